What follows belongs to an exercise in optimizing a design on an open flow for small area and a short achievable clock period; a production flow would make more cautious choices. RTL that was checked went through simulation tests only; none was proved equivalent to the original. Order is by start time. A run may have started before the one above it ended, and the first run may already hold edits. The series may have gaps, and a smaller design here may also do less where the tests do not look. For runs 1 to 8, 11 to 14, 21 and 24, only the layout was checked, not whether the RTL still works. Power is estimated from default activity; no workload was simulated.

==> flow/design.v <==
module neuron(
    input  logic clk,
    input  logic rst_n,
    input  logic signed [7:0] x,
    input  logic signed [7:0] w,
    input  logic signed [7:0] bias,
    output logic signed [17:0] y
);
  logic [7:0] x1;
  logic [3:0] bone, btwo, bneg;
  wire [8:0] we = {w, 1'b0};
  logic [3:0] one_d, two_d, neg_d;
  always_comb begin
    for (int i = 0; i < 4; i++) begin
      one_d[i] = we[2*i+1] ^ we[2*i];
      two_d[i] = (we[2*i+2] & ~we[2*i+1] & ~we[2*i]) | (~we[2*i+2] & we[2*i+1] & we[2*i]);
      neg_d[i] = we[2*i+2] & ~(we[2*i+1] & we[2*i]);
    end
  end
  always_ff @(posedge clk or negedge rst_n) begin
    if (!rst_n) begin
      x1 <= 8'd0; bone <= 4'd0; btwo <= 4'd0; bneg <= 4'd0;
    end else begin
      x1 <= x; bone <= one_d; btwo <= two_d; bneg <= neg_d;
    end
  end
  wire sel0_0 = (bone[0] & x1[0]);
  wire sel0_1 = (bone[0] & x1[1]) | (btwo[0] & x1[0]);
  wire sel0_2 = (bone[0] & x1[2]) | (btwo[0] & x1[1]);
  wire sel0_3 = (bone[0] & x1[3]) | (btwo[0] & x1[2]);
  wire sel0_4 = (bone[0] & x1[4]) | (btwo[0] & x1[3]);
  wire sel0_5 = (bone[0] & x1[5]) | (btwo[0] & x1[4]);
  wire sel0_6 = (bone[0] & x1[6]) | (btwo[0] & x1[5]);
  wire sel0_7 = (bone[0] & x1[7]) | (btwo[0] & x1[6]);
  wire sel0_8 = (bone[0] & x1[7]) | (btwo[0] & x1[7]);
  wire pp0_0 = sel0_0 ^ bneg[0];
  wire pp0_1 = sel0_1 ^ bneg[0];
  wire pp0_2 = sel0_2 ^ bneg[0];
  wire pp0_3 = sel0_3 ^ bneg[0];
  wire pp0_4 = sel0_4 ^ bneg[0];
  wire pp0_5 = sel0_5 ^ bneg[0];
  wire pp0_6 = sel0_6 ^ bneg[0];
  wire pp0_7 = sel0_7 ^ bneg[0];
  wire ps0_s = sel0_8 ^ bneg[0];
  wire sel1_0 = (bone[1] & x1[0]);
  wire sel1_1 = (bone[1] & x1[1]) | (btwo[1] & x1[0]);
  wire sel1_2 = (bone[1] & x1[2]) | (btwo[1] & x1[1]);
  wire sel1_3 = (bone[1] & x1[3]) | (btwo[1] & x1[2]);
  wire sel1_4 = (bone[1] & x1[4]) | (btwo[1] & x1[3]);
  wire sel1_5 = (bone[1] & x1[5]) | (btwo[1] & x1[4]);
  wire sel1_6 = (bone[1] & x1[6]) | (btwo[1] & x1[5]);
  wire sel1_7 = (bone[1] & x1[7]) | (btwo[1] & x1[6]);
  wire sel1_8 = (bone[1] & x1[7]) | (btwo[1] & x1[7]);
  wire pp1_0 = sel1_0 ^ bneg[1];
  wire pp1_1 = sel1_1 ^ bneg[1];
  wire pp1_2 = sel1_2 ^ bneg[1];
  wire pp1_3 = sel1_3 ^ bneg[1];
  wire pp1_4 = sel1_4 ^ bneg[1];
  wire pp1_5 = sel1_5 ^ bneg[1];
  wire pp1_6 = sel1_6 ^ bneg[1];
  wire pp1_7 = sel1_7 ^ bneg[1];
  wire ps1_s = sel1_8 ^ bneg[1];
  wire sel2_0 = (bone[2] & x1[0]);
  wire sel2_1 = (bone[2] & x1[1]) | (btwo[2] & x1[0]);
  wire sel2_2 = (bone[2] & x1[2]) | (btwo[2] & x1[1]);
  wire sel2_3 = (bone[2] & x1[3]) | (btwo[2] & x1[2]);
  wire sel2_4 = (bone[2] & x1[4]) | (btwo[2] & x1[3]);
  wire sel2_5 = (bone[2] & x1[5]) | (btwo[2] & x1[4]);
  wire sel2_6 = (bone[2] & x1[6]) | (btwo[2] & x1[5]);
  wire sel2_7 = (bone[2] & x1[7]) | (btwo[2] & x1[6]);
  wire sel2_8 = (bone[2] & x1[7]) | (btwo[2] & x1[7]);
  wire pp2_0 = sel2_0 ^ bneg[2];
  wire pp2_1 = sel2_1 ^ bneg[2];
  wire pp2_2 = sel2_2 ^ bneg[2];
  wire pp2_3 = sel2_3 ^ bneg[2];
  wire pp2_4 = sel2_4 ^ bneg[2];
  wire pp2_5 = sel2_5 ^ bneg[2];
  wire pp2_6 = sel2_6 ^ bneg[2];
  wire pp2_7 = sel2_7 ^ bneg[2];
  wire ps2_s = sel2_8 ^ bneg[2];
  wire sel3_0 = (bone[3] & x1[0]);
  wire sel3_1 = (bone[3] & x1[1]) | (btwo[3] & x1[0]);
  wire sel3_2 = (bone[3] & x1[2]) | (btwo[3] & x1[1]);
  wire sel3_3 = (bone[3] & x1[3]) | (btwo[3] & x1[2]);
  wire sel3_4 = (bone[3] & x1[4]) | (btwo[3] & x1[3]);
  wire sel3_5 = (bone[3] & x1[5]) | (btwo[3] & x1[4]);
  wire sel3_6 = (bone[3] & x1[6]) | (btwo[3] & x1[5]);
  wire sel3_7 = (bone[3] & x1[7]) | (btwo[3] & x1[6]);
  wire sel3_8 = (bone[3] & x1[7]) | (btwo[3] & x1[7]);
  wire pp3_0 = sel3_0;
  wire pp3_1 = sel3_1 ^ (bneg[3] & (sel3_0));
  wire pp3_2 = sel3_2 ^ (bneg[3] & (sel3_0 | sel3_1));
  wire pp3_3 = sel3_3 ^ (bneg[3] & (sel3_0 | sel3_1 | sel3_2));
  wire pp3_4 = sel3_4 ^ (bneg[3] & (sel3_0 | sel3_1 | sel3_2 | sel3_3));
  wire pp3_5 = sel3_5 ^ (bneg[3] & (sel3_0 | sel3_1 | sel3_2 | sel3_3 | sel3_4));
  wire pp3_6 = sel3_6 ^ bneg[3];
  wire pp3_7 = sel3_7 ^ bneg[3];
  wire ps3_s = sel3_8 ^ bneg[3];
  wire neg3c = bneg[3] & ~(sel3_0 | sel3_1 | sel3_2 | sel3_3 | sel3_4 | sel3_5);
  wire hs0 = pp0_4 ^ pp1_2;
  wire hc0 = pp0_4 & pp1_2;
  wire hs1 = pp0_5 ^ pp1_3;
  wire hc1 = pp0_5 & pp1_3;
  wire fs2 = pp0_6 ^ pp1_4 ^ pp2_2;
  wire fc2 = (pp0_6 & pp1_4) | (pp0_6 & pp2_2) | (pp1_4 & pp2_2);
  wire fs3 = pp0_7 ^ pp1_5 ^ pp2_3;
  wire fc3 = (pp0_7 & pp1_5) | (pp0_7 & pp2_3) | (pp1_5 & pp2_3);
  wire fs4 = ps0_s ^ pp1_6 ^ pp2_4;
  wire fc4 = (ps0_s & pp1_6) | (ps0_s & pp2_4) | (pp1_6 & pp2_4);
  wire fs5 = ps0_s ^ pp1_7 ^ pp2_5;
  wire fc5 = (ps0_s & pp1_7) | (ps0_s & pp2_5) | (pp1_7 & pp2_5);
  wire fs6 = ~ps0_s ^ ~ps1_s ^ pp2_6;
  wire fc6 = (~ps0_s & ~ps1_s) | (~ps0_s & pp2_6) | (~ps1_s & pp2_6);
  wire hs7 = pp2_7 ^ 1'b1;
  wire hc7 = pp2_7 & 1'b1;
  wire hs8 = ~ps2_s ^ pp3_6;
  wire hc8 = ~ps2_s & pp3_6;
  wire hs9 = pp0_2 ^ pp1_0;
  wire hc9 = pp0_2 & pp1_0;
  wire hs10 = pp0_3 ^ pp1_1;
  wire hc10 = pp0_3 & pp1_1;
  wire fs11 = pp2_0 ^ bneg[2] ^ hs0;
  wire fc11 = (pp2_0 & bneg[2]) | (pp2_0 & hs0) | (bneg[2] & hs0);
  wire fs12 = pp2_1 ^ hs1 ^ hc0;
  wire fc12 = (pp2_1 & hs1) | (pp2_1 & hc0) | (hs1 & hc0);
  wire fs13 = pp3_0 ^ hc1 ^ fs2;
  wire fc13 = (pp3_0 & hc1) | (pp3_0 & fs2) | (hc1 & fs2);
  wire fs14 = pp3_1 ^ fs3 ^ fc2;
  wire fc14 = (pp3_1 & fs3) | (pp3_1 & fc2) | (fs3 & fc2);
  wire fs15 = pp3_2 ^ fs4 ^ fc3;
  wire fc15 = (pp3_2 & fs4) | (pp3_2 & fc3) | (fs4 & fc3);
  wire fs16 = pp3_3 ^ fs5 ^ fc4;
  wire fc16 = (pp3_3 & fs5) | (pp3_3 & fc4) | (fs5 & fc4);
  wire fs17 = pp3_4 ^ fs6 ^ fc5;
  wire fc17 = (pp3_4 & fs6) | (pp3_4 & fc5) | (fs6 & fc5);
  wire fs18 = pp3_5 ^ hs7 ^ fc6;
  wire fc18 = (pp3_5 & hs7) | (pp3_5 & fc6) | (hs7 & fc6);
  wire fs19 = neg3c ^ hs8 ^ hc7;
  wire fc19 = (neg3c & hs8) | (neg3c & hc7) | (hs8 & hc7);
  wire fs20 = pp3_7 ^ 1'b1 ^ hc8;
  wire fc20 = (pp3_7 & 1'b1) | (pp3_7 & hc8) | (1'b1 & hc8);
  logic [16:0] ps, pc;
  assign ps[15] = 1'b1;
  assign ps[16] = 1'b1;
  assign pc[1] = 1'b0;
  assign pc[15] = 1'b0;
  assign pc[16] = 1'b0;
  always_ff @(posedge clk) begin
    ps[0] <= pp0_0;
    ps[1] <= pp0_1;
    ps[2] <= bneg[1];
    ps[3] <= hs10;
    ps[4] <= fs11;
    ps[5] <= fs12;
    ps[6] <= fs13;
    ps[7] <= fs14;
    ps[8] <= fs15;
    ps[9] <= fs16;
    ps[10] <= fs17;
    ps[11] <= fs18;
    ps[12] <= fs19;
    ps[13] <= fs20;
    ps[14] <= ~ps3_s;
    pc[0] <= bneg[0];
    pc[2] <= hs9;
    pc[3] <= hc9;
    pc[4] <= hc10;
    pc[5] <= fc11;
    pc[6] <= fc12;
    pc[7] <= fc13;
    pc[8] <= fc14;
    pc[9] <= fc15;
    pc[10] <= fc16;
    pc[11] <= fc17;
    pc[12] <= fc18;
    pc[13] <= fc19;
    pc[14] <= fc20;
  end
  logic [16:0] acc;
  wire [16:0] cs_s = acc ^ ps ^ pc;
  wire [16:0] cs_c = (acc & ps) | (acc & pc) | (ps & pc);
  wire [16:0] acc_d = cs_s + {cs_c[15:0], 1'b0};
  always_ff @(posedge clk or negedge rst_n) begin
    if (!rst_n) acc <= 17'd0;
    else acc <= acc_d;
  end
  logic vld;
  always_ff @(posedge clk or negedge rst_n) begin
    if (!rst_n) vld <= 1'b0;
    else vld <= 1'b1;
  end
  logic [17:0] v;
  wire [8:0] vlo = {1'b0, acc[7:0]} + {1'b0, bias};
  wire [9:0] ah  = {acc[16], acc[16:8]};
  wire [9:0] ahp = ah + 10'd1;
  wire [9:0] ahm = ah - 10'd1;
  wire vup = vlo[8] & ~bias[7];
  wire vdn = ~vlo[8] & bias[7];
  wire [9:0] vhi = vup ? ahp : (vdn ? ahm : ah);
  always_ff @(posedge clk) v <= {vhi, vlo[7:0]};
  logic [16:0] r;
  wire keep = vld & ~v[17];
  always_ff @(posedge clk) r <= v[16:0] & {17{keep}};
  logic [16:0] r2, yr;
  always_ff @(posedge clk or negedge rst_n) begin
    if (!rst_n) begin r2 <= 17'd0; yr <= 17'd0; end
    else begin r2 <= r; yr <= r2; end
  end
  assign y = {1'b0, yr};
endmodule
==> flow/run.sh <==
#!/bin/bash
# synth_recipe.tcl (not shown) runs the flow's synth.tcl, then flattens the netlist and writes it again
# the make line also repeats each setting of config.mk as NAME=value (left out here)
make -C /OpenROAD-flow-scripts/flow DESIGN_CONFIG=/design/flow/config.mk WORK_HOME=/design/flow/orfs CLKGATE_MAP_FILE= SYNTH_SCRIPT=/design/flow/synth_recipe.tcl finish
==> flow/config.mk <==
export PLATFORM = sky130hd
export DESIGN_NAME = neuron
export DESIGN_NICKNAME = neuron
export VERILOG_FILES = /design/flow/design.v
export SDC_FILE = /design/flow/constraint.sdc
export NUM_CORES = 4
export LEC_CHECK = 0
export CAP_MARGIN = 20
export CORE_MARGIN = 2
export CORE_UTILIZATION = 40
export SETUP_SLACK_MARGIN = 3.3
export SLEW_MARGIN = 20
==> flow/constraint.sdc <==
create_clock -name core_clock -period 6.0 [get_ports {clk}]
set_input_delay 1.2000 -clock core_clock [delete_from_list [all_inputs] [get_ports {clk}]]
set_output_delay 1.2000 -clock core_clock [all_outputs]
set_load 0.01 [all_outputs]
==> tab_implementation.tex, run 1 <==
\begin{tabular}{lr}
\hline
Metric & Value \\
\hline
\multicolumn{2}{l}{\textbf{Pwr}} \\
Power, Total & around 4.6 mW \\
LEAKAGE & 3.36 nW \\
Worst VDD drop & 0.285 mV \\
Pwr per Cell Area & approximately 600 nW/um\^{}2 \\
\multicolumn{2}{l}{\textbf{Finish}} \\
Most common cell after layout, fill and taps aside & dfrtp\_1 \\
Layout Utilization & 50.4\% \\
Fraction of final layout cells sized beyond drive strength 1 & between 10\% and 20\% \\
Antenna cells & 0 \\
Layout Area Growth over Synthesis & 23.1\% \\
Non-Filler Cell Area, Final & 7690 sq um \\
Leading cell types in the layout, fill and taps excluded & dfrtp\_1, dfxtp\_1, inv\_1 \\
Fill cell count & around 1.3k \\
Final Net Count & just under 700 \\
\multicolumn{2}{l}{\textbf{Clock tree}} \\
Count of H-tree levels built during CTS & 4 \\
Clock sink count & 136 \\
CTS Root Cell & clkbuf\_16 \\
Number of buffers on the longest clock path & 2 \\
CTS clk-pin slew, worst paths & approximately 0.060 ns \\
Clock buffers created by TritonCTS & 17 \\
Worst-Skew Late Latency & 0.41 ns \\
Hold bufs inserted after CTS & 0 \\
Clock tree from TritonCTS & done \\
\multicolumn{2}{l}{\textbf{Synth}} \\
Flop and latch count out of synthesis & $\sim$140 \\
Fraction of post-synthesis cell area in the top cell type by area & 28.8\% \\
Post-synth ARST share & roughly 53\% \\
Main flop type after synthesis & dfrtp\_1 \\
Syn Area/Cell & about 11 sq um \\
Number of nets produced by synthesis & $\sim$640 \\
Proportion of synthesized chip area in sequential cells & about half \\
Count of flip-flops with a built-in enable after synthesis & 0 \\
Number of distinct standard cells referenced by the synthesized netlist & 53 \\
Post-synthesis adder-cell area fraction & between 10\% and 20\% \\
Largest family of logic cells by synthesized area & adder cells \\
Yosys warning count & 1 \\
Post-synthesis cell type with the largest combined area & dfrtp\_1 \\
Instance count of the mapped netlist & around 550 \\
Area share of and/or/nand/nor cells after synthesis & 9.17\% \\
Synthesized area & 6250 sq um \\
Compound-gate portion of the synthesized area & 11.0\% \\
Cell types with the largest area share after synthesis & dfrtp\_1, dfxtp\_1, fa\_1 \\
Share of the synthesized netlist area taken by xor and xnor gates & approximately 7.8\% \\
Portion of netlist area occupied by mux cells & around 2.0\% \\
\multicolumn{2}{l}{\textbf{Critical path}} \\
Arrival time worst endpoint & 3.03 ns \\
Type of destination of the critical path & register \\
Worst Setup Path Type & register to register \\
Nature of the critical path startpoint & register \\
R2R Setup Slk & about 3.3 ns \\
Reg2reg end & acc[16] \\
Crit path capture & acc[16] \\
Number of cell instances on the worst register-to-register path & 8 \\
R2r startpoint & acc[2] \\
CP max FO & 3 \\
CP required & $\sim$6.3 ns \\
Startpoint of the worst setup timing path & acc[2] \\
\multicolumn{2}{l}{\textbf{Timing}} \\
Setup-failing EPs final & 0 \\
Max\_slew headroom & between 40\% and 50\% \\
Final Worst Setup Slack & roughly 3.3 ns \\
Final hold violation count & 0 \\
Aggregate negative setup slack & 0 ns \\
Final Max Tran Viols & 0 \\
Max Clk Rate & $\sim$370 MHz \\
Worst Max-Slew Pin Slew & approximately 0.86 ns \\
Unrepaired setup endpoints after global routing & yes \\
Final worst-path cycle share & a little under half \\
Post-layout minimum cycle time & $\sim$2.7 ns \\
Final worst clock skew & about 0.0064 ns \\
\multicolumn{2}{l}{\textbf{Placement}} \\
Placed Area & a little under 7000 sq um \\
DPL Wire Length & roughly 7300 um \\
Count of buffers inserted at the top-level ports & 42 \\
Setup WS pre-CTS & about 2.2 ns \\
Global placement routability congestion & approximately 0.86 \\
\multicolumn{2}{l}{\textbf{Detailed routing}} \\
DRC violation count after routing & 0 \\
Wirelength, routed & a little over 10,000 um \\
First DRT Iteration DRCs & between 100 and 150 \\
Residual antenna-violating net count after detailed routing & 0 \\
Via density per instance & approximately 4.7 \\
Wire length per cell after detailed routing & roughly 13 um \\
Overall via count from detail\_route & around 3.8k \\
First drt pass iteration count & 4 \\
\multicolumn{2}{l}{\textbf{Die}} \\
Area enclosed by the die boundary & around 17,000 sq um \\
IO Count & 44 \\
FP Rows & 45 \\
Die boundary width & $\sim$130 um \\
Die height & between 100 and 150 um \\
Core Box Area & around 15,000 sq um \\
Starting utilization of the core area & roughly two fifths \\
\multicolumn{2}{l}{\textbf{Flow run}} \\
Max-cap violation count & 0 \\
\multicolumn{2}{l}{\textbf{GRT}} \\
Largest net degree at the start of global routing & between 70 and 80 \\
Vias in the first global route & between 3k and 4k \\
Antenna violations before repair & 0 \\
Wire length of the first global-routing pass & roughly 18,000 um \\
Total global routing track utilization & between 10\% and 20\% \\
Congestion Overflow GR & 0 \\
\multicolumn{2}{l}{\textbf{Hold path}} \\
Startpoint of the lowest-slack hold path & r[12] \\
Type of the worst min-delay path & register to register \\
\multicolumn{2}{l}{\textbf{Status}} \\
Status & timing/DRC/antenna clean \\
\hline
\end{tabular}
## area by class of cell
class | instances | area [sq um] | area share (%)
clock buffers | 19 | 433 | 5.63
clock inverters | 13 | 145 | 1.89
inverters | 37 | 139 | 1.80
multi-input cells | 346 | 3080 | 40.0
flip-flops and latches | 136 | 3080 | 40.1
well taps | 211 | 264 | 3.43
repair buffers | 57 | 553 | 7.19
## state kept, by name (all words and copies together), names as in the netlist
register	cells
v	18
acc	17
r2	17
r	17
yr	17
ps	15
pc	14
x1	8
bneg	4
bone	4
btwo	4
vld	1
## cell usage after synthesis (all sizes together), types with 3 or more instances
master / instances
dfrtp: 72
dfxtp: 64
ha: 37
inv: 37
xnor2: 34
fa: 29
a22oi: 24
clkbuf: 24
nand2: 22
nor2: 22
o21ai: 22
xor2: 22
a21oi: 20
and2: 18
nor2b: 12
mux2i: 10
nand3: 10
nand2b: 6
nor3: 6
nand3b: 5
o31ai: 5
a21o: 4
a211oi: 3
a22o: 3
buf: 3
o21a: 3
o31a: 3
## kinds of logic after synthesis
family                     Yosys count
DFF                                136
and+or+nand+nor                    109
AOI/OAI and AO/OA                  101
adders and majority gates           66
buffers and inverters               64
xor gates and xnor gates            56
muxes                               12
other                                2
## power breakdown
part	total (mW)	internal [mW]	switching, mW	leakage (nW)
Clock	1.01	0.616	0.391	0.275
Sequential	1.43	1.24	0.189	1.44
Combinational	2.19	1.11	1.08	1.65
## critical path: stages (launching register included)
cell	delay (ns)
dfrtp_1	0.40
fa_1	0.47
ha_1	0.31
a211o_1	0.29
a211oi_2	0.31
nor3_1	0.10
o31a_1	0.30
o211a_1	0.25
a211oi_2	0.19
## repair_timing
action / CTS / global route
pin swaps: 10 / 3
endpoints found under the setup margin: 12 / 14
gates resized for setup: 22 / 16
setup buffers: 8 / 6
## worst min-delay path by stage
stage          slack, ns  depth (start not counted)  endpoint
2_1_floorplan       0.32                          0     r2[0]
5_1_grt             0.33                          0     r2[2]
6_report            0.33                          0    r2[12]
3_5_place_dp        0.32                          0    r2[11]
3_3_place_gp        0.32                          0    r2[13]
4_1_cts             0.33                          0     r2[1]
## through the flow
stage / std cells / hold slack, ns
6_report: 819 / 0.325
3_5_place_dp: 773 / 0.320
2_1_floorplan: 546 / 0.316
5_1_grt: 819 / 0.328
3_3_place_gp: 773 / 0.317
4_1_cts: 813 / 0.328
## metal layers
layer | share of wire, % | GRT usage, % | vias up | wire length [um]
li1 | - | - | 1936 | -
met1 | 46 | 16.4 | 1795 | 4710
met2 | 50 | 23.2 | 80 | 5150
met3 | 3.2 | 4.13 | 12 | 333
met4 | 1.2 | 6.07 | 0 | 123
met5 | 0 | 0 | - | 0
==> run 2: changes to the inputs <==
--- a/flow/design.v
+++ b/flow/design.v
@@ -192,10 +192,3 @@
   logic [17:0] v;
-  wire [8:0] vlo = {1'b0, acc[7:0]} + {1'b0, bias};
-  wire [9:0] ah  = {acc[16], acc[16:8]};
-  wire [9:0] ahp = ah + 10'd1;
-  wire [9:0] ahm = ah - 10'd1;
-  wire vup = vlo[8] & ~bias[7];
-  wire vdn = ~vlo[8] & bias[7];
-  wire [9:0] vhi = vup ? ahp : (vdn ? ahm : ah);
-  always_ff @(posedge clk) v <= {vhi, vlo[7:0]};
+  always_ff @(posedge clk) v <= {acc[16], acc} + {{10{bias[7]}}, bias};
   logic [16:0] r;
==> run 2 against run 1 <==
Register-to-register slack gained 0.13 ns. Critical path depth grew 1. Total power grew 1.0%. Worst hold slack gained 0.0021 ns. Core utilization shrank 1.6 points. Combinational power grew 4%. Clock power is essentially flat. Via count grew 6.5%.
==> tab_implementation.tex, run 2 <==
\begin{tabular}{lr}
\hline
Metric & Value \\
\hline
\multicolumn{2}{l}{\textbf{Finish}} \\
Final Net Count & 709 (was 687) \\
Layout Utilization & 48.8\% (was 50.4\%) \\
Most common cell after layout, fill and taps aside & dfrtp\_1 (unchanged) \\
Post-layout instance count excluding filler cells & 840 (was 819) \\
Fill cell count & 1,454 (was 1,331) \\
Non-Filler Cell Area, Final & 7750 sq um (was 7690 sq um) \\
Fraction of final layout cells sized beyond drive strength 1 & 10.3\% (was 12.8\%) \\
Most flops, register & v (unchanged) \\
Leading cell types in the layout, fill and taps excluded & dfrtp\_1, dfxtp\_1, inv\_1 (unchanged) \\
Flip-flop count of the largest register after layout & 18 (unchanged) \\
Antenna cells & 0 (unchanged) \\
Layout Area Growth over Synthesis & 19.5\% (was 23.1\%) \\
Combined flip-flop and latch cell area & 3080 sq um (unchanged) \\
Footprint of the multi-input gates & 3250 sq um (was 3080 sq um) \\
\multicolumn{2}{l}{\textbf{Timing}} \\
Unrepaired setup endpoints after global routing & no (was yes) \\
Max\_slew headroom & 41.5\% (was 42.4\%) \\
Worst slack on hold paths & 0.327 ns (was 0.325 ns) \\
Worst Max-Slew Pin Slew & 0.877 ns (was 0.864 ns) \\
Aggregate negative setup slack & 0 ns (unchanged) \\
Post-layout minimum cycle time & 2.66 ns (was 2.70 ns) \\
Final worst-path cycle share & 44.3\% (was 45.1\%) \\
Setup-failing EPs final & 0 (unchanged) \\
Final Max Tran Viols & 0 (unchanged) \\
Final hold violation count & 0 (unchanged) \\
Max Clk Rate & 376 MHz (was 370 MHz) \\
Final worst clock skew & 0.00702 ns (was 0.00643 ns) \\
\multicolumn{2}{l}{\textbf{Critical path}} \\
Nature of the critical path startpoint & input pin (was register) \\
Type of destination of the critical path & register (unchanged) \\
CP required & 6.35 ns (was 6.33 ns) \\
Worst Setup Path Type & input pin to register (was register to register) \\
CP max FO & 3 (unchanged) \\
Arrival time worst endpoint & 3.01 ns (was 3.03 ns) \\
\multicolumn{2}{l}{\textbf{Synth}} \\
Proportion of synthesized chip area in sequential cells & 47.5\% (was 49.3\%) \\
Most common library cells after synthesis & dfrtp\_1, dfxtp\_1, ha\_1 (was dfrtp\_1, dfxtp\_1, ha\_1, inv\_1, xnor2\_1) \\
Instance count of the mapped netlist & 576 (was 546) \\
Syn Area/Cell & 11.3 sq um (was 11.5 sq um) \\
Synthesized area & 6480 sq um (was 6250 sq um) \\
Flop and latch count out of synthesis & 136 (unchanged) \\
Number of nets produced by synthesis & 673 (was 638) \\
Post-synthesis cell type with the largest combined area & dfrtp\_1 (unchanged) \\
Fraction of post-synthesis cell area in the top cell type by area & 27.8\% (was 28.8\%) \\
Main flop type after synthesis & dfrtp\_1 (unchanged) \\
Post-synth ARST share & 52.9\% (unchanged) \\
Most common cell in the synthesized netlist & dfrtp\_1 (unchanged) \\
Cell types with the largest area share after synthesis & dfrtp\_1, dfxtp\_1, fa\_1 (unchanged) \\
Number of distinct standard cells referenced by the synthesized netlist & 57 (was 53) \\
Yosys warning count & 1 (unchanged) \\
Count of flip-flops with a built-in enable after synthesis & 0 (unchanged) \\
\multicolumn{2}{l}{\textbf{Clock tree}} \\
CTS Root Cell & clkbuf\_16 (unchanged) \\
Count of H-tree levels built during CTS & 4 (unchanged) \\
Clock sink count & 136 (unchanged) \\
Clock tree from TritonCTS & done (unchanged) \\
Number of buffers on the longest clock path & 2 (unchanged) \\
Hold bufs inserted after CTS & 0 (unchanged) \\
Clock buffers created by TritonCTS & 17 (unchanged) \\
CTS clk-pin slew, worst paths & 0.06 ns (about the same) \\
Worst-Skew Late Latency & 0.42 ns (was 0.41 ns) \\
\multicolumn{2}{l}{\textbf{Die}} \\
Area enclosed by the die boundary & 17,200 sq um (was 16,600 sq um) \\
Die height & 131 um (was 129 um) \\
FP Rows & 46 (was 45) \\
Die boundary width & 131 um (was 129 um) \\
IO Count & 44 (unchanged) \\
Core Box Area & 15,900 sq um (was 15,300 sq um) \\
Starting utilization of the core area & 40.8\% (was 41.0\%) \\
\multicolumn{2}{l}{\textbf{GRT}} \\
Total global routing track utilization & 14.1\% (was 13.8\%) \\
Congestion Overflow GR & 0 (unchanged) \\
Vias in the first global route & 4,179 (was 3,941) \\
Largest net degree at the start of global routing & 73 (unchanged) \\
Wire length of the first global-routing pass & 19,400 um (was 17,900 um) \\
Antenna violations before repair & 0 (unchanged) \\
\multicolumn{2}{l}{\textbf{Detailed routing}} \\
Overall via count from detail\_route & 4,071 (was 3,823) \\
Wirelength, routed & 11,000 um (was 10,300 um) \\
First DRT Iteration DRCs & 126 (was 133) \\
DRC violation count after routing & 0 (unchanged) \\
Wire length per cell after detailed routing & 13.1 um (was 12.6 um) \\
Residual antenna-violating net count after detailed routing & 0 (unchanged) \\
Via density per instance & 4.85 (was 4.67) \\
First drt pass iteration count & 4 (unchanged) \\
\multicolumn{2}{l}{\textbf{Flow run}} \\
Max-cap violation count & 0 (unchanged) \\
\multicolumn{2}{l}{\textbf{Placement}} \\
DPL Wire Length & 8090 um (was 7250 um) \\
Number of placed cells counting well taps & 807 (was 773) \\
Global placement routability congestion & 0.863 (about the same) \\
Placed Area & 7080 sq um (was 6860 sq um) \\
Count of buffers inserted at the top-level ports & 42 (unchanged) \\
\multicolumn{2}{l}{\textbf{Pwr}} \\
Worst VDD drop & 0.294 mV (was 0.285 mV) \\
Pwr per Cell Area & 603 nW/um\^{}2 (was 601 nW/um\^{}2) \\
LEAKAGE & 3.41 nW (was 3.36 nW) \\
\multicolumn{2}{l}{\textbf{Hold path}} \\
Type of the worst min-delay path & register to register (unchanged) \\
\multicolumn{2}{l}{\textbf{Status}} \\
Status & timing/DRC/antenna clean (unchanged) \\
\hline
\end{tabular}
==> run 2: cell types whose count changed in the layout (fill, tap and decap cells not counted), moves of 5 or more <==
cell | previous run | this run
a21o_1 | 3 | 13
buf_4 | 12 | 3
a21oi_1 | 18 | 26
o21a_1 | 2 | 8
nand3_1 | 10 | 5
o211ai_1 | 0 | 5
xor2_1 | 22 | 27
==> run 2: final timing paths <==
kind	cells past startpoint	slack [ns]	endpoint	start
worst max-delay path	9	3.34	v[16]	bias[2]
worst min-delay path	0	0.33	r2[11]	r[11]
worst max register to register	12	3.43	acc[13]	acc[0]
worst min register to register	0	0.33	r2[11]	r[11]
max in group asynchronous	2	4.44	bone[3]	rst_n
min in group asynchronous	2	0.98	yr[0]	rst_n
==> run 2: logic make-up after synthesis <==
kind of cell,count (synthesis),synth area share [%]
AO/OA/AOI/OAI,137,14.8
flip-flops,136,47.5
AND/OR/NAND/NOR,103,8.18
adder cells (fa/ha/maj),71,17.1
buffers and inverters,67,4.09
XOR/XNOR,58,7.83
other,2,0.116
multiplexers,2,0.347
==> run 2: area by class of cell <==
cell class | count | area share [%]
clock buffer | 19 | 5.84
clock inverter | 12 | 1.57
inverter | 39 | 1.89
multi-input combinational | 373 | 41.9
sequential | 136 | 39.8
tap | 216 | 3.49
timing repair buffer | 45 | 5.57
==> run 2: metrics by stage <==
stage	power [mW]	setup WS (ns)
after floorplan	3.15	3.27
after global placement	3.58	2.48
after detailed placement	3.63	2.41
after CTS	4.69	3.30
after global routing	5.10	3.30
final	4.67	3.34
==> run 2: where the power goes <==
part	total [mW]	internal [mW]	switching [mW]
Sequential	1.42	1.25	0.162
Clock	0.981	0.594	0.387
Combinational	2.28	1.07	1.21
==> run 2: critical path: stages <==
cell and delay [ns]:
clkdlybuf4s50_1 0.45, ha_4 0.31, nand2b_4 0.07, a21oi_4 0.19
o211ai_1 0.10, buf_4 0.16, a211o_1 0.26, o211ai_1 0.11
xor2_1 0.15
==> run 2: metal layers <==
metal	global-route usage, %	part of all wire (%)	wire, um
met5	0	0	0
met4	5.80	1.7	187
met3	5.13	4.6	510
met2	24.4	51	5600
met1	15.8	43	4710
==> run 2: what timing repair did <==
action | in CTS | in global routing
gates resized for setup | 17 | 9
pin swaps | 9 | 6
endpoints found under the setup margin | 10 | 8
cloned | 0 | 0
buffers inserted | 1 | 1
==> run 3: changes to the inputs <==
==> flow/flow/run.sh (new file) <==
#!/bin/bash
# Standard ORFS layout, except that the port buffers are the smallest
# plain buffer (buffer_ports picks a slow delay cell by default).
# Each step's full output goes to a log file in the work folder.
set -euo pipefail
export BUFFER_PORTS_ARGS="-buffer_cell sky130_fd_sc_hd__buf_1"
bash standard.sh synth > synth.log 2>&1
bash standard.sh > layout.log 2>&1
==> flow/standard.sh (new file) <==
#!/bin/bash
# synth_recipe.tcl (not shown) runs the flow's synth.tcl, then flattens the netlist and writes it again
# the make line also repeats each setting of config.mk as NAME=value (left out here)
make -C /OpenROAD-flow-scripts/flow DESIGN_CONFIG=/design/flow/config.mk WORK_HOME=/design/flow/orfs CLKGATE_MAP_FILE= SYNTH_SCRIPT=/design/flow/synth_recipe.tcl "${@:-finish}"
--- a/flow/config.mk
+++ b/flow/config.mk
@@ -10,3 +10,6 @@
 export CORE_UTILIZATION = 40
-export SETUP_SLACK_MARGIN = 3.3
+export CTS_BUF_LIST = sky130_fd_sc_hd__clkbuf_4 sky130_fd_sc_hd__clkbuf_8
+export CTS_CLUSTER_DIAMETER = 100
+export CTS_CLUSTER_SIZE = 30
+export SETUP_SLACK_MARGIN = 3.4
 export SLEW_MARGIN = 20
removed: flow/run.sh
==> run 3 against run 2 <==
First-iteration DRC count is 5.6% higher. Clock skew is 0.0081 ns higher. Combinational power hardly changed. Critical path type unchanged. Largest power group unchanged.
==> tab_implementation.tex, run 3 <==
\begin{tabular}{lr}
\hline
Metric & Value \\
\hline
\multicolumn{2}{l}{\textbf{Finish}} \\
Final Net Count & 708 (was 709) \\
Layout Area Growth over Synthesis & 12.6\% (was 19.5\%) \\
Most flops, register & v (unchanged) \\
Flip-flop count of the largest register after layout & 18 (unchanged) \\
Fraction of final layout cells sized beyond drive strength 1 & 10.4\% (was 10.3\%) \\
Non-Filler Cell Area, Final & 7300 sq um (was 7750 sq um) \\
Leading cell types in the layout, fill and taps excluded & dfrtp\_1, dfxtp\_1, buf\_1 (was dfrtp\_1, dfxtp\_1, inv\_1) \\
Antenna cells & 0 (unchanged) \\
Fill cell count & 1,492 (was 1,454) \\
Most common cell after layout, fill and taps aside & dfrtp\_1 (unchanged) \\
Post-layout instance count excluding filler cells & 840 (unchanged) \\
\multicolumn{2}{l}{\textbf{Clock tree}} \\
CTS clk-pin slew, worst paths & 0.08 ns (was 0.06 ns) \\
Worst-Skew Late Latency & 0.45 ns (was 0.42 ns) \\
Clock buffers created by TritonCTS & 17 (unchanged) \\
Number of buffers on the longest clock path & 2 (unchanged) \\
Clock tree from TritonCTS & done (unchanged) \\
Clock sink count & 136 (unchanged) \\
CTS Root Cell & clkbuf\_8 (was clkbuf\_16) \\
Count of H-tree levels built during CTS & 4 (unchanged) \\
\multicolumn{2}{l}{\textbf{Critical path}} \\
Arrival time worst endpoint & 2.93 ns (was 3.01 ns) \\
Nature of the critical path startpoint & input pin (unchanged) \\
CP max FO & 3 (unchanged) \\
Worst Setup Path Type & input pin to register (unchanged) \\
CP required & 6.38 ns (was 6.35 ns) \\
Type of destination of the critical path & register (unchanged) \\
\multicolumn{2}{l}{\textbf{GRT}} \\
Vias in the first global route & 3,936 (was 4,179) \\
Largest net degree at the start of global routing & 73 (unchanged) \\
Congestion Overflow GR & 0 (unchanged) \\
Total global routing track utilization & 13.5\% (was 14.1\%) \\
Wire length of the first global-routing pass & 18,400 um (was 19,400 um) \\
Antenna violations before repair & 0 (unchanged) \\
\multicolumn{2}{l}{\textbf{Detailed routing}} \\
First DRT Iteration DRCs & 133 (was 126) \\
Wirelength, routed & 10,800 um (was 11,000 um) \\
Residual antenna-violating net count after detailed routing & 0 (unchanged) \\
Overall via count from detail\_route & 4,066 (was 4,071) \\
First drt pass iteration count & 4 (unchanged) \\
Wire length per cell after detailed routing & 12.9 um (was 13.1 um) \\
Met2 WL post-DR & 5310 um (was 5600 um) \\
DRT met1 WL & 4640 um (was 4710 um) \\
Detailed route wirelength on metal3 & 466 um (was 510 um) \\
Highest Signal Layer & met4 (unchanged) \\
DRC violation count after routing & 0 (unchanged) \\
Via density per instance & 4.84 (was 4.85) \\
\multicolumn{2}{l}{\textbf{Synth}} \\
Number of nets produced by synthesis & 673 (unchanged) \\
Instance count of the mapped netlist & 576 (unchanged) \\
Post-synthesis cell type with the largest combined area & dfrtp\_1 (unchanged) \\
Syn Area/Cell & 11.3 sq um (unchanged) \\
Main flop type after synthesis & dfrtp\_1 (unchanged) \\
Flop and latch count out of synthesis & 136 (unchanged) \\
Most common cell in the synthesized netlist & dfrtp\_1 (unchanged) \\
Synthesized area & 6480 sq um (unchanged) \\
Number of distinct standard cells referenced by the synthesized netlist & 57 (unchanged) \\
Fraction of post-synthesis cell area in the top cell type by area & 27.8\% (unchanged) \\
Most common library cells after synthesis & dfrtp\_1, dfxtp\_1, ha\_1 (unchanged) \\
Yosys warning count & 1 (unchanged) \\
Count of flip-flops with a built-in enable after synthesis & 0 (unchanged) \\
Post-synth ARST share & 52.9\% (unchanged) \\
Cell types with the largest area share after synthesis & dfrtp\_1, dfxtp\_1, fa\_1 (unchanged) \\
Proportion of synthesized chip area in sequential cells & 47.5\% (unchanged) \\
\multicolumn{2}{l}{\textbf{Pwr}} \\
Net switching component of the power & 1.77 mW (was 1.76 mW) \\
Pwr per Cell Area & 600 nW/um\^{}2 (was 603 nW/um\^{}2) \\
Share of power burned in the clock network & 16.2\% (was 21.0\%) \\
LEAKAGE & 3.21 nW (was 3.41 nW) \\
Internal portion of total power & 2.61 mW (was 2.92 mW) \\
Share of total power in combinational logic & 51.7\% (was 48.7\%) \\
Reg power frac & 32.1\% (was 30.3\%) \\
Net switching share of the total power & 40.4\% (was 37.6\%) \\
Worst VDD drop & 0.216 mV (was 0.294 mV) \\
\multicolumn{2}{l}{\textbf{Die}} \\
FP Rows & 46 (unchanged) \\
Die height & 131 um (unchanged) \\
Die boundary width & 131 um (unchanged) \\
Area enclosed by the die boundary & 17,200 sq um (unchanged) \\
Starting utilization of the core area & 40.8\% (unchanged) \\
Core Box Area & 15,900 sq um (unchanged) \\
IO Count & 44 (unchanged) \\
\multicolumn{2}{l}{\textbf{Timing}} \\
Final worst clock skew & 0.0151 ns (was 0.00702 ns) \\
Aggregate negative setup slack & 0 ns (unchanged) \\
Worst Max-Slew Pin Slew & 0.941 ns (was 0.877 ns) \\
Final Max Tran Viols & 0 (unchanged) \\
Max Clk Rate & 392 MHz (was 376 MHz) \\
Final worst-path cycle share & 42.5\% (was 44.3\%) \\
Worst slack on hold paths & 0.330 ns (was 0.327 ns) \\
Unrepaired setup endpoints after global routing & yes (was no) \\
Final hold violation count & 0 (unchanged) \\
Max\_slew headroom & 37.2\% (was 41.5\%) \\
Post-layout minimum cycle time & 2.55 ns (was 2.66 ns) \\
Final Worst Setup Slack & 3.45 ns (was 3.34 ns) \\
Setup-failing EPs final & 0 (unchanged) \\
\multicolumn{2}{l}{\textbf{Flow run}} \\
Max-cap violation count & 0 (unchanged) \\
\multicolumn{2}{l}{\textbf{Hold path}} \\
Type of the worst min-delay path & register to register (unchanged) \\
\multicolumn{2}{l}{\textbf{Placement}} \\
Placed Area & 6860 sq um (was 7080 sq um) \\
Number of placed cells counting well taps & 806 (was 807) \\
Count of buffers inserted at the top-level ports & 42 (unchanged) \\
Setup WS pre-CTS & 2.71 ns (was 2.41 ns) \\
Global placement routability congestion & 0.872 (was 0.863) \\
DPL Wire Length & 8170 um (was 8090 um) \\
\multicolumn{2}{l}{\textbf{Status}} \\
Status & timing/DRC/antenna clean (unchanged) \\
\hline
\end{tabular}
## run 3: changes by cell type in the layout (fill, tap and decap cells not counted), sizes merged
cell / change
dlymetal6s2s: -2
clkbuf: -1
inv: +4
buf: +37
clkinvlp: -1
clkdlybuf4s50: -34
dlygate4sd2: -3
## run 3: logic make-up (layout without fill, tap and decap cells)
kind of cell	after synthesis	in the layout	share of synthesized area [%]
AO/OA/AOI/OAI	137	137	14.8
XOR/XNOR	58	58	7.83
adder cells (fa/ha/maj)	71	71	17.1
buffers and inverters	67	115	4.09
flip-flops	136	136	47.5
multiplexers	2	2	0.347
other	2	2	0.116
AND/OR/NAND/NOR	103	103	8.18
## run 3: worst paths after layout
kind                       slack (ns)  cells after the start      end    start
max                              3.45                     10    v[16]  bias[0]
min                              0.33                      0    r2[0]     r[0]
max reg2reg                      3.54                      8  acc[16]   acc[9]
min reg2reg                      0.33                      0    r2[0]     r[0]
max in group asynchronous        4.48                      1    x1[6]    rst_n
min in group asynchronous        0.92                      1    yr[3]    rst_n
## run 3: final cells by class
type / count / area, sq um / share of cell area (%)
Tap cell: 216 / 270 / 3.70
Sequential cell: 136 / 3080 / 42.2
Clock buffer: 17 / 234 / 3.21
Inverter: 39 / 146 / 2.01
Multi-Input combinational cell: 373 / 3240 / 44.4
Clock inverter: 15 / 144 / 1.97
Timing Repair Buffer: 44 / 181 / 2.49
## run 3: worst max-delay path, stage by stage
cell and delay, ns:
clkbuf_2 0.10, ha_4 0.14, inv_2 0.04, fa_2 0.36, nand2b_4 0.16, a21oi_4 0.18
o211ai_1 0.18, a211o_1 0.32, o211ai_1 0.09, xor2_1 0.15
## run 3: per-stage QoR
step                util [%]  power [mW]
floorplan                  -        3.17
global placement        43.2        3.58
detailed placement      43.2        3.62
CTS                     45.6        4.35
global route            46.0        4.82
finish                  46.0        4.38
## run 3: what timing repair did
item | in CTS | in global routing
cloned | 0 | 0
setup buffers | 1 | 1
setup endpoints to repair | 5 | 6
pin swaps | 0 | 4
hold buffers | 0 | 0
endpoints found under the hold margin | 0 | 0
gates resized for setup | 2 | 10
## run 3: layer usage
metal  GRT usage, %  vias to the layer above
met4           7.07                        0
met2           22.4                       97
li1               -                     2034
met3           4.55                       30
met5              0                        -
met1           15.4                     1905
## run 3: power by group through the flow
stage | sequential, mW | combinational (mW) | clock (mW)
finish | 1.41 | 2.26 | 0.710
global route | 1.45 | 2.58 | 0.791
CTS | 1.42 | 2.20 | 0.740
detailed placement | 1.44 | 2.18 | 0
global placement | 1.43 | 2.15 | 0
floorplan | 1.39 | 1.77 | 0
==> run 4: changes to the inputs <==
--- a/flow/config.mk
+++ b/flow/config.mk
@@ -10,5 +10,2 @@
 export CORE_UTILIZATION = 40
-export CTS_BUF_LIST = sky130_fd_sc_hd__clkbuf_4 sky130_fd_sc_hd__clkbuf_8
-export CTS_CLUSTER_DIAMETER = 100
-export CTS_CLUSTER_SIZE = 30
 export SETUP_SLACK_MARGIN = 3.4
==> run 4 against run 3 <==
Worst setup slack improved by 0.042 ns. Maximum frequency increased by 1.7%. Via count increased by 0.20%. Global-route usage increased by 0.072 points. Largest cell class unchanged. Count of clock-buffer cells in the layout unchanged. Worst hold slack got worse by 0.0044 ns. Register-to-register slack about the same. Still clean on timing, DRC and antenna.
==> tab_implementation.tex, run 4 <==
\begin{tabular}{lr}
\hline
Metric & Value \\
\hline
\multicolumn{2}{l}{\textbf{Finish}} \\
Antenna cells & 0 (unchanged) \\
Layout Area Growth over Synthesis & 15.4\% (was 12.6\%) \\
Leading cell types in the layout, fill and taps excluded & dfrtp\_1, dfxtp\_1, buf\_1 (unchanged) \\
Post-layout instance count excluding filler cells & 840 (unchanged) \\
Non-Filler Cell Area, Final & 7480 sq um (was 7300 sq um) \\
Flip-flop count of the largest register after layout & 18 (unchanged) \\
Fraction of final layout cells sized beyond drive strength 1 & 10.4\% (unchanged) \\
Most flops, register & v (unchanged) \\
Final Net Count & 708 (unchanged) \\
Fill cell count & 1,472 (was 1,492) \\
Layout Utilization & 47.1\% (was 46.0\%) \\
Combined flip-flop and latch cell area & 3080 sq um (unchanged) \\
Footprint of the multi-input gates & 3230 sq um (was 3240 sq um) \\
Most common cell after layout, fill and taps aside & dfrtp\_1 (unchanged) \\
\multicolumn{2}{l}{\textbf{Timing}} \\
Setup-failing EPs final & 0 (unchanged) \\
Unrepaired setup endpoints after global routing & no (was yes) \\
Final hold violation count & 0 (unchanged) \\
Worst Max-Slew Pin Slew & 0.953 ns (was 0.941 ns) \\
Post-layout minimum cycle time & 2.51 ns (was 2.55 ns) \\
Final Worst Setup Slack & 3.49 ns (was 3.45 ns) \\
Worst slack on hold paths & 0.326 ns (was 0.330 ns) \\
Final worst clock skew & 0.00731 ns (was 0.0151 ns) \\
Aggregate negative setup slack & 0 ns (unchanged) \\
Final worst-path cycle share & 41.8\% (was 42.5\%) \\
Max\_slew headroom & 36.5\% (was 37.2\%) \\
Final Max Tran Viols & 0 (unchanged) \\
Max Clk Rate & 399 MHz (was 392 MHz) \\
\multicolumn{2}{l}{\textbf{Die}} \\
Die boundary width & 131 um (unchanged) \\
Starting utilization of the core area & 40.8\% (unchanged) \\
Area enclosed by the die boundary & 17,200 sq um (unchanged) \\
Core Box Area & 15,900 sq um (unchanged) \\
Die height & 131 um (unchanged) \\
IO Count & 44 (unchanged) \\
FP Rows & 46 (unchanged) \\
\multicolumn{2}{l}{\textbf{GRT}} \\
Antenna violations before repair & 0 (unchanged) \\
Total global routing track utilization & 13.5\% (about the same) \\
Vias in the first global route & 3,965 (was 3,936) \\
Wire length of the first global-routing pass & 18,600 um (was 18,400 um) \\
Largest net degree at the start of global routing & 73 (unchanged) \\
Congestion Overflow GR & 0 (unchanged) \\
\multicolumn{2}{l}{\textbf{Synth}} \\
Yosys warning count & 1 (unchanged) \\
Post-synth ARST share & 52.9\% (unchanged) \\
Share of the synthesized netlist area taken by xor and xnor gates & 7.83\% (unchanged) \\
Number of nets produced by synthesis & 673 (unchanged) \\
Post-synthesis cell type with the largest combined area & dfrtp\_1 (unchanged) \\
Largest family of logic cells by synthesized area & adder cells (unchanged) \\
Most common cell in the synthesized netlist & dfrtp\_1 (unchanged) \\
Most common library cells after synthesis & dfrtp\_1, dfxtp\_1, ha\_1 (unchanged) \\
Synthesized area & 6480 sq um (unchanged) \\
Syn Area/Cell & 11.3 sq um (unchanged) \\
Count of flip-flops with a built-in enable after synthesis & 0 (unchanged) \\
Main flop type after synthesis & dfrtp\_1 (unchanged) \\
Compound-gate portion of the synthesized area & 14.8\% (unchanged) \\
Post-synthesis adder-cell area fraction & 17.1\% (unchanged) \\
Portion of netlist area occupied by mux cells & 0.347\% (unchanged) \\
Cell types with the largest area share after synthesis & dfrtp\_1, dfxtp\_1, fa\_1 (unchanged) \\
Proportion of synthesized chip area in sequential cells & 47.5\% (unchanged) \\
Number of distinct standard cells referenced by the synthesized netlist & 57 (unchanged) \\
Area share of and/or/nand/nor cells after synthesis & 8.18\% (unchanged) \\
Instance count of the mapped netlist & 576 (unchanged) \\
Flop and latch count out of synthesis & 136 (unchanged) \\
Fraction of post-synthesis cell area in the top cell type by area & 27.8\% (unchanged) \\
\multicolumn{2}{l}{\textbf{Clock tree}} \\
Number of buffers on the longest clock path & 2 (unchanged) \\
CTS Root Cell & clkbuf\_16 (was clkbuf\_8) \\
CTS clk-pin slew, worst paths & 0.06 ns (was 0.08 ns) \\
Clock tree from TritonCTS & done (unchanged) \\
Clock sink count & 136 (unchanged) \\
Hold bufs inserted after CTS & 0 (unchanged) \\
Clock buffers created by TritonCTS & 17 (unchanged) \\
Worst-Skew Late Latency & 0.42 ns (was 0.45 ns) \\
Count of H-tree levels built during CTS & 4 (unchanged) \\
\multicolumn{2}{l}{\textbf{Critical path}} \\
Type of destination of the critical path & register (unchanged) \\
CP max FO & 3 (unchanged) \\
Worst Setup Path Type & input pin to register (unchanged) \\
Arrival time worst endpoint & 2.86 ns (was 2.93 ns) \\
Nature of the critical path startpoint & input pin (unchanged) \\
CP required & 6.35 ns (was 6.38 ns) \\
\multicolumn{2}{l}{\textbf{Detailed routing}} \\
DRC violation count after routing & 0 (unchanged) \\
Wirelength, routed & 10,800 um (about the same) \\
Residual antenna-violating net count after detailed routing & 0 (unchanged) \\
Overall via count from detail\_route & 4,074 (was 4,066) \\
Via density per instance & 4.85 (was 4.84) \\
First drt pass iteration count & 4 (unchanged) \\
First DRT Iteration DRCs & 144 (was 133) \\
Wire length per cell after detailed routing & 12.8 um (was 12.9 um) \\
\multicolumn{2}{l}{\textbf{Status}} \\
Status & timing/DRC/antenna clean (unchanged) \\
\multicolumn{2}{l}{\textbf{Hold path}} \\
Type of the worst min-delay path & register to register (unchanged) \\
\multicolumn{2}{l}{\textbf{Flow run}} \\
Max-cap violation count & 0 (unchanged) \\
\multicolumn{2}{l}{\textbf{Placement}} \\
DPL Wire Length & 8170 um (unchanged) \\
Number of placed cells counting well taps & 806 (unchanged) \\
Setup WS pre-CTS & 2.71 ns (unchanged) \\
Global placement routability congestion & 0.872 (unchanged) \\
Count of buffers inserted at the top-level ports & 42 (unchanged) \\
Placed Area & 6860 sq um (unchanged) \\
\multicolumn{2}{l}{\textbf{Pwr}} \\
Pwr per Cell Area & 618 nW/um\^{}2 (was 600 nW/um\^{}2) \\
LEAKAGE & 3.29 nW (was 3.21 nW) \\
Power, Total & 4.62 mW (was 4.38 mW) \\
Worst VDD drop & 0.321 mV (was 0.216 mV) \\
\hline
\end{tabular}
## run 4: changes by cell type in the layout (fill, tap and decap cells not counted)
cell	previous run	this run
o2111ai_1	0	1
o31ai_1	5	6
clkbuf_16	0	17
o2111ai_2	1	0
ha_2	0	2
clkbuf_8	17	0
ha_1	38	36
o31ai_2	1	0
## run 4: layer usage
layer / global-route usage (%) / share of wire, % / up-vias
li1: - / - / 2038
met1: 15.5 / 43 / 1910
met2: 22.8 / 49 / 94
met3: 4.55 / 4.1 / 32
met4: 6.52 / 4.1 / 0
met5: 0 / 0 / -
## run 4: worst paths after layout
check,cells past startpoint,from,slack (ns),end
setup reg to reg,8,acc[9],3.54,acc[16]
setup / recovery,10,bias[0],3.49,v[16]
hold / removal,0,r[5],0.33,r2[5]
hold reg to reg,0,r[5],0.33,r2[5]
max in group asynchronous,1,rst_n,4.43,bneg[1]
min in group asynchronous,1,rst_n,0.96,yr[3]
## run 4: report_power, final
group          internal [mW]  switching [mW]  total (mW)
Combinational           1.02            1.21        2.23
Clock                  0.579           0.405       0.984
Sequential              1.25           0.156        1.41
## run 4: cell families (layout without fill, tap and decap cells)
kind of cell / count (synthesis) / count (layout)
adder cells (fa/ha/maj): 71 / 71
XOR/XNOR: 58 / 58
AO/OA/AOI/OAI: 137 / 137
multiplexers: 2 / 2
buffers and inverters: 67 / 115
flip-flops: 136 / 136
other: 2 / 2
AND/OR/NAND/NOR: 103 / 103
## run 4: repair_timing
item	CTS	global route
resized for setup	4	8
pin swaps	0	7
setup buffers	0	2
hold endpoints to repair	0	0
setup endpoints to repair	6	6
## run 4: critical path: stages
cell and delay (ns):
clkbuf_2 0.10, ha_4 0.13, inv_2 0.03, fa_2 0.34, nand2b_4 0.16, a21oi_4 0.18, o211ai_1 0.18, a211o_1 0.29
o211ai_1 0.09, xor2_1 0.15
## run 4: area by class of cell
| class | count | share of cell area (%) |
|---|---|---|
| flip-flops and latches | 136 | 41.2 |
| repair buffers | 44 | 2.42 |
| inverters | 39 | 1.96 |
| clock buffers | 17 | 5.68 |
| clock inverters | 15 | 1.92 |
| multi-input cells | 373 | 43.2 |
| well taps | 216 | 3.61 |
==> run 5: changes to the inputs <==
--- a/flow/config.mk
+++ b/flow/config.mk
@@ -10,3 +10,6 @@
 export CORE_UTILIZATION = 40
-export SETUP_SLACK_MARGIN = 3.4
+export CTS_BUF_LIST = sky130_fd_sc_hd__clkbuf_4 sky130_fd_sc_hd__clkbuf_8
+export CTS_CLUSTER_DIAMETER = 100
+export CTS_CLUSTER_SIZE = 30
+export SETUP_SLACK_MARGIN = 3.6
 export SLEW_MARGIN = 20
==> run 5 against run 4 <==
Worst setup slack better by 0.0072 ns. Count of clock-buffer cells in the layout up 3. Critical path depth unchanged. Synthesized cell count unchanged. Still clean on timing, DRC and antenna.
==> tab_implementation.tex, run 5 <==
\begin{tabular}{lr}
\hline
Metric & Value \\
\hline
\multicolumn{2}{l}{\textbf{Timing}} \\
Worst Max-Slew Pin Slew & 0.937 ns (was 0.953 ns) \\
Max Clk Rate & 400 MHz (was 399 MHz) \\
Final worst clock skew & 0.0141 ns (was 0.00731 ns) \\
Setup-failing EPs final & 0 (unchanged) \\
Aggregate negative setup slack & 0 ns (unchanged) \\
Post-layout minimum cycle time & 2.50 ns (was 2.51 ns) \\
Max\_slew headroom & 37.5\% (was 36.5\%) \\
Final hold violation count & 0 (unchanged) \\
Final Max Tran Viols & 0 (unchanged) \\
Unrepaired setup endpoints after global routing & yes (was no) \\
Worst slack on hold paths & 0.329 ns (was 0.326 ns) \\
Final worst-path cycle share & 41.6\% (was 41.8\%) \\
\multicolumn{2}{l}{\textbf{Finish}} \\
Post-layout instance count excluding filler cells & 846 (was 840) \\
Fraction of final layout cells sized beyond drive strength 1 & 14.8\% (was 10.4\%) \\
Layout Area Growth over Synthesis & 16.5\% (was 15.4\%) \\
Leading cell types in the layout, fill and taps excluded & dfrtp\_1, dfxtp\_1, buf\_1 (unchanged) \\
Non-Filler Cell Area, Final & 7550 sq um (was 7480 sq um) \\
Final Net Count & 714 (was 708) \\
Antenna cells & 0 (unchanged) \\
Flip-flop count of the largest register after layout & 18 (unchanged) \\
Most common cell after layout, fill and taps aside & dfrtp\_1 (unchanged) \\
Most flops, register & v (unchanged) \\
\multicolumn{2}{l}{\textbf{Clock tree}} \\
Clock buffers created by TritonCTS & 17 (unchanged) \\
Count of H-tree levels built during CTS & 4 (unchanged) \\
Hold bufs inserted after CTS & 0 (unchanged) \\
Clock tree from TritonCTS & done (unchanged) \\
CTS Root Cell & clkbuf\_8 (was clkbuf\_16) \\
Worst-Skew Late Latency & 0.44 ns (was 0.42 ns) \\
Number of buffers on the longest clock path & 2 (unchanged) \\
CTS clk-pin slew, worst paths & 0.07 ns (was 0.06 ns) \\
Clock sink count & 136 (unchanged) \\
\multicolumn{2}{l}{\textbf{Detailed routing}} \\
DRC violation count after routing & 0 (unchanged) \\
First drt pass iteration count & 4 (unchanged) \\
Met2 WL post-DR & 5680 um (was 5270 um) \\
First DRT Iteration DRCs & 126 (was 144) \\
Residual antenna-violating net count after detailed routing & 0 (unchanged) \\
Highest Signal Layer & met4 (unchanged) \\
Wirelength, routed & 11,100 um (was 10,800 um) \\
DRT met1 WL & 4780 um (was 4620 um) \\
Via density per instance & 4.86 (was 4.85) \\
Wire length per cell after detailed routing & 13.1 um (was 12.8 um) \\
Detailed route wirelength on metal3 & 386 um (was 444 um) \\
Overall via count from detail\_route & 4,111 (was 4,074) \\
\multicolumn{2}{l}{\textbf{Critical path}} \\
Slowest CP cell & fa\_2 (unchanged) \\
CP max FO & 3 (unchanged) \\
Series of cell instances along the critical path & buf\_2, ha\_4, inv\_2, fa\_2, nand2b\_4, a21oi\_4, o211ai\_1, a211o\_1, o211ai\_1, xor2\_1 (was clkbuf\_2, ha\_4, inv\_2, fa\_2, nand2b\_4, a21oi\_4, o211ai\_1, a211o\_1, o211ai\_1, xor2\_1) \\
Largest stage delay on the critical path & 0.34 ns (about the same) \\
Type of destination of the critical path & register (unchanged) \\
Arrival time worst endpoint & 2.87 ns (was 2.86 ns) \\
Most common cell on crit path & o211ai\_1 (unchanged) \\
CP required & 6.37 ns (was 6.35 ns) \\
Worst Setup Path Type & input pin to register (unchanged) \\
Nature of the critical path startpoint & input pin (unchanged) \\
\multicolumn{2}{l}{\textbf{Synth}} \\
Proportion of synthesized chip area in sequential cells & 47.5\% (unchanged) \\
Synthesized area & 6480 sq um (unchanged) \\
Post-synthesis cell type with the largest combined area & dfrtp\_1 (unchanged) \\
Flop and latch count out of synthesis & 136 (unchanged) \\
Fraction of post-synthesis cell area in the top cell type by area & 27.8\% (unchanged) \\
Count of flip-flops with a built-in enable after synthesis & 0 (unchanged) \\
Yosys warning count & 1 (unchanged) \\
Cell types with the largest area share after synthesis & dfrtp\_1, dfxtp\_1, fa\_1 (unchanged) \\
Most common library cells after synthesis & dfrtp\_1, dfxtp\_1, ha\_1 (unchanged) \\
Main flop type after synthesis & dfrtp\_1 (unchanged) \\
Instance count of the mapped netlist & 576 (unchanged) \\
Number of nets produced by synthesis & 673 (unchanged) \\
Most common cell in the synthesized netlist & dfrtp\_1 (unchanged) \\
Post-synth ARST share & 52.9\% (unchanged) \\
Number of distinct standard cells referenced by the synthesized netlist & 57 (unchanged) \\
Syn Area/Cell & 11.3 sq um (unchanged) \\
\multicolumn{2}{l}{\textbf{GRT}} \\
Wire length of the first global-routing pass & 19,400 um (was 18,600 um) \\
Total global routing track utilization & 14.1\% (was 13.5\%) \\
Antenna violations before repair & 0 (unchanged) \\
Congestion Overflow GR & 0 (unchanged) \\
Vias in the first global route & 4,168 (was 3,965) \\
Largest net degree at the start of global routing & 73 (unchanged) \\
\multicolumn{2}{l}{\textbf{Flow run}} \\
Max-cap violation count & 0 (unchanged) \\
\multicolumn{2}{l}{\textbf{Placement}} \\
DPL Wire Length & 8120 um (was 8170 um) \\
Global placement routability congestion & 0.867 (was 0.872) \\
Count of buffers inserted at the top-level ports & 42 (unchanged) \\
Number of placed cells counting well taps & 806 (unchanged) \\
Placed Area & 6910 sq um (was 6860 sq um) \\
\multicolumn{2}{l}{\textbf{Die}} \\
Die height & 131 um (unchanged) \\
Die boundary width & 131 um (unchanged) \\
Area enclosed by the die boundary & 17,200 sq um (unchanged) \\
IO Count & 44 (unchanged) \\
Starting utilization of the core area & 40.8\% (unchanged) \\
Core Box Area & 15,900 sq um (unchanged) \\
FP Rows & 46 (unchanged) \\
\multicolumn{2}{l}{\textbf{Pwr}} \\
Pwr per Cell Area & 625 nW/um\^{}2 (was 618 nW/um\^{}2) \\
Power, Total & 4.72 mW (was 4.62 mW) \\
Worst VDD drop & 0.229 mV (was 0.321 mV) \\
LEAKAGE & 3.27 nW (was 3.29 nW) \\
\multicolumn{2}{l}{\textbf{Status}} \\
Status & timing/DRC/antenna clean (unchanged) \\
\multicolumn{2}{l}{\textbf{Hold path}} \\
Type of the worst min-delay path & register to register (unchanged) \\
\hline
\end{tabular}
run 5: layout make-up:
class,instances,area (sq um)
clock buffer,20,269
clock inverter,12,164
fill,1436,8330
inverter,39,146
multi-input combinational,373,3390
sequential,136,3080
tap,216,270
timing repair buffer,50,231
run 5: critical path, delay by kind of cell:
kind	cells	cell delay [ns]
AND/OR/NAND/NOR	1	0.16
buffers and inverters	2	0.13
adder cells (fa/ha/maj)	2	0.47
XOR/XNOR	1	0.15
AO/OA/AOI/OAI	4	0.74
run 5: logic make-up (layout without fill, tap and decap cells):
group	count (synthesis)	count (layout)	synth area share, %
AO/OA/AOI/OAI	137	137	14.8
XOR/XNOR	58	58	7.83
adder cells (fa/ha/maj)	71	71	17.1
buffers and inverters	67	121	4.09
flip-flops	136	136	47.5
multiplexers	2	2	0.347
other	2	2	0.116
AND/OR/NAND/NOR	103	103	8.18
run 5: final timing paths:
kind / from / to / slack, ns / cells past startpoint
max: bias[0] / v[16] / 3.50 / 10
min: r[14] / r2[14] / 0.33 / 0
max reg2reg: acc[2] / acc[15] / 3.56 / 9
min reg2reg: r[14] / r2[14] / 0.33 / 0
max in group asynchronous: rst_n / x1[3] / 4.46 / 1
min in group asynchronous: rst_n / yr[0] / 0.94 / 1
run 5: metal layers:
| metal | vias to the layer above | global-route usage [%] |
|---|---|---|
| met4 | 0 | 5.98 |
| met2 | 87 | 24.6 |
| met5 | - | 0 |
| met3 | 21 | 4.82 |
| met1 | 1955 | 15.6 |
| li1 | 2048 | - |
run 5: where the power goes:
group	total [mW]	internal (mW)	switching [mW]
registers	1.41	1.25	0.161
clock network	0.800	0.444	0.356
logic	2.51	1.20	1.31
total	4.72	2.89	1.83
run 5: what timing repair did:
action	4_1_cts	5_1_grt
setup endpoints to repair	15	16
hold endpoints to repair	0	0
resized for setup	25	10
buffers inserted	4	4
pin swaps	13	6
run 5: per-stage QoR:
stage | utilization, % | worst slack (ns)
after floorplan | - | 3.27
after global placement | 43.5 | 2.73
after detailed placement | 43.5 | 2.66
after CTS | 47.1 | 3.52
after global routing | 47.6 | 3.45
final | 47.6 | 3.50
==> run 6: changes to the inputs <==
==> flow/flow/run.sh (replaced) <==
#!/bin/bash
# Standard ORFS layout, except that the port buffers are the smallest
# plain buffer (buffer_ports picks a slow delay cell by default) and the
# clock tree uses fewer, larger sink clusters and no dummy loads.
# Each step's full output goes to a log file in the work folder.
set -euo pipefail
export BUFFER_PORTS_ARGS="-buffer_cell sky130_fd_sc_hd__buf_1"
export CTS_ARGS="-sink_clustering_enable -repair_clock_nets -sink_clustering_size 30 -sink_clustering_max_diameter 200 -buf_list {sky130_fd_sc_hd__clkbuf_4 sky130_fd_sc_hd__clkbuf_8} -dont_use_dummy_load"
bash standard.sh synth > synth.log 2>&1
bash standard.sh > layout.log 2>&1
--- a/flow/config.mk
+++ b/flow/config.mk
@@ -10,5 +10,2 @@
 export CORE_UTILIZATION = 40
-export CTS_BUF_LIST = sky130_fd_sc_hd__clkbuf_4 sky130_fd_sc_hd__clkbuf_8
-export CTS_CLUSTER_DIAMETER = 100
-export CTS_CLUSTER_SIZE = 30
 export SETUP_SLACK_MARGIN = 3.6
==> run 6 against run 5 <==
Critical path type unchanged. Sequential share of layout area grew 0.93 points. Total power shrank 5.5%. Largest cell class unchanged. Clock skew grew 0.0077 ns. Synthesized area unchanged. Still clean on timing, DRC and antenna.
==> tab_implementation.tex, run 6 <==
\begin{tabular}{lr}
\hline
Metric & Value \\
\hline
\multicolumn{2}{l}{\textbf{Critical path}} \\
CP required & 6.37 ns (about the same) \\
CP max FO & 3 (unchanged) \\
R2R Setup Slk & 3.57 ns (was 3.56 ns) \\
R2r startpoint & acc[2] (unchanged) \\
Arrival time worst endpoint & 2.84 ns (was 2.87 ns) \\
Number of cell instances on the worst register-to-register path & 9 (unchanged) \\
Reg2reg end & acc[11] (was acc[15]) \\
Type of destination of the critical path & register (unchanged) \\
Worst Setup Path Type & input pin to register (unchanged) \\
Nature of the critical path startpoint & input pin (unchanged) \\
\multicolumn{2}{l}{\textbf{Detailed routing}} \\
Wirelength, routed & 11,000 um (was 11,100 um) \\
Residual antenna-violating net count after detailed routing & 0 (unchanged) \\
First DRT Iteration DRCs & 128 (was 126) \\
Overall via count from detail\_route & 4,065 (was 4,111) \\
Via density per instance & 4.89 (was 4.86) \\
DRC violation count after routing & 0 (unchanged) \\
Wire length per cell after detailed routing & 13.3 um (was 13.1 um) \\
First drt pass iteration count & 4 (unchanged) \\
\multicolumn{2}{l}{\textbf{Timing}} \\
Setup-failing EPs final & 0 (unchanged) \\
Final worst clock skew & 0.0219 ns (was 0.0141 ns) \\
Unrepaired setup endpoints after global routing & yes (unchanged) \\
Final Max Tran Viols & 0 (unchanged) \\
Worst slack on hold paths & 0.326 ns (was 0.329 ns) \\
Post-layout minimum cycle time & 2.47 ns (was 2.50 ns) \\
Max\_slew headroom & 37.9\% (was 37.5\%) \\
Max Clk Rate & 405 MHz (was 400 MHz) \\
Final worst-path cycle share & 41.2\% (was 41.6\%) \\
Aggregate negative setup slack & 0 ns (unchanged) \\
Worst Max-Slew Pin Slew & 0.931 ns (was 0.937 ns) \\
Final hold violation count & 0 (unchanged) \\
\multicolumn{2}{l}{\textbf{Clock tree}} \\
Hold bufs inserted after CTS & 0 (unchanged) \\
Worst-Skew Late Latency & 0.43 ns (was 0.44 ns) \\
CTS Root Cell & clkbuf\_8 (unchanged) \\
Number of buffers on the longest clock path & 2 (unchanged) \\
Clock buffers created by TritonCTS & 17 (unchanged) \\
Count of H-tree levels built during CTS & 4 (unchanged) \\
Clock tree from TritonCTS & done (unchanged) \\
CTS clk-pin slew, worst paths & 0.07 ns (about the same) \\
Clock sink count & 136 (unchanged) \\
\multicolumn{2}{l}{\textbf{Synth}} \\
Syn Area/Cell & 11.3 sq um (unchanged) \\
Instance count of the mapped netlist & 576 (unchanged) \\
Number of distinct standard cells referenced by the synthesized netlist & 57 (unchanged) \\
Fraction of post-synthesis cell area in the top cell type by area & 27.8\% (unchanged) \\
Post-synth ARST share & 52.9\% (unchanged) \\
Number of nets produced by synthesis & 673 (unchanged) \\
Flop and latch count out of synthesis & 136 (unchanged) \\
Main flop type after synthesis & dfrtp\_1 (unchanged) \\
Most common cell in the synthesized netlist & dfrtp\_1 (unchanged) \\
Cell types with the largest area share after synthesis & dfrtp\_1, dfxtp\_1, fa\_1 (unchanged) \\
Proportion of synthesized chip area in sequential cells & 47.5\% (unchanged) \\
Synthesized area & 6480 sq um (unchanged) \\
Count of flip-flops with a built-in enable after synthesis & 0 (unchanged) \\
Most common library cells after synthesis & dfrtp\_1, dfxtp\_1, ha\_1 (unchanged) \\
Post-synthesis cell type with the largest combined area & dfrtp\_1 (unchanged) \\
Yosys warning count & 1 (unchanged) \\
\multicolumn{2}{l}{\textbf{Finish}} \\
Layout Area Growth over Synthesis & 13.9\% (was 16.5\%) \\
Antenna cells & 0 (unchanged) \\
Most flops, register & v (unchanged) \\
Fill cell count & 1,448 (was 1,436) \\
Most common cell after layout, fill and taps aside & dfrtp\_1 (unchanged) \\
Combined flip-flop and latch cell area & 3080 sq um (unchanged) \\
Final Net Count & 714 (unchanged) \\
Layout Utilization & 46.5\% (was 47.6\%) \\
Fraction of final layout cells sized beyond drive strength 1 & 13.2\% (was 14.8\%) \\
Flip-flop count of the largest register after layout & 18 (unchanged) \\
Leading cell types in the layout, fill and taps excluded & dfrtp\_1, dfxtp\_1, buf\_1 (unchanged) \\
Footprint of the multi-input gates & 3410 sq um (was 3390 sq um) \\
\multicolumn{2}{l}{\textbf{GRT}} \\
Total global routing track utilization & 14.0\% (was 14.1\%) \\
Wire length of the first global-routing pass & 19,300 um (was 19,400 um) \\
Antenna violations before repair & 0 (unchanged) \\
Largest net degree at the start of global routing & 73 (unchanged) \\
Vias in the first global route & 4,139 (was 4,168) \\
Congestion Overflow GR & 0 (unchanged) \\
\multicolumn{2}{l}{\textbf{Die}} \\
Die height & 131 um (unchanged) \\
Die boundary width & 131 um (unchanged) \\
FP Rows & 46 (unchanged) \\
Area enclosed by the die boundary & 17,200 sq um (unchanged) \\
IO Count & 44 (unchanged) \\
Core Box Area & 15,900 sq um (unchanged) \\
Starting utilization of the core area & 40.8\% (unchanged) \\
\multicolumn{2}{l}{\textbf{Flow run}} \\
Max-cap violation count & 0 (unchanged) \\
\multicolumn{2}{l}{\textbf{Placement}} \\
Global placement routability congestion & 0.867 (unchanged) \\
Count of buffers inserted at the top-level ports & 42 (unchanged) \\
DPL Wire Length & 8120 um (unchanged) \\
\multicolumn{2}{l}{\textbf{Hold path}} \\
Type of the worst min-delay path & register to register (unchanged) \\
Startpoint of the lowest-slack hold path & r[15] (was r[14]) \\
Number of cells on the worst hold path & 0 (unchanged) \\
Worst hold path endpoint & r2[15] (was r2[14]) \\
\multicolumn{2}{l}{\textbf{Pwr}} \\
Worst VDD drop & 0.233 mV (was 0.229 mV) \\
LEAKAGE & 3.18 nW (was 3.27 nW) \\
Pwr per Cell Area & 604 nW/um\^{}2 (was 625 nW/um\^{}2) \\
Power, Total & 4.46 mW (was 4.72 mW) \\
\multicolumn{2}{l}{\textbf{Status}} \\
Status & timing/DRC/antenna clean (unchanged) \\
\hline
\end{tabular}
## run 6: routing by layer
layer	GRT usage [%]	part of all wire (%)	vias up
met2	24.3	51	83
met4	6.76	2.7	0
met1	15.7	43	1928
met3	4.24	3.4	22
met5	0	0	-
li1	-	-	2032
## run 6: final cells by class
type                            instances  share of cell area (%)
Clock buffer                           17                    3.17
Multi-Input combinational cell        373                    46.2
Inverter                               39                    1.98
Tap cell                              216                    3.66
Timing Repair Buffer                   50                    3.27
Sequential cell                       136                    41.7
## run 6: worst max path at each step
stage / slack, ns / cells past startpoint / start / end
floorplan: 3.27 / 9 / bias[0] / v[16]
global placement: 2.73 / 8 / bias[7] / v[16]
detailed placement: 2.66 / 8 / bias[7] / v[16]
CTS: 3.52 / 10 / bias[0] / v[16]
global route: 3.45 / 9 / acc[2] / acc[11]
finish: 3.53 / 10 / bias[0] / v[16]
## run 6: power breakdown
group | total, mW | switching [mW] | internal, mW | leakage (nW)
sequential | 1.42 | 0.161 | 1.25 | 1.44
combinational | 2.51 | 1.32 | 1.20 | 1.62
clock | 0.534 | 0.285 | 0.248 | 0.122
## run 6: critical path, cell delays in order
cell and delay, ns:
buf_6 0.08, ha_4 0.12, inv_2 0.03, fa_2 0.34, nand2b_4 0.16, a21oi_4 0.18, o211ai_1 0.17, a211o_1 0.30
o211ai_1 0.11, xor2_1 0.15
## run 6: kinds of logic (layout without fill, tap and decap cells)
family / count (synthesis) / count (layout) / share of synthesized area [%]
AO/OA/AOI/OAI: 137 / 137 / 14.8
flip-flops: 136 / 136 / 47.5
AND/OR/NAND/NOR: 103 / 103 / 8.18
adder cells (fa/ha/maj): 71 / 71 / 17.1
buffers and inverters: 67 / 106 / 4.09
XOR/XNOR: 58 / 58 / 7.83
other: 2 / 2 / 0.116
multiplexers: 2 / 2 / 0.347
## run 6: per-stage QoR
step / setup WS [ns] / instances / instance area, sq um
after floorplan: 3.27 / 576 / 6600
after global placement: 2.73 / 806 / 6910
after detailed placement: 2.66 / 806 / 6910
after CTS: 3.52 / 827 / 7290
after global routing: 3.45 / 831 / 7390
final: 3.53 / 831 / 7390
## run 6: timing repair
action | CTS | global route
resized for setup | 25 | 18
setup endpoints to repair | 16 | 17
setup buffers | 4 | 4
pin swaps | 13 | 10
==> run 7: changes to the inputs <==
--- a/flow/config.mk
+++ b/flow/config.mk
@@ -9,3 +9,4 @@
 export CORE_MARGIN = 2
-export CORE_UTILIZATION = 40
+export CORE_UTILIZATION = 55
+export PLACE_DENSITY = 0.75
 export SETUP_SLACK_MARGIN = 3.6
==> run 7 against run 6 <==
Die area is 27% lower. Clock power is 1% lower. Highest routed layer unchanged. Non-clock buffer count is 4 higher. Maximum frequency is 1.5% lower. Worst setup slack worse by 0.038 ns. Synthesized cell count stayed put. Core utilization is 17 points higher. Total power is 0.26% higher.
==> tab_implementation.tex, run 7 <==
\begin{tabular}{lr}
\hline
Metric & Value \\
\hline
\multicolumn{2}{l}{\textbf{Critical path}} \\
Arrival time worst endpoint & 2.87 ns (was 2.84 ns) \\
Type of destination of the critical path & register (unchanged) \\
Cell class contributing the biggest share of worst-path delay & compound AO/OA/AOI/OAI gates (unchanged) \\
Most common cell on crit path & o211ai\_1 (unchanged) \\
Series of cell instances along the critical path & buf\_8, ha\_4, inv\_2, fa\_2, nand2b\_4, a21oi\_4, o211ai\_1, buf\_4, a211o\_1, o211ai\_1, xor2\_1 (was buf\_6, ha\_4, inv\_2, fa\_2, nand2b\_4, a21oi\_4, o211ai\_1, a211o\_1, o211ai\_1, xor2\_1) \\
R2r startpoint & acc[2] (unchanged) \\
CP max FO & 3 (unchanged) \\
CP required & 6.36 ns (was 6.37 ns) \\
Largest stage delay on the critical path & 0.35 ns (was 0.34 ns) \\
Worst Setup Path Type & input pin to register (unchanged) \\
Nature of the critical path startpoint & input pin (unchanged) \\
R2R Setup Slk & 3.54 ns (was 3.57 ns) \\
Number of buffer and inverter instances along the worst setup path & 3 (was 2) \\
Number of cell instances on the worst register-to-register path & 9 (unchanged) \\
Slowest CP cell & fa\_2 (unchanged) \\
Reg2reg end & acc[11] (unchanged) \\
\multicolumn{2}{l}{\textbf{Detailed routing}} \\
First DRT Iteration DRCs & 208 (was 128) \\
Residual antenna-violating net count after detailed routing & 0 (unchanged) \\
Overall via count from detail\_route & 4,135 (was 4,065) \\
Wire length per cell after detailed routing & 14.0 um (was 13.3 um) \\
Via density per instance & 5.43 (was 4.89) \\
First drt pass iteration count & 4 (unchanged) \\
DRC violation count after routing & 0 (unchanged) \\
Wirelength, routed & 10,700 um (was 11,000 um) \\
\multicolumn{2}{l}{\textbf{Synth}} \\
Flop and latch count out of synthesis & 136 (unchanged) \\
Number of nets produced by synthesis & 673 (unchanged) \\
Instance count of the mapped netlist & 576 (unchanged) \\
Yosys warning count & 1 (unchanged) \\
Fraction of post-synthesis cell area in the top cell type by area & 27.8\% (unchanged) \\
Synthesized area & 6480 sq um (unchanged) \\
Most common library cells after synthesis & dfrtp\_1, dfxtp\_1, ha\_1 (unchanged) \\
Syn Area/Cell & 11.3 sq um (unchanged) \\
Post-synthesis cell type with the largest combined area & dfrtp\_1 (unchanged) \\
Main flop type after synthesis & dfrtp\_1 (unchanged) \\
Post-synth ARST share & 52.9\% (unchanged) \\
Most common cell in the synthesized netlist & dfrtp\_1 (unchanged) \\
Cell types with the largest area share after synthesis & dfrtp\_1, dfxtp\_1, fa\_1 (unchanged) \\
Number of distinct standard cells referenced by the synthesized netlist & 57 (unchanged) \\
Count of flip-flops with a built-in enable after synthesis & 0 (unchanged) \\
Proportion of synthesized chip area in sequential cells & 47.5\% (unchanged) \\
\multicolumn{2}{l}{\textbf{Placement}} \\
DPL Wire Length & 7850 um (was 8120 um) \\
Global placement routability congestion & 0.831 (was 0.867) \\
Count of buffers inserted at the top-level ports & 42 (unchanged) \\
\multicolumn{2}{l}{\textbf{Clock tree}} \\
Clock sink count & 136 (unchanged) \\
CTS Root Cell & clkbuf\_8 (unchanged) \\
Clock buffers created by TritonCTS & 17 (unchanged) \\
Hold bufs inserted after CTS & 0 (unchanged) \\
Count of H-tree levels built during CTS & 4 (unchanged) \\
CTS clk-pin slew, worst paths & 0.07 ns (about the same) \\
Number of buffers on the longest clock path & 2 (unchanged) \\
Worst-Skew Late Latency & 0.43 ns (about the same) \\
Clock tree from TritonCTS & done (unchanged) \\
\multicolumn{2}{l}{\textbf{Pwr}} \\
Share of power burned in the clock network & 11.8\% (was 12.0\%) \\
Pwr per Cell Area & 611 nW/um\^{}2 (was 604 nW/um\^{}2) \\
Net switching share of the total power & 39.2\% (was 39.5\%) \\
Net switching component of the power & 1.76 mW (about the same) \\
Worst VDD drop & 0.281 mV (was 0.233 mV) \\
Internal portion of total power & 2.72 mW (was 2.70 mW) \\
Share of total power in combinational logic & 56.4\% (was 56.3\%) \\
LEAKAGE & 3.20 nW (was 3.18 nW) \\
Reg power frac & 31.8\% (was 31.7\%) \\
\multicolumn{2}{l}{\textbf{GRT}} \\
Wire length of the first global-routing pass & 18,200 um (was 19,300 um) \\
Antenna violations before repair & 0 (unchanged) \\
Largest net degree at the start of global routing & 73 (unchanged) \\
Total global routing track utilization & 18.0\% (was 14.0\%) \\
Vias in the first global route & 4,139 (unchanged) \\
Congestion Overflow GR & 0 (unchanged) \\
\multicolumn{2}{l}{\textbf{Timing}} \\
Post-layout minimum cycle time & 2.51 ns (was 2.47 ns) \\
Aggregate negative setup slack & 0 ns (unchanged) \\
Max\_slew headroom & 42.1\% (was 37.9\%) \\
Final Max Tran Viols & 0 (unchanged) \\
Unrepaired setup endpoints after global routing & yes (unchanged) \\
Worst slack on hold paths & 0.306 ns (was 0.326 ns) \\
Worst Max-Slew Pin Slew & 0.868 ns (was 0.931 ns) \\
Max Clk Rate & 399 MHz (was 405 MHz) \\
Setup-failing EPs final & 0 (unchanged) \\
Final worst clock skew & 0.0276 ns (was 0.0219 ns) \\
Final hold violation count & 0 (unchanged) \\
Final worst-path cycle share & 41.8\% (was 41.2\%) \\
\multicolumn{2}{l}{\textbf{Die}} \\
FP Rows & 39 (was 46) \\
Die height & 113 um (was 131 um) \\
Die boundary width & 113 um (was 131 um) \\
Starting utilization of the core area & 56.5\% (was 40.8\%) \\
Core Box Area & 11,500 sq um (was 15,900 sq um) \\
Area enclosed by the die boundary & 12,700 sq um (was 17,200 sq um) \\
IO Count & 44 (unchanged) \\
\multicolumn{2}{l}{\textbf{Finish}} \\
Leading cell types in the layout, fill and taps excluded & dfrtp\_1, dfxtp\_1, buf\_1 (unchanged) \\
Flip-flop count of the largest register after layout & 18 (unchanged) \\
Layout Area Growth over Synthesis & 12.9\% (was 13.9\%) \\
Final Net Count & 718 (was 714) \\
Most flops, register & v (unchanged) \\
Most common cell after layout, fill and taps aside & dfrtp\_1 (unchanged) \\
Fraction of final layout cells sized beyond drive strength 1 & 13.7\% (was 13.2\%) \\
Antenna cells & 0 (unchanged) \\
\multicolumn{2}{l}{\textbf{Flow run}} \\
Max-cap violation count & 0 (unchanged) \\
\multicolumn{2}{l}{\textbf{Hold path}} \\
Startpoint of the lowest-slack hold path & r[0] (was r[15]) \\
Worst hold path endpoint & r2[0] (was r2[15]) \\
Number of cells on the worst hold path & 0 (unchanged) \\
Type of the worst min-delay path & register to register (unchanged) \\
\multicolumn{2}{l}{\textbf{Status}} \\
Status & timing/DRC/antenna clean (unchanged) \\
\hline
\end{tabular}
## run 7: cells by family (layout without fill, tap and decap cells)
group	count (synthesis)	after routing	synth area share, %
AOI/OAI and AO/OA	137	137	14.8
xor gates and xnor gates	58	58	7.83
adders and majority gates	71	71	17.1
buffers and inverters	67	110	4.09
DFF	136	136	47.5
muxes	2	2	0.347
other	2	2	0.116
and+or+nand+nor	103	103	8.18
## run 7: how the worst max path moves through the flow
| stage | cells past startpoint | from | slack, ns | endpoint |
|---|---|---|---|---|
| 6_report | 11 | bias[0] | 3.49 | v[16] |
| 5_1_grt | 11 | bias[0] | 3.42 | v[16] |
| 3_5_place_dp | 8 | bias[7] | 2.67 | v[16] |
| 4_1_cts | 11 | bias[0] | 3.51 | v[16] |
| 2_1_floorplan | 9 | bias[0] | 3.27 | v[16] |
| 3_3_place_gp | 8 | bias[7] | 2.76 | v[16] |
## run 7: final cells by class
type,instances,area [sq um]
Fill cell,843,4150
Tap cell,143,179
Inverter,39,146
Timing Repair Buffer,54,270
Sequential cell,136,3080
Clock buffer,17,234
Multi-Input combinational cell,373,3400
## run 7: timing repair
item                       4_1_cts  5_1_grt
resized for setup               29       14
cloned                           0        0
buffers inserted                 6        5
setup endpoints to repair       15       10
pin swaps                       12       19
## run 7: power groups by stage
stage	combinational, mW	clock [mW]	sequential [mW]
floorplan	1.79	0	1.40
global placement	2.10	0	1.43
detailed placement	2.17	0	1.44
CTS	2.37	0.545	1.43
global route	2.81	0.581	1.46
finish	2.52	0.527	1.42
## run 7: worst reg2reg max path, stage by stage, from the launching register on
cell and delay (ns):
dfrtp_1 0.41, fa_1 0.54, inv_2 0.05, fa_2 0.39
nor2b_4 0.14, o2111ai_2 0.14, a21o_1 0.25, a21boi_2 0.18
o31ai_2 0.10, a21boi_1 0.13
## run 7: routing by layer
layer	up-vias	GRT usage, %	part of all wire [%]
li1	2037	-	-
met1	1968	20.2	42
met2	97	30.9	50
met3	33	5.62	4.4
met4	0	9.35	3.1
met5	-	0	0
## run 7: stage by stage
stage	utilization, %	instance area [sq um]	power [mW]	setup slack [ns]	instances
finish	63.8	7320	4.47	3.49	762
global route	63.8	7320	4.86	3.42	762
CTS	63.1	7230	4.34	3.51	757
detailed placement	59.5	6820	3.61	2.67	734
global placement	59.5	6820	3.53	2.76	734
floorplan	-	6600	3.19	3.27	576
==> run 8: changes to the inputs <==
--- a/flow/config.mk
+++ b/flow/config.mk
@@ -9,5 +9,4 @@
 export CORE_MARGIN = 2
-export CORE_UTILIZATION = 55
-export PLACE_DENSITY = 0.75
-export SETUP_SLACK_MARGIN = 3.6
+export CORE_UTILIZATION = 40
+export SETUP_SLACK_MARGIN = 3.8
 export SLEW_MARGIN = 20
==> run 8 against run 7 <==
Still clean. Via count increased by 2.7%. First-iteration DRC count increased by 1.4%. Critical path depth decreased by 1. Register-to-register slack improved by 0.03 ns. Maximum frequency increased by 2.9%. Worst hold slack improved by 0.017 ns. Count of clock-buffer cells in the layout unchanged. Worst setup slack improved by 0.071 ns. Highest routed layer unchanged.
==> tab_implementation.tex, run 8 <==
\begin{tabular}{lr}
\hline
Metric & Value \\
\hline
\multicolumn{2}{l}{\textbf{Clock tree}} \\
Clock tree from TritonCTS & done (unchanged) \\
Clock sink count & 136 (unchanged) \\
CTS Root Cell & clkbuf\_8 (unchanged) \\
Count of H-tree levels built during CTS & 4 (unchanged) \\
Worst-Skew Late Latency & 0.43 ns (about the same) \\
Hold bufs inserted after CTS & 0 (unchanged) \\
Clock buffers created by TritonCTS & 17 (unchanged) \\
Number of buffers on the longest clock path & 2 (unchanged) \\
CTS clk-pin slew, worst paths & 0.07 ns (about the same) \\
\multicolumn{2}{l}{\textbf{Pwr}} \\
Net switching share of the total power & 39.5\% (was 39.2\%) \\
Net switching component of the power & 1.92 mW (was 1.76 mW) \\
Share of power burned in the clock network & 10.9\% (was 11.8\%) \\
Worst VDD drop & 0.259 mV (was 0.281 mV) \\
Internal portion of total power & 2.95 mW (was 2.72 mW) \\
Reg power frac & 29.1\% (was 31.8\%) \\
Pwr per Cell Area & 627 nW/um\^{}2 (was 611 nW/um\^{}2) \\
LEAKAGE & 3.34 nW (was 3.20 nW) \\
Power, Total & 4.87 mW (was 4.47 mW) \\
Share of total power in combinational logic & 60.0\% (was 56.4\%) \\
\multicolumn{2}{l}{\textbf{Timing}} \\
Setup-failing EPs final & 0 (unchanged) \\
Final Max Tran Viols & 0 (unchanged) \\
Post-layout minimum cycle time & 2.44 ns (was 2.51 ns) \\
Final hold violation count & 0 (unchanged) \\
Worst Max-Slew Pin Slew & 0.954 ns (was 0.868 ns) \\
Unrepaired setup endpoints after global routing & yes (unchanged) \\
Max\_slew headroom & 36.4\% (was 42.1\%) \\
Aggregate negative setup slack & 0 ns (unchanged) \\
Final worst clock skew & 0.0200 ns (was 0.0276 ns) \\
Final worst-path cycle share & 40.6\% (was 41.8\%) \\
Final Worst Setup Slack & 3.56 ns (was 3.49 ns) \\
Max Clk Rate & 410 MHz (was 399 MHz) \\
\multicolumn{2}{l}{\textbf{Synth}} \\
Most common cell in the synthesized netlist & dfrtp\_1 (unchanged) \\
Count of flip-flops with a built-in enable after synthesis & 0 (unchanged) \\
Number of distinct standard cells referenced by the synthesized netlist & 57 (unchanged) \\
Fraction of post-synthesis cell area in the top cell type by area & 27.8\% (unchanged) \\
Most common library cells after synthesis & dfrtp\_1, dfxtp\_1, ha\_1 (unchanged) \\
Syn Area/Cell & 11.3 sq um (unchanged) \\
Cell types with the largest area share after synthesis & dfrtp\_1, dfxtp\_1, fa\_1 (unchanged) \\
Main flop type after synthesis & dfrtp\_1 (unchanged) \\
Flop and latch count out of synthesis & 136 (unchanged) \\
Number of nets produced by synthesis & 673 (unchanged) \\
Synthesized area & 6480 sq um (unchanged) \\
Post-synthesis cell type with the largest combined area & dfrtp\_1 (unchanged) \\
Yosys warning count & 1 (unchanged) \\
Post-synth ARST share & 52.9\% (unchanged) \\
Proportion of synthesized chip area in sequential cells & 47.5\% (unchanged) \\
Instance count of the mapped netlist & 576 (unchanged) \\
\multicolumn{2}{l}{\textbf{Die}} \\
Area enclosed by the die boundary & 17,200 sq um (was 12,700 sq um) \\
FP Rows & 46 (was 39) \\
Starting utilization of the core area & 40.8\% (was 56.5\%) \\
Die height & 131 um (was 113 um) \\
IO Count & 44 (unchanged) \\
Die boundary width & 131 um (was 113 um) \\
Core Box Area & 15,900 sq um (was 11,500 sq um) \\
\multicolumn{2}{l}{\textbf{Finish}} \\
Layout Area Growth over Synthesis & 19.9\% (was 12.9\%) \\
Flip-flop count of the largest register after layout & 18 (unchanged) \\
Fill cell count & 1,410 (was 843) \\
Final Net Count & 742 (was 718) \\
Leading cell types in the layout, fill and taps excluded & dfrtp\_1, dfxtp\_1, buf\_4 (was dfrtp\_1, dfxtp\_1, buf\_1) \\
Antenna cells & 0 (unchanged) \\
Non-Filler Cell Area, Final & 7770 sq um (was 7320 sq um) \\
Fraction of final layout cells sized beyond drive strength 1 & 22.4\% (was 13.7\%) \\
Most flops, register & v (unchanged) \\
Post-layout instance count excluding filler cells & 859 (was 762) \\
\multicolumn{2}{l}{\textbf{GRT}} \\
Vias in the first global route & 4,350 (was 4,139) \\
Congestion Overflow GR & 0 (unchanged) \\
GR Layer Usage met3 & 3.97\% (was 5.62\%) \\
Largest net degree at the start of global routing & 73 (unchanged) \\
Total global routing track utilization & 14.6\% (was 18.0\%) \\
Wire length of the first global-routing pass & 20,200 um (was 18,200 um) \\
Met1 demand-to-capacity share in global routing & 16.6\% (was 20.2\%) \\
Antenna violations before repair & 0 (unchanged) \\
Gr busiest metal & met2 (unchanged) \\
Fraction of met2 tracks used by global routing & 24.9\% (was 30.9\%) \\
\multicolumn{2}{l}{\textbf{Hold path}} \\
Startpoint of the lowest-slack hold path & r[12] (was r[0]) \\
Type of the worst min-delay path & register to register (unchanged) \\
\multicolumn{2}{l}{\textbf{Critical path}} \\
Worst Setup Path Type & input pin to register (unchanged) \\
Startpoint of the worst setup timing path & bias[0] (unchanged) \\
R2r startpoint & acc[3] (was acc[2]) \\
Nature of the critical path startpoint & input pin (unchanged) \\
Arrival time worst endpoint & 2.81 ns (was 2.87 ns) \\
Type of destination of the critical path & register (unchanged) \\
CP max FO & 3 (unchanged) \\
CP required & 6.37 ns (was 6.36 ns) \\
\multicolumn{2}{l}{\textbf{Placement}} \\
Placed Area & 6940 sq um (was 6820 sq um) \\
Setup WS pre-CTS & 2.68 ns (was 2.67 ns) \\
Count of buffers inserted at the top-level ports & 42 (unchanged) \\
Global placement routability congestion & 0.879 (was 0.831) \\
DPL Wire Length & 8250 um (was 7850 um) \\
Number of placed cells counting well taps & 806 (was 734) \\
\multicolumn{2}{l}{\textbf{Flow run}} \\
Max-cap violation count & 0 (unchanged) \\
\multicolumn{2}{l}{\textbf{Detailed routing}} \\
Overall via count from detail\_route & 4,245 (was 4,135) \\
Wire length per cell after detailed routing & 13.5 um (was 14.0 um) \\
Via density per instance & 4.94 (was 5.43) \\
DRC violation count after routing & 0 (unchanged) \\
Wirelength, routed & 11,600 um (was 10,700 um) \\
Residual antenna-violating net count after detailed routing & 0 (unchanged) \\
First DRT Iteration DRCs & 211 (was 208) \\
First drt pass iteration count & 4 (unchanged) \\
\multicolumn{2}{l}{\textbf{Status}} \\
Status & timing/DRC/antenna clean (unchanged) \\
\hline
\end{tabular}
## run 8: cell counts after synthesis
Identical to the previous run, type by type.
## run 8: power groups by stage
stage          registers (mW)  clock network, mW  logic, mW
2_1_floorplan            1.40                  0       1.82
3_3_place_gp             1.44                  0       2.19
3_5_place_dp             1.45                  0       2.21
4_1_cts                  1.42              0.559       2.61
5_1_grt                  1.45              0.605       3.26
6_report                 1.42              0.533       2.92
## run 8: worst paths after layout
path / to / slack, ns / depth (start not counted)
setup reg to reg: acc[11] / 3.57 / 8
hold / removal: r2[12] / 0.32 / 0
setup / recovery: v[16] / 3.56 / 10
min in group asynchronous: r2[2] / 0.92 / 1
hold reg to reg: r2[12] / 0.32 / 0
max in group asynchronous: x1[3] / 4.36 / 1
## run 8: per-stage QoR
stage	utilization [%]	hold slack (ns)
3_3_place_gp	43.7	0.317
3_5_place_dp	43.7	0.320
6_report	48.9	0.324
5_1_grt	48.9	0.324
4_1_cts	47.1	0.324
2_1_floorplan	-	0.316
## run 8: kinds of logic after synthesis
| family | share of synthesized area [%] |
|---|---|
| AOI/OAI and AO/OA | 14.8 |
| DFF | 47.5 |
| and+or+nand+nor | 8.18 |
| adders and majority gates | 17.1 |
| buffers and inverters | 4.09 |
| xor gates and xnor gates | 7.83 |
| other | 0.116 |
| muxes | 0.347 |
## run 8: worst max-delay path, cell delays in order
cell	delay (ns)
buf_6	0.07
ha_4	0.12
inv_2	0.03
fa_2	0.34
nand2b_4	0.16
a21oi_4	0.14
o211ai_1	0.17
a211o_1	0.30
o211ai_1	0.12
xor2_1	0.15
## run 8: area by class of cell
type | count | area, sq um | area share, %
Sequential cell | 136 | 3100 | 39.8
Tap cell | 216 | 270 | 3.48
Multi-Input combinational cell | 373 | 3540 | 45.5
Inverter | 39 | 146 | 1.88
Clock buffer | 17 | 234 | 3.01
Timing Repair Buffer | 78 | 490 | 6.31
## run 8: routing by layer
metal | share of wire (%) | vias to the layer above
met2 | 50 | 109
met3 | 3.5 | 32
li1 | - | 2085
met1 | 43 | 2019
met5 | 0 | -
met4 | 3.6 | 0
## run 8: timing repair
action                     in CTS  in global routing
resized for setup              44                 44
setup endpoints to repair      25                 27
setup buffers                  19                 17
cloned                          0                  0
pin swaps                      39                 28
==> run 9: changes to the inputs <==
--- a/flow/design.v
+++ b/flow/design.v
@@ -178,9 +178,16 @@
   end
-  logic [16:0] acc;
+  logic [8:0] alo;
+  logic [16:9] ahi;
+  logic cy;
+  wire [16:0] acc = {ahi, alo};
   wire [16:0] cs_s = acc ^ ps ^ pc;
   wire [16:0] cs_c = (acc & ps) | (acc & pc) | (ps & pc);
-  wire [16:0] acc_d = cs_s + {cs_c[15:0], 1'b0};
-  always_ff @(posedge clk or negedge rst_n) begin
-    if (!rst_n) acc <= 17'd0;
-    else acc <= acc_d;
+  wire [9:0] lo_d = {1'b0, cs_s[8:0]} + {1'b0, cs_c[7:0], 1'b0};
+  wire [7:0] hi_d = cs_s[16:9] + cs_c[15:8] + {7'd0, cy};
+  always_ff @(posedge clk or negedge rst_n) begin
+    if (!rst_n) begin
+      alo <= 9'd0; ahi <= 8'd0; cy <= 1'b0;
+    end else begin
+      alo <= lo_d[8:0]; ahi <= hi_d; cy <= lo_d[9];
+    end
   end
@@ -191,7 +198,17 @@
   end
-  logic [17:0] v;
-  always_ff @(posedge clk) v <= {acc[16], acc} + {{10{bias[7]}}, bias};
+  logic [8:0] vlo, vh;
+  logic vcy, vb7;
+  always_ff @(posedge clk) begin
+    vlo <= {1'b0, alo[7:0]} + {1'b0, bias};
+    vh  <= acc[16:8];
+    vcy <= cy;
+    vb7 <= bias[7];
+  end
+  wire [8:0] sh = vh + {7'd0, vcy, 1'b0};           
+  wire c8 = vlo[8];
+  wire [9:0] vd = {{9{vb7 & ~c8}}, vb7 ^ c8};        
+  wire [9:0] vhi = {sh[8], sh} + vd;                 
   logic [16:0] r;
-  wire keep = vld & ~v[17];
-  always_ff @(posedge clk) r <= v[16:0] & {17{keep}};
+  wire keep = vld & ~vhi[9];
+  always_ff @(posedge clk) r <= {vhi[8:0], vlo[7:0]} & {17{keep}};
   logic [16:0] r2, yr;
==> run 9 against run 8 <==
Still clean on timing, DRC and antenna. Total power is 6.5% lower. Cell area down 2.7%. Clock power decreased by 0.8%. Critical path depth is the same. Final cell count fell by 4.2%. Critical endpoint is now ahi[15].
==> tab_implementation.tex, run 9 <==
\begin{tabular}{lr}
\hline
Metric & Value \\
\hline
\multicolumn{2}{l}{\textbf{Clock tree}} \\
Clock sink count & 139 (was 136) \\
Clock tree from TritonCTS & done (unchanged) \\
Count of H-tree levels built during CTS & 4 (unchanged) \\
Worst-Skew Late Latency & 0.42 ns (was 0.43 ns) \\
CTS clk-pin slew, worst paths & 0.07 ns (about the same) \\
Hold bufs inserted after CTS & 0 (unchanged) \\
Clock buffers created by TritonCTS & 17 (unchanged) \\
Number of buffers on the longest clock path & 2 (unchanged) \\
CTS Root Cell & clkbuf\_8 (unchanged) \\
\multicolumn{2}{l}{\textbf{Synth}} \\
Most common library cells after synthesis & dfrtp\_1, dfxtp\_1, inv\_1 (was dfrtp\_1, dfxtp\_1, ha\_1) \\
Flop and latch count out of synthesis & 139 (was 136) \\
Post-synthesis cell type with the largest combined area & dfrtp\_1 (unchanged) \\
Syn Area/Cell & 11.8 sq um (was 11.3 sq um) \\
Number of distinct standard cells referenced by the synthesized netlist & 53 (was 57) \\
Post-synth ARST share & 52.5\% (was 52.9\%) \\
Main flop type after synthesis & dfrtp\_1 (unchanged) \\
Instance count of the mapped netlist & 547 (was 576) \\
Most common cell in the synthesized netlist & dfrtp\_1 (unchanged) \\
Synthesized area & 6450 sq um (was 6480 sq um) \\
Yosys warning count & 1 (unchanged) \\
Number of nets produced by synthesis & 649 (was 673) \\
Count of flip-flops with a built-in enable after synthesis & 0 (unchanged) \\
Cell types with the largest area share after synthesis & dfrtp\_1, dfxtp\_1, fa\_1 (unchanged) \\
Proportion of synthesized chip area in sequential cells & 48.8\% (was 47.5\%) \\
Fraction of post-synthesis cell area in the top cell type by area & 28.3\% (was 27.8\%) \\
\multicolumn{2}{l}{\textbf{Finish}} \\
Layout Area Growth over Synthesis & 17.3\% (was 19.9\%) \\
Non-Filler Cell Area, Final & 7570 sq um (was 7770 sq um) \\
Fraction of final layout cells sized beyond drive strength 1 & 20.6\% (was 22.4\%) \\
Leading cell types in the layout, fill and taps excluded & dfrtp\_1, dfxtp\_1, inv\_1 (was dfrtp\_1, dfxtp\_1, buf\_4) \\
Antenna cells & 0 (unchanged) \\
Most common cell after layout, fill and taps aside & dfrtp\_1 \\
Final Net Count & 711 (was 742) \\
Fill cell count & 1,446 (was 1,410) \\
Biggest regs & r2 (17), r (17), yr (17) \\
\multicolumn{2}{l}{\textbf{Placement}} \\
Count of buffers inserted at the top-level ports & 42 (unchanged) \\
DPL Wire Length & 7150 um (was 8250 um) \\
Global placement routability congestion & 0.851 (was 0.879) \\
Placed Area & 6820 sq um (was 6940 sq um) \\
\multicolumn{2}{l}{\textbf{Flow run}} \\
Max-cap violation count & 0 (unchanged) \\
\multicolumn{2}{l}{\textbf{Critical path}} \\
Worst Setup Path Type & register to register (was input pin to register) \\
Nature of the critical path startpoint & register (was input pin) \\
CP required & 6.35 ns (was 6.37 ns) \\
Slowest CP cell & fa\_1 (was fa\_2) \\
Largest stage delay on the critical path & 0.47 ns (was 0.34 ns) \\
Reg2reg end & ahi[15] (was acc[11]) \\
Series of cell instances along the critical path & inv\_1, fa\_1, inv\_1, fa\_2, fa\_2, a21o\_1, a21oi\_2, o21bai\_1, a21oi\_1, xnor2\_1 (was buf\_6, ha\_4, inv\_2, fa\_2, nand2b\_4, a21oi\_4, o211ai\_1, a211o\_1, o211ai\_1, xor2\_1) \\
R2R Setup Slk & 3.58 ns (was 3.57 ns) \\
CP max FO & 2 (was 3) \\
Number of cell instances on the worst register-to-register path & 10 (was 8) \\
Arrival time worst endpoint & 2.77 ns (was 2.81 ns) \\
Type of destination of the critical path & register (unchanged) \\
R2r startpoint & ahi[9] (was acc[3]) \\
\multicolumn{2}{l}{\textbf{Timing}} \\
Post-layout minimum cycle time & 2.42 ns (was 2.44 ns) \\
Setup-failing EPs final & 0 (unchanged) \\
Unrepaired setup endpoints after global routing & yes (unchanged) \\
Max Clk Rate & 412 MHz (was 410 MHz) \\
Final hold violation count & 0 (unchanged) \\
Final worst-path cycle share & 40.4\% (was 40.6\%) \\
Worst Max-Slew Pin Slew & 0.893 ns (was 0.954 ns) \\
Aggregate negative setup slack & 0 ns (unchanged) \\
Final worst clock skew & 0.0194 ns (was 0.0200 ns) \\
Final Max Tran Viols & 0 (unchanged) \\
Max\_slew headroom & 40.5\% (was 36.4\%) \\
\multicolumn{2}{l}{\textbf{GRT}} \\
Vias in the first global route & 3,963 (was 4,350) \\
Congestion Overflow GR & 0 (unchanged) \\
Largest net degree at the start of global routing & 74 (was 73) \\
Total global routing track utilization & 13.0\% (was 14.6\%) \\
Antenna violations before repair & 0 (unchanged) \\
Wire length of the first global-routing pass & 17,400 um (was 20,200 um) \\
\multicolumn{2}{l}{\textbf{Detailed routing}} \\
First DRT Iteration DRCs & 113 (was 211) \\
Wirelength, routed & 10,200 um (was 11,600 um) \\
Overall via count from detail\_route & 3,846 (was 4,245) \\
First drt pass iteration count & 4 (unchanged) \\
DRC violation count after routing & 0 (unchanged) \\
Wire length per cell after detailed routing & 12.4 um (was 13.5 um) \\
Residual antenna-violating net count after detailed routing & 0 (unchanged) \\
Via density per instance & 4.67 (was 4.94) \\
\multicolumn{2}{l}{\textbf{Die}} \\
Core Box Area & 15,800 sq um (was 15,900 sq um) \\
Die height & 131 um (about the same) \\
Starting utilization of the core area & 40.8\% (about the same) \\
FP Rows & 46 (unchanged) \\
Die boundary width & 131 um (about the same) \\
IO Count & 44 (unchanged) \\
Area enclosed by the die boundary & 17,200 sq um (about the same) \\
\multicolumn{2}{l}{\textbf{Hold path}} \\
Worst hold path endpoint & r2[13] (was r2[12]) \\
Type of the worst min-delay path & register to register (unchanged) \\
Number of cells on the worst hold path & 0 (unchanged) \\
Startpoint of the lowest-slack hold path & r[13] (was r[12]) \\
\multicolumn{2}{l}{\textbf{Pwr}} \\
Worst VDD drop & 0.225 mV (was 0.259 mV) \\
Pwr per Cell Area & 602 nW/um\^{}2 (was 627 nW/um\^{}2) \\
LEAKAGE & 3.31 nW (was 3.34 nW) \\
\multicolumn{2}{l}{\textbf{Status}} \\
Status & timing/DRC/antenna clean (unchanged) \\
\hline
\end{tabular}
==> run 9: how the worst max path moves through the flow <==
stage	startpoint	to	slack (ns)	depth (start not counted)
after floorplan	bias[0]	vlo[8]	3.55	8
after global placement	bias[0]	vlo[8]	3.31	9
after detailed placement	bias[0]	vlo[8]	3.25	9
after CTS	ahi[9]	ahi[15]	3.56	10
after global routing	ahi[9]	ahi[15]	3.48	10
final	ahi[9]	ahi[15]	3.58	10
==> run 9: cell families (layout without fill, tap and decap cells) <==
logic type | Yosys count | count (layout) | share of synthesized area (%)
AO/OA/AOI/OAI | 118 | 118 | 13.6
XOR/XNOR | 59 | 59 | 8.01
adder cells (fa/ha/maj) | 76 | 76 | 18.5
buffers and inverters | 78 | 138 | 4.81
flip-flops | 139 | 139 | 48.8
multiplexers | 1 | 1 | 0.175
other | 2 | 2 | 0.116
AND/OR/NAND/NOR | 74 | 74 | 6.09
==> run 9: where the power goes <==
part	switching (mW)	internal (mW)
Sequential	0.174	1.30
Clock	0.280	0.249
Combinational	1.28	1.27
==> run 9: final cells by class <==
cell class                 instances  area, sq um  area share (%)
tap                              216          270            3.57
multi-input combinational        330         3290            43.4
inverter                          54          203            2.68
sequential                       139         3160            41.8
clock buffer                      17          234            3.09
timing repair buffer              67          414            5.47
==> run 9: worst max-delay path, delay by kind of cell, from the launching register on <==
family,cells,cell delay [ns]
adders and majority gates,3,1.19
AOI/OAI and AO/OA,4,0.58
DFF,1,0.35
xor gates and xnor gates,1,0.13
buffers and inverters,2,0.10
==> run 9: metrics by stage <==
step           std cells  utilization, %  power (mW)  setup slack [ns]  hold slack, ns
2_1_floorplan        547               -        3.11              3.55           0.316
6_report             823            47.8        4.56              3.58           0.325
5_1_grt              823            47.8        4.97              3.48           0.322
3_5_place_dp         783            43.1        3.49              3.25           0.320
4_1_cts              813            45.5        4.18              3.56           0.325
3_3_place_gp         783            43.1        3.39              3.31           0.318
==> run 9: repair_timing <==
item                                    CTS  global route
gates resized for setup                   9            65
gates cloned                              0             1
buffers inserted                         13             9
pin swaps                                12            43
endpoints found under the setup margin   24            38
==> run 9: routing by layer <==
layer	GRT usage, %	part of all wire, %
met5	0	0
met4	6.51	1.1
met3	4.44	4.2
met2	22.0	51
met1	14.7	44
==> run 10: changes to the inputs <==
--- a/flow/config.mk
+++ b/flow/config.mk
@@ -10,3 +10,3 @@
 export CORE_UTILIZATION = 40
-export SETUP_SLACK_MARGIN = 3.8
+export SETUP_SLACK_MARGIN = 3.6
 export SLEW_MARGIN = 20
==> run 10 against run 9 <==
Count of clock-buffer cells in the layout is the same. Sequential cell count unchanged. Via count is 0.57% higher. Routed wire length shrank 2.6%. Critical path depth is the same. Critical endpoint unchanged. Non-clock buffer count down 16. Synthesized area unchanged. Combinational power down 11%. Cell area is 5.1% lower. Maximum frequency shrank 2.8%.
==> tab_implementation.tex, run 10 <==
\begin{tabular}{lr}
\hline
Metric & Value \\
\hline
\multicolumn{2}{l}{\textbf{Critical path}} \\
Worst Setup Path Type & register to register (unchanged) \\
Type of destination of the critical path & register (unchanged) \\
R2R Setup Slk & 3.50 ns (was 3.58 ns) \\
Reg2reg end & ahi[15] (unchanged) \\
Number of cell instances on the worst register-to-register path & 10 (unchanged) \\
Arrival time worst endpoint & 2.84 ns (was 2.77 ns) \\
CP max FO & 2 (unchanged) \\
R2r startpoint & ps[9] (was ahi[9]) \\
Nature of the critical path startpoint & register (unchanged) \\
CP required & 6.35 ns (about the same) \\
\multicolumn{2}{l}{\textbf{Timing}} \\
Unrepaired setup endpoints after global routing & yes (unchanged) \\
Final Max Tran Viols & 0 (unchanged) \\
Max\_slew headroom & 40.7\% (was 40.5\%) \\
Final hold violation count & 0 (unchanged) \\
Worst Max-Slew Pin Slew & 0.890 ns (was 0.893 ns) \\
Post-layout minimum cycle time & 2.50 ns (was 2.42 ns) \\
Max Clk Rate & 401 MHz (was 412 MHz) \\
Final worst-path cycle share & 41.6\% (was 40.4\%) \\
Aggregate negative setup slack & 0 ns (unchanged) \\
Final worst clock skew & 0.0199 ns (was 0.0194 ns) \\
Worst slack on hold paths & 0.316 ns (was 0.325 ns) \\
Setup-failing EPs final & 0 (unchanged) \\
\multicolumn{2}{l}{\textbf{Synth}} \\
Number of distinct standard cells referenced by the synthesized netlist & 53 (unchanged) \\
Most common cell in the synthesized netlist & dfrtp\_1 (unchanged) \\
Cell types with the largest area share after synthesis & dfrtp\_1, dfxtp\_1, fa\_1 (unchanged) \\
Fraction of post-synthesis cell area in the top cell type by area & 28.3\% (unchanged) \\
Synthesized area & 6450 sq um (unchanged) \\
Post-synthesis cell type with the largest combined area & dfrtp\_1 (unchanged) \\
Main flop type after synthesis & dfrtp\_1 (unchanged) \\
Post-synth ARST share & 52.5\% (unchanged) \\
Number of nets produced by synthesis & 649 (unchanged) \\
Most common library cells after synthesis & dfrtp\_1, dfxtp\_1, inv\_1 (unchanged) \\
Syn Area/Cell & 11.8 sq um (unchanged) \\
Instance count of the mapped netlist & 547 (unchanged) \\
Proportion of synthesized chip area in sequential cells & 48.8\% (unchanged) \\
Flop and latch count out of synthesis & 139 (unchanged) \\
Count of flip-flops with a built-in enable after synthesis & 0 (unchanged) \\
Yosys warning count & 1 (unchanged) \\
\multicolumn{2}{l}{\textbf{Detailed routing}} \\
First DRT Iteration DRCs & 106 (was 113) \\
Via density per instance & 4.79 (was 4.67) \\
Residual antenna-violating net count after detailed routing & 0 (unchanged) \\
DRC violation count after routing & 0 (unchanged) \\
Wirelength, routed & 9910 um (was 10,200 um) \\
Overall via count from detail\_route & 3,868 (was 3,846) \\
First drt pass iteration count & 4 (unchanged) \\
Wire length per cell after detailed routing & 12.3 um (was 12.4 um) \\
\multicolumn{2}{l}{\textbf{Clock tree}} \\
Number of buffers on the longest clock path & 2 (unchanged) \\
CTS Root Cell & clkbuf\_8 (unchanged) \\
Clock buffers created by TritonCTS & 17 (unchanged) \\
Clock tree from TritonCTS & done (unchanged) \\
Clock sink count & 139 (unchanged) \\
Worst-Skew Late Latency & 0.42 ns (about the same) \\
CTS clk-pin slew, worst paths & 0.07 ns (about the same) \\
Count of H-tree levels built during CTS & 4 (unchanged) \\
\multicolumn{2}{l}{\textbf{Die}} \\
Die boundary width & 131 um (unchanged) \\
Die height & 131 um (unchanged) \\
Area enclosed by the die boundary & 17,200 sq um (unchanged) \\
Core Box Area & 15,800 sq um (unchanged) \\
IO Count & 44 (unchanged) \\
FP Rows & 46 (unchanged) \\
Starting utilization of the core area & 40.8\% (unchanged) \\
\multicolumn{2}{l}{\textbf{Pwr}} \\
LEAKAGE & 3.17 nW (was 3.31 nW) \\
Pwr per Cell Area & 591 nW/um\^{}2 (was 602 nW/um\^{}2) \\
Worst VDD drop & 0.220 mV (was 0.225 mV) \\
\multicolumn{2}{l}{\textbf{Hold path}} \\
Number of cells on the worst hold path & 0 (unchanged) \\
Worst hold path endpoint & r2[12] (was r2[13]) \\
Startpoint of the lowest-slack hold path & r[12] (was r[13]) \\
Type of the worst min-delay path & register to register (unchanged) \\
\multicolumn{2}{l}{\textbf{GRT}} \\
Wire length of the first global-routing pass & 17,100 um (was 17,400 um) \\
Vias in the first global route & 3,870 (was 3,963) \\
Total global routing track utilization & 12.8\% (was 13.0\%) \\
Antenna violations before repair & 0 (unchanged) \\
Largest net degree at the start of global routing & 74 (unchanged) \\
Congestion Overflow GR & 0 (unchanged) \\
\multicolumn{2}{l}{\textbf{Status}} \\
Status & timing/DRC/antenna clean (unchanged) \\
\multicolumn{2}{l}{\textbf{Placement}} \\
DPL Wire Length & 7400 um (was 7150 um) \\
Count of buffers inserted at the top-level ports & 42 (unchanged) \\
Global placement routability congestion & 0.849 (was 0.851) \\
\multicolumn{2}{l}{\textbf{Finish}} \\
Fraction of final layout cells sized beyond drive strength 1 & 10.5\% (was 20.6\%) \\
Antenna cells & 0 (unchanged) \\
Layout Area Growth over Synthesis & 11.3\% (was 17.3\%) \\
Most common cell after layout, fill and taps aside & dfrtp\_1 (unchanged) \\
Biggest regs & r2 (17), r (17), yr (17) (unchanged) \\
Leading cell types in the layout, fill and taps excluded & dfrtp\_1, dfxtp\_1, inv\_1 (unchanged) \\
Final Net Count & 695 (was 711) \\
\multicolumn{2}{l}{\textbf{Flow run}} \\
Max-cap violation count & 0 (unchanged) \\
\hline
\end{tabular}
-- run 10: cell count changes in the layout (fill, tap and decap cells not counted), sizes merged --
cell / previous run / this run
clkbuf: 22 / 17
buf: 62 / 51
-- run 10: layout make-up --
class	instances	area (sq um)
Timing Repair Buffer	51	249
Multi-Input combinational cell	330	3080
Clock buffer	17	234
Sequential cell	139	3150
Inverter	54	203
Tap cell	216	270
Fill cell	1461	8640
-- run 10: logic make-up after synthesis --
logic type	count (synthesis)	share of synthesized area (%)
buffers and inverters	78	4.81
and+or+nand+nor	74	6.09
xor gates and xnor gates	59	8.01
muxes	1	0.175
other	2	0.116
DFF	139	48.8
AOI/OAI and AO/OA	118	13.6
adders and majority gates	76	18.5
-- run 10: report_power, final --
part           leakage, nW  internal, mW  switching (mW)  total [mW]
clock network        0.122         0.249           0.279       0.527
logic                 1.58          1.08            1.17        2.26
registers             1.47          1.30           0.166        1.47
total                 3.17          2.63            1.62        4.25
-- run 10: worst max-delay path, stage by stage, from the launching register on --
cell	delay, ns
dfxtp_1	0.30
inv_1	0.05
fa_1	0.52
inv_1	0.05
fa_2	0.35
fa_2	0.37
a21o_1	0.18
a21oi_2	0.17
o21bai_1	0.15
a21oi_2	0.16
xnor2_1	0.13
-- run 10: per-layer routing --
| layer | vias up | GRT usage [%] | wire length [um] |
|---|---|---|---|
| li1 | 1928 | - | - |
| met1 | 1832 | 14.6 | 4390 |
| met2 | 91 | 21.8 | 4820 |
| met3 | 17 | 4.56 | 488 |
| met4 | 0 | 5.69 | 222 |
| met5 | - | 0 | 0 |
-- run 10: timing repair --
action / in CTS / in global routing
resized for setup: 2 / 12
hold buffers: 0 / 0
setup buffers: 5 / 2
hold endpoints to repair: 0 / 0
endpoints found under the setup margin: 4 / 12
pin swaps: 8 / 3
-- run 10: how the worst max path moves through the flow --
stage            start      end  slack, ns  depth (start not counted)
2_1_floorplan  bias[0]   vlo[8]       3.55                          8
3_3_place_gp   bias[0]   vlo[8]       3.31                          9
3_5_place_dp   bias[0]   vlo[8]       3.27                          9
4_1_cts         ahi[9]  ahi[15]       3.50                         10
5_1_grt         ahi[9]  ahi[15]       3.42                         10
6_report         ps[9]  ahi[15]       3.50                         10
-- run 10: stage by stage --
step | util, % | worst slack (ns) | area [sq um] | total power, mW | instances
CTS | 45.0 | 3.50 | 7120 | 4.18 | 805
finish | 45.4 | 3.50 | 7180 | 4.25 | 807
floorplan | - | 3.55 | 6480 | 3.10 | 547
global placement | 43.1 | 3.31 | 6820 | 3.38 | 783
global route | 45.4 | 3.42 | 7180 | 4.65 | 807
detailed placement | 43.1 | 3.27 | 6820 | 3.51 | 783
==> run 11: changes to the inputs <==
--- a/flow/design.v
+++ b/flow/design.v
@@ -185,3 +185,4 @@
   wire [9:0] lo_d = {1'b0, cs_s[8:0]} + {1'b0, cs_c[7:0], 1'b0};
-  wire [7:0] hi_d = cs_s[16:9] + cs_c[15:8] + {7'd0, cy};
+  wire [8:0] hi_w = {cs_s[16:9], 1'b1} + {cs_c[15:8], cy};
+  wire [7:0] hi_d = hi_w[8:1];
   always_ff @(posedge clk or negedge rst_n) begin
@@ -199,10 +200,9 @@
   logic [8:0] vlo, vh;
-  logic vcy, vb7;
+  logic vb7;
   always_ff @(posedge clk) begin
     vlo <= {1'b0, alo[7:0]} + {1'b0, bias};
-    vh  <= acc[16:8];
-    vcy <= cy;
+    vh  <= acc[16:8] + {7'd0, cy, 1'b0};              
     vb7 <= bias[7];
   end
-  wire [8:0] sh = vh + {7'd0, vcy, 1'b0};           
+  wire [8:0] sh = vh;
   wire c8 = vlo[8];
==> run 11 against run 10 <==
Non-clock buffer count up 2. Register-to-register slack better by 0.06 ns. Largest power group unchanged. Highest routed layer unchanged. Critical endpoint unchanged. Sequential power about the same. Final cell count up 4.6%. Synthesized area up 2.6%. Sequential cell count down 1. Still clean on timing, DRC and antenna. First-iteration DRC count up 66%. Worst hold slack worse by 0.011 ns. Clock power about the same. Via count up 3.3%.
==> tab_implementation.tex, run 11 <==
\begin{tabular}{lr}
\hline
Metric & Value \\
\hline
\multicolumn{2}{l}{\textbf{Finish}} \\
Biggest regs & r2 (17), r (17), yr (17) (unchanged) \\
Leading cell types in the layout, fill and taps excluded & dfrtp\_1, dfxtp\_1, inv\_1 (unchanged) \\
Layout Utilization & 45.2\% (was 45.4\%) \\
Final Net Count & 722 (was 695) \\
Most common cell after layout, fill and taps aside & dfrtp\_1 (unchanged) \\
Fraction of final layout cells sized beyond drive strength 1 & 12.2\% (was 10.5\%) \\
Non-Filler Cell Area, Final & 7390 sq um (was 7180 sq um) \\
Antenna cells & 0 (unchanged) \\
Layout Area Growth over Synthesis & 11.7\% (was 11.3\%) \\
Post-layout instance count excluding filler cells & 844 (was 807) \\
\multicolumn{2}{l}{\textbf{Detailed routing}} \\
Wire length per cell after detailed routing & 12.0 um (was 12.3 um) \\
Via density per instance & 4.74 (was 4.79) \\
Detailed route wirelength on metal3 & 455 um (was 488 um) \\
Highest Signal Layer & met4 (unchanged) \\
Overall via count from detail\_route & 3,997 (was 3,868) \\
First drt pass iteration count & 5 (was 4) \\
DRC violation count after routing & 0 (unchanged) \\
DRT met1 WL & 4670 um (was 4390 um) \\
First DRT Iteration DRCs & 176 (was 106) \\
Residual antenna-violating net count after detailed routing & 0 (unchanged) \\
Wirelength, routed & 10,100 um (was 9910 um) \\
Met2 WL post-DR & 4880 um (was 4820 um) \\
\multicolumn{2}{l}{\textbf{Pwr}} \\
Pwr per Cell Area & 561 nW/um\^{}2 (was 591 nW/um\^{}2) \\
Worst VDD drop & 0.178 mV (was 0.220 mV) \\
LEAKAGE & 3.25 nW (was 3.17 nW) \\
Power, Total & 4.15 mW (was 4.25 mW) \\
\multicolumn{2}{l}{\textbf{Critical path}} \\
Type of destination of the critical path & register (unchanged) \\
Arrival time worst endpoint & 2.79 ns (was 2.84 ns) \\
Nature of the critical path startpoint & register (unchanged) \\
CP max FO & 2 (unchanged) \\
Worst Setup Path Type & register to register (unchanged) \\
CP required & 6.36 ns (was 6.35 ns) \\
Number of cell instances on the worst register-to-register path & 10 (unchanged) \\
\multicolumn{2}{l}{\textbf{Die}} \\
Core Box Area & 16,300 sq um (was 15,800 sq um) \\
Area enclosed by the die boundary & 17,600 sq um (was 17,200 sq um) \\
Die height & 133 um (was 131 um) \\
Starting utilization of the core area & 40.5\% (was 40.8\%) \\
FP Rows & 47 (was 46) \\
IO Count & 44 (unchanged) \\
Die boundary width & 133 um (was 131 um) \\
\multicolumn{2}{l}{\textbf{Clock tree}} \\
Worst-Skew Late Latency & 0.44 ns (was 0.42 ns) \\
Clock sink count & 138 (was 139) \\
Number of buffers on the longest clock path & 2 (unchanged) \\
Clock tree from TritonCTS & done (unchanged) \\
CTS clk-pin slew, worst paths & 0.08 ns (was 0.07 ns) \\
Clock buffers created by TritonCTS & 17 (unchanged) \\
CTS Root Cell & clkbuf\_8 (unchanged) \\
Count of H-tree levels built during CTS & 4 (unchanged) \\
Hold bufs inserted after CTS & 0 (unchanged) \\
\multicolumn{2}{l}{\textbf{Synth}} \\
Most common library cells after synthesis & dfrtp\_1, dfxtp\_1, inv\_1 (unchanged) \\
Number of distinct standard cells referenced by the synthesized netlist & 59 (was 53) \\
Main flop type after synthesis & dfrtp\_1 (unchanged) \\
Cell types with the largest area share after synthesis & dfrtp\_1, dfxtp\_1, fa\_1 (unchanged) \\
Syn Area/Cell & 11.4 sq um (was 11.8 sq um) \\
Flop and latch count out of synthesis & 138 (was 139) \\
Most common cell in the synthesized netlist & dfrtp\_1 (unchanged) \\
Instance count of the mapped netlist & 582 (was 547) \\
Post-synth ARST share & 52.9\% (was 52.5\%) \\
Fraction of post-synthesis cell area in the top cell type by area & 27.6\% (was 28.3\%) \\
Count of flip-flops with a built-in enable after synthesis & 0 (unchanged) \\
Post-synthesis cell type with the largest combined area & dfrtp\_1 (unchanged) \\
Number of nets produced by synthesis & 678 (was 649) \\
Synthesized area & 6620 sq um (was 6450 sq um) \\
Yosys warning count & 1 (unchanged) \\
Proportion of synthesized chip area in sequential cells & 47.3\% (was 48.8\%) \\
\multicolumn{2}{l}{\textbf{Timing}} \\
Final worst-path cycle share & 40.6\% (was 41.6\%) \\
Final worst clock skew & 0.0204 ns (was 0.0199 ns) \\
Worst slack on hold paths & 0.305 ns (was 0.316 ns) \\
Aggregate negative setup slack & 0 ns (unchanged) \\
Unrepaired setup endpoints after global routing & yes (unchanged) \\
Setup-failing EPs final & 0 (unchanged) \\
Max\_slew headroom & 61.4\% (was 40.7\%) \\
Post-layout minimum cycle time & 2.43 ns (was 2.50 ns) \\
Worst Max-Slew Pin Slew & 0.579 ns (was 0.890 ns) \\
Final Max Tran Viols & 0 (unchanged) \\
Final Worst Setup Slack & 3.57 ns (was 3.50 ns) \\
Final hold violation count & 0 (unchanged) \\
Max Clk Rate & 411 MHz (was 401 MHz) \\
\multicolumn{2}{l}{\textbf{Placement}} \\
Global placement routability congestion & 0.834 (was 0.849) \\
DPL Wire Length & 7390 um (was 7400 um) \\
Setup WS pre-CTS & 2.99 ns (was 3.27 ns) \\
Number of placed cells counting well taps & 816 (was 783) \\
Placed Area & 6940 sq um (was 6820 sq um) \\
Count of buffers inserted at the top-level ports & 42 (unchanged) \\
\multicolumn{2}{l}{\textbf{Flow run}} \\
Max-cap violation count & 0 (unchanged) \\
\multicolumn{2}{l}{\textbf{Hold path}} \\
Type of the worst min-delay path & register to register (unchanged) \\
Number of cells on the worst hold path & 0 (unchanged) \\
\multicolumn{2}{l}{\textbf{GRT}} \\
Congestion Overflow GR & 0 (unchanged) \\
Vias in the first global route & 4,057 (was 3,870) \\
Wire length of the first global-routing pass & 17,800 um (was 17,100 um) \\
Antenna violations before repair & 0 (unchanged) \\
Total global routing track utilization & 12.6\% (was 12.8\%) \\
Largest net degree at the start of global routing & 74 (unchanged) \\
\multicolumn{2}{l}{\textbf{Status}} \\
Status & timing/DRC/antenna clean (unchanged) \\
\hline
\end{tabular}
[run 11: final timing paths]
path                        start      end  slack (ns)
max in group asynchronous   rst_n  bneg[1]        4.65
min in group asynchronous   rst_n    yr[0]        0.75
min reg2reg                  r[4]    r2[4]        0.30
max reg2reg                ahi[9]  ahi[15]        3.57
max                        ahi[9]  ahi[15]        3.57
min                          r[4]    r2[4]        0.30
[run 11: logic make-up (layout without fill, tap and decap cells)]
group                      Yosys count  count (layout)  share of synthesized area (%)
DFF                                138             138                           47.3
AOI/OAI and AO/OA                  114             114                           12.2
and+or+nand+nor                    104             104                           9.11
buffers and inverters               85             127                           5.41
adders and majority gates           70              70                           16.6
xor gates and xnor gates            67              67                           8.87
other                                2               2                          0.113
muxes                                2               2                          0.397
[run 11: layout make-up]
type | count | area, sq um
tap | 220 | 275
inverter | 57 | 214
multi-input combinational | 359 | 3250
clock buffer | 17 | 234
timing repair buffer | 53 | 294
fill | 1531 | 8950
sequential | 138 | 3130
[run 11: power by group]
part           leakage, nW  internal [mW]  total [mW]  switching [mW]
registers             1.46           1.28        1.49           0.211
logic                 1.67           1.06        2.13            1.07
clock network        0.122          0.248       0.528           0.279
total                 3.25           2.59        4.15            1.56
[run 11: timing repair]
action                                 CTS  global route
gates resized for setup                  2            20
setup endpoints to repair               18            26
setup buffers                            6             4
endpoints found under the hold margin    0             0
pin swaps                                3            12
[run 11: critical path, cell delays in order, from the launching register on]
cell,delay [ns]
dfrtp_1,0.36
inv_2,0.05
fa_1,0.53
inv_1,0.05
ha_1,0.26
a21o_1,0.17
a21oi_2,0.17
o21ai_2,0.08
or4_4,0.49
o311ai_4,0.08
xnor2_1,0.14
[run 11: per-layer routing]
layer	GRT usage, %	vias to the layer above
li1	-	2009
met5	0	-
met2	20.8	95
met4	5.56	0
met1	14.9	1882
met3	4.25	11
==> run 12: changes to the inputs <==
--- a/flow/config.mk
+++ b/flow/config.mk
@@ -10,3 +10,3 @@
 export CORE_UTILIZATION = 40
-export SETUP_SLACK_MARGIN = 3.6
+export SETUP_SLACK_MARGIN = 3.45
 export SLEW_MARGIN = 20
==> run 12 against run 11 <==
Still clean. Worst setup slack got worse by 0.011 ns. Cell area decreased by 2.8%. Die area did not move. Sequential share of layout area up 1.2 points. Sequential power about the same. Worst hold slack better by 0.023 ns. Clock skew rose by 0.0027 ns. Core utilization shrank 1.3 points. Routed wire length shrank 1.1%. Total power is 6.0% lower. Combinational power decreased by 11%. Global-route usage grew 0.068 points. Critical path type unchanged. Highest routed layer unchanged.
==> tab_implementation.tex, run 12 <==
\begin{tabular}{lr}
\hline
Metric & Value \\
\hline
\multicolumn{2}{l}{\textbf{Status}} \\
Status & timing/DRC/antenna clean (unchanged) \\
\multicolumn{2}{l}{\textbf{Clock tree}} \\
Clock sink count & 138 (unchanged) \\
CTS clk-pin slew, worst paths & 0.06 ns (was 0.08 ns) \\
Count of H-tree levels built during CTS & 4 (unchanged) \\
Hold bufs inserted after CTS & 0 (unchanged) \\
CTS Root Cell & clkbuf\_8 (unchanged) \\
Clock buffers created by TritonCTS & 17 (unchanged) \\
Worst-Skew Late Latency & 0.43 ns (was 0.44 ns) \\
Number of buffers on the longest clock path & 2 (unchanged) \\
Clock tree from TritonCTS & done (unchanged) \\
\multicolumn{2}{l}{\textbf{Synth}} \\
Fraction of post-synthesis cell area in the top cell type by area & 27.6\% (unchanged) \\
Proportion of synthesized chip area in sequential cells & 47.3\% (unchanged) \\
Instance count of the mapped netlist & 582 (unchanged) \\
Most common cell in the synthesized netlist & dfrtp\_1 (unchanged) \\
Yosys warning count & 1 (unchanged) \\
Cell types with the largest area share after synthesis & dfrtp\_1, dfxtp\_1, fa\_1 (unchanged) \\
Post-synthesis cell type with the largest combined area & dfrtp\_1 (unchanged) \\
Flop and latch count out of synthesis & 138 (unchanged) \\
Count of flip-flops with a built-in enable after synthesis & 0 (unchanged) \\
Main flop type after synthesis & dfrtp\_1 (unchanged) \\
Most common library cells after synthesis & dfrtp\_1, dfxtp\_1, inv\_1 (unchanged) \\
Syn Area/Cell & 11.4 sq um (unchanged) \\
Post-synth ARST share & 52.9\% (unchanged) \\
Number of nets produced by synthesis & 678 (unchanged) \\
Synthesized area & 6620 sq um (unchanged) \\
Number of distinct standard cells referenced by the synthesized netlist & 59 (unchanged) \\
\multicolumn{2}{l}{\textbf{Flow run}} \\
Max-cap violation count & 0 (unchanged) \\
\multicolumn{2}{l}{\textbf{Die}} \\
Area enclosed by the die boundary & 17,600 sq um (unchanged) \\
Core Box Area & 16,300 sq um (unchanged) \\
Die height & 133 um (unchanged) \\
FP Rows & 47 (unchanged) \\
IO Count & 44 (unchanged) \\
Starting utilization of the core area & 40.5\% (unchanged) \\
Die boundary width & 133 um (unchanged) \\
\multicolumn{2}{l}{\textbf{Timing}} \\
Unrepaired setup endpoints after global routing & yes (unchanged) \\
Final worst-path cycle share & 40.7\% (was 40.6\%) \\
Final hold violation count & 0 (unchanged) \\
Post-layout minimum cycle time & 2.44 ns (was 2.43 ns) \\
Final worst clock skew & 0.0231 ns (was 0.0204 ns) \\
Max\_slew headroom & 40.2\% (was 61.4\%) \\
Final Worst Setup Slack & 3.56 ns (was 3.57 ns) \\
Max Clk Rate & 409 MHz (was 411 MHz) \\
Final Max Tran Viols & 0 (unchanged) \\
Worst Max-Slew Pin Slew & 0.897 ns (was 0.579 ns) \\
Aggregate negative setup slack & 0 ns (unchanged) \\
Setup-failing EPs final & 0 (unchanged) \\
Worst slack on hold paths & 0.328 ns (was 0.305 ns) \\
\multicolumn{2}{l}{\textbf{Pwr}} \\
Worst VDD drop & 0.181 mV (was 0.178 mV) \\
LEAKAGE & 3.17 nW (was 3.25 nW) \\
Pwr per Cell Area & 543 nW/um\^{}2 (was 561 nW/um\^{}2) \\
Power, Total & 3.90 mW (was 4.15 mW) \\
\multicolumn{2}{l}{\textbf{Placement}} \\
Count of buffers inserted at the top-level ports & 42 (unchanged) \\
Number of placed cells counting well taps & 816 (unchanged) \\
DPL Wire Length & 7500 um (was 7390 um) \\
Setup WS pre-CTS & 3.00 ns (was 2.99 ns) \\
Placed Area & 6910 sq um (was 6940 sq um) \\
Global placement routability congestion & 0.839 (was 0.834) \\
\multicolumn{2}{l}{\textbf{GRT}} \\
Largest net degree at the start of global routing & 74 (unchanged) \\
Total global routing track utilization & 12.6\% (about the same) \\
Wire length of the first global-routing pass & 18,000 um (was 17,800 um) \\
Antenna violations before repair & 0 (unchanged) \\
Congestion Overflow GR & 0 (unchanged) \\
Vias in the first global route & 4,024 (was 4,057) \\
\multicolumn{2}{l}{\textbf{Finish}} \\
Combined flip-flop and latch cell area & 3130 sq um (unchanged) \\
Antenna cells & 0 (unchanged) \\
Post-layout instance count excluding filler cells & 835 (was 844) \\
Fraction of final layout cells sized beyond drive strength 1 & 7.64\% (was 12.2\%) \\
Layout Utilization & 44.0\% (was 45.2\%) \\
Final Net Count & 713 (was 722) \\
Layout Area Growth over Synthesis & 8.56\% (was 11.7\%) \\
Biggest regs & r2 (17), r (17), yr (17) (unchanged) \\
Leading cell types in the layout, fill and taps excluded & dfrtp\_1, dfxtp\_1, inv\_1 (unchanged) \\
Non-Filler Cell Area, Final & 7190 sq um (was 7390 sq um) \\
Most common cell after layout, fill and taps aside & dfrtp\_1 (unchanged) \\
Footprint of the multi-input gates & 3150 sq um (was 3250 sq um) \\
Fill cell count & 1,603 (was 1,531) \\
\multicolumn{2}{l}{\textbf{Critical path}} \\
Series of cell instances along the critical path & inv\_1, fa\_1, inv\_1, ha\_1, a21o\_1, a21oi\_2, o21ai\_1, or4\_1, o311ai\_1, xnor2\_1 (was inv\_2, fa\_1, inv\_1, ha\_1, a21o\_1, a21oi\_2, o21ai\_2, or4\_4, o311ai\_4, xnor2\_1) \\
CP max FO & 2 (unchanged) \\
Most common cell on crit path & inv\_1 \\
Type of destination of the critical path & register (unchanged) \\
Slowest CP cell & fa\_1 (unchanged) \\
Nature of the critical path startpoint & register (unchanged) \\
CP required & 6.34 ns (was 6.36 ns) \\
Largest stage delay on the critical path & 0.58 ns (was 0.53 ns) \\
Worst Setup Path Type & register to register (unchanged) \\
Arrival time worst endpoint & 2.79 ns (about the same) \\
Cell class contributing the biggest share of worst-path delay & adder cells (unchanged) \\
Number of buffer and inverter instances along the worst setup path & 2 (unchanged) \\
\multicolumn{2}{l}{\textbf{Detailed routing}} \\
First drt pass iteration count & 5 (unchanged) \\
First DRT Iteration DRCs & 168 (was 176) \\
Residual antenna-violating net count after detailed routing & 0 (unchanged) \\
Overall via count from detail\_route & 3,948 (was 3,997) \\
Via density per instance & 4.73 (was 4.74) \\
DRC violation count after routing & 0 (unchanged) \\
Wire length per cell after detailed routing & 12.0 um (about the same) \\
Wirelength, routed & 10,000 um (was 10,100 um) \\
\multicolumn{2}{l}{\textbf{Hold path}} \\
Type of the worst min-delay path & register to register (unchanged) \\
\hline
\end{tabular}
## run 12: path summary, 6_finish.rpt
check,cells after the start,endpoint,start,slack (ns)
setup / recovery,10,ahi[15],ps[9],3.56
hold / removal,0,r2[15],r[15],0.33
max in group asynchronous,1,x1[7],rst_n,4.50
hold reg to reg,0,r2[15],r[15],0.33
setup reg to reg,10,ahi[15],ps[9],3.56
min in group asynchronous,1,yr[2],rst_n,0.89
## run 12: metal layers
metal	share of wire [%]	global-route usage, %	wire, um	vias to the layer above
met2	48	21.2	4840	79
met4	1.7	4.84	169	0
met3	3.9	4.44	395	16
li1	-	-	-	1992
met5	0	0	0	-
met1	46	14.9	4620	1861
## run 12: kinds of logic (layout without fill, tap and decap cells)
| family | Yosys count | after routing | synth area share, % |
|---|---|---|---|
| and+or+nand+nor | 104 | 104 | 9.11 |
| DFF | 138 | 138 | 47.3 |
| xor gates and xnor gates | 67 | 67 | 8.87 |
| other | 2 | 2 | 0.113 |
| AOI/OAI and AO/OA | 114 | 114 | 12.2 |
| buffers and inverters | 85 | 118 | 5.41 |
| adders and majority gates | 70 | 70 | 16.6 |
| muxes | 2 | 2 | 0.397 |
## run 12: timing repair
item                                    CTS  global route
pin swaps                                 1             1
endpoints found under the setup margin   16            13
gates cloned                              0             0
resized for setup                         1             2
buffers inserted                          1             1
## run 12: final cells by class
| class | instances | share of cell area (%) |
|---|---|---|
| repair buffers | 44 | 2.63 |
| well taps | 220 | 3.83 |
| flip-flops and latches | 138 | 43.5 |
| inverters | 57 | 2.98 |
| multi-input cells | 359 | 43.8 |
| clock buffers | 17 | 3.26 |
## run 12: where the power goes
group / internal (mW) / switching (mW) / total (mW)
Sequential: 1.28 / 0.208 / 1.49
Clock: 0.249 / 0.274 / 0.522
Combinational: 0.923 / 0.969 / 1.89
Total: 2.45 / 1.45 / 3.90
==> run 13: changes to the inputs <==
--- a/flow/config.mk
+++ b/flow/config.mk
@@ -10,3 +10,3 @@
 export CORE_UTILIZATION = 40
-export SETUP_SLACK_MARGIN = 3.45
+export SETUP_SLACK_MARGIN = 3.2
 export SLEW_MARGIN = 20
==> run 13 against run 12 <==
Combinational power hardly changed. Sequential cell count stayed put. Critical path type unchanged. Register-to-register slack worse by 0.03 ns. Synthesized area stayed put. Largest cell class unchanged. Critical path depth stayed put. Sequential power hardly changed. Global-route usage hardly changed.
==> tab_implementation.tex, run 13 <==
\begin{tabular}{lr}
\hline
Metric & Value \\
\hline
\multicolumn{2}{l}{\textbf{Status}} \\
Status & timing/DRC/antenna clean (unchanged) \\
\multicolumn{2}{l}{\textbf{Placement}} \\
Count of buffers inserted at the top-level ports & 42 (unchanged) \\
DPL Wire Length & 7500 um (unchanged) \\
Global placement routability congestion & 0.839 (unchanged) \\
\multicolumn{2}{l}{\textbf{Synth}} \\
Yosys warning count & 1 (unchanged) \\
Post-synth ARST share & 52.9\% (unchanged) \\
Most common cell in the synthesized netlist & dfrtp\_1 (unchanged) \\
Flop and latch count out of synthesis & 138 (unchanged) \\
Number of distinct standard cells referenced by the synthesized netlist & 59 (unchanged) \\
Cell types with the largest area share after synthesis & dfrtp\_1, dfxtp\_1, fa\_1 (unchanged) \\
Post-synthesis cell type with the largest combined area & dfrtp\_1 (unchanged) \\
Most common library cells after synthesis & dfrtp\_1, dfxtp\_1, inv\_1 (unchanged) \\
Main flop type after synthesis & dfrtp\_1 (unchanged) \\
Fraction of post-synthesis cell area in the top cell type by area & 27.6\% (unchanged) \\
Synthesized area & 6620 sq um (unchanged) \\
Syn Area/Cell & 11.4 sq um (unchanged) \\
Proportion of synthesized chip area in sequential cells & 47.3\% (unchanged) \\
Number of nets produced by synthesis & 678 (unchanged) \\
Count of flip-flops with a built-in enable after synthesis & 0 (unchanged) \\
Instance count of the mapped netlist & 582 (unchanged) \\
\multicolumn{2}{l}{\textbf{Die}} \\
Die boundary width & 133 um (unchanged) \\
Die height & 133 um (unchanged) \\
FP Rows & 47 (unchanged) \\
Starting utilization of the core area & 40.5\% (unchanged) \\
Core Box Area & 16,300 sq um (unchanged) \\
Area enclosed by the die boundary & 17,600 sq um (unchanged) \\
IO Count & 44 (unchanged) \\
\multicolumn{2}{l}{\textbf{GRT}} \\
Vias in the first global route & 4,018 (was 4,024) \\
Fraction of met2 tracks used by global routing & 21.2\% (about the same) \\
GR Layer Usage met3 & 4.44\% (unchanged) \\
Gr busiest metal & met2 (unchanged) \\
Met1 demand-to-capacity share in global routing & 14.9\% (unchanged) \\
Antenna violations before repair & 0 (unchanged) \\
Congestion Overflow GR & 0 (unchanged) \\
Total global routing track utilization & 12.6\% (about the same) \\
Wire length of the first global-routing pass & 17,900 um (was 18,000 um) \\
Largest net degree at the start of global routing & 74 (unchanged) \\
\multicolumn{2}{l}{\textbf{Critical path}} \\
Worst Setup Path Type & register to register (unchanged) \\
Type of destination of the critical path & register (unchanged) \\
Largest stage delay on the critical path & 0.58 ns (about the same) \\
Most common cell on crit path & inv\_1 (unchanged) \\
CP required & 6.34 ns (about the same) \\
Nature of the critical path startpoint & register (unchanged) \\
Series of cell instances along the critical path & inv\_1, fa\_1, inv\_1, ha\_1, a21o\_1, a21oi\_2, o21ai\_1, or4\_1, o311ai\_1, xnor2\_1 (unchanged) \\
Number of buffer and inverter instances along the worst setup path & 2 (unchanged) \\
Cell class contributing the biggest share of worst-path delay & adder cells (unchanged) \\
Slowest CP cell & fa\_1 (unchanged) \\
Arrival time worst endpoint & 2.82 ns (was 2.79 ns) \\
CP max FO & 2 (unchanged) \\
\multicolumn{2}{l}{\textbf{Detailed routing}} \\
Wirelength, routed & 10,000 um (about the same) \\
Via density per instance & 4.74 (was 4.73) \\
First DRT Iteration DRCs & 148 (was 168) \\
Residual antenna-violating net count after detailed routing & 0 (unchanged) \\
First drt pass iteration count & 4 (was 5) \\
Overall via count from detail\_route & 3,949 (was 3,948) \\
DRC violation count after routing & 0 (unchanged) \\
Wire length per cell after detailed routing & 12.0 um (about the same) \\
\multicolumn{2}{l}{\textbf{Timing}} \\
Final worst clock skew & 0.0225 ns (was 0.0231 ns) \\
Worst Max-Slew Pin Slew & 0.897 ns (about the same) \\
Aggregate negative setup slack & 0 ns (unchanged) \\
Setup-failing EPs final & 0 (unchanged) \\
Worst slack on hold paths & 0.328 ns (about the same) \\
Max Clk Rate & 403 MHz (was 409 MHz) \\
Final Max Tran Viols & 0 (unchanged) \\
Unrepaired setup endpoints after global routing & no (was yes) \\
Final worst-path cycle share & 41.3\% (was 40.7\%) \\
Post-layout minimum cycle time & 2.48 ns (was 2.44 ns) \\
Max\_slew headroom & 40.2\% (about the same) \\
Final hold violation count & 0 (unchanged) \\
\multicolumn{2}{l}{\textbf{Pwr}} \\
Pwr per Cell Area & 540 nW/um\^{}2 (was 543 nW/um\^{}2) \\
Worst VDD drop & 0.181 mV (about the same) \\
Power, Total & 3.87 mW (was 3.90 mW) \\
LEAKAGE & 3.17 nW (about the same) \\
\multicolumn{2}{l}{\textbf{Clock tree}} \\
Worst-Skew Late Latency & 0.43 ns (about the same) \\
CTS clk-pin slew, worst paths & 0.06 ns (about the same) \\
Clock sink count & 138 (unchanged) \\
Count of H-tree levels built during CTS & 4 (unchanged) \\
Clock tree from TritonCTS & done (unchanged) \\
CTS Root Cell & clkbuf\_8 (unchanged) \\
Clock buffers created by TritonCTS & 17 (unchanged) \\
Hold bufs inserted after CTS & 0 (unchanged) \\
Number of buffers on the longest clock path & 2 (unchanged) \\
\multicolumn{2}{l}{\textbf{Finish}} \\
Leading cell types in the layout, fill and taps excluded & dfrtp\_1, dfxtp\_1, inv\_1 (unchanged) \\
Final Net Count & 712 (was 713) \\
Fraction of final layout cells sized beyond drive strength 1 & 7.49\% (was 7.64\%) \\
Layout Area Growth over Synthesis & 8.30\% (was 8.56\%) \\
Biggest regs & r2 (17), r (17), yr (17) (unchanged) \\
Antenna cells & 0 (unchanged) \\
Most common cell after layout, fill and taps aside & dfrtp\_1 (unchanged) \\
\multicolumn{2}{l}{\textbf{Flow run}} \\
Max-cap violation count & 0 (unchanged) \\
\multicolumn{2}{l}{\textbf{Hold path}} \\
Type of the worst min-delay path & register to register (unchanged) \\
\hline
\end{tabular}
[run 13: cell counts after synthesis]
Identical to the previous run, type by type.
[run 13: worst paths after layout]
kind,startpoint,endpoint,slack [ns],cells after the start
setup / recovery,ps[9],ahi[15],3.52,10
max in group asynchronous,rst_n,x1[7],4.50,1
hold / removal,r[15],r2[15],0.33,0
min in group asynchronous,rst_n,yr[2],0.89,1
hold reg to reg,r[15],r2[15],0.33,0
setup reg to reg,ps[9],ahi[15],3.52,10
[run 13: kinds of logic after synthesis]
kind of cell / count (synthesis) / synth area share (%)
AND/OR/NAND/NOR: 104 / 9.11
AO/OA/AOI/OAI: 114 / 12.2
XOR/XNOR: 67 / 8.87
multiplexers: 2 / 0.397
buffers and inverters: 85 / 5.41
adder cells (fa/ha/maj): 70 / 16.6
other: 2 / 0.113
flip-flops: 138 / 47.3
[run 13: where the power goes]
part | internal, mW | total [mW] | switching (mW)
Combinational | 0.904 | 1.86 | 0.960
Sequential | 1.28 | 1.49 | 0.208
Clock | 0.249 | 0.522 | 0.273
Total | 2.43 | 3.87 | 1.44
[run 13: area by class of cell]
class / count / area, sq um
clock buffers: 17 / 234
well taps: 220 / 275
inverters: 57 / 214
flip-flops and latches: 138 / 3130
multi-input cells: 359 / 3140
fillers: 1604 / 9180
repair buffers: 43 / 181
[run 13: repair_timing]
action,4_1_cts,5_1_grt
resized for setup,0,1
setup endpoints to repair,16,16
endpoints found under the hold margin,0,0
pin swaps,1,0
buffers inserted,1,0
[run 13: routing by layer]
layer  wire (um)  part of all wire [%]
met2        4840                    48
met5           0                     0
met4         148                   1.5
met3         380                   3.8
met1        4650                    46
[run 13: metrics by stage]
| step | setup slack [ns] | cell area [sq um] | std cells | util, % |
|---|---|---|---|---|
| 6_report | 3.52 | 7170 | 834 | 43.8 |
| 5_1_grt | 3.32 | 7170 | 834 | 43.8 |
| 4_1_cts | 3.30 | 7170 | 834 | 43.8 |
| 3_5_place_dp | 3.00 | 6910 | 816 | 42.3 |
| 3_3_place_gp | 3.07 | 6910 | 816 | 42.3 |
| 2_1_floorplan | 3.52 | 6620 | 582 | - |
==> run 14: changes to the inputs <==
--- a/flow/config.mk
+++ b/flow/config.mk
@@ -10,3 +10,3 @@
 export CORE_UTILIZATION = 40
-export SETUP_SLACK_MARGIN = 3.2
+export SETUP_SLACK_MARGIN = 0
 export SLEW_MARGIN = 20
==> run 14 against run 13 <==
Maximum frequency down 17%. Final cell count shrank 0.12%. Cell area is 0.31% lower. Core utilization fell by 0.14 points. Clock skew is 0.0013 ns lower. Total power is 0.30% lower. Critical path depth decreased by 2. Synthesized area unchanged. Routed wire length barely moved. Global-route usage hardly changed. Sequential share of layout area increased by 0.14 points. Largest cell class unchanged.
==> tab_implementation.tex, run 14 <==
\begin{tabular}{lr}
\hline
Metric & Value \\
\hline
\multicolumn{2}{l}{\textbf{Timing}} \\
Unrepaired setup endpoints after global routing & no (unchanged) \\
Max Clk Rate & 335 MHz (was 403 MHz) \\
Final hold violation count & 0 (unchanged) \\
Final worst-path cycle share & 49.8\% (was 41.3\%) \\
Worst slack on hold paths & 0.328 ns (about the same) \\
Max\_slew headroom & 40.8\% (was 40.2\%) \\
Aggregate negative setup slack & 0 ns (unchanged) \\
Setup-failing EPs final & 0 (unchanged) \\
Final Max Tran Viols & 0 (unchanged) \\
Post-layout minimum cycle time & 2.99 ns (was 2.48 ns) \\
Final worst clock skew & 0.0212 ns (was 0.0225 ns) \\
Worst Max-Slew Pin Slew & 0.889 ns (was 0.897 ns) \\
\multicolumn{2}{l}{\textbf{Synth}} \\
Count of flip-flops with a built-in enable after synthesis & 0 (unchanged) \\
Instance count of the mapped netlist & 582 (unchanged) \\
Yosys warning count & 1 (unchanged) \\
Main flop type after synthesis & dfrtp\_1 (unchanged) \\
Proportion of synthesized chip area in sequential cells & 47.3\% (unchanged) \\
Flop and latch count out of synthesis & 138 (unchanged) \\
Fraction of post-synthesis cell area in the top cell type by area & 27.6\% (unchanged) \\
Most common library cells after synthesis & dfrtp\_1, dfxtp\_1, inv\_1 (unchanged) \\
Synthesized area & 6620 sq um (unchanged) \\
Post-synthesis cell type with the largest combined area & dfrtp\_1 (unchanged) \\
Number of distinct standard cells referenced by the synthesized netlist & 59 (unchanged) \\
Post-synth ARST share & 52.9\% (unchanged) \\
Syn Area/Cell & 11.4 sq um (unchanged) \\
Most common cell in the synthesized netlist & dfrtp\_1 (unchanged) \\
Number of nets produced by synthesis & 678 (unchanged) \\
Cell types with the largest area share after synthesis & dfrtp\_1, dfxtp\_1, fa\_1 (unchanged) \\
\multicolumn{2}{l}{\textbf{Hold path}} \\
Number of cells on the worst hold path & 0 (unchanged) \\
Worst hold path endpoint & r2[15] (unchanged) \\
Type of the worst min-delay path & register to register (unchanged) \\
Startpoint of the lowest-slack hold path & r[15] (unchanged) \\
\multicolumn{2}{l}{\textbf{Finish}} \\
Antenna cells & 0 (unchanged) \\
Biggest regs & r2 (17), r (17), yr (17) (unchanged) \\
Fraction of final layout cells sized beyond drive strength 1 & 7.18\% (was 7.49\%) \\
Final Net Count & 711 (was 712) \\
Non-Filler Cell Area, Final & 7150 sq um (was 7170 sq um) \\
Most common cell after layout, fill and taps aside & dfrtp\_1 (unchanged) \\
Fill cell count & 1,601 (was 1,604) \\
Leading cell types in the layout, fill and taps excluded & dfrtp\_1, dfxtp\_1, inv\_1 (unchanged) \\
Layout Area Growth over Synthesis & 7.96\% (was 8.30\%) \\
\multicolumn{2}{l}{\textbf{Placement}} \\
Placed Area & 6910 sq um (unchanged) \\
Global placement routability congestion & 0.839 (unchanged) \\
Count of buffers inserted at the top-level ports & 42 (unchanged) \\
DPL Wire Length & 7500 um (unchanged) \\
\multicolumn{2}{l}{\textbf{Critical path}} \\
Slowest CP cell & o21ai\_4 (was fa\_1) \\
Number of cell instances on the worst register-to-register path & 8 (was 10) \\
CP required & 6.28 ns (was 6.34 ns) \\
Cell class contributing the biggest share of worst-path delay & compound AO/OA/AOI/OAI gates (was adder cells) \\
Path length in cells of the critical path & 8 (was 10) \\
R2r startpoint & vb7 (was ps[9]) \\
Number of buffer and inverter instances along the worst setup path & 0 (was 2) \\
Arrival time worst endpoint & 3.27 ns (was 2.82 ns) \\
Nature of the critical path startpoint & register (unchanged) \\
CP max FO & 20 (was 2) \\
Series of cell instances along the critical path & ha\_1, ha\_1, a311oi\_1, o21ai\_0, o31ai\_1, a21oi\_1, o21ai\_4, nor2\_1 (was inv\_1, fa\_1, inv\_1, ha\_1, a21o\_1, a21oi\_2, o21ai\_1, or4\_1, o311ai\_1, xnor2\_1) \\
Reg2reg end & r[14] (was ahi[15]) \\
Largest stage delay on the critical path & 0.69 ns (was 0.58 ns) \\
R2R Setup Slk & 3.01 ns (was 3.52 ns) \\
Most common cell on crit path & ha\_1 (was inv\_1) \\
Type of destination of the critical path & register (unchanged) \\
Worst Setup Path Type & register to register (unchanged) \\
\multicolumn{2}{l}{\textbf{Status}} \\
Status & timing/DRC/antenna clean (unchanged) \\
\multicolumn{2}{l}{\textbf{Clock tree}} \\
Number of buffers on the longest clock path & 2 (unchanged) \\
Post-cts gate resize count & 0 (unchanged) \\
Clock tree from TritonCTS & done (unchanged) \\
CTS Root Cell & clkbuf\_8 (unchanged) \\
Count of H-tree levels built during CTS & 4 (unchanged) \\
Clock sink count & 138 (unchanged) \\
Clock buffers created by TritonCTS & 17 (unchanged) \\
CTS clk-pin slew, worst paths & 0.06 ns (about the same) \\
Worst-Skew Late Latency & 0.43 ns (about the same) \\
Hold bufs inserted after CTS & 0 (unchanged) \\
Post-CTS repair timing setup buffer count & 0 (was 1) \\
\multicolumn{2}{l}{\textbf{GRT}} \\
Vias in the first global route & 4,008 (was 4,018) \\
Largest net degree at the start of global routing & 74 (unchanged) \\
Wire length of the first global-routing pass & 17,900 um (about the same) \\
Antenna violations before repair & 0 (unchanged) \\
Congestion Overflow GR & 0 (unchanged) \\
Total global routing track utilization & 12.6\% (about the same) \\
\multicolumn{2}{l}{\textbf{Pwr}} \\
LEAKAGE & 3.16 nW (was 3.17 nW) \\
Worst VDD drop & 0.181 mV (about the same) \\
Pwr per Cell Area & 540 nW/um\^{}2 (about the same) \\
\multicolumn{2}{l}{\textbf{Die}} \\
Starting utilization of the core area & 40.5\% (unchanged) \\
IO Count & 44 (unchanged) \\
Core Box Area & 16,300 sq um (unchanged) \\
Die height & 133 um (unchanged) \\
FP Rows & 47 (unchanged) \\
Die boundary width & 133 um (unchanged) \\
Area enclosed by the die boundary & 17,600 sq um (unchanged) \\
\multicolumn{2}{l}{\textbf{Detailed routing}} \\
First DRT Iteration DRCs & 171 (was 148) \\
Wirelength, routed & 10,000 um (about the same) \\
First drt pass iteration count & 4 (unchanged) \\
Residual antenna-violating net count after detailed routing & 0 (unchanged) \\
DRC violation count after routing & 0 (unchanged) \\
Overall via count from detail\_route & 3,960 (was 3,949) \\
Via density per instance & 4.75 (was 4.74) \\
Wire length per cell after detailed routing & 12.0 um (about the same) \\
\multicolumn{2}{l}{\textbf{Flow run}} \\
Max-cap violation count & 0 (unchanged) \\
\hline
\end{tabular}
-- run 14: cell counts after synthesis --
Identical to the previous run, type by type.
-- run 14: cells by family after synthesis --
group | count (synthesis) | share of synthesized area, %
xor gates and xnor gates | 67 | 8.87
adders and majority gates | 70 | 16.6
other | 2 | 0.113
AOI/OAI and AO/OA | 114 | 12.2
buffers and inverters | 85 | 5.41
and+or+nand+nor | 104 | 9.11
muxes | 2 | 0.397
DFF | 138 | 47.3
-- run 14: final cells by class --
class,count,area [sq um],share of cell area [%]
Clock buffer,17,234,3.27
Inverter,57,214,2.99
Multi-Input combinational cell,359,3130,43.8
Sequential cell,138,3130,43.8
Tap cell,220,275,3.85
Timing Repair Buffer,42,161,2.26
-- run 14: routing by layer --
| layer | vias to the layer above | GRT usage (%) | part of all wire, % |
|---|---|---|---|
| li1 | 1987 | - | - |
| met1 | 1872 | 14.9 | 46 |
| met2 | 82 | 21.2 | 48 |
| met3 | 19 | 4.44 | 3.9 |
| met4 | 0 | 4.84 | 2.0 |
| met5 | - | 0 | 0 |
-- run 14: metrics by stage --
stage | power (mW) | cells | utilization (%) | setup slack (ns)
2_1_floorplan | 3.04 | 582 | - | 3.52
3_3_place_gp | 3.31 | 816 | 42.3 | 3.07
3_5_place_dp | 3.38 | 816 | 42.3 | 3.00
4_1_cts | 3.92 | 833 | 43.7 | 2.98
5_1_grt | 4.27 | 833 | 43.7 | 2.67
6_report | 3.86 | 833 | 43.7 | 3.01
-- run 14: how the worst max path moves through the flow --
| stage | startpoint | end | slack (ns) |
|---|---|---|---|
| global route | vlo[8] | r[13] | 2.67 |
| global placement | vlo[8] | r[10] | 3.07 |
| floorplan | bias[0] | vlo[8] | 3.52 |
| finish | vb7 | r[14] | 3.01 |
| CTS | vb7 | r[13] | 2.98 |
| detailed placement | vlo[8] | r[11] | 3.00 |
-- run 14: worst reg2reg max path, stage by stage (launching register included) --
cell and delay, ns:
dfxtp_1 0.35, ha_1 0.63, ha_1 0.45, a311oi_1 0.28, o21ai_0 0.10, o31ai_1 0.10, a21oi_1 0.14, o21ai_4 0.69
nor2_1 0.11
-- run 14: report_power, final --
group	internal (mW)	total, mW	switching, mW
Sequential	1.28	1.49	0.208
Clock	0.248	0.523	0.275
Combinational	0.894	1.85	0.957
Total	2.42	3.86	1.44
==> run 15: changes to the inputs <==
--- a/flow/design.v
+++ b/flow/design.v
@@ -210,9 +210,16 @@
   wire [9:0] vhi = {sh[8], sh} + vd;                 
-  logic [16:0] r;
-  wire keep = vld & ~vhi[9];
-  always_ff @(posedge clk) r <= {vhi[8:0], vlo[7:0]} & {17{keep}};
-  logic [16:0] r2, yr;
-  always_ff @(posedge clk or negedge rst_n) begin
-    if (!rst_n) begin r2 <= 17'd0; yr <= 17'd0; end
-    else begin r2 <= r; yr <= r2; end
+  logic [17:0] v5;
+  always_ff @(posedge clk) v5 <= {vhi, vlo[7:0]};
+  logic vld2;
+  always_ff @(posedge clk or negedge rst_n) begin
+    if (!rst_n) vld2 <= 1'b0;
+    else vld2 <= vld;
+  end
+  logic [16:0] r2;
+  wire keep = vld2 & ~v5[17];
+  always_ff @(posedge clk) r2 <= v5[16:0] & {17{keep}};
+  logic [16:0] yr;
+  always_ff @(posedge clk or negedge rst_n) begin
+    if (!rst_n) yr <= 17'd0;
+    else yr <= r2;
   end
--- a/flow/config.mk
+++ b/flow/config.mk
@@ -10,3 +10,3 @@
 export CORE_UTILIZATION = 40
-export SETUP_SLACK_MARGIN = 0
+export SETUP_SLACK_MARGIN = 3.45
 export SLEW_MARGIN = 20
==> run 15 against run 14 <==
Still clean. Die area down 2.1%. Sequential share of layout area is 0.36 points higher. Combinational power decreased by 5%. Via count decreased by 1.2%. Count of clock-buffer cells in the layout unchanged. Final cell count fell by 1.4%. Non-clock buffer count is 1 higher. Synthesized cell count is 1.0% lower. Cell area fell by 2.1%. Largest power group unchanged.
==> tab_implementation.tex, run 15 <==
\begin{tabular}{lr}
\hline
Metric & Value \\
\hline
\multicolumn{2}{l}{\textbf{Synth}} \\
Fraction of post-synthesis cell area in the top cell type by area & 25.7\% (was 27.6\%) \\
Most common cell in the synthesized netlist & dfxtp\_1 (was dfrtp\_1) \\
Post-synth ARST share & 40.7\% (was 52.9\%) \\
Cell types with the largest area share after synthesis & dfxtp\_1, dfrtp\_1, fa\_1 (was dfrtp\_1, dfxtp\_1, fa\_1) \\
Share of the synthesized netlist area taken by xor and xnor gates & 8.93\% (was 8.87\%) \\
Largest family of logic cells by synthesized area & adder cells (unchanged) \\
Post-synthesis adder-cell area fraction & 16.8\% (was 16.6\%) \\
Flop and latch count out of synthesis & 140 (was 138) \\
Area share of and/or/nand/nor cells after synthesis & 9.39\% (was 9.11\%) \\
Proportion of synthesized chip area in sequential cells & 47.7\% (was 47.3\%) \\
Portion of netlist area occupied by mux cells & 0.329\% (was 0.397\%) \\
Syn Area/Cell & 11.2 sq um (was 11.4 sq um) \\
Number of distinct standard cells referenced by the synthesized netlist & 59 (unchanged) \\
Compound-gate portion of the synthesized area & 11.6\% (was 12.2\%) \\
Most common library cells after synthesis & dfxtp\_1, dfrtp\_1, xnor2\_1 (was dfrtp\_1, dfxtp\_1, inv\_1) \\
Number of nets produced by synthesis & 671 (was 678) \\
Instance count of the mapped netlist & 576 (was 582) \\
Count of flip-flops with a built-in enable after synthesis & 0 (unchanged) \\
Post-synthesis cell type with the largest combined area & dfxtp\_1 (was dfrtp\_1) \\
Main flop type after synthesis & dfxtp\_1 (was dfrtp\_1) \\
Yosys warning count & 1 (unchanged) \\
Synthesized area & 6470 sq um (was 6620 sq um) \\
\multicolumn{2}{l}{\textbf{Finish}} \\
Layout Area Growth over Synthesis & 8.10\% (was 7.96\%) \\
Non-Filler Cell Area, Final & 7000 sq um (was 7150 sq um) \\
Fill cell count & 1,484 (was 1,601) \\
Most common cell after layout, fill and taps aside & dfxtp\_1 (was dfrtp\_1) \\
Leading cell types in the layout, fill and taps excluded & dfxtp\_1, dfrtp\_1, xnor2\_1 (was dfrtp\_1, dfxtp\_1, inv\_1) \\
Most flops, register & v5 \\
Flip-flop count of the largest register after layout & 18 \\
Biggest regs & v5 (18), r2 (17), yr (17) (was r2 (17), r (17), yr (17)) \\
Antenna cells & 0 (unchanged) \\
Fraction of final layout cells sized beyond drive strength 1 & 5.29\% (was 7.18\%) \\
Final Net Count & 702 (was 711) \\
Post-layout instance count excluding filler cells & 821 (was 833) \\
\multicolumn{2}{l}{\textbf{Die}} \\
Starting utilization of the core area & 40.9\% (was 40.5\%) \\
IO Count & 44 (unchanged) \\
Die boundary width & 131 um (was 133 um) \\
Die height & 131 um (was 133 um) \\
Area enclosed by the die boundary & 17,200 sq um (was 17,600 sq um) \\
FP Rows & 46 (was 47) \\
Core Box Area & 15,800 sq um (was 16,300 sq um) \\
\multicolumn{2}{l}{\textbf{Critical path}} \\
Series of cell instances along the critical path & buf\_1, ha\_4, fa\_2, a21o\_1, a21oi\_2, nor2b\_1, o31ai\_2, a21boi\_1 (was ha\_1, ha\_1, a311oi\_1, o21ai\_0, o31ai\_1, a21oi\_1, o21ai\_4, nor2\_1) \\
Nature of the critical path startpoint & input pin (was register) \\
Cell class contributing the biggest share of worst-path delay & compound AO/OA/AOI/OAI gates (unchanged) \\
Worst Setup Path Type & input pin to register (was register to register) \\
Arrival time worst endpoint & 2.79 ns (was 3.27 ns) \\
Type of destination of the critical path & register (unchanged) \\
CP max FO & 2 (was 20) \\
CP required & 6.36 ns (was 6.28 ns) \\
Number of buffer and inverter instances along the worst setup path & 1 (was 0) \\
Largest stage delay on the critical path & 0.39 ns (was 0.69 ns) \\
Slowest CP cell & fa\_2 (was o21ai\_4) \\
\multicolumn{2}{l}{\textbf{Detailed routing}} \\
First drt pass iteration count & 4 (unchanged) \\
Residual antenna-violating net count after detailed routing & 0 (unchanged) \\
Wirelength, routed & 9790 um (was 10,000 um) \\
Overall via count from detail\_route & 3,914 (was 3,960) \\
Via density per instance & 4.77 (was 4.75) \\
Wire length per cell after detailed routing & 11.9 um (was 12.0 um) \\
First DRT Iteration DRCs & 269 (was 171) \\
DRC violation count after routing & 0 (unchanged) \\
\multicolumn{2}{l}{\textbf{Timing}} \\
Setup-failing EPs final & 0 (unchanged) \\
Final worst clock skew & 0.0177 ns (was 0.0212 ns) \\
Worst Max-Slew Pin Slew & 0.881 ns (was 0.889 ns) \\
Aggregate negative setup slack & 0 ns (unchanged) \\
Final Worst Setup Slack & 3.56 ns (was 3.01 ns) \\
Unrepaired setup endpoints after global routing & no (unchanged) \\
Final hold violation count & 0 (unchanged) \\
Final Max Tran Viols & 0 (unchanged) \\
Final worst-path cycle share & 40.6\% (was 49.8\%) \\
Max Clk Rate & 410 MHz (was 335 MHz) \\
Post-layout minimum cycle time & 2.44 ns (was 2.99 ns) \\
Max\_slew headroom & 41.3\% (was 40.8\%) \\
\multicolumn{2}{l}{\textbf{Pwr}} \\
Pwr per Cell Area & 547 nW/um\^{}2 (was 540 nW/um\^{}2) \\
LEAKAGE & 3.04 nW (was 3.16 nW) \\
Worst VDD drop & 0.248 mV (was 0.181 mV) \\
Power, Total & 3.83 mW (was 3.86 mW) \\
\multicolumn{2}{l}{\textbf{Hold path}} \\
Type of the worst min-delay path & register to register (unchanged) \\
\multicolumn{2}{l}{\textbf{GRT}} \\
Congestion Overflow GR & 0 (unchanged) \\
Vias in the first global route & 3,946 (was 4,008) \\
Largest net degree at the start of global routing & 58 (was 74) \\
Antenna violations before repair & 0 (unchanged) \\
Total global routing track utilization & 12.4\% (was 12.6\%) \\
Wire length of the first global-routing pass & 17,400 um (was 17,900 um) \\
\multicolumn{2}{l}{\textbf{Placement}} \\
Global placement routability congestion & 0.854 (was 0.839) \\
Count of buffers inserted at the top-level ports & 42 (unchanged) \\
Placed Area & 6750 sq um (was 6910 sq um) \\
DPL Wire Length & 7260 um (was 7500 um) \\
Number of placed cells counting well taps & 804 (was 816) \\
Setup WS pre-CTS & 3.07 ns (was 3.00 ns) \\
\multicolumn{2}{l}{\textbf{Status}} \\
Status & timing/DRC/antenna clean (unchanged) \\
\multicolumn{2}{l}{\textbf{Clock tree}} \\
Number of buffers on the longest clock path & 2 (unchanged) \\
CTS clk-pin slew, worst paths & 0.07 ns (was 0.06 ns) \\
Clock sink count & 140 (was 138) \\
Hold bufs inserted after CTS & 0 (unchanged) \\
CTS Root Cell & clkbuf\_8 (unchanged) \\
Clock buffers created by TritonCTS & 17 (unchanged) \\
Clock tree from TritonCTS & done (unchanged) \\
Count of H-tree levels built during CTS & 4 (unchanged) \\
Worst-Skew Late Latency & 0.43 ns (about the same) \\
\multicolumn{2}{l}{\textbf{Flow run}} \\
Max-cap violation count & 0 (unchanged) \\
\hline
\end{tabular}
run 15: path summary, 6_finish.rpt:
| kind | start | end | slack, ns | cells past startpoint |
|---|---|---|---|---|
| worst max register to register | alo[1] | cy | 3.60 | 8 |
| min in group asynchronous | rst_n | yr[1] | 0.88 | 2 |
| worst min register to register | vlo[7] | v5[7] | 0.32 | 0 |
| max in group asynchronous | rst_n | bone[1] | 4.61 | 2 |
| worst min-delay path | vlo[7] | v5[7] | 0.32 | 0 |
| worst max-delay path | bias[0] | vlo[6] | 3.56 | 8 |
run 15: cells by family after synthesis:
family,count (synthesis)
adder cells (fa/ha/maj),69
flip-flops,140
AO/OA/AOI/OAI,112
multiplexers,2
buffers and inverters,72
AND/OR/NAND/NOR,113
other,2
XOR/XNOR,66
run 15: layout make-up:
type / count / area [sq um] / share of cell area (%)
clock buffer: 17 / 234 / 3.34
inverter: 41 / 154 / 2.20
multi-input combinational: 364 / 3080 / 44.1
sequential: 140 / 3090 / 44.1
tap: 216 / 270 / 3.86
timing repair buffer: 43 / 166 / 2.38
run 15: repair_timing:
action                                  in CTS  in global routing
endpoints found under the setup margin       0                  2
gates resized for setup                      0                  2
setup buffers                                0                  0
run 15: metrics by stage:
stage	hold slack [ns]	util, %
after floorplan	0.310	-
after global placement	0.313	42.6
after detailed placement	0.312	42.6
after CTS	0.311	44.1
after global routing	0.318	44.2
final	0.316	44.2
run 15: layer usage:
metal,track usage [%],part of all wire [%]
met5,0,0
met4,5.92,1.9
met3,3.67,4.2
met2,21.3,49
met1,14.2,45
run 15: report_power, final:
part	internal, mW	switching (mW)
logic	0.869	0.896
registers	1.31	0.218
clock network	0.248	0.284
run 15: worst register-to-register path, stage by stage (launching register included):
cell     delay (ns)
dfrtp_1        0.44
ha_1           0.30
ha_1           0.21
fa_1           0.40
a21o_1         0.17
a21oi_1        0.27
o21ai_1        0.13
a21o_1         0.19
a21o_1         0.17
==> run 16: changes to the inputs <==
--- a/flow/config.mk
+++ b/flow/config.mk
@@ -10,3 +10,3 @@
 export CORE_UTILIZATION = 40
-export SETUP_SLACK_MARGIN = 3.45
+export SETUP_SLACK_MARGIN = 3.6
 export SLEW_MARGIN = 20
==> run 16 against run 15 <==
Global-route usage about the same. Core utilization increased by 0.32 points. Count of clock-buffer cells in the layout unchanged. Die area unchanged. Clock skew about the same. Cell area increased by 0.72%.
==> tab_implementation.tex, run 16 <==
\begin{tabular}{lr}
\hline
Metric & Value \\
\hline
\multicolumn{2}{l}{\textbf{Critical path}} \\
Largest stage delay on the critical path & 0.39 ns (about the same) \\
CP max FO & 2 (unchanged) \\
R2R Setup Slk & 3.63 ns (was 3.60 ns) \\
Worst Setup Path Type & input pin to register (unchanged) \\
Number of cell instances on the worst register-to-register path & 9 (was 8) \\
Nature of the critical path startpoint & input pin (unchanged) \\
R2r startpoint & ahi[9] (was alo[1]) \\
Arrival time worst endpoint & 2.73 ns (was 2.79 ns) \\
Cell class contributing the biggest share of worst-path delay & compound AO/OA/AOI/OAI gates (unchanged) \\
Slowest CP cell & fa\_2 (unchanged) \\
Number of buffer and inverter instances along the worst setup path & 1 (unchanged) \\
Path length in cells of the critical path & 8 (unchanged) \\
Type of destination of the critical path & register (unchanged) \\
Reg2reg end & ahi[15] (was cy) \\
CP required & 6.35 ns (was 6.36 ns) \\
Series of cell instances along the critical path & buf\_1, ha\_4, fa\_2, a21o\_1, a21oi\_2, nor2b\_1, o31ai\_2, a21boi\_2 (was buf\_1, ha\_4, fa\_2, a21o\_1, a21oi\_2, nor2b\_1, o31ai\_2, a21boi\_1) \\
\multicolumn{2}{l}{\textbf{Pwr}} \\
LEAKAGE & 3.06 nW (was 3.04 nW) \\
Pwr per Cell Area & 553 nW/um\^{}2 (was 547 nW/um\^{}2) \\
Worst VDD drop & 0.247 mV (was 0.248 mV) \\
\multicolumn{2}{l}{\textbf{Synth}} \\
Instance count of the mapped netlist & 576 (unchanged) \\
Largest family of logic cells by synthesized area & adder cells (unchanged) \\
Flop and latch count out of synthesis & 140 (unchanged) \\
Syn Area/Cell & 11.2 sq um (unchanged) \\
Most common cell in the synthesized netlist & dfxtp\_1 (unchanged) \\
Cell types with the largest area share after synthesis & dfxtp\_1, dfrtp\_1, fa\_1 (unchanged) \\
Yosys warning count & 1 (unchanged) \\
Number of distinct standard cells referenced by the synthesized netlist & 59 (unchanged) \\
Proportion of synthesized chip area in sequential cells & 47.7\% (unchanged) \\
Area share of and/or/nand/nor cells after synthesis & 9.39\% (unchanged) \\
Synthesized area & 6470 sq um (unchanged) \\
Post-synth ARST share & 40.7\% (unchanged) \\
Count of flip-flops with a built-in enable after synthesis & 0 (unchanged) \\
Post-synthesis cell type with the largest combined area & dfxtp\_1 (unchanged) \\
Compound-gate portion of the synthesized area & 11.6\% (unchanged) \\
Fraction of post-synthesis cell area in the top cell type by area & 25.7\% (unchanged) \\
Share of the synthesized netlist area taken by xor and xnor gates & 8.93\% (unchanged) \\
Main flop type after synthesis & dfxtp\_1 (unchanged) \\
Post-synthesis adder-cell area fraction & 16.8\% (unchanged) \\
Portion of netlist area occupied by mux cells & 0.329\% (unchanged) \\
Most common library cells after synthesis & dfxtp\_1, dfrtp\_1, xnor2\_1 (unchanged) \\
Number of nets produced by synthesis & 671 (unchanged) \\
\multicolumn{2}{l}{\textbf{Clock tree}} \\
Clock tree from TritonCTS & done (unchanged) \\
CTS clk-pin slew, worst paths & 0.07 ns (about the same) \\
CTS Root Cell & clkbuf\_8 (unchanged) \\
Number of buffers on the longest clock path & 2 (unchanged) \\
Count of H-tree levels built during CTS & 4 (unchanged) \\
Clock sink count & 140 (unchanged) \\
Clock buffers created by TritonCTS & 17 (unchanged) \\
Worst-Skew Late Latency & 0.42 ns (was 0.43 ns) \\
\multicolumn{2}{l}{\textbf{GRT}} \\
Congestion Overflow GR & 0 (unchanged) \\
Antenna violations before repair & 0 (unchanged) \\
Largest net degree at the start of global routing & 58 (unchanged) \\
Vias in the first global route & 3,952 (was 3,946) \\
Wire length of the first global-routing pass & 17,400 um (about the same) \\
Total global routing track utilization & 12.4\% (about the same) \\
\multicolumn{2}{l}{\textbf{Finish}} \\
Flip-flop count of the largest register after layout & 18 (unchanged) \\
Biggest regs & v5 (18), r2 (17), yr (17) (unchanged) \\
Footprint of the multi-input gates & 3110 sq um (was 3080 sq um) \\
Layout Area Growth over Synthesis & 8.87\% (was 8.10\%) \\
Antenna cells & 0 (unchanged) \\
Most common cell after layout, fill and taps aside & dfxtp\_1 (unchanged) \\
Final Net Count & 705 (was 702) \\
Layout Utilization & 44.5\% (was 44.2\%) \\
Fraction of final layout cells sized beyond drive strength 1 & 7.07\% (was 5.29\%) \\
Most flops, register & v5 (unchanged) \\
Fill cell count & 1,479 (was 1,484) \\
Combined flip-flop and latch cell area & 3090 sq um (unchanged) \\
Post-layout instance count excluding filler cells & 824 (was 821) \\
Leading cell types in the layout, fill and taps excluded & dfxtp\_1, dfrtp\_1, xnor2\_1 (unchanged) \\
\multicolumn{2}{l}{\textbf{Timing}} \\
Setup-failing EPs final & 0 (unchanged) \\
Final worst clock skew & 0.0174 ns (was 0.0177 ns) \\
Post-layout minimum cycle time & 2.38 ns (was 2.44 ns) \\
Aggregate negative setup slack & 0 ns (unchanged) \\
Worst Max-Slew Pin Slew & 0.789 ns (was 0.881 ns) \\
Final hold violation count & 0 (unchanged) \\
Final Max Tran Viols & 0 (unchanged) \\
Unrepaired setup endpoints after global routing & yes (was no) \\
Final worst-path cycle share & 39.6\% (was 40.6\%) \\
Max Clk Rate & 421 MHz (was 410 MHz) \\
Max\_slew headroom & 47.3\% (was 41.3\%) \\
\multicolumn{2}{l}{\textbf{Die}} \\
Starting utilization of the core area & 40.9\% (unchanged) \\
Core Box Area & 15,800 sq um (unchanged) \\
Die height & 131 um (unchanged) \\
IO Count & 44 (unchanged) \\
Die boundary width & 131 um (unchanged) \\
FP Rows & 46 (unchanged) \\
Area enclosed by the die boundary & 17,200 sq um (unchanged) \\
\multicolumn{2}{l}{\textbf{Detailed routing}} \\
Wirelength, routed & 9840 um (was 9790 um) \\
Wire length per cell after detailed routing & 11.9 um (about the same) \\
Residual antenna-violating net count after detailed routing & 0 (unchanged) \\
First drt pass iteration count & 5 (was 4) \\
DRC violation count after routing & 0 (unchanged) \\
Overall via count from detail\_route & 3,935 (was 3,914) \\
First DRT Iteration DRCs & 280 (was 269) \\
Via density per instance & 4.78 (was 4.77) \\
\multicolumn{2}{l}{\textbf{Flow run}} \\
Max-cap violation count & 0 (unchanged) \\
\multicolumn{2}{l}{\textbf{Placement}} \\
Number of placed cells counting well taps & 804 (unchanged) \\
DPL Wire Length & 7260 um (unchanged) \\
Global placement routability congestion & 0.854 (unchanged) \\
Count of buffers inserted at the top-level ports & 42 (unchanged) \\
\multicolumn{2}{l}{\textbf{Status}} \\
Status & timing/DRC/antenna clean (unchanged) \\
\multicolumn{2}{l}{\textbf{Hold path}} \\
Startpoint of the lowest-slack hold path & vlo[7] (unchanged) \\
Worst hold path endpoint & v5[7] (unchanged) \\
Type of the worst min-delay path & register to register (unchanged) \\
Number of cells on the worst hold path & 0 (unchanged) \\
\hline
\end{tabular}
## run 16: layout make-up
cell class | count | share of cell area (%)
well taps | 216 | 3.84
multi-input cells | 364 | 44.2
repair buffers | 46 | 2.68
flip-flops and latches | 140 | 43.8
clock buffers | 17 | 3.32
inverters | 41 | 2.18
## run 16: worst register-to-register path, delay by kind of cell, from the launching register on
kind            cells  cell delay (ns)
simple gates        1             0.07
compound gates      3             0.78
buf+inv             2             0.10
flops               1             0.36
xor+xnor            1             0.13
fa+ha+maj           2             0.81
## run 16: routing by layer
layer | global-route usage [%] | part of all wire [%] | vias to the layer above
met1 | 14.2 | 45 | 1855
met4 | 5.92 | 1.5 | 0
met2 | 21.3 | 48 | 97
met5 | 0 | 0 | -
met3 | 3.67 | 5.0 | 13
li1 | - | - | 1970
## run 16: logic make-up after synthesis
kind of cell	after synthesis
buffers and inverters	72
adder cells (fa/ha/maj)	69
multiplexers	2
flip-flops	140
other	2
AND/OR/NAND/NOR	113
AO/OA/AOI/OAI	112
XOR/XNOR	66
## run 16: timing repair
action                                  in CTS  in global routing
buffers inserted                             0                  3
hold buffers                                 0                  0
resized for setup                            3                  7
pin swaps                                    0                 11
endpoints found under the setup margin       3                  9
## run 16: per-stage QoR
stage / hold slack [ns] / total power, mW / cell area, sq um / worst slack [ns]
finish: 0.315 / 3.90 / 7050 / 3.62
floorplan: 0.310 / 3.00 / 6490 / 3.41
detailed placement: 0.312 / 3.31 / 6750 / 3.07
global route: 0.318 / 4.27 / 7050 / 3.54
CTS: 0.311 / 3.88 / 7000 / 3.58
global placement: 0.313 / 3.23 / 6750 / 3.22
## run 16: worst max-delay path by stage
stage                     slack (ns)      end    start
after floorplan                 3.41   vlo[6]  bias[0]
after global placement          3.22   vlo[6]  bias[0]
after detailed placement        3.07   vlo[6]  bias[0]
after CTS                       3.58   vlo[6]  bias[0]
after global routing            3.54  ahi[15]   ahi[9]
final                           3.62   vlo[6]  bias[0]
## run 16: power by group
| part | leakage (nW) | switching [mW] | internal, mW |
|---|---|---|---|
| Clock | 0.122 | 0.280 | 0.249 |
| Combinational | 1.54 | 0.927 | 0.908 |
| Sequential | 1.40 | 0.220 | 1.31 |
==> run 17: changes to the inputs <==
--- a/flow/config.mk
+++ b/flow/config.mk
@@ -7,2 +7,3 @@
 export LEC_CHECK = 0
+export ABC_AREA = 1
 export CAP_MARGIN = 20
==> run 17 against run 16 <==
Clock power is essentially flat. Final cell count grew 8.9%. Global-route usage grew 0.39 points. Sequential share of layout area grew 0.39 points. Worst hold slack gained 0.0024 ns. Critical path type is now register to register. Critical endpoint is now cy.
==> tab_implementation.tex, run 17 <==
\begin{tabular}{lr}
\hline
Metric & Value \\
\hline
\multicolumn{2}{l}{\textbf{Clock tree}} \\
Hold bufs inserted after CTS & 0 (unchanged) \\
Clock tree from TritonCTS & done (unchanged) \\
Count of H-tree levels built during CTS & 4 (unchanged) \\
Number of buffers on the longest clock path & 2 (unchanged) \\
Worst-Skew Late Latency & 0.44 ns (was 0.42 ns) \\
CTS Root Cell & clkbuf\_8 (unchanged) \\
Clock buffers created by TritonCTS & 17 (unchanged) \\
CTS clk-pin slew, worst paths & 0.07 ns (about the same) \\
Clock sink count & 140 (unchanged) \\
\multicolumn{2}{l}{\textbf{Finish}} \\
Layout Area Growth over Synthesis & 9.88\% (was 8.87\%) \\
Flip-flop count of the largest register after layout & 18 (unchanged) \\
Most common cell after layout, fill and taps aside & inv\_1 (was dfxtp\_1) \\
Non-Filler Cell Area, Final & 6980 sq um (was 7050 sq um) \\
Footprint of the multi-input gates & 2810 sq um (was 3110 sq um) \\
Most flops, register & v5 (unchanged) \\
Fill cell count & 1,473 (was 1,479) \\
Fraction of final layout cells sized beyond drive strength 1 & 6.46\% (was 7.07\%) \\
Combined flip-flop and latch cell area & 3090 sq um (unchanged) \\
Antenna cells & 0 (unchanged) \\
Biggest regs & v5 (18), r2 (17), yr (17) (unchanged) \\
Leading cell types in the layout, fill and taps excluded & inv\_1, dfxtp\_1, nand2\_1 (was dfxtp\_1, dfrtp\_1, xnor2\_1) \\
Final Net Count & 778 (was 705) \\
\multicolumn{2}{l}{\textbf{Timing}} \\
Setup-failing EPs final & 0 (unchanged) \\
Worst Max-Slew Pin Slew & 0.713 ns (was 0.789 ns) \\
Max\_slew headroom & 52.5\% (was 47.3\%) \\
Final hold violation count & 0 (unchanged) \\
Unrepaired setup endpoints after global routing & no (was yes) \\
Final Max Tran Viols & 0 (unchanged) \\
Aggregate negative setup slack & 0 ns (unchanged) \\
Final worst clock skew & 0.0179 ns (was 0.0174 ns) \\
Post-layout minimum cycle time & 2.24 ns (was 2.38 ns) \\
Max Clk Rate & 446 MHz (was 421 MHz) \\
Final worst-path cycle share & 37.4\% (was 39.6\%) \\
\multicolumn{2}{l}{\textbf{GRT}} \\
Vias in the first global route & 4,074 (was 3,952) \\
Antenna violations before repair & 0 (unchanged) \\
Wire length of the first global-routing pass & 17,000 um (was 17,400 um) \\
Total global routing track utilization & 12.8\% (was 12.4\%) \\
Congestion Overflow GR & 0 (unchanged) \\
Largest net degree at the start of global routing & 58 (unchanged) \\
\multicolumn{2}{l}{\textbf{Pwr}} \\
Share of total power in combinational logic & 46.2\% (was 47.1\%) \\
Reg power frac & 39.6\% (was 39.3\%) \\
LEAKAGE & 3.48 nW (was 3.06 nW) \\
Worst VDD drop & 0.181 mV (was 0.247 mV) \\
Internal portion of total power & 2.28 mW (was 2.47 mW) \\
Share of power burned in the clock network & 14.2\% (was 13.6\%) \\
Pwr per Cell Area & 531 nW/um\^{}2 (was 553 nW/um\^{}2) \\
Net switching component of the power & 1.43 mW (about the same) \\
Net switching share of the total power & 38.4\% (was 36.6\%) \\
\multicolumn{2}{l}{\textbf{Flow run}} \\
Max-cap violation count & 0 (unchanged) \\
\multicolumn{2}{l}{\textbf{Die}} \\
Die boundary width & 130 um (was 131 um) \\
Starting utilization of the core area & 40.5\% (was 40.9\%) \\
IO Count & 44 (unchanged) \\
Area enclosed by the die boundary & 16,900 sq um (was 17,200 sq um) \\
Core Box Area & 15,700 sq um (was 15,800 sq um) \\
FP Rows & 46 (unchanged) \\
Die height & 130 um (was 131 um) \\
\multicolumn{2}{l}{\textbf{Critical path}} \\
CP required & 6.31 ns (was 6.35 ns) \\
Type of destination of the critical path & register (unchanged) \\
Worst Setup Path Type & register to register (was input pin to register) \\
Arrival time worst endpoint & 2.56 ns (was 2.73 ns) \\
Number of cell instances on the worst register-to-register path & 8 (was 9) \\
R2r startpoint & alo[2] (was ahi[9]) \\
Nature of the critical path startpoint & register (was input pin) \\
Startpoint of the worst setup timing path & alo[2] (was bias[0]) \\
CP max FO & 2 (unchanged) \\
\multicolumn{2}{l}{\textbf{Synth}} \\
Most common cell in the synthesized netlist & inv\_1 (was dfxtp\_1) \\
Fraction of post-synthesis cell area in the top cell type by area & 26.1\% (was 25.7\%) \\
Post-synthesis cell type with the largest combined area & dfxtp\_1 (unchanged) \\
Syn Area/Cell & 10.1 sq um (was 11.2 sq um) \\
Cell types with the largest area share after synthesis & dfxtp\_1, dfrtp\_1, fa\_1 (unchanged) \\
Main flop type after synthesis & dfxtp\_1 (unchanged) \\
Flop and latch count out of synthesis & 140 (unchanged) \\
Post-synth ARST share & 40.7\% (unchanged) \\
Proportion of synthesized chip area in sequential cells & 48.6\% (was 47.7\%) \\
Yosys warning count & 1 (unchanged) \\
Count of flip-flops with a built-in enable after synthesis & 0 (unchanged) \\
Synthesized area & 6360 sq um (was 6470 sq um) \\
Number of distinct standard cells referenced by the synthesized netlist & 31 (was 59) \\
Most common library cells after synthesis & inv\_1, dfxtp\_1, nand2\_1 (was dfxtp\_1, dfrtp\_1, xnor2\_1) \\
Number of nets produced by synthesis & 723 (was 671) \\
Instance count of the mapped netlist & 628 (was 576) \\
\multicolumn{2}{l}{\textbf{Placement}} \\
DPL Wire Length & 7410 um (was 7260 um) \\
Global placement routability congestion & 0.849 (was 0.854) \\
Placed Area & 6740 sq um (was 6750 sq um) \\
Count of buffers inserted at the top-level ports & 42 (unchanged) \\
\multicolumn{2}{l}{\textbf{Detailed routing}} \\
Wirelength, routed & 9370 um (was 9840 um) \\
First drt pass iteration count & 4 (was 5) \\
Wire length per cell after detailed routing & 10.5 um (was 11.9 um) \\
First DRT Iteration DRCs & 97 (was 280) \\
Overall via count from detail\_route & 4,018 (was 3,935) \\
DRC violation count after routing & 0 (unchanged) \\
Residual antenna-violating net count after detailed routing & 0 (unchanged) \\
Via density per instance & 4.48 (was 4.78) \\
\multicolumn{2}{l}{\textbf{Hold path}} \\
Startpoint of the lowest-slack hold path & vlo[2] (was vlo[7]) \\
Number of cells on the worst hold path & 0 (unchanged) \\
Type of the worst min-delay path & register to register (unchanged) \\
\multicolumn{2}{l}{\textbf{Status}} \\
Status & timing/DRC/antenna clean (unchanged) \\
\hline
\end{tabular}
## run 17: changes by cell type after synthesis, sizes merged, moves of 9 or more
cell / before / now
nand3: 4 / 34
xnor2: 44 / 5
nor2b: 10 / 0
nand2: 19 / 88
inv: 41 / 107
nand2b: 9 / 0
clkbuf: 24 / 5
nor2: 27 / 45
o21ai: 27 / 13
o22ai: 3 / 24
a22oi: 25 / 0
xor2: 22 / 56
and2: 18 / 0
## run 17: worst paths after layout
check | to | slack [ns]
setup reg to reg | cy | 3.76
hold reg to reg | v5[2] | 0.32
max in group asynchronous | x1[5] | 4.60
setup / recovery | cy | 3.76
min in group asynchronous | yr[1] | 0.87
hold / removal | v5[2] | 0.32
## run 17: final cells by class
class / instances / area share, %
Clock buffer: 17 / 3.35
Inverter: 109 / 5.86
Timing Repair Buffer: 44 / 2.49
Multi-Input combinational cell: 371 / 40.2
Sequential cell: 140 / 44.2
Tap cell: 216 / 3.87
## run 17: timing repair
item / 4_1_cts / 5_1_grt
buffers inserted: 0 / 1
endpoints found under the hold margin: 0 / 0
resized for setup: 0 / 1
setup endpoints to repair: 0 / 3
## run 17: cell families (layout without fill, tap and decap cells)
| kind of cell | count (synthesis) | after routing | share of synthesized area (%) |
|---|---|---|---|
| other | 2 | 2 | 0.118 |
| flip-flops | 140 | 140 | 48.6 |
| buffers and inverters | 117 | 170 | 7.34 |
| adder cells (fa/ha/maj) | 69 | 69 | 17.1 |
| AO/OA/AOI/OAI | 62 | 62 | 5.53 |
| XOR/XNOR | 61 | 61 | 8.41 |
| AND/OR/NAND/NOR | 177 | 177 | 12.9 |
## run 17: power groups by stage
stage                     Combinational (mW)  Clock [mW]  Sequential, mW
final                                   1.71       0.528            1.47
after global routing                    2.03       0.589            1.51
after CTS                               1.74       0.554            1.48
after detailed placement                1.73           0            1.50
after global placement                  1.66           0            1.49
after floorplan                         1.41           0            1.47
## run 17: metal layers
layer / vias up / track usage [%] / share of wire, %
li1: 2061 / - / -
met1: 1843 / 14.2 / 45
met2: 93 / 21.8 / 48
met3: 21 / 3.40 / 4.6
met4: 0 / 7.97 / 2.5
met5: - / 0 / 0
## run 17: critical path, cell delays in order (launching register included)
cell	delay [ns]
dfrtp_1	0.40
fa_1	0.49
fa_1	0.45
nand3_1	0.11
nand2_1	0.08
a21boi_0	0.31
nor2_1	0.07
o21ai_0	0.15
nand2_1	0.07
## run 17: metrics by stage
| step | total power, mW | util, % | setup WS, ns | hold WS, ns | cells |
|---|---|---|---|---|---|
| CTS | 3.77 | 44.4 | 3.65 | 0.319 | 896 |
| global placement | 3.16 | 42.9 | 3.61 | 0.313 | 879 |
| finish | 3.71 | 44.4 | 3.76 | 0.317 | 897 |
| floorplan | 2.88 | - | 3.66 | 0.310 | 628 |
| global route | 4.13 | 44.4 | 3.60 | 0.310 | 897 |
| detailed placement | 3.23 | 42.9 | 3.58 | 0.312 | 879 |
==> run 18: changes to the inputs <==
--- a/flow/config.mk
+++ b/flow/config.mk
@@ -11,3 +11,3 @@
 export CORE_UTILIZATION = 40
-export SETUP_SLACK_MARGIN = 3.6
+export SETUP_SLACK_MARGIN = 3.75
 export SLEW_MARGIN = 20
==> run 18 against run 17 <==
Routed wire length increased by 1.8%. Synthesized area unchanged. Count of clock-buffer cells in the layout unchanged.
==> tab_implementation.tex, run 18 <==
\begin{tabular}{lr}
\hline
Metric & Value \\
\hline
\multicolumn{2}{l}{\textbf{Synth}} \\
Post-synthesis cell type with the largest combined area & dfxtp\_1 (unchanged) \\
Cell types with the largest area share after synthesis & dfxtp\_1, dfrtp\_1, fa\_1 (unchanged) \\
Main flop type after synthesis & dfxtp\_1 (unchanged) \\
Number of distinct standard cells referenced by the synthesized netlist & 31 (unchanged) \\
Proportion of synthesized chip area in sequential cells & 48.6\% (unchanged) \\
Flop and latch count out of synthesis & 140 (unchanged) \\
Count of flip-flops with a built-in enable after synthesis & 0 (unchanged) \\
Number of nets produced by synthesis & 723 (unchanged) \\
Yosys warning count & 1 (unchanged) \\
Syn Area/Cell & 10.1 sq um (unchanged) \\
Fraction of post-synthesis cell area in the top cell type by area & 26.1\% (unchanged) \\
Instance count of the mapped netlist & 628 (unchanged) \\
Most common library cells after synthesis & inv\_1, dfxtp\_1, nand2\_1 (unchanged) \\
Most common cell in the synthesized netlist & inv\_1 (unchanged) \\
Post-synth ARST share & 40.7\% (unchanged) \\
Synthesized area & 6360 sq um (unchanged) \\
\multicolumn{2}{l}{\textbf{Critical path}} \\
Type of destination of the critical path & register (unchanged) \\
CP max FO & 8 (was 2) \\
Largest stage delay on the critical path & 0.53 ns (was 0.49 ns) \\
Series of cell instances along the critical path & inv\_1, a21oi\_2, xor2\_2, buf\_4, fa\_1, inv\_1, fa\_1 (was fa\_1, fa\_1, nand3\_1, nand2\_1, a21boi\_0, nor2\_1, o21ai\_0, nand2\_1) \\
Arrival time worst endpoint & 2.43 ns (was 2.56 ns) \\
Worst Setup Path Type & register to register (unchanged) \\
Slowest CP cell & fa\_1 (unchanged) \\
CP required & 6.29 ns (was 6.31 ns) \\
Nature of the critical path startpoint & register (unchanged) \\
Number of cell instances on the worst register-to-register path & 7 (was 8) \\
\multicolumn{2}{l}{\textbf{Clock tree}} \\
Clock tree from TritonCTS & done (unchanged) \\
CTS Root Cell & clkbuf\_8 (unchanged) \\
Number of buffers on the longest clock path & 2 (unchanged) \\
Hold bufs inserted after CTS & 0 (unchanged) \\
Worst-Skew Late Latency & 0.42 ns (was 0.44 ns) \\
Clock sink count & 140 (unchanged) \\
Clock buffers created by TritonCTS & 17 (unchanged) \\
Count of H-tree levels built during CTS & 4 (unchanged) \\
CTS clk-pin slew, worst paths & 0.08 ns (was 0.07 ns) \\
\multicolumn{2}{l}{\textbf{GRT}} \\
Antenna violations before repair & 0 (unchanged) \\
Congestion Overflow GR & 0 (unchanged) \\
Largest net degree at the start of global routing & 58 (unchanged) \\
Total global routing track utilization & 13.1\% (was 12.8\%) \\
Vias in the first global route & 4,162 (was 4,074) \\
Wire length of the first global-routing pass & 17,500 um (was 17,000 um) \\
\multicolumn{2}{l}{\textbf{Timing}} \\
Final Max Tran Viols & 0 (unchanged) \\
Final worst clock skew & 0.0222 ns (was 0.0179 ns) \\
Max Clk Rate & 467 MHz (was 446 MHz) \\
Setup-failing EPs final & 0 (unchanged) \\
Final Worst Setup Slack & 3.86 ns (was 3.76 ns) \\
Post-layout minimum cycle time & 2.14 ns (was 2.24 ns) \\
Aggregate negative setup slack & 0 ns (unchanged) \\
Final hold violation count & 0 (unchanged) \\
Unrepaired setup endpoints after global routing & no (unchanged) \\
Max\_slew headroom & 52.3\% (was 52.5\%) \\
Final worst-path cycle share & 35.7\% (was 37.4\%) \\
Worst Max-Slew Pin Slew & 0.716 ns (was 0.713 ns) \\
\multicolumn{2}{l}{\textbf{Die}} \\
FP Rows & 46 (unchanged) \\
Core Box Area & 15,700 sq um (unchanged) \\
Starting utilization of the core area & 40.5\% (unchanged) \\
Area enclosed by the die boundary & 16,900 sq um (unchanged) \\
IO Count & 44 (unchanged) \\
Die boundary width & 130 um (unchanged) \\
Die height & 130 um (unchanged) \\
\multicolumn{2}{l}{\textbf{Finish}} \\
Most flops, register & v5 (unchanged) \\
Layout Area Growth over Synthesis & 10.4\% (was 9.88\%) \\
Biggest regs & v5 (18), r2 (17), yr (17) (unchanged) \\
Fraction of final layout cells sized beyond drive strength 1 & 8.06\% (was 6.46\%) \\
Leading cell types in the layout, fill and taps excluded & inv\_1, dfxtp\_1, nand2\_1 (unchanged) \\
Flip-flop count of the largest register after layout & 18 (unchanged) \\
Fill cell count & 1,480 (was 1,473) \\
Final Net Count & 779 (was 778) \\
Antenna cells & 0 (unchanged) \\
Most common cell after layout, fill and taps aside & inv\_1 (unchanged) \\
\multicolumn{2}{l}{\textbf{Pwr}} \\
Pwr per Cell Area & 536 nW/um\^{}2 (was 531 nW/um\^{}2) \\
Worst VDD drop & 0.202 mV (was 0.181 mV) \\
LEAKAGE & 3.49 nW (was 3.48 nW) \\
\multicolumn{2}{l}{\textbf{Status}} \\
Status & timing/DRC/antenna clean (unchanged) \\
\multicolumn{2}{l}{\textbf{Detailed routing}} \\
Wirelength, routed & 9540 um (was 9370 um) \\
First DRT Iteration DRCs & 140 (was 97) \\
Via density per instance & 4.46 (was 4.48) \\
Overall via count from detail\_route & 4,001 (was 4,018) \\
First drt pass iteration count & 5 (was 4) \\
DRC violation count after routing & 0 (unchanged) \\
Wire length per cell after detailed routing & 10.6 um (was 10.5 um) \\
Residual antenna-violating net count after detailed routing & 0 (unchanged) \\
\multicolumn{2}{l}{\textbf{Hold path}} \\
Number of cells on the worst hold path & 0 (unchanged) \\
Type of the worst min-delay path & register to register (unchanged) \\
\multicolumn{2}{l}{\textbf{Placement}} \\
Global placement routability congestion & 0.865 (was 0.849) \\
Count of buffers inserted at the top-level ports & 42 (unchanged) \\
DPL Wire Length & 7540 um (was 7410 um) \\
Setup WS pre-CTS & 3.64 ns (was 3.58 ns) \\
\multicolumn{2}{l}{\textbf{Flow run}} \\
Max-cap violation count & 0 (unchanged) \\
\hline
\end{tabular}
run 18: layout make-up:
type                            count  area (sq um)  area share [%]
Inverter                          109           409            5.83
Timing Repair Buffer               45           181            2.59
Tap cell                          216           270            3.85
Sequential cell                   140          3090            44.0
Clock buffer                       17           234            3.34
Multi-Input combinational cell    371          2830            40.3
run 18: stage by stage:
step / hold WS (ns) / std cells / util [%] / total power [mW] / instance area [sq um]
finish: 0.311 / 898 / 44.6 / 3.76 / 7010
global route: 0.322 / 898 / 44.6 / 4.17 / 7010
CTS: 0.316 / 896 / 44.4 / 3.78 / 6980
detailed placement: 0.314 / 879 / 42.9 / 3.24 / 6750
global placement: 0.314 / 879 / 42.9 / 3.16 / 6750
floorplan: 0.310 / 628 / - / 2.88 / 6370
run 18: repair_timing:
action                                  in CTS  in global routing
gates resized for setup                      2                  9
buffers inserted                             0                  2
endpoints found under the setup margin       2                 10
pin swaps                                    0                  1
run 18: power breakdown:
group / switching (mW) / total [mW] / internal (mW)
Combinational: 1.02 / 1.76 / 0.745
Sequential: 0.164 / 1.48 / 1.31
Clock: 0.277 / 0.526 / 0.249
Total: 1.46 / 3.76 / 2.30
run 18: cells by family after synthesis:
family	synth area share [%]
AND/OR/NAND/NOR	12.9
flip-flops	48.6
other	0.118
AO/OA/AOI/OAI	5.53
adder cells (fa/ha/maj)	17.1
buffers and inverters	7.34
XOR/XNOR	8.41
run 18: worst paths after layout:
check                      startpoint       to  slack, ns
max                           btwo[0]    ps[9]       3.86
min                            r2[16]   yr[16]       0.31
max reg2reg                   btwo[0]    ps[9]       3.86
min reg2reg                    r2[16]   yr[16]       0.31
max in group asynchronous       rst_n  bneg[0]       4.54
min in group asynchronous       rst_n    yr[0]       0.90
run 18: critical path, delay by kind of cell, from the launching register on:
| kind | cells | cell delay (ns) |
|---|---|---|
| buf+inv | 3 | 0.40 |
| xor+xnor | 1 | 0.20 |
| flops | 1 | 0.35 |
| fa+ha+maj | 2 | 0.96 |
| compound gates | 1 | 0.11 |
run 18: layer usage:
layer / vias up / GRT usage [%] / share of wire [%]
met1: 1834 / 14.6 / 45
met3: 16 / 3.85 / 4.4
met2: 94 / 23.0 / 49
li1: 2057 / - / -
met4: 0 / 6.07 / 1.9
met5: - / 0 / 0
==> run 19: changes to the inputs <==
--- a/flow/config.mk
+++ b/flow/config.mk
@@ -11,3 +11,3 @@
 export CORE_UTILIZATION = 40
-export SETUP_SLACK_MARGIN = 3.75
+export SETUP_SLACK_MARGIN = 3.85
 export SLEW_MARGIN = 20
==> run 19 against run 18 <==
Still clean. Count of clock-buffer cells in the layout stayed put. Clock skew shrank 0.0037 ns. Worst hold slack gained 0.0089 ns. Global-route usage decreased by 0.46 points. Register-to-register slack gained 0.07 ns. Worst setup slack better by 0.0072 ns. Combinational power rose by 5%. Maximum frequency grew 0.34%. Synthesized cell count unchanged. Critical path type is now register to output pin. Critical endpoint is now y[15].
==> tab_implementation.tex, run 19 <==
\begin{tabular}{lr}
\hline
Metric & Value \\
\hline
\multicolumn{2}{l}{\textbf{Critical path}} \\
CP required & 4.80 ns (was 6.29 ns) \\
Series of cell instances along the critical path & buf\_6 (was inv\_1, a21oi\_2, xor2\_2, buf\_4, fa\_1, inv\_1, fa\_1) \\
Type of destination of the critical path & output pin (was register) \\
Largest stage delay on the critical path & 0.38 ns (was 0.53 ns) \\
Worst Setup Path Type & register to output pin (was register to register) \\
Nature of the critical path startpoint & register (unchanged) \\
Slowest CP cell & dfrtp\_1 (was fa\_1) \\
Number of buffer and inverter instances along the worst setup path & 1 (was 3) \\
CP max FO & 1 (was 8) \\
Cell class contributing the biggest share of worst-path delay & flip-flops (was adder cells) \\
Arrival time worst endpoint & 0.93 ns (was 2.43 ns) \\
\multicolumn{2}{l}{\textbf{GRT}} \\
Largest net degree at the start of global routing & 58 (unchanged) \\
Antenna violations before repair & 0 (unchanged) \\
Vias in the first global route & 3,968 (was 4,162) \\
Wire length of the first global-routing pass & 16,600 um (was 17,500 um) \\
Congestion Overflow GR & 0 (unchanged) \\
Total global routing track utilization & 12.6\% (was 13.1\%) \\
\multicolumn{2}{l}{\textbf{Timing}} \\
Aggregate negative setup slack & 0 ns (unchanged) \\
Max Clk Rate & 469 MHz (was 467 MHz) \\
Final Max Tran Viols & 0 (unchanged) \\
Final worst-path cycle share & 35.6\% (was 35.7\%) \\
Post-layout minimum cycle time & 2.13 ns (was 2.14 ns) \\
Worst slack on hold paths & 0.320 ns (was 0.311 ns) \\
Worst Max-Slew Pin Slew & 0.700 ns (was 0.716 ns) \\
Max\_slew headroom & 53.3\% (was 52.3\%) \\
Final worst clock skew & 0.0185 ns (was 0.0222 ns) \\
Unrepaired setup endpoints after global routing & yes (was no) \\
Setup-failing EPs final & 0 (unchanged) \\
Final hold violation count & 0 (unchanged) \\
\multicolumn{2}{l}{\textbf{Finish}} \\
Antenna cells & 0 (unchanged) \\
Layout Area Growth over Synthesis & 12.8\% (was 10.4\%) \\
Leading cell types in the layout, fill and taps excluded & inv\_1, dfxtp\_1, nand2\_1 (unchanged) \\
Most flops, register & v5 (unchanged) \\
Non-Filler Cell Area, Final & 7170 sq um (was 7010 sq um) \\
Biggest regs & v5 (18), r2 (17), yr (17) (unchanged) \\
Final Net Count & 784 (was 779) \\
Most common cell after layout, fill and taps aside & inv\_1 (unchanged) \\
Fraction of final layout cells sized beyond drive strength 1 & 13.2\% (was 8.06\%) \\
Flip-flop count of the largest register after layout & 18 (unchanged) \\
Post-layout instance count excluding filler cells & 903 (was 898) \\
\multicolumn{2}{l}{\textbf{Die}} \\
Core Box Area & 15,700 sq um (unchanged) \\
Die boundary width & 130 um (unchanged) \\
Starting utilization of the core area & 40.5\% (unchanged) \\
IO Count & 44 (unchanged) \\
Area enclosed by the die boundary & 16,900 sq um (unchanged) \\
FP Rows & 46 (unchanged) \\
Die height & 130 um (unchanged) \\
\multicolumn{2}{l}{\textbf{Synth}} \\
Most common library cells after synthesis & inv\_1, dfxtp\_1, nand2\_1 (unchanged) \\
Fraction of post-synthesis cell area in the top cell type by area & 26.1\% (unchanged) \\
Most common cell in the synthesized netlist & inv\_1 (unchanged) \\
Post-synth ARST share & 40.7\% (unchanged) \\
Main flop type after synthesis & dfxtp\_1 (unchanged) \\
Proportion of synthesized chip area in sequential cells & 48.6\% (unchanged) \\
Yosys warning count & 1 (unchanged) \\
Number of nets produced by synthesis & 723 (unchanged) \\
Synthesized area & 6360 sq um (unchanged) \\
Syn Area/Cell & 10.1 sq um (unchanged) \\
Post-synthesis cell type with the largest combined area & dfxtp\_1 (unchanged) \\
Instance count of the mapped netlist & 628 (unchanged) \\
Number of distinct standard cells referenced by the synthesized netlist & 31 (unchanged) \\
Cell types with the largest area share after synthesis & dfxtp\_1, dfrtp\_1, fa\_1 (unchanged) \\
Flop and latch count out of synthesis & 140 (unchanged) \\
Count of flip-flops with a built-in enable after synthesis & 0 (unchanged) \\
\multicolumn{2}{l}{\textbf{Detailed routing}} \\
DRC violation count after routing & 0 (unchanged) \\
First drt pass iteration count & 5 (unchanged) \\
Residual antenna-violating net count after detailed routing & 0 (unchanged) \\
Wire length per cell after detailed routing & 10.4 um (was 10.6 um) \\
Via density per instance & 4.37 (was 4.46) \\
First DRT Iteration DRCs & 158 (was 140) \\
Overall via count from detail\_route & 3,945 (was 4,001) \\
Wirelength, routed & 9370 um (was 9540 um) \\
\multicolumn{2}{l}{\textbf{Clock tree}} \\
Clock buffers created by TritonCTS & 17 (unchanged) \\
Hold bufs inserted after CTS & 0 (unchanged) \\
Clock tree from TritonCTS & done (unchanged) \\
Clock sink count & 140 (unchanged) \\
Worst-Skew Late Latency & 0.43 ns (was 0.42 ns) \\
CTS clk-pin slew, worst paths & 0.08 ns (about the same) \\
Count of H-tree levels built during CTS & 4 (unchanged) \\
Number of buffers on the longest clock path & 2 (unchanged) \\
CTS Root Cell & clkbuf\_8 (unchanged) \\
\multicolumn{2}{l}{\textbf{Pwr}} \\
Pwr per Cell Area & 536 nW/um\^{}2 (about the same) \\
LEAKAGE & 3.57 nW (was 3.49 nW) \\
Worst VDD drop & 0.181 mV (was 0.202 mV) \\
\multicolumn{2}{l}{\textbf{Placement}} \\
Placed Area & 6770 sq um (was 6750 sq um) \\
DPL Wire Length & 7330 um (was 7540 um) \\
Global placement routability congestion & 0.849 (was 0.865) \\
Number of placed cells counting well taps & 879 (unchanged) \\
Count of buffers inserted at the top-level ports & 42 (unchanged) \\
\multicolumn{2}{l}{\textbf{Flow run}} \\
Max-cap violation count & 0 (unchanged) \\
\multicolumn{2}{l}{\textbf{Status}} \\
Status & timing/DRC/antenna clean (unchanged) \\
\multicolumn{2}{l}{\textbf{Hold path}} \\
Type of the worst min-delay path & register to register (unchanged) \\
\hline
\end{tabular}
-- run 19: area by class of cell --
cell class / instances / area (sq um)
Sequential cell: 140 / 3090
Clock buffer: 17 / 234
Timing Repair Buffer: 50 / 265
Tap cell: 216 / 270
Multi-Input combinational cell: 371 / 2890
Fill cell: 1477 / 8540
Inverter: 109 / 419
-- run 19: per-layer routing --
metal	share of wire (%)	up-vias	track usage [%]
met5	0	-	0
met4	1.5	0	5.69
met3	5.0	12	4.96
met2	49	80	21.3
met1	45	1788	14.2
li1	-	2065	-
-- run 19: stage by stage --
stage                     worst slack, ns  util [%]  total power [mW]
after floorplan                      3.82         -              2.89
after global placement               3.66      43.1              3.17
after detailed placement             3.62      43.1              3.24
after CTS                            3.79      44.6              3.79
after global routing                 3.79      45.6              4.26
final                                3.87      45.6              3.84
-- run 19: worst paths after layout --
check                          end  slack [ns]  cells after the start   start
setup / recovery             y[15]        3.87                      1  yr[15]
hold / removal               v5[7]        0.32                      0  vlo[7]
setup reg to reg                cy        3.93                      8  alo[2]
hold reg to reg              v5[7]        0.32                      0  vlo[7]
max in group asynchronous  bneg[1]        4.57                      2   rst_n
min in group asynchronous    yr[4]        0.88                      2   rst_n
-- run 19: where the power goes --
part	switching (mW)	internal (mW)	leakage [nW]
sequential	0.162	1.31	1.40
clock	0.276	0.248	0.122
combinational	1.02	0.821	2.05
total	1.46	2.38	3.57
-- run 19: cells by family (layout without fill, tap and decap cells) --
family	after synthesis	count (layout)	synth area share (%)
xor+xnor	61	61	8.41
compound gates	62	62	5.53
buf+inv	117	176	7.34
simple gates	177	177	12.9
other cells	2	2	0.118
flops	140	140	48.6
fa+ha+maj	69	69	17.1
-- run 19: what timing repair did --
| item | CTS | global route |
|---|---|---|
| resized for setup | 3 | 47 |
| endpoints found under the setup margin | 18 | 37 |
| hold endpoints to repair | 0 | 0 |
| buffers inserted | 1 | 6 |
| pin swaps | 1 | 5 |
==> run 20: changes to the inputs <==
--- a/flow/config.mk
+++ b/flow/config.mk
@@ -10,4 +10,4 @@
 export CORE_MARGIN = 2
-export CORE_UTILIZATION = 40
-export SETUP_SLACK_MARGIN = 3.85
+export CORE_UTILIZATION = 50
+export SETUP_SLACK_MARGIN = 3.75
 export SLEW_MARGIN = 20
==> run 20 against run 19 <==
First-iteration DRC count grew 11%. Count of clock-buffer cells in the layout unchanged. Non-clock buffer count fell by 6. Largest cell class unchanged. Largest power group unchanged. Highest routed layer unchanged.
==> tab_implementation.tex, run 20 <==
\begin{tabular}{lr}
\hline
Metric & Value \\
\hline
\multicolumn{2}{l}{\textbf{GRT}} \\
Largest net degree at the start of global routing & 58 (unchanged) \\
Antenna violations before repair & 0 (unchanged) \\
Congestion Overflow GR & 0 (unchanged) \\
Vias in the first global route & 3,878 (was 3,968) \\
Wire length of the first global-routing pass & 16,500 um (was 16,600 um) \\
Total global routing track utilization & 15.9\% (was 12.6\%) \\
\multicolumn{2}{l}{\textbf{Die}} \\
Die height & 117 um (was 130 um) \\
Area enclosed by the die boundary & 13,600 sq um (was 16,900 sq um) \\
Starting utilization of the core area & 50.8\% (was 40.5\%) \\
Core Box Area & 12,500 sq um (was 15,700 sq um) \\
Die boundary width & 117 um (was 130 um) \\
FP Rows & 41 (was 46) \\
IO Count & 44 (unchanged) \\
\multicolumn{2}{l}{\textbf{Critical path}} \\
R2R Setup Slk & 3.87 ns (was 3.93 ns) \\
Series of cell instances along the critical path & inv\_1, xor2\_2, inv\_1, fa\_1, inv\_1, fa\_1 (was buf\_6) \\
Most common cell on crit path & inv\_1 \\
Number of cell instances on the worst register-to-register path & 6 (was 8) \\
Slowest CP cell & fa\_1 (was dfrtp\_1) \\
R2r startpoint & bneg[0] (was alo[2]) \\
Worst Setup Path Type & register to register (was register to output pin) \\
Reg2reg end & ps[10] (was cy) \\
CP required & 6.29 ns (was 4.80 ns) \\
Largest stage delay on the critical path & 0.54 ns (was 0.38 ns) \\
Type of destination of the critical path & register (was output pin) \\
CP max FO & 7 (was 1) \\
Nature of the critical path startpoint & register (unchanged) \\
Arrival time worst endpoint & 2.41 ns (was 0.93 ns) \\
\multicolumn{2}{l}{\textbf{Pwr}} \\
Share of power burned in the clock network & 14.2\% (was 13.7\%) \\
Net switching share of the total power & 38.4\% (was 38.0\%) \\
Internal portion of total power & 2.29 mW (was 2.38 mW) \\
Share of total power in combinational logic & 46.2\% (was 48.0\%) \\
Net switching component of the power & 1.43 mW (was 1.46 mW) \\
Reg power frac & 39.6\% (was 38.3\%) \\
Power, Total & 3.72 mW (was 3.84 mW) \\
Pwr per Cell Area & 535 nW/um\^{}2 (was 536 nW/um\^{}2) \\
Worst VDD drop & 0.177 mV (was 0.181 mV) \\
LEAKAGE & 3.47 nW (was 3.57 nW) \\
\multicolumn{2}{l}{\textbf{Synth}} \\
Syn Area/Cell & 10.1 sq um (unchanged) \\
Synthesized area & 6360 sq um (unchanged) \\
Cell types with the largest area share after synthesis & dfxtp\_1, dfrtp\_1, fa\_1 (unchanged) \\
Yosys warning count & 1 (unchanged) \\
Number of distinct standard cells referenced by the synthesized netlist & 31 (unchanged) \\
Proportion of synthesized chip area in sequential cells & 48.6\% (unchanged) \\
Count of flip-flops with a built-in enable after synthesis & 0 (unchanged) \\
Post-synthesis cell type with the largest combined area & dfxtp\_1 (unchanged) \\
Post-synth ARST share & 40.7\% (unchanged) \\
Most common library cells after synthesis & inv\_1, dfxtp\_1, nand2\_1 (unchanged) \\
Main flop type after synthesis & dfxtp\_1 (unchanged) \\
Fraction of post-synthesis cell area in the top cell type by area & 26.1\% (unchanged) \\
Most common cell in the synthesized netlist & inv\_1 (unchanged) \\
Number of nets produced by synthesis & 723 (unchanged) \\
Flop and latch count out of synthesis & 140 (unchanged) \\
Instance count of the mapped netlist & 628 (unchanged) \\
\multicolumn{2}{l}{\textbf{Timing}} \\
Max\_slew headroom & 53.0\% (was 53.3\%) \\
Max Clk Rate & 470 MHz (was 469 MHz) \\
Final Max Tran Viols & 0 (unchanged) \\
Post-layout minimum cycle time & 2.13 ns (about the same) \\
Aggregate negative setup slack & 0 ns (unchanged) \\
Worst Max-Slew Pin Slew & 0.705 ns (was 0.700 ns) \\
Final hold violation count & 0 (unchanged) \\
Worst slack on hold paths & 0.317 ns (was 0.320 ns) \\
Setup-failing EPs final & 0 (unchanged) \\
Final Worst Setup Slack & 3.87 ns (about the same) \\
Final worst-path cycle share & 35.4\% (was 35.6\%) \\
Final worst clock skew & 0.0207 ns (was 0.0185 ns) \\
Unrepaired setup endpoints after global routing & no (was yes) \\
\multicolumn{2}{l}{\textbf{Placement}} \\
Global placement routability congestion & 0.845 (was 0.849) \\
Number of placed cells counting well taps & 835 (was 879) \\
DPL Wire Length & 7570 um (was 7330 um) \\
Count of buffers inserted at the top-level ports & 42 (unchanged) \\
Setup WS pre-CTS & 3.63 ns (was 3.62 ns) \\
\multicolumn{2}{l}{\textbf{Detailed routing}} \\
DRC violation count after routing & 0 (unchanged) \\
Overall via count from detail\_route & 4,002 (was 3,945) \\
First DRT Iteration DRCs & 175 (was 158) \\
Residual antenna-violating net count after detailed routing & 0 (unchanged) \\
Wirelength, routed & 9560 um (was 9370 um) \\
Wire length per cell after detailed routing & 11.2 um (was 10.4 um) \\
First drt pass iteration count & 4 (was 5) \\
Via density per instance & 4.69 (was 4.37) \\
\multicolumn{2}{l}{\textbf{Finish}} \\
Most common cell after layout, fill and taps aside & inv\_1 (unchanged) \\
Post-layout instance count excluding filler cells & 853 (was 903) \\
Layout Area Growth over Synthesis & 9.31\% (was 12.8\%) \\
Fill cell count & 1,138 (was 1,477) \\
Flip-flop count of the largest register after layout & 18 (unchanged) \\
Final Net Count & 778 (was 784) \\
Fraction of final layout cells sized beyond drive strength 1 & 7.78\% (was 13.2\%) \\
Antenna cells & 0 (unchanged) \\
Leading cell types in the layout, fill and taps excluded & inv\_1, dfxtp\_1, nand2\_1 (unchanged) \\
Biggest regs & v5 (18), r2 (17), yr (17) (unchanged) \\
Most flops, register & v5 (unchanged) \\
\multicolumn{2}{l}{\textbf{Clock tree}} \\
Worst-Skew Late Latency & 0.42 ns (was 0.43 ns) \\
Hold bufs inserted after CTS & 0 (unchanged) \\
Count of H-tree levels built during CTS & 4 (unchanged) \\
CTS Root Cell & clkbuf\_8 (unchanged) \\
Number of buffers on the longest clock path & 2 (unchanged) \\
Clock sink count & 140 (unchanged) \\
CTS clk-pin slew, worst paths & 0.07 ns (was 0.08 ns) \\
Clock tree from TritonCTS & done (unchanged) \\
Clock buffers created by TritonCTS & 17 (unchanged) \\
\multicolumn{2}{l}{\textbf{Hold path}} \\
Startpoint of the lowest-slack hold path & vlo[4] (was vlo[7]) \\
Worst hold path endpoint & v5[4] (was v5[7]) \\
Type of the worst min-delay path & register to register (unchanged) \\
Number of cells on the worst hold path & 0 (unchanged) \\
\multicolumn{2}{l}{\textbf{Flow run}} \\
Max-cap violation count & 0 (unchanged) \\
\multicolumn{2}{l}{\textbf{Status}} \\
Status & timing/DRC/antenna clean (unchanged) \\
\hline
\end{tabular}
-- run 20: cell counts after synthesis --
Identical to the previous run, type by type.
-- run 20: final cells by class --
class | instances | area, sq um | area share [%]
Multi-Input combinational cell | 371 | 2820 | 40.6
Inverter | 109 | 413 | 5.94
Clock buffer | 17 | 234 | 3.37
Timing Repair Buffer | 44 | 174 | 2.50
Sequential cell | 140 | 3090 | 44.5
Tap cell | 172 | 215 | 3.10
-- run 20: power by group through the flow --
stage | Clock, mW | Combinational, mW | Sequential (mW)
after floorplan | 0 | 1.41 | 1.47
after global placement | 0 | 1.68 | 1.49
after detailed placement | 0 | 1.73 | 1.50
after CTS | 0.551 | 1.74 | 1.48
after global routing | 0.595 | 2.04 | 1.51
final | 0.526 | 1.72 | 1.47
-- run 20: worst max path at each step --
stage,startpoint,end,slack [ns],depth (start not counted)
2_1_floorplan,bias[0],vlo[6],3.80,5
3_3_place_gp,bias[0],vlo[6],3.66,6
3_5_place_dp,bias[0],vlo[6],3.63,6
4_1_cts,ahi[9],ahi[16],3.78,9
5_1_grt,ahi[9],ahi[16],3.75,9
6_report,bneg[0],ps[10],3.87,6
-- run 20: routing by layer --
metal	wire length, um	vias to the layer above	GRT usage (%)	share of wire [%]
met1	4110	1849	17.4	43
met3	351	22	4.31	3.7
met4	252	0	8.63	2.6
met2	4840	71	27.9	51
li1	-	2060	-	-
met5	0	-	0	0
-- run 20: what timing repair did --
action / CTS / global route
pin swaps: 1 / 0
endpoints found under the setup margin: 3 / 13
setup buffers: 1 / 0
gates resized for setup: 2 / 8
-- run 20: cell families after synthesis --
family	count (synthesis)	synth area share, %
simple gates	177	12.9
flops	140	48.6
buf+inv	117	7.34
fa+ha+maj	69	17.1
compound gates	62	5.53
xor+xnor	61	8.41
other cells	2	0.118
-- run 20: critical path, delay by kind of cell (launching register included) --
| family | cells | cell delay, ns |
|---|---|---|
| xor+xnor | 1 | 0.19 |
| fa+ha+maj | 2 | 0.97 |
| buf+inv | 3 | 0.35 |
| flops | 1 | 0.47 |
-- run 20: through the flow --
| stage | area (sq um) | util [%] |
|---|---|---|
| finish | 6950 | 55.5 |
| global placement | 6690 | 53.4 |
| detailed placement | 6690 | 53.4 |
| global route | 6950 | 55.5 |
| CTS | 6930 | 55.4 |
| floorplan | 6370 | - |
==> run 21: changes to the inputs <==
--- a/flow/design.v
+++ b/flow/design.v
@@ -8,18 +8,17 @@
 );
-  logic [7:0] x1;
+  logic [7:0] x1, w1;
+  always_ff @(posedge clk or negedge rst_n) begin
+    if (!rst_n) begin
+      x1 <= 8'd0; w1 <= 8'd0;
+    end else begin
+      x1 <= x; w1 <= w;
+    end
+  end
+  wire [8:0] we = {w1, 1'b0};
   logic [3:0] bone, btwo, bneg;
-  wire [8:0] we = {w, 1'b0};
-  logic [3:0] one_d, two_d, neg_d;
   always_comb begin
     for (int i = 0; i < 4; i++) begin
-      one_d[i] = we[2*i+1] ^ we[2*i];
-      two_d[i] = (we[2*i+2] & ~we[2*i+1] & ~we[2*i]) | (~we[2*i+2] & we[2*i+1] & we[2*i]);
-      neg_d[i] = we[2*i+2] & ~(we[2*i+1] & we[2*i]);
-    end
-  end
-  always_ff @(posedge clk or negedge rst_n) begin
-    if (!rst_n) begin
-      x1 <= 8'd0; bone <= 4'd0; btwo <= 4'd0; bneg <= 4'd0;
-    end else begin
-      x1 <= x; bone <= one_d; btwo <= two_d; bneg <= neg_d;
+      bone[i] = we[2*i+1] ^ we[2*i];
+      btwo[i] = (we[2*i+2] & ~we[2*i+1] & ~we[2*i]) | (~we[2*i+2] & we[2*i+1] & we[2*i]);
+      bneg[i] = we[2*i+2] & ~(we[2*i+1] & we[2*i]);
     end
--- a/flow/config.mk
+++ b/flow/config.mk
@@ -10,3 +10,3 @@
 export CORE_MARGIN = 2
-export CORE_UTILIZATION = 50
+export CORE_UTILIZATION = 40
 export SETUP_SLACK_MARGIN = 3.75
==> run 21 against run 20 <==
Still clean. Synthesized cell count is 7.2% lower. Worst hold slack worse by 0.015 ns. Count of clock-buffer cells in the layout stayed put. Die area is 20% higher. Clock power hardly changed. Sequential power is 3% lower. Final cell count is 1.2% lower. Core utilization is 8.9 points lower. Routed wire length is 5.6% higher.
==> tab_implementation.tex, run 21 <==
\begin{tabular}{lr}
\hline
Metric & Value \\
\hline
\multicolumn{2}{l}{\textbf{Status}} \\
Status & timing/DRC/antenna clean (unchanged) \\
\multicolumn{2}{l}{\textbf{Timing}} \\
Final worst clock skew & 0.0246 ns (was 0.0207 ns) \\
Post-layout minimum cycle time & 2.26 ns (was 2.13 ns) \\
Final hold violation count & 0 (unchanged) \\
Final worst-path cycle share & 37.6\% (was 35.4\%) \\
Max Clk Rate & 443 MHz (was 470 MHz) \\
Aggregate negative setup slack & 0 ns (unchanged) \\
Worst Max-Slew Pin Slew & 0.667 ns (was 0.705 ns) \\
Setup-failing EPs final & 0 (unchanged) \\
Max\_slew headroom & 55.5\% (was 53.0\%) \\
Unrepaired setup endpoints after global routing & yes (was no) \\
Final Max Tran Viols & 0 (unchanged) \\
\multicolumn{2}{l}{\textbf{Pwr}} \\
Pwr per Cell Area & 545 nW/um\^{}2 (was 535 nW/um\^{}2) \\
LEAKAGE & 3.38 nW (was 3.47 nW) \\
Worst VDD drop & 0.169 mV (was 0.177 mV) \\
\multicolumn{2}{l}{\textbf{Critical path}} \\
CP required & 6.37 ns (was 6.29 ns) \\
R2R Setup Slk & 3.74 ns (was 3.87 ns) \\
Arrival time worst endpoint & 2.63 ns (was 2.41 ns) \\
Worst Setup Path Type & register to register (unchanged) \\
Nature of the critical path startpoint & register (unchanged) \\
CP max FO & 6 (was 7) \\
Type of destination of the critical path & register (unchanged) \\
\multicolumn{2}{l}{\textbf{GRT}} \\
Congestion Overflow GR & 0 (unchanged) \\
Largest net degree at the start of global routing & 54 (was 58) \\
Fraction of met2 tracks used by global routing & 24.1\% (was 27.9\%) \\
Met1 demand-to-capacity share in global routing & 16.1\% (was 17.4\%) \\
GR Layer Usage met3 & 5.18\% (was 4.31\%) \\
Total global routing track utilization & 14.1\% (was 15.9\%) \\
Antenna violations before repair & 0 (unchanged) \\
Gr busiest metal & met2 (unchanged) \\
Vias in the first global route & 4,112 (was 3,878) \\
Wire length of the first global-routing pass & 18,000 um (was 16,500 um) \\
\multicolumn{2}{l}{\textbf{Synth}} \\
Yosys warning count & 1 (unchanged) \\
Post-synthesis cell type with the largest combined area & dfxtp\_1 (unchanged) \\
Flop and latch count out of synthesis & 136 (was 140) \\
Post-synth ARST share & 39.0\% (was 40.7\%) \\
Syn Area/Cell & 10.5 sq um (was 10.1 sq um) \\
Most common cell in the synthesized netlist & inv\_1 (unchanged) \\
Instance count of the mapped netlist & 583 (was 628) \\
Most common library cells after synthesis & inv\_1, dfxtp\_1, nand2\_1 (unchanged) \\
Number of distinct standard cells referenced by the synthesized netlist & 33 (was 31) \\
Cell types with the largest area share after synthesis & dfxtp\_1, dfrtp\_1, fa\_1 (unchanged) \\
Fraction of post-synthesis cell area in the top cell type by area & 27.1\% (was 26.1\%) \\
Main flop type after synthesis & dfxtp\_1 (unchanged) \\
Count of flip-flops with a built-in enable after synthesis & 0 (unchanged) \\
Proportion of synthesized chip area in sequential cells & 48.7\% (was 48.6\%) \\
Synthesized area & 6130 sq um (was 6360 sq um) \\
Number of nets produced by synthesis & 685 (was 723) \\
\multicolumn{2}{l}{\textbf{Clock tree}} \\
Clock tree from TritonCTS & done (unchanged) \\
Number of buffers on the longest clock path & 2 (unchanged) \\
CTS Root Cell & clkbuf\_8 (unchanged) \\
Worst-Skew Late Latency & 0.43 ns (was 0.42 ns) \\
Clock buffers created by TritonCTS & 17 (unchanged) \\
CTS clk-pin slew, worst paths & 0.07 ns (about the same) \\
Count of H-tree levels built during CTS & 4 (unchanged) \\
Clock sink count & 136 (was 140) \\
Hold bufs inserted after CTS & 0 (unchanged) \\
\multicolumn{2}{l}{\textbf{Finish}} \\
Fraction of final layout cells sized beyond drive strength 1 & 13.6\% (was 7.78\%) \\
Most flops, register & v5 (unchanged) \\
Fill cell count & 1,386 (was 1,138) \\
Footprint of the multi-input gates & 2910 sq um (was 2820 sq um) \\
Flip-flop count of the largest register after layout & 18 (unchanged) \\
Final Net Count & 759 (was 778) \\
Leading cell types in the layout, fill and taps excluded & inv\_1, dfxtp\_1, nand2\_1 (unchanged) \\
Biggest regs & v5 (18), r2 (17), yr (17) (unchanged) \\
Most common cell after layout, fill and taps aside & inv\_1 (unchanged) \\
Antenna cells & 0 (unchanged) \\
Non-Filler Cell Area, Final & 7030 sq um (was 6950 sq um) \\
Combined flip-flop and latch cell area & 3000 sq um (was 3090 sq um) \\
Layout Area Growth over Synthesis & 14.7\% (was 9.31\%) \\
\multicolumn{2}{l}{\textbf{Hold path}} \\
Type of the worst min-delay path & register to register (unchanged) \\
\multicolumn{2}{l}{\textbf{Detailed routing}} \\
First drt pass iteration count & 4 (unchanged) \\
Wirelength, routed & 10,100 um (was 9560 um) \\
Overall via count from detail\_route & 3,942 (was 4,002) \\
Residual antenna-violating net count after detailed routing & 0 (unchanged) \\
Via density per instance & 4.68 (was 4.69) \\
First DRT Iteration DRCs & 170 (was 175) \\
DRC violation count after routing & 0 (unchanged) \\
Wire length per cell after detailed routing & 12.0 um (was 11.2 um) \\
\multicolumn{2}{l}{\textbf{Flow run}} \\
Max-cap violation count & 0 (unchanged) \\
\multicolumn{2}{l}{\textbf{Die}} \\
FP Rows & 45 (was 41) \\
Area enclosed by the die boundary & 16,300 sq um (was 13,600 sq um) \\
Core Box Area & 15,100 sq um (was 12,500 sq um) \\
Die height & 128 um (was 117 um) \\
Starting utilization of the core area & 40.6\% (was 50.8\%) \\
Die boundary width & 128 um (was 117 um) \\
IO Count & 44 (unchanged) \\
\multicolumn{2}{l}{\textbf{Placement}} \\
DPL Wire Length & 7620 um (was 7570 um) \\
Global placement routability congestion & 0.842 (was 0.845) \\
Count of buffers inserted at the top-level ports & 42 (unchanged) \\
Placed Area & 6540 sq um (was 6690 sq um) \\
\hline
\end{tabular}
-- run 21: changes by cell type after synthesis, moves of 10 or more --
cell	previous run	this run
nand2_1	81	64
inv_1	104	92
xor2_1	56	44
xnor2_1	5	16
a21oi_1	20	30
nand3_1	32	22
nor2_1	35	25
-- run 21: where the power goes --
part	internal (mW)	switching, mW	leakage (nW)
clock	0.249	0.278	0.122
sequential	1.28	0.144	1.34
combinational	0.821	1.05	1.92
-- run 21: path summary, 6_finish.rpt --
path	cells past startpoint	start	to
max	8	w1[3]	ps[7]
min in group asynchronous	2	rst_n	yr[6]
min	0	vlo[7]	v5[7]
max reg2reg	8	w1[3]	ps[7]
min reg2reg	0	vlo[7]	v5[7]
max in group asynchronous	2	rst_n	w1[2]
-- run 21: what timing repair did --
action | CTS | global route
buffers inserted | 11 | 5
endpoints found under the setup margin | 13 | 14
resized for setup | 14 | 22
pin swaps | 6 | 11
-- run 21: area by class of cell --
cell class                      instances  area share [%]
Sequential cell                       136            42.6
Multi-Input combinational cell        346            41.3
Inverter                               97            5.32
Timing Repair Buffer                   59            4.08
Tap cell                              188            3.35
Clock buffer                           17            3.33
-- run 21: per-stage QoR --
step	util (%)	hold WS, ns	power (mW)	std cells	setup WS (ns)
floorplan	-	0.310	2.89	583	3.72
CTS	45.7	0.305	3.84	838	3.71
global placement	43.3	0.312	3.19	810	3.49
detailed placement	43.3	0.314	3.28	810	3.38
global route	46.6	0.307	4.25	843	3.64
finish	46.6	0.302	3.83	843	3.74
-- run 21: cells by family (layout without fill, tap and decap cells) --
group	Yosys count	count (layout)	synth area share [%]
DFF	136	136	48.7
xor gates and xnor gates	60	60	8.57
adders and majority gates	76	76	19.3
AOI/OAI and AO/OA	75	75	7.25
buffers and inverters	101	173	6.25
and+or+nand+nor	133	133	9.76
other	2	2	0.123
-- run 21: worst max-delay path, stage by stage, from the launching register on --
cell     delay [ns]
dfrtp_2        0.45
inv_2          0.09
nor2_1         0.07
o21ai_4        0.23
o22ai_2        0.11
xor2_1         0.19
fa_1           0.52
inv_2          0.04
fa_2           0.51
-- run 21: layer usage --
metal  wire length, um  up-vias
met1              4470     1852
met5                 0        -
met3               467       17
met4               172        0
li1                  -     1988
met2              5000       85
==> run 22: changes to the inputs <==
--- a/flow/design.v
+++ b/flow/design.v
@@ -8,17 +8,18 @@
 );
-  logic [7:0] x1, w1;
-  always_ff @(posedge clk or negedge rst_n) begin
-    if (!rst_n) begin
-      x1 <= 8'd0; w1 <= 8'd0;
-    end else begin
-      x1 <= x; w1 <= w;
-    end
-  end
-  wire [8:0] we = {w1, 1'b0};
+  logic [7:0] x1;
   logic [3:0] bone, btwo, bneg;
+  wire [8:0] we = {w, 1'b0};
+  logic [3:0] one_d, two_d, neg_d;
   always_comb begin
     for (int i = 0; i < 4; i++) begin
-      bone[i] = we[2*i+1] ^ we[2*i];
-      btwo[i] = (we[2*i+2] & ~we[2*i+1] & ~we[2*i]) | (~we[2*i+2] & we[2*i+1] & we[2*i]);
-      bneg[i] = we[2*i+2] & ~(we[2*i+1] & we[2*i]);
+      one_d[i] = we[2*i+1] ^ we[2*i];
+      two_d[i] = (we[2*i+2] & ~we[2*i+1] & ~we[2*i]) | (~we[2*i+2] & we[2*i+1] & we[2*i]);
+      neg_d[i] = we[2*i+2] & ~(we[2*i+1] & we[2*i]);
+    end
+  end
+  always_ff @(posedge clk or negedge rst_n) begin
+    if (!rst_n) begin
+      x1 <= 8'd0; bone <= 4'd0; btwo <= 4'd0; bneg <= 4'd0;
+    end else begin
+      x1 <= x; bone <= one_d; btwo <= two_d; bneg <= neg_d;
     end
--- a/flow/config.mk
+++ b/flow/config.mk
@@ -10,4 +10,4 @@
 export CORE_MARGIN = 2
-export CORE_UTILIZATION = 40
-export SETUP_SLACK_MARGIN = 3.75
+export CORE_UTILIZATION = 50
+export SETUP_SLACK_MARGIN = 3.8
 export SLEW_MARGIN = 20
==> run 22 against run 21 <==
Still clean. Routed wire length decreased by 5.1%. Worst setup slack improved by 0.12 ns. Critical path depth down 7. Sequential cell count up 4. Highest routed layer unchanged. Largest power group unchanged. Final cell count up 1.3%. Largest cell class unchanged.
==> tab_implementation.tex, run 22 <==
\begin{tabular}{lr}
\hline
Metric & Value \\
\hline
\multicolumn{2}{l}{\textbf{Timing}} \\
Setup-failing EPs final & 0 (unchanged) \\
Unrepaired setup endpoints after global routing & yes (unchanged) \\
Max Clk Rate & 468 MHz (was 443 MHz) \\
Final Max Tran Viols & 0 (unchanged) \\
Aggregate negative setup slack & 0 ns (unchanged) \\
Worst Max-Slew Pin Slew & 0.702 ns (was 0.667 ns) \\
Final hold violation count & 0 (unchanged) \\
Final Worst Setup Slack & 3.86 ns (was 3.74 ns) \\
Post-layout minimum cycle time & 2.14 ns (was 2.26 ns) \\
Max\_slew headroom & 53.2\% (was 55.5\%) \\
Final worst-path cycle share & 35.6\% (was 37.6\%) \\
Final worst clock skew & 0.0184 ns (was 0.0246 ns) \\
\multicolumn{2}{l}{\textbf{Critical path}} \\
Type of destination of the critical path & output pin (was register) \\
Cell class contributing the biggest share of worst-path delay & flip-flops (was adder cells) \\
Arrival time worst endpoint & 0.94 ns (was 2.63 ns) \\
Number of buffer and inverter instances along the worst setup path & 1 (was 2) \\
Worst Setup Path Type & register to output pin (was register to register) \\
Nature of the critical path startpoint & register (unchanged) \\
CP max FO & 1 (was 6) \\
Series of cell instances along the critical path & buf\_6 (was inv\_2, nor2\_1, o21ai\_4, o22ai\_2, xor2\_1, fa\_1, inv\_2, fa\_2) \\
Largest stage delay on the critical path & 0.38 ns (was 0.52 ns) \\
CP required & 4.80 ns (was 6.37 ns) \\
Slowest CP cell & dfrtp\_1 (was fa\_1) \\
\multicolumn{2}{l}{\textbf{Finish}} \\
Antenna cells & 0 (unchanged) \\
Biggest regs & v5 (18), r2 (17), yr (17) (unchanged) \\
Fraction of final layout cells sized beyond drive strength 1 & 9.09\% (was 13.6\%) \\
Most common cell after layout, fill and taps aside & inv\_1 (unchanged) \\
Flip-flop count of the largest register after layout & 18 (unchanged) \\
Layout Area Growth over Synthesis & 10.2\% (was 14.7\%) \\
Final Net Count & 779 (was 759) \\
Leading cell types in the layout, fill and taps excluded & inv\_1, dfxtp\_1, nand2\_1 (unchanged) \\
Most flops, register & v5 (unchanged) \\
Fill cell count & 1,134 (was 1,386) \\
\multicolumn{2}{l}{\textbf{Clock tree}} \\
Number of buffers on the longest clock path & 2 (unchanged) \\
Count of H-tree levels built during CTS & 4 (unchanged) \\
Clock tree from TritonCTS & done (unchanged) \\
CTS Root Cell & clkbuf\_8 (unchanged) \\
Hold bufs inserted after CTS & 0 (unchanged) \\
Clock sink count & 140 (was 136) \\
Worst-Skew Late Latency & 0.43 ns (about the same) \\
CTS clk-pin slew, worst paths & 0.07 ns (about the same) \\
Clock buffers created by TritonCTS & 17 (unchanged) \\
\multicolumn{2}{l}{\textbf{Detailed routing}} \\
DRC violation count after routing & 0 (unchanged) \\
Residual antenna-violating net count after detailed routing & 0 (unchanged) \\
Overall via count from detail\_route & 3,996 (was 3,942) \\
Wire length per cell after detailed routing & 11.2 um (was 12.0 um) \\
First drt pass iteration count & 4 (unchanged) \\
First DRT Iteration DRCs & 188 (was 170) \\
Wirelength, routed & 9590 um (was 10,100 um) \\
Via density per instance & 4.68 (about the same) \\
\multicolumn{2}{l}{\textbf{Die}} \\
FP Rows & 41 (was 45) \\
Area enclosed by the die boundary & 13,600 sq um (was 16,300 sq um) \\
Starting utilization of the core area & 50.8\% (was 40.6\%) \\
Die boundary width & 117 um (was 128 um) \\
Core Box Area & 12,500 sq um (was 15,100 sq um) \\
Die height & 117 um (was 128 um) \\
IO Count & 44 (unchanged) \\
\multicolumn{2}{l}{\textbf{GRT}} \\
Congestion Overflow GR & 0 (unchanged) \\
Largest net degree at the start of global routing & 58 (was 54) \\
Gr busiest metal & met2 (unchanged) \\
Wire length of the first global-routing pass & 16,600 um (was 18,000 um) \\
Fraction of met2 tracks used by global routing & 28.9\% (was 24.1\%) \\
GR Layer Usage met3 & 4.62\% (was 5.18\%) \\
Total global routing track utilization & 16.1\% (was 14.1\%) \\
Antenna violations before repair & 0 (unchanged) \\
Met1 demand-to-capacity share in global routing & 17.4\% (was 16.1\%) \\
Vias in the first global route & 3,892 (was 4,112) \\
\multicolumn{2}{l}{\textbf{Synth}} \\
Main flop type after synthesis & dfxtp\_1 (unchanged) \\
Most common cell in the synthesized netlist & inv\_1 (unchanged) \\
Cell types with the largest area share after synthesis & dfxtp\_1, dfrtp\_1, fa\_1 (unchanged) \\
Fraction of post-synthesis cell area in the top cell type by area & 26.1\% (was 27.1\%) \\
Most common library cells after synthesis & inv\_1, dfxtp\_1, nand2\_1 (unchanged) \\
Number of nets produced by synthesis & 723 (was 685) \\
Yosys warning count & 1 (unchanged) \\
Post-synth ARST share & 40.7\% (was 39.0\%) \\
Syn Area/Cell & 10.1 sq um (was 10.5 sq um) \\
Instance count of the mapped netlist & 628 (was 583) \\
Synthesized area & 6360 sq um (was 6130 sq um) \\
Number of distinct standard cells referenced by the synthesized netlist & 31 (was 33) \\
Count of flip-flops with a built-in enable after synthesis & 0 (unchanged) \\
Flop and latch count out of synthesis & 140 (was 136) \\
Proportion of synthesized chip area in sequential cells & 48.6\% (was 48.7\%) \\
Post-synthesis cell type with the largest combined area & dfxtp\_1 (unchanged) \\
\multicolumn{2}{l}{\textbf{Placement}} \\
Global placement routability congestion & 0.848 (was 0.842) \\
Setup WS pre-CTS & 3.63 ns (was 3.38 ns) \\
Count of buffers inserted at the top-level ports & 42 (unchanged) \\
DPL Wire Length & 7500 um (was 7620 um) \\
\multicolumn{2}{l}{\textbf{Pwr}} \\
Worst VDD drop & 0.207 mV (was 0.169 mV) \\
Power, Total & 3.77 mW (was 3.83 mW) \\
Pwr per Cell Area & 538 nW/um\^{}2 (was 545 nW/um\^{}2) \\
LEAKAGE & 3.49 nW (was 3.38 nW) \\
\multicolumn{2}{l}{\textbf{Status}} \\
Status & timing/DRC/antenna clean (unchanged) \\
\multicolumn{2}{l}{\textbf{Flow run}} \\
Max-cap violation count & 0 (unchanged) \\
\multicolumn{2}{l}{\textbf{Hold path}} \\
Type of the worst min-delay path & register to register (unchanged) \\
\hline
\end{tabular}
-- run 22: final timing paths --
| check | start | to | slack (ns) | cells after the start |
|---|---|---|---|---|
| setup / recovery | yr[16] | y[16] | 3.86 | 1 |
| hold / removal | vlo[5] | v5[5] | 0.31 | 0 |
| setup reg to reg | bneg[0] | ps[8] | 3.91 | 6 |
| hold reg to reg | vlo[5] | v5[5] | 0.31 | 0 |
| max in group asynchronous | rst_n | bneg[0] | 4.60 | 2 |
| min in group asynchronous | rst_n | yr[1] | 0.88 | 2 |
-- run 22: what timing repair did --
item	4_1_cts	5_1_grt
buffers inserted	0	2
pin swaps	1	1
endpoints found under the setup margin	6	15
resized for setup	7	14
-- run 22: cells by family after synthesis --
family / share of synthesized area, %
simple gates: 12.9
flops: 48.6
buf+inv: 7.34
fa+ha+maj: 17.1
compound gates: 5.53
xor+xnor: 8.41
other cells: 0.118
-- run 22: layer usage --
layer | vias to the layer above | wire (um)
met1 | 1845 | 4100
met5 | - | 0
li1 | 2056 | -
met2 | 74 | 4900
met3 | 21 | 355
met4 | 0 | 233
-- run 22: power breakdown --
part,internal [mW],leakage [nW],total (mW),switching [mW]
logic,0.748,1.98,1.76,1.01
registers,1.31,1.40,1.47,0.162
clock network,0.249,0.122,0.532,0.283
total,2.31,3.49,3.77,1.46
-- run 22: cell type report --
| cell class | instances | area [sq um] | area share (%) |
|---|---|---|---|
| tap | 172 | 215 | 3.07 |
| inverter | 109 | 414 | 5.91 |
| clock buffer | 17 | 234 | 3.34 |
| timing repair buffer | 45 | 191 | 2.73 |
| sequential | 140 | 3090 | 44.1 |
| multi-input combinational | 371 | 2860 | 40.8 |
-- run 22: metrics by stage --
step           cell area (sq um)  util, %  hold slack, ns  std cells
6_report                    7000     55.9           0.313        854
3_5_place_dp                6700     53.5           0.312        835
2_1_floorplan               6380        -           0.310        628
5_1_grt                     7000     55.9           0.314        854
4_1_cts                     6960     55.6           0.315        852
3_3_place_gp                6700     53.5           0.310        835
==> run 23: changes to the inputs <==
--- a/flow/config.mk
+++ b/flow/config.mk
@@ -11,3 +11,4 @@
 export CORE_UTILIZATION = 50
-export SETUP_SLACK_MARGIN = 3.8
+export PLACE_DENSITY = 0.7
+export SETUP_SLACK_MARGIN = 3.75
 export SLEW_MARGIN = 20
==> run 23 against run 22 <==
Via count rose by 1.1%. Die area is the same. Global-route usage up 0.21 points. Count of clock-buffer cells in the layout unchanged. Synthesized cell count unchanged.
==> tab_implementation.tex, run 23 <==
\begin{tabular}{lr}
\hline
Metric & Value \\
\hline
\multicolumn{2}{l}{\textbf{Critical path}} \\
Crit path capture & ps[9] (was y[16]) \\
CP required & 6.31 ns (was 4.80 ns) \\
Type of destination of the critical path & register (was output pin) \\
Reg2reg end & ps[9] (was ps[8]) \\
Arrival time worst endpoint & 2.46 ns (was 0.94 ns) \\
R2r startpoint & bneg[2] (was bneg[0]) \\
CP max FO & 6 (was 1) \\
Worst Setup Path Type & register to register (was register to output pin) \\
Number of cell instances on the worst register-to-register path & 5 (was 6) \\
Startpoint of the worst setup timing path & bneg[2] (was yr[16]) \\
R2R Setup Slk & 3.84 ns (was 3.91 ns) \\
Nature of the critical path startpoint & register (unchanged) \\
\multicolumn{2}{l}{\textbf{Placement}} \\
Placed Area & 6690 sq um (was 6700 sq um) \\
Count of buffers inserted at the top-level ports & 42 (unchanged) \\
DPL Wire Length & 7610 um (was 7500 um) \\
Global placement routability congestion & 0.861 (was 0.848) \\
\multicolumn{2}{l}{\textbf{Synth}} \\
Cell types with the largest area share after synthesis & dfxtp\_1, dfrtp\_1, fa\_1 (unchanged) \\
Number of distinct standard cells referenced by the synthesized netlist & 31 (unchanged) \\
Yosys warning count & 1 (unchanged) \\
Fraction of post-synthesis cell area in the top cell type by area & 26.1\% (unchanged) \\
Post-synth ARST share & 40.7\% (unchanged) \\
Count of flip-flops with a built-in enable after synthesis & 0 (unchanged) \\
Main flop type after synthesis & dfxtp\_1 (unchanged) \\
Proportion of synthesized chip area in sequential cells & 48.6\% (unchanged) \\
Most common library cells after synthesis & inv\_1, dfxtp\_1, nand2\_1 (unchanged) \\
Syn Area/Cell & 10.1 sq um (unchanged) \\
Flop and latch count out of synthesis & 140 (unchanged) \\
Number of nets produced by synthesis & 723 (unchanged) \\
Synthesized area & 6360 sq um (unchanged) \\
Most common cell in the synthesized netlist & inv\_1 (unchanged) \\
Post-synthesis cell type with the largest combined area & dfxtp\_1 (unchanged) \\
Instance count of the mapped netlist & 628 (unchanged) \\
\multicolumn{2}{l}{\textbf{Timing}} \\
Worst Max-Slew Pin Slew & 0.703 ns (was 0.702 ns) \\
Final worst-path cycle share & 35.9\% (was 35.6\%) \\
Unrepaired setup endpoints after global routing & no (was yes) \\
Setup-failing EPs final & 0 (unchanged) \\
Final hold violation count & 0 (unchanged) \\
Max\_slew headroom & 53.1\% (was 53.2\%) \\
Worst slack on hold paths & 0.320 ns (was 0.313 ns) \\
Post-layout minimum cycle time & 2.16 ns (was 2.14 ns) \\
Max Clk Rate & 464 MHz (was 468 MHz) \\
Aggregate negative setup slack & 0 ns (unchanged) \\
Final worst clock skew & 0.0231 ns (was 0.0184 ns) \\
Final Max Tran Viols & 0 (unchanged) \\
\multicolumn{2}{l}{\textbf{GRT}} \\
Antenna violations before repair & 0 (unchanged) \\
Largest net degree at the start of global routing & 58 (unchanged) \\
Wire length of the first global-routing pass & 17,000 um (was 16,600 um) \\
Total global routing track utilization & 16.3\% (was 16.1\%) \\
Vias in the first global route & 4,021 (was 3,892) \\
Congestion Overflow GR & 0 (unchanged) \\
\multicolumn{2}{l}{\textbf{Pwr}} \\
LEAKAGE & 3.48 nW (was 3.49 nW) \\
Pwr per Cell Area & 544 nW/um\^{}2 (was 538 nW/um\^{}2) \\
Worst VDD drop & 0.172 mV (was 0.207 mV) \\
\multicolumn{2}{l}{\textbf{Die}} \\
Die boundary width & 117 um (unchanged) \\
Die height & 117 um (unchanged) \\
FP Rows & 41 (unchanged) \\
Starting utilization of the core area & 50.8\% (unchanged) \\
IO Count & 44 (unchanged) \\
Core Box Area & 12,500 sq um (unchanged) \\
Area enclosed by the die boundary & 13,600 sq um (unchanged) \\
\multicolumn{2}{l}{\textbf{Clock tree}} \\
Clock sink count & 140 (unchanged) \\
CTS clk-pin slew, worst paths & 0.07 ns (about the same) \\
Count of H-tree levels built during CTS & 4 (unchanged) \\
CTS Root Cell & clkbuf\_8 (unchanged) \\
Clock buffers created by TritonCTS & 17 (unchanged) \\
Worst-Skew Late Latency & 0.44 ns (was 0.43 ns) \\
Number of buffers on the longest clock path & 2 (unchanged) \\
Clock tree from TritonCTS & done (unchanged) \\
\multicolumn{2}{l}{\textbf{Finish}} \\
Final Net Count & 779 (unchanged) \\
Leading cell types in the layout, fill and taps excluded & inv\_1, dfxtp\_1, nand2\_1 (unchanged) \\
Most common cell after layout, fill and taps aside & inv\_1 (unchanged) \\
Non-Filler Cell Area, Final & 6960 sq um (was 7000 sq um) \\
Layout Area Growth over Synthesis & 9.53\% (was 10.2\%) \\
Most flops, register & v5 (unchanged) \\
Antenna cells & 0 (unchanged) \\
Fraction of final layout cells sized beyond drive strength 1 & 8.36\% (was 9.09\%) \\
Biggest regs & v5 (18), r2 (17), yr (17) (unchanged) \\
Flip-flop count of the largest register after layout & 18 (unchanged) \\
\multicolumn{2}{l}{\textbf{Detailed routing}} \\
Wire length per cell after detailed routing & 11.4 um (was 11.2 um) \\
First DRT Iteration DRCs & 152 (was 188) \\
Wirelength, routed & 9780 um (was 9590 um) \\
Residual antenna-violating net count after detailed routing & 0 (unchanged) \\
Overall via count from detail\_route & 4,040 (was 3,996) \\
DRC violation count after routing & 0 (unchanged) \\
First drt pass iteration count & 4 (unchanged) \\
Via density per instance & 4.73 (was 4.68) \\
\multicolumn{2}{l}{\textbf{Hold path}} \\
Number of cells on the worst hold path & 0 (unchanged) \\
Type of the worst min-delay path & register to register (unchanged) \\
\multicolumn{2}{l}{\textbf{Status}} \\
Status & timing/DRC/antenna clean (unchanged) \\
\multicolumn{2}{l}{\textbf{Flow run}} \\
Max-cap violation count & 0 (unchanged) \\
\hline
\end{tabular}
## run 23: worst min path at each step
stage	startpoint	end	slack [ns]
after global placement	vlo[1]	v5[1]	0.31
after floorplan	vlo[0]	v5[0]	0.31
after CTS	vlo[1]	v5[1]	0.32
after global routing	r2[10]	yr[10]	0.32
after detailed placement	vlo[1]	v5[1]	0.31
final	vlo[1]	v5[1]	0.32
## run 23: cells by family after synthesis
family                     synth area share [%]
DFF                                        48.6
buffers and inverters                      7.34
and+or+nand+nor                            12.9
adders and majority gates                  17.1
other                                     0.118
xor gates and xnor gates                   8.41
AOI/OAI and AO/OA                          5.53
## run 23: cell type report
type,instances,area (sq um)
inverter,109,413
tap,172,215
multi-input combinational,371,2830
clock buffer,17,234
sequential,140,3090
timing repair buffer,45,181
fill,1131,5560
## run 23: what timing repair did
item	in CTS	in global routing
endpoints found under the setup margin	2	12
pin swaps	1	1
setup buffers	1	1
endpoints found under the hold margin	0	0
hold buffers	0	0
gates resized for setup	1	12
## run 23: worst max-delay path, stage by stage (launching register included)
cell	delay (ns)
dfrtp_1	0.46
clkinv_1	0.32
xor2_1	0.27
fa_1	0.50
inv_1	0.05
fa_1	0.43
## run 23: layer usage
| layer | up-vias | share of wire, % | global-route usage [%] | routed length [um] |
|---|---|---|---|---|
| li1 | 2060 | - | - | - |
| met1 | 1895 | 44 | 17.8 | 4270 |
| met2 | 78 | 52 | 29.3 | 5070 |
| met3 | 7 | 3.4 | 4.72 | 330 |
| met4 | 0 | 1.1 | 7.37 | 112 |
| met5 | - | 0 | 0 | 0 |
## run 23: stage by stage
step	setup WS, ns	power [mW]	utilization, %	instances
6_report	3.84	3.79	55.6	854
5_1_grt	3.76	4.19	55.6	854
4_1_cts	3.79	3.81	55.4	853
3_5_place_dp	3.62	3.25	53.4	835
3_3_place_gp	3.66	3.15	53.4	835
2_1_floorplan	3.80	2.88	-	628
## run 23: power by group
group | internal, mW | switching, mW
clock | 0.248 | 0.283
combinational | 0.754 | 1.03
sequential | 1.31 | 0.163
total | 2.31 | 1.48
==> run 24: changes to the inputs <==
--- a/flow/design.v
+++ b/flow/design.v
@@ -178,17 +178,9 @@
   end
-  logic [8:0] alo;
-  logic [16:9] ahi;
-  logic cy;
-  wire [16:0] acc = {ahi, alo};
+  logic [16:0] acc;
   wire [16:0] cs_s = acc ^ ps ^ pc;
   wire [16:0] cs_c = (acc & ps) | (acc & pc) | (ps & pc);
-  wire [9:0] lo_d = {1'b0, cs_s[8:0]} + {1'b0, cs_c[7:0], 1'b0};
-  wire [8:0] hi_w = {cs_s[16:9], 1'b1} + {cs_c[15:8], cy};
-  wire [7:0] hi_d = hi_w[8:1];
-  always_ff @(posedge clk or negedge rst_n) begin
-    if (!rst_n) begin
-      alo <= 9'd0; ahi <= 8'd0; cy <= 1'b0;
-    end else begin
-      alo <= lo_d[8:0]; ahi <= hi_d; cy <= lo_d[9];
-    end
+  wire [16:0] acc_d = cs_s + {cs_c[15:0], 1'b0};
+  always_ff @(posedge clk or negedge rst_n) begin
+    if (!rst_n) acc <= 17'd0;
+    else acc <= acc_d;
   end
@@ -199,27 +191,11 @@
   end
-  logic [8:0] vlo, vh;
-  logic vb7;
-  always_ff @(posedge clk) begin
-    vlo <= {1'b0, alo[7:0]} + {1'b0, bias};
-    vh  <= acc[16:8] + {7'd0, cy, 1'b0};              
-    vb7 <= bias[7];
-  end
-  wire [8:0] sh = vh;
-  wire c8 = vlo[8];
-  wire [9:0] vd = {{9{vb7 & ~c8}}, vb7 ^ c8};        
-  wire [9:0] vhi = {sh[8], sh} + vd;                 
-  logic [17:0] v5;
-  always_ff @(posedge clk) v5 <= {vhi, vlo[7:0]};
-  logic vld2;
-  always_ff @(posedge clk or negedge rst_n) begin
-    if (!rst_n) vld2 <= 1'b0;
-    else vld2 <= vld;
-  end
-  logic [16:0] r2;
-  wire keep = vld2 & ~v5[17];
-  always_ff @(posedge clk) r2 <= v5[16:0] & {17{keep}};
-  logic [16:0] yr;
-  always_ff @(posedge clk or negedge rst_n) begin
-    if (!rst_n) yr <= 17'd0;
-    else yr <= r2;
+  logic [17:0] v;
+  always_ff @(posedge clk) v <= {acc[16], acc} + {{10{bias[7]}}, bias};
+  logic [16:0] r;
+  wire keep = vld & ~v[17];
+  always_ff @(posedge clk) r <= v[16:0] & {17{keep}};
+  logic [16:0] r2, yr;
+  always_ff @(posedge clk or negedge rst_n) begin
+    if (!rst_n) begin r2 <= 17'd0; yr <= 17'd0; end
+    else begin r2 <= r; yr <= r2; end
   end
--- a/flow/config.mk
+++ b/flow/config.mk
@@ -10,4 +10,3 @@
 export CORE_MARGIN = 2
-export CORE_UTILIZATION = 50
-export PLACE_DENSITY = 0.7
+export CORE_UTILIZATION = 40
 export SETUP_SLACK_MARGIN = 3.75
==> run 24 against run 23 <==
Worst hold slack is essentially flat. Sequential cell count shrank 4. Still clean. Core utilization shrank 9.4 points. Die area grew 28%. Combinational power grew 33%.
==> tab_implementation.tex, run 24 <==
\begin{tabular}{lr}
\hline
Metric & Value \\
\hline
\multicolumn{2}{l}{\textbf{Finish}} \\
Final Net Count & 866 (was 779) \\
Flip-flop count of the largest register after layout & 18 (unchanged) \\
Non-Filler Cell Area, Final & 7370 sq um (was 6960 sq um) \\
Layout Utilization & 46.2\% (was 55.6\%) \\
Most common cell after layout, fill and taps aside & nand2\_1 (was inv\_1) \\
Layout Area Growth over Synthesis & 12.2\% (was 9.53\%) \\
Fraction of final layout cells sized beyond drive strength 1 & 7.56\% (was 8.36\%) \\
Leading cell types in the layout, fill and taps excluded & nand2\_1, inv\_1, dfrtp\_1 (was inv\_1, dfxtp\_1, nand2\_1) \\
Antenna cells & 0 (unchanged) \\
Most flops, register & v (was v5) \\
Post-layout instance count excluding filler cells & 983 (was 854) \\
Fill cell count & 1,542 (was 1,131) \\
\multicolumn{2}{l}{\textbf{Timing}} \\
Final Max Tran Viols & 0 (unchanged) \\
Max\_slew headroom & 36.6\% (was 53.1\%) \\
Unrepaired setup endpoints after global routing & yes (was no) \\
Post-layout minimum cycle time & 2.15 ns (was 2.16 ns) \\
Final Worst Setup Slack & 3.85 ns (was 3.84 ns) \\
Worst Max-Slew Pin Slew & 0.951 ns (was 0.703 ns) \\
Final worst-path cycle share & 35.8\% (was 35.9\%) \\
Setup-failing EPs final & 0 (unchanged) \\
Aggregate negative setup slack & 0 ns (unchanged) \\
Final hold violation count & 0 (unchanged) \\
Worst slack on hold paths & 0.320 ns (about the same) \\
Max Clk Rate & 465 MHz (was 464 MHz) \\
Final worst clock skew & 0.0224 ns (was 0.0231 ns) \\
\multicolumn{2}{l}{\textbf{Synth}} \\
Yosys warning count & 1 (unchanged) \\
Cell types with the largest area share after synthesis & dfrtp\_1, dfxtp\_1, fa\_1 (was dfxtp\_1, dfrtp\_1, fa\_1) \\
Main flop type after synthesis & dfrtp\_1 (was dfxtp\_1) \\
Count of flip-flops with a built-in enable after synthesis & 0 (unchanged) \\
Instance count of the mapped netlist & 708 (was 628) \\
Synthesized area & 6570 sq um (was 6360 sq um) \\
Proportion of synthesized chip area in sequential cells & 46.9\% (was 48.6\%) \\
Post-synth ARST share & 52.9\% (was 40.7\%) \\
Number of distinct standard cells referenced by the synthesized netlist & 32 (was 31) \\
Most common cell in the synthesized netlist & nand2\_1 (was inv\_1) \\
Most common library cells after synthesis & nand2\_1, inv\_1, dfrtp\_1 (was inv\_1, dfxtp\_1, nand2\_1) \\
Fraction of post-synthesis cell area in the top cell type by area & 27.4\% (was 26.1\%) \\
Flop and latch count out of synthesis & 136 (was 140) \\
Syn Area/Cell & 9.28 sq um (was 10.1 sq um) \\
Number of nets produced by synthesis & 805 (was 723) \\
Post-synthesis cell type with the largest combined area & dfrtp\_1 (was dfxtp\_1) \\
\multicolumn{2}{l}{\textbf{Clock tree}} \\
Clock sink count & 136 (was 140) \\
Clock tree from TritonCTS & done (unchanged) \\
Worst-Skew Late Latency & 0.43 ns (was 0.44 ns) \\
Clock buffers created by TritonCTS & 17 (unchanged) \\
Number of buffers on the longest clock path & 2 (unchanged) \\
Count of H-tree levels built during CTS & 4 (unchanged) \\
CTS Root Cell & clkbuf\_8 (unchanged) \\
CTS clk-pin slew, worst paths & 0.07 ns (about the same) \\
Hold bufs inserted after CTS & 0 (unchanged) \\
\multicolumn{2}{l}{\textbf{Critical path}} \\
CP required & 6.29 ns (was 6.31 ns) \\
Type of destination of the critical path & register (unchanged) \\
Arrival time worst endpoint & 2.44 ns (was 2.46 ns) \\
Worst Setup Path Type & register to register (unchanged) \\
CP max FO & 5 (was 6) \\
Nature of the critical path startpoint & register (unchanged) \\
\multicolumn{2}{l}{\textbf{GRT}} \\
Total global routing track utilization & 14.1\% (was 16.3\%) \\
Wire length of the first global-routing pass & 19,800 um (was 17,000 um) \\
Vias in the first global route & 4,401 (was 4,021) \\
Antenna violations before repair & 0 (unchanged) \\
Congestion Overflow GR & 0 (unchanged) \\
Largest net degree at the start of global routing & 73 (was 58) \\
\multicolumn{2}{l}{\textbf{Die}} \\
IO Count & 44 (unchanged) \\
Die height & 132 um (was 117 um) \\
Area enclosed by the die boundary & 17,500 sq um (was 13,600 sq um) \\
Core Box Area & 15,900 sq um (was 12,500 sq um) \\
Starting utilization of the core area & 41.2\% (was 50.8\%) \\
FP Rows & 46 (was 41) \\
Die boundary width & 132 um (was 117 um) \\
\multicolumn{2}{l}{\textbf{Pwr}} \\
Worst VDD drop & 0.255 mV (was 0.172 mV) \\
LEAKAGE & 3.71 nW (was 3.48 nW) \\
Pwr per Cell Area & 582 nW/um\^{}2 (was 544 nW/um\^{}2) \\
Power, Total & 4.29 mW (was 3.79 mW) \\
\multicolumn{2}{l}{\textbf{Placement}} \\
Setup WS pre-CTS & 3.19 ns (was 3.62 ns) \\
Placed Area & 6990 sq um (was 6690 sq um) \\
Count of buffers inserted at the top-level ports & 42 (unchanged) \\
DPL Wire Length & 8960 um (was 7610 um) \\
Number of placed cells counting well taps & 961 (was 835) \\
Global placement routability congestion & 0.857 (was 0.861) \\
\multicolumn{2}{l}{\textbf{Detailed routing}} \\
Wire length per cell after detailed routing & 11.6 um (was 11.4 um) \\
DRC violation count after routing & 0 (unchanged) \\
First DRT Iteration DRCs & 186 (was 152) \\
Via density per instance & 4.58 (was 4.73) \\
Wirelength, routed & 11,400 um (was 9780 um) \\
Residual antenna-violating net count after detailed routing & 0 (unchanged) \\
First drt pass iteration count & 5 (was 4) \\
Overall via count from detail\_route & 4,499 (was 4,040) \\
\multicolumn{2}{l}{\textbf{Status}} \\
Status & timing/DRC/antenna clean (unchanged) \\
\multicolumn{2}{l}{\textbf{Flow run}} \\
Max-cap violation count & 0 (unchanged) \\
\multicolumn{2}{l}{\textbf{Hold path}} \\
Type of the worst min-delay path & register to register (unchanged) \\
\hline
\end{tabular}
==> run 24: path summary, 6_finish.rpt <==
| path | to | slack, ns | start | depth (start not counted) |
|---|---|---|---|---|
| min reg2reg | r2[5] | 0.32 | r[5] | 0 |
| min in group asynchronous | yr[1] | 0.94 | rst_n | 1 |
| max in group asynchronous | bneg[1] | 4.37 | rst_n | 1 |
| max reg2reg | ps[8] | 3.85 | x1[7] | 7 |
| min | r2[5] | 0.32 | r[5] | 0 |
| max | ps[8] | 3.85 | x1[7] | 7 |
==> run 24: layout make-up <==
type | instances | area [sq um] | share of cell area [%]
clock buffer | 17 | 234 | 3.17
inverter | 119 | 450 | 6.11
multi-input combinational | 448 | 3130 | 42.5
sequential | 136 | 3090 | 41.8
tap | 216 | 270 | 3.67
timing repair buffer | 47 | 203 | 2.75
==> run 24: critical path, stage by stage, from the launching register on <==
cell     delay [ns]
dfrtp_1        0.42
inv_1          0.21
a21oi_2        0.07
xor2_2         0.15
buf_4          0.15
fa_1           0.54
inv_1          0.05
fa_1           0.43
==> run 24: metal layers <==
metal,global-route usage (%),part of all wire (%),vias up
met5,0,0,-
met4,6.69,2.4,0
met3,3.61,4.1,25
met2,24.7,49,95
met1,16.2,44,2051
li1,-,-,2328
==> run 24: report_power, final <==
group | internal [mW] | total [mW] | switching (mW) | leakage (nW)
registers | 1.25 | 1.39 | 0.144 | 1.44
clock network | 0.249 | 0.532 | 0.284 | 0.122
logic | 0.928 | 2.37 | 1.44 | 2.15
total | 2.42 | 4.29 | 1.87 | 3.71
==> run 24: repair_timing <==
action,CTS,global route
resized for setup,5,19
setup endpoints to repair,16,15
pin swaps,1,5
setup buffers,3,2
==> run 24: cell families after synthesis <==
family,count (synthesis),synth area share (%)
simple gates,247,15.4
other cells,2,0.114
xor+xnor,50,6.66
fa+ha+maj,71,16.8
buf+inv,124,7.20
flops,136,46.9
compound gates,78,6.89
==> run 25: changes to the inputs <==
--- a/flow/design.v
+++ b/flow/design.v
@@ -178,9 +178,17 @@
   end
-  logic [16:0] acc;
+  logic [8:0] alo;
+  logic [16:9] ahi;
+  logic cy;
+  wire [16:0] acc = {ahi, alo};
   wire [16:0] cs_s = acc ^ ps ^ pc;
   wire [16:0] cs_c = (acc & ps) | (acc & pc) | (ps & pc);
-  wire [16:0] acc_d = cs_s + {cs_c[15:0], 1'b0};
-  always_ff @(posedge clk or negedge rst_n) begin
-    if (!rst_n) acc <= 17'd0;
-    else acc <= acc_d;
+  wire [9:0] lo_d = {1'b0, cs_s[8:0]} + {1'b0, cs_c[7:0], 1'b0};
+  wire [8:0] hi_w = {cs_s[16:9], 1'b1} + {cs_c[15:8], cy};
+  wire [7:0] hi_d = hi_w[8:1];
+  always_ff @(posedge clk or negedge rst_n) begin
+    if (!rst_n) begin
+      alo <= 9'd0; ahi <= 8'd0; cy <= 1'b0;
+    end else begin
+      alo <= lo_d[8:0]; ahi <= hi_d; cy <= lo_d[9];
+    end
   end
@@ -191,11 +199,27 @@
   end
-  logic [17:0] v;
-  always_ff @(posedge clk) v <= {acc[16], acc} + {{10{bias[7]}}, bias};
-  logic [16:0] r;
-  wire keep = vld & ~v[17];
-  always_ff @(posedge clk) r <= v[16:0] & {17{keep}};
-  logic [16:0] r2, yr;
-  always_ff @(posedge clk or negedge rst_n) begin
-    if (!rst_n) begin r2 <= 17'd0; yr <= 17'd0; end
-    else begin r2 <= r; yr <= r2; end
+  logic [8:0] vlo, vh;
+  logic vb7;
+  always_ff @(posedge clk) begin
+    vlo <= {1'b0, alo[7:0]} + {1'b0, bias};
+    vh  <= acc[16:8] + {7'd0, cy, 1'b0};              
+    vb7 <= bias[7];
+  end
+  wire [8:0] sh = vh;
+  wire c8 = vlo[8];
+  wire [9:0] vd = {{9{vb7 & ~c8}}, vb7 ^ c8};        
+  wire [9:0] vhi = {sh[8], sh} + vd;                 
+  logic [17:0] v5;
+  always_ff @(posedge clk) v5 <= {vhi, vlo[7:0]};
+  logic vld2;
+  always_ff @(posedge clk or negedge rst_n) begin
+    if (!rst_n) vld2 <= 1'b0;
+    else vld2 <= vld;
+  end
+  logic [16:0] r2;
+  wire keep = vld2 & ~v5[17];
+  always_ff @(posedge clk) r2 <= v5[16:0] & {17{keep}};
+  logic [16:0] yr;
+  always_ff @(posedge clk or negedge rst_n) begin
+    if (!rst_n) yr <= 17'd0;
+    else yr <= r2;
   end
--- a/flow/config.mk
+++ b/flow/config.mk
@@ -10,3 +10,3 @@
 export CORE_MARGIN = 2
-export CORE_UTILIZATION = 40
+export CORE_UTILIZATION = 60
 export SETUP_SLACK_MARGIN = 3.75
==> run 25 against run 24 <==
Still clean. First-iteration DRC count fell by 53%. Final cell count fell by 17%. Maximum frequency barely moved. Largest power group unchanged.
==> tab_implementation.tex, run 25 <==
\begin{tabular}{lr}
\hline
Metric & Value \\
\hline
\multicolumn{2}{l}{\textbf{Status}} \\
Status & timing/DRC/antenna clean (unchanged) \\
\multicolumn{2}{l}{\textbf{Finish}} \\
Final Net Count & 779 (was 866) \\
Flip-flop count of the largest register after layout & 18 (unchanged) \\
Biggest regs & v5 (18), r2 (17), yr (17) \\
Most common cell after layout, fill and taps aside & inv\_1 (was nand2\_1) \\
Fill cell count & 842 (was 1,542) \\
Leading cell types in the layout, fill and taps excluded & inv\_1, dfxtp\_1, nand2\_1 (was nand2\_1, inv\_1, dfrtp\_1) \\
Antenna cells & 0 (unchanged) \\
Non-Filler Cell Area, Final & 6910 sq um (was 7370 sq um) \\
Fraction of final layout cells sized beyond drive strength 1 & 7.92\% (was 7.56\%) \\
Most flops, register & v5 (was v) \\
Layout Utilization & 66.9\% (was 46.2\%) \\
Layout Area Growth over Synthesis & 8.72\% (was 12.2\%) \\
\multicolumn{2}{l}{\textbf{Critical path}} \\
Worst Setup Path Type & register to register (unchanged) \\
Arrival time worst endpoint & 2.43 ns (was 2.44 ns) \\
R2R Setup Slk & 3.85 ns (about the same) \\
Largest stage delay on the critical path & 0.53 ns (was 0.54 ns) \\
Number of cell instances on the worst register-to-register path & 6 (was 7) \\
Slowest CP cell & fa\_1 (unchanged) \\
Nature of the critical path startpoint & register (unchanged) \\
CP required & 6.28 ns (was 6.29 ns) \\
Reg2reg end & ps[9] (was ps[8]) \\
R2r startpoint & bneg[0] (was x1[7]) \\
Type of destination of the critical path & register (unchanged) \\
CP max FO & 7 (was 5) \\
Startpoint of the worst setup timing path & bneg[0] (was x1[7]) \\
Series of cell instances along the critical path & inv\_1, xor2\_2, buf\_4, fa\_1, inv\_1, fa\_1 (was inv\_1, a21oi\_2, xor2\_2, buf\_4, fa\_1, inv\_1, fa\_1) \\
\multicolumn{2}{l}{\textbf{Synth}} \\
Cell types with the largest area share after synthesis & dfxtp\_1, dfrtp\_1, fa\_1 (was dfrtp\_1, dfxtp\_1, fa\_1) \\
Proportion of synthesized chip area in sequential cells & 48.6\% (was 46.9\%) \\
Most common cell in the synthesized netlist & inv\_1 (was nand2\_1) \\
Post-synthesis cell type with the largest combined area & dfxtp\_1 (was dfrtp\_1) \\
Largest family of logic cells by synthesized area & adder cells (unchanged) \\
Post-synth ARST share & 40.7\% (was 52.9\%) \\
Number of nets produced by synthesis & 723 (was 805) \\
Count of flip-flops with a built-in enable after synthesis & 0 (unchanged) \\
Flop and latch count out of synthesis & 140 (was 136) \\
Fraction of post-synthesis cell area in the top cell type by area & 26.1\% (was 27.4\%) \\
Area share of and/or/nand/nor cells after synthesis & 12.9\% (was 15.4\%) \\
Main flop type after synthesis & dfxtp\_1 (was dfrtp\_1) \\
Portion of netlist area occupied by mux cells & 0\% (unchanged) \\
Syn Area/Cell & 10.1 sq um (was 9.28 sq um) \\
Yosys warning count & 1 (unchanged) \\
Compound-gate portion of the synthesized area & 5.53\% (was 6.89\%) \\
Most common library cells after synthesis & inv\_1, dfxtp\_1, nand2\_1 (was nand2\_1, inv\_1, dfrtp\_1) \\
Synthesized area & 6360 sq um (was 6570 sq um) \\
Share of the synthesized netlist area taken by xor and xnor gates & 8.41\% (was 6.66\%) \\
Instance count of the mapped netlist & 628 (was 708) \\
Post-synthesis adder-cell area fraction & 17.1\% (was 16.8\%) \\
Number of distinct standard cells referenced by the synthesized netlist & 31 (was 32) \\
\multicolumn{2}{l}{\textbf{Detailed routing}} \\
Residual antenna-violating net count after detailed routing & 0 (unchanged) \\
First DRT Iteration DRCs & 88 (was 186) \\
Overall via count from detail\_route & 4,003 (was 4,499) \\
Wirelength, routed & 9220 um (was 11,400 um) \\
DRC violation count after routing & 0 (unchanged) \\
Via density per instance & 4.89 (was 4.58) \\
First drt pass iteration count & 4 (was 5) \\
Wire length per cell after detailed routing & 11.3 um (was 11.6 um) \\
\multicolumn{2}{l}{\textbf{GRT}} \\
Antenna violations before repair & 0 (unchanged) \\
Congestion Overflow GR & 0 (unchanged) \\
Wire length of the first global-routing pass & 16,200 um (was 19,800 um) \\
Vias in the first global route & 3,874 (was 4,401) \\
Largest net degree at the start of global routing & 58 (was 73) \\
Total global routing track utilization & 18.2\% (was 14.1\%) \\
\multicolumn{2}{l}{\textbf{Pwr}} \\
Pwr per Cell Area & 541 nW/um\^{}2 (was 582 nW/um\^{}2) \\
Worst VDD drop & 0.273 mV (was 0.255 mV) \\
LEAKAGE & 3.48 nW (was 3.71 nW) \\
Power, Total & 3.74 mW (was 4.29 mW) \\
\multicolumn{2}{l}{\textbf{Die}} \\
Die boundary width & 107 um (was 132 um) \\
Die height & 107 um (was 132 um) \\
Core Box Area & 10,300 sq um (was 15,900 sq um) \\
IO Count & 44 (unchanged) \\
FP Rows & 37 (was 46) \\
Starting utilization of the core area & 61.6\% (was 41.2\%) \\
Area enclosed by the die boundary & 11,400 sq um (was 17,500 sq um) \\
\multicolumn{2}{l}{\textbf{Clock tree}} \\
Clock buffers created by TritonCTS & 17 (unchanged) \\
CTS clk-pin slew, worst paths & 0.08 ns (was 0.07 ns) \\
CTS Root Cell & clkbuf\_8 (unchanged) \\
Clock tree from TritonCTS & done (unchanged) \\
Hold bufs inserted after CTS & 0 (unchanged) \\
Worst-Skew Late Latency & 0.42 ns (was 0.43 ns) \\
Count of H-tree levels built during CTS & 4 (unchanged) \\
Clock sink count & 140 (was 136) \\
Number of buffers on the longest clock path & 2 (unchanged) \\
\multicolumn{2}{l}{\textbf{Placement}} \\
DPL Wire Length & 7080 um (was 8960 um) \\
Placed Area & 6650 sq um (was 6990 sq um) \\
Count of buffers inserted at the top-level ports & 42 (unchanged) \\
Global placement routability congestion & 0.893 (was 0.857) \\
\multicolumn{2}{l}{\textbf{Timing}} \\
Final hold violation count & 0 (unchanged) \\
Post-layout minimum cycle time & 2.15 ns (about the same) \\
Final Max Tran Viols & 0 (unchanged) \\
Unrepaired setup endpoints after global routing & yes (unchanged) \\
Final worst-path cycle share & 35.8\% (about the same) \\
Aggregate negative setup slack & 0 ns (unchanged) \\
Final worst clock skew & 0.0244 ns (was 0.0224 ns) \\
Max Clk Rate & 466 MHz (was 465 MHz) \\
Max\_slew headroom & 54.1\% (was 36.6\%) \\
Worst Max-Slew Pin Slew & 0.688 ns (was 0.951 ns) \\
Setup-failing EPs final & 0 (unchanged) \\
\multicolumn{2}{l}{\textbf{Hold path}} \\
Worst hold path endpoint & v5[1] (was r2[5]) \\
Number of cells on the worst hold path & 0 (unchanged) \\
Startpoint of the lowest-slack hold path & vlo[1] (was r[5]) \\
Type of the worst min-delay path & register to register (unchanged) \\
\multicolumn{2}{l}{\textbf{Flow run}} \\
Max-cap violation count & 0 (unchanged) \\
\hline
\end{tabular}
-- run 25: changes by cell type after synthesis, sizes merged, moves of 8 or more --
cell,change
a21oi,-9
dfrtp,-15
dfxtp,+19
inv,-10
nand2,-60
nor2,-13
o21ai,-8
xor2,+9
-- run 25: power breakdown --
part	switching, mW	internal, mW
logic	1.00	0.735
clock network	0.280	0.249
registers	0.161	1.31
total	1.44	2.30
-- run 25: layer usage --
layer / GRT usage (%) / share of wire [%] / up-vias
li1: - / - / 2062
met1: 19.9 / 43 / 1849
met2: 32.6 / 51 / 69
met3: 4.92 / 3.0 / 23
met4: 8.44 / 2.7 / 0
met5: 0 / 0 / -
-- run 25: area by class of cell --
type / instances / area (sq um) / area share [%]
multi-input cells: 371 / 2820 / 40.8
clock buffers: 17 / 234 / 3.39
well taps: 136 / 170 / 2.46
flip-flops and latches: 140 / 3090 / 44.7
repair buffers: 45 / 181 / 2.63
inverters: 109 / 413 / 5.98
-- run 25: worst max-delay path: cells and delay by family, from the launching register on --
kind / cells / cell delay [ns]
xor gates and xnor gates: 1 / 0.12
adders and majority gates: 2 / 0.96
buffers and inverters: 3 / 0.43
DFF: 1 / 0.48
-- run 25: repair_timing --
item                                   4_1_cts  5_1_grt
resized for setup                            2        9
setup endpoints to repair                    3       12
gates cloned                                 0        0
pin swaps                                    1        0
buffers inserted                             2        0
endpoints found under the hold margin        0        0
-- run 25: metrics by stage --
stage	setup slack, ns	hold slack (ns)	std cells
4_1_cts	3.73	0.308	818
3_5_place_dp	3.65	0.312	799
3_3_place_gp	3.66	0.311	799
2_1_floorplan	3.80	0.310	628
6_report	3.85	0.311	818
5_1_grt	3.73	0.310	818
-- run 25: how the worst max path moves through the flow --
stage	slack [ns]	cells past startpoint	endpoint
floorplan	3.80	5	vlo[6]
global placement	3.66	6	vlo[6]
detailed placement	3.65	6	vlo[6]
CTS	3.73	7	ps[9]
global route	3.73	6	ps[10]
finish	3.85	6	ps[9]
-- run 25: kinds of logic after synthesis --
group           after synthesis
compound gates               62
xor+xnor                     61
fa+ha+maj                    69
buf+inv                     117
flops                       140
other cells                   2
simple gates                177
==> run 26: changes to the inputs <==
--- a/flow/flow/run.sh
+++ b/flow/flow/run.sh
@@ -7,3 +7,3 @@
 export BUFFER_PORTS_ARGS="-buffer_cell sky130_fd_sc_hd__buf_1"
-export CTS_ARGS="-sink_clustering_enable -repair_clock_nets -sink_clustering_size 30 -sink_clustering_max_diameter 200 -buf_list {sky130_fd_sc_hd__clkbuf_4 sky130_fd_sc_hd__clkbuf_8} -dont_use_dummy_load"
+export CTS_ARGS="-sink_clustering_enable -repair_clock_nets -sink_clustering_size 30 -sink_clustering_max_diameter 200 -buf_list {sky130_fd_sc_hd__clkbuf_4} -dont_use_dummy_load"
 bash standard.sh synth > synth.log 2>&1
--- a/flow/config.mk
+++ b/flow/config.mk
@@ -10,3 +10,3 @@
 export CORE_MARGIN = 2
-export CORE_UTILIZATION = 60
+export CORE_UTILIZATION = 50
 export SETUP_SLACK_MARGIN = 3.75
==> run 26 against run 25 <==
Still clean on timing, DRC and antenna. First-iteration DRC count rose by 95%. Sequential power barely moved. Synthesized area did not move. Critical path depth fell by 5. Combinational power barely moved. Register-to-register slack barely moved. Final cell count rose by 4.3%. Global-route usage fell by 2.1 points. Clock power fell by 25%. Die area rose by 19%. Routed wire length rose by 5.3%. Non-clock buffer count fell by 1. Highest routed layer unchanged.
==> tab_implementation.tex, run 26 <==
\begin{tabular}{lr}
\hline
Metric & Value \\
\hline
\multicolumn{2}{l}{\textbf{Clock tree}} \\
Number of buffers on the longest clock path & 2 (unchanged) \\
Worst-Skew Late Latency & 0.54 ns (was 0.42 ns) \\
Clock tree from TritonCTS & done (unchanged) \\
Count of H-tree levels built during CTS & 4 (unchanged) \\
Clock sink count & 140 (unchanged) \\
CTS Root Cell & clkbuf\_4 (was clkbuf\_8) \\
Clock buffers created by TritonCTS & 17 (unchanged) \\
Hold bufs inserted after CTS & 0 (unchanged) \\
CTS clk-pin slew, worst paths & 0.12 ns (was 0.08 ns) \\
\multicolumn{2}{l}{\textbf{Critical path}} \\
Nature of the critical path startpoint & register (unchanged) \\
CP required & 4.80 ns (was 6.28 ns) \\
Largest stage delay on the critical path & 0.39 ns (was 0.53 ns) \\
Number of buffer and inverter instances along the worst setup path & 1 (was 3) \\
Series of cell instances along the critical path & buf\_6 (was inv\_1, xor2\_2, buf\_4, fa\_1, inv\_1, fa\_1) \\
Slowest CP cell & dfrtp\_1 (was fa\_1) \\
Type of destination of the critical path & output pin (was register) \\
Worst Setup Path Type & register to output pin (was register to register) \\
Arrival time worst endpoint & 1.05 ns (was 2.43 ns) \\
Cell class contributing the biggest share of worst-path delay & flip-flops (was adder cells) \\
CP max FO & 1 (was 7) \\
R2R Setup Slk & 3.85 ns (about the same) \\
\multicolumn{2}{l}{\textbf{Finish}} \\
Footprint of the multi-input gates & 2830 sq um (was 2820 sq um) \\
Non-Filler Cell Area, Final & 6900 sq um (was 6910 sq um) \\
Final Net Count & 778 (was 779) \\
Flip-flop count of the largest register after layout & 18 (unchanged) \\
Leading cell types in the layout, fill and taps excluded & inv\_1, dfxtp\_1, nand2\_1 (unchanged) \\
Layout Area Growth over Synthesis & 8.54\% (was 8.72\%) \\
Most flops, register & v5 (unchanged) \\
Most common cell after layout, fill and taps aside & inv\_1 (unchanged) \\
Biggest regs & v5 (18), r2 (17), yr (17) (unchanged) \\
Antenna cells & 0 (unchanged) \\
Post-layout instance count excluding filler cells & 853 (was 818) \\
Fraction of final layout cells sized beyond drive strength 1 & 10.6\% (was 7.92\%) \\
Fill cell count & 1,155 (was 842) \\
Combined flip-flop and latch cell area & 3090 sq um (about the same) \\
\multicolumn{2}{l}{\textbf{Synth}} \\
Cell types with the largest area share after synthesis & dfxtp\_1, dfrtp\_1, fa\_1 (unchanged) \\
Count of flip-flops with a built-in enable after synthesis & 0 (unchanged) \\
Main flop type after synthesis & dfxtp\_1 (unchanged) \\
Most common library cells after synthesis & inv\_1, dfxtp\_1, nand2\_1 (unchanged) \\
Syn Area/Cell & 10.1 sq um (unchanged) \\
Post-synthesis cell type with the largest combined area & dfxtp\_1 (unchanged) \\
Number of distinct standard cells referenced by the synthesized netlist & 31 (unchanged) \\
Yosys warning count & 1 (unchanged) \\
Number of nets produced by synthesis & 723 (unchanged) \\
Flop and latch count out of synthesis & 140 (unchanged) \\
Fraction of post-synthesis cell area in the top cell type by area & 26.1\% (unchanged) \\
Most common cell in the synthesized netlist & inv\_1 (unchanged) \\
Synthesized area & 6360 sq um (unchanged) \\
Proportion of synthesized chip area in sequential cells & 48.6\% (unchanged) \\
Instance count of the mapped netlist & 628 (unchanged) \\
Post-synth ARST share & 40.7\% (unchanged) \\
\multicolumn{2}{l}{\textbf{Detailed routing}} \\
Residual antenna-violating net count after detailed routing & 0 (unchanged) \\
Overall via count from detail\_route & 4,029 (was 4,003) \\
First DRT Iteration DRCs & 172 (was 88) \\
Wirelength, routed & 9710 um (was 9220 um) \\
Via density per instance & 4.72 (was 4.89) \\
DRC violation count after routing & 0 (unchanged) \\
Wire length per cell after detailed routing & 11.4 um (was 11.3 um) \\
First drt pass iteration count & 4 (unchanged) \\
\multicolumn{2}{l}{\textbf{Pwr}} \\
Worst VDD drop & 0.170 mV (was 0.273 mV) \\
Pwr per Cell Area & 525 nW/um\^{}2 (was 541 nW/um\^{}2) \\
LEAKAGE & 3.50 nW (was 3.48 nW) \\
\multicolumn{2}{l}{\textbf{Timing}} \\
Final Worst Setup Slack & 3.75 ns (was 3.85 ns) \\
Post-layout minimum cycle time & 2.25 ns (was 2.15 ns) \\
Setup-failing EPs final & 0 (unchanged) \\
Worst slack on hold paths & 0.320 ns (was 0.311 ns) \\
Worst Max-Slew Pin Slew & 0.708 ns (was 0.688 ns) \\
Final worst clock skew & 0.0331 ns (was 0.0244 ns) \\
Final Max Tran Viols & 0 (unchanged) \\
Final hold violation count & 0 (unchanged) \\
Final worst-path cycle share & 37.5\% (was 35.8\%) \\
Max Clk Rate & 444 MHz (was 466 MHz) \\
Max\_slew headroom & 52.8\% (was 54.1\%) \\
Aggregate negative setup slack & 0 ns (unchanged) \\
Unrepaired setup endpoints after global routing & yes (unchanged) \\
\multicolumn{2}{l}{\textbf{Die}} \\
IO Count & 44 (unchanged) \\
Area enclosed by the die boundary & 13,600 sq um (was 11,400 sq um) \\
FP Rows & 41 (was 37) \\
Die height & 117 um (was 107 um) \\
Starting utilization of the core area & 50.8\% (was 61.6\%) \\
Die boundary width & 117 um (was 107 um) \\
Core Box Area & 12,500 sq um (was 10,300 sq um) \\
\multicolumn{2}{l}{\textbf{GRT}} \\
Total global routing track utilization & 16.1\% (was 18.2\%) \\
Largest net degree at the start of global routing & 58 (unchanged) \\
Wire length of the first global-routing pass & 16,700 um (was 16,200 um) \\
Vias in the first global route & 3,900 (was 3,874) \\
Antenna violations before repair & 0 (unchanged) \\
Congestion Overflow GR & 0 (unchanged) \\
\multicolumn{2}{l}{\textbf{Placement}} \\
Count of buffers inserted at the top-level ports & 42 (unchanged) \\
Setup WS pre-CTS & 3.63 ns (was 3.65 ns) \\
Global placement routability congestion & 0.845 (was 0.893) \\
Placed Area & 6690 sq um (was 6650 sq um) \\
DPL Wire Length & 7570 um (was 7080 um) \\
Number of placed cells counting well taps & 835 (was 799) \\
\multicolumn{2}{l}{\textbf{Status}} \\
Status & timing/DRC/antenna clean (unchanged) \\
\multicolumn{2}{l}{\textbf{Flow run}} \\
Max-cap violation count & 0 (unchanged) \\
\multicolumn{2}{l}{\textbf{Hold path}} \\
Type of the worst min-delay path & register to register (unchanged) \\
\hline
\end{tabular}
==> run 26: cell counts after synthesis <==
No cell type changed its count.
==> run 26: kinds of logic after synthesis <==
logic type	synth area share, %
fa+ha+maj	17.1
compound gates	5.53
flops	48.6
buf+inv	7.34
simple gates	12.9
other cells	0.118
xor+xnor	8.41
==> run 26: report_power, final <==
| group | switching (mW) | total [mW] | internal (mW) |
|---|---|---|---|
| combinational | 0.998 | 1.75 | 0.756 |
| sequential | 0.164 | 1.47 | 1.31 |
| clock | 0.267 | 0.396 | 0.129 |
| total | 1.43 | 3.62 | 2.19 |
==> run 26: final timing paths <==
path / startpoint / end / cells past startpoint
max reg2reg: bneg[0] / ps[10] / 6
min: vlo[4] / v5[4] / 0
max: yr[3] / y[3] / 1
min reg2reg: vlo[4] / v5[4] / 0
min in group asynchronous: rst_n / yr[0] / 2
max in group asynchronous: rst_n / bneg[0] / 2
==> run 26: area by class of cell <==
type                       instances  area share (%)
timing repair buffer              44            3.28
tap                              172            3.12
sequential                       140            44.8
multi-input combinational        371            41.0
clock buffer                      17            1.85
inverter                         109            5.98
==> run 26: layer usage <==
layer	GRT usage [%]	wire, um
met1	17.5	4140
met4	9.33	285
met2	28.3	4880
met3	4.15	400
met5	0	0
==> run 26: what timing repair did <==
action	4_1_cts	5_1_grt
gates resized for setup	2	37
endpoints found under the setup margin	17	31
buffers inserted	1	0
pin swaps	1	0
==> run 26: metrics by stage <==
stage / util [%] / power, mW
finish: 55.1 / 3.62
global route: 55.1 / 4.05
CTS: 54.5 / 3.64
detailed placement: 53.4 / 3.23
global placement: 53.4 / 3.17
floorplan: - / 2.88
==> run 27: changes to the inputs <==
--- a/flow/design.v
+++ b/flow/design.v
@@ -19,7 +19,8 @@
   end
+  always_ff @(posedge clk) x1 <= x;
   always_ff @(posedge clk or negedge rst_n) begin
     if (!rst_n) begin
-      x1 <= 8'd0; bone <= 4'd0; btwo <= 4'd0; bneg <= 4'd0;
+      bone <= 4'd0; btwo <= 4'd0; bneg <= 4'd0;
     end else begin
-      x1 <= x; bone <= one_d; btwo <= two_d; bneg <= neg_d;
+      bone <= one_d; btwo <= two_d; bneg <= neg_d;
     end
--- a/flow/flow/run.sh
+++ b/flow/flow/run.sh
@@ -7,3 +7,3 @@
 export BUFFER_PORTS_ARGS="-buffer_cell sky130_fd_sc_hd__buf_1"
-export CTS_ARGS="-sink_clustering_enable -repair_clock_nets -sink_clustering_size 30 -sink_clustering_max_diameter 200 -buf_list {sky130_fd_sc_hd__clkbuf_4} -dont_use_dummy_load"
+export CTS_ARGS="-sink_clustering_enable -repair_clock_nets -sink_clustering_size 30 -sink_clustering_max_diameter 200 -buf_list {sky130_fd_sc_hd__clkbuf_4 sky130_fd_sc_hd__clkbuf_8} -dont_use_dummy_load"
 bash standard.sh synth > synth.log 2>&1
==> run 27 against run 26 <==
Still clean on timing, DRC and antenna. Core utilization increased by 0.44 points. Worst hold slack got worse by 0.0048 ns. Sequential cell count unchanged. Critical path type is now register to register. Critical endpoint is now ps[7]. Largest cell class unchanged. Largest power group unchanged. Highest routed layer unchanged.
==> tab_implementation.tex, run 27 <==
\begin{tabular}{lr}
\hline
Metric & Value \\
\hline
\multicolumn{2}{l}{\textbf{Detailed routing}} \\
First drt pass iteration count & 4 (unchanged) \\
Wirelength, routed & 9590 um (was 9710 um) \\
First DRT Iteration DRCs & 133 (was 172) \\
Overall via count from detail\_route & 4,013 (was 4,029) \\
Wire length per cell after detailed routing & 11.2 um (was 11.4 um) \\
Via density per instance & 4.69 (was 4.72) \\
Residual antenna-violating net count after detailed routing & 0 (unchanged) \\
DRC violation count after routing & 0 (unchanged) \\
\multicolumn{2}{l}{\textbf{Finish}} \\
Most flops, register & v5 (unchanged) \\
Layout Area Growth over Synthesis & 9.65\% (was 8.54\%) \\
Fraction of final layout cells sized beyond drive strength 1 & 8.35\% (was 10.6\%) \\
Footprint of the multi-input gates & 2820 sq um (was 2830 sq um) \\
Fill cell count & 1,137 (was 1,155) \\
Layout Utilization & 55.6\% (was 55.1\%) \\
Biggest regs & v5 (18), r2 (17), yr (17) (unchanged) \\
Final Net Count & 780 (was 778) \\
Antenna cells & 0 (unchanged) \\
Leading cell types in the layout, fill and taps excluded & inv\_1, dfxtp\_1, nand2\_1 (unchanged) \\
Flip-flop count of the largest register after layout & 18 (unchanged) \\
Most common cell after layout, fill and taps aside & inv\_1 (unchanged) \\
Combined flip-flop and latch cell area & 3050 sq um (was 3090 sq um) \\
\multicolumn{2}{l}{\textbf{Pwr}} \\
Net switching component of the power & 1.44 mW (was 1.43 mW) \\
Share of power burned in the clock network & 13.9\% (was 10.9\%) \\
Reg power frac & 39.3\% (was 40.7\%) \\
Net switching share of the total power & 38.3\% (was 39.4\%) \\
LEAKAGE & 3.46 nW (was 3.50 nW) \\
Worst VDD drop & 0.198 mV (was 0.170 mV) \\
Internal portion of total power & 2.31 mW (was 2.19 mW) \\
Power, Total & 3.74 mW (was 3.62 mW) \\
Pwr per Cell Area & 541 nW/um\^{}2 (was 525 nW/um\^{}2) \\
Share of total power in combinational logic & 46.8\% (was 48.4\%) \\
\multicolumn{2}{l}{\textbf{Die}} \\
Die height & 116 um (was 117 um) \\
Die boundary width & 116 um (was 117 um) \\
Starting utilization of the core area & 50.7\% (was 50.8\%) \\
IO Count & 44 (unchanged) \\
Core Box Area & 12,500 sq um (about the same) \\
Area enclosed by the die boundary & 13,500 sq um (was 13,600 sq um) \\
FP Rows & 41 (unchanged) \\
\multicolumn{2}{l}{\textbf{Timing}} \\
Final Max Tran Viols & 0 (unchanged) \\
Unrepaired setup endpoints after global routing & no (was yes) \\
Worst slack on hold paths & 0.315 ns (was 0.320 ns) \\
Post-layout minimum cycle time & 2.12 ns (was 2.25 ns) \\
Final worst clock skew & 0.0322 ns (was 0.0331 ns) \\
Max\_slew headroom & 59.6\% (was 52.8\%) \\
Worst Max-Slew Pin Slew & 0.605 ns (was 0.708 ns) \\
Max Clk Rate & 472 MHz (was 444 MHz) \\
Setup-failing EPs final & 0 (unchanged) \\
Final Worst Setup Slack & 3.88 ns (was 3.75 ns) \\
Final hold violation count & 0 (unchanged) \\
Final worst-path cycle share & 35.3\% (was 37.5\%) \\
Aggregate negative setup slack & 0 ns (unchanged) \\
\multicolumn{2}{l}{\textbf{Synth}} \\
Post-synth ARST share & 35.0\% (was 40.7\%) \\
Most common library cells after synthesis & inv\_1, dfxtp\_1, nand2\_1 (unchanged) \\
Number of nets produced by synthesis & 723 (unchanged) \\
Main flop type after synthesis & dfxtp\_1 (unchanged) \\
Proportion of synthesized chip area in sequential cells & 48.3\% (was 48.6\%) \\
Fraction of post-synthesis cell area in the top cell type by area & 28.8\% (was 26.1\%) \\
Syn Area/Cell & 10.1 sq um (about the same) \\
Most common cell in the synthesized netlist & inv\_1 (unchanged) \\
Synthesized area & 6320 sq um (was 6360 sq um) \\
Yosys warning count & 1 (unchanged) \\
Count of flip-flops with a built-in enable after synthesis & 0 (unchanged) \\
Number of distinct standard cells referenced by the synthesized netlist & 31 (unchanged) \\
Instance count of the mapped netlist & 628 (unchanged) \\
Cell types with the largest area share after synthesis & dfxtp\_1, dfrtp\_1, fa\_1 (unchanged) \\
Post-synthesis cell type with the largest combined area & dfxtp\_1 (unchanged) \\
Flop and latch count out of synthesis & 140 (unchanged) \\
\multicolumn{2}{l}{\textbf{Critical path}} \\
Largest stage delay on the critical path & 0.49 ns (was 0.39 ns) \\
R2R Setup Slk & 3.88 ns (was 3.85 ns) \\
Number of buffer and inverter instances along the worst setup path & 2 (was 1) \\
Arrival time worst endpoint & 2.41 ns (was 1.05 ns) \\
Series of cell instances along the critical path & clkinv\_1, xor2\_1, fa\_1, inv\_1, fa\_1 (was buf\_6) \\
Cell class contributing the biggest share of worst-path delay & adder cells (was flip-flops) \\
CP max FO & 6 (was 1) \\
Slowest CP cell & fa\_1 (was dfrtp\_1) \\
Path length in cells of the critical path & 5 (was 1) \\
Crit path capture & ps[7] (was y[3]) \\
Most common cell on crit path & fa\_1 \\
Number of cell instances on the worst register-to-register path & 5 (was 6) \\
Reg2reg end & ps[7] (was ps[10]) \\
R2r startpoint & bneg[2] (was bneg[0]) \\
Startpoint of the worst setup timing path & bneg[2] (was yr[3]) \\
Worst Setup Path Type & register to register (was register to output pin) \\
Nature of the critical path startpoint & register (unchanged) \\
CP required & 6.29 ns (was 4.80 ns) \\
Type of destination of the critical path & register (was output pin) \\
\multicolumn{2}{l}{\textbf{GRT}} \\
Antenna violations before repair & 0 (unchanged) \\
Largest net degree at the start of global routing & 50 (was 58) \\
Congestion Overflow GR & 0 (unchanged) \\
Total global routing track utilization & 15.9\% (was 16.1\%) \\
Wire length of the first global-routing pass & 16,600 um (was 16,700 um) \\
Vias in the first global route & 3,895 (was 3,900) \\
\multicolumn{2}{l}{\textbf{Clock tree}} \\
CTS clk-pin slew, worst paths & 0.08 ns (was 0.12 ns) \\
Number of buffers on the longest clock path & 2 (unchanged) \\
Clock buffers created by TritonCTS & 17 (unchanged) \\
Clock tree from TritonCTS & done (unchanged) \\
Count of H-tree levels built during CTS & 4 (unchanged) \\
Clock sink count & 140 (unchanged) \\
Worst-Skew Late Latency & 0.43 ns (was 0.54 ns) \\
CTS Root Cell & clkbuf\_8 (was clkbuf\_4) \\
Hold bufs inserted after CTS & 0 (unchanged) \\
\multicolumn{2}{l}{\textbf{Placement}} \\
DPL Wire Length & 7590 um (was 7570 um) \\
Setup WS pre-CTS & 3.62 ns (was 3.63 ns) \\
Count of buffers inserted at the top-level ports & 42 (unchanged) \\
Global placement routability congestion & 0.856 (was 0.845) \\
\multicolumn{2}{l}{\textbf{Hold path}} \\
Type of the worst min-delay path & register to register (unchanged) \\
Startpoint of the lowest-slack hold path & r2[16] (was vlo[4]) \\
\multicolumn{2}{l}{\textbf{Status}} \\
Status & timing/DRC/antenna clean (unchanged) \\
\multicolumn{2}{l}{\textbf{Flow run}} \\
Max-cap violation count & 0 (unchanged) \\
\hline
\end{tabular}
run 27: cells by family (layout without fill, tap and decap cells):
family,after synthesis,in the layout,share of synthesized area [%]
buffers and inverters,117,172,7.39
DFF,140,140,48.3
adders and majority gates,69,69,17.2
AOI/OAI and AO/OA,62,62,5.57
and+or+nand+nor,177,177,13.0
xor gates and xnor gates,61,61,8.46
other,2,2,0.119
run 27: how the worst min path moves through the flow:
stage / endpoint / cells past startpoint
3_3_place_gp: v5[1] / 0
4_1_cts: yr[16] / 0
2_1_floorplan: v5[0] / 0
5_1_grt: yr[16] / 0
3_5_place_dp: v5[0] / 0
6_report: yr[16] / 0
run 27: through the flow:
| stage | cell area [sq um] | instances |
|---|---|---|
| floorplan | 6330 | 628 |
| global placement | 6650 | 835 |
| detailed placement | 6650 | 835 |
| CTS | 6890 | 852 |
| global route | 6930 | 855 |
| finish | 6930 | 855 |
run 27: power groups by stage:
stage / Combinational (mW) / Clock (mW) / Sequential (mW)
after detailed placement: 1.74 / 0 / 1.50
after CTS: 1.75 / 0.545 / 1.48
after global routing: 2.06 / 0.588 / 1.52
final: 1.75 / 0.520 / 1.47
after global placement: 1.68 / 0 / 1.49
after floorplan: 1.41 / 0 / 1.47
run 27: area by class of cell:
cell class / instances / area share, %
well taps: 172 / 3.11
multi-input cells: 371 / 40.8
flip-flops and latches: 140 / 44.0
inverters: 109 / 5.96
repair buffers: 46 / 2.73
clock buffers: 17 / 3.38
run 27: timing repair:
item / in CTS / in global routing
pin swaps: 0 / 2
gates cloned: 0 / 0
setup buffers: 0 / 3
gates resized for setup: 2 / 10
setup endpoints to repair: 3 / 13
run 27: per-layer routing:
| metal | vias up | share of wire (%) | global-route usage [%] | wire length [um] |
|---|---|---|---|---|
| met2 | 77 | 52 | 28.7 | 4980 |
| met4 | 0 | 2.9 | 7.78 | 280 |
| met5 | - | 0 | 0 | 0 |
| met1 | 1847 | 41 | 17.3 | 3960 |
| met3 | 26 | 3.9 | 4.36 | 375 |
| li1 | 2063 | - | - | - |
==> run 28: changes to the inputs <==
--- a/flow/config.mk
+++ b/flow/config.mk
@@ -11,3 +11,3 @@
 export CORE_UTILIZATION = 50
-export SETUP_SLACK_MARGIN = 3.75
+export SETUP_SLACK_MARGIN = 3.8
 export SLEW_MARGIN = 20
==> run 28 against run 27 <==
Combinational power about the same. Non-clock buffer count rose by 5. Synthesized cell count stayed put. Sequential power is essentially flat. Final cell count grew 0.58%. Register-to-register slack hardly changed. Maximum frequency is 0.65% higher. Critical endpoint is now ps[10]. Highest routed layer unchanged.
==> tab_implementation.tex, run 28 <==
\begin{tabular}{lr}
\hline
Metric & Value \\
\hline
\multicolumn{2}{l}{\textbf{Critical path}} \\
Path length in cells of the critical path & 7 (was 5) \\
CP required & 6.29 ns (about the same) \\
Number of cell instances on the worst register-to-register path & 7 (was 5) \\
CP max FO & 8 (was 6) \\
Worst Setup Path Type & register to register (unchanged) \\
Nature of the critical path startpoint & register (unchanged) \\
Largest stage delay on the critical path & 0.53 ns (was 0.49 ns) \\
Series of cell instances along the critical path & inv\_4, a21oi\_4, xor2\_4, inv\_2, fa\_1, inv\_1, fa\_1 (was clkinv\_1, xor2\_1, fa\_1, inv\_1, fa\_1) \\
Number of buffer and inverter instances along the worst setup path & 3 (was 2) \\
Type of destination of the critical path & register (unchanged) \\
R2R Setup Slk & 3.90 ns (was 3.88 ns) \\
Arrival time worst endpoint & 2.40 ns (was 2.41 ns) \\
Reg2reg end & ps[10] (was ps[7]) \\
Most common cell on crit path & fa\_1 (unchanged) \\
Cell class contributing the biggest share of worst-path delay & adder cells (unchanged) \\
Slowest CP cell & fa\_1 (unchanged) \\
R2r startpoint & bone[0] (was bneg[2]) \\
\multicolumn{2}{l}{\textbf{Synth}} \\
Yosys warning count & 1 (unchanged) \\
Post-synthesis cell type with the largest combined area & dfxtp\_1 (unchanged) \\
Flop and latch count out of synthesis & 140 (unchanged) \\
Post-synth ARST share & 35.0\% (unchanged) \\
Instance count of the mapped netlist & 628 (unchanged) \\
Cell types with the largest area share after synthesis & dfxtp\_1, dfrtp\_1, fa\_1 (unchanged) \\
Count of flip-flops with a built-in enable after synthesis & 0 (unchanged) \\
Number of nets produced by synthesis & 723 (unchanged) \\
Proportion of synthesized chip area in sequential cells & 48.3\% (unchanged) \\
Synthesized area & 6320 sq um (unchanged) \\
Syn Area/Cell & 10.1 sq um (unchanged) \\
Most common library cells after synthesis & inv\_1, dfxtp\_1, nand2\_1 (unchanged) \\
Number of distinct standard cells referenced by the synthesized netlist & 31 (unchanged) \\
Fraction of post-synthesis cell area in the top cell type by area & 28.8\% (unchanged) \\
Most common cell in the synthesized netlist & inv\_1 (unchanged) \\
Main flop type after synthesis & dfxtp\_1 (unchanged) \\
\multicolumn{2}{l}{\textbf{Finish}} \\
Fill cell count & 1,100 (was 1,137) \\
Fraction of final layout cells sized beyond drive strength 1 & 9.59\% (was 8.35\%) \\
Non-Filler Cell Area, Final & 7020 sq um (was 6930 sq um) \\
Most common cell after layout, fill and taps aside & inv\_1 (unchanged) \\
Layout Area Growth over Synthesis & 11.2\% (was 9.65\%) \\
Biggest regs & v5 (18), r2 (17), yr (17) (unchanged) \\
Antenna cells & 0 (unchanged) \\
Final Net Count & 785 (was 780) \\
Most flops, register & v5 (unchanged) \\
Leading cell types in the layout, fill and taps excluded & inv\_1, dfxtp\_1, nand2\_1 (unchanged) \\
Flip-flop count of the largest register after layout & 18 (unchanged) \\
Post-layout instance count excluding filler cells & 860 (was 855) \\
Layout Utilization & 56.3\% (was 55.6\%) \\
\multicolumn{2}{l}{\textbf{Die}} \\
FP Rows & 41 (unchanged) \\
Starting utilization of the core area & 50.7\% (unchanged) \\
Area enclosed by the die boundary & 13,500 sq um (unchanged) \\
Die boundary width & 116 um (unchanged) \\
Core Box Area & 12,500 sq um (unchanged) \\
IO Count & 44 (unchanged) \\
Die height & 116 um (unchanged) \\
\multicolumn{2}{l}{\textbf{Detailed routing}} \\
Overall via count from detail\_route & 4,001 (was 4,013) \\
First drt pass iteration count & 4 (unchanged) \\
Residual antenna-violating net count after detailed routing & 0 (unchanged) \\
DRC violation count after routing & 0 (unchanged) \\
Via density per instance & 4.65 (was 4.69) \\
Wirelength, routed & 9520 um (was 9590 um) \\
First DRT Iteration DRCs & 148 (was 133) \\
Wire length per cell after detailed routing & 11.1 um (was 11.2 um) \\
\multicolumn{2}{l}{\textbf{Timing}} \\
Worst Max-Slew Pin Slew & 0.605 ns (about the same) \\
Worst slack on hold paths & 0.316 ns (was 0.315 ns) \\
Final hold violation count & 0 (unchanged) \\
Post-layout minimum cycle time & 2.10 ns (was 2.12 ns) \\
Aggregate negative setup slack & 0 ns (unchanged) \\
Final Max Tran Viols & 0 (unchanged) \\
Max Clk Rate & 475 MHz (was 472 MHz) \\
Final worst-path cycle share & 35.1\% (was 35.3\%) \\
Unrepaired setup endpoints after global routing & no (unchanged) \\
Max\_slew headroom & 59.6\% (about the same) \\
Final worst clock skew & 0.0148 ns (was 0.0322 ns) \\
Setup-failing EPs final & 0 (unchanged) \\
\multicolumn{2}{l}{\textbf{Clock tree}} \\
Clock tree from TritonCTS & done (unchanged) \\
CTS Root Cell & clkbuf\_8 (unchanged) \\
Worst-Skew Late Latency & 0.43 ns (about the same) \\
Number of buffers on the longest clock path & 2 (unchanged) \\
CTS clk-pin slew, worst paths & 0.07 ns (was 0.08 ns) \\
Clock sink count & 140 (unchanged) \\
Hold bufs inserted after CTS & 0 (unchanged) \\
Count of H-tree levels built during CTS & 4 (unchanged) \\
Clock buffers created by TritonCTS & 17 (unchanged) \\
\multicolumn{2}{l}{\textbf{Pwr}} \\
Pwr per Cell Area & 537 nW/um\^{}2 (was 541 nW/um\^{}2) \\
LEAKAGE & 3.48 nW (was 3.46 nW) \\
Worst VDD drop & 0.186 mV (was 0.198 mV) \\
\multicolumn{2}{l}{\textbf{GRT}} \\
Antenna violations before repair & 0 (unchanged) \\
Congestion Overflow GR & 0 (unchanged) \\
Wire length of the first global-routing pass & 16,700 um (was 16,600 um) \\
Vias in the first global route & 3,876 (was 3,895) \\
Total global routing track utilization & 16.1\% (was 15.9\%) \\
Largest net degree at the start of global routing & 50 (unchanged) \\
\multicolumn{2}{l}{\textbf{Hold path}} \\
Worst hold path endpoint & v5[3] (was yr[16]) \\
Startpoint of the lowest-slack hold path & vlo[3] (was r2[16]) \\
Type of the worst min-delay path & register to register (unchanged) \\
Number of cells on the worst hold path & 0 (unchanged) \\
\multicolumn{2}{l}{\textbf{Placement}} \\
Count of buffers inserted at the top-level ports & 42 (unchanged) \\
Placed Area & 6660 sq um (was 6650 sq um) \\
Number of placed cells counting well taps & 835 (unchanged) \\
DPL Wire Length & 7500 um (was 7590 um) \\
Global placement routability congestion & 0.845 (was 0.856) \\
\multicolumn{2}{l}{\textbf{Status}} \\
Status & timing/DRC/antenna clean (unchanged) \\
\multicolumn{2}{l}{\textbf{Flow run}} \\
Max-cap violation count & 0 (unchanged) \\
\hline
\end{tabular}
run 28: cell types whose count changed in the layout (fill, tap and decap cells not counted), moves of 2 or more:
| cell | delta |
|---|---|
| clkinvlp_4 | +2 |
| inv_1 | -2 |
| buf_4 | +4 |
| inv_4 | +2 |
run 28: per-layer routing:
metal | part of all wire, % | vias up | global-route usage (%) | wire [um]
met5 | 0 | - | 0 | 0
met4 | 2.3 | 0 | 8.49 | 215
met3 | 3.6 | 18 | 4.41 | 340
met2 | 51 | 82 | 28.8 | 4850
met1 | 43 | 1830 | 17.2 | 4110
li1 | - | 2071 | - | -
run 28: power breakdown:
part	internal [mW]	switching, mW
Combinational	0.767	1.01
Clock	0.249	0.276
Sequential	1.31	0.158
run 28: layout make-up:
class	count	area, sq um	area share [%]
clock buffers	17	234	3.33
inverters	109	425	6.06
multi-input cells	371	2860	40.7
flip-flops and latches	140	3050	43.5
well taps	172	215	3.07
repair buffers	51	239	3.40
run 28: timing repair:
item,in CTS,in global routing
pin swaps,0,3
setup endpoints to repair,4,18
resized for setup,4,16
setup buffers,0,8
endpoints found under the hold margin,0,0
run 28: cells by family after synthesis:
group	share of synthesized area, %
compound gates	5.57
xor+xnor	8.46
fa+ha+maj	17.2
buf+inv	7.39
flops	48.3
other cells	0.119
simple gates	13.0
run 28: through the flow:
stage               power, mW  setup slack, ns
finish                   3.77             3.90
global route             4.19             3.80
CTS                      3.77             3.74
detailed placement       3.23             3.63
global placement         3.17             3.65
floorplan                2.89             3.82
run 28: worst max path at each step:
stage	startpoint	end	slack, ns
after floorplan	bias[0]	vlo[6]	3.82
after global placement	bias[0]	vlo[6]	3.65
after detailed placement	bias[0]	vlo[6]	3.63
after CTS	bneg[0]	ps[10]	3.74
after global routing	bone[0]	ps[10]	3.80
final	bone[0]	ps[10]	3.90
==> run 29: changes to the inputs <==
--- a/flow/config.mk
+++ b/flow/config.mk
@@ -8,6 +8,6 @@
 export ABC_AREA = 1
-export CAP_MARGIN = 20
+export CAP_MARGIN = 0
 export CORE_MARGIN = 2
 export CORE_UTILIZATION = 50
-export SETUP_SLACK_MARGIN = 3.8
-export SLEW_MARGIN = 20
+export SETUP_SLACK_MARGIN = 3.75
+export SLEW_MARGIN = 0
==> run 29 against run 28 <==
Critical path type unchanged. Non-clock buffer count is 5 lower. Die area stayed put. Sequential share of layout area is 0.60 points higher. Still clean. Sequential cell count stayed put.
==> tab_implementation.tex, run 29 <==
\begin{tabular}{lr}
\hline
Metric & Value \\
\hline
\multicolumn{2}{l}{\textbf{Status}} \\
Status & timing/DRC/antenna clean (unchanged) \\
\multicolumn{2}{l}{\textbf{Synth}} \\
Proportion of synthesized chip area in sequential cells & 48.3\% (unchanged) \\
Most common library cells after synthesis & inv\_1, dfxtp\_1, nand2\_1 (unchanged) \\
Syn Area/Cell & 10.1 sq um (unchanged) \\
Most common cell in the synthesized netlist & inv\_1 (unchanged) \\
Post-synthesis cell type with the largest combined area & dfxtp\_1 (unchanged) \\
Post-synth ARST share & 35.0\% (unchanged) \\
Flop and latch count out of synthesis & 140 (unchanged) \\
Share of the synthesized netlist area taken by xor and xnor gates & 8.46\% (unchanged) \\
Cell types with the largest area share after synthesis & dfxtp\_1, dfrtp\_1, fa\_1 (unchanged) \\
Compound-gate portion of the synthesized area & 5.57\% (unchanged) \\
Count of flip-flops with a built-in enable after synthesis & 0 (unchanged) \\
Area share of and/or/nand/nor cells after synthesis & 13.0\% (unchanged) \\
Yosys warning count & 1 (unchanged) \\
Largest family of logic cells by synthesized area & adder cells (unchanged) \\
Portion of netlist area occupied by mux cells & 0\% (unchanged) \\
Fraction of post-synthesis cell area in the top cell type by area & 28.8\% (unchanged) \\
Number of distinct standard cells referenced by the synthesized netlist & 31 (unchanged) \\
Synthesized area & 6320 sq um (unchanged) \\
Main flop type after synthesis & dfxtp\_1 (unchanged) \\
Instance count of the mapped netlist & 628 (unchanged) \\
Number of nets produced by synthesis & 723 (unchanged) \\
Post-synthesis adder-cell area fraction & 17.2\% (unchanged) \\
\multicolumn{2}{l}{\textbf{Flow run}} \\
Max-cap violation count & 0 (unchanged) \\
\multicolumn{2}{l}{\textbf{Critical path}} \\
Series of cell instances along the critical path & clkinv\_1, xor2\_1, fa\_1, inv\_1, fa\_1 (was inv\_4, a21oi\_4, xor2\_4, inv\_2, fa\_1, inv\_1, fa\_1) \\
R2r startpoint & bneg[2] (was bone[0]) \\
Number of cell instances on the worst register-to-register path & 5 (was 7) \\
CP required & 6.29 ns (about the same) \\
Reg2reg end & ps[7] (was ps[10]) \\
Nature of the critical path startpoint & register (unchanged) \\
Startpoint of the worst setup timing path & bneg[2] (was bone[0]) \\
CP max FO & 6 (was 8) \\
Largest stage delay on the critical path & 0.49 ns (was 0.53 ns) \\
Worst Setup Path Type & register to register (unchanged) \\
Arrival time worst endpoint & 2.41 ns (was 2.40 ns) \\
Most common cell on crit path & fa\_1 (unchanged) \\
Type of destination of the critical path & register (unchanged) \\
R2R Setup Slk & 3.88 ns (was 3.90 ns) \\
Crit path capture & ps[7] (was ps[10]) \\
Slowest CP cell & fa\_1 (unchanged) \\
\multicolumn{2}{l}{\textbf{GRT}} \\
Total global routing track utilization & 15.9\% (was 16.1\%) \\
Vias in the first global route & 3,895 (was 3,876) \\
Wire length of the first global-routing pass & 16,600 um (was 16,700 um) \\
Congestion Overflow GR & 0 (unchanged) \\
Largest net degree at the start of global routing & 50 (unchanged) \\
Antenna violations before repair & 0 (unchanged) \\
\multicolumn{2}{l}{\textbf{Timing}} \\
Aggregate negative setup slack & 0 ns (unchanged) \\
Unrepaired setup endpoints after global routing & no (unchanged) \\
Final hold violation count & 0 (unchanged) \\
Max Clk Rate & 472 MHz (was 475 MHz) \\
Setup-failing EPs final & 0 (unchanged) \\
Final worst-path cycle share & 35.3\% (was 35.1\%) \\
Final Max Tran Viols & 0 (unchanged) \\
Max\_slew headroom & 59.6\% (about the same) \\
Worst Max-Slew Pin Slew & 0.605 ns (about the same) \\
Post-layout minimum cycle time & 2.12 ns (was 2.10 ns) \\
Final worst clock skew & 0.0322 ns (was 0.0148 ns) \\
\multicolumn{2}{l}{\textbf{Finish}} \\
Final Net Count & 780 (was 785) \\
Most flops, register & v5 (unchanged) \\
Layout Utilization & 55.6\% (was 56.3\%) \\
Fill cell count & 1,137 (was 1,100) \\
Flip-flop count of the largest register after layout & 18 (unchanged) \\
Biggest regs & v5 (18), r2 (17), yr (17) (unchanged) \\
Antenna cells & 0 (unchanged) \\
Most common cell after layout, fill and taps aside & inv\_1 (unchanged) \\
Leading cell types in the layout, fill and taps excluded & inv\_1, dfxtp\_1, nand2\_1 (unchanged) \\
Fraction of final layout cells sized beyond drive strength 1 & 8.35\% (was 9.59\%) \\
Layout Area Growth over Synthesis & 9.65\% (was 11.2\%) \\
\multicolumn{2}{l}{\textbf{Clock tree}} \\
Clock buffers created by TritonCTS & 17 (unchanged) \\
CTS Root Cell & clkbuf\_8 (unchanged) \\
Number of buffers on the longest clock path & 2 (unchanged) \\
Worst-Skew Late Latency & 0.43 ns (about the same) \\
Count of H-tree levels built during CTS & 4 (unchanged) \\
CTS clk-pin slew, worst paths & 0.08 ns (was 0.07 ns) \\
Clock tree from TritonCTS & done (unchanged) \\
Hold bufs inserted after CTS & 0 (unchanged) \\
Clock sink count & 140 (unchanged) \\
\multicolumn{2}{l}{\textbf{Detailed routing}} \\
First drt pass iteration count & 4 (unchanged) \\
Residual antenna-violating net count after detailed routing & 0 (unchanged) \\
First DRT Iteration DRCs & 133 (was 148) \\
Wire length per cell after detailed routing & 11.2 um (was 11.1 um) \\
Overall via count from detail\_route & 4,013 (was 4,001) \\
DRC violation count after routing & 0 (unchanged) \\
Wirelength, routed & 9590 um (was 9520 um) \\
Via density per instance & 4.69 (was 4.65) \\
\multicolumn{2}{l}{\textbf{Pwr}} \\
Pwr per Cell Area & 541 nW/um\^{}2 (was 537 nW/um\^{}2) \\
Worst VDD drop & 0.198 mV (was 0.186 mV) \\
LEAKAGE & 3.46 nW (was 3.48 nW) \\
\multicolumn{2}{l}{\textbf{Hold path}} \\
Startpoint of the lowest-slack hold path & r2[16] (was vlo[3]) \\
Type of the worst min-delay path & register to register (unchanged) \\
\multicolumn{2}{l}{\textbf{Placement}} \\
DPL Wire Length & 7590 um (was 7500 um) \\
Count of buffers inserted at the top-level ports & 42 (unchanged) \\
Global placement routability congestion & 0.856 (was 0.845) \\
\multicolumn{2}{l}{\textbf{Die}} \\
Starting utilization of the core area & 50.7\% (unchanged) \\
FP Rows & 41 (unchanged) \\
Area enclosed by the die boundary & 13,500 sq um (unchanged) \\
Die height & 116 um (unchanged) \\
Core Box Area & 12,500 sq um (unchanged) \\
IO Count & 44 (unchanged) \\
Die boundary width & 116 um (unchanged) \\
\hline
\end{tabular}
run 29: cell count changes in the layout (fill, tap and decap cells not counted), moves of 2 or more:
cell,before,now
inv_1,99,101
clkinvlp_4,3,1
buf_4,8,4
inv_4,2,0
run 29: metrics by stage:
step	hold slack (ns)	instance area [sq um]	power, mW	cells	setup slack, ns
finish	0.315	6930	3.74	855	3.88
global placement	0.310	6650	3.17	835	3.66
CTS	0.317	6890	3.77	852	3.74
global route	0.317	6930	4.16	855	3.76
detailed placement	0.314	6650	3.23	835	3.62
floorplan	0.310	6330	2.88	628	3.80
run 29: worst min path at each step:
stage / slack [ns] / cells after the start / endpoint
floorplan: 0.31 / 0 / v5[0]
global placement: 0.31 / 0 / v5[1]
detailed placement: 0.31 / 0 / v5[0]
CTS: 0.32 / 0 / yr[16]
global route: 0.32 / 0 / yr[16]
finish: 0.32 / 0 / yr[16]
run 29: kinds of logic after synthesis:
group	count (synthesis)
AO/OA/AOI/OAI	62
flip-flops	140
other	2
buffers and inverters	117
AND/OR/NAND/NOR	177
adder cells (fa/ha/maj)	69
XOR/XNOR	61
run 29: timing repair:
item / CTS / global route
buffers inserted: 0 / 3
resized for setup: 2 / 10
pin swaps: 0 / 2
endpoints found under the setup margin: 3 / 13
run 29: report_power, final:
group          leakage, nW  total [mW]  internal (mW)  switching, mW
logic                 1.96        1.75          0.750           1.00
registers             1.37        1.47           1.31          0.159
clock network        0.122       0.520          0.248          0.272
total                 3.46        3.74           2.31           1.44
run 29: final cells by class:
type / count / area, sq um / area share [%]
tap: 172 / 215 / 3.11
clock buffer: 17 / 234 / 3.38
inverter: 109 / 413 / 5.96
sequential: 140 / 3050 / 44.0
multi-input combinational: 371 / 2820 / 40.8
timing repair buffer: 46 / 189 / 2.73
run 29: critical path: cells and delay by family (launching register included):
family                   cells  cell delay [ns]
XOR/XNOR                     1             0.26
adder cells (fa/ha/maj)      2             0.92
buffers and inverters        2             0.34
flip-flops                   1             0.45
run 29: per-layer routing:
| metal | track usage (%) | up-vias | share of wire (%) |
|---|---|---|---|
| met5 | 0 | - | 0 |
| met3 | 4.36 | 26 | 3.9 |
| li1 | - | 2063 | - |
| met1 | 17.3 | 1847 | 41 |
| met4 | 7.78 | 0 | 2.9 |
| met2 | 28.7 | 77 | 52 |
==> run 30: changes to the inputs <==
--- a/flow/config.mk
+++ b/flow/config.mk
@@ -8,6 +8,7 @@
 export ABC_AREA = 1
-export CAP_MARGIN = 0
+export CAP_MARGIN = 20
 export CORE_MARGIN = 2
 export CORE_UTILIZATION = 50
+export GPL_TIMING_DRIVEN = 0
 export SETUP_SLACK_MARGIN = 3.75
-export SLEW_MARGIN = 0
+export SLEW_MARGIN = 20
==> run 30 against run 29 <==
Global-route usage rose by 0.26 points. Clock power rose by 2%. Maximum frequency fell by 0.98%. Non-clock buffer count rose by 14. Critical path depth rose by 3. Worst setup slack got worse by 0.021 ns. Via count rose by 0.37%. Count of clock-buffer cells in the layout did not move. Largest power group unchanged. Highest routed layer unchanged.
==> tab_implementation.tex, run 30 <==
\begin{tabular}{lr}
\hline
Metric & Value \\
\hline
\multicolumn{2}{l}{\textbf{Status}} \\
Status & timing/DRC/antenna clean (unchanged) \\
\multicolumn{2}{l}{\textbf{Die}} \\
IO Count & 44 (unchanged) \\
Core Box Area & 12,500 sq um (unchanged) \\
Die boundary width & 116 um (unchanged) \\
Starting utilization of the core area & 50.7\% (unchanged) \\
FP Rows & 41 (unchanged) \\
Die height & 116 um (unchanged) \\
Area enclosed by the die boundary & 13,500 sq um (unchanged) \\
\multicolumn{2}{l}{\textbf{Critical path}} \\
Largest stage delay on the critical path & 0.49 ns (about the same) \\
Nature of the critical path startpoint & register (unchanged) \\
Series of cell instances along the critical path & fa\_1, fa\_1, nand3\_1, nand2\_1, a21boi\_2, nor2\_1, o21ai\_0, nand2\_1 (was clkinv\_1, xor2\_1, fa\_1, inv\_1, fa\_1) \\
CP max FO & 2 (was 6) \\
Reg2reg end & cy (was ps[7]) \\
Type of destination of the critical path & register (unchanged) \\
R2r startpoint & alo[2] (was bneg[2]) \\
Number of cell instances on the worst register-to-register path & 8 (was 5) \\
Slowest CP cell & fa\_1 (unchanged) \\
Crit path capture & cy (was ps[7]) \\
CP required & 6.29 ns (about the same) \\
R2R Setup Slk & 3.86 ns (was 3.88 ns) \\
Startpoint of the worst setup timing path & alo[2] (was bneg[2]) \\
Arrival time worst endpoint & 2.43 ns (was 2.41 ns) \\
Worst Setup Path Type & register to register (unchanged) \\
\multicolumn{2}{l}{\textbf{Detailed routing}} \\
DRC violation count after routing & 0 (unchanged) \\
Wire length per cell after detailed routing & 11.3 um (was 11.2 um) \\
First DRT Iteration DRCs & 125 (was 133) \\
Via density per instance & 4.64 (was 4.69) \\
Residual antenna-violating net count after detailed routing & 0 (unchanged) \\
Wirelength, routed & 9780 um (was 9590 um) \\
First drt pass iteration count & 4 (unchanged) \\
Overall via count from detail\_route & 4,028 (was 4,013) \\
\multicolumn{2}{l}{\textbf{Timing}} \\
Final Max Tran Viols & 0 (unchanged) \\
Max Clk Rate & 468 MHz (was 472 MHz) \\
Post-layout minimum cycle time & 2.14 ns (was 2.12 ns) \\
Final worst clock skew & 0.0266 ns (was 0.0322 ns) \\
Aggregate negative setup slack & 0 ns (unchanged) \\
Setup-failing EPs final & 0 (unchanged) \\
Final worst-path cycle share & 35.6\% (was 35.3\%) \\
Final hold violation count & 0 (unchanged) \\
Unrepaired setup endpoints after global routing & yes (was no) \\
\multicolumn{2}{l}{\textbf{Flow run}} \\
Max-cap violation count & 0 (unchanged) \\
\multicolumn{2}{l}{\textbf{Clock tree}} \\
Hold bufs inserted after CTS & 0 (unchanged) \\
Clock buffers created by TritonCTS & 17 (unchanged) \\
Number of buffers on the longest clock path & 2 (unchanged) \\
Count of H-tree levels built during CTS & 4 (unchanged) \\
CTS Root Cell & clkbuf\_8 (unchanged) \\
CTS clk-pin slew, worst paths & 0.08 ns (about the same) \\
Clock sink count & 140 (unchanged) \\
Worst-Skew Late Latency & 0.43 ns (about the same) \\
Clock tree from TritonCTS & done (unchanged) \\
\multicolumn{2}{l}{\textbf{Finish}} \\
Fill cell count & 1,153 (was 1,137) \\
Fraction of final layout cells sized beyond drive strength 1 & 9.47\% (was 8.35\%) \\
Final Net Count & 794 (was 780) \\
Flip-flop count of the largest register after layout & 18 (unchanged) \\
Footprint of the multi-input gates & 2840 sq um (was 2820 sq um) \\
Most common cell after layout, fill and taps aside & inv\_1 (unchanged) \\
Antenna cells & 0 (unchanged) \\
Post-layout instance count excluding filler cells & 869 (was 855) \\
Most flops, register & v5 (unchanged) \\
Layout Area Growth over Synthesis & 11.9\% (was 9.65\%) \\
Combined flip-flop and latch cell area & 3050 sq um (about the same) \\
Biggest regs & v5 (18), r2 (17), yr (17) (unchanged) \\
Leading cell types in the layout, fill and taps excluded & inv\_1, dfxtp\_1, nand2\_1 (unchanged) \\
\multicolumn{2}{l}{\textbf{Placement}} \\
Count of buffers inserted at the top-level ports & 42 (unchanged) \\
Global placement routability congestion & 0.884 (was 0.856) \\
DPL Wire Length & 7790 um (was 7590 um) \\
Number of placed cells counting well taps & 843 (was 835) \\
\multicolumn{2}{l}{\textbf{GRT}} \\
Wire length of the first global-routing pass & 17,000 um (was 16,600 um) \\
Total global routing track utilization & 16.2\% (was 15.9\%) \\
Congestion Overflow GR & 0 (unchanged) \\
Vias in the first global route & 4,024 (was 3,895) \\
Largest net degree at the start of global routing & 31 (was 50) \\
Antenna violations before repair & 0 (unchanged) \\
\multicolumn{2}{l}{\textbf{Synth}} \\
Count of flip-flops with a built-in enable after synthesis & 0 (unchanged) \\
Largest family of logic cells by synthesized area & adder cells (unchanged) \\
Most common cell in the synthesized netlist & inv\_1 (unchanged) \\
Cell types with the largest area share after synthesis & dfxtp\_1, dfrtp\_1, fa\_1 (unchanged) \\
Portion of netlist area occupied by mux cells & 0\% (unchanged) \\
Fraction of post-synthesis cell area in the top cell type by area & 28.8\% (unchanged) \\
Flop and latch count out of synthesis & 140 (unchanged) \\
Area share of and/or/nand/nor cells after synthesis & 13.0\% (unchanged) \\
Proportion of synthesized chip area in sequential cells & 48.3\% (unchanged) \\
Compound-gate portion of the synthesized area & 5.57\% (unchanged) \\
Most common library cells after synthesis & inv\_1, dfxtp\_1, nand2\_1 (unchanged) \\
Syn Area/Cell & 10.1 sq um (unchanged) \\
Number of nets produced by synthesis & 723 (unchanged) \\
Number of distinct standard cells referenced by the synthesized netlist & 31 (unchanged) \\
Post-synthesis adder-cell area fraction & 17.2\% (unchanged) \\
Share of the synthesized netlist area taken by xor and xnor gates & 8.46\% (unchanged) \\
Main flop type after synthesis & dfxtp\_1 (unchanged) \\
Yosys warning count & 1 (unchanged) \\
Synthesized area & 6320 sq um (unchanged) \\
Post-synthesis cell type with the largest combined area & dfxtp\_1 (unchanged) \\
Instance count of the mapped netlist & 628 (unchanged) \\
Post-synth ARST share & 35.0\% (unchanged) \\
\multicolumn{2}{l}{\textbf{Pwr}} \\
LEAKAGE & 3.53 nW (was 3.46 nW) \\
Pwr per Cell Area & 534 nW/um\^{}2 (was 541 nW/um\^{}2) \\
Worst VDD drop & 0.185 mV (was 0.198 mV) \\
\multicolumn{2}{l}{\textbf{Hold path}} \\
Type of the worst min-delay path & register to register (unchanged) \\
\hline
\end{tabular}
run 30: cell types whose count changed in the layout (fill, tap and decap cells not counted), moves of 2 or more:
cell      before  now
clkbuf_1       0    3
buf_4          4   10
buf_6          0    2
dfrtp_1       47   49
dfrtp_2        2    0
buf_12         0    2
run 30: logic make-up (layout without fill, tap and decap cells):
group	Yosys count	after routing
compound gates	62	62
xor+xnor	61	61
fa+ha+maj	69	69
buf+inv	117	186
flops	140	140
other cells	2	2
simple gates	177	177
run 30: how the worst min path moves through the flow:
stage	start	cells after the start	end
2_1_floorplan	vlo[0]	0	v5[0]
5_1_grt	r2[16]	0	yr[16]
6_report	r2[16]	0	yr[16]
4_1_cts	r2[16]	0	yr[16]
3_5_place_dp	vlo[6]	0	v5[6]
3_3_place_gp	vlo[1]	0	v5[1]
run 30: power by group:
part           total, mW  internal, mW  switching (mW)
clock network      0.530         0.249           0.282
logic               1.78         0.755            1.02
registers           1.47          1.31           0.158
total               3.78          2.31            1.46
run 30: repair_timing:
item / CTS / global route
pin swaps: 0 / 2
gates resized for setup: 6 / 11
endpoints found under the setup margin: 8 / 12
setup buffers: 2 / 7
run 30: critical path: cells and delay by family (launching register included):
kind                       cells  cell delay [ns]
and+or+nand+nor                4             0.32
adders and majority gates      2             0.94
DFF                            1             0.41
AOI/OAI and AO/OA              2             0.33
run 30: through the flow:
stage / power, mW / hold WS, ns / worst slack, ns / utilization, % / area [sq um]
final: 3.78 / 0.302 / 3.86 / 56.7 / 7070
after global routing: 4.17 / 0.306 / 3.73 / 56.7 / 7070
after CTS: 3.81 / 0.308 / 3.76 / 56.1 / 6990
after detailed placement: 3.26 / 0.313 / 3.63 / 53.9 / 6720
after global placement: 3.19 / 0.310 / 2.27 / 53.7 / 6700
after floorplan: 2.88 / 0.310 / 3.80 / - / 6330
run 30: per-layer routing:
layer  routed length (um)  track usage (%)
met4                  198             6.98
met5                    0                0
met2                 5030             29.8
met1                 4240             17.5
met3                  312             4.20
run 30: area by class of cell:
| type | instances | area share (%) |
|---|---|---|
| flip-flops and latches | 140 | 43.1 |
| repair buffers | 52 | 3.49 |
| well taps | 172 | 3.04 |
| inverters | 109 | 5.91 |
| multi-input cells | 371 | 40.2 |
| plain buffers | 8 | 0.938 |
| clock buffers | 17 | 3.31 |

[afterwards: timing with drivers on the ports]
Ports are ideal in the flow. The routed layouts listed here were re-timed in OpenROAD. Step 1 (the two cells are an assumption about what drives the block):
set clk [get_ports {clk}]
set_driving_cell -lib_cell sky130_fd_sc_hd__clkbuf_16 $clk
set_driving_cell -lib_cell sky130_fd_sc_hd__buf_2 [delete_from_list [all_inputs] $clk]
Step 2 also shifts input and output timing later by t, the mid clock arrival at the registers, as if the neighbouring blocks saw the same clock. a / b / c = no drivers / after step 1 / after step 2; a / b = the first two.
run	t (ns)	slack for setup (ns)	worst hold slack (ns)	worst setup path after step 2	worst register clock-pin slew, ns
run 1	0.445	3.296 / 3.296 / 2.873	0.325 / 0.325 / 0.325	input to register	0.06 / 0.06
run 2	0.452	3.340 / 3.354 / 2.902	0.327 / 0.327 / 0.327	input to register	0.06 / 0.06
run 3	0.481	3.452 / 3.462 / 2.981	0.330 / 0.330 / 0.330	input to register	0.09 / 0.09
run 4	0.452	3.494 / 3.505 / 3.053	0.326 / 0.326 / 0.326	input to register	0.06 / 0.06
run 5	0.467	3.501 / 3.511 / 3.044	0.329 / 0.329 / 0.329	input to register	0.09 / 0.09
run 6	0.460	3.530 / 3.524 / 3.064	0.326 / 0.326 / 0.326	input to register	0.07 / 0.07
run 7	0.458	3.492 / 3.474 / 3.016	0.306 / 0.306 / 0.306	input to register	0.08 / 0.08
run 8	0.462	3.563 / 3.563 / 3.102	0.324 / 0.324 / 0.324	input to register	0.07 / 0.07
run 9	0.453	3.575 / 3.575 / 3.369	0.325 / 0.325 / 0.325	input to register	0.08 / 0.08
run 10	0.454	3.505 / 3.505 / 3.229	0.316 / 0.316 / 0.316	input to register	0.08 / 0.08
run 11	0.456	3.566 / 3.566 / 3.372	0.305 / 0.305 / 0.305	input to register	0.08 / 0.08
run 12	0.453	3.555 / 3.555 / 3.281	0.328 / 0.328 / 0.328	input to register	0.08 / 0.08
run 13	0.450	3.521 / 3.521 / 3.281	0.328 / 0.328 / 0.328	input to register	0.08 / 0.08
run 14	0.453	3.011 / 3.011 / 3.011	0.328 / 0.328 / 0.328	register to register	0.08 / 0.08
run 15	0.461	3.563 / 3.575 / 3.114	0.316 / 0.316 / 0.316	input to register	0.08 / 0.08
run 16	0.450	3.623 / 3.631 / 3.186	0.315 / 0.315 / 0.315	input to register	0.08 / 0.08
run 17	0.456	3.756 / 3.756 / 3.579	0.317 / 0.317 / 0.317	input to register	0.08 / 0.08
run 18	0.448	3.860 / 3.847 / 3.643	0.311 / 0.311 / 0.311	input to register	0.08 / 0.08
run 19	0.457	3.867 / 3.832 / 3.645	0.320 / 0.320 / 0.320	input to register	0.08 / 0.08
run 20	0.447	3.873 / 3.859 / 3.634	0.317 / 0.317 / 0.317	input to register	0.08 / 0.08
run 21	0.457	3.742 / 3.742 / 3.459	0.302 / 0.302 / 0.302	input to register	0.08 / 0.08
run 22	0.459	3.861 / 3.828 / 3.636	0.313 / 0.313 / 0.313	input to register	0.07 / 0.07
run 23	0.461	3.843 / 3.837 / 3.637	0.320 / 0.320 / 0.320	input to register	0.07 / 0.07
run 24	0.458	3.851 / 3.849 / 3.403	0.320 / 0.320 / 0.320	input to register	0.07 / 0.07
run 25	0.445	3.852 / 3.852 / 3.640	0.311 / 0.311 / 0.311	input to register	0.08 / 0.08
run 26	0.556	3.747 / 3.715 / 3.643	0.320 / 0.320 / 0.320	input to register	0.12 / 0.12
run 27	0.446	3.883 / 3.853 / 3.617	0.315 / 0.315 / 0.315	input to register	0.08 / 0.08
run 28	0.452	3.896 / 3.865 / 3.635	0.316 / 0.316 / 0.316	input to register	0.07 / 0.07
run 29	0.446	3.883 / 3.853 / 3.617	0.315 / 0.315 / 0.315	input to register	0.08 / 0.08
run 30	0.453	3.862 / 3.840 / 3.624	0.302 / 0.302 / 0.302	input to register	0.08 / 0.08
After both steps setup and hold are still met in every run listed. For run 7, which loses most, drivers alone change the setup slack by -0.018 ns; drivers and shift together by -0.476 ns.
